What follows belongs to an exercise in optimizing a design on an open flow for small area and a short achievable clock period; a production flow would make more cautious choices. Where RTL was checked, it was by simulation tests only, not by an equivalence proof against the original. Order is by start time. A run may have started before the one above it ended, and the first run may already hold edits. Not every run is shown, and edits may drop behaviour that the tests do not exercise. For run 15, only the layout was checked, not whether the RTL still works.

==> config.mk <==
export PLATFORM = sky130hd
export DESIGN_NAME = cordicsqrt
export DESIGN_NICKNAME = cordicsqrt
export VERILOG_FILES = /design/flow/design.v
export SDC_FILE = /design/flow/constraint.sdc
export NUM_CORES = 4
export LEC_CHECK = 0
export CAP_MARGIN = 20
export CORE_MARGIN = 2
export CORE_UTILIZATION = 40
export SLEW_MARGIN = 20
==> constraint.sdc <==
create_clock -name core_clock -period 10.0 [get_ports {clk}]
set_input_delay 2.0000 -clock core_clock [delete_from_list [all_inputs] [get_ports {clk}]]
set_output_delay 2.0000 -clock core_clock [all_outputs]
set_load 0.01 [all_outputs]
==> design.v <==
module Vectoring_Single
  					 #(parameter i = 0,
    		  					 width = 16)
  					  (input clk,
                       input signed [width-1:0] xin,
                       input signed [width-1:0] yin,
                       input dir_in,
                       output dir_out,
                       input signed [width-1:0] x_ref,
                       output reg signed [width-1:0] x_out,y_out
                      );
  reg signed [width-1:0] x;
  reg signed [width-1:0] y;
  reg signed [width-1:0] x_add_out;
  reg signed [width-1:0] y_add_out;
  wire [width-1:0] x_shift;
  wire [width-1:0] y_shift;
  assign x_shift = xin >>> i;
  assign y_shift = yin >>> i;
  assign dir_out = (x_out < x_ref) & (y_out[width-1] == 0);
  always@(*)
    begin
      if(dir_in == 1)
        begin
          x_add_out = xin + y_shift;
          y_add_out = yin - x_shift;
        end
      else
        begin
          x_add_out = xin - y_shift;
          y_add_out = yin + x_shift;
        end
    end
  always@(posedge clk) begin
    x_out <= x_add_out;
  	y_out <= y_add_out;
  end
endmodule
module Rotation_Single
  					#(parameter i = 0,
    		  					 width = 16,
                      			 f_width = 14)
  					  (input clk,
                       input signed [width-1:0] xin,
                       input signed [width-1:0] yin,
                       input [1:0] dir_in,
                       input [width-1:0] sec,
                       output reg signed [width-1:0] x_out,y_out
                      );
  reg signed [width-1:0] x;
  reg signed [width-1:0] y;
  reg signed [width-1:0] x_add_out;
  reg signed [width-1:0] y_add_out;
  wire [width-1:0] x_shift;
  wire [width-1:0] y_shift;
  wire [2*width-1:0] x_mult;
  wire [2*width-1:0] y_mult;
  assign x_mult = sec*xin;
  assign y_mult = sec*yin;
  assign x_shift = xin >>> i;
  assign y_shift = yin >>> i;
  always@(*)
    begin
      if(dir_in[0] == 1)
        begin
          x_add_out = xin + y_shift;
          y_add_out = yin - x_shift;
        end
      else
        begin
          x_add_out = xin - y_shift;
          y_add_out = yin + x_shift;
        end
    end
  always@(posedge clk) begin
    if (dir_in[1]^dir_in[0] == 0) begin
    	x_out <= x_add_out;
  		y_out <= y_add_out;
    end  
    else begin
      x_out <= x_mult[width+f_width-1:f_width];
      y_out <= y_mult[width+f_width-1:f_width];
    end
  end
endmodule
module index16_module(input [15:0] num , output reg [3:0] out);
  always@(*)
    begin
      casez(num)
        16'b1zzzzzzzzzzzzzzz : out = 'd0;
        16'b01zzzzzzzzzzzzzz : out = 'd1;
        16'b001zzzzzzzzzzzzz : out = 'd2;
        16'b0001zzzzzzzzzzzz : out = 'd3;
        16'b00001zzzzzzzzzzz : out = 'd4;
        16'b000001zzzzzzzzzz : out = 'd5;
        16'b0000001zzzzzzzzz : out = 'd6;
        16'b00000001zzzzzzzz : out = 'd7;
        16'b000000001zzzzzzz : out = 'd8;
        16'b0000000001zzzzzz : out = 'd9;
        16'b00000000001zzzzz : out = 'd10;
        16'b000000000001zzzz : out = 'd11;
        16'b0000000000001zzz : out = 'd12;
        16'b00000000000001zz : out = 'd13;
        16'b000000000000001z : out = 'd14;
        16'b0000000000000001 : out = 'd15;
        default : out = 'd0;
      endcase
    end  
endmodule
module barrel_shift_left_16 (input [15:0] in, output [15:0] out, input [3:0] ctrl);
  wire [15:0] shift_0, shift_1, shift_2, shift_3;
  assign shift_0 = ctrl[0] ? in << 1 : in;
  assign shift_1 = ctrl[1] ? shift_0 << 2 : shift_0;
  assign shift_2 = ctrl[2] ? shift_1 << 4 : shift_1;
  assign shift_3 = ctrl[3] ? shift_2 << 8 : shift_2;
  assign out = shift_3;
endmodule
module barrel_shift_right_16 (input [15:0] in, output [15:0] out, input [3:0] ctrl);
  wire [15:0] shift_0, shift_1, shift_2, shift_3;
  assign shift_0 = ctrl[0] ? in >> 1 : in;
  assign shift_1 = ctrl[1] ? shift_0 >> 2 : shift_0;
  assign shift_2 = ctrl[2] ? shift_1 >> 4 : shift_1;
  assign shift_3 = ctrl[3] ? shift_2 >> 8 : shift_2;
  assign out = shift_3;
endmodule
module cordicsqrt 
  #( parameter width = 16,
    f_width = 14,
    out_f_width = 6
  )
  (
    input [width-1:0] N,
    input clk, in_valid,
    output reg [width-1:0] sqrt,
    output out_valid
  );
  localparam [0:15] zero_rot = 16'b0111010011110011;
  localparam [15:0] sf = 16'b0010011011011101,
  					sf_root_2 = 16'b0011011011110110;
  localparam latency = 17;
  wire [$clog2(width)-1:0] index;
  wire [$clog2(width):0] init_sf;
  assign init_sf = width - index;
  reg [$clog2(width):0] init_sf_delay [15:0];
  wire [width-1:0] left_barrel_out, scaled_N;
  assign scaled_N = left_barrel_out >> (width - f_width);
  reg valid_delay [latency-1:0];
  assign out_valid = valid_delay[latency-1];
  reg [width-1:0] sec [15:0];
  initial begin
    $readmemb("sec.mem",sec);
  end
  wire [width-1:0] vector_x_out [14:0];
  wire [width-1:0] vector_y_out [14:0];
  wire [width-1:0] rotate_x_out [15:0];
  wire [width-1:0] rotate_y_out [15:0];
  wire vector_dir_out [14:0];
  wire [2*width-1:0] N2;
  wire [width-1:0] x_init;
  assign N2 = (16'b10 << f_width)*scaled_N;
  assign x_init = N2[width+f_width-1:f_width] - (16'b1 << f_width);
  reg [width-1:0] x_ref [14:0];
  reg [2*width-1:0] x_ref_in [14:0];
  wire [2*width-1:0] scaled_out;
  assign scaled_out = init_sf_delay[15][0] ? rotate_x_out[15]*sf_root_2 : rotate_x_out[15]*sf;
  wire [width-1:0] right_barrel_out;
  always @ (posedge clk) begin
    sqrt <= right_barrel_out;
  end
  genvar i;
  integer j;
  for (i=1;i<15;i=i+1) begin
  Vectoring_Single
   #(.i(i),
     .width(width))
    Vectoring
    (.clk(clk),
     .xin(vector_x_out[i-1]),
     .yin(vector_y_out[i-1]),
     .dir_in(vector_dir_out[i-1]),
     .dir_out(vector_dir_out[i]),
     .x_ref(x_ref[i]),
     .x_out(vector_x_out[i]),
     .y_out(vector_y_out[i])
    );
  end
  for (i=1;i<16;i=i+1) begin   
     Rotation_Single
       #(.i(i),
         .width(width))
        Rotation
        (.clk(clk),
         .xin(rotate_x_out[i-1]),
         .yin(rotate_y_out[i-1]),
         .dir_in({vector_dir_out[i-1], zero_rot[i]}),
         .sec(sec[i]),
         .x_out(rotate_x_out[i]),
         .y_out(rotate_y_out[i])
        );
  end
    Vectoring_Single
  #(.i(0),
     .width(width))
    Vectoring_first
    (.clk(clk),
     .xin({{width-f_width-1{1'b0}},1'b1,{f_width{1'b0}}}),
     .yin('b0),
     .dir_in('b0),
     .dir_out(vector_dir_out[0]),
     .x_ref(x_ref[0]),
     .x_out(vector_x_out[0]),
     .y_out(vector_y_out[0])
    );
    Rotation_Single
  #(.i(0),
     .width(width))
    Rotation_first
    (.clk(clk),
     .xin(N == 0 ? 0 : {{width-f_width-1{1'b0}},1'b1,{f_width{1'b0}}}),
     .yin('b0),
     .dir_in('b00),
     .sec(sec[0]),
     .x_out(rotate_x_out[0]),
     .y_out(rotate_y_out[0])
    );
  always @ (*) begin
    x_ref_in[0] <= x_init*sec[0];
    for(j=1;j<15;j=j+1) begin
      x_ref_in[j] = x_ref[j-1]*sec[j];
    end
  end
  always @ (posedge clk) begin
    for(j=0;j<15;j=j+1) begin
      x_ref[j] <= x_ref_in[j][width+f_width-1:f_width];
    end
  end
  always @ (posedge clk) begin
    init_sf_delay[0] <= init_sf;
    for(j=1;j<16;j=j+1) begin
      init_sf_delay[j] <= init_sf_delay[j-1];
    end
  end
  always @ (posedge clk) begin
    valid_delay[0] <= in_valid;
    for(j=1;j<latency;j=j+1) begin
      valid_delay[j] <= valid_delay[j-1];
    end
  end
  index16_module index_module(.num(N) , 
                       .out(index)
                      ); 
  barrel_shift_left_16 brl_shft_in(.in(N), 
                                   .out(left_barrel_out),
                                .ctrl(index));
  barrel_shift_right_16 brl_shft_out(.in(scaled_out[width+f_width-1:f_width]), 
                                     .out(right_barrel_out),
                                     .ctrl(f_width - out_f_width - (init_sf_delay[15] >> 1)));
endmodule
==> sec.mem <==
0101101010000010
0100011110001101
0100000111111000
0100000001111111
0100000000011111
0100000000000111
0100000000000001
0100000000000000
0100000000000000
0100000000000000
0100000000000000
0100000000000000
0100000000000000
0100000000000000
0100000000000000
0100000000000000
==> run.sh <==
#!/bin/bash
# synth_recipe.tcl (not shown) runs the flow's synth.tcl, then flattens the netlist and writes it again
# the make line also repeats each setting of config.mk as NAME=value (left out here)
make -C /OpenROAD-flow-scripts/flow DESIGN_CONFIG=/design/flow/config.mk WORK_HOME=/design/flow/orfs CLKGATE_MAP_FILE= SYNTH_SCRIPT=/design/flow/synth_recipe.tcl finish
==> results of run 1 <==
sequential cells by signal, indices dropped and copies added (netlist names):
| name | flops |
|---|---|
| Rotation_first.y_out | 1 |
| genblk1.Vectoring.x_out | 183 |
| genblk1.Vectoring.y_out | 168 |
| genblk2.Rotation.x_out | 222 |
| genblk2.Rotation.y_out | 193 |
| init_sf_delay | 80 |
| sqrt | 16 |
| valid_delay | 17 |
| x_ref | 240 |
cell families after synthesis:
group / after synthesis
multiplexers: 124
AND/OR/NAND/NOR: 1995
flip-flops: 1120
adder cells (fa/ha/maj): 3073
AO/OA/AOI/OAI: 2182
other: 2
XOR/XNOR: 840
buffers and inverters: 2244
cell usage after synthesis (43+ instances only):
cell type and n:
fa_1 758, o31ai_1 103, mux2_2 51, xnor2_1 580
nand2_1 612, nor3_1 177, nand2b_1 99, o21ai_0 564
nor2_1 530, nand3_1 112, dfxtp_1 1120, a21oi_1 630
a21o_1 261, inv_1 2104, o21a_1 79, clkbuf_1 107
o21bai_1 128, nor2b_1 120, a21boi_0 88, nand4_1 43
ha_1 2315, and3_1 61, or3_1 54, or2_2 47
xor2_1 257, mux2i_1 70, a31oi_1 68
layer usage:
metal | GRT usage | share of wire
met4 | 0.0413 | 0.026
met3 | 0.0165 | 0.024
met5 | 0 | 0
met2 | 0.285 | 0.48
met1 | 0.206 | 0.47
stage by stage:
step / utilization / worst slack (ns) / instances / hold slack [ns] / instance area (µm²)
after floorplan: - / 1.27 / 11600 / 0.310 / 107000
after global placement: 0.421 / 0.387 / 15100 / 0.310 / 112000
after detailed placement: 0.421 / 0.370 / 15100 / 0.312 / 112000
after CTS: 0.438 / 1.22 / 15300 / 0.307 / 116000
after global routing: 0.438 / 0.612 / 15300 / 0.314 / 116000
final: 0.438 / 1.16 / 15300 / 0.304 / 116000
layout make-up:
cell class / count / area (µm²) / area share
clock buffer: 196 / 4080 / 0.0351
multi-input combinational: 8220 / 76100 / 0.655
timing repair buffer: 100 / 836 / 0.00720
sequential: 1120 / 22400 / 0.193
clock inverter: 41 / 434 / 0.00374
inverter: 2108 / 7910 / 0.0681
tap: 3533 / 4420 / 0.0381
how the worst max path moves through the flow:
| stage | slack (ns) | endpoint | start |
|---|---|---|---|
| 4_1_cts | 1.22 | x_ref[0][15] | N[4] |
| 3_3_place_gp | 0.39 | x_ref[0][14] | N[4] |
| 5_1_grt | 0.61 | x_ref[0][15] | N[4] |
| 3_5_place_dp | 0.37 | x_ref[0][14] | N[4] |
| 6_report | 1.16 | x_ref[0][15] | N[4] |
| 2_1_floorplan | 1.27 | x_ref[0][14] | N[12] |
==> flow_metrics.env, run 1 <==
export IMPL_status="complete, no violations"
export IMPL_grt_max_degree=88
export IMPL_syn_avg_cell_area_um2=9.22
export IMPL_hold_class="reg -> reg"
export IMPL_root_buffer="clkbuf_16"
export IMPL_cp_start_kind="primary input"
export IMPL_path_buf_inv=7
export IMPL_ys_seq_elements=1120
export IMPL_cts_tree="done"
export IMPL_viasPerCell=4.83
export IMPL_synth_distinct_cells=95
export IMPL_rrSetupSlack_ns=2.74
export IMPL_worst_path_max_fanout=5
export IMPL_cts_made_buffers=140
export IMPL_cts_hold_buf=0
export IMPL_worstPathRequired_ns=10.69
export IMPL_hold_depth=0
export IMPL_tightest_slew_ns=0.963
export IMPL_r2r_end="sqrt[0]"
export IMPL_synthCells=11600
export IMPL_post_route_min_period_ns=8.84
export IMPL_hpwl_um=177000
export IMPL_post_route_cells_drive_above_1_share=0.0373
export IMPL_cts_clk_slew_worst_paths_ns=0.06
export IMPL_drt_iter0_drc=2635
export IMPL_crit_path_end_kind="flop"
export IMPL_yosysTopAreaCell="ha_1"
export IMPL_yosysTopAreaCellShare=0.271
export IMPL_ys_flop_type="dfxtp_1"
export IMPL_drtPass1Iterations=5
export IMPL_vias=73900
export IMPL_layout_commonest_cell="ha_1"
export IMPL_clockBufferDepth=4
export IMPL_r2r_start="genblk2[15].Rotation.x_out[10]"
export IMPL_rsz0062_at_grt="no"
export IMPL_path_class="in -> reg"
export IMPL_synth_xor_area_frac=0.0693
export IMPL_cpPeakStageDelay_ns=0.52
export IMPL_die_h_um=521
export IMPL_yosysWarnings=42
export IMPL_slew_headroom=0.358
export IMPL_cts_repair_resized=0
export IMPL_ys_seq_area_frac=0.210
export IMPL_fmax_mhz=113
export IMPL_synth_adder_area_share=0.413
export IMPL_syn_to_final_growth_pct=8.77
export IMPL_nFillCells=26200
export IMPL_setup_violations_final=0
export IMPL_post_cts_buffers=0
export IMPL_io_pins=35
export IMPL_synth_top_family_by_area="adder cells"
export IMPL_die_area_um2=271000
export IMPL_drv_slew=0
export IMPL_hold_viol_final=0
export IMPL_rows=189
export IMPL_synth_area_um2=107000
export IMPL_grt_total_usage=0.160
export IMPL_mostFrequentLayoutCells="ha_1, inv_1, dfxtp_1"
export IMPL_finalSetupTns_ns=0
export IMPL_htree_levels=4
export IMPL_port_buffers=34
export IMPL_fin_nets=14800
export IMPL_ant_nets=0
export IMPL_min_from="init_sf_delay[14][2]"
export IMPL_slowest_stage="nor4_1"
export IMPL_cts_sinks=1120
export IMPL_grt_pass1_vias=74500
export IMPL_holdPathEnd="init_sf_delay[15][2]"
export IMPL_synth_area_top_cells="ha_1, dfxtp_1, fa_1"
export IMPL_min_period_over_period=0.884
export IMPL_start_util=0.403
export IMPL_gp_congestion=0.838
export IMPL_cpLargestDelayFamily="adder cells"
export IMPL_r2r_cells=21
export IMPL_synth_compound_area_frac=0.127
export IMPL_grt_pass1_wl_um=365000
export IMPL_synthArstFlopShare=0
export IMPL_antenna_found_initial=0
export IMPL_route_detailed_drc=0
export IMPL_n_antenna_cell=0
export IMPL_synth_edf_count=0
export IMPL_cp_data_arrival_time_ns=9.54
export IMPL_skew_ns=0.0606
export IMPL_worstSetupPathDepth=32
export IMPL_clk_latency_ns=0.82
export IMPL_die_w_um=521
export IMPL_maxCapViolCount=0
export IMPL_grt_overflow=0
export IMPL_drt_total_wl_um=213000
export IMPL_synth_mux_area_frac=0.0126
export IMPL_synthSimpleGateAreaFrac=0.0885
export IMPL_coreArea_um2=265000
export IMPL_wl_per_cell_um=13.9
Power of run 1 is not shown: default switching activity piles up to over one toggle a cycle in this logic, so the estimate is an artifact.
==> run 2: too many edits to list; what changed since run 1 <==
design.v: 258 -> 1158 lines; modules unchanged: 0
  cordicsqrt: edited, 133 -> 1158 lines, shown in part
  removed: Vectoring_Single, Rotation_Single, index16_module, barrel_shift_left_16, barrel_shift_right_16
==> module cordicsqrt as of run 2, first 29 of 1158 lines <==
module cordicsqrt (
    input [15:0] N,
    input clk, in_valid,
    output [15:0] sqrt,
    output out_valid
  );
  wire [0:0] v = in_valid;
  wire [3:0] idx = N_q1[15] ? 4'd0 : N_q1[14] ? 4'd1 : N_q1[13] ? 4'd2 : N_q1[12] ? 4'd3 : N_q1[11] ? 4'd4 : N_q1[10] ? 4'd5 : N_q1[9] ? 4'd6 : N_q1[8] ? 4'd7 : N_q1[7] ? 4'd8 : N_q1[6] ? 4'd9 : N_q1[5] ? 4'd10 : N_q1[4] ? 4'd11 : N_q1[3] ? 4'd12 : N_q1[2] ? 4'd13 : N_q1[1] ? 4'd14 : N_q1[0] ? 4'd15 : 4'd0;
  wire [0:0] z = ~|N_q1;
  wire [15:0] nsh = N_q1 << idx;
  wire [12:0] m = nsh[14:2];
  wire [12:0] xr0_op_1 = m_q2;
  wire [12:0] xr0_op_2 = m_q2;
  wire [12:0] xr0_op_3 = m_q2;
  wire [12:0] xr0_op_4 = m_q2;
  wire [12:0] xr0_op_5 = m_q2;
  wire [12:0] xr0_op_6 = m_q2;
  wire xr0_fa_7_s = xr0_op_1[8] ^ xr0_op_2[2] ^ xr0_op_3[0];
  wire xr0_fa_7_c = (xr0_op_1[8] & xr0_op_2[2]) | (xr0_op_1[8] & xr0_op_3[0]) | (xr0_op_2[2] & xr0_op_3[0]);
  wire xr0_fa_8_s = xr0_op_1[9] ^ xr0_op_2[3] ^ xr0_op_3[1];
  wire xr0_fa_8_c = (xr0_op_1[9] & xr0_op_2[3]) | (xr0_op_1[9] & xr0_op_3[1]) | (xr0_op_2[3] & xr0_op_3[1]);
  wire xr0_fa_9_s = xr0_op_1[10] ^ xr0_op_2[4] ^ xr0_op_3[2];
  wire xr0_fa_9_c = (xr0_op_1[10] & xr0_op_2[4]) | (xr0_op_1[10] & xr0_op_3[2]) | (xr0_op_2[4] & xr0_op_3[2]);
  wire xr0_fa_10_s = xr0_op_1[11] ^ xr0_op_2[5] ^ xr0_op_3[3];
  wire xr0_fa_10_c = (xr0_op_1[11] & xr0_op_2[5]) | (xr0_op_1[11] & xr0_op_3[3]) | (xr0_op_2[5] & xr0_op_3[3]);
  wire xr0_fa_11_s = xr0_op_1[12] ^ xr0_op_2[6] ^ xr0_op_3[4];
  wire xr0_fa_11_c = (xr0_op_1[12] & xr0_op_2[6]) | (xr0_op_1[12] & xr0_op_3[4]) | (xr0_op_2[6] & xr0_op_3[4]);
  wire xr0_fa_12_s = ~xr0_op_4[2] ^ ~xr0_op_5[0] ^ 1'b1;
  wire xr0_fa_12_c = (~xr0_op_4[2] & ~xr0_op_5[0]) | (~xr0_op_4[2] & 1'b1) | (~xr0_op_5[0] & 1'b1);
removed: sec.mem
==> flow_metrics.env, run 2 <==
export IMPL_status="complete, no violations"
export IMPL_slowest_stage="fa_1"
export IMPL_synth_area_um2=49600
export IMPL_post_route_cells_drive_above_1_share=0.0489
export IMPL_synth_edf_count=0
export IMPL_met3_length_um=3300
export IMPL_grt_pass1_vias=34700
export IMPL_final_cells=6951
export IMPL_cp_data_arrival_time_ns=6.48
export IMPL_yosysWarnings=1
export IMPL_yosysTopAreaCellShare=0.344
export IMPL_cpMostUsedCell="fa_1"
export IMPL_post_cts_buffers=0
export IMPL_slew_headroom=0.337
export IMPL_tightest_slew_ns=0.990
export IMPL_met2_length_um=48100
export IMPL_grt_pass1_wl_um=171000
export IMPL_cpLargestDelayFamily="adder cells"
export IMPL_cts_hold_buf=0
export IMPL_regArea_um2=17100
export IMPL_placed_cell_area_um2=51800
export IMPL_n_antenna_cell=0
export IMPL_htree_levels=3
export IMPL_grt_total_usage=0.163
export IMPL_setup_violations_final=0
export IMPL_hold_viol_final=0
export IMPL_fin_nets=6080
export IMPL_path_class="reg -> reg"
export IMPL_synth_distinct_cells=88
export IMPL_die_area_um2=127000
export IMPL_io_pins=35
export IMPL_min_period_over_period=0.587
export IMPL_cpPeakStageDelay_ns=0.53
export IMPL_skew_ns=0.0310
export IMPL_drv_slew=0
export IMPL_crit_path_end_kind="flop"
export IMPL_ys_seq_elements=852
export IMPL_ys_flop_type="dfxtp_1"
export IMPL_yosysMostFrequentCell="dfxtp_1"
export IMPL_dpl_cell_count=6783
export IMPL_worst_path_max_fanout=4
export IMPL_drt_met1_wl_um=47300
export IMPL_worstPathRequired_ns=10.61
export IMPL_yosysTopAreaCell="dfxtp_1"
export IMPL_syn_to_final_growth_pct=11.2
export IMPL_post_route_min_period_ns=5.87
export IMPL_viasPerCell=4.91
export IMPL_die_h_um=356
export IMPL_port_buffers=34
export IMPL_final_area_um2=55100
export IMPL_drt_iter0_drc=1804
export IMPL_nFillCells=11800
export IMPL_cts_repair_resized=0
export IMPL_rsz0062_at_grt="no"
export IMPL_synthArstFlopShare=0
export IMPL_cts_sinks=852
export IMPL_clockBufferDepth=3
export IMPL_ant_nets=0
export IMPL_path_buf_inv=5
export IMPL_cts_tree="done"
export IMPL_synthCells=5167
export IMPL_mostFrequentLayoutCells="dfxtp_1, inv_1, ha_1"
export IMPL_cts_made_buffers=91
export IMPL_synth_area_top_cells="dfxtp_1, ha_1, fa_1"
export IMPL_ys_seq_area_frac=0.344
export IMPL_coreArea_um2=123000
export IMPL_drtPass1Iterations=5
export IMPL_maxCapViolCount=0
export IMPL_route_detailed_drc=0
export IMPL_fmax_mhz=170
export IMPL_die_w_um=356
export IMPL_cp_cell_sequence="inv_1 > fa_1 > fa_1 > inv_1 > fa_1 > inv_1 > fa_1 > inv_1 > fa_1 > inv_1 > fa_1 > fa_1 > fa_1 > nor4_1 > nand2_1 > a211oi_1 > a21oi_1 > nand2b_1 > or2_2 > nor4_1 > xnor2_1"
export IMPL_hold_class="reg -> reg"
export IMPL_vias=34200
export IMPL_syn_avg_cell_area_um2=9.59
export IMPL_clk_latency_ns=0.68
export IMPL_grt_max_degree=67
export IMPL_hpwl_um=80800
export IMPL_finalSetupTns_ns=0
export IMPL_start_util=0.402
export IMPL_cts_clk_slew_worst_paths_ns=0.06
export IMPL_cp_start_kind="flop"
export IMPL_multi_input_area_um2=29800
export IMPL_gp_congestion=0.877
export IMPL_rows=129
export IMPL_drt_total_wl_um=102000
export IMPL_grt_overflow=0
export IMPL_synthTopCellsByCount="dfxtp_1, inv_1, ha_1"
export IMPL_root_buffer="clkbuf_16"
export IMPL_top_layer="met4"
export IMPL_layout_commonest_cell="dfxtp_1"
export IMPL_antenna_found_initial=2
export IMPL_wl_per_cell_um=14.6
## run 2: cell count changes in the layout (fill, tap and decap cells not counted), moves of 71 or more
| cell | change |
|---|---|
| a21boi_0 | -72 |
| dfxtp_1 | -270 |
| ha_1 | -1734 |
| nand2_1 | -356 |
| o31ai_1 | -71 |
| xnor2_1 | -201 |
| a21o_1 | -190 |
| fa_1 | -516 |
| inv_1 | -1474 |
| nor2_1 | -211 |
| o21bai_1 | -76 |
| a21oi_1 | -325 |
| o21ai_0 | -387 |
## run 2: worst paths after layout
path                    from          to  slack [ns]  cells after the start
hold / removal    code_q3[2]  code_q4[2]        0.32                      0
setup reg to reg   xr0_q3[7]  xr1_q4[11]        4.13                     21
hold reg to reg   code_q3[2]  code_q4[2]        0.32                      0
setup / recovery   xr0_q3[7]  xr1_q4[11]        4.13                     21
## run 2: cell type report
type / count / area share
Sequential cell: 852 / 0.310
Multi-Input combinational cell: 3605 / 0.541
Timing Repair Buffer: 54 / 0.00890
Tap cell: 1637 / 0.0372
Clock buffer: 133 / 0.0493
Clock inverter: 35 / 0.0103
Inverter: 635 / 0.0433
## run 2: stage by stage
step                hold slack [ns]  setup slack (ns)   util
floorplan                     0.310              4.56      -
global placement              0.310              4.21  0.420
detailed placement            0.312              4.12  0.420
CTS                           0.322              4.09  0.447
global route                  0.328              3.70  0.447
finish                        0.321              4.13  0.447
## run 2: metal layers
layer / up-vias / global-route usage
met5: - / 0
met4: 0 / 0.0497
met3: 180 / 0.0259
met2: 463 / 0.279
met1: 15800 / 0.211
li1: 17700 / -
## run 2: cell families (layout without fill, tap and decap cells)
group / after synthesis / count (layout) / synth area share
flops: 852 / 852 / 0.344
mux: 64 / 64 / 0.0144
simple gates: 1176 / 1176 / 0.115
buf+inv: 710 / 857 / 0.0540
xor+xnor: 577 / 577 / 0.102
fa+ha+maj: 823 / 823 / 0.244
compound gates: 965 / 965 / 0.126
## run 2: worst register-to-register path, delay by kind of cell (launching register included)
family / cells / cell delay, ns
AOI/OAI and AO/OA: 2 / 0.51
and+or+nand+nor: 5 / 1.12
DFF: 1 / 0.40
buffers and inverters: 5 / 0.46
adders and majority gates: 8 / 3.16
xor gates and xnor gates: 1 / 0.16
Power of run 2 is left out for the same reason.
==> run 3: too many edits to list; what changed since run 2 <==
design.v: 1158 -> 1174 lines; modules unchanged: 0
  cordicsqrt: edited, 1158 -> 1174 lines, shown in part
==> module cordicsqrt as of run 3, first 32 of 1174 lines <==
module cordicsqrt (
    input [15:0] N,
    input clk, in_valid,
    output [15:0] sqrt,
    output out_valid
  );
  wire [0:0] v = in_valid;
  wire [3:0] idx = N_q1[15] ? 4'd0 : N_q1[14] ? 4'd1 : N_q1[13] ? 4'd2 : N_q1[12] ? 4'd3 : N_q1[11] ? 4'd4 : N_q1[10] ? 4'd5 : N_q1[9] ? 4'd6 : N_q1[8] ? 4'd7 : N_q1[7] ? 4'd8 : N_q1[6] ? 4'd9 : N_q1[5] ? 4'd10 : N_q1[4] ? 4'd11 : N_q1[3] ? 4'd12 : N_q1[2] ? 4'd13 : N_q1[1] ? 4'd14 : N_q1[0] ? 4'd15 : 4'd0;
  wire [0:0] z = ~|N_q1;
  wire [15:0] nsh = N_q1 << idx;
  wire [12:0] m = nsh[14:2];
  wire [12:0] xr0_op_1 = m_q2;
  wire [12:0] xr0_op_2 = m_q2;
  wire [12:0] xr0_op_3 = m_q2;
  wire [12:0] xr0_op_4 = m_q2;
  wire [12:0] xr0_op_5 = m_q2;
  wire [12:0] xr0_op_6 = m_q2;
  wire xr0_ha_7_s = xr0_op_1[10] ^ xr0_op_2[4];
  wire xr0_ha_7_c = xr0_op_1[10] & xr0_op_2[4];
  wire xr0_ha_8_s = xr0_op_1[11] ^ xr0_op_2[5];
  wire xr0_ha_8_c = xr0_op_1[11] & xr0_op_2[5];
  wire xr0_fa_9_s = xr0_op_1[12] ^ xr0_op_2[6] ^ xr0_op_3[4];
  wire xr0_fa_9_c = (xr0_op_1[12] & xr0_op_2[6]) | (xr0_op_1[12] & xr0_op_3[4]) | (xr0_op_2[6] & xr0_op_3[4]);
  wire xr0_ha_10_s = ~xr0_op_4[2] ^ ~xr0_op_5[0];
  wire xr0_ha_10_c = ~xr0_op_4[2] & ~xr0_op_5[0];
  wire xr0_fa_11_s = xr0_op_2[7] ^ xr0_op_3[5] ^ ~xr0_op_4[3];
  wire xr0_fa_11_c = (xr0_op_2[7] & xr0_op_3[5]) | (xr0_op_2[7] & ~xr0_op_4[3]) | (xr0_op_3[5] & ~xr0_op_4[3]);
  wire xr0_fa_12_s = xr0_op_2[8] ^ xr0_op_3[6] ^ ~xr0_op_4[4];
  wire xr0_fa_12_c = (xr0_op_2[8] & xr0_op_3[6]) | (xr0_op_2[8] & ~xr0_op_4[4]) | (xr0_op_3[6] & ~xr0_op_4[4]);
  wire xr0_fa_13_s = xr0_op_2[9] ^ xr0_op_3[7] ^ ~xr0_op_4[5];
  wire xr0_fa_13_c = (xr0_op_2[9] & xr0_op_3[7]) | (xr0_op_2[9] & ~xr0_op_4[5]) | (xr0_op_3[7] & ~xr0_op_4[5]);
  wire xr0_fa_14_s = xr0_op_2[10] ^ xr0_op_3[8] ^ ~xr0_op_4[6];
==> flow_metrics.env, run 3 <==
export IMPL_status="complete, no violations"
export IMPL_crit_path_end_kind="flop"
export IMPL_drv_slew=0
export IMPL_fmax_mhz=232
export IMPL_io_pins=35
export IMPL_fin_ws_ns=5.69
export IMPL_synth_area_top_cells="dfxtp_1, ha_1, fa_1"
export IMPL_dpl_cell_count=7257
export IMPL_rows=133
export IMPL_final_area_um2=58700
export IMPL_yosysMostFrequentCell="dfxtp_1"
export IMPL_coreArea_um2=131000
export IMPL_die_h_um=367
export IMPL_r2r_start="idx_q19[0]"
export IMPL_htree_levels=3
export IMPL_cts_made_buffers=102
export IMPL_start_util=0.402
export IMPL_grt_max_degree=93
export IMPL_cts_sinks=937
export IMPL_die_w_um=367
export IMPL_antenna_found_initial=0
export IMPL_synthArstFlopShare=0
export IMPL_route_detailed_drc=0
export IMPL_ys_seq_area_frac=0.356
export IMPL_tightest_slew_ns=1.03
export IMPL_cts_tree="done"
export IMPL_r2r_cells=13
export IMPL_ys_flop_type="dfxtp_1"
export IMPL_post_route_cells_drive_above_1_share=0.0502
export IMPL_synth_distinct_cells=93
export IMPL_cts_clk_slew_worst_paths_ns=0.06
export IMPL_die_area_um2=135000
export IMPL_rrSetupSlack_ns=5.69
export IMPL_drtPass1Iterations=5
export IMPL_layout_commonest_cell="dfxtp_1"
export IMPL_skew_ns=0.0261
export IMPL_multi_input_area_um2=31100
export IMPL_syn_to_final_growth_pct=11.3
export IMPL_root_buffer="clkbuf_16"
export IMPL_yosysTopAreaCellShare=0.356
export IMPL_synthTopCellsByCount="dfxtp_1, ha_1, inv_1"
export IMPL_rsz0062_at_grt="no"
export IMPL_cts_hold_buf=0
export IMPL_synth_area_um2=52700
export IMPL_min_from="d4_q5"
export IMPL_cp_data_arrival_time_ns=4.89
export IMPL_finalSetupTns_ns=0
export IMPL_vias=36400
export IMPL_gp_congestion=0.870
export IMPL_grt_total_usage=0.152
export IMPL_hold_depth=0
export IMPL_min_period_over_period=0.431
export IMPL_place_ws_ns=5.70
export IMPL_cts_repair_resized=0
export IMPL_ys_seq_elements=937
export IMPL_synthCells=5540
export IMPL_cp_start_kind="flop"
export IMPL_hold_viol_final=0
export IMPL_fin_nets=6509
export IMPL_post_route_min_period_ns=4.31
export IMPL_syn_avg_cell_area_um2=9.51
export IMPL_setup_violations_final=0
export IMPL_clk_latency_ns=0.70
export IMPL_hpwl_um=81000
export IMPL_synth_edf_count=0
export IMPL_port_buffers=34
export IMPL_ant_nets=0
export IMPL_regArea_um2=18800
export IMPL_wl_per_cell_um=13.8
export IMPL_path_class="reg -> reg"
export IMPL_crit_start="idx_q19[0]"
export IMPL_yosysWarnings=1
export IMPL_viasPerCell=4.89
export IMPL_grt_pass1_wl_um=174000
export IMPL_maxCapViolCount=0
export IMPL_grt_pass1_vias=36400
export IMPL_placed_cell_area_um2=55000
export IMPL_clockBufferDepth=3
export IMPL_n_antenna_cell=0
export IMPL_grt_overflow=0
export IMPL_final_cells=7449
export IMPL_drt_total_wl_um=103000
export IMPL_slew_headroom=0.310
export IMPL_mostFrequentLayoutCells="dfxtp_1, ha_1, inv_1"
export IMPL_nFillCells=12700
export IMPL_post_cts_buffers=0
export IMPL_worstPathRequired_ns=10.58
export IMPL_drt_iter0_drc=1643
export IMPL_yosysTopAreaCell="dfxtp_1"
export IMPL_hold_class="reg -> reg"
export IMPL_worst_path_max_fanout=44
## run 3: cell types whose count changed after synthesis, moves of 28 or more
cell,before,now
nor2_1,318,389
inv_1,630,672
or3_1,45,15
o21ai_1,0,46
o21bai_1,52,80
fa_1,242,176
ha_1,581,709
xor2_1,198,163
a31oi_1,67,38
a21oi_1,301,356
dfxtp_1,852,937
nand3_1,130,82
## run 3: cells by family after synthesis
| logic type | count (synthesis) | synth area share |
|---|---|---|
| DFF | 937 | 0.356 |
| other | 1 | 0.0000711 |
| muxes | 56 | 0.0132 |
| buffers and inverters | 766 | 0.0547 |
| adders and majority gates | 886 | 0.235 |
| AOI/OAI and AO/OA | 1148 | 0.142 |
| and+or+nand+nor | 1189 | 0.107 |
| xor gates and xnor gates | 557 | 0.0926 |
## run 3: worst paths after layout
| kind | to |
|---|---|
| worst max-delay path | ps_lc_q20 |
| worst min-delay path | d4_q6 |
| worst max register to register | ps_lc_q20 |
| worst min register to register | d4_q6 |
## run 3: layout make-up
type	instances	area share
multi-input cells	3837	0.529
flip-flops and latches	937	0.320
clock buffers	146	0.0508
inverters	677	0.0433
well taps	1755	0.0374
clock inverters	46	0.0112
repair buffers	51	0.00798
## run 3: metrics by stage
stage	utilization	hold WS (ns)
after floorplan	-	0.310
after global placement	0.420	0.310
after detailed placement	0.420	0.312
after CTS	0.447	0.298
after global routing	0.447	0.309
final	0.447	0.300
## run 3: metal layers
layer,up-vias,global-route usage,share of wire
li1,19000,-,-
met1,16700,0.193,0.46
met2,563,0.266,0.48
met3,174,0.0241,0.036
met4,0,0.0422,0.025
met5,-,0,0
## run 3: worst max-delay path, cell delays in order, from the launching register on
cell	delay, ns
dfxtp_1	0.31
buf_4	0.38
inv_1	0.25
buf_4	0.33
ha_1	0.35
fa_1	0.49
fa_1	0.49
inv_1	0.05
fa_1	0.47
inv_1	0.04
ha_1	0.19
a2111oi_0	0.36
o21ai_0	0.17
a221o_1	0.31
Power of run 3 is left out for the same reason.
==> run 4, diff against run 3 <==
--- a/design.v
+++ b/design.v
@@ -9,6 +9,8 @@
   wire [0:0] z = ~|N_q1;
   wire [15:0] nsh = N_q1 << idx;
   wire [12:0] m = nsh[14:2];
+  wire [0:0] par = idx[0];
+  wire [3:0] sh = z ? 4'd15 : (({1'b0,idx} + 5'd1) >> 1);
   wire [12:0] xr0_op_1 = m_q2;
   wire [12:0] xr0_op_2 = m_q2;
   wire [12:0] xr0_op_3 = m_q2;
@@ -109,39 +111,15 @@
   wire xr0_ha_52_c = xr0_op_6[12] & 1'b1;
   wire [27:0] xr0_ra_53 = {xr0_ha_51_c, xr0_fa_50_c, xr0_fa_49_c, xr0_fa_48_c, xr0_fa_47_c, xr0_fa_46_c, xr0_fa_45_c, xr0_fa_44_c, xr0_fa_43_c, xr0_fa_42_c, xr0_fa_41_c, xr0_fa_40_c, xr0_fa_39_c, xr0_fa_38_c, xr0_fa_37_c, xr0_fa_36_c, xr0_fa_35_c, xr0_ha_34_c, xr0_op_3[0], xr0_op_1[7], xr0_op_1[6], xr0_op_1[5], xr0_op_1[4], xr0_op_1[3], xr0_op_1[2], xr0_op_1[1], xr0_op_1[0], 1'b0};
   wire [27:0] xr0_rb_54 = {xr0_ha_52_s, xr0_ha_51_s, xr0_fa_50_s, xr0_fa_49_s, xr0_fa_48_s, xr0_fa_47_s, xr0_fa_46_s, xr0_fa_45_s, xr0_fa_44_s, xr0_fa_43_s, xr0_fa_42_s, xr0_fa_41_s, xr0_fa_40_s, xr0_fa_39_s, xr0_fa_38_s, xr0_fa_37_s, xr0_fa_36_s, xr0_fa_35_s, xr0_ha_34_s, xr0_op_2[1], xr0_op_2[0], 1'b0, 1'b0, 1'b0, 1'b0, 1'b0, 1'b0, 1'b0};
-  wire [14:0] xr0_ha = xr0_ra_53[27:13];
-  wire [14:0] xr0_hb = xr0_rb_54[27:13];
-  wire [13:0] xr0_lo = {1'b0,xr0_ra_53[12:0]} + {1'b0,xr0_rb_54[12:0]};
-  wire [0:0] xr0_lc = xr0_lo[13];
-  wire [3:0] code = (m_q2 >= 13'd8170) ? 4'd14 : (m_q2 >= 13'd8029) ? 4'd13 : (m_q2 >= 13'd7773) ? 4'd12 : (m_q2 >= 13'd7405) ? 4'd11 : (m_q2 >= 13'd6913) ? 4'd10 : (m_q2 >= 13'd6314) ? 4'd9 : (m_q2 >= 13'd5794) ? 4'd8 : (m_q2 >= 13'd5224) ? 4'd7 : (m_q2 >= 13'd4400) ? 4'd6 : (m_q2 >= 13'd3509) ? 4'd5 : (m_q2 >= 13'd2592) ? 4'd4 : (m_q2 >= 13'd1638) ? 4'd3 : (m_q2 >= 13'd629) ? 4'd2 : 4'd1;
-  wire [14:0] xr0 = xr0_ha_q3 + xr0_hb_q3 + {14'd0,xr0_lc_q3};
-  reg [13:0] t4;
-  always @(*) case (code_q3)
-      4'd0: t4 = 14'd123;
-      4'd1: t4 = 14'd123;
-      4'd2: t4 = 14'd1134;
-      4'd3: t4 = 14'd2136;
-      4'd4: t4 = 14'd3040;
-      4'd5: t4 = 14'd3964;
-      4'd6: t4 = 14'd4820;
-      4'd7: t4 = 14'd5608;
-      4'd8: t4 = 14'd5977;
-      4'd9: t4 = 14'd6628;
-      4'd10: t4 = 14'd7173;
-      4'd11: t4 = 14'd7610;
-      4'd12: t4 = 14'd7912;
-      4'd13: t4 = 14'd8116;
-      4'd14: t4 = 14'd8192;
-      4'd15: t4 = 14'd123;
-      default: t4 = 14'd0;
-    endcase
-  wire [0:0] d4 = {1'b0,m_q3} >= t4;
-  wire [14:0] xr1_op_1 = xr0_q4;
-  wire [14:0] xr1_op_2 = xr0_q4;
-  wire [14:0] xr1_op_3 = xr0_q4;
-  wire [14:0] xr1_op_4 = xr0_q4;
-  wire [14:0] xr1_op_5 = xr0_q4;
-  wire [14:0] xr1_op_6 = xr0_q4;
+  wire [27:0] xr0_full = xr0_ra_53 + xr0_rb_54;
+  wire [14:0] xr0 = xr0_full[27:13];
+  wire [4:0] c5 = (m_q2 >= 13'd8170) ? 5'd28 : (m_q2 >= 13'd8116) ? 5'd27 : (m_q2 >= 13'd8029) ? 5'd26 : (m_q2 >= 13'd7912) ? 5'd25 : (m_q2 >= 13'd7773) ? 5'd24 : (m_q2 >= 13'd7610) ? 5'd23 : (m_q2 >= 13'd7405) ? 5'd22 : (m_q2 >= 13'd7173) ? 5'd21 : (m_q2 >= 13'd6913) ? 5'd20 : (m_q2 >= 13'd6628) ? 5'd19 : (m_q2 >= 13'd6314) ? 5'd18 : (m_q2 >= 13'd5977) ? 5'd17 : (m_q2 >= 13'd5794) ? 5'd16 : (m_q2 >= 13'd5608) ? 5'd15 : (m_q2 >= 13'd5224) ? 5'd14 : (m_q2 >= 13'd4820) ? 5'd13 : (m_q2 >= 13'd4400) ? 5'd12 : (m_q2 >= 13'd3964) ? 5'd11 : (m_q2 >= 13'd3509) ? 5'd10 : (m_q2 >= 13'd3040) ? 5'd9 : (m_q2 >= 13'd2592) ? 5'd8 : (m_q2 >= 13'd2136) ? 5'd7 : (m_q2 >= 13'd1638) ? 5'd6 : (m_q2 >= 13'd1134) ? 5'd5 : (m_q2 >= 13'd629) ? 5'd4 : (m_q2 >= 13'd123) ? 5'd3 : 5'd2;
+  wire [14:0] xr1_op_1 = xr0_q3;
+  wire [14:0] xr1_op_2 = xr0_q3;
+  wire [14:0] xr1_op_3 = xr0_q3;
+  wire [14:0] xr1_op_4 = xr0_q3;
+  wire [14:0] xr1_op_5 = xr0_q3;
+  wire [14:0] xr1_op_6 = xr0_q3;
   wire xr1_ha_7_s = xr1_op_1[7] ^ ~xr1_op_2[5];
   wire xr1_ha_7_c = xr1_op_1[7] & ~xr1_op_2[5];
   wire xr1_ha_8_s = xr1_op_1[8] ^ ~xr1_op_2[6];
@@ -276,14 +254,11 @@
   wire xr1_ha_72_c = xr1_op_6[14] & 1'b1;
   wire [28:0] xr1_ra_73 = {xr1_ha_71_c, xr1_fa_70_c, xr1_fa_69_c, xr1_fa_68_c, xr1_fa_67_c, xr1_fa_66_c, xr1_fa_65_c, xr1_fa_64_c, xr1_fa_63_c, xr1_fa_62_c, xr1_fa_61_c, xr1_fa_60_c, xr1_fa_59_c, xr1_fa_58_c, xr1_fa_57_c, xr1_fa_56_c, xr1_fa_55_c, xr1_fa_54_c, xr1_fa_53_c, xr1_fa_52_c, xr1_fa_51_c, xr1_fa_50_c, xr1_fa_49_c, xr1_fa_48_c, xr1_ha_47_c, xr1_ha_46_c, 1'b1, xr1_op_1[1], xr1_op_1[0]};
   wire [28:0] xr1_rb_74 = {xr1_ha_72_s, xr1_ha_71_s, xr1_fa_70_s, xr1_fa_69_s, xr1_fa_68_s, xr1_fa_67_s, xr1_fa_66_s, xr1_fa_65_s, xr1_fa_64_s, xr1_fa_63_s, xr1_fa_62_s, xr1_fa_61_s, xr1_fa_60_s, xr1_fa_59_s, xr1_fa_58_s, xr1_fa_57_s, xr1_fa_56_s, xr1_fa_55_s, xr1_fa_54_s, xr1_fa_53_s, xr1_fa_52_s, xr1_fa_51_s, xr1_fa_50_s, xr1_fa_49_s, xr1_fa_48_s, xr1_ha_47_s, xr1_ha_46_s, 1'b0, 1'b0};
-  wire [14:0] xr1_ha = xr1_ra_73[28:14];
-  wire [14:0] xr1_hb = xr1_rb_74[28:14];
-  wire [14:0] xr1_lo = {1'b0,xr1_ra_73[13:0]} + {1'b0,xr1_rb_74[13:0]};
-  wire [0:0] xr1_lc = xr1_lo[14];
-  wire [14:0] xr1 = xr1_ha_q5 + xr1_hb_q5 + {14'd0,xr1_lc_q5};
-  wire [14:0] xr2_op_1 = xr1_q6;
-  wire [14:0] xr2_op_2 = xr1_q6;
-  wire [14:0] xr2_op_3 = xr1_q6;
+  wire [28:0] xr1_full = xr1_ra_73 + xr1_rb_74;
+  wire [14:0] xr1 = xr1_full[28:14];
+  wire [14:0] xr2_op_1 = xr1_q4;
+  wire [14:0] xr2_op_2 = xr1_q4;
+  wire [14:0] xr2_op_3 = xr1_q4;
   wire xr2_ha_4_s = ~xr2_op_1[11] ^ xr2_op_2[5];
   wire xr2_ha_4_c = ~xr2_op_1[11] & xr2_op_2[5];
   wire xr2_fa_5_s = ~xr2_op_1[12] ^ xr2_op_2[6] ^ xr2_op_3[1];
@@ -318,9 +293,9 @@
   wire [28:0] xr2_rb_20 = {xr2_ha_18_s, xr2_ha_17_s, xr2_ha_16_s, xr2_ha_15_s, xr2_ha_14_s, xr2_fa_13_s, xr2_fa_12_s, xr2_fa_11_s, xr2_fa_10_s, xr2_fa_9_s, xr2_fa_8_s, xr2_fa_7_s, xr2_fa_6_s, xr2_fa_5_s, xr2_ha_4_s, xr2_op_2[4], xr2_op_2[3], xr2_op_2[2], xr2_op_2[1], xr2_op_2[0], 1'b0, 1'b0, 1'b0, 1'b0, 1'b0, 1'b1, 1'b0, 1'b0, 1'b0};
   wire [28:0] xr2_full = xr2_ra_19 + xr2_rb_20;
   wire [14:0] xr2 = xr2_full[28:14];
-  wire [14:0] xr3_op_1 = xr2_q7;
-  wire [14:0] xr3_op_2 = xr2_q7;
-  wire [14:0] xr3_op_3 = xr2_q7;
+  wire [14:0] xr3_op_1 = xr2_q5;
+  wire [14:0] xr3_op_2 = xr2_q5;
+  wire [14:0] xr3_op_3 = xr2_q5;
   wire xr3_ha_4_s = ~xr3_op_1[14] ^ xr3_op_2[7];
   wire xr3_ha_4_c = ~xr3_op_1[14] & xr3_op_2[7];
   wire xr3_fa_5_s = xr3_op_2[8] ^ xr3_op_3[1] ^ 1'b1;
@@ -355,9 +330,9 @@
   wire [28:0] xr3_rb_20 = {xr3_ha_18_s, xr3_ha_17_s, xr3_ha_16_s, xr3_ha_15_s, xr3_ha_14_s, xr3_ha_13_s, xr3_ha_12_s, xr3_fa_11_s, xr3_fa_10_s, xr3_fa_9_s, xr3_fa_8_s, xr3_fa_7_s, xr3_fa_6_s, xr3_fa_5_s, xr3_ha_4_s, xr3_op_2[6], xr3_op_2[5], xr3_op_2[4], xr3_op_2[3], xr3_op_2[2], xr3_op_2[1], xr3_op_2[0], 1'b0, 1'b0, 1'b0, 1'b0, 1'b0, 1'b0, 1'b1};
   wire [28:0] xr3_full = xr3_ra_19 + xr3_rb_20;
   wire [14:0] xr3 = xr3_full[28:14];
-  wire [14:0] xr4_op_1 = xr3_q8;
-  wire [14:0] xr4_op_2 = xr3_q8;
-  wire [14:0] xr4_op_3 = xr3_q8;
+  wire [14:0] xr4_op_1 = xr3_q6;
+  wire [14:0] xr4_op_2 = xr3_q6;
+  wire [14:0] xr4_op_3 = xr3_q6;
   wire xr4_ha_4_s = ~xr4_op_1[14] ^ xr4_op_2[9];
   wire xr4_ha_4_c = ~xr4_op_1[14] & xr4_op_2[9];
   wire xr4_fa_5_s = xr4_op_2[10] ^ xr4_op_3[1] ^ 1'b1;
@@ -392,9 +367,9 @@
   wire [28:0] xr4_rb_20 = {xr4_ha_18_s, xr4_ha_17_s, xr4_ha_16_s, xr4_ha_15_s, xr4_ha_14_s, xr4_ha_13_s, xr4_ha_12_s, xr4_ha_11_s, xr4_ha_10_s, xr4_fa_9_s, xr4_fa_8_s, xr4_fa_7_s, xr4_fa_6_s, xr4_fa_5_s, xr4_ha_4_s, xr4_op_2[8], xr4_op_2[7], xr4_op_2[6], xr4_op_2[5], xr4_op_2[4], xr4_op_2[3], xr4_op_2[2], xr4_op_2[1], xr4_op_2[0], 1'b0, 1'b0, 1'b0, 1'b0, 1'b1};
   wire [28:0] xr4_full = xr4_ra_19 + xr4_rb_20;
   wire [14:0] xr4 = xr4_full[28:14];
-  wire [14:0] xr5_op_1 = xr4_q9;
-  wire [14:0] xr5_op_2 = xr4_q9;
-  wire [14:0] xr5_op_3 = xr4_q9;
+  wire [14:0] xr5_op_1 = xr4_q7;
+  wire [14:0] xr5_op_2 = xr4_q7;
+  wire [14:0] xr5_op_3 = xr4_q7;
   wire xr5_ha_4_s = ~xr5_op_1[14] ^ xr5_op_2[11];
   wire xr5_ha_4_c = ~xr5_op_1[14] & xr5_op_2[11];
   wire xr5_fa_5_s = xr5_op_2[12] ^ xr5_op_3[1] ^ 1'b1;
@@ -429,9 +404,8 @@
   wire [28:0] xr5_rb_20 = {xr5_ha_18_s, xr5_ha_17_s, xr5_ha_16_s, xr5_ha_15_s, xr5_ha_14_s, xr5_ha_13_s, xr5_ha_12_s, xr5_ha_11_s, xr5_ha_10_s, xr5_ha_9_s, xr5_ha_8_s, xr5_fa_7_s, xr5_fa_6_s, xr5_fa_5_s, xr5_ha_4_s, xr5_op_2[10], xr5_op_2[9], xr5_op_2[8], xr5_op_2[7], xr5_op_2[6], xr5_op_2[5], xr5_op_2[4], xr5_op_2[3], xr5_op_2[2], xr5_op_2[1], xr5_op_2[0], 1'b0, 1'b0, 1'b1};
   wire [28:0] xr5_full = xr5_ra_19 + xr5_rb_20;
   wire [14:0] xr5 = xr5_full[28:14];
-  wire [4:0] c5 = {code_q10,d4_q10};
   reg [15:0] vx5;
-  always @(*) case (c5)
+  always @(*) case (c5_q8)
       5'd0: vx5 = 16'd65094;
       5'd1: vx5 = 16'd1242;
       5'd2: vx5 = 16'd65094;
@@ -467,7 +441,7 @@
       default: vx5 = 16'd0;
     endcase
   reg [14:0] vy5;
-  always @(*) case (c5)
+  always @(*) case (c5_q8)
       5'd0: vy5 = 15'd26972;
       5'd1: vy5 = 15'd26948;
       5'd2: vy5 = 15'd26972;
@@ -502,44 +476,44 @@
       5'd31: vy5 = 15'd26948;
       default: vy5 = 15'd0;
     endcase
-  reg [14:0] rx5;
-  always @(*) case (c5)
-      5'd0: rx5 = 15'd19069;
-      5'd1: rx5 = 15'd19656;
-      5'd2: rx5 = 15'd19069;
-      5'd3: rx5 = 15'd19656;
-      5'd4: rx5 = 15'd20216;
-      5'd5: rx5 = 15'd20765;
-      5'd6: rx5 = 15'd21289;
-      5'd7: rx5 = 15'd21797;
-      5'd8: rx5 = 15'd22217;
-      5'd9: rx5 = 15'd22685;
-      5'd10: rx5 = 15'd23125;
-      5'd11: rx5 = 15'd23549;
-      5'd12: rx5 = 15'd23944;
-      5'd13: rx5 = 15'd24321;
-      5'd14: rx5 = 15'd24669;
-      5'd15: rx5 = 15'd24999;
-      5'd16: rx5 = 15'd25007;
-      5'd17: rx5 = 15'd25312;
-      5'd18: rx5 = 15'd25586;
-      5'd19: rx5 = 15'd25842;
-      5'd20: rx5 = 15'd26069;
-      5'd21: rx5 = 15'd26274;
-      5'd22: rx5 = 15'd26447;
-      5'd23: rx5 = 15'd26601;
-      5'd24: rx5 = 15'd26713;
-      5'd25: rx5 = 15'd26818;
-      5'd26: rx5 = 15'd26891;
-      5'd27: rx5 = 15'd26944;
-      5'd28: rx5 = 15'd26971;
-      5'd29: rx5 = 15'd26972;
-      5'd30: rx5 = 15'd19069;
-      5'd31: rx5 = 15'd19656;
-      default: rx5 = 15'd0;
+  reg [13:0] rx5;
+  always @(*) case (c5_q8)
+      5'd0: rx5 = 14'd2685;
+      5'd1: rx5 = 14'd3272;
+      5'd2: rx5 = 14'd2685;
+      5'd3: rx5 = 14'd3272;
+      5'd4: rx5 = 14'd3832;
+      5'd5: rx5 = 14'd4381;
+      5'd6: rx5 = 14'd4905;
+      5'd7: rx5 = 14'd5413;
+      5'd8: rx5 = 14'd5833;
+      5'd9: rx5 = 14'd6301;
+      5'd10: rx5 = 14'd6741;
+      5'd11: rx5 = 14'd7165;
+      5'd12: rx5 = 14'd7560;
+      5'd13: rx5 = 14'd7937;
+      5'd14: rx5 = 14'd8285;
+      5'd15: rx5 = 14'd8615;
+      5'd16: rx5 = 14'd8623;
+      5'd17: rx5 = 14'd8928;
+      5'd18: rx5 = 14'd9202;
+      5'd19: rx5 = 14'd9458;
+      5'd20: rx5 = 14'd9685;
+      5'd21: rx5 = 14'd9890;
+      5'd22: rx5 = 14'd10063;
+      5'd23: rx5 = 14'd10217;
+      5'd24: rx5 = 14'd10329;
+      5'd25: rx5 = 14'd10434;
+      5'd26: rx5 = 14'd10507;
+      5'd27: rx5 = 14'd10560;
+      5'd28: rx5 = 14'd10587;
+      5'd29: rx5 = 14'd10588;
+      5'd30: rx5 = 14'd2685;
+      5'd31: rx5 = 14'd3272;
+      default: rx5 = 14'd0;
     endcase
   reg [14:0] ry5;
-  always @(*) case (c5)
+  always @(*) case (c5_q8)
       5'd0: ry5 = 15'd19069;
       5'd1: ry5 = 15'd18466;
       5'd2: ry5 = 15'd19069;
@@ -574,106 +548,116 @@
       5'd31: ry5 = 15'd18466;
       default: ry5 = 15'd0;
     endcase
-  wire [10:0] e5 = xr5_q10[10:0] - vx5[10:0];
+  wire [10:0] e5 = xr5_q8[10:0] - vx5[10:0];
   wire [0:0] d5 = ~e5[10] & (|e5);
-  wire [10:0] ep5 = e5 + {10'd0,xr5_q10[14]};
-  wire [9:0] ys6 = vy5_q11 >> 6;
-  wire [9:0] e6 = ep5_q11[9:0] + (ys6 ^ {10{d5_q11}}) + {9'd0,d5_q11};
+  wire [0:0] dn5 = e5[10] | ~(|e5);
+  wire [10:0] ep5 = e5 + {10'd0,xr5_q8[14]};
+  wire [9:0] ys6 = vy5_q9 >> 6;
+  wire [9:0] e6 = ep5_q9[9:0] + (ys6 ^ {10{d5_q9}}) + {9'd0,d5_q9};
   wire [0:0] d6 = ~e6[9] & (|e6);
-  wire [15:0] xs6 = {{6{vx5_q11[15]}},vx5_q11[15:6]};
-  wire [15:0] vx6 = vx5_q11 + ({1'b0,vy5_q11} >> 6 ^ {16{~d5_q11}}) + {15'd0,~d5_q11};
-  wire [14:0] vy6 = vy5_q11 + (xs6[14:0] ^ {15{d5_q11}}) + {14'd0,d5_q11};
-  wire [0:0] rot6 = ~d5_q11;
-  wire [14:0] rys6 = ry5_q11 >> 6;
-  wire [14:0] rxs6 = rx5_q11 >> 6;
-  wire [14:0] rx6 = rx5_q11 + (~rys6 & {15{rot6}}) + 15'd1;
-  wire [14:0] ry6 = ry5_q11 + (rot6 ? rxs6 : {14'd0,ry5_q11[14]});
-  wire [8:0] ys7 = vy6_q12 >> 7;
-  wire [8:0] e7 = e6_q12[8:0] + (ys7 ^ {9{d6_q12}}) + {8'd0,d6_q12};
+  wire [0:0] dn6 = e6[9] | ~(|e6);
+  wire [15:0] xs6 = {{6{vx5_q9[15]}},vx5_q9[15:6]};
+  wire [15:0] vx6 = vx5_q9 + ({1'b0,vy5_q9} >> 6 ^ {16{dn5_q9}}) + {15'd0,dn5_q9};
+  wire [14:0] vy6 = vy5_q9 + (xs6[14:0] ^ {15{d5_q9}}) + {14'd0,d5_q9};
+  wire [14:0] rys6 = ry5_q9 >> 6;
+  wire [14:0] rxs6 = {1'b1,rx5_q9} >> 6;
+  wire [14:0] rxf6 = {1'b1,rx5_q9} + (~rys6 & {15{dn5_q9}}) + 15'd1;
+  wire [14:0] ry6 = ry5_q9 + (dn5_q9 ? rxs6 : {14'd0,ry5_q9[14]});
+  wire [13:0] rx6 = rxf6[13:0];
+  wire [8:0] ys7 = vy6_q10 >> 7;
+  wire [8:0] e7 = e6_q10[8:0] + (ys7 ^ {9{d6_q10}}) + {8'd0,d6_q10};
   wire [0:0] d7 = ~e7[8] & (|e7);
-  wire [15:0] xs7 = {{7{vx6_q12[15]}},vx6_q12[15:7]};
-  wire [15:0] vx7 = vx6_q12 + ({1'b0,vy6_q12} >> 7 ^ {16{~d6_q12}}) + {15'd0,~d6_q12};
-  wire [14:0] vy7 = vy6_q12 + (xs7[14:0] ^ {15{d6_q12}}) + {14'd0,d6_q12};
-  wire [0:0] rot7 = ~d6_q12;
-  wire [14:0] rys7 = ry6_q12 >> 7;
-  wire [14:0] rxs7 = rx6_q12 >> 7;
-  wire [14:0] rx7 = rx6_q12 + (~rys7 & {15{rot7}}) + {14'd0,rot7};
-  wire [14:0] ry7 = ry6_q12 + (rxs7 & {15{rot7}});
-  wire [7:0] ys8 = vy7_q13 >> 8;
-  wire [7:0] e8 = e7_q13[7:0] + (ys8 ^ {8{d7_q13}}) + {7'd0,d7_q13};
+  wire [0:0] dn7 = e7[8] | ~(|e7);
+  wire [15:0] xs7 = {{7{vx6_q10[15]}},vx6_q10[15:7]};
+  wire [15:0] vx7 = vx6_q10 + ({1'b0,vy6_q10} >> 7 ^ {16{dn6_q10}}) + {15'd0,dn6_q10};
+  wire [14:0] vy7 = vy6_q10 + (xs7[14:0] ^ {15{d6_q10}}) + {14'd0,d6_q10};
+  wire [14:0] rys7 = ry6_q10 >> 7;
+  wire [14:0] rxs7 = {1'b1,rx6_q10} >> 7;
+  wire [14:0] rxf7 = {1'b1,rx6_q10} + (~rys7 & {15{dn6_q10}}) + {14'd0,dn6_q10};
+  wire [14:0] ry7 = ry6_q10 + (rxs7 & {15{dn6_q10}});
+  wire [13:0] rx7 = rxf7[13:0];
+  wire [7:0] ys8 = vy7_q11 >> 8;
+  wire [7:0] e8 = e7_q11[7:0] + (ys8 ^ {8{d7_q11}}) + {7'd0,d7_q11};
   wire [0:0] d8 = ~e8[7] & (|e8);
-  wire [15:0] xs8 = {{8{vx7_q13[15]}},vx7_q13[15:8]};
-  wire [15:0] vx8 = vx7_q13 + ({1'b0,vy7_q13} >> 8 ^ {16{~d7_q13}}) + {15'd0,~d7_q13};
-  wire [14:0] vy8 = vy7_q13 + (xs8[14:0] ^ {15{d7_q13}}) + {14'd0,d7_q13};
-  wire [0:0] rot8 = d7_q13;
-  wire [14:0] rys8 = ry7_q13 >> 8;
-  wire [14:0] rxs8 = rx7_q13 >> 8;
-  wire [14:0] rx8 = rx7_q13 + (rys8 & {15{rot8}});
-  wire [14:0] ry8 = ry7_q13 + (~rxs8 & {15{rot8}}) + {14'd0,rot8};
-  wire [6:0] ys9 = vy8_q14 >> 9;
-  wire [6:0] e9 = e8_q14[6:0] + (ys9 ^ {7{d8_q14}}) + {6'd0,d8_q14};
+  wire [0:0] dn8 = e8[7] | ~(|e8);
+  wire [15:0] xs8 = {{8{vx7_q11[15]}},vx7_q11[15:8]};
+  wire [15:0] vx8 = vx7_q11 + ({1'b0,vy7_q11} >> 8 ^ {16{dn7_q11}}) + {15'd0,dn7_q11};
+  wire [14:0] vy8 = vy7_q11 + (xs8[14:0] ^ {15{d7_q11}}) + {14'd0,d7_q11};
+  wire [14:0] rys8 = ry7_q11 >> 8;
+  wire [14:0] rxs8 = {1'b1,rx7_q11} >> 8;
+  wire [14:0] rxf8 = {1'b1,rx7_q11} + (rys8 & {15{d7_q11}});
+  wire [14:0] ry8 = ry7_q11 + (~rxs8 & {15{d7_q11}}) + {14'd0,d7_q11};
+  wire [13:0] rx8 = rxf8[13:0];
+  wire [6:0] ys9 = vy8_q12 >> 9;
+  wire [6:0] e9 = e8_q12[6:0] + (ys9 ^ {7{d8_q12}}) + {6'd0,d8_q12};
   wire [0:0] d9 = ~e9[6] & (|e9);
-  wire [15:0] xs9 = {{9{vx8_q14[15]}},vx8_q14[15:9]};
-  wire [15:0] vx9 = vx8_q14 + ({1'b0,vy8_q14} >> 9 ^ {16{~d8_q14}}) + {15'd0,~d8_q14};
-  wire [14:0] vy9 = vy8_q14 + (xs9[14:0] ^ {15{d8_q14}}) + {14'd0,d8_q14};
-  wire [0:0] rot9 = d8_q14;
-  wire [14:0] rys9 = ry8_q14 >> 9;
-  wire [14:0] rxs9 = rx8_q14 >> 9;
-  wire [14:0] rx9 = rx8_q14 + (rys9 & {15{rot9}});
-  wire [14:0] ry9 = ry8_q14 + (~rxs9 & {15{rot9}}) + {14'd0,rot9};
-  wire [5:0] ys10 = vy9_q15 >> 10;
-  wire [5:0] e10 = e9_q15[5:0] + (ys10 ^ {6{d9_q15}}) + {5'd0,d9_q15};
+  wire [0:0] dn9 = e9[6] | ~(|e9);
+  wire [15:0] xs9 = {{9{vx8_q12[15]}},vx8_q12[15:9]};
+  wire [15:0] vx9 = vx8_q12 + ({1'b0,vy8_q12} >> 9 ^ {16{dn8_q12}}) + {15'd0,dn8_q12};
+  wire [14:0] vy9 = vy8_q12 + (xs9[14:0] ^ {15{d8_q12}}) + {14'd0,d8_q12};
+  wire [14:0] rys9 = ry8_q12 >> 9;
+  wire [14:0] rxs9 = {1'b1,rx8_q12} >> 9;
+  wire [14:0] rxf9 = {1'b1,rx8_q12} + (rys9 & {15{d8_q12}});
+  wire [14:0] ry9 = ry8_q12 + (~rxs9 & {15{d8_q12}}) + {14'd0,d8_q12};
+  wire [13:0] rx9 = rxf9[13:0];
+  wire [5:0] ys10 = vy9_q13 >> 10;
+  wire [5:0] e10 = e9_q13[5:0] + (ys10 ^ {6{d9_q13}}) + {5'd0,d9_q13};
   wire [0:0] d10 = ~e10[5] & (|e10);
-  wire [15:0] xs10 = {{10{vx9_q15[15]}},vx9_q15[15:10]};
-  wire [15:0] vx10 = vx9_q15 + ({1'b0,vy9_q15} >> 10 ^ {16{~d9_q15}}) + {15'd0,~d9_q15};
-  wire [14:0] vy10 = vy9_q15 + (xs10[14:0] ^ {15{d9_q15}}) + {14'd0,d9_q15};
-  wire [0:0] rot10 = d9_q15;
-  wire [14:0] rys10 = ry9_q15 >> 10;
-  wire [14:0] rxs10 = rx9_q15 >> 10;
-  wire [14:0] rx10 = rx9_q15 + (rys10 & {15{rot10}});
-  wire [14:0] ry10 = ry9_q15 + (~rxs10 & {15{rot10}}) + {14'd0,rot10};
-  wire [4:0] ys11 = vy10_q16 >> 11;
-  wire [4:0] e11 = e10_q16[4:0] + (ys11 ^ {5{d10_q16}}) + {4'd0,d10_q16};
+  wire [0:0] dn10 = e10[5] | ~(|e10);
+  wire [15:0] xs10 = {{10{vx9_q13[15]}},vx9_q13[15:10]};
+  wire [15:0] vx10 = vx9_q13 + ({1'b0,vy9_q13} >> 10 ^ {16{dn9_q13}}) + {15'd0,dn9_q13};
+  wire [14:0] vy10 = vy9_q13 + (xs10[14:0] ^ {15{d9_q13}}) + {14'd0,d9_q13};
+  wire [14:0] rys10 = ry9_q13 >> 10;
+  wire [14:0] rxs10 = {1'b1,rx9_q13} >> 10;
+  wire [14:0] rxf10 = {1'b1,rx9_q13} + (rys10 & {15{d9_q13}});
+  wire [14:0] ry10 = ry9_q13 + (~rxs10 & {15{d9_q13}}) + {14'd0,d9_q13};
+  wire [13:0] rx10 = rxf10[13:0];
+  wire [4:0] ys11 = vy10_q14 >> 11;
+  wire [4:0] e11 = e10_q14[4:0] + (ys11 ^ {5{d10_q14}}) + {4'd0,d10_q14};
   wire [0:0] d11 = ~e11[4] & (|e11);
-  wire [15:0] xs11 = {{11{vx10_q16[15]}},vx10_q16[15:11]};
-  wire [15:0] vx11 = vx10_q16 + ({1'b0,vy10_q16} >> 11 ^ {16{~d10_q16}}) + {15'd0,~d10_q16};
-  wire [14:0] vy11 = vy10_q16 + (xs11[14:0] ^ {15{d10_q16}}) + {14'd0,d10_q16};
-  wire [0:0] rot11 = d10_q16;
-  wire [14:0] rys11 = ry10_q16 >> 11;
-  wire [14:0] rxs11 = rx10_q16 >> 11;
-  wire [14:0] rx11 = rx10_q16 + (rys11 & {15{rot11}});
-  wire [14:0] ry11 = ry10_q16 + (~rxs11 & {15{rot11}}) + {14'd0,rot11};
-  wire [4:0] ys12 = vy11_q17 >> 12;
-  wire [4:0] e12 = e11_q17[4:0] + (ys12 ^ {5{d11_q17}}) + {4'd0,d11_q17};
+  wire [0:0] dn11 = e11[4] | ~(|e11);
+  wire [15:0] xs11 = {{11{vx10_q14[15]}},vx10_q14[15:11]};
+  wire [15:0] vx11 = vx10_q14 + ({1'b0,vy10_q14} >> 11 ^ {16{dn10_q14}}) + {15'd0,dn10_q14};
+  wire [14:0] vy11 = vy10_q14 + (xs11[14:0] ^ {15{d10_q14}}) + {14'd0,d10_q14};
+  wire [14:0] rys11 = ry10_q14 >> 11;
+  wire [14:0] rxs11 = {1'b1,rx10_q14} >> 11;
+  wire [14:0] rxf11 = {1'b1,rx10_q14} + (rys11 & {15{d10_q14}});
+  wire [14:0] ry11 = ry10_q14 + (~rxs11 & {15{d10_q14}}) + {14'd0,d10_q14};
+  wire [13:0] rx11 = rxf11[13:0];
+  wire [4:0] ys12 = vy11_q15 >> 12;
+  wire [4:0] e12 = e11_q15[4:0] + (ys12 ^ {5{d11_q15}}) + {4'd0,d11_q15};
   wire [0:0] d12 = ~e12[4] & (|e12);
-  wire [15:0] xs12 = {{12{vx11_q17[15]}},vx11_q17[15:12]};
-  wire [15:0] vx12 = vx11_q17 + ({1'b0,vy11_q17} >> 12 ^ {16{~d11_q17}}) + {15'd0,~d11_q17};
-  wire [14:0] vy12 = vy11_q17 + (xs12[14:0] ^ {15{d11_q17}}) + {14'd0,d11_q17};
-  wire [0:0] rot12 = ~d11_q17;
-  wire [14:0] rys12 = ry11_q17 >> 12;
-  wire [14:0] rxs12 = rx11_q17 >> 12;
-  wire [14:0] rx12 = rx11_q17 + (~rys12 & {15{rot12}}) + {14'd0,rot12};
-  wire [14:0] ry12 = ry11_q17 + (rxs12 & {15{rot12}});
-  wire [4:0] ys13 = vy12_q18 >> 13;
-  wire [4:0] e13 = e12_q18[4:0] + (ys13 ^ {5{d12_q18}}) + {4'd0,d12_q18};
+  wire [0:0] dn12 = e12[4] | ~(|e12);
+  wire [15:0] xs12 = {{12{vx11_q15[15]}},vx11_q15[15:12]};
+  wire [15:0] vx12 = vx11_q15 + ({1'b0,vy11_q15} >> 12 ^ {16{dn11_q15}}) + {15'd0,dn11_q15};
+  wire [14:0] vy12 = vy11_q15 + (xs12[14:0] ^ {15{d11_q15}}) + {14'd0,d11_q15};
+  wire [14:0] rys12 = ry11_q15 >> 12;
+  wire [14:0] rxs12 = {1'b1,rx11_q15} >> 12;
+  wire [14:0] rxf12 = {1'b1,rx11_q15} + (~rys12 & {15{dn11_q15}}) + {14'd0,dn11_q15};
+  wire [14:0] ry12 = ry11_q15 + (rxs12 & {15{dn11_q15}});
+  wire [13:0] rx12 = rxf12[13:0];
+  wire [4:0] ys13 = vy12_q16 >> 13;
+  wire [4:0] e13 = e12_q16[4:0] + (ys13 ^ {5{d12_q16}}) + {4'd0,d12_q16};
   wire [0:0] d13 = ~e13[4] & (|e13);
-  wire [0:0] rot13 = ~d12_q18;
-  wire [14:0] rys13 = ry12_q18 >> 13;
-  wire [14:0] rxs13 = rx12_q18 >> 13;
-  wire [14:0] rx13 = rx12_q18 + (~rys13 & {15{rot13}}) + {14'd0,rot13};
-  wire [14:0] ry13 = ry12_q18 + (rxs13 & {15{rot13}});
-  wire [0:0] b14 = d13_q19 & ry13_q19[14];
-  wire [14:0] ps_op_1 = rx13_q19;
-  wire [14:0] ps_mx_2 = rx13_q19;
-  wire ps_p_3 = idx_q19[0];
-  wire [14:0] ps_mx_4 = rx13_q19;
-  wire ps_p_5 = idx_q19[0];
-  wire [14:0] ps_mx_6 = rx13_q19;
-  wire ps_p_7 = idx_q19[0];
-  wire [14:0] ps_mx_8 = rx13_q19;
-  wire ps_p_9 = idx_q19[0];
-  wire [14:0] ps_mx_10 = rx13_q19;
-  wire ps_p_11 = idx_q19[0];
+  wire [0:0] dn13 = e13[4] | ~(|e13);
+  wire [14:0] rys13 = ry12_q16 >> 13;
+  wire [14:0] rxs13 = {1'b1,rx12_q16} >> 13;
+  wire [14:0] rxf13 = {1'b1,rx12_q16} + (~rys13 & {15{dn12_q16}}) + {14'd0,dn12_q16};
+  wire [14:0] ry13 = ry12_q16 + (rxs13 & {15{dn12_q16}});
+  wire [13:0] rx13 = rxf13[13:0];
+  wire [0:0] b14 = d13_q17 & ry13_q17[14];
+  wire [14:0] X13 = {1'b1,rx13_q17};
+  wire [14:0] ps_op_1 = X13;
+  wire [14:0] ps_mx_2 = X13;
+  wire ps_p_3 = par_q17;
+  wire [14:0] ps_mx_4 = X13;
+  wire ps_p_5 = par_q17;
+  wire [14:0] ps_mx_6 = X13;
+  wire ps_p_7 = par_q17;
+  wire [14:0] ps_mx_8 = X13;
+  wire ps_p_9 = par_q17;
+  wire [14:0] ps_mx_10 = X13;
+  wire ps_p_11 = par_q17;
   wire ps_ha_12_s = ~ps_op_1[5] ^ (~ps_p_3 & ps_mx_2[0]);
   wire ps_ha_12_c = ~ps_op_1[5] & (~ps_p_3 & ps_mx_2[0]);
   wire ps_ha_13_s = ~ps_op_1[6] ^ (ps_p_3 ? ps_mx_2[0] : ps_mx_2[1]);
@@ -684,16 +668,16 @@
   wire ps_ha_15_c = ps_p_5 & (ps_p_9 ? ~ps_mx_8[1] : ~ps_mx_8[0]);
   wire ps_fa_16_s = ps_p_5 ^ (~ps_p_7 | ~ps_mx_6[0]) ^ (ps_p_9 ? ~ps_mx_8[2] : ~ps_mx_8[1]);
   wire ps_fa_16_c = (ps_p_5 & (~ps_p_7 | ~ps_mx_6[0])) | (ps_p_5 & (ps_p_9 ? ~ps_mx_8[2] : ~ps_mx_8[1])) | ((~ps_p_7 | ~ps_mx_6[0]) & (ps_p_9 ? ~ps_mx_8[2] : ~ps_mx_8[1]));
-  wire ps_ha_17_s = (~ps_p_11 & ps_mx_10[3]) ^ (b14 & ~idx_q19[0]);
-  wire ps_ha_17_c = (~ps_p_11 & ps_mx_10[3]) & (b14 & ~idx_q19[0]);
+  wire ps_ha_17_s = (~ps_p_11 & ps_mx_10[3]) ^ (b14 & ~par_q17);
+  wire ps_ha_17_c = (~ps_p_11 & ps_mx_10[3]) & (b14 & ~par_q17);
   wire ps_fa_18_s = ps_p_5 ^ (~ps_p_7 | ~ps_mx_6[1]) ^ (ps_p_9 ? ~ps_mx_8[3] : ~ps_mx_8[2]);
   wire ps_fa_18_c = (ps_p_5 & (~ps_p_7 | ~ps_mx_6[1])) | (ps_p_5 & (ps_p_9 ? ~ps_mx_8[3] : ~ps_mx_8[2])) | ((~ps_p_7 | ~ps_mx_6[1]) & (ps_p_9 ? ~ps_mx_8[3] : ~ps_mx_8[2]));
   wire ps_ha_19_s = (~ps_p_11 & ps_mx_10[4]) ^ b14;
   wire ps_ha_19_c = (~ps_p_11 & ps_mx_10[4]) & b14;
   wire ps_fa_20_s = ps_p_5 ^ (ps_p_7 ? ~ps_mx_6[2] : ~ps_mx_6[0]) ^ (ps_p_9 ? ~ps_mx_8[4] : ~ps_mx_8[3]);
   wire ps_fa_20_c = (ps_p_5 & (ps_p_7 ? ~ps_mx_6[2] : ~ps_mx_6[0])) | (ps_p_5 & (ps_p_9 ? ~ps_mx_8[4] : ~ps_mx_8[3])) | ((ps_p_7 ? ~ps_mx_6[2] : ~ps_mx_6[0]) & (ps_p_9 ? ~ps_mx_8[4] : ~ps_mx_8[3]));
-  wire ps_ha_21_s = (~ps_p_11 & ps_mx_10[5]) ^ (b14 & idx_q19[0]);
-  wire ps_ha_21_c = (~ps_p_11 & ps_mx_10[5]) & (b14 & idx_q19[0]);
+  wire ps_ha_21_s = (~ps_p_11 & ps_mx_10[5]) ^ (b14 & par_q17);
+  wire ps_ha_21_c = (~ps_p_11 & ps_mx_10[5]) & (b14 & par_q17);
   wire ps_fa_22_s = ps_p_5 ^ (ps_p_7 ? ~ps_mx_6[3] : ~ps_mx_6[1]) ^ (ps_p_9 ? ~ps_mx_8[5] : ~ps_mx_8[4]);
   wire ps_fa_22_c = (ps_p_5 & (ps_p_7 ? ~ps_mx_6[3] : ~ps_mx_6[1])) | (ps_p_5 & (ps_p_9 ? ~ps_mx_8[5] : ~ps_mx_8[4])) | ((ps_p_7 ? ~ps_mx_6[3] : ~ps_mx_6[1]) & (ps_p_9 ? ~ps_mx_8[5] : ~ps_mx_8[4]));
   wire ps_ha_23_s = (~ps_p_11 & ps_mx_10[6]) ^ b14;
@@ -720,8 +704,8 @@
   wire ps_ha_33_c = (ps_p_9 ? ~ps_mx_8[10] : ~ps_mx_8[9]) & (~ps_p_11 & ps_mx_10[11]);
   wire ps_fa_34_s = ~ps_op_1[4] ^ (ps_p_5 ? ~ps_mx_4[1] : ps_mx_4[1]) ^ (ps_p_7 ? ~ps_mx_6[9] : ~ps_mx_6[7]);
   wire ps_fa_34_c = (~ps_op_1[4] & (ps_p_5 ? ~ps_mx_4[1] : ps_mx_4[1])) | (~ps_op_1[4] & (ps_p_7 ? ~ps_mx_6[9] : ~ps_mx_6[7])) | ((ps_p_5 ? ~ps_mx_4[1] : ps_mx_4[1]) & (ps_p_7 ? ~ps_mx_6[9] : ~ps_mx_6[7]));
-  wire ps_fa_35_s = (ps_p_9 ? ~ps_mx_8[11] : ~ps_mx_8[10]) ^ (~ps_p_11 & ps_mx_10[12]) ^ (b14 & idx_q19[0]);
-  wire ps_fa_35_c = ((ps_p_9 ? ~ps_mx_8[11] : ~ps_mx_8[10]) & (~ps_p_11 & ps_mx_10[12])) | ((ps_p_9 ? ~ps_mx_8[11] : ~ps_mx_8[10]) & (b14 & idx_q19[0])) | ((~ps_p_11 & ps_mx_10[12]) & (b14 & idx_q19[0]));
+  wire ps_fa_35_s = (ps_p_9 ? ~ps_mx_8[11] : ~ps_mx_8[10]) ^ (~ps_p_11 & ps_mx_10[12]) ^ (b14 & par_q17);
+  wire ps_fa_35_c = ((ps_p_9 ? ~ps_mx_8[11] : ~ps_mx_8[10]) & (~ps_p_11 & ps_mx_10[12])) | ((ps_p_9 ? ~ps_mx_8[11] : ~ps_mx_8[10]) & (b14 & par_q17)) | ((~ps_p_11 & ps_mx_10[12]) & (b14 & par_q17));
   wire ps_fa_36_s = (ps_p_5 ? ~ps_mx_4[2] : ps_mx_4[2]) ^ (ps_p_7 ? ~ps_mx_6[10] : ~ps_mx_6[8]) ^ (ps_p_9 ? ~ps_mx_8[12] : ~ps_mx_8[11]);
   wire ps_fa_36_c = ((ps_p_5 ? ~ps_mx_4[2] : ps_mx_4[2]) & (ps_p_7 ? ~ps_mx_6[10] : ~ps_mx_6[8])) | ((ps_p_5 ? ~ps_mx_4[2] : ps_mx_4[2]) & (ps_p_9 ? ~ps_mx_8[12] : ~ps_mx_8[11])) | ((ps_p_7 ? ~ps_mx_6[10] : ~ps_mx_6[8]) & (ps_p_9 ? ~ps_mx_8[12] : ~ps_mx_8[11]));
   wire ps_fa_37_s = (~ps_p_11 & ps_mx_10[13]) ^ b14 ^ ps_ha_12_s;
@@ -758,8 +742,8 @@
   wire ps_ha_52_c = ~ps_op_1[14] & (ps_p_3 ? ps_mx_2[8] : ps_mx_2[9]);
   wire ps_ha_53_s = ps_p_5 ^ (~ps_p_11 & ps_mx_10[0]);
   wire ps_ha_53_c = ps_p_5 & (~ps_p_11 & ps_mx_10[0]);
-  wire ps_fa_54_s = (~ps_p_11 & ps_mx_10[1]) ^ (b14 & idx_q19[0]) ^ 1'b1;
-  wire ps_fa_54_c = ((~ps_p_11 & ps_mx_10[1]) & (b14 & idx_q19[0])) | ((~ps_p_11 & ps_mx_10[1]) & 1'b1) | ((b14 & idx_q19[0]) & 1'b1);
+  wire ps_fa_54_s = (~ps_p_11 & ps_mx_10[1]) ^ (b14 & par_q17) ^ 1'b1;
+  wire ps_fa_54_c = ((~ps_p_11 & ps_mx_10[1]) & (b14 & par_q17)) | ((~ps_p_11 & ps_mx_10[1]) & 1'b1) | ((b14 & par_q17) & 1'b1);
   wire ps_fa_55_s = (~ps_p_11 & ps_mx_10[2]) ^ b14 ^ ps_ha_14_c;
   wire ps_fa_55_c = ((~ps_p_11 & ps_mx_10[2]) & b14) | ((~ps_p_11 & ps_mx_10[2]) & ps_ha_14_c) | (b14 & ps_ha_14_c);
   wire ps_fa_56_s = 1'b1 ^ ps_ha_15_c ^ ps_fa_16_s;
@@ -814,8 +798,8 @@
   wire ps_ha_80_c = (ps_p_3 ? ps_mx_2[13] : ps_mx_2[14]) & ps_p_5;
   wire ps_ha_81_s = (ps_p_3 & ps_mx_2[14]) ^ ps_p_5;
   wire ps_ha_81_c = (ps_p_3 & ps_mx_2[14]) & ps_p_5;
-  wire ps_ha_82_s = ps_p_11 ^ (b14 & ~idx_q19[0]);
-  wire ps_ha_82_c = ps_p_11 & (b14 & ~idx_q19[0]);
+  wire ps_ha_82_s = ps_p_11 ^ (b14 & ~par_q17);
+  wire ps_ha_82_c = ps_p_11 & (b14 & ~par_q17);
   wire ps_fa_83_s = ps_ha_14_s ^ ps_ha_53_c ^ ps_fa_54_s;
   wire ps_fa_83_c = (ps_ha_14_s & ps_ha_53_c) | (ps_ha_14_s & ps_fa_54_s) | (ps_ha_53_c & ps_fa_54_s);
   wire ps_fa_84_s = ps_ha_15_s ^ ps_fa_54_c ^ ps_fa_55_s;
@@ -880,9 +864,8 @@
   wire [15:0] ps_hb = ps_rb_113[29:14];
   wire [14:0] ps_lo = {1'b0,ps_ra_112[13:0]} + {1'b0,ps_rb_113[13:0]};
   wire [0:0] ps_lc = ps_lo[14];
-  wire [15:0] ps = ps_ha_q20 + ps_hb_q20 + {15'd0,ps_lc_q20};
-  wire [3:0] shamt = ({1'b0,idx_q20} + 5'd1) >> 1;
-  wire [15:0] res = z_q20 ? 16'd0 : (ps >> shamt);
+  wire [15:0] ps = ps_ha_q18 + ps_hb_q18 + {15'd0,ps_lc_q18};
+  wire [15:0] res = ps >> sh_q18;
   reg [15:0] N_q1;
   always @(posedge clk) N_q1 <= N;
   reg [0:0] v_q1;
@@ -923,252 +906,222 @@
   always @(posedge clk) v_q18 <= v_q17;
   reg [0:0] v_q19;
   always @(posedge clk) v_q19 <= v_q18;
-  reg [0:0] v_q20;
-  always @(posedge clk) v_q20 <= v_q19;
-  reg [0:0] v_q21;
-  always @(posedge clk) v_q21 <= v_q20;
-  reg [3:0] idx_q2;
-  always @(posedge clk) idx_q2 <= idx;
-  reg [3:0] idx_q3;
-  always @(posedge clk) idx_q3 <= idx_q2;
-  reg [3:0] idx_q4;
-  always @(posedge clk) idx_q4 <= idx_q3;
-  reg [3:0] idx_q5;
-  always @(posedge clk) idx_q5 <= idx_q4;
-  reg [3:0] idx_q6;
-  always @(posedge clk) idx_q6 <= idx_q5;
-  reg [3:0] idx_q7;
-  always @(posedge clk) idx_q7 <= idx_q6;
-  reg [3:0] idx_q8;
-  always @(posedge clk) idx_q8 <= idx_q7;
-  reg [3:0] idx_q9;
-  always @(posedge clk) idx_q9 <= idx_q8;
-  reg [3:0] idx_q10;
-  always @(posedge clk) idx_q10 <= idx_q9;
-  reg [3:0] idx_q11;
-  always @(posedge clk) idx_q11 <= idx_q10;
-  reg [3:0] idx_q12;
-  always @(posedge clk) idx_q12 <= idx_q11;
-  reg [3:0] idx_q13;
-  always @(posedge clk) idx_q13 <= idx_q12;
-  reg [3:0] idx_q14;
-  always @(posedge clk) idx_q14 <= idx_q13;
-  reg [3:0] idx_q15;
-  always @(posedge clk) idx_q15 <= idx_q14;
-  reg [3:0] idx_q16;
-  always @(posedge clk) idx_q16 <= idx_q15;
-  reg [3:0] idx_q17;
-  always @(posedge clk) idx_q17 <= idx_q16;
-  reg [3:0] idx_q18;
-  always @(posedge clk) idx_q18 <= idx_q17;
-  reg [3:0] idx_q19;
-  always @(posedge clk) idx_q19 <= idx_q18;
-  reg [3:0] idx_q20;
-  always @(posedge clk) idx_q20 <= idx_q19;
-  reg [0:0] z_q2;
-  always @(posedge clk) z_q2 <= z;
-  reg [0:0] z_q3;
-  always @(posedge clk) z_q3 <= z_q2;
-  reg [0:0] z_q4;
-  always @(posedge clk) z_q4 <= z_q3;
-  reg [0:0] z_q5;
-  always @(posedge clk) z_q5 <= z_q4;
-  reg [0:0] z_q6;
-  always @(posedge clk) z_q6 <= z_q5;
-  reg [0:0] z_q7;
-  always @(posedge clk) z_q7 <= z_q6;
-  reg [0:0] z_q8;
-  always @(posedge clk) z_q8 <= z_q7;
-  reg [0:0] z_q9;
-  always @(posedge clk) z_q9 <= z_q8;
-  reg [0:0] z_q10;
-  always @(posedge clk) z_q10 <= z_q9;
-  reg [0:0] z_q11;
-  always @(posedge clk) z_q11 <= z_q10;
-  reg [0:0] z_q12;
-  always @(posedge clk) z_q12 <= z_q11;
-  reg [0:0] z_q13;
-  always @(posedge clk) z_q13 <= z_q12;
-  reg [0:0] z_q14;
-  always @(posedge clk) z_q14 <= z_q13;
-  reg [0:0] z_q15;
-  always @(posedge clk) z_q15 <= z_q14;
-  reg [0:0] z_q16;
-  always @(posedge clk) z_q16 <= z_q15;
-  reg [0:0] z_q17;
-  always @(posedge clk) z_q17 <= z_q16;
-  reg [0:0] z_q18;
-  always @(posedge clk) z_q18 <= z_q17;
-  reg [0:0] z_q19;
-  always @(posedge clk) z_q19 <= z_q18;
-  reg [0:0] z_q20;
-  always @(posedge clk) z_q20 <= z_q19;
   reg [12:0] m_q2;
   always @(posedge clk) m_q2 <= m;
-  reg [12:0] m_q3;
-  always @(posedge clk) m_q3 <= m_q2;
-  reg [14:0] xr0_ha_q3;
-  always @(posedge clk) xr0_ha_q3 <= xr0_ha;
-  reg [14:0] xr0_hb_q3;
-  always @(posedge clk) xr0_hb_q3 <= xr0_hb;
-  reg [0:0] xr0_lc_q3;
-  always @(posedge clk) xr0_lc_q3 <= xr0_lc;
-  reg [14:0] xr0_q4;
-  always @(posedge clk) xr0_q4 <= xr0;
-  reg [14:0] xr1_ha_q5;
-  always @(posedge clk) xr1_ha_q5 <= xr1_ha;
-  reg [14:0] xr1_hb_q5;
-  always @(posedge clk) xr1_hb_q5 <= xr1_hb;
-  reg [0:0] xr1_lc_q5;
-  always @(posedge clk) xr1_lc_q5 <= xr1_lc;
-  reg [14:0] xr1_q6;
-  always @(posedge clk) xr1_q6 <= xr1;
-  reg [14:0] xr2_q7;
-  always @(posedge clk) xr2_q7 <= xr2;
-  reg [14:0] xr3_q8;
-  always @(posedge clk) xr3_q8 <= xr3;
-  reg [14:0] xr4_q9;
-  always @(posedge clk) xr4_q9 <= xr4;
-  reg [14:0] xr5_q10;
-  always @(posedge clk) xr5_q10 <= xr5;
-  reg [3:0] code_q3;
-  always @(posedge clk) code_q3 <= code;
-  reg [3:0] code_q4;
-  always @(posedge clk) code_q4 <= code_q3;
-  reg [3:0] code_q5;
-  always @(posedge clk) code_q5 <= code_q4;
-  reg [3:0] code_q6;
-  always @(posedge clk) code_q6 <= code_q5;
-  reg [3:0] code_q7;
-  always @(posedge clk) code_q7 <= code_q6;
-  reg [3:0] code_q8;
-  always @(posedge clk) code_q8 <= code_q7;
-  reg [3:0] code_q9;
-  always @(posedge clk) code_q9 <= code_q8;
-  reg [3:0] code_q10;
-  always @(posedge clk) code_q10 <= code_q9;
-  reg [0:0] d4_q4;
-  always @(posedge clk) d4_q4 <= d4;
-  reg [0:0] d4_q5;
-  always @(posedge clk) d4_q5 <= d4_q4;
-  reg [0:0] d4_q6;
-  always @(posedge clk) d4_q6 <= d4_q5;
-  reg [0:0] d4_q7;
-  always @(posedge clk) d4_q7 <= d4_q6;
-  reg [0:0] d4_q8;
-  always @(posedge clk) d4_q8 <= d4_q7;
-  reg [0:0] d4_q9;
-  always @(posedge clk) d4_q9 <= d4_q8;
-  reg [0:0] d4_q10;
-  always @(posedge clk) d4_q10 <= d4_q9;
-  reg [15:0] vx5_q11;
-  always @(posedge clk) vx5_q11 <= vx5;
-  reg [14:0] vy5_q11;
-  always @(posedge clk) vy5_q11 <= vy5;
-  reg [14:0] rx5_q11;
-  always @(posedge clk) rx5_q11 <= rx5;
-  reg [14:0] ry5_q11;
-  always @(posedge clk) ry5_q11 <= ry5;
-  reg [0:0] d5_q11;
-  always @(posedge clk) d5_q11 <= d5;
-  reg [10:0] ep5_q11;
-  always @(posedge clk) ep5_q11 <= ep5;
-  reg [9:0] e6_q12;
-  always @(posedge clk) e6_q12 <= e6;
-  reg [0:0] d6_q12;
-  always @(posedge clk) d6_q12 <= d6;
-  reg [15:0] vx6_q12;
-  always @(posedge clk) vx6_q12 <= vx6;
-  reg [14:0] vy6_q12;
-  always @(posedge clk) vy6_q12 <= vy6;
-  reg [8:0] e7_q13;
-  always @(posedge clk) e7_q13 <= e7;
-  reg [0:0] d7_q13;
-  always @(posedge clk) d7_q13 <= d7;
-  reg [15:0] vx7_q13;
-  always @(posedge clk) vx7_q13 <= vx7;
-  reg [14:0] vy7_q13;
-  always @(posedge clk) vy7_q13 <= vy7;
-  reg [7:0] e8_q14;
-  always @(posedge clk) e8_q14 <= e8;
-  reg [0:0] d8_q14;
-  always @(posedge clk) d8_q14 <= d8;
-  reg [15:0] vx8_q14;
-  always @(posedge clk) vx8_q14 <= vx8;
-  reg [14:0] vy8_q14;
-  always @(posedge clk) vy8_q14 <= vy8;
-  reg [6:0] e9_q15;
-  always @(posedge clk) e9_q15 <= e9;
-  reg [0:0] d9_q15;
-  always @(posedge clk) d9_q15 <= d9;
-  reg [15:0] vx9_q15;
-  always @(posedge clk) vx9_q15 <= vx9;
-  reg [14:0] vy9_q15;
-  always @(posedge clk) vy9_q15 <= vy9;
-  reg [5:0] e10_q16;
-  always @(posedge clk) e10_q16 <= e10;
-  reg [0:0] d10_q16;
-  always @(posedge clk) d10_q16 <= d10;
-  reg [15:0] vx10_q16;
-  always @(posedge clk) vx10_q16 <= vx10;
-  reg [14:0] vy10_q16;
-  always @(posedge clk) vy10_q16 <= vy10;
-  reg [4:0] e11_q17;
-  always @(posedge clk) e11_q17 <= e11;
-  reg [0:0] d11_q17;
-  always @(posedge clk) d11_q17 <= d11;
-  reg [15:0] vx11_q17;
-  always @(posedge clk) vx11_q17 <= vx11;
-  reg [14:0] vy11_q17;
-  always @(posedge clk) vy11_q17 <= vy11;
-  reg [4:0] e12_q18;
-  always @(posedge clk) e12_q18 <= e12;
-  reg [0:0] d12_q18;
-  always @(posedge clk) d12_q18 <= d12;
-  reg [14:0] vy12_q18;
-  always @(posedge clk) vy12_q18 <= vy12;
-  reg [0:0] d13_q19;
-  always @(posedge clk) d13_q19 <= d13;
-  reg [14:0] rx6_q12;
-  always @(posedge clk) rx6_q12 <= rx6;
-  reg [14:0] ry6_q12;
-  always @(posedge clk) ry6_q12 <= ry6;
-  reg [14:0] rx7_q13;
-  always @(posedge clk) rx7_q13 <= rx7;
-  reg [14:0] ry7_q13;
-  always @(posedge clk) ry7_q13 <= ry7;
-  reg [14:0] rx8_q14;
-  always @(posedge clk) rx8_q14 <= rx8;
-  reg [14:0] ry8_q14;
-  always @(posedge clk) ry8_q14 <= ry8;
-  reg [14:0] rx9_q15;
-  always @(posedge clk) rx9_q15 <= rx9;
-  reg [14:0] ry9_q15;
-  always @(posedge clk) ry9_q15 <= ry9;
-  reg [14:0] rx10_q16;
-  always @(posedge clk) rx10_q16 <= rx10;
-  reg [14:0] ry10_q16;
-  always @(posedge clk) ry10_q16 <= ry10;
-  reg [14:0] rx11_q17;
-  always @(posedge clk) rx11_q17 <= rx11;
-  reg [14:0] ry11_q17;
-  always @(posedge clk) ry11_q17 <= ry11;
-  reg [14:0] rx12_q18;
-  always @(posedge clk) rx12_q18 <= rx12;
-  reg [14:0] ry12_q18;
-  always @(posedge clk) ry12_q18 <= ry12;
-  reg [14:0] rx13_q19;
-  always @(posedge clk) rx13_q19 <= rx13;
-  reg [14:0] ry13_q19;
-  always @(posedge clk) ry13_q19 <= ry13;
-  reg [15:0] ps_ha_q20;
-  always @(posedge clk) ps_ha_q20 <= ps_ha;
-  reg [15:0] ps_hb_q20;
-  always @(posedge clk) ps_hb_q20 <= ps_hb;
-  reg [0:0] ps_lc_q20;
-  always @(posedge clk) ps_lc_q20 <= ps_lc;
-  reg [15:0] res_q21;
-  always @(posedge clk) res_q21 <= res;
-  assign sqrt = res_q21;
-  assign out_valid = v_q21;
+  reg [0:0] par_q2;
+  always @(posedge clk) par_q2 <= par;
+  reg [0:0] par_q3;
+  always @(posedge clk) par_q3 <= par_q2;
+  reg [0:0] par_q4;
+  always @(posedge clk) par_q4 <= par_q3;
+  reg [0:0] par_q5;
+  always @(posedge clk) par_q5 <= par_q4;
+  reg [0:0] par_q6;
+  always @(posedge clk) par_q6 <= par_q5;
+  reg [0:0] par_q7;
+  always @(posedge clk) par_q7 <= par_q6;
+  reg [0:0] par_q8;
+  always @(posedge clk) par_q8 <= par_q7;
+  reg [0:0] par_q9;
+  always @(posedge clk) par_q9 <= par_q8;
+  reg [0:0] par_q10;
+  always @(posedge clk) par_q10 <= par_q9;
+  reg [0:0] par_q11;
+  always @(posedge clk) par_q11 <= par_q10;
+  reg [0:0] par_q12;
+  always @(posedge clk) par_q12 <= par_q11;
+  reg [0:0] par_q13;
+  always @(posedge clk) par_q13 <= par_q12;
+  reg [0:0] par_q14;
+  always @(posedge clk) par_q14 <= par_q13;
+  reg [0:0] par_q15;
+  always @(posedge clk) par_q15 <= par_q14;
+  reg [0:0] par_q16;
+  always @(posedge clk) par_q16 <= par_q15;
+  reg [0:0] par_q17;
+  always @(posedge clk) par_q17 <= par_q16;
+  reg [3:0] sh_q2;
+  always @(posedge clk) sh_q2 <= sh;
+  reg [3:0] sh_q3;
+  always @(posedge clk) sh_q3 <= sh_q2;
+  reg [3:0] sh_q4;
+  always @(posedge clk) sh_q4 <= sh_q3;
+  reg [3:0] sh_q5;
+  always @(posedge clk) sh_q5 <= sh_q4;
+  reg [3:0] sh_q6;
+  always @(posedge clk) sh_q6 <= sh_q5;
+  reg [3:0] sh_q7;
+  always @(posedge clk) sh_q7 <= sh_q6;
+  reg [3:0] sh_q8;
+  always @(posedge clk) sh_q8 <= sh_q7;
+  reg [3:0] sh_q9;
+  always @(posedge clk) sh_q9 <= sh_q8;
+  reg [3:0] sh_q10;
+  always @(posedge clk) sh_q10 <= sh_q9;
+  reg [3:0] sh_q11;
+  always @(posedge clk) sh_q11 <= sh_q10;
+  reg [3:0] sh_q12;
+  always @(posedge clk) sh_q12 <= sh_q11;
+  reg [3:0] sh_q13;
+  always @(posedge clk) sh_q13 <= sh_q12;
+  reg [3:0] sh_q14;
+  always @(posedge clk) sh_q14 <= sh_q13;
+  reg [3:0] sh_q15;
+  always @(posedge clk) sh_q15 <= sh_q14;
+  reg [3:0] sh_q16;
+  always @(posedge clk) sh_q16 <= sh_q15;
+  reg [3:0] sh_q17;
+  always @(posedge clk) sh_q17 <= sh_q16;
+  reg [3:0] sh_q18;
+  always @(posedge clk) sh_q18 <= sh_q17;
+  reg [14:0] xr0_q3;
+  always @(posedge clk) xr0_q3 <= xr0;
+  reg [14:0] xr1_q4;
+  always @(posedge clk) xr1_q4 <= xr1;
+  reg [14:0] xr2_q5;
+  always @(posedge clk) xr2_q5 <= xr2;
+  reg [14:0] xr3_q6;
+  always @(posedge clk) xr3_q6 <= xr3;
+  reg [14:0] xr4_q7;
+  always @(posedge clk) xr4_q7 <= xr4;
+  reg [14:0] xr5_q8;
+  always @(posedge clk) xr5_q8 <= xr5;
+  reg [4:0] c5_q3;
+  always @(posedge clk) c5_q3 <= c5;
+  reg [4:0] c5_q4;
+  always @(posedge clk) c5_q4 <= c5_q3;
+  reg [4:0] c5_q5;
+  always @(posedge clk) c5_q5 <= c5_q4;
+  reg [4:0] c5_q6;
+  always @(posedge clk) c5_q6 <= c5_q5;
+  reg [4:0] c5_q7;
+  always @(posedge clk) c5_q7 <= c5_q6;
+  reg [4:0] c5_q8;
+  always @(posedge clk) c5_q8 <= c5_q7;
+  reg [15:0] vx5_q9;
+  always @(posedge clk) vx5_q9 <= vx5;
+  reg [14:0] vy5_q9;
+  always @(posedge clk) vy5_q9 <= vy5;
+  reg [13:0] rx5_q9;
+  always @(posedge clk) rx5_q9 <= rx5;
+  reg [14:0] ry5_q9;
+  always @(posedge clk) ry5_q9 <= ry5;
+  reg [0:0] d5_q9;
+  always @(posedge clk) d5_q9 <= d5;
+  reg [0:0] dn5_q9;
+  always @(posedge clk) dn5_q9 <= dn5;
+  reg [10:0] ep5_q9;
+  always @(posedge clk) ep5_q9 <= ep5;
+  reg [9:0] e6_q10;
+  always @(posedge clk) e6_q10 <= e6;
+  reg [0:0] d6_q10;
+  always @(posedge clk) d6_q10 <= d6;
+  reg [0:0] dn6_q10;
+  always @(posedge clk) dn6_q10 <= dn6;
+  reg [15:0] vx6_q10;
+  always @(posedge clk) vx6_q10 <= vx6;
+  reg [14:0] vy6_q10;
+  always @(posedge clk) vy6_q10 <= vy6;
+  reg [8:0] e7_q11;
+  always @(posedge clk) e7_q11 <= e7;
+  reg [0:0] d7_q11;
+  always @(posedge clk) d7_q11 <= d7;
+  reg [0:0] dn7_q11;
+  always @(posedge clk) dn7_q11 <= dn7;
+  reg [15:0] vx7_q11;
+  always @(posedge clk) vx7_q11 <= vx7;
+  reg [14:0] vy7_q11;
+  always @(posedge clk) vy7_q11 <= vy7;
+  reg [7:0] e8_q12;
+  always @(posedge clk) e8_q12 <= e8;
+  reg [0:0] d8_q12;
+  always @(posedge clk) d8_q12 <= d8;
+  reg [0:0] dn8_q12;
+  always @(posedge clk) dn8_q12 <= dn8;
+  reg [15:0] vx8_q12;
+  always @(posedge clk) vx8_q12 <= vx8;
+  reg [14:0] vy8_q12;
+  always @(posedge clk) vy8_q12 <= vy8;
+  reg [6:0] e9_q13;
+  always @(posedge clk) e9_q13 <= e9;
+  reg [0:0] d9_q13;
+  always @(posedge clk) d9_q13 <= d9;
+  reg [0:0] dn9_q13;
+  always @(posedge clk) dn9_q13 <= dn9;
+  reg [15:0] vx9_q13;
+  always @(posedge clk) vx9_q13 <= vx9;
+  reg [14:0] vy9_q13;
+  always @(posedge clk) vy9_q13 <= vy9;
+  reg [5:0] e10_q14;
+  always @(posedge clk) e10_q14 <= e10;
+  reg [0:0] d10_q14;
+  always @(posedge clk) d10_q14 <= d10;
+  reg [0:0] dn10_q14;
+  always @(posedge clk) dn10_q14 <= dn10;
+  reg [15:0] vx10_q14;
+  always @(posedge clk) vx10_q14 <= vx10;
+  reg [14:0] vy10_q14;
+  always @(posedge clk) vy10_q14 <= vy10;
+  reg [4:0] e11_q15;
+  always @(posedge clk) e11_q15 <= e11;
+  reg [0:0] d11_q15;
+  always @(posedge clk) d11_q15 <= d11;
+  reg [0:0] dn11_q15;
+  always @(posedge clk) dn11_q15 <= dn11;
+  reg [15:0] vx11_q15;
+  always @(posedge clk) vx11_q15 <= vx11;
+  reg [14:0] vy11_q15;
+  always @(posedge clk) vy11_q15 <= vy11;
+  reg [4:0] e12_q16;
+  always @(posedge clk) e12_q16 <= e12;
+  reg [0:0] d12_q16;
+  always @(posedge clk) d12_q16 <= d12;
+  reg [0:0] dn12_q16;
+  always @(posedge clk) dn12_q16 <= dn12;
+  reg [14:0] vy12_q16;
+  always @(posedge clk) vy12_q16 <= vy12;
+  reg [0:0] d13_q17;
+  always @(posedge clk) d13_q17 <= d13;
+  reg [14:0] ry6_q10;
+  always @(posedge clk) ry6_q10 <= ry6;
+  reg [13:0] rx6_q10;
+  always @(posedge clk) rx6_q10 <= rx6;
+  reg [14:0] ry7_q11;
+  always @(posedge clk) ry7_q11 <= ry7;
+  reg [13:0] rx7_q11;
+  always @(posedge clk) rx7_q11 <= rx7;
+  reg [14:0] ry8_q12;
+  always @(posedge clk) ry8_q12 <= ry8;
+  reg [13:0] rx8_q12;
+  always @(posedge clk) rx8_q12 <= rx8;
+  reg [14:0] ry9_q13;
+  always @(posedge clk) ry9_q13 <= ry9;
+  reg [13:0] rx9_q13;
+  always @(posedge clk) rx9_q13 <= rx9;
+  reg [14:0] ry10_q14;
+  always @(posedge clk) ry10_q14 <= ry10;
+  reg [13:0] rx10_q14;
+  always @(posedge clk) rx10_q14 <= rx10;
+  reg [14:0] ry11_q15;
+  always @(posedge clk) ry11_q15 <= ry11;
+  reg [13:0] rx11_q15;
+  always @(posedge clk) rx11_q15 <= rx11;
+  reg [14:0] ry12_q16;
+  always @(posedge clk) ry12_q16 <= ry12;
+  reg [13:0] rx12_q16;
+  always @(posedge clk) rx12_q16 <= rx12;
+  reg [14:0] ry13_q17;
+  always @(posedge clk) ry13_q17 <= ry13;
+  reg [13:0] rx13_q17;
+  always @(posedge clk) rx13_q17 <= rx13;
+  reg [15:0] ps_ha_q18;
+  always @(posedge clk) ps_ha_q18 <= ps_ha;
+  reg [15:0] ps_hb_q18;
+  always @(posedge clk) ps_hb_q18 <= ps_hb;
+  reg [0:0] ps_lc_q18;
+  always @(posedge clk) ps_lc_q18 <= ps_lc;
+  reg [15:0] res_q19;
+  always @(posedge clk) res_q19 <= res;
+  assign sqrt = res_q19;
+  assign out_valid = v_q19;
 endmodule
==> flow_metrics.env, run 4 <==
export IMPL_worst_path_max_fanout=6
export IMPL_htree_levels=3
export IMPL_hpwl_um=79200
export IMPL_placed_cell_area_um2=52800
export IMPL_synth_edf_count=0
export IMPL_ys_seq_area_frac=0.331
export IMPL_ys_seq_elements=839
export IMPL_ant_nets=0
export IMPL_viasPerCell=5.04
export IMPL_dpl_cell_count=7002
export IMPL_path_buf_inv=4
export IMPL_hold_slack_ns=0.320
export IMPL_synthTopCellsByCount="dfxtp_1, ha_1, inv_1"
export IMPL_yosysTopAreaCell="dfxtp_1"
export IMPL_die_h_um=360
export IMPL_finalSetupTns_ns=0
export IMPL_r2r_start="xr0_q3[10]"
export IMPL_cts_repair_resized=0
export IMPL_drt_total_wl_um=101000
export IMPL_coreArea_um2=126000
export IMPL_grt_pass1_vias=36400
export IMPL_cts_made_buffers=95
export IMPL_rows=130
export IMPL_final_cells=7178
export IMPL_wl_per_cell_um=14.1
export IMPL_cts_tree="done"
export IMPL_mostFrequentLayoutCells="dfxtp_1, ha_1, inv_1"
export IMPL_status="complete, no violations"
export IMPL_synth_area_top_cells="dfxtp_1, ha_1, fa_1"
export IMPL_cpPeakStageDelay_ns=0.52
export IMPL_drt_iter0_drc=1985
export IMPL_cpMostUsedCell="inv_1"
export IMPL_synthCells=5402
export IMPL_post_cts_buffers=0
export IMPL_crit_path_end_kind="flop"
export IMPL_fin_nets=6321
export IMPL_yosysWarnings=1
export IMPL_fmax_mhz=211
export IMPL_crit_start="xr0_q3[10]"
export IMPL_hold_class="reg -> reg"
export IMPL_nFillCells=12100
export IMPL_n_antenna_cell=0
export IMPL_ys_flop_type="dfxtp_1"
export IMPL_port_buffers=34
export IMPL_drtPass1Iterations=8
export IMPL_worstPathRequired_ns=10.55
export IMPL_grt_total_usage=0.157
export IMPL_cp_start_kind="flop"
export IMPL_cts_hold_buf=0
export IMPL_drv_slew=0
export IMPL_tightest_slew_ns=0.974
export IMPL_cp_cell_sequence="inv_1 > fa_1 > inv_1 > fa_1 > inv_1 > fa_1 > inv_1 > ha_1 > and3_1 > and3_1 > a32oi_1 > a21o_1 > o211ai_1 > o41ai_4 > o21ai_2 > o41ai_2 > o21bai_1 > xnor2_1"
export IMPL_post_route_cells_drive_above_1_share=0.0550
export IMPL_post_route_min_period_ns=4.73
export IMPL_start_util=0.403
export IMPL_grt_max_degree=75
export IMPL_synthArstFlopShare=0
export IMPL_die_area_um2=130000
export IMPL_gp_congestion=0.857
export IMPL_grt_pass1_wl_um=173000
export IMPL_min_period_over_period=0.473
export IMPL_root_buffer="clkbuf_16"
export IMPL_route_detailed_drc=0
export IMPL_final_area_um2=56300
export IMPL_cts_sinks=839
export IMPL_antenna_found_initial=0
export IMPL_grt_overflow=0
export IMPL_maxCapViolCount=0
export IMPL_cpLargestDelayFamily="adder cells"
export IMPL_yosysMostFrequentCell="dfxtp_1"
export IMPL_syn_avg_cell_area_um2=9.38
export IMPL_clk_latency_ns=0.68
export IMPL_io_pins=35
export IMPL_min_from="c5_q3[0]"
export IMPL_synth_distinct_cells=107
export IMPL_hold_viol_final=0
export IMPL_die_w_um=360
export IMPL_path_class="reg -> reg"
export IMPL_clockBufferDepth=3
export IMPL_slew_headroom=0.348
export IMPL_yosysTopAreaCellShare=0.331
export IMPL_rsz0062_at_grt="no"
export IMPL_cp_data_arrival_time_ns=5.28
export IMPL_cts_clk_slew_worst_paths_ns=0.06
export IMPL_synth_area_um2=50700
export IMPL_layout_commonest_cell="dfxtp_1"
export IMPL_setup_violations_final=0
export IMPL_syn_to_final_growth_pct=11.2
export IMPL_slowest_stage="dfxtp_1"
export IMPL_vias=36200
export IMPL_skew_ns=0.0307
[run 4: routing by layer]
layer  vias to the layer above  GRT usage  wire, µm
met2                       511      0.285     50400
met4                         0     0.0454      2510
met1                     16800      0.190     44900
met3                       178     0.0226      3240
li1                      18700          -         -
met5                         -          0         0
[run 4: logic make-up after synthesis]
kind of cell    synth area share
simple gates               0.113
compound gates             0.155
fa+ha+maj                  0.236
flops                      0.331
buf+inv                   0.0522
xor+xnor                   0.101
mux                       0.0125
other cells            0.0000740
[run 4: cell type report]
type                       count  area (µm²)  share of cell area
sequential                   839       16800               0.298
inverter                     591        2220              0.0394
clock inverter                57         938              0.0167
timing repair buffer          54         498             0.00884
clock buffer                 118        2580              0.0459
tap                         1650        2060              0.0366
multi-input combinational   3869       31200               0.554
[run 4: stage by stage]
| stage | setup WS, ns | utilization |
|---|---|---|
| floorplan | 5.73 | - |
| global placement | 5.30 | 0.420 |
| detailed placement | 5.30 | 0.420 |
| CTS | 5.27 | 0.448 |
| global route | 4.94 | 0.448 |
| finish | 5.27 | 0.448 |
[run 4: path summary, 6_finish.rpt]
kind / slack (ns) / endpoint / cells past startpoint
setup / recovery: 5.27 / xr1_q4[14] / 18
hold / removal: 0.32 / c5_q4[0] / 0
setup reg to reg: 5.27 / xr1_q4[14] / 18
hold reg to reg: 0.32 / c5_q4[0] / 0
Power of run 4 is left out for the same reason.
==> run 5, diff against run 4 <==
==> flow/run.sh (new file) <==
#!/bin/bash
set -o pipefail
export SETUP_SLACK_MARGIN=${MARGIN:-6.5}
bash standard.sh > standard.log 2>&1
==> standard.sh (new file) <==
#!/bin/bash
# synth_recipe.tcl (not shown) runs the flow's synth.tcl, then flattens the netlist and writes it again
# the make line also repeats each setting of config.mk as NAME=value (left out here)
make -C /OpenROAD-flow-scripts/flow DESIGN_CONFIG=/design/flow/config.mk WORK_HOME=/design/flow/orfs CLKGATE_MAP_FILE= SYNTH_SCRIPT=/design/flow/synth_recipe.tcl "${@:-finish}"
removed: run.sh
==> flow_metrics.env, run 5 <==
export IMPL_status="complete, no violations"
export IMPL_n_antenna_cell=0
export IMPL_grt_overflow=0
export IMPL_clk_latency_ns=0.70
export IMPL_dpl_cell_count=7000
export IMPL_synthTopCellsByCount="dfxtp_1, ha_1, inv_1"
export IMPL_grt_max_degree=75
export IMPL_crit_path_end_kind="flop"
export IMPL_slew_headroom=0.272
export IMPL_setup_violations_final=0
export IMPL_clockBufferDepth=3
export IMPL_synth_area_um2=50700
export IMPL_hold_class="reg -> reg"
export IMPL_skew_ns=0.0272
export IMPL_cts_clk_slew_worst_paths_ns=0.07
export IMPL_ys_seq_elements=839
export IMPL_start_util=0.403
export IMPL_vias=36500
export IMPL_post_route_cells_drive_above_1_share=0.0878
export IMPL_grt_total_usage=0.159
export IMPL_grt_pass1_vias=36500
export IMPL_hold_depth=0
export IMPL_cpMostUsedCell="fa_1"
export IMPL_min_period_over_period=0.425
export IMPL_route_detailed_drc=0
export IMPL_yosysTopAreaCellShare=0.331
export IMPL_antenna_found_initial=0
export IMPL_cts_sinks=839
export IMPL_worstPathRequired_ns=10.58
export IMPL_maxCapViolCount=0
export IMPL_coreArea_um2=126000
export IMPL_yosysWarnings=1
export IMPL_rrSetupSlack_ns=5.75
export IMPL_r2r_start="xr0_q3[14]"
export IMPL_cts_made_buffers=95
export IMPL_synth_distinct_cells=107
export IMPL_r2r_end="xr1_q4[14]"
export IMPL_htree_levels=3
export IMPL_final_cells=7233
export IMPL_finalSetupTns_ns=0
export IMPL_yosysTopAreaCell="dfxtp_1"
export IMPL_syn_avg_cell_area_um2=9.38
export IMPL_fin_nets=6373
export IMPL_drt_iter0_drc=1850
export IMPL_wl_per_cell_um=14.3
export IMPL_yosysMostFrequentCell="dfxtp_1"
export IMPL_drt_total_wl_um=103000
export IMPL_synthCells=5402
export IMPL_synth_area_top_cells="dfxtp_1, ha_1, fa_1"
export IMPL_min_from="sh_q10[3]"
export IMPL_cpPeakStageDelay_ns=0.52
export IMPL_ys_flop_type="dfxtp_1"
export IMPL_r2r_cells=18
export IMPL_post_route_min_period_ns=4.25
export IMPL_cp_cell_sequence="inv_6 > fa_1 > inv_1 > fa_1 > inv_1 > fa_1 > inv_2 > ha_4 > and3_4 > and3_4 > a32oi_2 > a21o_1 > o211ai_1 > o41ai_4 > o21ai_2 > o41ai_2 > o21bai_1 > xnor2_1"
export IMPL_die_h_um=360
export IMPL_port_buffers=34
export IMPL_rsz0062_at_grt="yes"
export IMPL_die_area_um2=130000
export IMPL_syn_to_final_growth_pct=13.3
export IMPL_hold_viol_final=0
export IMPL_io_pins=35
export IMPL_drv_slew=0
export IMPL_grt_pass1_wl_um=175000
export IMPL_rows=130
export IMPL_drtPass1Iterations=6
export IMPL_hpwl_um=79400
export IMPL_cp_start_kind="flop"
export IMPL_worst_path_max_fanout=3
export IMPL_ys_seq_area_frac=0.331
export IMPL_root_buffer="clkbuf_16"
export IMPL_gp_congestion=0.868
export IMPL_ant_nets=0
export IMPL_layout_commonest_cell="dfxtp_1"
export IMPL_viasPerCell=5.05
export IMPL_synthArstFlopShare=0
export IMPL_path_class="reg -> reg"
export IMPL_cp_data_arrival_time_ns=4.82
export IMPL_mostFrequentLayoutCells="dfxtp_1, ha_1, inv_1"
export IMPL_cts_hold_buf=0
export IMPL_tightest_slew_ns=1.09
export IMPL_die_w_um=360
export IMPL_cts_tree="done"
export IMPL_holdPathEnd="sh_q11[3]"
export IMPL_synth_edf_count=0
export IMPL_fmax_mhz=236
export IMPL_slowest_stage="fa_1"
run 5: per-stage QoR:
step	hold slack (ns)	setup WS, ns	instance area (µm²)	utilization
after floorplan	0.310	5.80	50900	-
after global placement	0.310	5.43	52900	0.421
after detailed placement	0.312	5.39	52900	0.421
after CTS	0.317	5.75	57000	0.453
after global routing	0.320	5.57	57400	0.457
final	0.309	5.75	57400	0.457
run 5: how the worst max path moves through the flow:
stage	start	to	slack, ns	cells past startpoint
floorplan	xr0_q3[14]	xr1_q4[14]	5.80	18
detailed placement	xr0_q3[9]	xr1_q4[14]	5.39	18
finish	xr0_q3[14]	xr1_q4[14]	5.75	18
global route	xr0_q3[14]	xr1_q4[14]	5.57	18
CTS	xr0_q3[14]	xr1_q4[14]	5.75	18
global placement	xr0_q3[11]	xr1_q4[14]	5.43	16
run 5: what timing repair did:
item	in CTS	in global routing
gates cloned	3	0
setup buffers	39	13
gates resized for setup	86	93
pin swaps	40	23
hold endpoints to repair	0	0
setup endpoints to repair	56	59
run 5: cell type report:
cell class	count	area, µm²
timing repair buffer	106	1020
clock buffer	116	2610
tap	1650	2060
clock inverter	62	896
multi-input combinational	3869	31700
inverter	591	2260
sequential	839	16900
fill	11900	68300
run 5: cell families after synthesis:
kind of cell,after synthesis,share of synthesized area
AND/OR/NAND/NOR,1205,0.113
other,1,0.0000740
buffers and inverters,694,0.0522
AO/OA/AOI/OAI,1173,0.155
XOR/XNOR,582,0.101
adder cells (fa/ha/maj),853,0.236
multiplexers,55,0.0125
flip-flops,839,0.331
run 5: worst max-delay path: cells and delay by family, from the launching register on:
kind	cells	cell delay (ns)
AND/OR/NAND/NOR	2	0.32
buffers and inverters	4	0.17
adder cells (fa/ha/maj)	4	1.72
AO/OA/AOI/OAI	7	1.39
XOR/XNOR	1	0.14
flip-flops	1	0.37
run 5: routing by layer:
layer  track usage  vias up  share of wire
li1              -    18800              -
met1         0.193    16900           0.44
met2         0.288      564           0.50
met3        0.0250      204          0.037
met4        0.0484        0          0.026
met5             0        -              0
Power of run 5 is left out for the same reason.
==> run 6, diff against run 5 <==
--- a/design.v
+++ b/design.v
@@ -111,15 +111,18 @@
   wire xr0_ha_52_c = xr0_op_6[12] & 1'b1;
   wire [27:0] xr0_ra_53 = {xr0_ha_51_c, xr0_fa_50_c, xr0_fa_49_c, xr0_fa_48_c, xr0_fa_47_c, xr0_fa_46_c, xr0_fa_45_c, xr0_fa_44_c, xr0_fa_43_c, xr0_fa_42_c, xr0_fa_41_c, xr0_fa_40_c, xr0_fa_39_c, xr0_fa_38_c, xr0_fa_37_c, xr0_fa_36_c, xr0_fa_35_c, xr0_ha_34_c, xr0_op_3[0], xr0_op_1[7], xr0_op_1[6], xr0_op_1[5], xr0_op_1[4], xr0_op_1[3], xr0_op_1[2], xr0_op_1[1], xr0_op_1[0], 1'b0};
   wire [27:0] xr0_rb_54 = {xr0_ha_52_s, xr0_ha_51_s, xr0_fa_50_s, xr0_fa_49_s, xr0_fa_48_s, xr0_fa_47_s, xr0_fa_46_s, xr0_fa_45_s, xr0_fa_44_s, xr0_fa_43_s, xr0_fa_42_s, xr0_fa_41_s, xr0_fa_40_s, xr0_fa_39_s, xr0_fa_38_s, xr0_fa_37_s, xr0_fa_36_s, xr0_fa_35_s, xr0_ha_34_s, xr0_op_2[1], xr0_op_2[0], 1'b0, 1'b0, 1'b0, 1'b0, 1'b0, 1'b0, 1'b0};
-  wire [27:0] xr0_full = xr0_ra_53 + xr0_rb_54;
-  wire [14:0] xr0 = xr0_full[27:13];
+  wire [14:0] xr0_ha = xr0_ra_53[27:13];
+  wire [14:0] xr0_hb = xr0_rb_54[27:13];
+  wire [13:0] xr0_lo = {1'b0,xr0_ra_53[12:0]} + {1'b0,xr0_rb_54[12:0]};
+  wire [0:0] xr0_lc = xr0_lo[13];
   wire [4:0] c5 = (m_q2 >= 13'd8170) ? 5'd28 : (m_q2 >= 13'd8116) ? 5'd27 : (m_q2 >= 13'd8029) ? 5'd26 : (m_q2 >= 13'd7912) ? 5'd25 : (m_q2 >= 13'd7773) ? 5'd24 : (m_q2 >= 13'd7610) ? 5'd23 : (m_q2 >= 13'd7405) ? 5'd22 : (m_q2 >= 13'd7173) ? 5'd21 : (m_q2 >= 13'd6913) ? 5'd20 : (m_q2 >= 13'd6628) ? 5'd19 : (m_q2 >= 13'd6314) ? 5'd18 : (m_q2 >= 13'd5977) ? 5'd17 : (m_q2 >= 13'd5794) ? 5'd16 : (m_q2 >= 13'd5608) ? 5'd15 : (m_q2 >= 13'd5224) ? 5'd14 : (m_q2 >= 13'd4820) ? 5'd13 : (m_q2 >= 13'd4400) ? 5'd12 : (m_q2 >= 13'd3964) ? 5'd11 : (m_q2 >= 13'd3509) ? 5'd10 : (m_q2 >= 13'd3040) ? 5'd9 : (m_q2 >= 13'd2592) ? 5'd8 : (m_q2 >= 13'd2136) ? 5'd7 : (m_q2 >= 13'd1638) ? 5'd6 : (m_q2 >= 13'd1134) ? 5'd5 : (m_q2 >= 13'd629) ? 5'd4 : (m_q2 >= 13'd123) ? 5'd3 : 5'd2;
-  wire [14:0] xr1_op_1 = xr0_q3;
-  wire [14:0] xr1_op_2 = xr0_q3;
-  wire [14:0] xr1_op_3 = xr0_q3;
-  wire [14:0] xr1_op_4 = xr0_q3;
-  wire [14:0] xr1_op_5 = xr0_q3;
-  wire [14:0] xr1_op_6 = xr0_q3;
+  wire [14:0] xr0 = xr0_ha_q3 + xr0_hb_q3 + {14'd0,xr0_lc_q3};
+  wire [14:0] xr1_op_1 = xr0_q4;
+  wire [14:0] xr1_op_2 = xr0_q4;
+  wire [14:0] xr1_op_3 = xr0_q4;
+  wire [14:0] xr1_op_4 = xr0_q4;
+  wire [14:0] xr1_op_5 = xr0_q4;
+  wire [14:0] xr1_op_6 = xr0_q4;
   wire xr1_ha_7_s = xr1_op_1[7] ^ ~xr1_op_2[5];
   wire xr1_ha_7_c = xr1_op_1[7] & ~xr1_op_2[5];
   wire xr1_ha_8_s = xr1_op_1[8] ^ ~xr1_op_2[6];
@@ -254,11 +257,14 @@
   wire xr1_ha_72_c = xr1_op_6[14] & 1'b1;
   wire [28:0] xr1_ra_73 = {xr1_ha_71_c, xr1_fa_70_c, xr1_fa_69_c, xr1_fa_68_c, xr1_fa_67_c, xr1_fa_66_c, xr1_fa_65_c, xr1_fa_64_c, xr1_fa_63_c, xr1_fa_62_c, xr1_fa_61_c, xr1_fa_60_c, xr1_fa_59_c, xr1_fa_58_c, xr1_fa_57_c, xr1_fa_56_c, xr1_fa_55_c, xr1_fa_54_c, xr1_fa_53_c, xr1_fa_52_c, xr1_fa_51_c, xr1_fa_50_c, xr1_fa_49_c, xr1_fa_48_c, xr1_ha_47_c, xr1_ha_46_c, 1'b1, xr1_op_1[1], xr1_op_1[0]};
   wire [28:0] xr1_rb_74 = {xr1_ha_72_s, xr1_ha_71_s, xr1_fa_70_s, xr1_fa_69_s, xr1_fa_68_s, xr1_fa_67_s, xr1_fa_66_s, xr1_fa_65_s, xr1_fa_64_s, xr1_fa_63_s, xr1_fa_62_s, xr1_fa_61_s, xr1_fa_60_s, xr1_fa_59_s, xr1_fa_58_s, xr1_fa_57_s, xr1_fa_56_s, xr1_fa_55_s, xr1_fa_54_s, xr1_fa_53_s, xr1_fa_52_s, xr1_fa_51_s, xr1_fa_50_s, xr1_fa_49_s, xr1_fa_48_s, xr1_ha_47_s, xr1_ha_46_s, 1'b0, 1'b0};
-  wire [28:0] xr1_full = xr1_ra_73 + xr1_rb_74;
-  wire [14:0] xr1 = xr1_full[28:14];
-  wire [14:0] xr2_op_1 = xr1_q4;
-  wire [14:0] xr2_op_2 = xr1_q4;
-  wire [14:0] xr2_op_3 = xr1_q4;
+  wire [14:0] xr1_ha = xr1_ra_73[28:14];
+  wire [14:0] xr1_hb = xr1_rb_74[28:14];
+  wire [14:0] xr1_lo = {1'b0,xr1_ra_73[13:0]} + {1'b0,xr1_rb_74[13:0]};
+  wire [0:0] xr1_lc = xr1_lo[14];
+  wire [14:0] xr1 = xr1_ha_q5 + xr1_hb_q5 + {14'd0,xr1_lc_q5};
+  wire [14:0] xr2_op_1 = xr1_q6;
+  wire [14:0] xr2_op_2 = xr1_q6;
+  wire [14:0] xr2_op_3 = xr1_q6;
   wire xr2_ha_4_s = ~xr2_op_1[11] ^ xr2_op_2[5];
   wire xr2_ha_4_c = ~xr2_op_1[11] & xr2_op_2[5];
   wire xr2_fa_5_s = ~xr2_op_1[12] ^ xr2_op_2[6] ^ xr2_op_3[1];
@@ -293,9 +299,9 @@
   wire [28:0] xr2_rb_20 = {xr2_ha_18_s, xr2_ha_17_s, xr2_ha_16_s, xr2_ha_15_s, xr2_ha_14_s, xr2_fa_13_s, xr2_fa_12_s, xr2_fa_11_s, xr2_fa_10_s, xr2_fa_9_s, xr2_fa_8_s, xr2_fa_7_s, xr2_fa_6_s, xr2_fa_5_s, xr2_ha_4_s, xr2_op_2[4], xr2_op_2[3], xr2_op_2[2], xr2_op_2[1], xr2_op_2[0], 1'b0, 1'b0, 1'b0, 1'b0, 1'b0, 1'b1, 1'b0, 1'b0, 1'b0};
   wire [28:0] xr2_full = xr2_ra_19 + xr2_rb_20;
   wire [14:0] xr2 = xr2_full[28:14];
-  wire [14:0] xr3_op_1 = xr2_q5;
-  wire [14:0] xr3_op_2 = xr2_q5;
-  wire [14:0] xr3_op_3 = xr2_q5;
+  wire [14:0] xr3_op_1 = xr2_q7;
+  wire [14:0] xr3_op_2 = xr2_q7;
+  wire [14:0] xr3_op_3 = xr2_q7;
   wire xr3_ha_4_s = ~xr3_op_1[14] ^ xr3_op_2[7];
   wire xr3_ha_4_c = ~xr3_op_1[14] & xr3_op_2[7];
   wire xr3_fa_5_s = xr3_op_2[8] ^ xr3_op_3[1] ^ 1'b1;
@@ -330,9 +336,9 @@
   wire [28:0] xr3_rb_20 = {xr3_ha_18_s, xr3_ha_17_s, xr3_ha_16_s, xr3_ha_15_s, xr3_ha_14_s, xr3_ha_13_s, xr3_ha_12_s, xr3_fa_11_s, xr3_fa_10_s, xr3_fa_9_s, xr3_fa_8_s, xr3_fa_7_s, xr3_fa_6_s, xr3_fa_5_s, xr3_ha_4_s, xr3_op_2[6], xr3_op_2[5], xr3_op_2[4], xr3_op_2[3], xr3_op_2[2], xr3_op_2[1], xr3_op_2[0], 1'b0, 1'b0, 1'b0, 1'b0, 1'b0, 1'b0, 1'b1};
   wire [28:0] xr3_full = xr3_ra_19 + xr3_rb_20;
   wire [14:0] xr3 = xr3_full[28:14];
-  wire [14:0] xr4_op_1 = xr3_q6;
-  wire [14:0] xr4_op_2 = xr3_q6;
-  wire [14:0] xr4_op_3 = xr3_q6;
+  wire [14:0] xr4_op_1 = xr3_q8;
+  wire [14:0] xr4_op_2 = xr3_q8;
+  wire [14:0] xr4_op_3 = xr3_q8;
   wire xr4_ha_4_s = ~xr4_op_1[14] ^ xr4_op_2[9];
   wire xr4_ha_4_c = ~xr4_op_1[14] & xr4_op_2[9];
   wire xr4_fa_5_s = xr4_op_2[10] ^ xr4_op_3[1] ^ 1'b1;
@@ -367,9 +373,9 @@
   wire [28:0] xr4_rb_20 = {xr4_ha_18_s, xr4_ha_17_s, xr4_ha_16_s, xr4_ha_15_s, xr4_ha_14_s, xr4_ha_13_s, xr4_ha_12_s, xr4_ha_11_s, xr4_ha_10_s, xr4_fa_9_s, xr4_fa_8_s, xr4_fa_7_s, xr4_fa_6_s, xr4_fa_5_s, xr4_ha_4_s, xr4_op_2[8], xr4_op_2[7], xr4_op_2[6], xr4_op_2[5], xr4_op_2[4], xr4_op_2[3], xr4_op_2[2], xr4_op_2[1], xr4_op_2[0], 1'b0, 1'b0, 1'b0, 1'b0, 1'b1};
   wire [28:0] xr4_full = xr4_ra_19 + xr4_rb_20;
   wire [14:0] xr4 = xr4_full[28:14];
-  wire [14:0] xr5_op_1 = xr4_q7;
-  wire [14:0] xr5_op_2 = xr4_q7;
-  wire [14:0] xr5_op_3 = xr4_q7;
+  wire [14:0] xr5_op_1 = xr4_q9;
+  wire [14:0] xr5_op_2 = xr4_q9;
+  wire [14:0] xr5_op_3 = xr4_q9;
   wire xr5_ha_4_s = ~xr5_op_1[14] ^ xr5_op_2[11];
   wire xr5_ha_4_c = ~xr5_op_1[14] & xr5_op_2[11];
   wire xr5_fa_5_s = xr5_op_2[12] ^ xr5_op_3[1] ^ 1'b1;
@@ -405,7 +411,7 @@
   wire [28:0] xr5_full = xr5_ra_19 + xr5_rb_20;
   wire [14:0] xr5 = xr5_full[28:14];
   reg [15:0] vx5;
-  always @(*) case (c5_q8)
+  always @(*) case (c5_q10)
       5'd0: vx5 = 16'd65094;
       5'd1: vx5 = 16'd1242;
       5'd2: vx5 = 16'd65094;
@@ -441,7 +447,7 @@
       default: vx5 = 16'd0;
     endcase
   reg [14:0] vy5;
-  always @(*) case (c5_q8)
+  always @(*) case (c5_q10)
       5'd0: vy5 = 15'd26972;
       5'd1: vy5 = 15'd26948;
       5'd2: vy5 = 15'd26972;
@@ -477,7 +483,7 @@
       default: vy5 = 15'd0;
     endcase
   reg [13:0] rx5;
-  always @(*) case (c5_q8)
+  always @(*) case (c5_q10)
       5'd0: rx5 = 14'd2685;
       5'd1: rx5 = 14'd3272;
       5'd2: rx5 = 14'd2685;
@@ -513,7 +519,7 @@
       default: rx5 = 14'd0;
     endcase
   reg [14:0] ry5;
-  always @(*) case (c5_q8)
+  always @(*) case (c5_q10)
       5'd0: ry5 = 15'd19069;
       5'd1: ry5 = 15'd18466;
       5'd2: ry5 = 15'd19069;
@@ -548,116 +554,116 @@
       5'd31: ry5 = 15'd18466;
       default: ry5 = 15'd0;
     endcase
-  wire [10:0] e5 = xr5_q8[10:0] - vx5[10:0];
+  wire [10:0] e5 = xr5_q10[10:0] - vx5[10:0];
   wire [0:0] d5 = ~e5[10] & (|e5);
   wire [0:0] dn5 = e5[10] | ~(|e5);
-  wire [10:0] ep5 = e5 + {10'd0,xr5_q8[14]};
-  wire [9:0] ys6 = vy5_q9 >> 6;
-  wire [9:0] e6 = ep5_q9[9:0] + (ys6 ^ {10{d5_q9}}) + {9'd0,d5_q9};
+  wire [10:0] ep5 = e5 + {10'd0,xr5_q10[14]};
+  wire [9:0] ys6 = vy5_q11 >> 6;
+  wire [9:0] e6 = ep5_q11[9:0] + (ys6 ^ {10{d5_q11}}) + {9'd0,d5_q11};
   wire [0:0] d6 = ~e6[9] & (|e6);
   wire [0:0] dn6 = e6[9] | ~(|e6);
-  wire [15:0] xs6 = {{6{vx5_q9[15]}},vx5_q9[15:6]};
-  wire [15:0] vx6 = vx5_q9 + ({1'b0,vy5_q9} >> 6 ^ {16{dn5_q9}}) + {15'd0,dn5_q9};
-  wire [14:0] vy6 = vy5_q9 + (xs6[14:0] ^ {15{d5_q9}}) + {14'd0,d5_q9};
-  wire [14:0] rys6 = ry5_q9 >> 6;
-  wire [14:0] rxs6 = {1'b1,rx5_q9} >> 6;
-  wire [14:0] rxf6 = {1'b1,rx5_q9} + (~rys6 & {15{dn5_q9}}) + 15'd1;
-  wire [14:0] ry6 = ry5_q9 + (dn5_q9 ? rxs6 : {14'd0,ry5_q9[14]});
+  wire [15:0] xs6 = {{6{vx5_q11[15]}},vx5_q11[15:6]};
+  wire [15:0] vx6 = vx5_q11 + ({1'b0,vy5_q11} >> 6 ^ {16{dn5_q11}}) + {15'd0,dn5_q11};
+  wire [14:0] vy6 = vy5_q11 + (xs6[14:0] ^ {15{d5_q11}}) + {14'd0,d5_q11};
+  wire [14:0] rys6 = ry5_q11 >> 6;
+  wire [14:0] rxs6 = {1'b1,rx5_q11} >> 6;
+  wire [14:0] rxf6 = {1'b1,rx5_q11} + (~rys6 & {15{dn5_q11}}) + 15'd1;
+  wire [14:0] ry6 = ry5_q11 + (dn5_q11 ? rxs6 : {14'd0,ry5_q11[14]});
   wire [13:0] rx6 = rxf6[13:0];
-  wire [8:0] ys7 = vy6_q10 >> 7;
-  wire [8:0] e7 = e6_q10[8:0] + (ys7 ^ {9{d6_q10}}) + {8'd0,d6_q10};
+  wire [8:0] ys7 = vy6_q12 >> 7;
+  wire [8:0] e7 = e6_q12[8:0] + (ys7 ^ {9{d6_q12}}) + {8'd0,d6_q12};
   wire [0:0] d7 = ~e7[8] & (|e7);
   wire [0:0] dn7 = e7[8] | ~(|e7);
-  wire [15:0] xs7 = {{7{vx6_q10[15]}},vx6_q10[15:7]};
-  wire [15:0] vx7 = vx6_q10 + ({1'b0,vy6_q10} >> 7 ^ {16{dn6_q10}}) + {15'd0,dn6_q10};
-  wire [14:0] vy7 = vy6_q10 + (xs7[14:0] ^ {15{d6_q10}}) + {14'd0,d6_q10};
-  wire [14:0] rys7 = ry6_q10 >> 7;
-  wire [14:0] rxs7 = {1'b1,rx6_q10} >> 7;
-  wire [14:0] rxf7 = {1'b1,rx6_q10} + (~rys7 & {15{dn6_q10}}) + {14'd0,dn6_q10};
-  wire [14:0] ry7 = ry6_q10 + (rxs7 & {15{dn6_q10}});
+  wire [15:0] xs7 = {{7{vx6_q12[15]}},vx6_q12[15:7]};
+  wire [15:0] vx7 = vx6_q12 + ({1'b0,vy6_q12} >> 7 ^ {16{dn6_q12}}) + {15'd0,dn6_q12};
+  wire [14:0] vy7 = vy6_q12 + (xs7[14:0] ^ {15{d6_q12}}) + {14'd0,d6_q12};
+  wire [14:0] rys7 = ry6_q12 >> 7;
+  wire [14:0] rxs7 = {1'b1,rx6_q12} >> 7;
+  wire [14:0] rxf7 = {1'b1,rx6_q12} + (~rys7 & {15{dn6_q12}}) + {14'd0,dn6_q12};
+  wire [14:0] ry7 = ry6_q12 + (rxs7 & {15{dn6_q12}});
   wire [13:0] rx7 = rxf7[13:0];
-  wire [7:0] ys8 = vy7_q11 >> 8;
-  wire [7:0] e8 = e7_q11[7:0] + (ys8 ^ {8{d7_q11}}) + {7'd0,d7_q11};
+  wire [7:0] ys8 = vy7_q13 >> 8;
+  wire [7:0] e8 = e7_q13[7:0] + (ys8 ^ {8{d7_q13}}) + {7'd0,d7_q13};
   wire [0:0] d8 = ~e8[7] & (|e8);
   wire [0:0] dn8 = e8[7] | ~(|e8);
-  wire [15:0] xs8 = {{8{vx7_q11[15]}},vx7_q11[15:8]};
-  wire [15:0] vx8 = vx7_q11 + ({1'b0,vy7_q11} >> 8 ^ {16{dn7_q11}}) + {15'd0,dn7_q11};
-  wire [14:0] vy8 = vy7_q11 + (xs8[14:0] ^ {15{d7_q11}}) + {14'd0,d7_q11};
-  wire [14:0] rys8 = ry7_q11 >> 8;
-  wire [14:0] rxs8 = {1'b1,rx7_q11} >> 8;
-  wire [14:0] rxf8 = {1'b1,rx7_q11} + (rys8 & {15{d7_q11}});
-  wire [14:0] ry8 = ry7_q11 + (~rxs8 & {15{d7_q11}}) + {14'd0,d7_q11};
+  wire [15:0] xs8 = {{8{vx7_q13[15]}},vx7_q13[15:8]};
+  wire [15:0] vx8 = vx7_q13 + ({1'b0,vy7_q13} >> 8 ^ {16{dn7_q13}}) + {15'd0,dn7_q13};
+  wire [14:0] vy8 = vy7_q13 + (xs8[14:0] ^ {15{d7_q13}}) + {14'd0,d7_q13};
+  wire [14:0] rys8 = ry7_q13 >> 8;
+  wire [14:0] rxs8 = {1'b1,rx7_q13} >> 8;
+  wire [14:0] rxf8 = {1'b1,rx7_q13} + (rys8 & {15{d7_q13}});
+  wire [14:0] ry8 = ry7_q13 + (~rxs8 & {15{d7_q13}}) + {14'd0,d7_q13};
   wire [13:0] rx8 = rxf8[13:0];
-  wire [6:0] ys9 = vy8_q12 >> 9;
-  wire [6:0] e9 = e8_q12[6:0] + (ys9 ^ {7{d8_q12}}) + {6'd0,d8_q12};
+  wire [6:0] ys9 = vy8_q14 >> 9;
+  wire [6:0] e9 = e8_q14[6:0] + (ys9 ^ {7{d8_q14}}) + {6'd0,d8_q14};
   wire [0:0] d9 = ~e9[6] & (|e9);
   wire [0:0] dn9 = e9[6] | ~(|e9);
-  wire [15:0] xs9 = {{9{vx8_q12[15]}},vx8_q12[15:9]};
-  wire [15:0] vx9 = vx8_q12 + ({1'b0,vy8_q12} >> 9 ^ {16{dn8_q12}}) + {15'd0,dn8_q12};
-  wire [14:0] vy9 = vy8_q12 + (xs9[14:0] ^ {15{d8_q12}}) + {14'd0,d8_q12};
-  wire [14:0] rys9 = ry8_q12 >> 9;
-  wire [14:0] rxs9 = {1'b1,rx8_q12} >> 9;
-  wire [14:0] rxf9 = {1'b1,rx8_q12} + (rys9 & {15{d8_q12}});
-  wire [14:0] ry9 = ry8_q12 + (~rxs9 & {15{d8_q12}}) + {14'd0,d8_q12};
+  wire [15:0] xs9 = {{9{vx8_q14[15]}},vx8_q14[15:9]};
+  wire [15:0] vx9 = vx8_q14 + ({1'b0,vy8_q14} >> 9 ^ {16{dn8_q14}}) + {15'd0,dn8_q14};
+  wire [14:0] vy9 = vy8_q14 + (xs9[14:0] ^ {15{d8_q14}}) + {14'd0,d8_q14};
+  wire [14:0] rys9 = ry8_q14 >> 9;
+  wire [14:0] rxs9 = {1'b1,rx8_q14} >> 9;
+  wire [14:0] rxf9 = {1'b1,rx8_q14} + (rys9 & {15{d8_q14}});
+  wire [14:0] ry9 = ry8_q14 + (~rxs9 & {15{d8_q14}}) + {14'd0,d8_q14};
   wire [13:0] rx9 = rxf9[13:0];
-  wire [5:0] ys10 = vy9_q13 >> 10;
-  wire [5:0] e10 = e9_q13[5:0] + (ys10 ^ {6{d9_q13}}) + {5'd0,d9_q13};
+  wire [5:0] ys10 = vy9_q15 >> 10;
+  wire [5:0] e10 = e9_q15[5:0] + (ys10 ^ {6{d9_q15}}) + {5'd0,d9_q15};
   wire [0:0] d10 = ~e10[5] & (|e10);
   wire [0:0] dn10 = e10[5] | ~(|e10);
-  wire [15:0] xs10 = {{10{vx9_q13[15]}},vx9_q13[15:10]};
-  wire [15:0] vx10 = vx9_q13 + ({1'b0,vy9_q13} >> 10 ^ {16{dn9_q13}}) + {15'd0,dn9_q13};
-  wire [14:0] vy10 = vy9_q13 + (xs10[14:0] ^ {15{d9_q13}}) + {14'd0,d9_q13};
-  wire [14:0] rys10 = ry9_q13 >> 10;
-  wire [14:0] rxs10 = {1'b1,rx9_q13} >> 10;
-  wire [14:0] rxf10 = {1'b1,rx9_q13} + (rys10 & {15{d9_q13}});
-  wire [14:0] ry10 = ry9_q13 + (~rxs10 & {15{d9_q13}}) + {14'd0,d9_q13};
+  wire [15:0] xs10 = {{10{vx9_q15[15]}},vx9_q15[15:10]};
+  wire [15:0] vx10 = vx9_q15 + ({1'b0,vy9_q15} >> 10 ^ {16{dn9_q15}}) + {15'd0,dn9_q15};
+  wire [14:0] vy10 = vy9_q15 + (xs10[14:0] ^ {15{d9_q15}}) + {14'd0,d9_q15};
+  wire [14:0] rys10 = ry9_q15 >> 10;
+  wire [14:0] rxs10 = {1'b1,rx9_q15} >> 10;
+  wire [14:0] rxf10 = {1'b1,rx9_q15} + (rys10 & {15{d9_q15}});
+  wire [14:0] ry10 = ry9_q15 + (~rxs10 & {15{d9_q15}}) + {14'd0,d9_q15};
   wire [13:0] rx10 = rxf10[13:0];
-  wire [4:0] ys11 = vy10_q14 >> 11;
-  wire [4:0] e11 = e10_q14[4:0] + (ys11 ^ {5{d10_q14}}) + {4'd0,d10_q14};
+  wire [4:0] ys11 = vy10_q16 >> 11;
+  wire [4:0] e11 = e10_q16[4:0] + (ys11 ^ {5{d10_q16}}) + {4'd0,d10_q16};
   wire [0:0] d11 = ~e11[4] & (|e11);
   wire [0:0] dn11 = e11[4] | ~(|e11);
-  wire [15:0] xs11 = {{11{vx10_q14[15]}},vx10_q14[15:11]};
-  wire [15:0] vx11 = vx10_q14 + ({1'b0,vy10_q14} >> 11 ^ {16{dn10_q14}}) + {15'd0,dn10_q14};
-  wire [14:0] vy11 = vy10_q14 + (xs11[14:0] ^ {15{d10_q14}}) + {14'd0,d10_q14};
-  wire [14:0] rys11 = ry10_q14 >> 11;
-  wire [14:0] rxs11 = {1'b1,rx10_q14} >> 11;
-  wire [14:0] rxf11 = {1'b1,rx10_q14} + (rys11 & {15{d10_q14}});
-  wire [14:0] ry11 = ry10_q14 + (~rxs11 & {15{d10_q14}}) + {14'd0,d10_q14};
+  wire [15:0] xs11 = {{11{vx10_q16[15]}},vx10_q16[15:11]};
+  wire [15:0] vx11 = vx10_q16 + ({1'b0,vy10_q16} >> 11 ^ {16{dn10_q16}}) + {15'd0,dn10_q16};
+  wire [14:0] vy11 = vy10_q16 + (xs11[14:0] ^ {15{d10_q16}}) + {14'd0,d10_q16};
+  wire [14:0] rys11 = ry10_q16 >> 11;
+  wire [14:0] rxs11 = {1'b1,rx10_q16} >> 11;
+  wire [14:0] rxf11 = {1'b1,rx10_q16} + (rys11 & {15{d10_q16}});
+  wire [14:0] ry11 = ry10_q16 + (~rxs11 & {15{d10_q16}}) + {14'd0,d10_q16};
   wire [13:0] rx11 = rxf11[13:0];
-  wire [4:0] ys12 = vy11_q15 >> 12;
-  wire [4:0] e12 = e11_q15[4:0] + (ys12 ^ {5{d11_q15}}) + {4'd0,d11_q15};
+  wire [4:0] ys12 = vy11_q17 >> 12;
+  wire [4:0] e12 = e11_q17[4:0] + (ys12 ^ {5{d11_q17}}) + {4'd0,d11_q17};
   wire [0:0] d12 = ~e12[4] & (|e12);
   wire [0:0] dn12 = e12[4] | ~(|e12);
-  wire [15:0] xs12 = {{12{vx11_q15[15]}},vx11_q15[15:12]};
-  wire [15:0] vx12 = vx11_q15 + ({1'b0,vy11_q15} >> 12 ^ {16{dn11_q15}}) + {15'd0,dn11_q15};
-  wire [14:0] vy12 = vy11_q15 + (xs12[14:0] ^ {15{d11_q15}}) + {14'd0,d11_q15};
-  wire [14:0] rys12 = ry11_q15 >> 12;
-  wire [14:0] rxs12 = {1'b1,rx11_q15} >> 12;
-  wire [14:0] rxf12 = {1'b1,rx11_q15} + (~rys12 & {15{dn11_q15}}) + {14'd0,dn11_q15};
-  wire [14:0] ry12 = ry11_q15 + (rxs12 & {15{dn11_q15}});
+  wire [15:0] xs12 = {{12{vx11_q17[15]}},vx11_q17[15:12]};
+  wire [15:0] vx12 = vx11_q17 + ({1'b0,vy11_q17} >> 12 ^ {16{dn11_q17}}) + {15'd0,dn11_q17};
+  wire [14:0] vy12 = vy11_q17 + (xs12[14:0] ^ {15{d11_q17}}) + {14'd0,d11_q17};
+  wire [14:0] rys12 = ry11_q17 >> 12;
+  wire [14:0] rxs12 = {1'b1,rx11_q17} >> 12;
+  wire [14:0] rxf12 = {1'b1,rx11_q17} + (~rys12 & {15{dn11_q17}}) + {14'd0,dn11_q17};
+  wire [14:0] ry12 = ry11_q17 + (rxs12 & {15{dn11_q17}});
   wire [13:0] rx12 = rxf12[13:0];
-  wire [4:0] ys13 = vy12_q16 >> 13;
-  wire [4:0] e13 = e12_q16[4:0] + (ys13 ^ {5{d12_q16}}) + {4'd0,d12_q16};
+  wire [4:0] ys13 = vy12_q18 >> 13;
+  wire [4:0] e13 = e12_q18[4:0] + (ys13 ^ {5{d12_q18}}) + {4'd0,d12_q18};
   wire [0:0] d13 = ~e13[4] & (|e13);
   wire [0:0] dn13 = e13[4] | ~(|e13);
-  wire [14:0] rys13 = ry12_q16 >> 13;
-  wire [14:0] rxs13 = {1'b1,rx12_q16} >> 13;
-  wire [14:0] rxf13 = {1'b1,rx12_q16} + (~rys13 & {15{dn12_q16}}) + {14'd0,dn12_q16};
-  wire [14:0] ry13 = ry12_q16 + (rxs13 & {15{dn12_q16}});
+  wire [14:0] rys13 = ry12_q18 >> 13;
+  wire [14:0] rxs13 = {1'b1,rx12_q18} >> 13;
+  wire [14:0] rxf13 = {1'b1,rx12_q18} + (~rys13 & {15{dn12_q18}}) + {14'd0,dn12_q18};
+  wire [14:0] ry13 = ry12_q18 + (rxs13 & {15{dn12_q18}});
   wire [13:0] rx13 = rxf13[13:0];
-  wire [0:0] b14 = d13_q17 & ry13_q17[14];
-  wire [14:0] X13 = {1'b1,rx13_q17};
+  wire [0:0] b14 = d13_q19 & ry13_q19[14];
+  wire [14:0] X13 = {1'b1,rx13_q19};
   wire [14:0] ps_op_1 = X13;
   wire [14:0] ps_mx_2 = X13;
-  wire ps_p_3 = par_q17;
+  wire ps_p_3 = par_q19;
   wire [14:0] ps_mx_4 = X13;
-  wire ps_p_5 = par_q17;
+  wire ps_p_5 = par_q19;
   wire [14:0] ps_mx_6 = X13;
-  wire ps_p_7 = par_q17;
+  wire ps_p_7 = par_q19;
   wire [14:0] ps_mx_8 = X13;
-  wire ps_p_9 = par_q17;
+  wire ps_p_9 = par_q19;
   wire [14:0] ps_mx_10 = X13;
-  wire ps_p_11 = par_q17;
+  wire ps_p_11 = par_q19;
   wire ps_ha_12_s = ~ps_op_1[5] ^ (~ps_p_3 & ps_mx_2[0]);
   wire ps_ha_12_c = ~ps_op_1[5] & (~ps_p_3 & ps_mx_2[0]);
   wire ps_ha_13_s = ~ps_op_1[6] ^ (ps_p_3 ? ps_mx_2[0] : ps_mx_2[1]);
@@ -668,16 +674,16 @@
   wire ps_ha_15_c = ps_p_5 & (ps_p_9 ? ~ps_mx_8[1] : ~ps_mx_8[0]);
   wire ps_fa_16_s = ps_p_5 ^ (~ps_p_7 | ~ps_mx_6[0]) ^ (ps_p_9 ? ~ps_mx_8[2] : ~ps_mx_8[1]);
   wire ps_fa_16_c = (ps_p_5 & (~ps_p_7 | ~ps_mx_6[0])) | (ps_p_5 & (ps_p_9 ? ~ps_mx_8[2] : ~ps_mx_8[1])) | ((~ps_p_7 | ~ps_mx_6[0]) & (ps_p_9 ? ~ps_mx_8[2] : ~ps_mx_8[1]));
-  wire ps_ha_17_s = (~ps_p_11 & ps_mx_10[3]) ^ (b14 & ~par_q17);
-  wire ps_ha_17_c = (~ps_p_11 & ps_mx_10[3]) & (b14 & ~par_q17);
+  wire ps_ha_17_s = (~ps_p_11 & ps_mx_10[3]) ^ (b14 & ~par_q19);
+  wire ps_ha_17_c = (~ps_p_11 & ps_mx_10[3]) & (b14 & ~par_q19);
   wire ps_fa_18_s = ps_p_5 ^ (~ps_p_7 | ~ps_mx_6[1]) ^ (ps_p_9 ? ~ps_mx_8[3] : ~ps_mx_8[2]);
   wire ps_fa_18_c = (ps_p_5 & (~ps_p_7 | ~ps_mx_6[1])) | (ps_p_5 & (ps_p_9 ? ~ps_mx_8[3] : ~ps_mx_8[2])) | ((~ps_p_7 | ~ps_mx_6[1]) & (ps_p_9 ? ~ps_mx_8[3] : ~ps_mx_8[2]));
   wire ps_ha_19_s = (~ps_p_11 & ps_mx_10[4]) ^ b14;
   wire ps_ha_19_c = (~ps_p_11 & ps_mx_10[4]) & b14;
   wire ps_fa_20_s = ps_p_5 ^ (ps_p_7 ? ~ps_mx_6[2] : ~ps_mx_6[0]) ^ (ps_p_9 ? ~ps_mx_8[4] : ~ps_mx_8[3]);
   wire ps_fa_20_c = (ps_p_5 & (ps_p_7 ? ~ps_mx_6[2] : ~ps_mx_6[0])) | (ps_p_5 & (ps_p_9 ? ~ps_mx_8[4] : ~ps_mx_8[3])) | ((ps_p_7 ? ~ps_mx_6[2] : ~ps_mx_6[0]) & (ps_p_9 ? ~ps_mx_8[4] : ~ps_mx_8[3]));
-  wire ps_ha_21_s = (~ps_p_11 & ps_mx_10[5]) ^ (b14 & par_q17);
-  wire ps_ha_21_c = (~ps_p_11 & ps_mx_10[5]) & (b14 & par_q17);
+  wire ps_ha_21_s = (~ps_p_11 & ps_mx_10[5]) ^ (b14 & par_q19);
+  wire ps_ha_21_c = (~ps_p_11 & ps_mx_10[5]) & (b14 & par_q19);
   wire ps_fa_22_s = ps_p_5 ^ (ps_p_7 ? ~ps_mx_6[3] : ~ps_mx_6[1]) ^ (ps_p_9 ? ~ps_mx_8[5] : ~ps_mx_8[4]);
   wire ps_fa_22_c = (ps_p_5 & (ps_p_7 ? ~ps_mx_6[3] : ~ps_mx_6[1])) | (ps_p_5 & (ps_p_9 ? ~ps_mx_8[5] : ~ps_mx_8[4])) | ((ps_p_7 ? ~ps_mx_6[3] : ~ps_mx_6[1]) & (ps_p_9 ? ~ps_mx_8[5] : ~ps_mx_8[4]));
   wire ps_ha_23_s = (~ps_p_11 & ps_mx_10[6]) ^ b14;
@@ -704,8 +710,8 @@
   wire ps_ha_33_c = (ps_p_9 ? ~ps_mx_8[10] : ~ps_mx_8[9]) & (~ps_p_11 & ps_mx_10[11]);
   wire ps_fa_34_s = ~ps_op_1[4] ^ (ps_p_5 ? ~ps_mx_4[1] : ps_mx_4[1]) ^ (ps_p_7 ? ~ps_mx_6[9] : ~ps_mx_6[7]);
   wire ps_fa_34_c = (~ps_op_1[4] & (ps_p_5 ? ~ps_mx_4[1] : ps_mx_4[1])) | (~ps_op_1[4] & (ps_p_7 ? ~ps_mx_6[9] : ~ps_mx_6[7])) | ((ps_p_5 ? ~ps_mx_4[1] : ps_mx_4[1]) & (ps_p_7 ? ~ps_mx_6[9] : ~ps_mx_6[7]));
-  wire ps_fa_35_s = (ps_p_9 ? ~ps_mx_8[11] : ~ps_mx_8[10]) ^ (~ps_p_11 & ps_mx_10[12]) ^ (b14 & par_q17);
-  wire ps_fa_35_c = ((ps_p_9 ? ~ps_mx_8[11] : ~ps_mx_8[10]) & (~ps_p_11 & ps_mx_10[12])) | ((ps_p_9 ? ~ps_mx_8[11] : ~ps_mx_8[10]) & (b14 & par_q17)) | ((~ps_p_11 & ps_mx_10[12]) & (b14 & par_q17));
+  wire ps_fa_35_s = (ps_p_9 ? ~ps_mx_8[11] : ~ps_mx_8[10]) ^ (~ps_p_11 & ps_mx_10[12]) ^ (b14 & par_q19);
+  wire ps_fa_35_c = ((ps_p_9 ? ~ps_mx_8[11] : ~ps_mx_8[10]) & (~ps_p_11 & ps_mx_10[12])) | ((ps_p_9 ? ~ps_mx_8[11] : ~ps_mx_8[10]) & (b14 & par_q19)) | ((~ps_p_11 & ps_mx_10[12]) & (b14 & par_q19));
   wire ps_fa_36_s = (ps_p_5 ? ~ps_mx_4[2] : ps_mx_4[2]) ^ (ps_p_7 ? ~ps_mx_6[10] : ~ps_mx_6[8]) ^ (ps_p_9 ? ~ps_mx_8[12] : ~ps_mx_8[11]);
   wire ps_fa_36_c = ((ps_p_5 ? ~ps_mx_4[2] : ps_mx_4[2]) & (ps_p_7 ? ~ps_mx_6[10] : ~ps_mx_6[8])) | ((ps_p_5 ? ~ps_mx_4[2] : ps_mx_4[2]) & (ps_p_9 ? ~ps_mx_8[12] : ~ps_mx_8[11])) | ((ps_p_7 ? ~ps_mx_6[10] : ~ps_mx_6[8]) & (ps_p_9 ? ~ps_mx_8[12] : ~ps_mx_8[11]));
   wire ps_fa_37_s = (~ps_p_11 & ps_mx_10[13]) ^ b14 ^ ps_ha_12_s;
@@ -742,8 +748,8 @@
   wire ps_ha_52_c = ~ps_op_1[14] & (ps_p_3 ? ps_mx_2[8] : ps_mx_2[9]);
   wire ps_ha_53_s = ps_p_5 ^ (~ps_p_11 & ps_mx_10[0]);
   wire ps_ha_53_c = ps_p_5 & (~ps_p_11 & ps_mx_10[0]);
-  wire ps_fa_54_s = (~ps_p_11 & ps_mx_10[1]) ^ (b14 & par_q17) ^ 1'b1;
-  wire ps_fa_54_c = ((~ps_p_11 & ps_mx_10[1]) & (b14 & par_q17)) | ((~ps_p_11 & ps_mx_10[1]) & 1'b1) | ((b14 & par_q17) & 1'b1);
+  wire ps_fa_54_s = (~ps_p_11 & ps_mx_10[1]) ^ (b14 & par_q19) ^ 1'b1;
+  wire ps_fa_54_c = ((~ps_p_11 & ps_mx_10[1]) & (b14 & par_q19)) | ((~ps_p_11 & ps_mx_10[1]) & 1'b1) | ((b14 & par_q19) & 1'b1);
   wire ps_fa_55_s = (~ps_p_11 & ps_mx_10[2]) ^ b14 ^ ps_ha_14_c;
   wire ps_fa_55_c = ((~ps_p_11 & ps_mx_10[2]) & b14) | ((~ps_p_11 & ps_mx_10[2]) & ps_ha_14_c) | (b14 & ps_ha_14_c);
   wire ps_fa_56_s = 1'b1 ^ ps_ha_15_c ^ ps_fa_16_s;
@@ -798,8 +804,8 @@
   wire ps_ha_80_c = (ps_p_3 ? ps_mx_2[13] : ps_mx_2[14]) & ps_p_5;
   wire ps_ha_81_s = (ps_p_3 & ps_mx_2[14]) ^ ps_p_5;
   wire ps_ha_81_c = (ps_p_3 & ps_mx_2[14]) & ps_p_5;
-  wire ps_ha_82_s = ps_p_11 ^ (b14 & ~par_q17);
-  wire ps_ha_82_c = ps_p_11 & (b14 & ~par_q17);
+  wire ps_ha_82_s = ps_p_11 ^ (b14 & ~par_q19);
+  wire ps_ha_82_c = ps_p_11 & (b14 & ~par_q19);
   wire ps_fa_83_s = ps_ha_14_s ^ ps_ha_53_c ^ ps_fa_54_s;
   wire ps_fa_83_c = (ps_ha_14_s & ps_ha_53_c) | (ps_ha_14_s & ps_fa_54_s) | (ps_ha_53_c & ps_fa_54_s);
   wire ps_fa_84_s = ps_ha_15_s ^ ps_fa_54_c ^ ps_fa_55_s;
@@ -860,12 +866,11 @@
   wire ps_fa_111_c = (ps_p_5 & 1'b1) | (ps_p_5 & ps_ha_81_c) | (1'b1 & ps_ha_81_c);
   wire [29:0] ps_ra_112 = {ps_fa_110_c, ps_fa_109_c, ps_fa_108_c, ps_fa_107_c, ps_fa_106_c, ps_fa_105_c, ps_fa_104_c, ps_fa_103_c, ps_fa_102_c, ps_fa_101_c, ps_fa_100_c, ps_fa_99_c, ps_fa_98_c, ps_fa_97_c, ps_fa_96_c, ps_fa_95_c, ps_fa_94_c, ps_fa_93_c, ps_fa_92_c, ps_fa_91_c, ps_fa_90_c, ps_fa_89_c, ps_fa_88_c, ps_fa_87_c, ps_fa_86_c, ps_fa_85_c, ps_fa_84_c, ps_fa_83_c, ps_ha_82_c, ps_ha_53_s};
   wire [29:0] ps_rb_113 = {ps_fa_111_s, ps_fa_110_s, ps_fa_109_s, ps_fa_108_s, ps_fa_107_s, ps_fa_106_s, ps_fa_105_s, ps_fa_104_s, ps_fa_103_s, ps_fa_102_s, ps_fa_101_s, ps_fa_100_s, ps_fa_99_s, ps_fa_98_s, ps_fa_97_s, ps_fa_96_s, ps_fa_95_s, ps_fa_94_s, ps_fa_93_s, ps_fa_92_s, ps_fa_91_s, ps_fa_90_s, ps_fa_89_s, ps_fa_88_s, ps_fa_87_s, ps_fa_86_s, ps_fa_85_s, ps_fa_84_s, ps_fa_83_s, ps_ha_82_s};
-  wire [15:0] ps_ha = ps_ra_112[29:14];
-  wire [15:0] ps_hb = ps_rb_113[29:14];
-  wire [14:0] ps_lo = {1'b0,ps_ra_112[13:0]} + {1'b0,ps_rb_113[13:0]};
-  wire [0:0] ps_lc = ps_lo[14];
-  wire [15:0] ps = ps_ha_q18 + ps_hb_q18 + {15'd0,ps_lc_q18};
-  wire [15:0] res = ps >> sh_q18;
+  wire [29:0] ps_fa = ps_ra_112;
+  wire [29:0] ps_fb = ps_rb_113;
+  wire [29:0] ps_sum = ps_fa_q20 + ps_fb_q20;
+  wire [15:0] ps = ps_sum[29:14];
+  wire [15:0] res = ps >> sh_q20;
   reg [15:0] N_q1;
   always @(posedge clk) N_q1 <= N;
   reg [0:0] v_q1;
@@ -906,6 +911,10 @@
   always @(posedge clk) v_q18 <= v_q17;
   reg [0:0] v_q19;
   always @(posedge clk) v_q19 <= v_q18;
+  reg [0:0] v_q20;
+  always @(posedge clk) v_q20 <= v_q19;
+  reg [0:0] v_q21;
+  always @(posedge clk) v_q21 <= v_q20;
   reg [12:0] m_q2;
   always @(posedge clk) m_q2 <= m;
   reg [0:0] par_q2;
@@ -940,6 +949,10 @@
   always @(posedge clk) par_q16 <= par_q15;
   reg [0:0] par_q17;
   always @(posedge clk) par_q17 <= par_q16;
+  reg [0:0] par_q18;
+  always @(posedge clk) par_q18 <= par_q17;
+  reg [0:0] par_q19;
+  always @(posedge clk) par_q19 <= par_q18;
   reg [3:0] sh_q2;
   always @(posedge clk) sh_q2 <= sh;
   reg [3:0] sh_q3;
@@ -974,18 +987,34 @@
   always @(posedge clk) sh_q17 <= sh_q16;
   reg [3:0] sh_q18;
   always @(posedge clk) sh_q18 <= sh_q17;
-  reg [14:0] xr0_q3;
-  always @(posedge clk) xr0_q3 <= xr0;
-  reg [14:0] xr1_q4;
-  always @(posedge clk) xr1_q4 <= xr1;
-  reg [14:0] xr2_q5;
-  always @(posedge clk) xr2_q5 <= xr2;
-  reg [14:0] xr3_q6;
-  always @(posedge clk) xr3_q6 <= xr3;
-  reg [14:0] xr4_q7;
-  always @(posedge clk) xr4_q7 <= xr4;
-  reg [14:0] xr5_q8;
-  always @(posedge clk) xr5_q8 <= xr5;
+  reg [3:0] sh_q19;
+  always @(posedge clk) sh_q19 <= sh_q18;
+  reg [3:0] sh_q20;
+  always @(posedge clk) sh_q20 <= sh_q19;
+  reg [14:0] xr0_ha_q3;
+  always @(posedge clk) xr0_ha_q3 <= xr0_ha;
+  reg [14:0] xr0_hb_q3;
+  always @(posedge clk) xr0_hb_q3 <= xr0_hb;
+  reg [0:0] xr0_lc_q3;
+  always @(posedge clk) xr0_lc_q3 <= xr0_lc;
+  reg [14:0] xr0_q4;
+  always @(posedge clk) xr0_q4 <= xr0;
+  reg [14:0] xr1_ha_q5;
+  always @(posedge clk) xr1_ha_q5 <= xr1_ha;
+  reg [14:0] xr1_hb_q5;
+  always @(posedge clk) xr1_hb_q5 <= xr1_hb;
+  reg [0:0] xr1_lc_q5;
+  always @(posedge clk) xr1_lc_q5 <= xr1_lc;
+  reg [14:0] xr1_q6;
+  always @(posedge clk) xr1_q6 <= xr1;
+  reg [14:0] xr2_q7;
+  always @(posedge clk) xr2_q7 <= xr2;
+  reg [14:0] xr3_q8;
+  always @(posedge clk) xr3_q8 <= xr3;
+  reg [14:0] xr4_q9;
+  always @(posedge clk) xr4_q9 <= xr4;
+  reg [14:0] xr5_q10;
+  always @(posedge clk) xr5_q10 <= xr5;
   reg [4:0] c5_q3;
   always @(posedge clk) c5_q3 <= c5;
   reg [4:0] c5_q4;
@@ -998,130 +1027,132 @@
   always @(posedge clk) c5_q7 <= c5_q6;
   reg [4:0] c5_q8;
   always @(posedge clk) c5_q8 <= c5_q7;
-  reg [15:0] vx5_q9;
-  always @(posedge clk) vx5_q9 <= vx5;
-  reg [14:0] vy5_q9;
-  always @(posedge clk) vy5_q9 <= vy5;
-  reg [13:0] rx5_q9;
-  always @(posedge clk) rx5_q9 <= rx5;
-  reg [14:0] ry5_q9;
-  always @(posedge clk) ry5_q9 <= ry5;
-  reg [0:0] d5_q9;
-  always @(posedge clk) d5_q9 <= d5;
-  reg [0:0] dn5_q9;
-  always @(posedge clk) dn5_q9 <= dn5;
-  reg [10:0] ep5_q9;
-  always @(posedge clk) ep5_q9 <= ep5;
-  reg [9:0] e6_q10;
-  always @(posedge clk) e6_q10 <= e6;
-  reg [0:0] d6_q10;
-  always @(posedge clk) d6_q10 <= d6;
-  reg [0:0] dn6_q10;
-  always @(posedge clk) dn6_q10 <= dn6;
-  reg [15:0] vx6_q10;
-  always @(posedge clk) vx6_q10 <= vx6;
-  reg [14:0] vy6_q10;
-  always @(posedge clk) vy6_q10 <= vy6;
-  reg [8:0] e7_q11;
-  always @(posedge clk) e7_q11 <= e7;
-  reg [0:0] d7_q11;
-  always @(posedge clk) d7_q11 <= d7;
-  reg [0:0] dn7_q11;
-  always @(posedge clk) dn7_q11 <= dn7;
-  reg [15:0] vx7_q11;
-  always @(posedge clk) vx7_q11 <= vx7;
-  reg [14:0] vy7_q11;
-  always @(posedge clk) vy7_q11 <= vy7;
-  reg [7:0] e8_q12;
-  always @(posedge clk) e8_q12 <= e8;
-  reg [0:0] d8_q12;
-  always @(posedge clk) d8_q12 <= d8;
-  reg [0:0] dn8_q12;
-  always @(posedge clk) dn8_q12 <= dn8;
-  reg [15:0] vx8_q12;
-  always @(posedge clk) vx8_q12 <= vx8;
-  reg [14:0] vy8_q12;
-  always @(posedge clk) vy8_q12 <= vy8;
-  reg [6:0] e9_q13;
-  always @(posedge clk) e9_q13 <= e9;
-  reg [0:0] d9_q13;
-  always @(posedge clk) d9_q13 <= d9;
-  reg [0:0] dn9_q13;
-  always @(posedge clk) dn9_q13 <= dn9;
-  reg [15:0] vx9_q13;
-  always @(posedge clk) vx9_q13 <= vx9;
-  reg [14:0] vy9_q13;
-  always @(posedge clk) vy9_q13 <= vy9;
-  reg [5:0] e10_q14;
-  always @(posedge clk) e10_q14 <= e10;
-  reg [0:0] d10_q14;
-  always @(posedge clk) d10_q14 <= d10;
-  reg [0:0] dn10_q14;
-  always @(posedge clk) dn10_q14 <= dn10;
-  reg [15:0] vx10_q14;
-  always @(posedge clk) vx10_q14 <= vx10;
-  reg [14:0] vy10_q14;
-  always @(posedge clk) vy10_q14 <= vy10;
-  reg [4:0] e11_q15;
-  always @(posedge clk) e11_q15 <= e11;
-  reg [0:0] d11_q15;
-  always @(posedge clk) d11_q15 <= d11;
-  reg [0:0] dn11_q15;
-  always @(posedge clk) dn11_q15 <= dn11;
-  reg [15:0] vx11_q15;
-  always @(posedge clk) vx11_q15 <= vx11;
-  reg [14:0] vy11_q15;
-  always @(posedge clk) vy11_q15 <= vy11;
-  reg [4:0] e12_q16;
-  always @(posedge clk) e12_q16 <= e12;
-  reg [0:0] d12_q16;
-  always @(posedge clk) d12_q16 <= d12;
-  reg [0:0] dn12_q16;
-  always @(posedge clk) dn12_q16 <= dn12;
-  reg [14:0] vy12_q16;
-  always @(posedge clk) vy12_q16 <= vy12;
-  reg [0:0] d13_q17;
-  always @(posedge clk) d13_q17 <= d13;
-  reg [14:0] ry6_q10;
-  always @(posedge clk) ry6_q10 <= ry6;
-  reg [13:0] rx6_q10;
-  always @(posedge clk) rx6_q10 <= rx6;
-  reg [14:0] ry7_q11;
-  always @(posedge clk) ry7_q11 <= ry7;
-  reg [13:0] rx7_q11;
-  always @(posedge clk) rx7_q11 <= rx7;
-  reg [14:0] ry8_q12;
-  always @(posedge clk) ry8_q12 <= ry8;
-  reg [13:0] rx8_q12;
-  always @(posedge clk) rx8_q12 <= rx8;
-  reg [14:0] ry9_q13;
-  always @(posedge clk) ry9_q13 <= ry9;
-  reg [13:0] rx9_q13;
-  always @(posedge clk) rx9_q13 <= rx9;
-  reg [14:0] ry10_q14;
-  always @(posedge clk) ry10_q14 <= ry10;
-  reg [13:0] rx10_q14;
-  always @(posedge clk) rx10_q14 <= rx10;
-  reg [14:0] ry11_q15;
-  always @(posedge clk) ry11_q15 <= ry11;
-  reg [13:0] rx11_q15;
-  always @(posedge clk) rx11_q15 <= rx11;
-  reg [14:0] ry12_q16;
-  always @(posedge clk) ry12_q16 <= ry12;
-  reg [13:0] rx12_q16;
-  always @(posedge clk) rx12_q16 <= rx12;
-  reg [14:0] ry13_q17;
-  always @(posedge clk) ry13_q17 <= ry13;
-  reg [13:0] rx13_q17;
-  always @(posedge clk) rx13_q17 <= rx13;
-  reg [15:0] ps_ha_q18;
-  always @(posedge clk) ps_ha_q18 <= ps_ha;
-  reg [15:0] ps_hb_q18;
-  always @(posedge clk) ps_hb_q18 <= ps_hb;
-  reg [0:0] ps_lc_q18;
-  always @(posedge clk) ps_lc_q18 <= ps_lc;
-  reg [15:0] res_q19;
-  always @(posedge clk) res_q19 <= res;
-  assign sqrt = res_q19;
-  assign out_valid = v_q19;
+  reg [4:0] c5_q9;
+  always @(posedge clk) c5_q9 <= c5_q8;
+  reg [4:0] c5_q10;
+  always @(posedge clk) c5_q10 <= c5_q9;
+  reg [15:0] vx5_q11;
+  always @(posedge clk) vx5_q11 <= vx5;
+  reg [14:0] vy5_q11;
+  always @(posedge clk) vy5_q11 <= vy5;
+  reg [13:0] rx5_q11;
+  always @(posedge clk) rx5_q11 <= rx5;
+  reg [14:0] ry5_q11;
+  always @(posedge clk) ry5_q11 <= ry5;
+  reg [0:0] d5_q11;
+  always @(posedge clk) d5_q11 <= d5;
+  reg [0:0] dn5_q11;
+  always @(posedge clk) dn5_q11 <= dn5;
+  reg [10:0] ep5_q11;
+  always @(posedge clk) ep5_q11 <= ep5;
+  reg [9:0] e6_q12;
+  always @(posedge clk) e6_q12 <= e6;
+  reg [0:0] d6_q12;
+  always @(posedge clk) d6_q12 <= d6;
+  reg [0:0] dn6_q12;
+  always @(posedge clk) dn6_q12 <= dn6;
+  reg [15:0] vx6_q12;
+  always @(posedge clk) vx6_q12 <= vx6;
+  reg [14:0] vy6_q12;
+  always @(posedge clk) vy6_q12 <= vy6;
+  reg [8:0] e7_q13;
+  always @(posedge clk) e7_q13 <= e7;
+  reg [0:0] d7_q13;
+  always @(posedge clk) d7_q13 <= d7;
+  reg [0:0] dn7_q13;
+  always @(posedge clk) dn7_q13 <= dn7;
+  reg [15:0] vx7_q13;
+  always @(posedge clk) vx7_q13 <= vx7;
+  reg [14:0] vy7_q13;
+  always @(posedge clk) vy7_q13 <= vy7;
+  reg [7:0] e8_q14;
+  always @(posedge clk) e8_q14 <= e8;
+  reg [0:0] d8_q14;
+  always @(posedge clk) d8_q14 <= d8;
+  reg [0:0] dn8_q14;
+  always @(posedge clk) dn8_q14 <= dn8;
+  reg [15:0] vx8_q14;
+  always @(posedge clk) vx8_q14 <= vx8;
+  reg [14:0] vy8_q14;
+  always @(posedge clk) vy8_q14 <= vy8;
+  reg [6:0] e9_q15;
+  always @(posedge clk) e9_q15 <= e9;
+  reg [0:0] d9_q15;
+  always @(posedge clk) d9_q15 <= d9;
+  reg [0:0] dn9_q15;
+  always @(posedge clk) dn9_q15 <= dn9;
+  reg [15:0] vx9_q15;
+  always @(posedge clk) vx9_q15 <= vx9;
+  reg [14:0] vy9_q15;
+  always @(posedge clk) vy9_q15 <= vy9;
+  reg [5:0] e10_q16;
+  always @(posedge clk) e10_q16 <= e10;
+  reg [0:0] d10_q16;
+  always @(posedge clk) d10_q16 <= d10;
+  reg [0:0] dn10_q16;
+  always @(posedge clk) dn10_q16 <= dn10;
+  reg [15:0] vx10_q16;
+  always @(posedge clk) vx10_q16 <= vx10;
+  reg [14:0] vy10_q16;
+  always @(posedge clk) vy10_q16 <= vy10;
+  reg [4:0] e11_q17;
+  always @(posedge clk) e11_q17 <= e11;
+  reg [0:0] d11_q17;
+  always @(posedge clk) d11_q17 <= d11;
+  reg [0:0] dn11_q17;
+  always @(posedge clk) dn11_q17 <= dn11;
+  reg [15:0] vx11_q17;
+  always @(posedge clk) vx11_q17 <= vx11;
+  reg [14:0] vy11_q17;
+  always @(posedge clk) vy11_q17 <= vy11;
+  reg [4:0] e12_q18;
+  always @(posedge clk) e12_q18 <= e12;
+  reg [0:0] d12_q18;
+  always @(posedge clk) d12_q18 <= d12;
+  reg [0:0] dn12_q18;
+  always @(posedge clk) dn12_q18 <= dn12;
+  reg [14:0] vy12_q18;
+  always @(posedge clk) vy12_q18 <= vy12;
+  reg [0:0] d13_q19;
+  always @(posedge clk) d13_q19 <= d13;
+  reg [14:0] ry6_q12;
+  always @(posedge clk) ry6_q12 <= ry6;
+  reg [13:0] rx6_q12;
+  always @(posedge clk) rx6_q12 <= rx6;
+  reg [14:0] ry7_q13;
+  always @(posedge clk) ry7_q13 <= ry7;
+  reg [13:0] rx7_q13;
+  always @(posedge clk) rx7_q13 <= rx7;
+  reg [14:0] ry8_q14;
+  always @(posedge clk) ry8_q14 <= ry8;
+  reg [13:0] rx8_q14;
+  always @(posedge clk) rx8_q14 <= rx8;
+  reg [14:0] ry9_q15;
+  always @(posedge clk) ry9_q15 <= ry9;
+  reg [13:0] rx9_q15;
+  always @(posedge clk) rx9_q15 <= rx9;
+  reg [14:0] ry10_q16;
+  always @(posedge clk) ry10_q16 <= ry10;
+  reg [13:0] rx10_q16;
+  always @(posedge clk) rx10_q16 <= rx10;
+  reg [14:0] ry11_q17;
+  always @(posedge clk) ry11_q17 <= ry11;
+  reg [13:0] rx11_q17;
+  always @(posedge clk) rx11_q17 <= rx11;
+  reg [14:0] ry12_q18;
+  always @(posedge clk) ry12_q18 <= ry12;
+  reg [13:0] rx12_q18;
+  always @(posedge clk) rx12_q18 <= rx12;
+  reg [14:0] ry13_q19;
+  always @(posedge clk) ry13_q19 <= ry13;
+  reg [13:0] rx13_q19;
+  always @(posedge clk) rx13_q19 <= rx13;
+  reg [29:0] ps_fa_q20;
+  always @(posedge clk) ps_fa_q20 <= ps_fa;
+  reg [29:0] ps_fb_q20;
+  always @(posedge clk) ps_fb_q20 <= ps_fb;
+  reg [15:0] res_q21;
+  always @(posedge clk) res_q21 <= res;
+  assign sqrt = res_q21;
+  assign out_valid = v_q21;
 endmodule
==> flow/run.sh (replaced) <==
#!/bin/bash
set -o pipefail
export SETUP_SLACK_MARGIN=${MARGIN:-6.6}
bash standard.sh > standard.log 2>&1
==> flow_metrics.env, run 6 <==
export IMPL_status="complete, no violations"
export IMPL_worstSetupPathDepth=1
export IMPL_synth_xor_area_frac=0.0973
export IMPL_worstPathRequired_ns=8.00
export IMPL_post_route_cells_drive_above_1_share=0.0568
export IMPL_cpLargestDelayFamily="flip-flops"
export IMPL_syn_to_final_growth_pct=11.4
export IMPL_crit_path_end_kind="output pin"
export IMPL_antenna_found_initial=0
export IMPL_post_route_min_period_ns=3.33
export IMPL_r2r_end="rx7_q13[13]"
export IMPL_hold_class="reg -> reg"
export IMPL_io_pins=35
export IMPL_synth_adder_area_share=0.227
export IMPL_vias=36400
export IMPL_rows=133
export IMPL_crit_path_end="sqrt[9]"
export IMPL_fmax_mhz=300
export IMPL_gp_congestion=0.883
export IMPL_synth_area_top_cells="dfxtp_1, ha_1, fa_1"
export IMPL_grt_overflow=0
export IMPL_hold_viol_final=0
export IMPL_yosysTopAreaCell="dfxtp_1"
export IMPL_largest_register="ps_fa_q20"
export IMPL_layout_commonest_cell="dfxtp_1"
export IMPL_path_class="reg -> out"
export IMPL_yosysMostFrequentCell="dfxtp_1"
export IMPL_yosysTopAreaCellShare=0.360
export IMPL_hpwl_um=81900
export IMPL_cpPeakStageDelay_ns=0.36
export IMPL_clockBufferDepth=3
export IMPL_reg_largest_list="ps_fa_q20: 30 flops, ps_fb_q20: 29 flops"
export IMPL_cts_clk_slew_worst_paths_ns=0.06
export IMPL_cts_sinks=950
export IMPL_synth_mux_area_frac=0.0149
export IMPL_r2r_cells=13
export IMPL_grt_pass1_vias=36400
export IMPL_synthTopCellsByCount="dfxtp_1, ha_1, inv_1"
export IMPL_drt_iter0_drc=2288
export IMPL_cp_data_arrival_time_ns=1.33
export IMPL_synth_area_um2=52800
export IMPL_route_detailed_drc=0
export IMPL_cp_start_kind="flop"
export IMPL_grt_pass1_wl_um=178000
export IMPL_n_antenna_cell=0
export IMPL_ys_seq_elements=950
export IMPL_drt_total_wl_um=106000
export IMPL_tightest_slew_ns=0.923
export IMPL_coreArea_um2=131000
export IMPL_die_w_um=367
export IMPL_cp_cell_sequence="clkdlybuf4s15_1"
export IMPL_r2r_start="dn6_q12"
export IMPL_fin_nets=6456
export IMPL_ant_nets=0
export IMPL_rrSetupSlack_ns=6.73
export IMPL_crit_start="res_q21[9]"
export IMPL_finalSetupTns_ns=0
export IMPL_synth_edf_count=0
export IMPL_ys_seq_area_frac=0.360
export IMPL_path_buf_inv=1
export IMPL_cts_tree="done"
export IMPL_grt_total_usage=0.156
export IMPL_slowest_stage="dfxtp_1"
export IMPL_die_h_um=367
export IMPL_rsz0062_at_grt="yes"
export IMPL_synthCells=5543
export IMPL_yosysWarnings=1
export IMPL_worst_path_max_fanout=1
export IMPL_min_period_over_period=0.333
export IMPL_cts_made_buffers=103
export IMPL_root_buffer="clkbuf_16"
export IMPL_synth_compound_area_frac=0.147
export IMPL_synth_top_family_by_area="adder cells"
export IMPL_wl_per_cell_um=14.3
export IMPL_largest_reg_flops=30
export IMPL_clk_latency_ns=0.70
export IMPL_port_buffers=34
export IMPL_syn_avg_cell_area_um2=9.53
export IMPL_htree_levels=3
export IMPL_maxCapViolCount=0
export IMPL_ys_flop_type="dfxtp_1"
export IMPL_die_area_um2=135000
export IMPL_slew_headroom=0.384
export IMPL_synth_distinct_cells=87
export IMPL_grt_max_degree=78
export IMPL_drv_slew=0
export IMPL_setup_violations_final=0
export IMPL_synthSimpleGateAreaFrac=0.103
export IMPL_skew_ns=0.0306
export IMPL_synthArstFlopShare=0
export IMPL_mostFrequentLayoutCells="dfxtp_1, ha_1, inv_1"
export IMPL_drtPass1Iterations=6
export IMPL_viasPerCell=4.90
export IMPL_start_util=0.402
-- run 6: layout make-up --
| type | count | area [µm²] |
|---|---|---|
| multi-input combinational | 3873 | 31200 |
| inverter | 607 | 2280 |
| clock inverter | 46 | 682 |
| tap | 1755 | 2200 |
| fill | 12500 | 72500 |
| timing repair buffer | 48 | 455 |
| clock buffer | 143 | 2950 |
| sequential | 950 | 19100 |
-- run 6: repair_timing --
item | in CTS | in global routing
setup endpoints to repair | 33 | 52
setup buffers | 0 | 2
hold endpoints to repair | 0 | 0
gates resized for setup | 27 | 58
hold buffers | 0 | 0
pin swaps | 0 | 3
-- run 6: cell families (layout without fill, tap and decap cells) --
| group | count (synthesis) | count (layout) |
|---|---|---|
| other | 1 | 1 |
| AND/OR/NAND/NOR | 1161 | 1161 |
| adder cells (fa/ha/maj) | 855 | 855 |
| flip-flops | 950 | 950 |
| multiplexers | 67 | 67 |
| XOR/XNOR | 587 | 587 |
| AO/OA/AOI/OAI | 1202 | 1202 |
| buffers and inverters | 720 | 844 |
-- run 6: worst min-delay path by stage --
stage               cells past startpoint        end  startpoint
floorplan                               0    par_q19     par_q18
CTS                                     0  sh_q11[2]   sh_q10[2]
global placement                        0       v_q7        v_q6
detailed placement                      0   c5_q8[0]    c5_q7[0]
global route                            0   c5_q8[0]    c5_q7[0]
finish                                  0       v_q5        v_q4
-- run 6: stage by stage --
| step | hold WS, ns | instance area, µm² | worst slack [ns] | util | std cells |
|---|---|---|---|---|---|
| 6_report | 0.321 | 58800 | 6.67 | 0.448 | 7422 |
| 4_1_cts | 0.321 | 58600 | 6.53 | 0.447 | 7420 |
| 2_1_floorplan | 0.310 | 52800 | 6.63 | - | 5543 |
| 3_5_place_dp | 0.312 | 55000 | 6.13 | 0.419 | 7231 |
| 5_1_grt | 0.324 | 58800 | 6.43 | 0.448 | 7422 |
| 3_3_place_gp | 0.311 | 55000 | 6.18 | 0.419 | 7231 |
-- run 6: per-layer routing --
layer / vias up / track usage / part of all wire
li1: 19000 / - / -
met1: 16600 / 0.204 / 0.48
met2: 555 / 0.264 / 0.46
met3: 188 / 0.0213 / 0.034
met4: 0 / 0.0541 / 0.028
met5: - / 0 / 0
Power of run 6 is left out for the same reason.
## Run 7: large edit since run 6, in outline
design.v: 1158 -> 1253 lines; modules unchanged: 0
  cordicsqrt: edited, 1158 -> 1253 lines, shown in part
==> module cordicsqrt, changes in run 7, first 15 of 1198 lines <==
@@ -9,8 +9,7 @@
   wire [0:0] z = ~|N_q1;
   wire [15:0] nsh = N_q1 << idx;
   wire [12:0] m = nsh[14:2];
-  wire [0:0] par = idx[0];
-  wire [3:0] sh = z ? 4'd15 : (({1'b0,idx} + 5'd1) >> 1);
+  wire [4:0] tag = ~v_q1 ? 5'd17 : z ? 5'd16 : {1'b0,idx};
   wire [12:0] xr0_op_1 = m_q2;
   wire [12:0] xr0_op_2 = m_q2;
   wire [12:0] xr0_op_3 = m_q2;
@@ -115,7 +114,7 @@
   wire [14:0] xr0_hb = xr0_rb_54[27:13];
   wire [13:0] xr0_lo = {1'b0,xr0_ra_53[12:0]} + {1'b0,xr0_rb_54[12:0]};
   wire [0:0] xr0_lc = xr0_lo[13];
-  wire [4:0] c5 = (m_q2 >= 13'd8170) ? 5'd28 : (m_q2 >= 13'd8116) ? 5'd27 : (m_q2 >= 13'd8029) ? 5'd26 : (m_q2 >= 13'd7912) ? 5'd25 : (m_q2 >= 13'd7773) ? 5'd24 : (m_q2 >= 13'd7610) ? 5'd23 : (m_q2 >= 13'd7405) ? 5'd22 : (m_q2 >= 13'd7173) ? 5'd21 : (m_q2 >= 13'd6913) ? 5'd20 : (m_q2 >= 13'd6628) ? 5'd19 : (m_q2 >= 13'd6314) ? 5'd18 : (m_q2 >= 13'd5977) ? 5'd17 : (m_q2 >= 13'd5794) ? 5'd16 : (m_q2 >= 13'd5608) ? 5'd15 : (m_q2 >= 13'd5224) ? 5'd14 : (m_q2 >= 13'd4820) ? 5'd13 : (m_q2 >= 13'd4400) ? 5'd12 : (m_q2 >= 13'd3964) ? 5'd11 : (m_q2 >= 13'd3509) ? 5'd10 : (m_q2 >= 13'd3040) ? 5'd9 : (m_q2 >= 13'd2592) ? 5'd8 : (m_q2 >= 13'd2136) ? 5'd7 : (m_q2 >= 13'd1638) ? 5'd6 : (m_q2 >= 13'd1134) ? 5'd5 : (m_q2 >= 13'd629) ? 5'd4 : (m_q2 >= 13'd123) ? 5'd3 : 5'd2;
==> flow_metrics.env, run 7 <==
export IMPL_die_h_um=360
export IMPL_grt_max_degree=92
export IMPL_start_util=0.403
export IMPL_r2r_cells=14
export IMPL_layout_commonest_cell="dfxtp_1"
export IMPL_route_detailed_drc=0
export IMPL_fmax_mhz=303
export IMPL_status="complete, no violations"
export IMPL_met3_length_um=6500
export IMPL_cts_clk_slew_worst_paths_ns=0.06
export IMPL_mostFrequentLayoutCells="dfxtp_1, ha_1, inv_1"
export IMPL_post_route_cells_drive_above_1_share=0.0601
export IMPL_yosysMostFrequentCell="dfxtp_1"
export IMPL_min_period_over_period=0.330
export IMPL_vias=38600
export IMPL_grt_pass1_vias=38200
export IMPL_grt_pass1_wl_um=200000
export IMPL_worstPathRequired_ns=10.63
export IMPL_die_area_um2=129000
export IMPL_crit_path_end_kind="flop"
export IMPL_clk_latency_ns=0.71
export IMPL_ys_seq_elements=855
export IMPL_post_route_min_period_ns=3.30
export IMPL_hold_depth=0
export IMPL_cp_data_arrival_time_ns=3.94
export IMPL_skew_ns=0.0281
export IMPL_drv_slew=0
export IMPL_gp_congestion=0.952
export IMPL_yosysTopAreaCell="dfxtp_1"
export IMPL_met2_length_um=59100
export IMPL_synth_distinct_cells=87
export IMPL_synth_area_top_cells="dfxtp_1, ha_1, fa_1"
export IMPL_reg_largest_list="ps_fa_q19: 30 flops, ps_fb_q19: 29 flops"
export IMPL_grt_total_usage=0.189
export IMPL_fin_nets=6377
export IMPL_coreArea_um2=126000
export IMPL_path_class="reg -> reg"
export IMPL_n_antenna_cell=0
export IMPL_place_ws_ns=6.32
export IMPL_clockBufferDepth=3
export IMPL_drt_iter0_drc=2642
export IMPL_largest_register="ps_fa_q19"
export IMPL_largest_reg_flops=30
export IMPL_worst_path_max_fanout=24
export IMPL_yosysWarnings=1
export IMPL_root_buffer="clkbuf_16"
export IMPL_syn_avg_cell_area_um2=9.09
export IMPL_top_layer="met5"
export IMPL_drt_met1_wl_um=53100
export IMPL_synthArstFlopShare=0
export IMPL_io_pins=35
export IMPL_antenna_found_initial=4
export IMPL_synthTopCellsByCount="dfxtp_1, ha_1, inv_1"
export IMPL_wl_per_cell_um=17.0
export IMPL_cts_made_buffers=95
export IMPL_hpwl_um=94000
export IMPL_grt_overflow=0
export IMPL_slew_headroom=0.300
export IMPL_setup_violations_final=0
export IMPL_cp_start_kind="flop"
export IMPL_synthCells=5564
export IMPL_viasPerCell=5.28
export IMPL_cts_tree="done"
export IMPL_port_buffers=34
export IMPL_tightest_slew_ns=1.05
export IMPL_ys_flop_type="dfxtp_1"
export IMPL_drt_total_wl_um=124000
export IMPL_ant_nets=0
export IMPL_syn_to_final_growth_pct=11.5
export IMPL_finalSetupTns_ns=0
export IMPL_drtPass1Iterations=6
export IMPL_maxCapViolCount=0
export IMPL_cts_sinks=855
export IMPL_cts_hold_buf=0
export IMPL_ys_seq_area_frac=0.338
export IMPL_rows=130
export IMPL_htree_levels=3
export IMPL_yosysTopAreaCellShare=0.338
export IMPL_synth_edf_count=0
export IMPL_die_w_um=360
export IMPL_synth_area_um2=50600
export IMPL_fin_ws_ns=6.70
export IMPL_hold_viol_final=0
export IMPL_hold_class="reg -> reg"
export IMPL_rsz0062_at_grt="yes"
## run 7: cell types whose count changed in the layout (fill, tap and decap cells not counted), moves of 51 or more
cell,before,now
ha_1,683,616
xor2_1,294,242
nand2_1,305,356
nor2_1,340,399
inv_1,596,541
dfxtp_1,932,840
## run 7: final cells by class
cell class / count / area (µm²)
clock buffers: 125 / 2680
clock inverters: 52 / 727
fillers: 12200 / 69200
inverters: 554 / 2100
multi-input cells: 3980 / 30900
flip-flops and latches: 855 / 17200
well taps: 1650 / 2060
repair buffers: 87 / 798
repair inverters: 2 / 15.0
## run 7: per-stage QoR
step	hold WS [ns]	cells	utilization	cell area [µm²]
4_1_cts	0.305	7296	0.447	56100
6_report	0.308	7305	0.449	56400
3_5_place_dp	0.312	7115	0.419	52600
5_1_grt	0.313	7305	0.449	56400
3_3_place_gp	0.310	7115	0.419	52600
2_1_floorplan	0.310	5564	-	50600
## run 7: routing by layer
layer / GRT usage / up-vias
met5: 0 / -
met4: 0.0815 / 2
met3: 0.0309 / 333
met2: 0.325 / 1097
met1: 0.233 / 17800
li1: - / 19300
## run 7: cells by family after synthesis
kind of cell | share of synthesized area
AOI/OAI and AO/OA | 0.171
and+or+nand+nor | 0.121
DFF | 0.338
adders and majority gates | 0.219
buffers and inverters | 0.0546
xor gates and xnor gates | 0.0862
muxes | 0.00945
other | 0.0000741
## run 7: worst paths after layout
kind / from / endpoint / slack, ns
worst max-delay path: d8_q13 / ry9_q14[13] / 6.70
worst min-delay path: tag_q13[3] / tag_q14[3] / 0.31
worst max register to register: d8_q13 / ry9_q14[13] / 6.70
worst min register to register: tag_q13[3] / tag_q14[3] / 0.31
## run 7: worst max-delay path, cell delays in order (launching register included)
cell	delay, ns
dfxtp_1	0.35
buf_12	0.21
clkinvlp_4	0.21
nor2_4	0.17
ha_1	0.23
nor2b_1	0.12
o21ai_0	0.18
a21boi_0	0.14
o21ai_1	0.18
a21oi_1	0.12
o21a_1	0.20
o31a_1	0.27
o31a_1	0.27
or4b_1	0.48
nand3_1	0.09
## run 7: repair_timing
item / in CTS / in global routing
pin swaps: 0 / 10
gates resized for setup: 34 / 58
gates cloned: 2 / 0
setup buffers: 2 / 9
endpoints found under the setup margin: 54 / 54
Power of run 7 is left out for the same reason.
==> run 8, diff against run 7 <==
--- a/config.mk
+++ b/config.mk
@@ -7,5 +7,6 @@
 export LEC_CHECK = 0
 export CAP_MARGIN = 20
 export CORE_MARGIN = 2
-export CORE_UTILIZATION = 40
+export CORE_UTILIZATION = 60
+export CTS_BUF_LIST = sky130_fd_sc_hd__clkbuf_8
 export SLEW_MARGIN = 20
==> flow_metrics.env, run 8 <==
export IMPL_status="complete, no violations"
export IMPL_largest_reg_flops=30
export IMPL_root_buffer="clkbuf_8"
export IMPL_cp_start_kind="flop"
export IMPL_min_period_over_period=0.332
export IMPL_ys_seq_area_frac=0.338
export IMPL_hold_viol_final=0
export IMPL_post_route_min_period_ns=3.32
export IMPL_synthCells=5564
export IMPL_fmax_mhz=301
export IMPL_clockBufferDepth=3
export IMPL_synthArstFlopShare=0
export IMPL_cpPeakStageDelay_ns=0.30
export IMPL_die_area_um2=86600
export IMPL_slowest_stage="dfxtp_1"
export IMPL_layout_commonest_cell="dfxtp_1"
export IMPL_drtPass1Iterations=6
export IMPL_port_buffers=34
export IMPL_drv_slew=0
export IMPL_ys_seq_elements=855
export IMPL_slew_headroom=0.295
export IMPL_synth_edf_count=0
export IMPL_viasPerCell=5.77
export IMPL_synth_area_top_cells="dfxtp_1, ha_1, fa_1"
export IMPL_synth_top_family_by_area="adder cells"
export IMPL_cts_made_buffers=147
export IMPL_synthSimpleGateAreaFrac=0.121
export IMPL_synth_compound_area_frac=0.171
export IMPL_grt_total_usage=0.281
export IMPL_cts_hold_buf=0
export IMPL_post_route_cells_drive_above_1_share=0.0714
export IMPL_synth_area_um2=50600
export IMPL_clk_latency_ns=0.84
export IMPL_finalSetupTns_ns=0
export IMPL_cp_data_arrival_time_ns=1.32
export IMPL_tightest_slew_ns=1.06
export IMPL_yosysTopAreaCellShare=0.338
export IMPL_route_detailed_drc=0
export IMPL_syn_to_final_growth_pct=9.14
export IMPL_drt_iter0_drc=3002
export IMPL_cts_tree="done"
export IMPL_rsz0062_at_grt="yes"
export IMPL_drt_total_wl_um=122000
export IMPL_synth_distinct_cells=87
export IMPL_htree_levels=4
export IMPL_worstPathRequired_ns=8.00
export IMPL_syn_avg_cell_area_um2=9.09
export IMPL_cts_sinks=855
export IMPL_yosysWarnings=1
export IMPL_ant_nets=0
export IMPL_synth_xor_area_frac=0.0862
export IMPL_reg_largest_list="ps_fa_q19: 30 flops, ps_fb_q19: 29 flops"
export IMPL_final_core_util=0.661
export IMPL_skew_ns=0.0543
export IMPL_yosysMostFrequentCell="dfxtp_1"
export IMPL_setup_violations_final=0
export IMPL_coreArea_um2=83600
export IMPL_grt_pass1_vias=38500
export IMPL_yosysTopAreaCell="dfxtp_1"
export IMPL_path_buf_inv=1
export IMPL_path_class="reg -> out"
export IMPL_wl_per_cell_um=17.9
export IMPL_antenna_found_initial=2
export IMPL_cp_cell_sequence="clkdlybuf4s15_1"
export IMPL_grt_max_degree=81
export IMPL_io_pins=35
export IMPL_worst_path_max_fanout=1
export IMPL_vias=39300
export IMPL_cts_clk_slew_worst_paths_ns=0.06
export IMPL_fin_nets=6420
export IMPL_mostFrequentLayoutCells="dfxtp_1, ha_1, inv_1"
export IMPL_synth_adder_area_share=0.219
export IMPL_grt_overflow=0
export IMPL_hpwl_um=91200
export IMPL_rows=106
export IMPL_hold_class="reg -> reg"
export IMPL_start_util=0.605
export IMPL_grt_pass1_wl_um=196000
export IMPL_maxCapViolCount=0
export IMPL_crit_path_end_kind="output pin"
export IMPL_die_h_um=294
export IMPL_synth_mux_area_frac=0.00945
export IMPL_gp_congestion=1.00
export IMPL_largest_register="ps_fa_q19"
export IMPL_cpLargestDelayFamily="flip-flops"
export IMPL_synthTopCellsByCount="dfxtp_1, ha_1, inv_1"
export IMPL_ys_flop_type="dfxtp_1"
export IMPL_die_w_um=294
-- run 8: cell counts after synthesis --
Identical to the previous run, type by type.
-- run 8: per-stage QoR --
stage / cell area [µm²] / setup WS [ns] / hold slack [ns] / std cells
floorplan: 50600 / 6.47 / 0.310 / 5564
global placement: 51900 / 6.36 / 0.310 / 6544
detailed placement: 51900 / 6.32 / 0.312 / 6544
CTS: 55000 / 6.54 / 0.306 / 6806
global route: 55200 / 6.38 / 0.319 / 6808
finish: 55200 / 6.68 / 0.300 / 6808
-- run 8: layout make-up --
type,count,area (µm²)
clock inverters,69,502
flip-flops and latches,855,17200
fillers,6973,28400
diodes,2,5.00
repair inverters,2,15.0
well taps,1080,1350
repair buffers,78,653
multi-input cells,3980,30800
clock buffers,188,2590
inverters,554,2090
-- run 8: kinds of logic after synthesis --
| logic type | Yosys count |
|---|---|
| mux | 42 |
| xor+xnor | 498 |
| fa+ha+maj | 786 |
| compound gates | 1337 |
| other cells | 1 |
| simple gates | 1316 |
| flops | 855 |
| buf+inv | 729 |
-- run 8: worst paths after layout --
| check | from | to | slack, ns | cells after the start |
|---|---|---|---|---|
| max | res_q20[3] | sqrt[3] | 6.68 | 1 |
| max reg2reg | dn11_q16 | rx12_q17[12] | 6.69 | 14 |
| min reg2reg | tag_q11[4] | tag_q12[4] | 0.30 | 0 |
| min | tag_q11[4] | tag_q12[4] | 0.30 | 0 |
-- run 8: timing repair --
action,4_1_cts,5_1_grt
buffers inserted,3,0
pin swaps,0,4
endpoints found under the hold margin,0,0
setup endpoints to repair,47,64
gates resized for setup,70,64
cloned,2,0
-- run 8: per-layer routing --
layer  track usage  vias up  share of wire
met5             0        -              0
met4         0.125        0          0.044
met3        0.0535      377          0.061
met2         0.486     1292           0.48
met1         0.339    18200           0.42
li1              -    19400              -
Power of run 8 is left out for the same reason.
==> run 9, diff against run 8 <==
==> flow/run.sh (replaced) <==
#!/bin/bash
set -o pipefail
export SETUP_SLACK_MARGIN=${MARGIN:-6.9}
bash standard.sh > standard.log 2>&1
--- a/config.mk
+++ b/config.mk
@@ -7,6 +7,5 @@
 export LEC_CHECK = 0
 export CAP_MARGIN = 20
 export CORE_MARGIN = 2
-export CORE_UTILIZATION = 60
-export CTS_BUF_LIST = sky130_fd_sc_hd__clkbuf_8
+export CORE_UTILIZATION = 40
 export SLEW_MARGIN = 20
==> flow_metrics.env, run 9 <==
export IMPL_status="complete, no violations"
export IMPL_clk_latency_ns=0.71
export IMPL_grt_total_usage=0.183
export IMPL_r2r_cells=11
export IMPL_grt_busiest_layer="met2"
export IMPL_fin_ws_ns=6.82
export IMPL_cts_made_buffers=94
export IMPL_drt_iter0_drc=2750
export IMPL_yosysTopAreaCellShare=0.338
export IMPL_ant_nets=0
export IMPL_rsz0062_at_grt="yes"
export IMPL_hold_slack_ns=0.302
export IMPL_ys_flop_type="dfxtp_1"
export IMPL_htree_levels=3
export IMPL_grt_pass1_wl_um=196000
export IMPL_largest_register="ps_fa_q19"
export IMPL_ys_seq_elements=855
export IMPL_r2r_start="ps_fb_q19[5]"
export IMPL_cts_clk_slew_worst_paths_ns=0.07
export IMPL_place_ws_ns=6.29
export IMPL_die_area_um2=129000
export IMPL_crit_path_end_kind="flop"
export IMPL_clockBufferDepth=3
export IMPL_post_route_min_period_ns=3.18
export IMPL_die_w_um=360
export IMPL_cp_cell_sequence="ha_4 > a21o_1 > a2111oi_4 > a21o_4 > a311o_1 > a31oi_4 > or4_4 > a21oi_4 > a31oi_4 > o21ai_2 > o22ai_2"
export IMPL_start_util=0.403
export IMPL_hold_class="reg -> reg"
export IMPL_slowest_stage="or4_4"
export IMPL_min_from="tag_q6[0]"
export IMPL_use_met3=0.0330
export IMPL_fin_nets=6432
export IMPL_largest_reg_flops=30
export IMPL_die_h_um=360
export IMPL_wl_per_cell_um=16.6
export IMPL_layout_commonest_cell="dfxtp_1"
export IMPL_final_cells=7358
export IMPL_antenna_found_initial=0
export IMPL_tightest_slew_ns=1.23
export IMPL_ys_seq_area_frac=0.338
export IMPL_cts_sinks=855
export IMPL_min_period_over_period=0.318
export IMPL_synth_area_um2=50600
export IMPL_cpMostUsedCell="a31oi_4"
export IMPL_route_detailed_drc=0
export IMPL_cts_hold_buf=0
export IMPL_root_buffer="clkbuf_16"
export IMPL_vias=38500
export IMPL_hpwl_um=90700
export IMPL_cp_data_arrival_time_ns=3.74
export IMPL_yosysMostFrequentCell="dfxtp_1"
export IMPL_holdPathEnd="tag_q7[0]"
export IMPL_r2r_end="res_q20[5]"
export IMPL_drtPass1Iterations=8
export IMPL_grt_max_degree=84
export IMPL_viasPerCell=5.24
export IMPL_port_buffers=34
export IMPL_skew_ns=0.0421
export IMPL_synth_area_top_cells="dfxtp_1, ha_1, fa_1"
export IMPL_coreArea_um2=126000
export IMPL_cts_tree="done"
export IMPL_grt_overflow=0
export IMPL_gp_congestion=0.983
export IMPL_drv_slew=0
export IMPL_cpPeakStageDelay_ns=0.47
export IMPL_finalSetupTns_ns=0
export IMPL_synth_distinct_cells=87
export IMPL_post_route_cells_drive_above_1_share=0.0920
export IMPL_grt_util_met1=0.239
export IMPL_reg_largest_list="ps_fa_q19: 30 flops, ps_fb_q19: 29 flops"
export IMPL_hold_depth=0
export IMPL_use_met2=0.300
export IMPL_worstPathRequired_ns=10.56
export IMPL_slew_headroom=0.183
export IMPL_syn_avg_cell_area_um2=9.09
export IMPL_io_pins=35
export IMPL_path_class="reg -> reg"
export IMPL_grt_pass1_vias=37100
export IMPL_yosysWarnings=1
export IMPL_hold_viol_final=0
export IMPL_synthTopCellsByCount="dfxtp_1, ha_1, inv_1"
export IMPL_rows=130
export IMPL_mostFrequentLayoutCells="dfxtp_1, ha_1, inv_1"
export IMPL_n_antenna_cell=0
export IMPL_synth_edf_count=0
export IMPL_syn_to_final_growth_pct=13.1
export IMPL_dpl_cell_count=7109
export IMPL_drt_total_wl_um=122000
export IMPL_setup_violations_final=0
export IMPL_rrSetupSlack_ns=6.82
export IMPL_worst_path_max_fanout=4
export IMPL_yosysTopAreaCell="dfxtp_1"
export IMPL_cp_start_kind="flop"
export IMPL_synthCells=5564
export IMPL_fmax_mhz=314
export IMPL_maxCapViolCount=0
export IMPL_synthArstFlopShare=0
==> run 9: stage by stage <==
stage           util  instance area, µm²
2_1_floorplan      -               50600
3_3_place_gp   0.419               52600
3_5_place_dp   0.419               52600
4_1_cts        0.448               56300
5_1_grt        0.456               57200
6_report       0.456               57200
==> run 9: worst max-delay path, delay by kind of cell, from the launching register on <==
kind / cells / cell delay [ns]
adder cells (fa/ha/maj): 1 / 0.24
AND/OR/NAND/NOR: 1 / 0.47
AO/OA/AOI/OAI: 9 / 1.99
flip-flops: 1 / 0.33
==> run 9: cell type report <==
type / instances / area, µm²
fillers: 12000 / 68400
clock inverters: 42 / 512
flip-flops and latches: 855 / 17200
well taps: 1650 / 2060
multi-input cells: 3980 / 31400
repair buffers: 145 / 1230
clock buffers: 132 / 2700
inverters: 554 / 2100
==> run 9: logic make-up (layout without fill, tap and decap cells) <==
group | Yosys count | in the layout | share of synthesized area
multiplexers | 42 | 42 | 0.00945
XOR/XNOR | 498 | 498 | 0.0862
AO/OA/AOI/OAI | 1337 | 1337 | 0.171
flip-flops | 855 | 855 | 0.338
buffers and inverters | 729 | 873 | 0.0546
other | 1 | 1 | 0.0000741
adder cells (fa/ha/maj) | 786 | 786 | 0.219
AND/OR/NAND/NOR | 1316 | 1316 | 0.121
==> run 9: metal layers <==
| layer | wire [µm] | vias up | share of wire |
|---|---|---|---|
| li1 | - | 19400 | - |
| met1 | 54800 | 17700 | 0.45 |
| met2 | 55700 | 1090 | 0.46 |
| met3 | 6770 | 326 | 0.055 |
| met4 | 4790 | 0 | 0.039 |
| met5 | 0 | - | 0 |
==> run 9: repair_timing <==
action,in CTS,in global routing
buffers inserted,36,39
pin swaps,18,85
endpoints found under the setup margin,103,110
gates resized for setup,146,163
==> run 9: how the worst max path moves through the flow <==
stage | startpoint | to | cells after the start
after floorplan | d8_q13 | vy9_q14[14] | 14
after global placement | d7_q12 | ry8_q13[13] | 13
after detailed placement | d7_q12 | ry8_q13[13] | 13
after CTS | res_q20[1] | sqrt[1] | 1
after global routing | d8_q13 | vy9_q14[14] | 13
final | ps_fb_q19[5] | res_q20[5] | 11
Power of run 9 is left out for the same reason.
==> run 10, diff against run 9 <==
==> flow/run.sh (replaced) <==
#!/bin/bash
set -o pipefail
export SETUP_SLACK_MARGIN=${MARGIN:-6.6}
export CTS_ARGS="-sink_clustering_enable -repair_clock_nets -sink_clustering_size ${CSIZE:-20} -sink_clustering_max_diameter ${CDIAM:-80} -dont_use_dummy_load -buf_list {sky130_fd_sc_hd__clkbuf_16}"
bash standard.sh > standard.log 2>&1
--- a/config.mk
+++ b/config.mk
@@ -7,5 +7,5 @@
 export LEC_CHECK = 0
 export CAP_MARGIN = 20
 export CORE_MARGIN = 2
-export CORE_UTILIZATION = 40
+export CORE_UTILIZATION = 60
 export SLEW_MARGIN = 20
==> flow_metrics.env, run 10 <==
export IMPL_layout_commonest_cell="dfxtp_1"
export IMPL_die_area_um2=86600
export IMPL_ys_seq_elements=855
export IMPL_cp_data_arrival_time_ns=3.85
export IMPL_n_antenna_cell=0
export IMPL_slowest_stage="dfxtp_1"
export IMPL_synthCells=5564
export IMPL_io_pins=35
export IMPL_largest_register="ps_fa_q19"
export IMPL_worst_path_max_fanout=25
export IMPL_finalSetupTns_ns=0
export IMPL_drtPass1Iterations=6
export IMPL_cp_start_kind="flop"
export IMPL_place_ws_ns=6.32
export IMPL_fmax_mhz=301
export IMPL_yosysWarnings=1
export IMPL_skew_ns=0.0309
export IMPL_die_h_um=294
export IMPL_yosysTopAreaCellShare=0.338
export IMPL_post_route_cells_drive_above_1_share=0.0414
export IMPL_cts_sinks=855
export IMPL_tightest_slew_ns=1.05
export IMPL_clockBufferDepth=3
export IMPL_grt_pass1_wl_um=193000
export IMPL_port_buffers=34
export IMPL_final_cells=6606
export IMPL_cp_cell_sequence="buf_12 > clkinvlp_4 > nor2_2 > ha_1 > nor2b_1 > o21ai_0 > a21boi_0 > o21ai_0 > a21boi_0 > o21ai_1 > o21ai_0 > and2_1 > o31a_1 > o311ai_0"
export IMPL_syn_to_final_growth_pct=5.90
export IMPL_cpMostUsedCell="o21ai_0"
export IMPL_synthArstFlopShare=0
export IMPL_route_detailed_drc=0
export IMPL_synthTopCellsByCount="dfxtp_1, ha_1, inv_1"
export IMPL_slew_headroom=0.297
export IMPL_status="complete, no violations"
export IMPL_hold_class="reg -> reg"
export IMPL_maxCapViolCount=0
export IMPL_hold_viol_final=0
export IMPL_grt_total_usage=0.273
export IMPL_rsz0062_at_grt="yes"
export IMPL_worstPathRequired_ns=10.52
export IMPL_coreArea_um2=83600
export IMPL_yosysMostFrequentCell="dfxtp_1"
export IMPL_die_w_um=294
export IMPL_reg_largest_list="ps_fa_q19: 30 flops, ps_fb_q19: 29 flops"
export IMPL_drt_iter0_drc=2781
export IMPL_grt_overflow=0
export IMPL_post_route_min_period_ns=3.32
export IMPL_largest_reg_flops=30
export IMPL_fin_nets=6330
export IMPL_cpPeakStageDelay_ns=0.38
export IMPL_final_area_um2=53600
export IMPL_cts_tree="done"
export IMPL_drt_total_wl_um=120000
export IMPL_setup_violations_final=0
export IMPL_ys_seq_area_frac=0.338
export IMPL_min_period_over_period=0.332
export IMPL_yosysTopAreaCell="dfxtp_1"
export IMPL_hpwl_um=91200
export IMPL_viasPerCell=5.82
export IMPL_ant_nets=0
export IMPL_fin_ws_ns=6.68
export IMPL_synth_distinct_cells=87
export IMPL_htree_levels=2
export IMPL_drv_slew=0
export IMPL_rows=106
export IMPL_crit_path_end_kind="flop"
export IMPL_cts_made_buffers=54
export IMPL_mostFrequentLayoutCells="dfxtp_1, ha_1, inv_1"
export IMPL_wl_per_cell_um=18.2
export IMPL_vias=38500
export IMPL_dpl_cell_count=6544
export IMPL_root_buffer="clkbuf_16"
export IMPL_syn_avg_cell_area_um2=9.09
export IMPL_cts_hold_buf=0
export IMPL_clk_latency_ns=0.63
export IMPL_placed_cell_area_um2=51900
export IMPL_grt_max_degree=81
export IMPL_synth_area_top_cells="dfxtp_1, ha_1, fa_1"
export IMPL_gp_congestion=1.00
export IMPL_synth_area_um2=50600
export IMPL_antenna_found_initial=0
export IMPL_grt_pass1_vias=37400
export IMPL_synth_edf_count=0
export IMPL_cts_clk_slew_worst_paths_ns=0.08
export IMPL_start_util=0.605
export IMPL_path_class="reg -> reg"
export IMPL_ys_flop_type="dfxtp_1"
==> run 10: cell counts after synthesis <==
Identical to the previous run, type by type.
==> run 10: layout make-up <==
type	instances	area (µm²)
Fill cell	7115	30000
Inverter	554	2090
Timing Repair Buffer	81	733
Tap cell	1080	1350
Clock buffer	54	1350
Sequential cell	855	17200
Multi-Input combinational cell	3980	30900
Timing Repair inverter	2	15.0
==> run 10: worst max-delay path: cells and delay by family (launching register included) <==
family / cells / cell delay, ns
compound gates: 8 / 1.64
fa+ha+maj: 1 / 0.25
buf+inv: 2 / 0.43
flops: 1 / 0.38
simple gates: 3 / 0.52
==> run 10: layer usage <==
| metal | track usage | up-vias | part of all wire |
|---|---|---|---|
| met5 | 0 | - | 0 |
| met4 | 0.0999 | 0 | 0.038 |
| met3 | 0.0369 | 298 | 0.057 |
| met2 | 0.483 | 1167 | 0.48 |
| met1 | 0.339 | 17900 | 0.42 |
| li1 | - | 19100 | - |
==> run 10: kinds of logic (layout without fill, tap and decap cells) <==
logic type,Yosys count,in the layout,share of synthesized area
AOI/OAI and AO/OA,1337,1337,0.171
xor gates and xnor gates,498,498,0.0862
adders and majority gates,786,786,0.219
buffers and inverters,729,691,0.0546
DFF,855,855,0.338
muxes,42,42,0.00945
other,1,1,0.0000741
and+or+nand+nor,1316,1316,0.121
==> run 10: timing repair <==
action	4_1_cts	5_1_grt
gates cloned	2	1
setup endpoints to repair	49	59
buffers inserted	1	4
pin swaps	0	5
resized for setup	30	62
==> run 10: worst paths after layout <==
path	from	end	slack [ns]	cells after the start
max	d7_q12	ry8_q13[13]	6.68	14
max reg2reg	d7_q12	ry8_q13[13]	6.68	14
min	ck_q3[0]	ck_q4[0]	0.30	0
min reg2reg	ck_q3[0]	ck_q4[0]	0.30	0
==> run 10: metrics by stage <==
stage / hold WS (ns) / utilization
finish: 0.300 / 0.641
global route: 0.302 / 0.641
CTS: 0.303 / 0.638
detailed placement: 0.312 / 0.621
global placement: 0.310 / 0.621
floorplan: 0.310 / -
Power of run 10 is left out for the same reason.
==> run 11, diff against run 10 <==
==> flow/run.sh (replaced) <==
#!/bin/bash
set -o pipefail
export SETUP_SLACK_MARGIN=${MARGIN:-6.9}
export CTS_ARGS="-sink_clustering_enable -repair_clock_nets -sink_clustering_size ${CSIZE:-30} -sink_clustering_max_diameter ${CDIAM:-120} -dont_use_dummy_load -buf_list {sky130_fd_sc_hd__clkbuf_16}"
bash standard.sh > standard.log 2>&1
--- a/config.mk
+++ b/config.mk
@@ -5,6 +5,7 @@
 export SDC_FILE = /design/flow/constraint.sdc
 export NUM_CORES = 4
 export LEC_CHECK = 0
+export ABC_AREA = 1
 export CAP_MARGIN = 20
 export CORE_MARGIN = 2
 export CORE_UTILIZATION = 60
==> flow_metrics.env, run 11 <==
export IMPL_worst_path_max_fanout=3
export IMPL_syn_avg_cell_area_um2=8.72
export IMPL_met3_length_um=6440
export IMPL_worstPathRequired_ns=10.48
export IMPL_yosysTopAreaCellShare=0.354
export IMPL_maxCapViolCount=0
export IMPL_min_period_over_period=0.380
export IMPL_largest_reg_flops=30
export IMPL_drt_iter0_drc=2554
export IMPL_synthArstFlopShare=0
export IMPL_hold_class="reg -> reg"
export IMPL_cts_sinks=855
export IMPL_synth_edf_count=0
export IMPL_drv_slew=0
export IMPL_finalSetupTns_ns=0
export IMPL_grt_total_usage=0.280
export IMPL_rsz0062_at_grt="yes"
export IMPL_rows=104
export IMPL_fin_nets=6644
export IMPL_hold_viol_final=0
export IMPL_skew_ns=0.0823
export IMPL_yosysMostFrequentCell="inv_1"
export IMPL_die_h_um=288
export IMPL_setup_violations_final=0
export IMPL_crit_path_end_kind="flop"
export IMPL_yosysTopAreaCell="dfxtp_1"
export IMPL_top_layer="met5"
export IMPL_syn_to_final_growth_pct=13.7
export IMPL_slowest_stage="dfxtp_2"
export IMPL_n_antenna_cell=0
export IMPL_post_route_min_period_ns=3.80
export IMPL_synthTopCellsByCount="inv_1, dfxtp_1, ha_1"
export IMPL_port_buffers=34
export IMPL_hpwl_um=87500
export IMPL_cts_tree="done"
export IMPL_gp_congestion=1.01
export IMPL_root_buffer="clkbuf_16"
export IMPL_met2_length_um=56100
export IMPL_cp_start_kind="flop"
export IMPL_htree_levels=2
export IMPL_coreArea_um2=80200
export IMPL_largest_register="ps_fa_q19"
export IMPL_post_route_cells_drive_above_1_share=0.146
export IMPL_clockBufferDepth=3
export IMPL_mostFrequentLayoutCells="inv_1, dfxtp_1, ha_1"
export IMPL_synth_area_top_cells="dfxtp_1, ha_1, xor2_1"
export IMPL_start_util=0.603
export IMPL_fmax_mhz=263
export IMPL_yosysWarnings=1
export IMPL_die_w_um=288
export IMPL_route_detailed_drc=0
export IMPL_status="complete, no violations"
export IMPL_cpMostUsedCell="nand2_2"
export IMPL_clk_latency_ns=0.60
export IMPL_viasPerCell=5.41
export IMPL_ant_nets=0
export IMPL_tightest_slew_ns=0.839
export IMPL_grt_pass1_vias=36400
export IMPL_cts_made_buffers=36
export IMPL_ys_seq_area_frac=0.354
export IMPL_drtPass1Iterations=6
export IMPL_synth_area_um2=48300
export IMPL_ys_seq_elements=855
export IMPL_wl_per_cell_um=17.4
export IMPL_nFillCells=6411
export IMPL_io_pins=35
export IMPL_drt_total_wl_um=120000
export IMPL_grt_pass1_wl_um=187000
export IMPL_path_class="reg -> reg"
export IMPL_synthCells=5538
export IMPL_reg_largest_list="ps_fa_q19: 30 flops, ps_fb_q19: 29 flops"
export IMPL_cpPeakStageDelay_ns=0.34
export IMPL_die_area_um2=82800
export IMPL_rrSetupSlack_ns=6.20
export IMPL_grt_max_degree=58
export IMPL_ys_flop_type="dfxtp_1"
export IMPL_cp_data_arrival_time_ns=4.28
export IMPL_grt_overflow=0
export IMPL_antenna_found_initial=2
export IMPL_slew_headroom=0.440
export IMPL_drt_met1_wl_um=52800
export IMPL_synth_distinct_cells=67
export IMPL_layout_commonest_cell="inv_1"
export IMPL_vias=37300
export IMPL_cts_clk_slew_worst_paths_ns=0.10
## run 11: critical path: cells and delay by family, from the launching register on
kind                       cells  cell delay, ns
and+or+nand+nor               19            1.73
adders and majority gates      1            0.25
buffers and inverters          1            0.04
DFF                            1            0.34
AOI/OAI and AO/OA             10            1.33
## run 11: repair_timing
item	CTS	global route
buffers inserted	152	142
hold buffers	0	0
endpoints found under the setup margin	128	114
gates cloned	2	0
pin swaps	98	239
gates resized for setup	249	381
## run 11: path summary, 6_finish.rpt
check	depth (start not counted)	to	from
min reg2reg	0	tag_q14[0]	tag_q13[0]
max	31	res_q20[0]	ps_fb_q19[1]
min	0	tag_q14[0]	tag_q13[0]
max reg2reg	31	res_q20[0]	ps_fb_q19[1]
## run 11: cell families (layout without fill, tap and decap cells)
logic type / Yosys count / in the layout / synth area share
xor+xnor: 537 / 537 / 0.0974
flops: 855 / 855 / 0.354
simple gates: 1318 / 1318 / 0.113
other cells: 1 / 1 / 0.0000776
fa+ha+maj: 784 / 784 / 0.229
compound gates: 1069 / 1069 / 0.128
buf+inv: 963 / 1265 / 0.0751
mux: 11 / 11 / 0.00238
## run 11: routing by layer
metal / GRT usage / vias to the layer above
li1: - / 18600
met1: 0.368 / 17300
met2: 0.468 / 1076
met3: 0.0384 / 327
met4: 0.103 / 2
met5: 0 / -
## run 11: area by class of cell
class                   count  area [µm²]  share of cell area
repair inverters            1        7.51            0.000137
inverters                 878        3350              0.0611
clock buffers              36         901              0.0164
flip-flops and latches    855       17300               0.314
multi-input cells        3720       29200               0.531
repair buffers            350        2900              0.0528
well taps                1060        1330              0.0242
## run 11: stage by stage
| stage | cell area (µm²) | std cells | utilization | worst slack, ns | hold WS (ns) |
|---|---|---|---|---|---|
| floorplan | 48500 | 5538 | - | 6.71 | 0.310 |
| global placement | 50000 | 6568 | 0.623 | 5.98 | 0.310 |
| detailed placement | 50000 | 6568 | 0.623 | 6.08 | 0.312 |
| CTS | 52500 | 6758 | 0.655 | 6.33 | 0.299 |
| global route | 54900 | 6900 | 0.685 | 5.88 | 0.293 |
| finish | 54900 | 6900 | 0.685 | 6.20 | 0.297 |
Power of run 11 is left out for the same reason.
==> run 12, diff against run 11 <==
==> flow/run.sh (replaced) <==
#!/bin/bash
set -o pipefail
export SETUP_SLACK_MARGIN=${MARGIN:-7.1}
export CTS_ARGS="-sink_clustering_enable -repair_clock_nets -sink_clustering_size ${CSIZE:-30} -sink_clustering_max_diameter ${CDIAM:-120} -dont_use_dummy_load -buf_list {sky130_fd_sc_hd__clkbuf_16}"
bash standard.sh > standard.log 2>&1
==> flow_metrics.env, run 12 <==
export IMPL_fmax_mhz=275
export IMPL_cts_clk_slew_worst_paths_ns=0.11
export IMPL_drt_total_wl_um=137000
export IMPL_drtPass1Iterations=6
export IMPL_worstPathRequired_ns=10.48
export IMPL_rsz0062_at_grt="yes"
export IMPL_grt_total_usage=0.294
export IMPL_yosysTopAreaCellShare=0.354
export IMPL_synth_area_um2=48300
export IMPL_slew_headroom=0.393
export IMPL_ys_seq_area_frac=0.354
export IMPL_hold_slack_ns=0.301
export IMPL_yosysTopAreaCell="dfxtp_1"
export IMPL_die_h_um=288
export IMPL_min_from="ck_q4[3]"
export IMPL_vias=39400
export IMPL_yosysMostFrequentCell="inv_1"
export IMPL_post_route_cells_drive_above_1_share=0.204
export IMPL_synth_area_top_cells="dfxtp_1, ha_1, xor2_1"
export IMPL_hpwl_um=89600
export IMPL_slowest_stage="dfxtp_2"
export IMPL_viasPerCell=5.56
export IMPL_yosysWarnings=1
export IMPL_setup_violations_final=0
export IMPL_skew_ns=0.0940
export IMPL_r2r_end="res_q20[0]"
export IMPL_syn_to_final_growth_pct=19.0
export IMPL_grt_pass1_vias=37600
export IMPL_hold_class="reg -> reg"
export IMPL_mostFrequentLayoutCells="inv_1, dfxtp_1, ha_1"
export IMPL_grt_overflow=0
export IMPL_synthArstFlopShare=0
export IMPL_synthCells=5538
export IMPL_fin_ws_ns=6.36
export IMPL_path_buf_inv=8
export IMPL_start_util=0.603
export IMPL_cp_start_kind="flop"
export IMPL_crit_path_end_kind="flop"
export IMPL_synth_edf_count=0
export IMPL_hold_viol_final=0
export IMPL_cpPeakStageDelay_ns=0.35
export IMPL_synth_distinct_cells=67
export IMPL_die_area_um2=82800
export IMPL_grt_max_degree=53
export IMPL_gp_congestion=1.02
export IMPL_io_pins=35
export IMPL_place_ws_ns=6.23
export IMPL_port_buffers=34
export IMPL_largest_reg_flops=30
export IMPL_cpMostUsedCell="buf_4"
export IMPL_wl_per_cell_um=19.3
export IMPL_hold_depth=0
export IMPL_die_w_um=288
export IMPL_htree_levels=2
export IMPL_reg_largest_list="ps_fa_q19: 30 flops, ps_fb_q19: 29 flops"
export IMPL_dpl_cell_count=6567
export IMPL_clockBufferDepth=3
export IMPL_ant_nets=0
export IMPL_grt_pass1_wl_um=195000
export IMPL_antenna_found_initial=1
export IMPL_syn_avg_cell_area_um2=8.72
export IMPL_drv_slew=0
export IMPL_r2r_start="ps_fb_q19[1]"
export IMPL_route_detailed_drc=0
export IMPL_cts_tree="done"
export IMPL_layout_commonest_cell="inv_1"
export IMPL_cts_sinks=855
export IMPL_min_period_over_period=0.364
export IMPL_cts_hold_buf=0
export IMPL_cpLargestDelayFamily="compound AO/OA/AOI/OAI gates"
export IMPL_ys_seq_elements=855
export IMPL_cp_data_arrival_time_ns=4.12
export IMPL_path_class="reg -> reg"
export IMPL_ys_flop_type="dfxtp_1"
export IMPL_holdPathEnd="ck_q5[3]"
export IMPL_fin_nets=6819
export IMPL_post_route_min_period_ns=3.64
export IMPL_r2r_cells=29
export IMPL_coreArea_um2=80200
export IMPL_clk_latency_ns=0.62
export IMPL_worst_path_max_fanout=2
export IMPL_tightest_slew_ns=0.900
export IMPL_synthTopCellsByCount="inv_1, dfxtp_1, ha_1"
export IMPL_root_buffer="clkbuf_16"
export IMPL_drt_iter0_drc=2880
export IMPL_rrSetupSlack_ns=6.36
export IMPL_status="complete, no violations"
export IMPL_finalSetupTns_ns=0
export IMPL_rows=104
export IMPL_final_cells=7076
export IMPL_maxCapViolCount=0
export IMPL_largest_register="ps_fa_q19"
export IMPL_cts_made_buffers=36
==> run 12: cell counts after synthesis <==
Identical to the previous run, type by type.
==> run 12: what timing repair did <==
action                     CTS  global route
gates cloned                 1             0
resized for setup          357           505
setup endpoints to repair  194           172
pin swaps                  204           382
setup buffers              316           155
==> run 12: routing by layer <==
| layer | share of wire | vias to the layer above | wire [µm] | global-route usage |
|---|---|---|---|---|
| met2 | 0.48 | 1408 | 65400 | 0.495 |
| met5 | 0.000095 | - | 13 | 0 |
| met4 | 0.052 | 2 | 7160 | 0.121 |
| met1 | 0.42 | 18600 | 57100 | 0.383 |
| met3 | 0.052 | 456 | 7140 | 0.0349 |
| li1 | - | 18900 | - | - |
==> run 12: worst max path at each step <==
stage	depth (start not counted)	endpoint	start
global placement	34	ck_q3[0]	m_q2[12]
finish	29	res_q20[0]	ps_fb_q19[1]
CTS	28	res_q20[3]	ps_fa_q19[1]
floorplan	25	xr3_q8[14]	xr2_q7[9]
global route	31	res_q20[1]	ps_fa_q19[1]
detailed placement	31	res_q20[0]	ps_fa_q19[1]
==> run 12: kinds of logic after synthesis <==
| kind of cell | Yosys count | synth area share |
|---|---|---|
| fa+ha+maj | 784 | 0.229 |
| other cells | 1 | 0.0000776 |
| compound gates | 1069 | 0.128 |
| xor+xnor | 537 | 0.0974 |
| simple gates | 1318 | 0.113 |
| mux | 11 | 0.00238 |
| buf+inv | 963 | 0.0751 |
| flops | 855 | 0.354 |
==> run 12: worst reg2reg max path: cells and delay by family, from the launching register on <==
family | cells | cell delay (ns)
AO/OA/AOI/OAI | 10 | 1.09
adder cells (fa/ha/maj) | 1 | 0.26
buffers and inverters | 8 | 1.00
flip-flops | 1 | 0.35
AND/OR/NAND/NOR | 10 | 0.82
==> run 12: area by class of cell <==
cell class                 instances  area [µm²]
multi-input combinational       3720       30100
fill                            5656       22700
sequential                       855       17300
timing repair buffer             525        4470
inverter                         878        3360
tap                             1060        1330
clock buffer                      36         901
timing repair inverter             1        7.51
antenna                            1        2.50
==> run 12: metrics by stage <==
stage | utilization | instance area, µm²
2_1_floorplan | - | 48800
3_3_place_gp | 0.626 | 50100
3_5_place_dp | 0.626 | 50100
4_1_cts | 0.677 | 54300
5_1_grt | 0.717 | 57500
6_report | 0.717 | 57500
Power of run 12 is left out for the same reason.
==> run 13, diff against run 12 <==
==> flow/run.sh (replaced) <==
#!/bin/bash
set -o pipefail
export SETUP_SLACK_MARGIN=${MARGIN:-6.9}
export CTS_ARGS="-sink_clustering_enable -repair_clock_nets -sink_clustering_size ${CSIZE:-20} -sink_clustering_max_diameter ${CDIAM:-80} -dont_use_dummy_load -buf_list {sky130_fd_sc_hd__clkbuf_16}"
bash standard.sh > standard.log 2>&1
==> flow_metrics.env, run 13 <==
export IMPL_die_w_um=288
export IMPL_cts_tree="done"
export IMPL_yosysTopAreaCellShare=0.354
export IMPL_cts_made_buffers=52
export IMPL_use_met3=0.0372
export IMPL_hold_viol_final=0
export IMPL_synth_area_top_cells="dfxtp_1, ha_1, xor2_1"
export IMPL_min_period_over_period=0.379
export IMPL_port_buffers=34
export IMPL_post_route_min_period_ns=3.79
export IMPL_route_detailed_drc=0
export IMPL_rows=104
export IMPL_worst_path_max_fanout=3
export IMPL_reg_largest_list="ps_fa_q19: 30 flops, ps_fb_q19: 29 flops"
export IMPL_grt_busiest_layer="met2"
export IMPL_crit_path_end_kind="flop"
export IMPL_grt_util_met1=0.369
export IMPL_gp_congestion=1.01
export IMPL_r2r_start="ps_fb_q19[1]"
export IMPL_cpMostUsedCell="nand2_2"
export IMPL_drt_total_wl_um=121000
export IMPL_synth_distinct_cells=67
export IMPL_coreArea_um2=80200
export IMPL_clockBufferDepth=3
export IMPL_maxCapViolCount=0
export IMPL_yosysMostFrequentCell="inv_1"
export IMPL_antenna_found_initial=1
export IMPL_hold_class="reg -> reg"
export IMPL_cpPeakStageDelay_ns=0.33
export IMPL_syn_avg_cell_area_um2=8.72
export IMPL_path_class="reg -> reg"
export IMPL_cts_clk_slew_worst_paths_ns=0.08
export IMPL_hpwl_um=87500
export IMPL_viasPerCell=5.41
export IMPL_syn_to_final_growth_pct=14.7
export IMPL_ys_seq_area_frac=0.354
export IMPL_wl_per_cell_um=17.5
export IMPL_setup_violations_final=0
export IMPL_cp_start_kind="flop"
export IMPL_synthArstFlopShare=0
export IMPL_drtPass1Iterations=6
export IMPL_tightest_slew_ns=0.870
export IMPL_slowest_stage="dfxtp_2"
export IMPL_cts_hold_buf=0
export IMPL_vias=37400
export IMPL_start_util=0.603
export IMPL_grt_pass1_wl_um=187000
export IMPL_largest_register="ps_fa_q19"
export IMPL_worstPathRequired_ns=10.47
export IMPL_ant_nets=0
export IMPL_die_h_um=288
export IMPL_layout_commonest_cell="inv_1"
export IMPL_yosysTopAreaCell="dfxtp_1"
export IMPL_die_area_um2=82800
export IMPL_largest_reg_flops=30
export IMPL_htree_levels=2
export IMPL_fin_nets=6658
export IMPL_synthTopCellsByCount="inv_1, dfxtp_1, ha_1"
export IMPL_grt_pass1_vias=36400
export IMPL_grt_overflow=0
export IMPL_drv_slew=0
export IMPL_ys_flop_type="dfxtp_1"
export IMPL_rsz0062_at_grt="yes"
export IMPL_synth_area_um2=48300
export IMPL_clk_latency_ns=0.63
export IMPL_mostFrequentLayoutCells="inv_1, dfxtp_1, ha_1"
export IMPL_n_antenna_cell=0
export IMPL_drt_iter0_drc=2564
export IMPL_io_pins=35
export IMPL_use_met2=0.469
export IMPL_skew_ns=0.0710
export IMPL_yosysWarnings=1
export IMPL_fmax_mhz=264
export IMPL_ys_seq_elements=855
export IMPL_post_route_cells_drive_above_1_share=0.153
export IMPL_slew_headroom=0.419
export IMPL_nFillCells=6369
export IMPL_cp_data_arrival_time_ns=4.26
export IMPL_status="complete, no violations"
export IMPL_grt_total_usage=0.280
export IMPL_synthCells=5538
export IMPL_finalSetupTns_ns=0
export IMPL_synth_edf_count=0
export IMPL_cts_sinks=855
export IMPL_min_from="ck_q5[5]"
export IMPL_grt_max_degree=58
export IMPL_crit_start="ps_fb_q19[1]"
export IMPL_root_buffer="clkbuf_16"
[run 13: cell types whose count changed in the layout (fill, tap and decap cells not counted), moves of 13 or more]
cell and delta:
clkbuf_16 +16, nor2_1 +13, xor2_1 +14, o21ai_2 -14, ha_1 +15, a21oi_1 +55, ha_4 -18, buf_6 -41
inv_2 -16, buf_4 -141, inv_1 +18, a21oi_2 -50
[run 13: worst paths after layout]
check                    end  slack [ns]  cells past startpoint
setup / recovery  res_q20[0]        6.21                     31
hold / removal      ck_q6[5]        0.29                      0
setup reg to reg  res_q20[0]        6.21                     31
hold reg to reg     ck_q6[5]        0.29                      0
[run 13: cell families (layout without fill, tap and decap cells)]
kind of cell / count (synthesis) / after routing / share of synthesized area
buffers and inverters: 963 / 1279 / 0.0751
xor gates and xnor gates: 537 / 537 / 0.0974
DFF: 855 / 855 / 0.354
and+or+nand+nor: 1318 / 1318 / 0.113
muxes: 11 / 11 / 0.00238
other: 1 / 1 / 0.0000776
adders and majority gates: 784 / 784 / 0.229
AOI/OAI and AO/OA: 1069 / 1069 / 0.128
[run 13: routing by layer]
| metal | share of wire | routed length, µm |
|---|---|---|
| met1 | 0.44 | 53000 |
| met2 | 0.47 | 56500 |
| met3 | 0.053 | 6390 |
| met4 | 0.041 | 4940 |
| met5 | 0.00011 | 13 |
[run 13: through the flow]
stage | setup WS (ns) | utilization | hold WS [ns] | instances | area [µm²]
after floorplan | 6.71 | - | 0.310 | 5538 | 48500
after global placement | 5.98 | 0.623 | 0.310 | 6568 | 50000
after detailed placement | 6.08 | 0.623 | 0.312 | 6568 | 50000
after CTS | 6.30 | 0.659 | 0.295 | 6765 | 52800
after global routing | 5.90 | 0.691 | 0.302 | 6914 | 55400
final | 6.21 | 0.691 | 0.291 | 6914 | 55400
[run 13: final cells by class]
class / instances / area [µm²] / area share
clock buffer: 52 / 1300 / 0.0235
inverter: 878 / 3350 / 0.0605
multi-input combinational: 3720 / 29200 / 0.527
sequential: 855 / 17300 / 0.312
tap: 1060 / 1330 / 0.0239
timing repair buffer: 348 / 2930 / 0.0529
timing repair inverter: 1 / 7.51 / 0.000136
[run 13: what timing repair did]
item | in CTS | in global routing
setup endpoints to repair | 131 | 121
gates cloned | 2 | 0
setup buffers | 143 | 149
gates resized for setup | 241 | 427
pin swaps | 96 | 264
[run 13: worst max-delay path, delay by kind of cell, from the launching register on]
kind            cells  cell delay (ns)
buf+inv             1             0.04
fa+ha+maj           1             0.25
simple gates       19             1.72
flops               1             0.33
compound gates     10             1.26
Power of run 13 is left out for the same reason.
==> run 14, diff against run 13 <==
--- a/config.mk
+++ b/config.mk
@@ -5,7 +5,6 @@
 export SDC_FILE = /design/flow/constraint.sdc
 export NUM_CORES = 4
 export LEC_CHECK = 0
-export ABC_AREA = 1
 export CAP_MARGIN = 20
 export CORE_MARGIN = 2
 export CORE_UTILIZATION = 60
==> flow_metrics.env, run 14 <==
export IMPL_drt_iter0_drc=2637
export IMPL_grt_pass1_vias=37400
export IMPL_cp_data_arrival_time_ns=3.67
export IMPL_synthCells=5564
export IMPL_synth_compound_area_frac=0.171
export IMPL_drv_slew=0
export IMPL_status="complete, no violations"
export IMPL_cts_sinks=855
export IMPL_worst_path_max_fanout=24
export IMPL_synthSimpleGateAreaFrac=0.121
export IMPL_grt_total_usage=0.272
export IMPL_wl_per_cell_um=18.1
export IMPL_worstPathRequired_ns=10.56
export IMPL_n_antenna_cell=0
export IMPL_min_period_over_period=0.312
export IMPL_finalSetupTns_ns=0
export IMPL_yosysTopAreaCellShare=0.338
export IMPL_ys_seq_elements=855
export IMPL_maxCapViolCount=0
export IMPL_mostFrequentLayoutCells="dfxtp_1, ha_1, inv_1"
export IMPL_rsz0062_at_grt="yes"
export IMPL_largest_reg_flops=30
export IMPL_viasPerCell=5.84
export IMPL_hpwl_um=90300
export IMPL_root_buffer="clkbuf_16"
export IMPL_cts_clk_slew_worst_paths_ns=0.07
export IMPL_rrSetupSlack_ns=6.88
export IMPL_port_buffers=34
export IMPL_synth_mux_area_frac=0.00945
export IMPL_crit_path_end_kind="flop"
export IMPL_cts_tree="done"
export IMPL_synth_distinct_cells=87
export IMPL_die_area_um2=86600
export IMPL_start_util=0.605
export IMPL_synthTopCellsByCount="dfxtp_1, ha_1, inv_1"
export IMPL_ant_nets=0
export IMPL_grt_overflow=0
export IMPL_skew_ns=0.0470
export IMPL_synth_xor_area_frac=0.0862
export IMPL_layout_commonest_cell="dfxtp_1"
export IMPL_clockBufferDepth=3
export IMPL_synth_area_top_cells="dfxtp_1, ha_1, fa_1"
export IMPL_drtPass1Iterations=6
export IMPL_setup_violations_final=0
export IMPL_die_h_um=294
export IMPL_fmax_mhz=321
export IMPL_route_detailed_drc=0
export IMPL_rows=106
export IMPL_vias=38900
export IMPL_slew_headroom=0.342
export IMPL_synth_edf_count=0
export IMPL_ys_flop_type="dfxtp_1"
export IMPL_synth_adder_area_share=0.219
export IMPL_grt_max_degree=91
export IMPL_hold_slack_ns=0.290
export IMPL_fin_nets=6381
export IMPL_tightest_slew_ns=0.983
export IMPL_hold_viol_final=0
export IMPL_syn_avg_cell_area_um2=9.09
export IMPL_synthArstFlopShare=0
export IMPL_post_route_cells_drive_above_1_share=0.0742
export IMPL_io_pins=35
export IMPL_coreArea_um2=83600
export IMPL_die_w_um=294
export IMPL_yosysTopAreaCell="dfxtp_1"
export IMPL_ys_seq_area_frac=0.338
export IMPL_post_route_min_period_ns=3.12
export IMPL_grt_pass1_wl_um=192000
export IMPL_largest_register="ps_fa_q19"
export IMPL_hold_class="reg -> reg"
export IMPL_synth_area_um2=50600
export IMPL_gp_congestion=0.991
export IMPL_drt_total_wl_um=120000
export IMPL_cts_made_buffers=53
export IMPL_syn_to_final_growth_pct=7.73
export IMPL_path_class="reg -> reg"
export IMPL_clk_latency_ns=0.63
export IMPL_synth_top_family_by_area="adder cells"
export IMPL_antenna_found_initial=1
export IMPL_reg_largest_list="ps_fa_q19: 30 flops, ps_fb_q19: 29 flops"
export IMPL_yosysMostFrequentCell="dfxtp_1"
export IMPL_htree_levels=2
export IMPL_cp_start_kind="flop"
export IMPL_yosysWarnings=1
==> run 14: cells by family after synthesis <==
logic type               Yosys count
AO/OA/AOI/OAI                   1337
XOR/XNOR                         498
adder cells (fa/ha/maj)          786
buffers and inverters            729
flip-flops                       855
multiplexers                      42
other                              1
AND/OR/NAND/NOR                 1316
==> run 14: path summary, 6_finish.rpt <==
check	depth (start not counted)	end	start
setup / recovery	8	vx6_q11[10]	ck_q10[1]
hold / removal	0	ck_q5[1]	ck_q4[1]
setup reg to reg	8	vx6_q11[10]	ck_q10[1]
hold reg to reg	0	ck_q5[1]	ck_q4[1]
==> run 14: final cells by class <==
| class | instances | area (µm²) |
|---|---|---|
| repair buffers | 133 | 1090 |
| inverters | 554 | 2110 |
| flip-flops and latches | 855 | 17200 |
| clock buffers | 53 | 1330 |
| multi-input cells | 3980 | 31400 |
| fillers | 6929 | 29100 |
| repair inverters | 2 | 15.0 |
| well taps | 1080 | 1350 |
==> run 14: repair_timing <==
item,CTS,global route
setup buffers,26,36
cloned,2,0
pin swaps,17,73
hold buffers,0,0
resized for setup,133,168
setup endpoints to repair,102,88
==> run 14: per-layer routing <==
layer	routed length, µm	GRT usage	vias up
met5	0	0	-
met4	5130	0.110	0
met3	7070	0.0359	323
met2	58000	0.472	1268
met1	50200	0.341	18100
li1	-	-	19200
==> run 14: worst max-delay path: stages (launching register included) <==
cell and delay [ns]:
dfxtp_1 0.30, buf_4 0.23, inv_1 0.42, ha_1 0.73
nor2_2 0.23, nor2_1 0.23, a21oi_1 0.09, a221oi_1 0.62
a21o_1 0.18
==> run 14: metrics by stage <==
step           worst slack [ns]  utilization  instances  instance area (µm²)
2_1_floorplan              6.72            -       5564                50600
3_3_place_gp               6.44        0.621       6540                51900
3_5_place_dp               6.36        0.621       6540                51900
4_1_cts                    6.85        0.641       6621                53600
5_1_grt                    6.75        0.652       6657                54500
6_report                   6.88        0.652       6657                54500
Power of run 14 is left out for the same reason.
==> run 15, diff against run 14 <==
--- a/design.v
+++ b/design.v
@@ -110,18 +110,15 @@
   wire xr0_ha_52_c = xr0_op_6[12] & 1'b1;
   wire [27:0] xr0_ra_53 = {xr0_ha_51_c, xr0_fa_50_c, xr0_fa_49_c, xr0_fa_48_c, xr0_fa_47_c, xr0_fa_46_c, xr0_fa_45_c, xr0_fa_44_c, xr0_fa_43_c, xr0_fa_42_c, xr0_fa_41_c, xr0_fa_40_c, xr0_fa_39_c, xr0_fa_38_c, xr0_fa_37_c, xr0_fa_36_c, xr0_fa_35_c, xr0_ha_34_c, xr0_op_3[0], xr0_op_1[7], xr0_op_1[6], xr0_op_1[5], xr0_op_1[4], xr0_op_1[3], xr0_op_1[2], xr0_op_1[1], xr0_op_1[0], 1'b0};
   wire [27:0] xr0_rb_54 = {xr0_ha_52_s, xr0_ha_51_s, xr0_fa_50_s, xr0_fa_49_s, xr0_fa_48_s, xr0_fa_47_s, xr0_fa_46_s, xr0_fa_45_s, xr0_fa_44_s, xr0_fa_43_s, xr0_fa_42_s, xr0_fa_41_s, xr0_fa_40_s, xr0_fa_39_s, xr0_fa_38_s, xr0_fa_37_s, xr0_fa_36_s, xr0_fa_35_s, xr0_ha_34_s, xr0_op_2[1], xr0_op_2[0], 1'b0, 1'b0, 1'b0, 1'b0, 1'b0, 1'b0, 1'b0};
-  wire [14:0] xr0_ha = xr0_ra_53[27:13];
-  wire [14:0] xr0_hb = xr0_rb_54[27:13];
-  wire [13:0] xr0_lo = {1'b0,xr0_ra_53[12:0]} + {1'b0,xr0_rb_54[12:0]};
-  wire [0:0] xr0_lc = xr0_lo[13];
+  wire [27:0] xr0_full = xr0_ra_53 + xr0_rb_54;
+  wire [14:0] xr0 = xr0_full[27:13];
   wire [5:0] ck = (m_q2 >= 13'd8187) ? 6'd57 : (m_q2 >= 13'd8170) ? 6'd56 : (m_q2 >= 13'd8148) ? 6'd55 : (m_q2 >= 13'd8116) ? 6'd54 : (m_q2 >= 13'd8077) ? 6'd53 : (m_q2 >= 13'd8029) ? 6'd52 : (m_q2 >= 13'd7975) ? 6'd51 : (m_q2 >= 13'd7912) ? 6'd50 : (m_q2 >= 13'd7842) ? 6'd49 : (m_q2 >= 13'd7773) ? 6'd48 : (m_q2 >= 13'd7702) ? 6'd47 : (m_q2 >= 13'd7610) ? 6'd46 : (m_q2 >= 13'd7513) ? 6'd45 : (m_q2 >= 13'd7405) ? 6'd44 : (m_q2 >= 13'd7293) ? 6'd43 : (m_q2 >= 13'd7173) ? 6'd42 : (m_q2 >= 13'd7046) ? 6'd41 : (m_q2 >= 13'd6913) ? 6'd40 : (m_q2 >= 13'd6776) ? 6'd39 : (m_q2 >= 13'd6628) ? 6'd38 : (m_q2 >= 13'd6475) ? 6'd37 : (m_q2 >= 13'd6314) ? 6'd36 : (m_q2 >= 13'd6149) ? 6'd35 : (m_q2 >= 13'd5977) ? 6'd34 : (m_q2 >= 13'd5799) ? 6'd33 : (m_q2 >= 13'd5794) ? 6'd32 : (m_q2 >= 13'd5791) ? 6'd31 : (m_q2 >= 13'd5608) ? 6'd30 : (m_q2 >= 13'd5419) ? 6'd29 : (m_q2 >= 13'd5224) ? 6'd28 : (m_q2 >= 13'd5025) ? 6'd27 : (m_q2 >= 13'd4820) ? 6'd26 : (m_q2 >= 13'd4611) ? 6'd25 : (m_q2 >= 13'd4400) ? 6'd24 : (m_q2 >= 13'd4186) ? 6'd23 : (m_q2 >= 13'd3964) ? 6'd22 : (m_q2 >= 13'd3738) ? 6'd21 : (m_q2 >= 13'd3509) ? 6'd20 : (m_q2 >= 13'd3277) ? 6'd19 : (m_q2 >= 13'd3040) ? 6'd18 : (m_q2 >= 13'd2802) ? 6'd17 : (m_q2 >= 13'd2592) ? 6'd16 : (m_q2 >= 13'd2382) ? 6'd15 : (m_q2 >= 13'd2136) ? 6'd14 : (m_q2 >= 13'd1889) ? 6'd13 : (m_q2 >= 13'd1638) ? 6'd12 : (m_q2 >= 13'd1388) ? 6'd11 : (m_q2 >= 13'd1134) ? 6'd10 : (m_q2 >= 13'd881) ? 6'd9 : (m_q2 >= 13'd629) ? 6'd8 : (m_q2 >= 13'd379) ? 6'd7 : (m_q2 >= 13'd123) ? 6'd6 : 6'd5;
-  wire [14:0] xr0 = xr0_ha_q3 + xr0_hb_q3 + {14'd0,xr0_lc_q3};
-  wire [14:0] xr1_op_1 = xr0_q4;
-  wire [14:0] xr1_op_2 = xr0_q4;
-  wire [14:0] xr1_op_3 = xr0_q4;
-  wire [14:0] xr1_op_4 = xr0_q4;
-  wire [14:0] xr1_op_5 = xr0_q4;
-  wire [14:0] xr1_op_6 = xr0_q4;
+  wire [14:0] xr1_op_1 = xr0_q3;
+  wire [14:0] xr1_op_2 = xr0_q3;
+  wire [14:0] xr1_op_3 = xr0_q3;
+  wire [14:0] xr1_op_4 = xr0_q3;
+  wire [14:0] xr1_op_5 = xr0_q3;
+  wire [14:0] xr1_op_6 = xr0_q3;
   wire xr1_ha_7_s = xr1_op_1[7] ^ ~xr1_op_2[5];
   wire xr1_ha_7_c = xr1_op_1[7] & ~xr1_op_2[5];
   wire xr1_ha_8_s = xr1_op_1[8] ^ ~xr1_op_2[6];
@@ -256,14 +253,11 @@
   wire xr1_ha_72_c = xr1_op_6[14] & 1'b1;
   wire [28:0] xr1_ra_73 = {xr1_ha_71_c, xr1_fa_70_c, xr1_fa_69_c, xr1_fa_68_c, xr1_fa_67_c, xr1_fa_66_c, xr1_fa_65_c, xr1_fa_64_c, xr1_fa_63_c, xr1_fa_62_c, xr1_fa_61_c, xr1_fa_60_c, xr1_fa_59_c, xr1_fa_58_c, xr1_fa_57_c, xr1_fa_56_c, xr1_fa_55_c, xr1_fa_54_c, xr1_fa_53_c, xr1_fa_52_c, xr1_fa_51_c, xr1_fa_50_c, xr1_fa_49_c, xr1_fa_48_c, xr1_ha_47_c, xr1_ha_46_c, 1'b1, xr1_op_1[1], xr1_op_1[0]};
   wire [28:0] xr1_rb_74 = {xr1_ha_72_s, xr1_ha_71_s, xr1_fa_70_s, xr1_fa_69_s, xr1_fa_68_s, xr1_fa_67_s, xr1_fa_66_s, xr1_fa_65_s, xr1_fa_64_s, xr1_fa_63_s, xr1_fa_62_s, xr1_fa_61_s, xr1_fa_60_s, xr1_fa_59_s, xr1_fa_58_s, xr1_fa_57_s, xr1_fa_56_s, xr1_fa_55_s, xr1_fa_54_s, xr1_fa_53_s, xr1_fa_52_s, xr1_fa_51_s, xr1_fa_50_s, xr1_fa_49_s, xr1_fa_48_s, xr1_ha_47_s, xr1_ha_46_s, 1'b0, 1'b0};
-  wire [14:0] xr1_ha = xr1_ra_73[28:14];
-  wire [14:0] xr1_hb = xr1_rb_74[28:14];
-  wire [14:0] xr1_lo = {1'b0,xr1_ra_73[13:0]} + {1'b0,xr1_rb_74[13:0]};
-  wire [0:0] xr1_lc = xr1_lo[14];
-  wire [14:0] xr1 = xr1_ha_q5 + xr1_hb_q5 + {14'd0,xr1_lc_q5};
-  wire [14:0] xr2_op_1 = xr1_q6;
-  wire [14:0] xr2_op_2 = xr1_q6;
-  wire [14:0] xr2_op_3 = xr1_q6;
+  wire [28:0] xr1_full = xr1_ra_73 + xr1_rb_74;
+  wire [14:0] xr1 = xr1_full[28:14];
+  wire [14:0] xr2_op_1 = xr1_q4;
+  wire [14:0] xr2_op_2 = xr1_q4;
+  wire [14:0] xr2_op_3 = xr1_q4;
   wire xr2_ha_4_s = ~xr2_op_1[11] ^ xr2_op_2[5];
   wire xr2_ha_4_c = ~xr2_op_1[11] & xr2_op_2[5];
   wire xr2_fa_5_s = ~xr2_op_1[12] ^ xr2_op_2[6] ^ xr2_op_3[1];
@@ -298,9 +292,9 @@
   wire [28:0] xr2_rb_20 = {xr2_ha_18_s, xr2_ha_17_s, xr2_ha_16_s, xr2_ha_15_s, xr2_ha_14_s, xr2_fa_13_s, xr2_fa_12_s, xr2_fa_11_s, xr2_fa_10_s, xr2_fa_9_s, xr2_fa_8_s, xr2_fa_7_s, xr2_fa_6_s, xr2_fa_5_s, xr2_ha_4_s, xr2_op_2[4], xr2_op_2[3], xr2_op_2[2], xr2_op_2[1], xr2_op_2[0], 1'b0, 1'b0, 1'b0, 1'b0, 1'b0, 1'b1, 1'b0, 1'b0, 1'b0};
   wire [28:0] xr2_full = xr2_ra_19 + xr2_rb_20;
   wire [14:0] xr2 = xr2_full[28:14];
-  wire [14:0] xr3_op_1 = xr2_q7;
-  wire [14:0] xr3_op_2 = xr2_q7;
-  wire [14:0] xr3_op_3 = xr2_q7;
+  wire [14:0] xr3_op_1 = xr2_q5;
+  wire [14:0] xr3_op_2 = xr2_q5;
+  wire [14:0] xr3_op_3 = xr2_q5;
   wire xr3_ha_4_s = ~xr3_op_1[14] ^ xr3_op_2[7];
   wire xr3_ha_4_c = ~xr3_op_1[14] & xr3_op_2[7];
   wire xr3_fa_5_s = xr3_op_2[8] ^ xr3_op_3[1] ^ 1'b1;
@@ -335,9 +329,9 @@
   wire [28:0] xr3_rb_20 = {xr3_ha_18_s, xr3_ha_17_s, xr3_ha_16_s, xr3_ha_15_s, xr3_ha_14_s, xr3_ha_13_s, xr3_ha_12_s, xr3_fa_11_s, xr3_fa_10_s, xr3_fa_9_s, xr3_fa_8_s, xr3_fa_7_s, xr3_fa_6_s, xr3_fa_5_s, xr3_ha_4_s, xr3_op_2[6], xr3_op_2[5], xr3_op_2[4], xr3_op_2[3], xr3_op_2[2], xr3_op_2[1], xr3_op_2[0], 1'b0, 1'b0, 1'b0, 1'b0, 1'b0, 1'b0, 1'b1};
   wire [28:0] xr3_full = xr3_ra_19 + xr3_rb_20;
   wire [14:0] xr3 = xr3_full[28:14];
-  wire [14:0] xr4_op_1 = xr3_q8;
-  wire [14:0] xr4_op_2 = xr3_q8;
-  wire [14:0] xr4_op_3 = xr3_q8;
+  wire [14:0] xr4_op_1 = xr3_q6;
+  wire [14:0] xr4_op_2 = xr3_q6;
+  wire [14:0] xr4_op_3 = xr3_q6;
   wire xr4_ha_4_s = ~xr4_op_1[14] ^ xr4_op_2[9];
   wire xr4_ha_4_c = ~xr4_op_1[14] & xr4_op_2[9];
   wire xr4_fa_5_s = xr4_op_2[10] ^ xr4_op_3[1] ^ 1'b1;
@@ -372,9 +366,9 @@
   wire [28:0] xr4_rb_20 = {xr4_ha_18_s, xr4_ha_17_s, xr4_ha_16_s, xr4_ha_15_s, xr4_ha_14_s, xr4_ha_13_s, xr4_ha_12_s, xr4_ha_11_s, xr4_ha_10_s, xr4_fa_9_s, xr4_fa_8_s, xr4_fa_7_s, xr4_fa_6_s, xr4_fa_5_s, xr4_ha_4_s, xr4_op_2[8], xr4_op_2[7], xr4_op_2[6], xr4_op_2[5], xr4_op_2[4], xr4_op_2[3], xr4_op_2[2], xr4_op_2[1], xr4_op_2[0], 1'b0, 1'b0, 1'b0, 1'b0, 1'b1};
   wire [28:0] xr4_full = xr4_ra_19 + xr4_rb_20;
   wire [14:0] xr4 = xr4_full[28:14];
-  wire [14:0] xr5_op_1 = xr4_q9;
-  wire [14:0] xr5_op_2 = xr4_q9;
-  wire [14:0] xr5_op_3 = xr4_q9;
+  wire [14:0] xr5_op_1 = xr4_q7;
+  wire [14:0] xr5_op_2 = xr4_q7;
+  wire [14:0] xr5_op_3 = xr4_q7;
   wire xr5_ha_4_s = ~xr5_op_1[14] ^ xr5_op_2[11];
   wire xr5_ha_4_c = ~xr5_op_1[14] & xr5_op_2[11];
   wire xr5_fa_5_s = xr5_op_2[12] ^ xr5_op_3[1] ^ 1'b1;
@@ -410,7 +404,7 @@
   wire [28:0] xr5_full = xr5_ra_19 + xr5_rb_20;
   wire [14:0] xr5 = xr5_full[28:14];
   reg [15:0] vx6;
-  always @(*) case (ck_q10)
+  always @(*) case (ck_q8)
       6'd0: vx6 = 16'd65515;
       6'd1: vx6 = 16'd65515;
       6'd2: vx6 = 16'd65515;
@@ -478,7 +472,7 @@
       default: vx6 = 16'd0;
     endcase
   reg [14:0] vy6;
-  always @(*) case (ck_q10)
+  always @(*) case (ck_q8)
       6'd0: vy6 = 15'd26979;
       6'd1: vy6 = 15'd26979;
       6'd2: vy6 = 15'd26979;
@@ -546,7 +540,7 @@
       default: vy6 = 15'd0;
     endcase
   reg [13:0] rx6;
-  always @(*) case (ck_q10)
+  always @(*) case (ck_q8)
       6'd0: rx6 = 14'd2686;
       6'd1: rx6 = 14'd2686;
       6'd2: rx6 = 14'd2686;
@@ -614,7 +608,7 @@
       default: rx6 = 14'd0;
     endcase
   reg [14:0] ry6;
-  always @(*) case (ck_q10)
+  always @(*) case (ck_q8)
       6'd0: ry6 = 15'd19070;
       6'd1: ry6 = 15'd19070;
       6'd2: ry6 = 15'd19070;
@@ -682,7 +676,7 @@
       default: ry6 = 15'd0;
     endcase
   reg [9:0] nvx6;
-  always @(*) case (ck_q10)
+  always @(*) case (ck_q8)
       6'd0: nvx6 = 10'd20;
       6'd1: nvx6 = 10'd20;
       6'd2: nvx6 = 10'd20;
@@ -749,93 +743,93 @@
       6'd63: nvx6 = 10'd20;
       default: nvx6 = 10'd0;
     endcase
-  wire [9:0] e6 = xr5_q10[9:0] + nvx6 + {9'd0,xr5_q10[14]};
+  wire [9:0] e6 = xr5_q8[9:0] + nvx6 + {9'd0,xr5_q8[14]};
   wire [0:0] d6 = ~e6[9];
   wire [0:0] dn6 = e6[9];
-  wire [8:0] ys7 = vy6_q11 >> 7;
-  wire [8:0] e7 = e6_q11[8:0] + (ys7 ^ {9{d6_q11}}) + {8'd0,d6_q11};
+  wire [8:0] ys7 = vy6_q9 >> 7;
+  wire [8:0] e7 = e6_q9[8:0] + (ys7 ^ {9{d6_q9}}) + {8'd0,d6_q9};
   wire [0:0] d7 = ~e7[8];
   wire [0:0] dn7 = e7[8];
-  wire [15:0] xs7 = {{7{vx6_q11[15]}},vx6_q11[15:7]};
-  wire [15:0] vx7 = vx6_q11 + ({1'b0,vy6_q11} >> 7 ^ {16{dn6_q11}}) + {15'd0,dn6_q11};
-  wire [14:0] vy7 = vy6_q11 + (xs7[14:0] ^ {15{d6_q11}}) + {14'd0,d6_q11};
-  wire [14:0] rys7 = ry6_q11 >> 7;
-  wire [14:0] rxs7 = {1'b1,rx6_q11} >> 7;
-  wire [14:0] rxf7 = {1'b1,rx6_q11} + (~rys7 & {15{dn6_q11}}) + {14'd0,dn6_q11};
-  wire [14:0] ry7 = ry6_q11 + (rxs7 & {15{dn6_q11}});
+  wire [15:0] xs7 = {{7{vx6_q9[15]}},vx6_q9[15:7]};
+  wire [15:0] vx7 = vx6_q9 + ({1'b0,vy6_q9} >> 7 ^ {16{dn6_q9}}) + {15'd0,dn6_q9};
+  wire [14:0] vy7 = vy6_q9 + (xs7[14:0] ^ {15{d6_q9}}) + {14'd0,d6_q9};
+  wire [14:0] rys7 = ry6_q9 >> 7;
+  wire [14:0] rxs7 = {1'b1,rx6_q9} >> 7;
+  wire [14:0] rxf7 = {1'b1,rx6_q9} + (~rys7 & {15{dn6_q9}}) + {14'd0,dn6_q9};
+  wire [14:0] ry7 = ry6_q9 + (rxs7 & {15{dn6_q9}});
   wire [13:0] rx7 = rxf7[13:0];
-  wire [7:0] ys8 = vy7_q12 >> 8;
-  wire [7:0] e8 = e7_q12[7:0] + (ys8 ^ {8{d7_q12}}) + {7'd0,d7_q12};
+  wire [7:0] ys8 = vy7_q10 >> 8;
+  wire [7:0] e8 = e7_q10[7:0] + (ys8 ^ {8{d7_q10}}) + {7'd0,d7_q10};
   wire [0:0] d8 = ~e8[7];
   wire [0:0] dn8 = e8[7];
-  wire [15:0] xs8 = {{8{vx7_q12[15]}},vx7_q12[15:8]};
-  wire [15:0] vx8 = vx7_q12 + ({1'b0,vy7_q12} >> 8 ^ {16{dn7_q12}}) + {15'd0,dn7_q12};
-  wire [14:0] vy8 = vy7_q12 + (xs8[14:0] ^ {15{d7_q12}}) + {14'd0,d7_q12};
-  wire [14:0] rys8 = ry7_q12 >> 8;
-  wire [14:0] rxs8 = {1'b1,rx7_q12} >> 8;
-  wire [14:0] rxf8 = {1'b1,rx7_q12} + (rys8 & {15{d7_q12}});
-  wire [14:0] ry8 = ry7_q12 + (~rxs8 & {15{d7_q12}}) + {14'd0,d7_q12};
+  wire [15:0] xs8 = {{8{vx7_q10[15]}},vx7_q10[15:8]};
+  wire [15:0] vx8 = vx7_q10 + ({1'b0,vy7_q10} >> 8 ^ {16{dn7_q10}}) + {15'd0,dn7_q10};
+  wire [14:0] vy8 = vy7_q10 + (xs8[14:0] ^ {15{d7_q10}}) + {14'd0,d7_q10};
+  wire [14:0] rys8 = ry7_q10 >> 8;
+  wire [14:0] rxs8 = {1'b1,rx7_q10} >> 8;
+  wire [14:0] rxf8 = {1'b1,rx7_q10} + (rys8 & {15{d7_q10}});
+  wire [14:0] ry8 = ry7_q10 + (~rxs8 & {15{d7_q10}}) + {14'd0,d7_q10};
   wire [13:0] rx8 = rxf8[13:0];
-  wire [6:0] ys9 = vy8_q13 >> 9;
-  wire [6:0] e9 = e8_q13[6:0] + (ys9 ^ {7{d8_q13}}) + {6'd0,d8_q13};
+  wire [6:0] ys9 = vy8_q11 >> 9;
+  wire [6:0] e9 = e8_q11[6:0] + (ys9 ^ {7{d8_q11}}) + {6'd0,d8_q11};
   wire [0:0] d9 = ~e9[6];
   wire [0:0] dn9 = e9[6];
-  wire [15:0] xs9 = {{9{vx8_q13[15]}},vx8_q13[15:9]};
-  wire [15:0] vx9 = vx8_q13 + ({1'b0,vy8_q13} >> 9 ^ {16{dn8_q13}}) + {15'd0,dn8_q13};
-  wire [14:0] vy9 = vy8_q13 + (xs9[14:0] ^ {15{d8_q13}}) + {14'd0,d8_q13};
-  wire [14:0] rys9 = ry8_q13 >> 9;
-  wire [14:0] rxs9 = {1'b1,rx8_q13} >> 9;
-  wire [14:0] rxf9 = {1'b1,rx8_q13} + (rys9 & {15{d8_q13}});
-  wire [14:0] ry9 = ry8_q13 + (~rxs9 & {15{d8_q13}}) + {14'd0,d8_q13};
+  wire [15:0] xs9 = {{9{vx8_q11[15]}},vx8_q11[15:9]};
+  wire [15:0] vx9 = vx8_q11 + ({1'b0,vy8_q11} >> 9 ^ {16{dn8_q11}}) + {15'd0,dn8_q11};
+  wire [14:0] vy9 = vy8_q11 + (xs9[14:0] ^ {15{d8_q11}}) + {14'd0,d8_q11};
+  wire [14:0] rys9 = ry8_q11 >> 9;
+  wire [14:0] rxs9 = {1'b1,rx8_q11} >> 9;
+  wire [14:0] rxf9 = {1'b1,rx8_q11} + (rys9 & {15{d8_q11}});
+  wire [14:0] ry9 = ry8_q11 + (~rxs9 & {15{d8_q11}}) + {14'd0,d8_q11};
   wire [13:0] rx9 = rxf9[13:0];
-  wire [5:0] ys10 = vy9_q14 >> 10;
-  wire [5:0] e10 = e9_q14[5:0] + (ys10 ^ {6{d9_q14}}) + {5'd0,d9_q14};
+  wire [5:0] ys10 = vy9_q12 >> 10;
+  wire [5:0] e10 = e9_q12[5:0] + (ys10 ^ {6{d9_q12}}) + {5'd0,d9_q12};
   wire [0:0] d10 = ~e10[5];
   wire [0:0] dn10 = e10[5];
-  wire [15:0] xs10 = {{10{vx9_q14[15]}},vx9_q14[15:10]};
-  wire [15:0] vx10 = vx9_q14 + ({1'b0,vy9_q14} >> 10 ^ {16{dn9_q14}}) + {15'd0,dn9_q14};
-  wire [14:0] vy10 = vy9_q14 + (xs10[14:0] ^ {15{d9_q14}}) + {14'd0,d9_q14};
-  wire [14:0] rys10 = ry9_q14 >> 10;
-  wire [14:0] rxs10 = {1'b1,rx9_q14} >> 10;
-  wire [14:0] rxf10 = {1'b1,rx9_q14} + (rys10 & {15{d9_q14}});
-  wire [14:0] ry10 = ry9_q14 + (~rxs10 & {15{d9_q14}}) + {14'd0,d9_q14};
+  wire [15:0] xs10 = {{10{vx9_q12[15]}},vx9_q12[15:10]};
+  wire [15:0] vx10 = vx9_q12 + ({1'b0,vy9_q12} >> 10 ^ {16{dn9_q12}}) + {15'd0,dn9_q12};
+  wire [14:0] vy10 = vy9_q12 + (xs10[14:0] ^ {15{d9_q12}}) + {14'd0,d9_q12};
+  wire [14:0] rys10 = ry9_q12 >> 10;
+  wire [14:0] rxs10 = {1'b1,rx9_q12} >> 10;
+  wire [14:0] rxf10 = {1'b1,rx9_q12} + (rys10 & {15{d9_q12}});
+  wire [14:0] ry10 = ry9_q12 + (~rxs10 & {15{d9_q12}}) + {14'd0,d9_q12};
   wire [13:0] rx10 = rxf10[13:0];
-  wire [5:0] ys11 = vy10_q15 >> 11;
-  wire [5:0] e11 = e10_q15[5:0] + (ys11 ^ {6{d10_q15}}) + {5'd0,d10_q15};
+  wire [5:0] ys11 = vy10_q13 >> 11;
+  wire [5:0] e11 = e10_q13[5:0] + (ys11 ^ {6{d10_q13}}) + {5'd0,d10_q13};
   wire [0:0] d11 = ~e11[5];
   wire [0:0] dn11 = e11[5];
-  wire [15:0] xs11 = {{11{vx10_q15[15]}},vx10_q15[15:11]};
-  wire [15:0] vx11 = vx10_q15 + ({1'b0,vy10_q15} >> 11 ^ {16{dn10_q15}}) + {15'd0,dn10_q15};
-  wire [14:0] vy11 = vy10_q15 + (xs11[14:0] ^ {15{d10_q15}}) + {14'd0,d10_q15};
-  wire [14:0] rys11 = ry10_q15 >> 11;
-  wire [14:0] rxs11 = {1'b1,rx10_q15} >> 11;
-  wire [14:0] rxf11 = {1'b1,rx10_q15} + (rys11 & {15{d10_q15}});
-  wire [14:0] ry11 = ry10_q15 + (~rxs11 & {15{d10_q15}}) + {14'd0,d10_q15};
+  wire [15:0] xs11 = {{11{vx10_q13[15]}},vx10_q13[15:11]};
+  wire [15:0] vx11 = vx10_q13 + ({1'b0,vy10_q13} >> 11 ^ {16{dn10_q13}}) + {15'd0,dn10_q13};
+  wire [14:0] vy11 = vy10_q13 + (xs11[14:0] ^ {15{d10_q13}}) + {14'd0,d10_q13};
+  wire [14:0] rys11 = ry10_q13 >> 11;
+  wire [14:0] rxs11 = {1'b1,rx10_q13} >> 11;
+  wire [14:0] rxf11 = {1'b1,rx10_q13} + (rys11 & {15{d10_q13}});
+  wire [14:0] ry11 = ry10_q13 + (~rxs11 & {15{d10_q13}}) + {14'd0,d10_q13};
   wire [13:0] rx11 = rxf11[13:0];
-  wire [4:0] ys12 = vy11_q16 >> 12;
-  wire [4:0] e12 = e11_q16[4:0] + (ys12 ^ {5{d11_q16}}) + {4'd0,d11_q16};
+  wire [4:0] ys12 = vy11_q14 >> 12;
+  wire [4:0] e12 = e11_q14[4:0] + (ys12 ^ {5{d11_q14}}) + {4'd0,d11_q14};
   wire [0:0] d12 = ~e12[4];
   wire [0:0] dn12 = e12[4];
-  wire [15:0] xs12 = {{12{vx11_q16[15]}},vx11_q16[15:12]};
-  wire [15:0] vx12 = vx11_q16 + ({1'b0,vy11_q16} >> 12 ^ {16{dn11_q16}}) + {15'd0,dn11_q16};
-  wire [14:0] vy12 = vy11_q16 + (xs12[14:0] ^ {15{d11_q16}}) + {14'd0,d11_q16};
-  wire [14:0] rys12 = ry11_q16 >> 12;
-  wire [14:0] rxs12 = {1'b1,rx11_q16} >> 12;
-  wire [14:0] rxf12 = {1'b1,rx11_q16} + (~rys12 & {15{dn11_q16}}) + {14'd0,dn11_q16};
-  wire [14:0] ry12 = ry11_q16 + (rxs12 & {15{dn11_q16}});
+  wire [15:0] xs12 = {{12{vx11_q14[15]}},vx11_q14[15:12]};
+  wire [15:0] vx12 = vx11_q14 + ({1'b0,vy11_q14} >> 12 ^ {16{dn11_q14}}) + {15'd0,dn11_q14};
+  wire [14:0] vy12 = vy11_q14 + (xs12[14:0] ^ {15{d11_q14}}) + {14'd0,d11_q14};
+  wire [14:0] rys12 = ry11_q14 >> 12;
+  wire [14:0] rxs12 = {1'b1,rx11_q14} >> 12;
+  wire [14:0] rxf12 = {1'b1,rx11_q14} + (~rys12 & {15{dn11_q14}}) + {14'd0,dn11_q14};
+  wire [14:0] ry12 = ry11_q14 + (rxs12 & {15{dn11_q14}});
   wire [13:0] rx12 = rxf12[13:0];
-  wire [4:0] ys13 = vy12_q17 >> 13;
-  wire [4:0] e13 = e12_q17[4:0] + (ys13 ^ {5{d12_q17}}) + {4'd0,d12_q17};
+  wire [4:0] ys13 = vy12_q15 >> 13;
+  wire [4:0] e13 = e12_q15[4:0] + (ys13 ^ {5{d12_q15}}) + {4'd0,d12_q15};
   wire [0:0] d13 = ~e13[4];
   wire [0:0] dn13 = e13[4];
-  wire [14:0] rys13 = ry12_q17 >> 13;
-  wire [14:0] rxs13 = {1'b1,rx12_q17} >> 13;
-  wire [14:0] rxf13 = {1'b1,rx12_q17} + (~rys13 & {15{dn12_q17}}) + {14'd0,dn12_q17};
-  wire [14:0] ry13 = ry12_q17 + (rxs13 & {15{dn12_q17}});
+  wire [14:0] rys13 = ry12_q15 >> 13;
+  wire [14:0] rxs13 = {1'b1,rx12_q15} >> 13;
+  wire [14:0] rxf13 = {1'b1,rx12_q15} + (~rys13 & {15{dn12_q15}}) + {14'd0,dn12_q15};
+  wire [14:0] ry13 = ry12_q15 + (rxs13 & {15{dn12_q15}});
   wire [13:0] rx13 = rxf13[13:0];
-  wire [0:0] b14 = d13_q18 & ry13_q18[14];
-  wire [14:0] X13 = {1'b1,rx13_q18};
-  wire [0:0] par = tag_q18[0];
+  wire [0:0] b14 = d13_q16 & ry13_q16[14];
+  wire [14:0] X13 = {1'b1,rx13_q16};
+  wire [0:0] par = tag_q16[0];
   wire [14:0] ps_op_1 = X13;
   wire [14:0] ps_mx_2 = X13;
   wire ps_p_3 = par;
@@ -1051,10 +1045,10 @@
   wire [29:0] ps_rb_113 = {ps_fa_111_s, ps_fa_110_s, ps_fa_109_s, ps_fa_108_s, ps_fa_107_s, ps_fa_106_s, ps_fa_105_s, ps_fa_104_s, ps_fa_103_s, ps_fa_102_s, ps_fa_101_s, ps_fa_100_s, ps_fa_99_s, ps_fa_98_s, ps_fa_97_s, ps_fa_96_s, ps_fa_95_s, ps_fa_94_s, ps_fa_93_s, ps_fa_92_s, ps_fa_91_s, ps_fa_90_s, ps_fa_89_s, ps_fa_88_s, ps_fa_87_s, ps_fa_86_s, ps_fa_85_s, ps_fa_84_s, ps_fa_83_s, ps_ha_82_s};
   wire [29:0] ps_fa = ps_ra_112;
   wire [29:0] ps_fb = ps_rb_113;
-  wire [29:0] ps_sum = ps_fa_q19 + ps_fb_q19;
+  wire [29:0] ps_sum = ps_fa_q17 + ps_fb_q17;
   wire [15:0] ps = ps_sum[29:14];
-  wire [3:0] sh = tag_q19[4] ? 4'd15 : (({1'b0,tag_q19[3:0]} + 5'd1) >> 1);
-  wire [0:0] ov = tag_q19 != 5'd17;
+  wire [3:0] sh = tag_q17[4] ? 4'd15 : (({1'b0,tag_q17[3:0]} + 5'd1) >> 1);
+  wire [0:0] ov = tag_q17 != 5'd17;
   wire [15:0] res = ps >> sh;
   reg [15:0] N_q1;
   always @(posedge clk) N_q1 <= N;
@@ -1094,34 +1088,18 @@
   always @(posedge clk) tag_q16 <= tag_q15;
   reg [4:0] tag_q17;
   always @(posedge clk) tag_q17 <= tag_q16;
-  reg [4:0] tag_q18;
-  always @(posedge clk) tag_q18 <= tag_q17;
-  reg [4:0] tag_q19;
-  always @(posedge clk) tag_q19 <= tag_q18;
-  reg [14:0] xr0_ha_q3;
-  always @(posedge clk) xr0_ha_q3 <= xr0_ha;
-  reg [14:0] xr0_hb_q3;
-  always @(posedge clk) xr0_hb_q3 <= xr0_hb;
-  reg [0:0] xr0_lc_q3;
-  always @(posedge clk) xr0_lc_q3 <= xr0_lc;
-  reg [14:0] xr0_q4;
-  always @(posedge clk) xr0_q4 <= xr0;
-  reg [14:0] xr1_ha_q5;
-  always @(posedge clk) xr1_ha_q5 <= xr1_ha;
-  reg [14:0] xr1_hb_q5;
-  always @(posedge clk) xr1_hb_q5 <= xr1_hb;
-  reg [0:0] xr1_lc_q5;
-  always @(posedge clk) xr1_lc_q5 <= xr1_lc;
-  reg [14:0] xr1_q6;
-  always @(posedge clk) xr1_q6 <= xr1;
-  reg [14:0] xr2_q7;
-  always @(posedge clk) xr2_q7 <= xr2;
-  reg [14:0] xr3_q8;
-  always @(posedge clk) xr3_q8 <= xr3;
-  reg [14:0] xr4_q9;
-  always @(posedge clk) xr4_q9 <= xr4;
-  reg [14:0] xr5_q10;
-  always @(posedge clk) xr5_q10 <= xr5;
+  reg [14:0] xr0_q3;
+  always @(posedge clk) xr0_q3 <= xr0;
+  reg [14:0] xr1_q4;
+  always @(posedge clk) xr1_q4 <= xr1;
+  reg [14:0] xr2_q5;
+  always @(posedge clk) xr2_q5 <= xr2;
+  reg [14:0] xr3_q6;
+  always @(posedge clk) xr3_q6 <= xr3;
+  reg [14:0] xr4_q7;
+  always @(posedge clk) xr4_q7 <= xr4;
+  reg [14:0] xr5_q8;
+  always @(posedge clk) xr5_q8 <= xr5;
   reg [5:0] ck_q3;
   always @(posedge clk) ck_q3 <= ck;
   reg [5:0] ck_q4;
@@ -1134,120 +1112,116 @@
   always @(posedge clk) ck_q7 <= ck_q6;
   reg [5:0] ck_q8;
   always @(posedge clk) ck_q8 <= ck_q7;
-  reg [5:0] ck_q9;
-  always @(posedge clk) ck_q9 <= ck_q8;
-  reg [5:0] ck_q10;
-  always @(posedge clk) ck_q10 <= ck_q9;
-  reg [15:0] vx6_q11;
-  always @(posedge clk) vx6_q11 <= vx6;
-  reg [14:0] vy6_q11;
-  always @(posedge clk) vy6_q11 <= vy6;
-  reg [13:0] rx6_q11;
-  always @(posedge clk) rx6_q11 <= rx6;
-  reg [14:0] ry6_q11;
-  always @(posedge clk) ry6_q11 <= ry6;
-  reg [9:0] e6_q11;
-  always @(posedge clk) e6_q11 <= e6;
-  reg [0:0] d6_q11;
-  always @(posedge clk) d6_q11 <= d6;
-  reg [0:0] dn6_q11;
-  always @(posedge clk) dn6_q11 <= dn6;
-  reg [8:0] e7_q12;
-  always @(posedge clk) e7_q12 <= e7;
-  reg [0:0] d7_q12;
-  always @(posedge clk) d7_q12 <= d7;
-  reg [0:0] dn7_q12;
-  always @(posedge clk) dn7_q12 <= dn7;
-  reg [15:0] vx7_q12;
-  always @(posedge clk) vx7_q12 <= vx7;
-  reg [14:0] vy7_q12;
-  always @(posedge clk) vy7_q12 <= vy7;
-  reg [7:0] e8_q13;
-  always @(posedge clk) e8_q13 <= e8;
-  reg [0:0] d8_q13;
-  always @(posedge clk) d8_q13 <= d8;
-  reg [0:0] dn8_q13;
-  always @(posedge clk) dn8_q13 <= dn8;
-  reg [15:0] vx8_q13;
-  always @(posedge clk) vx8_q13 <= vx8;
-  reg [14:0] vy8_q13;
-  always @(posedge clk) vy8_q13 <= vy8;
-  reg [6:0] e9_q14;
-  always @(posedge clk) e9_q14 <= e9;
-  reg [0:0] d9_q14;
-  always @(posedge clk) d9_q14 <= d9;
-  reg [0:0] dn9_q14;
-  always @(posedge clk) dn9_q14 <= dn9;
-  reg [15:0] vx9_q14;
-  always @(posedge clk) vx9_q14 <= vx9;
-  reg [14:0] vy9_q14;
-  always @(posedge clk) vy9_q14 <= vy9;
-  reg [5:0] e10_q15;
-  always @(posedge clk) e10_q15 <= e10;
-  reg [0:0] d10_q15;
-  always @(posedge clk) d10_q15 <= d10;
-  reg [0:0] dn10_q15;
-  always @(posedge clk) dn10_q15 <= dn10;
-  reg [15:0] vx10_q15;
-  always @(posedge clk) vx10_q15 <= vx10;
-  reg [14:0] vy10_q15;
-  always @(posedge clk) vy10_q15 <= vy10;
-  reg [5:0] e11_q16;
-  always @(posedge clk) e11_q16 <= e11;
-  reg [0:0] d11_q16;
-  always @(posedge clk) d11_q16 <= d11;
-  reg [0:0] dn11_q16;
-  always @(posedge clk) dn11_q16 <= dn11;
-  reg [15:0] vx11_q16;
-  always @(posedge clk) vx11_q16 <= vx11;
-  reg [14:0] vy11_q16;
-  always @(posedge clk) vy11_q16 <= vy11;
-  reg [4:0] e12_q17;
-  always @(posedge clk) e12_q17 <= e12;
-  reg [0:0] d12_q17;
-  always @(posedge clk) d12_q17 <= d12;
-  reg [0:0] dn12_q17;
-  always @(posedge clk) dn12_q17 <= dn12;
-  reg [14:0] vy12_q17;
-  always @(posedge clk) vy12_q17 <= vy12;
-  reg [0:0] d13_q18;
-  always @(posedge clk) d13_q18 <= d13;
-  reg [14:0] ry7_q12;
-  always @(posedge clk) ry7_q12 <= ry7;
-  reg [13:0] rx7_q12;
-  always @(posedge clk) rx7_q12 <= rx7;
-  reg [14:0] ry8_q13;
-  always @(posedge clk) ry8_q13 <= ry8;
-  reg [13:0] rx8_q13;
-  always @(posedge clk) rx8_q13 <= rx8;
-  reg [14:0] ry9_q14;
-  always @(posedge clk) ry9_q14 <= ry9;
-  reg [13:0] rx9_q14;
-  always @(posedge clk) rx9_q14 <= rx9;
-  reg [14:0] ry10_q15;
-  always @(posedge clk) ry10_q15 <= ry10;
-  reg [13:0] rx10_q15;
-  always @(posedge clk) rx10_q15 <= rx10;
-  reg [14:0] ry11_q16;
-  always @(posedge clk) ry11_q16 <= ry11;
-  reg [13:0] rx11_q16;
-  always @(posedge clk) rx11_q16 <= rx11;
-  reg [14:0] ry12_q17;
-  always @(posedge clk) ry12_q17 <= ry12;
-  reg [13:0] rx12_q17;
-  always @(posedge clk) rx12_q17 <= rx12;
-  reg [14:0] ry13_q18;
-  always @(posedge clk) ry13_q18 <= ry13;
-  reg [13:0] rx13_q18;
-  always @(posedge clk) rx13_q18 <= rx13;
-  reg [29:0] ps_fa_q19;
-  always @(posedge clk) ps_fa_q19 <= ps_fa;
-  reg [29:0] ps_fb_q19;
-  always @(posedge clk) ps_fb_q19 <= ps_fb;
-  reg [0:0] ov_q20;
-  always @(posedge clk) ov_q20 <= ov;
-  reg [15:0] res_q20;
-  always @(posedge clk) res_q20 <= res;
-  assign sqrt = res_q20;
-  assign out_valid = ov_q20;
+  reg [15:0] vx6_q9;
+  always @(posedge clk) vx6_q9 <= vx6;
+  reg [14:0] vy6_q9;
+  always @(posedge clk) vy6_q9 <= vy6;
+  reg [13:0] rx6_q9;
+  always @(posedge clk) rx6_q9 <= rx6;
+  reg [14:0] ry6_q9;
+  always @(posedge clk) ry6_q9 <= ry6;
+  reg [9:0] e6_q9;
+  always @(posedge clk) e6_q9 <= e6;
+  reg [0:0] d6_q9;
+  always @(posedge clk) d6_q9 <= d6;
+  reg [0:0] dn6_q9;
+  always @(posedge clk) dn6_q9 <= dn6;
+  reg [8:0] e7_q10;
+  always @(posedge clk) e7_q10 <= e7;
+  reg [0:0] d7_q10;
+  always @(posedge clk) d7_q10 <= d7;
+  reg [0:0] dn7_q10;
+  always @(posedge clk) dn7_q10 <= dn7;
+  reg [15:0] vx7_q10;
+  always @(posedge clk) vx7_q10 <= vx7;
+  reg [14:0] vy7_q10;
+  always @(posedge clk) vy7_q10 <= vy7;
+  reg [7:0] e8_q11;
+  always @(posedge clk) e8_q11 <= e8;
+  reg [0:0] d8_q11;
+  always @(posedge clk) d8_q11 <= d8;
+  reg [0:0] dn8_q11;
+  always @(posedge clk) dn8_q11 <= dn8;
+  reg [15:0] vx8_q11;
+  always @(posedge clk) vx8_q11 <= vx8;
+  reg [14:0] vy8_q11;
+  always @(posedge clk) vy8_q11 <= vy8;
+  reg [6:0] e9_q12;
+  always @(posedge clk) e9_q12 <= e9;
+  reg [0:0] d9_q12;
+  always @(posedge clk) d9_q12 <= d9;
+  reg [0:0] dn9_q12;
+  always @(posedge clk) dn9_q12 <= dn9;
+  reg [15:0] vx9_q12;
+  always @(posedge clk) vx9_q12 <= vx9;
+  reg [14:0] vy9_q12;
+  always @(posedge clk) vy9_q12 <= vy9;
+  reg [5:0] e10_q13;
+  always @(posedge clk) e10_q13 <= e10;
+  reg [0:0] d10_q13;
+  always @(posedge clk) d10_q13 <= d10;
+  reg [0:0] dn10_q13;
+  always @(posedge clk) dn10_q13 <= dn10;
+  reg [15:0] vx10_q13;
+  always @(posedge clk) vx10_q13 <= vx10;
+  reg [14:0] vy10_q13;
+  always @(posedge clk) vy10_q13 <= vy10;
+  reg [5:0] e11_q14;
+  always @(posedge clk) e11_q14 <= e11;
+  reg [0:0] d11_q14;
+  always @(posedge clk) d11_q14 <= d11;
+  reg [0:0] dn11_q14;
+  always @(posedge clk) dn11_q14 <= dn11;
+  reg [15:0] vx11_q14;
+  always @(posedge clk) vx11_q14 <= vx11;
+  reg [14:0] vy11_q14;
+  always @(posedge clk) vy11_q14 <= vy11;
+  reg [4:0] e12_q15;
+  always @(posedge clk) e12_q15 <= e12;
+  reg [0:0] d12_q15;
+  always @(posedge clk) d12_q15 <= d12;
+  reg [0:0] dn12_q15;
+  always @(posedge clk) dn12_q15 <= dn12;
+  reg [14:0] vy12_q15;
+  always @(posedge clk) vy12_q15 <= vy12;
+  reg [0:0] d13_q16;
+  always @(posedge clk) d13_q16 <= d13;
+  reg [14:0] ry7_q10;
+  always @(posedge clk) ry7_q10 <= ry7;
+  reg [13:0] rx7_q10;
+  always @(posedge clk) rx7_q10 <= rx7;
+  reg [14:0] ry8_q11;
+  always @(posedge clk) ry8_q11 <= ry8;
+  reg [13:0] rx8_q11;
+  always @(posedge clk) rx8_q11 <= rx8;
+  reg [14:0] ry9_q12;
+  always @(posedge clk) ry9_q12 <= ry9;
+  reg [13:0] rx9_q12;
+  always @(posedge clk) rx9_q12 <= rx9;
+  reg [14:0] ry10_q13;
+  always @(posedge clk) ry10_q13 <= ry10;
+  reg [13:0] rx10_q13;
+  always @(posedge clk) rx10_q13 <= rx10;
+  reg [14:0] ry11_q14;
+  always @(posedge clk) ry11_q14 <= ry11;
+  reg [13:0] rx11_q14;
+  always @(posedge clk) rx11_q14 <= rx11;
+  reg [14:0] ry12_q15;
+  always @(posedge clk) ry12_q15 <= ry12;
+  reg [13:0] rx12_q15;
+  always @(posedge clk) rx12_q15 <= rx12;
+  reg [14:0] ry13_q16;
+  always @(posedge clk) ry13_q16 <= ry13;
+  reg [13:0] rx13_q16;
+  always @(posedge clk) rx13_q16 <= rx13;
+  reg [29:0] ps_fa_q17;
+  always @(posedge clk) ps_fa_q17 <= ps_fa;
+  reg [29:0] ps_fb_q17;
+  always @(posedge clk) ps_fb_q17 <= ps_fb;
+  reg [0:0] ov_q18;
+  always @(posedge clk) ov_q18 <= ov;
+  reg [15:0] res_q18;
+  always @(posedge clk) res_q18 <= res;
+  assign sqrt = res_q18;
+  assign out_valid = ov_q18;
 endmodule
==> flow_metrics.env, run 15 <==
export IMPL_grt_max_degree=76
export IMPL_die_w_um=288
export IMPL_root_buffer="clkbuf_16"
export IMPL_io_pins=35
export IMPL_worst_path_max_fanout=2
export IMPL_synth_area_top_cells="dfxtp_1, ha_1, fa_1"
export IMPL_layout_commonest_cell="dfxtp_1"
export IMPL_largest_register="ps_fa_q17"
export IMPL_cp_start_kind="flop"
export IMPL_multi_input_area_um2=31800
export IMPL_yosysTopAreaCell="dfxtp_1"
export IMPL_drv_slew=0
export IMPL_min_period_over_period=0.398
export IMPL_grt_pass1_vias=36800
export IMPL_largest_reg_flops=30
export IMPL_skew_ns=0.0713
export IMPL_synth_edf_count=0
export IMPL_cp_data_arrival_time_ns=4.54
export IMPL_port_buffers=34
export IMPL_clockBufferDepth=3
export IMPL_status="complete, no violations"
export IMPL_finalSetupTns_ns=0
export IMPL_crit_path_end_kind="flop"
export IMPL_gp_congestion=1.01
export IMPL_clk_latency_ns=0.63
export IMPL_cts_sinks=771
export IMPL_synth_area_um2=48500
export IMPL_die_h_um=288
export IMPL_worstPathRequired_ns=10.56
export IMPL_setup_violations_final=0
export IMPL_rows=104
export IMPL_start_util=0.604
export IMPL_path_class="reg -> reg"
export IMPL_yosysWarnings=1
export IMPL_ant_nets=0
export IMPL_rsz0062_at_grt="yes"
export IMPL_mostFrequentLayoutCells="dfxtp_1, ha_1, inv_1"
export IMPL_grt_overflow=0
export IMPL_wl_per_cell_um=18.0
export IMPL_cts_made_buffers=49
export IMPL_reg_largest_list="ps_fa_q17: 30 flops, ps_fb_q17: 29 flops"
export IMPL_nFillCells=6567
export IMPL_grt_pass1_wl_um=189000
export IMPL_antenna_found_initial=0
export IMPL_synth_distinct_cells=82
export IMPL_post_route_min_period_ns=3.98
export IMPL_post_route_cells_drive_above_1_share=0.132
export IMPL_syn_to_final_growth_pct=12.6
export IMPL_drt_iter0_drc=3477
export IMPL_final_core_util=0.680
export IMPL_cts_hold_buf=0
export IMPL_hold_class="reg -> reg"
export IMPL_viasPerCell=5.76
export IMPL_coreArea_um2=80300
export IMPL_synthCells=5415
export IMPL_hpwl_um=86300
export IMPL_hold_slack_ns=0.320
export IMPL_n_antenna_cell=0
export IMPL_ys_flop_type="dfxtp_1"
export IMPL_regArea_um2=15600
export IMPL_syn_avg_cell_area_um2=8.95
export IMPL_ys_seq_area_frac=0.319
export IMPL_slew_headroom=0.283
export IMPL_grt_total_usage=0.280
export IMPL_fin_ws_ns=6.02
export IMPL_route_detailed_drc=0
export IMPL_yosysTopAreaCellShare=0.319
export IMPL_synthTopCellsByCount="dfxtp_1, ha_1, inv_1"
export IMPL_yosysMostFrequentCell="dfxtp_1"
export IMPL_vias=38100
export IMPL_drt_total_wl_um=119000
export IMPL_fmax_mhz=251
export IMPL_synthArstFlopShare=0
export IMPL_fin_nets=6356
export IMPL_place_ws_ns=5.38
export IMPL_ys_seq_elements=771
export IMPL_hold_viol_final=0
export IMPL_drtPass1Iterations=8
export IMPL_tightest_slew_ns=1.08
export IMPL_maxCapViolCount=0
export IMPL_cts_tree="done"
export IMPL_cts_clk_slew_worst_paths_ns=0.08
export IMPL_die_area_um2=83000
export IMPL_htree_levels=2
run 15: final cells by class:
class | count | share of cell area
repair buffers | 266 | 0.0430
inverters | 583 | 0.0415
flip-flops and latches | 771 | 0.286
clock buffers | 49 | 0.0225
repair inverters | 1 | 0.000138
well taps | 1060 | 0.0243
multi-input cells | 3883 | 0.582
run 15: critical path, cell delays in order, from the launching register on:
cell,delay (ns)
dfxtp_4,0.37
inv_6,0.04
fa_1,0.52
inv_1,0.05
fa_1,0.47
inv_1,0.05
fa_1,0.49
inv_2,0.05
ha_4,0.21
a21o_1,0.18
a21o_1,0.18
a21o_1,0.18
a21oi_2,0.16
o21ai_2,0.10
nand4_1,0.14
a31oi_4,0.12
buf_6,0.15
a21o_1,0.18
a21oi_2,0.15
xnor2_1,0.12
run 15: logic make-up (layout without fill, tap and decap cells):
family,count (synthesis),in the layout,share of synthesized area
AO/OA/AOI/OAI,1318,1318,0.174
XOR/XNOR,515,515,0.0931
adder cells (fa/ha/maj),784,784,0.228
buffers and inverters,761,899,0.0590
flip-flops,771,771,0.319
multiplexers,55,55,0.0128
other,1,1,0.0000774
AND/OR/NAND/NOR,1210,1210,0.115
run 15: what timing repair did:
item / CTS / global route
setup endpoints to repair: 200 / 154
cloned: 4 / 2
pin swaps: 118 / 161
setup buffers: 123 / 79
gates resized for setup: 325 / 203
run 15: path summary, 6_finish.rpt:
| check | start | end | slack, ns | cells after the start |
|---|---|---|---|---|
| worst min-delay path | tag_q4[4] | tag_q5[4] | 0.32 | 0 |
| worst min register to register | tag_q4[4] | tag_q5[4] | 0.32 | 0 |
| worst max register to register | xr0_q3[14] | xr1_q4[11] | 6.02 | 19 |
| worst max-delay path | xr0_q3[14] | xr1_q4[11] | 6.02 | 19 |
run 15: per-stage QoR:
stage,cells,cell area (µm²)
after CTS,6532,53100
after global routing,6613,54600
after floorplan,5415,48900
final,6613,54600
after detailed placement,6356,50000
after global placement,6356,50000
run 15: layer usage:
metal / vias to the layer above / part of all wire / GRT usage
met2: 1210 / 0.47 / 0.476
met4: 0 / 0.036 / 0.0997
met1: 17800 / 0.43 / 0.370
met3: 280 / 0.057 / 0.0317
met5: - / 0 / 0
li1: 18800 / - / -
Power of run 15 is left out for the same reason.
==> run 16, diff against run 15 <==
==> design.v: back to that of run 7 <==
==> flow/run.sh (replaced) <==
#!/bin/bash
set -o pipefail
export SETUP_SLACK_MARGIN=${MARGIN:-7.1}
export CTS_ARGS="-sink_clustering_enable -repair_clock_nets -sink_clustering_size ${CSIZE:-20} -sink_clustering_max_diameter ${CDIAM:-80} -dont_use_dummy_load -buf_list {sky130_fd_sc_hd__clkbuf_16}"
bash standard.sh > standard.log 2>&1
==> flow_metrics.env, run 16 <==
export IMPL_min_from="tag_q5[3]"
export IMPL_r2r_start="d10_q15"
export IMPL_slowest_stage="dfxtp_1"
export IMPL_largest_register="ps_fa_q19"
export IMPL_grt_total_usage=0.281
export IMPL_r2r_end="ry11_q16[14]"
export IMPL_grt_max_degree=90
export IMPL_ant_nets=0
export IMPL_slew_headroom=0.405
export IMPL_post_route_min_period_ns=3.08
export IMPL_io_pins=35
export IMPL_hold_depth=0
export IMPL_yosysMostFrequentCell="dfxtp_1"
export IMPL_route_detailed_drc=0
export IMPL_worst_path_max_fanout=1
export IMPL_rrSetupSlack_ns=6.94
export IMPL_layout_commonest_cell="dfxtp_1"
export IMPL_cp_start_kind="flop"
export IMPL_hold_class="reg -> reg"
export IMPL_finalSetupTns_ns=0
export IMPL_setup_violations_final=0
export IMPL_die_area_um2=86600
export IMPL_vias=39600
export IMPL_synth_area_um2=50600
export IMPL_drtPass1Iterations=6
export IMPL_htree_levels=2
export IMPL_syn_to_final_growth_pct=11.4
export IMPL_min_period_over_period=0.308
export IMPL_cpLargestDelayFamily="flip-flops"
export IMPL_worstPathRequired_ns=8.00
export IMPL_syn_avg_cell_area_um2=9.09
export IMPL_antenna_found_initial=1
export IMPL_grt_pass1_wl_um=198000
export IMPL_cts_hold_buf=0
export IMPL_cts_made_buffers=51
export IMPL_port_buffers=34
export IMPL_tightest_slew_ns=0.883
export IMPL_reg_largest_list="ps_fa_q19: 30 flops, ps_fb_q19: 29 flops"
export IMPL_fin_nets=6506
export IMPL_die_w_um=294
export IMPL_ys_flop_type="dfxtp_1"
export IMPL_synthArstFlopShare=0
export IMPL_gp_congestion=0.993
export IMPL_holdPathEnd="tag_q6[3]"
export IMPL_rows=106
export IMPL_cp_data_arrival_time_ns=1.08
export IMPL_yosysTopAreaCellShare=0.338
export IMPL_viasPerCell=5.84
export IMPL_hold_viol_final=0
export IMPL_cts_tree="done"
export IMPL_synthTopCellsByCount="dfxtp_1, ha_1, inv_1"
export IMPL_yosysTopAreaCell="dfxtp_1"
export IMPL_synth_distinct_cells=87
export IMPL_crit_path_end_kind="output pin"
export IMPL_path_class="reg -> out"
export IMPL_start_util=0.605
export IMPL_ys_seq_elements=855
export IMPL_cp_cell_sequence="buf_2"
export IMPL_clockBufferDepth=3
export IMPL_post_route_cells_drive_above_1_share=0.122
export IMPL_nFillCells=6785
export IMPL_largest_reg_flops=30
export IMPL_ys_seq_area_frac=0.338
export IMPL_synth_edf_count=0
export IMPL_die_h_um=294
export IMPL_n_antenna_cell=0
export IMPL_drv_slew=0
export IMPL_root_buffer="clkbuf_16"
export IMPL_coreArea_um2=83600
export IMPL_grt_overflow=0
export IMPL_dpl_cell_count=6537
export IMPL_status="complete, no violations"
export IMPL_yosysWarnings=1
export IMPL_cts_sinks=855
export IMPL_grt_pass1_vias=38400
export IMPL_synth_area_top_cells="dfxtp_1, ha_1, fa_1"
export IMPL_skew_ns=0.0450
export IMPL_cts_clk_slew_worst_paths_ns=0.08
export IMPL_fmax_mhz=325
export IMPL_final_cells=6782
export IMPL_mostFrequentLayoutCells="dfxtp_1, ha_1, inv_1"
export IMPL_hpwl_um=90700
export IMPL_clk_latency_ns=0.64
export IMPL_drt_iter0_drc=3150
export IMPL_wl_per_cell_um=18.3
export IMPL_drt_total_wl_um=124000
export IMPL_final_core_util=0.674
export IMPL_cpPeakStageDelay_ns=0.32
export IMPL_r2r_cells=14
export IMPL_synthCells=5564
export IMPL_maxCapViolCount=0
export IMPL_rsz0062_at_grt="yes"
export IMPL_path_buf_inv=1
run 16: per-stage QoR:
stage	area [µm²]	hold WS (ns)	setup slack, ns
after floorplan	50800	0.309	6.93
after global placement	52000	0.310	6.41
after detailed placement	52000	0.312	6.37
after CTS	54700	0.318	6.84
after global routing	56300	0.324	6.81
final	56300	0.317	6.92
run 16: cells by family (layout without fill, tap and decap cells):
family / after synthesis / count (layout) / synth area share
AOI/OAI and AO/OA: 1337 / 1337 / 0.171
xor gates and xnor gates: 498 / 498 / 0.0862
adders and majority gates: 786 / 786 / 0.219
buffers and inverters: 729 / 867 / 0.0546
DFF: 855 / 855 / 0.338
muxes: 42 / 42 / 0.00945
other: 1 / 1 / 0.0000741
and+or+nand+nor: 1316 / 1316 / 0.121
run 16: layout make-up:
type,count,area (µm²),share of cell area
multi-input cells,3980,32100,0.570
well taps,1080,1350,0.0240
repair buffers,260,2220,0.0394
repair inverters,2,15.0,0.000266
flip-flops and latches,855,17300,0.306
clock buffers,51,1280,0.0227
inverters,554,2130,0.0378
run 16: how the worst max path moves through the flow:
stage / start / end / slack (ns) / cells after the start
after floorplan: d10_q15 / ry11_q16[14] / 6.93 / 15
after global placement: tag_q18[0] / ps_fb_q19[15] / 6.41 / 9
after detailed placement: tag_q18[0] / ps_fb_q19[15] / 6.37 / 9
after CTS: rx10_q15[11] / ry11_q16[14] / 6.84 / 14
after global routing: d10_q15 / ry11_q16[14] / 6.81 / 14
final: res_q20[3] / sqrt[3] / 6.92 / 1
run 16: per-layer routing:
metal	up-vias	wire (µm)	GRT usage
met5	-	0	0
met4	0	5360	0.115
met3	351	6650	0.0403
met2	1220	60800	0.498
met1	18600	51600	0.341
li1	19500	-	-
run 16: timing repair:
action                                  4_1_cts  5_1_grt
buffers inserted                            107       85
cloned                                        2        0
pin swaps                                    87      159
resized for setup                           235      261
endpoints found under the setup margin      207      177
Power of run 16 is left out for the same reason.
==> run 17, diff against run 16 <==
==> flow/run.sh (replaced) <==
#!/bin/bash
set -o pipefail
export SETUP_SLACK_MARGIN=${MARGIN:-6.9}
export CTS_ARGS="-sink_clustering_enable -repair_clock_nets -sink_clustering_size ${CSIZE:-20} -sink_clustering_max_diameter ${CDIAM:-80} -dont_use_dummy_load -buf_list {sky130_fd_sc_hd__clkbuf_16}"
bash standard.sh > standard.log 2>&1
--- a/config.mk
+++ b/config.mk
@@ -7,5 +7,6 @@
 export LEC_CHECK = 0
 export CAP_MARGIN = 20
 export CORE_MARGIN = 2
-export CORE_UTILIZATION = 60
+export CORE_UTILIZATION = 70
+export PLACE_DENSITY = 0.75
 export SLEW_MARGIN = 20
==> flow_metrics.env, run 17 <==
export IMPL_synth_distinct_cells=87
export IMPL_fmax_mhz=315
export IMPL_tightest_slew_ns=0.899
export IMPL_route_detailed_drc=0
export IMPL_drt_total_wl_um=125000
export IMPL_yosysTopAreaCellShare=0.338
export IMPL_port_buffers=34
export IMPL_antenna_found_initial=0
export IMPL_synth_edf_count=0
export IMPL_synthCells=5564
export IMPL_ys_seq_elements=855
export IMPL_status="complete, no violations"
export IMPL_min_period_over_period=0.317
export IMPL_cp_start_kind="flop"
export IMPL_synthTopCellsByCount="dfxtp_1, ha_1, inv_1"
export IMPL_slew_headroom=0.385
export IMPL_clk_latency_ns=0.62
export IMPL_layout_commonest_cell="dfxtp_1"
export IMPL_viasPerCell=6.10
export IMPL_io_pins=35
export IMPL_die_area_um2=74400
export IMPL_holdPathEnd="tag_q12[3]"
export IMPL_drv_slew=0
export IMPL_grt_pass1_wl_um=197000
export IMPL_n_antenna_cell=0
export IMPL_cts_clk_slew_worst_paths_ns=0.08
export IMPL_final_cells=6530
export IMPL_gp_congestion=1.03
export IMPL_rsz0062_at_grt="yes"
export IMPL_worstPathRequired_ns=10.43
export IMPL_cts_tree="done"
export IMPL_die_w_um=273
export IMPL_drtPass1Iterations=10
export IMPL_yosysTopAreaCell="dfxtp_1"
export IMPL_min_from="tag_q11[3]"
export IMPL_crit_path_end_kind="flop"
export IMPL_ant_nets=0
export IMPL_yosysWarnings=1
export IMPL_largest_reg_flops=30
export IMPL_hold_class="reg -> reg"
export IMPL_dpl_cell_count=6406
export IMPL_coreArea_um2=71500
export IMPL_setup_violations_final=0
export IMPL_cp_data_arrival_time_ns=3.60
export IMPL_wl_per_cell_um=19.1
export IMPL_path_class="reg -> reg"
export IMPL_cts_hold_buf=0
export IMPL_post_route_min_period_ns=3.17
export IMPL_root_buffer="clkbuf_16"
export IMPL_cts_made_buffers=50
export IMPL_clockBufferDepth=3
export IMPL_vias=39800
export IMPL_drt_iter0_drc=3458
export IMPL_r2r_cells=11
export IMPL_htree_levels=2
export IMPL_ys_seq_area_frac=0.338
export IMPL_grt_max_degree=86
export IMPL_start_util=0.708
export IMPL_hold_depth=0
export IMPL_synth_area_top_cells="dfxtp_1, ha_1, fa_1"
export IMPL_r2r_end="res_q20[1]"
export IMPL_hold_slack_ns=0.317
export IMPL_rrSetupSlack_ns=6.83
export IMPL_syn_to_final_growth_pct=7.35
export IMPL_die_h_um=273
export IMPL_synthArstFlopShare=0
export IMPL_hpwl_um=92100
export IMPL_grt_overflow=0
export IMPL_worst_path_max_fanout=4
export IMPL_maxCapViolCount=0
export IMPL_grt_pass1_vias=38900
export IMPL_hold_viol_final=0
export IMPL_post_route_cells_drive_above_1_share=0.0746
export IMPL_finalSetupTns_ns=0
export IMPL_synth_area_um2=50600
export IMPL_skew_ns=0.0252
export IMPL_fin_nets=6384
export IMPL_rows=98
export IMPL_reg_largest_list="ps_fa_q19: 30 flops, ps_fb_q19: 29 flops"
export IMPL_grt_total_usage=0.324
export IMPL_mostFrequentLayoutCells="dfxtp_1, ha_1, inv_1"
export IMPL_cts_sinks=855
export IMPL_syn_avg_cell_area_um2=9.09
export IMPL_ys_flop_type="dfxtp_1"
export IMPL_largest_register="ps_fa_q19"
export IMPL_yosysMostFrequentCell="dfxtp_1"
export IMPL_nFillCells=4970
export IMPL_r2r_start="ps_fb_q19[10]"
[run 17: cell types whose count changed in the layout (fill, tap and decap cells not counted), sizes merged]
cell	delta
buf	-123
inv	+2
clkinvlp	-1
[run 17: kinds of logic after synthesis]
| family | share of synthesized area |
|---|---|
| AOI/OAI and AO/OA | 0.171 |
| xor gates and xnor gates | 0.0862 |
| adders and majority gates | 0.219 |
| buffers and inverters | 0.0546 |
| DFF | 0.338 |
| muxes | 0.00945 |
| other | 0.0000741 |
| and+or+nand+nor | 0.121 |
[run 17: final cells by class]
cell class                      count  area [µm²]  share of cell area
Clock buffer                       50        1250              0.0230
Inverter                          554        2100              0.0387
Multi-Input combinational cell   3980       31400               0.578
Sequential cell                   855       17200               0.317
Tap cell                          950        1190              0.0219
Timing Repair Buffer              138        1140              0.0209
Timing Repair inverter              3        20.0            0.000369
[run 17: per-stage QoR]
| step | instance area (µm²) | utilization | setup slack (ns) |
|---|---|---|---|
| floorplan | 50600 | - | 6.72 |
| global placement | 51700 | 0.723 | 6.45 |
| detailed placement | 51700 | 0.723 | 6.31 |
| CTS | 53400 | 0.746 | 6.88 |
| global route | 54300 | 0.760 | 6.72 |
| finish | 54300 | 0.760 | 6.83 |
[run 17: worst max-delay path, stage by stage (launching register included)]
cell and delay [ns]:
dfxtp_2 0.34, ha_4 0.23, a21o_1 0.20, a211oi_2 0.32, o211a_1 0.29, a311o_1 0.32
a31oi_4 0.13, or4_4 0.52, a21oi_4 0.19, a31oi_2 0.10, o211ai_1 0.23, a31oi_1 0.13
[run 17: timing repair]
action / CTS / global route
gates cloned: 3 / 0
buffers inserted: 28 / 43
resized for setup: 137 / 161
pin swaps: 17 / 69
endpoints found under the hold margin: 0 / 0
endpoints found under the setup margin: 116 / 114
[run 17: layer usage]
layer | routed length (µm) | global-route usage | vias up
li1 | - | - | 19200
met1 | 49700 | 0.387 | 18700
met2 | 60800 | 0.571 | 1476
met3 | 8120 | 0.0537 | 391
met4 | 6140 | 0.146 | 0
met5 | 0 | 0 | -
[run 17: worst max path at each step]
| stage | start | end | slack, ns | depth (start not counted) |
|---|---|---|---|---|
| global placement | tag_q18[0] | ps_fb_q19[14] | 6.45 | 8 |
| detailed placement | d7_q12 | ry8_q13[13] | 6.31 | 13 |
| global route | d7_q12 | ry8_q13[13] | 6.72 | 13 |
| floorplan | d8_q13 | vy9_q14[14] | 6.72 | 14 |
| CTS | d7_q12 | ry8_q13[13] | 6.88 | 13 |
| finish | ps_fb_q19[10] | res_q20[1] | 6.83 | 11 |
Power of run 17 is left out for the same reason.
==> run 18, diff against run 17 <==
--- a/design.v
+++ b/design.v
@@ -409,141 +409,141 @@
   wire [28:0] xr5_rb_20 = {xr5_ha_18_s, xr5_ha_17_s, xr5_ha_16_s, xr5_ha_15_s, xr5_ha_14_s, xr5_ha_13_s, xr5_ha_12_s, xr5_ha_11_s, xr5_ha_10_s, xr5_ha_9_s, xr5_ha_8_s, xr5_fa_7_s, xr5_fa_6_s, xr5_fa_5_s, xr5_ha_4_s, xr5_op_2[10], xr5_op_2[9], xr5_op_2[8], xr5_op_2[7], xr5_op_2[6], xr5_op_2[5], xr5_op_2[4], xr5_op_2[3], xr5_op_2[2], xr5_op_2[1], xr5_op_2[0], 1'b0, 1'b0, 1'b1};
   wire [28:0] xr5_full = xr5_ra_19 + xr5_rb_20;
   wire [14:0] xr5 = xr5_full[28:14];
-  reg [15:0] vx6;
+  reg [8:0] vx6;
   always @(*) case (ck_q10)
-      6'd0: vx6 = 16'd65515;
-      6'd1: vx6 = 16'd65515;
-      6'd2: vx6 = 16'd65515;
-      6'd3: vx6 = 16'd65515;
-      6'd4: vx6 = 16'd65515;
-      6'd5: vx6 = 16'd65515;
-      6'd6: vx6 = 16'd821;
-      6'd7: vx6 = 16'd1663;
-      6'd8: vx6 = 16'd2475;
-      6'd9: vx6 = 16'd3313;
-      6'd10: vx6 = 16'd4147;
-      6'd11: vx6 = 16'd4977;
-      6'd12: vx6 = 16'd5801;
-      6'd13: vx6 = 16'd6621;
-      6'd14: vx6 = 16'd7434;
-      6'd15: vx6 = 16'd8240;
-      6'd16: vx6 = 16'd8822;
-      6'd17: vx6 = 16'd9614;
-      6'd18: vx6 = 16'd10396;
-      6'd19: vx6 = 16'd11168;
-      6'd20: vx6 = 16'd11928;
-      6'd21: vx6 = 16'd12678;
-      6'd22: vx6 = 16'd13415;
-      6'd23: vx6 = 16'd14139;
-      6'd24: vx6 = 16'd14827;
-      6'd25: vx6 = 16'd15523;
-      6'd26: vx6 = 16'd16204;
-      6'd27: vx6 = 16'd16870;
-      6'd28: vx6 = 16'd17518;
-      6'd29: vx6 = 16'd18150;
-      6'd30: vx6 = 16'd18764;
-      6'd31: vx6 = 16'd19360;
-      6'd32: vx6 = 16'd18791;
-      6'd33: vx6 = 16'd19385;
-      6'd34: vx6 = 16'd19962;
-      6'd35: vx6 = 16'd20518;
-      6'd36: vx6 = 16'd21055;
-      6'd37: vx6 = 16'd21571;
-      6'd38: vx6 = 16'd22066;
-      6'd39: vx6 = 16'd22540;
-      6'd40: vx6 = 16'd22978;
-      6'd41: vx6 = 16'd23408;
-      6'd42: vx6 = 16'd23815;
-      6'd43: vx6 = 16'd24199;
-      6'd44: vx6 = 16'd24560;
-      6'd45: vx6 = 16'd24896;
-      6'd46: vx6 = 16'd25208;
-      6'd47: vx6 = 16'd25496;
-      6'd48: vx6 = 16'd25691;
-      6'd49: vx6 = 16'd25935;
-      6'd50: vx6 = 16'd26154;
-      6'd51: vx6 = 16'd26348;
-      6'd52: vx6 = 16'd26517;
-      6'd53: vx6 = 16'd26659;
-      6'd54: vx6 = 16'd26775;
-      6'd55: vx6 = 16'd26865;
-      6'd56: vx6 = 16'd26929;
-      6'd57: vx6 = 16'd26967;
-      6'd58: vx6 = 16'd65515;
-      6'd59: vx6 = 16'd65515;
-      6'd60: vx6 = 16'd65515;
-      6'd61: vx6 = 16'd65515;
-      6'd62: vx6 = 16'd65515;
-      6'd63: vx6 = 16'd65515;
-      default: vx6 = 16'd0;
+      6'd0: vx6 = 9'd511;
+      6'd1: vx6 = 9'd511;
+      6'd2: vx6 = 9'd511;
+      6'd3: vx6 = 9'd511;
+      6'd4: vx6 = 9'd511;
+      6'd5: vx6 = 9'd511;
+      6'd6: vx6 = 9'd6;
+      6'd7: vx6 = 9'd12;
+      6'd8: vx6 = 9'd19;
+      6'd9: vx6 = 9'd25;
+      6'd10: vx6 = 9'd32;
+      6'd11: vx6 = 9'd38;
+      6'd12: vx6 = 9'd45;
+      6'd13: vx6 = 9'd51;
+      6'd14: vx6 = 9'd58;
+      6'd15: vx6 = 9'd64;
+      6'd16: vx6 = 9'd68;
+      6'd17: vx6 = 9'd75;
+      6'd18: vx6 = 9'd81;
+      6'd19: vx6 = 9'd87;
+      6'd20: vx6 = 9'd93;
+      6'd21: vx6 = 9'd99;
+      6'd22: vx6 = 9'd104;
+      6'd23: vx6 = 9'd110;
+      6'd24: vx6 = 9'd115;
+      6'd25: vx6 = 9'd121;
+      6'd26: vx6 = 9'd126;
+      6'd27: vx6 = 9'd131;
+      6'd28: vx6 = 9'd136;
+      6'd29: vx6 = 9'd141;
+      6'd30: vx6 = 9'd146;
+      6'd31: vx6 = 9'd151;
+      6'd32: vx6 = 9'd146;
+      6'd33: vx6 = 9'd151;
+      6'd34: vx6 = 9'd155;
+      6'd35: vx6 = 9'd160;
+      6'd36: vx6 = 9'd164;
+      6'd37: vx6 = 9'd168;
+      6'd38: vx6 = 9'd172;
+      6'd39: vx6 = 9'd176;
+      6'd40: vx6 = 9'd179;
+      6'd41: vx6 = 9'd182;
+      6'd42: vx6 = 9'd186;
+      6'd43: vx6 = 9'd189;
+      6'd44: vx6 = 9'd191;
+      6'd45: vx6 = 9'd194;
+      6'd46: vx6 = 9'd196;
+      6'd47: vx6 = 9'd199;
+      6'd48: vx6 = 9'd200;
+      6'd49: vx6 = 9'd202;
+      6'd50: vx6 = 9'd204;
+      6'd51: vx6 = 9'd205;
+      6'd52: vx6 = 9'd207;
+      6'd53: vx6 = 9'd208;
+      6'd54: vx6 = 9'd209;
+      6'd55: vx6 = 9'd209;
+      6'd56: vx6 = 9'd210;
+      6'd57: vx6 = 9'd210;
+      6'd58: vx6 = 9'd511;
+      6'd59: vx6 = 9'd511;
+      6'd60: vx6 = 9'd511;
+      6'd61: vx6 = 9'd511;
+      6'd62: vx6 = 9'd511;
+      6'd63: vx6 = 9'd511;
+      default: vx6 = 9'd0;
     endcase
-  reg [14:0] vy6;
+  reg [13:0] vy6;
   always @(*) case (ck_q10)
-      6'd0: vy6 = 15'd26979;
-      6'd1: vy6 = 15'd26979;
-      6'd2: vy6 = 15'd26979;
-      6'd3: vy6 = 15'd26979;
-      6'd4: vy6 = 15'd26979;
-      6'd5: vy6 = 15'd26979;
-      6'd6: vy6 = 15'd26967;
-      6'd7: vy6 = 15'd26929;
-      6'd8: vy6 = 15'd26865;
-      6'd9: vy6 = 15'd26775;
-      6'd10: vy6 = 15'd26659;
-      6'd11: vy6 = 15'd26517;
-      6'd12: vy6 = 15'd26348;
-      6'd13: vy6 = 15'd26154;
-      6'd14: vy6 = 15'd25935;
-      6'd15: vy6 = 15'd25691;
-      6'd16: vy6 = 15'd25496;
-      6'd17: vy6 = 15'd25208;
-      6'd18: vy6 = 15'd24896;
-      6'd19: vy6 = 15'd24560;
-      6'd20: vy6 = 15'd24199;
-      6'd21: vy6 = 15'd23815;
-      6'd22: vy6 = 15'd23408;
-      6'd23: vy6 = 15'd22978;
-      6'd24: vy6 = 15'd22540;
-      6'd25: vy6 = 15'd22066;
-      6'd26: vy6 = 15'd21571;
-      6'd27: vy6 = 15'd21055;
-      6'd28: vy6 = 15'd20518;
-      6'd29: vy6 = 15'd19962;
-      6'd30: vy6 = 15'd19385;
-      6'd31: vy6 = 15'd18791;
-      6'd32: vy6 = 15'd19360;
-      6'd33: vy6 = 15'd18764;
-      6'd34: vy6 = 15'd18150;
-      6'd35: vy6 = 15'd17518;
-      6'd36: vy6 = 15'd16870;
-      6'd37: vy6 = 15'd16204;
-      6'd38: vy6 = 15'd15523;
-      6'd39: vy6 = 15'd14827;
-      6'd40: vy6 = 15'd14139;
-      6'd41: vy6 = 15'd13415;
-      6'd42: vy6 = 15'd12678;
-      6'd43: vy6 = 15'd11928;
-      6'd44: vy6 = 15'd11168;
-      6'd45: vy6 = 15'd10396;
-      6'd46: vy6 = 15'd9614;
-      6'd47: vy6 = 15'd8822;
-      6'd48: vy6 = 15'd8240;
-      6'd49: vy6 = 15'd7434;
-      6'd50: vy6 = 15'd6621;
-      6'd51: vy6 = 15'd5801;
-      6'd52: vy6 = 15'd4977;
-      6'd53: vy6 = 15'd4147;
-      6'd54: vy6 = 15'd3313;
-      6'd55: vy6 = 15'd2475;
-      6'd56: vy6 = 15'd1663;
-      6'd57: vy6 = 15'd821;
-      6'd58: vy6 = 15'd26979;
-      6'd59: vy6 = 15'd26979;
-      6'd60: vy6 = 15'd26979;
-      6'd61: vy6 = 15'd26979;
-      6'd62: vy6 = 15'd26979;
-      6'd63: vy6 = 15'd26979;
-      default: vy6 = 15'd0;
+      6'd0: vy6 = 14'd13489;
+      6'd1: vy6 = 14'd13489;
+      6'd2: vy6 = 14'd13489;
+      6'd3: vy6 = 14'd13489;
+      6'd4: vy6 = 14'd13489;
+      6'd5: vy6 = 14'd13489;
+      6'd6: vy6 = 14'd13483;
+      6'd7: vy6 = 14'd13464;
+      6'd8: vy6 = 14'd13432;
+      6'd9: vy6 = 14'd13387;
+      6'd10: vy6 = 14'd13329;
+      6'd11: vy6 = 14'd13258;
+      6'd12: vy6 = 14'd13174;
+      6'd13: vy6 = 14'd13077;
+      6'd14: vy6 = 14'd12967;
+      6'd15: vy6 = 14'd12845;
+      6'd16: vy6 = 14'd12748;
+      6'd17: vy6 = 14'd12604;
+      6'd18: vy6 = 14'd12448;
+      6'd19: vy6 = 14'd12280;
+      6'd20: vy6 = 14'd12099;
+      6'd21: vy6 = 14'd11907;
+      6'd22: vy6 = 14'd11704;
+      6'd23: vy6 = 14'd11489;
+      6'd24: vy6 = 14'd11270;
+      6'd25: vy6 = 14'd11033;
+      6'd26: vy6 = 14'd10785;
+      6'd27: vy6 = 14'd10527;
+      6'd28: vy6 = 14'd10259;
+      6'd29: vy6 = 14'd9981;
+      6'd30: vy6 = 14'd9692;
+      6'd31: vy6 = 14'd9395;
+      6'd32: vy6 = 14'd9680;
+      6'd33: vy6 = 14'd9382;
+      6'd34: vy6 = 14'd9075;
+      6'd35: vy6 = 14'd8759;
+      6'd36: vy6 = 14'd8435;
+      6'd37: vy6 = 14'd8102;
+      6'd38: vy6 = 14'd7761;
+      6'd39: vy6 = 14'd7413;
+      6'd40: vy6 = 14'd7069;
+      6'd41: vy6 = 14'd6707;
+      6'd42: vy6 = 14'd6339;
+      6'd43: vy6 = 14'd5964;
+      6'd44: vy6 = 14'd5584;
+      6'd45: vy6 = 14'd5198;
+      6'd46: vy6 = 14'd4807;
+      6'd47: vy6 = 14'd4411;
+      6'd48: vy6 = 14'd4120;
+      6'd49: vy6 = 14'd3717;
+      6'd50: vy6 = 14'd3310;
+      6'd51: vy6 = 14'd2900;
+      6'd52: vy6 = 14'd2488;
+      6'd53: vy6 = 14'd2073;
+      6'd54: vy6 = 14'd1656;
+      6'd55: vy6 = 14'd1237;
+      6'd56: vy6 = 14'd831;
+      6'd57: vy6 = 14'd410;
+      6'd58: vy6 = 14'd13489;
+      6'd59: vy6 = 14'd13489;
+      6'd60: vy6 = 14'd13489;
+      6'd61: vy6 = 14'd13489;
+      6'd62: vy6 = 14'd13489;
+      6'd63: vy6 = 14'd13489;
+      default: vy6 = 14'd0;
     endcase
   reg [13:0] rx6;
   always @(*) case (ck_q10)
@@ -752,88 +752,125 @@
   wire [9:0] e6 = xr5_q10[9:0] + nvx6 + {9'd0,xr5_q10[14]};
   wire [0:0] d6 = ~e6[9];
   wire [0:0] dn6 = e6[9];
-  wire [8:0] ys7 = vy6_q11 >> 7;
+  wire [14:0] vyp6 = {vy6_q11,1'd0};
+  wire [8:0] ys7 = vyp6 >> 7;
   wire [8:0] e7 = e6_q11[8:0] + (ys7 ^ {9{d6_q11}}) + {8'd0,d6_q11};
   wire [0:0] d7 = ~e7[8];
   wire [0:0] dn7 = e7[8];
-  wire [15:0] xs7 = {{7{vx6_q11[15]}},vx6_q11[15:7]};
-  wire [15:0] vx7 = vx6_q11 + ({1'b0,vy6_q11} >> 7 ^ {16{dn6_q11}}) + {15'd0,dn6_q11};
-  wire [14:0] vy7 = vy6_q11 + (xs7[14:0] ^ {15{d6_q11}}) + {14'd0,d6_q11};
-  wire [14:0] rys7 = ry6_q11 >> 7;
+  wire [15:0] vxp6 = {vx6_q11,7'd0};
+  wire [15:0] xs7 = {{7{vxp6[15]}},vxp6[15:7]};
+  wire [15:0] vxf7 = vxp6 + ({1'b0,vyp6} >> 7 ^ {16{dn6_q11}}) + {15'd0,dn6_q11};
+  wire [6:0] vx7 = vxf7[15:9];
+  wire [14:0] vyf7 = vyp6 + (xs7[14:0] ^ {15{d6_q11}}) + {14'd0,d6_q11};
+  wire [13:0] vy7 = vyf7[14:1];
+  wire [14:0] ryp6 = ry6_q11;
+  wire [14:0] rys7 = ryp6 >> 7;
   wire [14:0] rxs7 = {1'b1,rx6_q11} >> 7;
   wire [14:0] rxf7 = {1'b1,rx6_q11} + (~rys7 & {15{dn6_q11}}) + {14'd0,dn6_q11};
-  wire [14:0] ry7 = ry6_q11 + (rxs7 & {15{dn6_q11}});
+  wire [14:0] ryf7 = ryp6 + (rxs7 & {15{dn6_q11}});
+  wire [14:0] ry7 = ryf7[14:0];
   wire [13:0] rx7 = rxf7[13:0];
-  wire [7:0] ys8 = vy7_q12 >> 8;
+  wire [14:0] vyp7 = {vy7_q12,1'd0};
+  wire [7:0] ys8 = vyp7 >> 8;
   wire [7:0] e8 = e7_q12[7:0] + (ys8 ^ {8{d7_q12}}) + {7'd0,d7_q12};
   wire [0:0] d8 = ~e8[7];
   wire [0:0] dn8 = e8[7];
-  wire [15:0] xs8 = {{8{vx7_q12[15]}},vx7_q12[15:8]};
-  wire [15:0] vx8 = vx7_q12 + ({1'b0,vy7_q12} >> 8 ^ {16{dn7_q12}}) + {15'd0,dn7_q12};
-  wire [14:0] vy8 = vy7_q12 + (xs8[14:0] ^ {15{d7_q12}}) + {14'd0,d7_q12};
-  wire [14:0] rys8 = ry7_q12 >> 8;
+  wire [15:0] vxp7 = {vx7_q12,9'd0};
+  wire [15:0] xs8 = {{8{vxp7[15]}},vxp7[15:8]};
+  wire [15:0] vxf8 = vxp7 + ({1'b0,vyp7} >> 8 ^ {16{dn7_q12}}) + {15'd0,dn7_q12};
+  wire [5:0] vx8 = vxf8[15:10];
+  wire [14:0] vyf8 = vyp7 + (xs8[14:0] ^ {15{d7_q12}}) + {14'd0,d7_q12};
+  wire [13:0] vy8 = vyf8[14:1];
+  wire [14:0] ryp7 = ry7_q12;
+  wire [14:0] rys8 = ryp7 >> 8;
   wire [14:0] rxs8 = {1'b1,rx7_q12} >> 8;
   wire [14:0] rxf8 = {1'b1,rx7_q12} + (rys8 & {15{d7_q12}});
-  wire [14:0] ry8 = ry7_q12 + (~rxs8 & {15{d7_q12}}) + {14'd0,d7_q12};
+  wire [14:0] ryf8 = ryp7 + (~rxs8 & {15{d7_q12}}) + {14'd0,d7_q12};
+  wire [14:0] ry8 = ryf8[14:0];
   wire [13:0] rx8 = rxf8[13:0];
-  wire [6:0] ys9 = vy8_q13 >> 9;
+  wire [14:0] vyp8 = {vy8_q13,1'd0};
+  wire [6:0] ys9 = vyp8 >> 9;
   wire [6:0] e9 = e8_q13[6:0] + (ys9 ^ {7{d8_q13}}) + {6'd0,d8_q13};
   wire [0:0] d9 = ~e9[6];
   wire [0:0] dn9 = e9[6];
-  wire [15:0] xs9 = {{9{vx8_q13[15]}},vx8_q13[15:9]};
-  wire [15:0] vx9 = vx8_q13 + ({1'b0,vy8_q13} >> 9 ^ {16{dn8_q13}}) + {15'd0,dn8_q13};
-  wire [14:0] vy9 = vy8_q13 + (xs9[14:0] ^ {15{d8_q13}}) + {14'd0,d8_q13};
-  wire [14:0] rys9 = ry8_q13 >> 9;
+  wire [15:0] vxp8 = {vx8_q13,10'd0};
+  wire [15:0] xs9 = {{9{vxp8[15]}},vxp8[15:9]};
+  wire [15:0] vxf9 = vxp8 + ({1'b0,vyp8} >> 9 ^ {16{dn8_q13}}) + {15'd0,dn8_q13};
+  wire [4:0] vx9 = vxf9[15:11];
+  wire [14:0] vyf9 = vyp8 + (xs9[14:0] ^ {15{d8_q13}}) + {14'd0,d8_q13};
+  wire [13:0] vy9 = vyf9[14:1];
+  wire [14:0] ryp8 = ry8_q13;
+  wire [14:0] rys9 = ryp8 >> 9;
   wire [14:0] rxs9 = {1'b1,rx8_q13} >> 9;
   wire [14:0] rxf9 = {1'b1,rx8_q13} + (rys9 & {15{d8_q13}});
-  wire [14:0] ry9 = ry8_q13 + (~rxs9 & {15{d8_q13}}) + {14'd0,d8_q13};
+  wire [14:0] ryf9 = ryp8 + (~rxs9 & {15{d8_q13}}) + {14'd0,d8_q13};
+  wire [14:0] ry9 = ryf9[14:0];
   wire [13:0] rx9 = rxf9[13:0];
-  wire [5:0] ys10 = vy9_q14 >> 10;
+  wire [14:0] vyp9 = {vy9_q14,1'd0};
+  wire [5:0] ys10 = vyp9 >> 10;
   wire [5:0] e10 = e9_q14[5:0] + (ys10 ^ {6{d9_q14}}) + {5'd0,d9_q14};
   wire [0:0] d10 = ~e10[5];
   wire [0:0] dn10 = e10[5];
-  wire [15:0] xs10 = {{10{vx9_q14[15]}},vx9_q14[15:10]};
-  wire [15:0] vx10 = vx9_q14 + ({1'b0,vy9_q14} >> 10 ^ {16{dn9_q14}}) + {15'd0,dn9_q14};
-  wire [14:0] vy10 = vy9_q14 + (xs10[14:0] ^ {15{d9_q14}}) + {14'd0,d9_q14};
-  wire [14:0] rys10 = ry9_q14 >> 10;
+  wire [15:0] vxp9 = {vx9_q14,11'd0};
+  wire [15:0] xs10 = {{10{vxp9[15]}},vxp9[15:10]};
+  wire [15:0] vxf10 = vxp9 + ({1'b0,vyp9} >> 10 ^ {16{dn9_q14}}) + {15'd0,dn9_q14};
+  wire [3:0] vx10 = vxf10[15:12];
+  wire [14:0] vyf10 = vyp9 + (xs10[14:0] ^ {15{d9_q14}}) + {14'd0,d9_q14};
+  wire [13:0] vy10 = vyf10[14:1];
+  wire [14:0] ryp9 = ry9_q14;
+  wire [14:0] rys10 = ryp9 >> 10;
   wire [14:0] rxs10 = {1'b1,rx9_q14} >> 10;
   wire [14:0] rxf10 = {1'b1,rx9_q14} + (rys10 & {15{d9_q14}});
-  wire [14:0] ry10 = ry9_q14 + (~rxs10 & {15{d9_q14}}) + {14'd0,d9_q14};
+  wire [14:0] ryf10 = ryp9 + (~rxs10 & {15{d9_q14}}) + {14'd0,d9_q14};
+  wire [13:0] ry10 = ryf10[14:1];
   wire [13:0] rx10 = rxf10[13:0];
-  wire [5:0] ys11 = vy10_q15 >> 11;
+  wire [14:0] vyp10 = {vy10_q15,1'd0};
+  wire [5:0] ys11 = vyp10 >> 11;
   wire [5:0] e11 = e10_q15[5:0] + (ys11 ^ {6{d10_q15}}) + {5'd0,d10_q15};
   wire [0:0] d11 = ~e11[5];
   wire [0:0] dn11 = e11[5];
-  wire [15:0] xs11 = {{11{vx10_q15[15]}},vx10_q15[15:11]};
-  wire [15:0] vx11 = vx10_q15 + ({1'b0,vy10_q15} >> 11 ^ {16{dn10_q15}}) + {15'd0,dn10_q15};
-  wire [14:0] vy11 = vy10_q15 + (xs11[14:0] ^ {15{d10_q15}}) + {14'd0,d10_q15};
-  wire [14:0] rys11 = ry10_q15 >> 11;
+  wire [15:0] vxp10 = {vx10_q15,12'd0};
+  wire [15:0] xs11 = {{11{vxp10[15]}},vxp10[15:11]};
+  wire [15:0] vxf11 = vxp10 + ({1'b0,vyp10} >> 11 ^ {16{dn10_q15}}) + {15'd0,dn10_q15};
+  wire [1:0] vx11 = vxf11[15:14];
+  wire [14:0] vyf11 = vyp10 + (xs11[14:0] ^ {15{d10_q15}}) + {14'd0,d10_q15};
+  wire [10:0] vy11 = vyf11[14:4];
+  wire [14:0] ryp10 = {ry10_q15,1'd0};
+  wire [14:0] rys11 = ryp10 >> 11;
   wire [14:0] rxs11 = {1'b1,rx10_q15} >> 11;
   wire [14:0] rxf11 = {1'b1,rx10_q15} + (rys11 & {15{d10_q15}});
-  wire [14:0] ry11 = ry10_q15 + (~rxs11 & {15{d10_q15}}) + {14'd0,d10_q15};
+  wire [14:0] ryf11 = ryp10 + (~rxs11 & {15{d10_q15}}) + {14'd0,d10_q15};
+  wire [5:0] ry11 = ryf11[14:9];
   wire [13:0] rx11 = rxf11[13:0];
-  wire [4:0] ys12 = vy11_q16 >> 12;
+  wire [14:0] vyp11 = {vy11_q16,4'd0};
+  wire [4:0] ys12 = vyp11 >> 12;
   wire [4:0] e12 = e11_q16[4:0] + (ys12 ^ {5{d11_q16}}) + {4'd0,d11_q16};
   wire [0:0] d12 = ~e12[4];
   wire [0:0] dn12 = e12[4];
-  wire [15:0] xs12 = {{12{vx11_q16[15]}},vx11_q16[15:12]};
-  wire [15:0] vx12 = vx11_q16 + ({1'b0,vy11_q16} >> 12 ^ {16{dn11_q16}}) + {15'd0,dn11_q16};
-  wire [14:0] vy12 = vy11_q16 + (xs12[14:0] ^ {15{d11_q16}}) + {14'd0,d11_q16};
-  wire [14:0] rys12 = ry11_q16 >> 12;
+  wire [15:0] vxp11 = {vx11_q16,14'd0};
+  wire [15:0] xs12 = {{12{vxp11[15]}},vxp11[15:12]};
+  wire [14:0] vyf12 = vyp11 + (xs12[14:0] ^ {15{d11_q16}}) + {14'd0,d11_q16};
+  wire [1:0] vy12 = vyf12[14:13];
+  wire [14:0] ryp11 = {ry11_q16,9'd0};
+  wire [14:0] rys12 = ryp11 >> 12;
   wire [14:0] rxs12 = {1'b1,rx11_q16} >> 12;
   wire [14:0] rxf12 = {1'b1,rx11_q16} + (~rys12 & {15{dn11_q16}}) + {14'd0,dn11_q16};
-  wire [14:0] ry12 = ry11_q16 + (rxs12 & {15{dn11_q16}});
+  wire [14:0] ryf12 = ryp11 + (rxs12 & {15{dn11_q16}});
+  wire [5:0] ry12 = ryf12[14:9];
   wire [13:0] rx12 = rxf12[13:0];
-  wire [4:0] ys13 = vy12_q17 >> 13;
+  wire [14:0] vyp12 = {vy12_q17,13'd0};
+  wire [4:0] ys13 = vyp12 >> 13;
   wire [4:0] e13 = e12_q17[4:0] + (ys13 ^ {5{d12_q17}}) + {4'd0,d12_q17};
   wire [0:0] d13 = ~e13[4];
   wire [0:0] dn13 = e13[4];
-  wire [14:0] rys13 = ry12_q17 >> 13;
+  wire [14:0] ryp12 = {ry12_q17,9'd0};
+  wire [14:0] rys13 = ryp12 >> 13;
   wire [14:0] rxs13 = {1'b1,rx12_q17} >> 13;
   wire [14:0] rxf13 = {1'b1,rx12_q17} + (~rys13 & {15{dn12_q17}}) + {14'd0,dn12_q17};
-  wire [14:0] ry13 = ry12_q17 + (rxs13 & {15{dn12_q17}});
+  wire [14:0] ryf13 = ryp12 + (rxs13 & {15{dn12_q17}});
+  wire [5:0] ry13 = ryf13[14:9];
   wire [13:0] rx13 = rxf13[13:0];
-  wire [0:0] b14 = d13_q18 & ry13_q18[14];
+  wire [0:0] b14 = d13_q18 & ry13_q18[5];
   wire [14:0] X13 = {1'b1,rx13_q18};
   wire [0:0] par = tag_q18[0];
   wire [14:0] ps_op_1 = X13;
@@ -1138,9 +1175,9 @@
   always @(posedge clk) ck_q9 <= ck_q8;
   reg [5:0] ck_q10;
   always @(posedge clk) ck_q10 <= ck_q9;
-  reg [15:0] vx6_q11;
+  reg [8:0] vx6_q11;
   always @(posedge clk) vx6_q11 <= vx6;
-  reg [14:0] vy6_q11;
+  reg [13:0] vy6_q11;
   always @(posedge clk) vy6_q11 <= vy6;
   reg [13:0] rx6_q11;
   always @(posedge clk) rx6_q11 <= rx6;
@@ -1158,9 +1195,9 @@
   always @(posedge clk) d7_q12 <= d7;
   reg [0:0] dn7_q12;
   always @(posedge clk) dn7_q12 <= dn7;
-  reg [15:0] vx7_q12;
+  reg [6:0] vx7_q12;
   always @(posedge clk) vx7_q12 <= vx7;
-  reg [14:0] vy7_q12;
+  reg [13:0] vy7_q12;
   always @(posedge clk) vy7_q12 <= vy7;
   reg [7:0] e8_q13;
   always @(posedge clk) e8_q13 <= e8;
@@ -1168,9 +1205,9 @@
   always @(posedge clk) d8_q13 <= d8;
   reg [0:0] dn8_q13;
   always @(posedge clk) dn8_q13 <= dn8;
-  reg [15:0] vx8_q13;
+  reg [5:0] vx8_q13;
   always @(posedge clk) vx8_q13 <= vx8;
-  reg [14:0] vy8_q13;
+  reg [13:0] vy8_q13;
   always @(posedge clk) vy8_q13 <= vy8;
   reg [6:0] e9_q14;
   always @(posedge clk) e9_q14 <= e9;
@@ -1178,9 +1215,9 @@
   always @(posedge clk) d9_q14 <= d9;
   reg [0:0] dn9_q14;
   always @(posedge clk) dn9_q14 <= dn9;
-  reg [15:0] vx9_q14;
+  reg [4:0] vx9_q14;
   always @(posedge clk) vx9_q14 <= vx9;
-  reg [14:0] vy9_q14;
+  reg [13:0] vy9_q14;
   always @(posedge clk) vy9_q14 <= vy9;
   reg [5:0] e10_q15;
   always @(posedge clk) e10_q15 <= e10;
@@ -1188,9 +1225,9 @@
   always @(posedge clk) d10_q15 <= d10;
   reg [0:0] dn10_q15;
   always @(posedge clk) dn10_q15 <= dn10;
-  reg [15:0] vx10_q15;
+  reg [3:0] vx10_q15;
   always @(posedge clk) vx10_q15 <= vx10;
-  reg [14:0] vy10_q15;
+  reg [13:0] vy10_q15;
   always @(posedge clk) vy10_q15 <= vy10;
   reg [5:0] e11_q16;
   always @(posedge clk) e11_q16 <= e11;
@@ -1198,9 +1235,9 @@
   always @(posedge clk) d11_q16 <= d11;
   reg [0:0] dn11_q16;
   always @(posedge clk) dn11_q16 <= dn11;
-  reg [15:0] vx11_q16;
+  reg [1:0] vx11_q16;
   always @(posedge clk) vx11_q16 <= vx11;
-  reg [14:0] vy11_q16;
+  reg [10:0] vy11_q16;
   always @(posedge clk) vy11_q16 <= vy11;
   reg [4:0] e12_q17;
   always @(posedge clk) e12_q17 <= e12;
@@ -1208,7 +1245,7 @@
   always @(posedge clk) d12_q17 <= d12;
   reg [0:0] dn12_q17;
   always @(posedge clk) dn12_q17 <= dn12;
-  reg [14:0] vy12_q17;
+  reg [1:0] vy12_q17;
   always @(posedge clk) vy12_q17 <= vy12;
   reg [0:0] d13_q18;
   always @(posedge clk) d13_q18 <= d13;
@@ -1224,19 +1261,19 @@
   always @(posedge clk) ry9_q14 <= ry9;
   reg [13:0] rx9_q14;
   always @(posedge clk) rx9_q14 <= rx9;
-  reg [14:0] ry10_q15;
+  reg [13:0] ry10_q15;
   always @(posedge clk) ry10_q15 <= ry10;
   reg [13:0] rx10_q15;
   always @(posedge clk) rx10_q15 <= rx10;
-  reg [14:0] ry11_q16;
+  reg [5:0] ry11_q16;
   always @(posedge clk) ry11_q16 <= ry11;
   reg [13:0] rx11_q16;
   always @(posedge clk) rx11_q16 <= rx11;
-  reg [14:0] ry12_q17;
+  reg [5:0] ry12_q17;
   always @(posedge clk) ry12_q17 <= ry12;
   reg [13:0] rx12_q17;
   always @(posedge clk) rx12_q17 <= rx12;
-  reg [14:0] ry13_q18;
+  reg [5:0] ry13_q18;
   always @(posedge clk) ry13_q18 <= ry13;
   reg [13:0] rx13_q18;
   always @(posedge clk) rx13_q18 <= rx13;
--- a/config.mk
+++ b/config.mk
@@ -7,6 +7,5 @@
 export LEC_CHECK = 0
 export CAP_MARGIN = 20
 export CORE_MARGIN = 2
-export CORE_UTILIZATION = 70
-export PLACE_DENSITY = 0.75
+export CORE_UTILIZATION = 60
 export SLEW_MARGIN = 20
==> flow_metrics.env, run 18 <==
export IMPL_cpLargestDelayFamily="compound AO/OA/AOI/OAI gates"
export IMPL_clk_latency_ns=0.63
export IMPL_port_buffers=34
export IMPL_synthCells=5057
export IMPL_worst_path_max_fanout=4
export IMPL_drtPass1Iterations=7
export IMPL_hold_slack_ns=0.287
export IMPL_grt_total_usage=0.265
export IMPL_cp_cell_sequence="nor2b_4 > ha_4 > a21o_1 > fa_2 > a21o_1 > a21oi_2 > nor2_1 > o21a_1 > o21a_1 > o21a_1 > o21a_1 > o31a_1 > o31ai_2 > xnor2_1"
export IMPL_tightest_slew_ns=0.914
export IMPL_grt_pass1_vias=33500
export IMPL_synthTopCellsByCount="dfxtp_1, ha_1, inv_1"
export IMPL_yosysWarnings=1
export IMPL_finalSetupTns_ns=0
export IMPL_die_h_um=280
export IMPL_cpMostUsedCell="o21a_1"
export IMPL_layout_commonest_cell="dfxtp_1"
export IMPL_synth_area_um2=45900
export IMPL_cts_sinks=769
export IMPL_maxCapViolCount=0
export IMPL_synthArstFlopShare=0
export IMPL_wl_per_cell_um=17.3
export IMPL_setup_violations_final=0
export IMPL_ys_seq_elements=769
export IMPL_viasPerCell=5.72
export IMPL_grt_busiest_layer="met2"
export IMPL_grt_pass1_wl_um=171000
export IMPL_synth_distinct_cells=87
export IMPL_path_buf_inv=0
export IMPL_cts_clk_slew_worst_paths_ns=0.08
export IMPL_syn_to_final_growth_pct=7.55
export IMPL_r2r_start="d9_q14"
export IMPL_yosysTopAreaCellShare=0.336
export IMPL_grt_max_degree=89
export IMPL_skew_ns=0.0636
export IMPL_drt_total_wl_um=104000
export IMPL_hpwl_um=77800
export IMPL_post_route_min_period_ns=3.09
export IMPL_fin_nets=5806
export IMPL_die_area_um2=78700
export IMPL_io_pins=35
export IMPL_syn_avg_cell_area_um2=9.07
export IMPL_grt_overflow=0
export IMPL_cts_tree="done"
export IMPL_crit_start="d9_q14"
export IMPL_final_core_util=0.650
export IMPL_root_buffer="clkbuf_16"
export IMPL_yosysTopAreaCell="dfxtp_1"
export IMPL_hold_class="reg -> reg"
export IMPL_post_route_cells_drive_above_1_share=0.0702
export IMPL_min_period_over_period=0.309
export IMPL_path_class="reg -> reg"
export IMPL_htree_levels=2
export IMPL_die_w_um=280
export IMPL_crit_path_end_kind="flop"
export IMPL_cts_made_buffers=48
export IMPL_route_detailed_drc=0
export IMPL_yosysMostFrequentCell="dfxtp_1"
export IMPL_grt_util_met1=0.358
export IMPL_min_from="tag_q2[1]"
export IMPL_largest_register="ps_fa_q19"
export IMPL_n_antenna_cell=0
export IMPL_ant_nets=0
export IMPL_worstPathRequired_ns=10.51
export IMPL_drt_iter0_drc=2627
export IMPL_largest_reg_flops=30
export IMPL_cp_start_kind="flop"
export IMPL_start_util=0.605
export IMPL_coreArea_um2=75800
export IMPL_clockBufferDepth=3
export IMPL_rsz0062_at_grt="yes"
export IMPL_reg_largest_list="ps_fa_q19: 30 flops, ps_fb_q19: 29 flops"
export IMPL_synth_edf_count=0
export IMPL_cts_hold_buf=0
export IMPL_hold_viol_final=0
export IMPL_slowest_stage="dfxtp_4"
export IMPL_antenna_found_initial=4
export IMPL_rows=101
export IMPL_synth_area_top_cells="dfxtp_1, ha_1, fa_1"
export IMPL_mostFrequentLayoutCells="dfxtp_1, ha_1, inv_1"
export IMPL_fmax_mhz=324
export IMPL_cp_data_arrival_time_ns=3.60
export IMPL_status="complete, no violations"
export IMPL_final_area_um2=49300
export IMPL_use_met2=0.433
export IMPL_ys_seq_area_frac=0.336
export IMPL_cpPeakStageDelay_ns=0.38
export IMPL_use_met3=0.0404
export IMPL_gp_congestion=0.965
export IMPL_ys_flop_type="dfxtp_1"
export IMPL_slew_headroom=0.387
export IMPL_vias=34500
export IMPL_drv_slew=0
export IMPL_placed_cell_area_um2=47100
## run 18: timing repair
| action | CTS | global route |
|---|---|---|
| pin swaps | 16 | 57 |
| setup endpoints to repair | 117 | 77 |
| cloned | 0 | 1 |
| setup buffers | 24 | 27 |
| gates resized for setup | 117 | 134 |
| endpoints found under the hold margin | 0 | 0 |
## run 18: kinds of logic (layout without fill, tap and decap cells)
group | after synthesis | in the layout | share of synthesized area
AOI/OAI and AO/OA | 1224 | 1225 | 0.173
xor gates and xnor gates | 399 | 399 | 0.0762
adders and majority gates | 731 | 731 | 0.225
buffers and inverters | 699 | 697 | 0.0574
DFF | 769 | 769 | 0.336
muxes | 43 | 43 | 0.0107
other | 1 | 1 | 0.0000818
and+or+nand+nor | 1191 | 1191 | 0.122
## run 18: path summary, 6_finish.rpt
kind	slack (ns)	to	cells after the start
min	0.29	tag_q3[1]	0
max	6.91	ry10_q15[13]	14
max reg2reg	6.91	ry10_q15[13]	14
min reg2reg	0.29	tag_q3[1]	0
## run 18: cell type report
type	count	area (µm²)
well taps	978	1220
fillers	6407	26500
repair buffers	113	937
inverters	536	2030
flip-flops and latches	769	15500
clock buffers	48	1200
multi-input cells	3590	28500
## run 18: routing by layer
metal | vias to the layer above | part of all wire
met5 | - | 0.00020
met4 | 4 | 0.031
met2 | 1014 | 0.46
met1 | 15900 | 0.45
met3 | 252 | 0.062
li1 | 17400 | -
## run 18: stage by stage
stage          std cells  worst slack (ns)
5_1_grt             6034              6.76
4_1_cts             6006              6.83
2_1_floorplan       5057              6.72
6_report            6034              6.91
3_5_place_dp        5934              6.36
3_3_place_gp        5934              6.46
Power of run 18 is left out for the same reason.
==> run 19, diff against run 18 <==
==> flow/run.sh (replaced) <==
#!/bin/bash
set -o pipefail
export SETUP_SLACK_MARGIN=${MARGIN:-7.1}
export CTS_ARGS="-sink_clustering_enable -repair_clock_nets -sink_clustering_size ${CSIZE:-20} -sink_clustering_max_diameter ${CDIAM:-80} -dont_use_dummy_load -buf_list {sky130_fd_sc_hd__clkbuf_16}"
bash standard.sh > standard.log 2>&1
==> flow_metrics.env, run 19 <==
export IMPL_coreArea_um2=75800
export IMPL_maxCapViolCount=0
export IMPL_clk_latency_ns=0.62
export IMPL_gp_congestion=0.999
export IMPL_cts_tree="done"
export IMPL_drt_met1_wl_um=47700
export IMPL_rsz0062_at_grt="yes"
export IMPL_hold_viol_final=0
export IMPL_port_buffers=34
export IMPL_met2_length_um=50300
export IMPL_root_buffer="clkbuf_16"
export IMPL_yosysWarnings=1
export IMPL_die_h_um=280
export IMPL_hold_class="reg -> reg"
export IMPL_grt_overflow=0
export IMPL_hpwl_um=78000
export IMPL_finalSetupTns_ns=0
export IMPL_nFillCells=6285
export IMPL_start_util=0.605
export IMPL_drv_slew=0
export IMPL_synth_area_top_cells="dfxtp_1, ha_1, fa_1"
export IMPL_grt_total_usage=0.270
export IMPL_synth_top_family_by_area="adder cells"
export IMPL_synthCells=5057
export IMPL_largest_reg_flops=30
export IMPL_yosysTopAreaCell="dfxtp_1"
export IMPL_die_w_um=280
export IMPL_largest_register="ps_fa_q19"
export IMPL_final_cells=6147
export IMPL_multi_input_area_um2=29100
export IMPL_die_area_um2=78700
export IMPL_skew_ns=0.0450
export IMPL_vias=35500
export IMPL_synth_adder_area_share=0.225
export IMPL_drt_total_wl_um=108000
export IMPL_grt_pass1_vias=34400
export IMPL_syn_to_final_growth_pct=11.1
export IMPL_yosysTopAreaCellShare=0.336
export IMPL_cp_start_kind="flop"
export IMPL_worstPathRequired_ns=10.48
export IMPL_slew_headroom=0.278
export IMPL_placed_cell_area_um2=47100
export IMPL_cts_made_buffers=49
export IMPL_ys_seq_elements=769
export IMPL_htree_levels=2
export IMPL_synth_compound_area_frac=0.173
export IMPL_cp_data_arrival_time_ns=3.62
export IMPL_setup_violations_final=0
export IMPL_synth_xor_area_frac=0.0762
export IMPL_synthTopCellsByCount="dfxtp_1, ha_1, inv_1"
export IMPL_reg_largest_list="ps_fa_q19: 30 flops, ps_fb_q19: 29 flops"
export IMPL_post_route_min_period_ns=3.14
export IMPL_dpl_cell_count=5932
export IMPL_post_route_cells_drive_above_1_share=0.116
export IMPL_top_layer="met4"
export IMPL_cts_clk_slew_worst_paths_ns=0.08
export IMPL_cts_sinks=769
export IMPL_rows=101
export IMPL_antenna_found_initial=3
export IMPL_synthSimpleGateAreaFrac=0.122
export IMPL_synth_area_um2=45900
export IMPL_clockBufferDepth=3
export IMPL_syn_avg_cell_area_um2=9.07
export IMPL_drt_iter0_drc=2906
export IMPL_synth_distinct_cells=87
export IMPL_hold_slack_ns=0.311
export IMPL_regArea_um2=15500
export IMPL_status="complete, no violations"
export IMPL_fmax_mhz=319
export IMPL_io_pins=35
export IMPL_ys_seq_area_frac=0.336
export IMPL_worst_path_max_fanout=4
export IMPL_mostFrequentLayoutCells="dfxtp_1, ha_1, inv_1"
export IMPL_ant_nets=0
export IMPL_grt_max_degree=89
export IMPL_yosysMostFrequentCell="dfxtp_1"
export IMPL_path_class="reg -> reg"
export IMPL_met3_length_um=6170
export IMPL_layout_commonest_cell="dfxtp_1"
export IMPL_final_area_um2=51000
export IMPL_viasPerCell=5.77
export IMPL_crit_path_end_kind="flop"
export IMPL_wl_per_cell_um=17.5
export IMPL_drtPass1Iterations=6
export IMPL_route_detailed_drc=0
export IMPL_min_period_over_period=0.314
export IMPL_fin_nets=5917
export IMPL_grt_pass1_wl_um=175000
export IMPL_ys_flop_type="dfxtp_1"
export IMPL_tightest_slew_ns=1.08
export IMPL_synth_mux_area_frac=0.0107
export IMPL_synthArstFlopShare=0
export IMPL_synth_edf_count=0
run 19: cell counts after synthesis:
Identical to the previous run, type by type.
run 19: metrics by stage:
step / utilization / setup WS (ns)
after floorplan: - / 6.72
after global placement: 0.622 / 6.47
after detailed placement: 0.622 / 6.42
after CTS: 0.654 / 6.90
after global routing: 0.672 / 6.79
final: 0.672 / 6.86
run 19: routing by layer:
layer	vias to the layer above	track usage
li1	17600	-
met1	16600	0.360
met2	1051	0.452
met3	233	0.0348
met4	0	0.0887
met5	-	0
run 19: cell type report:
class,count,area share
Tap cell,978,0.0240
Inverter,536,0.0407
Multi-Input combinational cell,3590,0.570
Clock buffer,49,0.0241
Sequential cell,769,0.304
Timing Repair Buffer,223,0.0366
Antenna cell,2,0.0000982
run 19: cell families (layout without fill, tap and decap cells):
logic type / count (synthesis) / count (layout)
AND/OR/NAND/NOR: 1191 / 1191
other: 1 / 3
flip-flops: 769 / 769
multiplexers: 43 / 43
adder cells (fa/ha/maj): 731 / 731
AO/OA/AOI/OAI: 1224 / 1225
XOR/XNOR: 399 / 399
buffers and inverters: 699 / 808
run 19: worst paths after layout:
check	startpoint	end	slack, ns	cells after the start
setup reg to reg	ps_fa_q19[10]	res_q20[3]	6.86	12
hold / removal	ck_q6[3]	ck_q7[3]	0.31	0
setup / recovery	ps_fa_q19[10]	res_q20[3]	6.86	12
hold reg to reg	ck_q6[3]	ck_q7[3]	0.31	0
run 19: critical path: stages (launching register included):
cell and delay (ns):
dfxtp_2 0.34, ha_4 0.24, a21o_1 0.20, a211oi_4 0.30
a2bb2oi_4 0.24, a311oi_4 0.14, buf_4 0.17, o211a_4 0.24
nor3_4 0.19, xnor2_2 0.10, a211o_1 0.40, o211ai_1 0.29
a31oi_1 0.14
run 19: what timing repair did:
action	in CTS	in global routing
hold buffers	0	0
buffers inserted	99	64
setup endpoints to repair	138	146
cloned	0	1
gates resized for setup	208	240
pin swaps	92	122
Power of run 19 is left out for the same reason.
==> run 20, diff against run 19 <==
==> flow/run.sh (replaced) <==
#!/bin/bash
set -o pipefail
export SETUP_SLACK_MARGIN=${MARGIN:-7.1}
export CTS_ARGS="-sink_clustering_enable -repair_clock_nets -sink_clustering_size ${CSIZE:-30} -sink_clustering_max_diameter ${CDIAM:-100} -dont_use_dummy_load -buf_list {sky130_fd_sc_hd__clkbuf_16}"
bash standard.sh > standard.log 2>&1
==> flow_metrics.env, run 20 <==
export IMPL_status="complete, no violations"
export IMPL_coreArea_um2=75800
export IMPL_mostFrequentLayoutCells="dfxtp_1, ha_1, inv_1"
export IMPL_cpLargestDelayFamily="compound AO/OA/AOI/OAI gates"
export IMPL_synth_area_um2=45900
export IMPL_ys_seq_area_frac=0.336
export IMPL_root_buffer="clkbuf_16"
export IMPL_crit_path_end_kind="flop"
export IMPL_synth_xor_area_frac=0.0762
export IMPL_worst_path_max_fanout=3
export IMPL_worstPathRequired_ns=10.53
export IMPL_crit_start="d9_q14"
export IMPL_route_detailed_drc=0
export IMPL_slew_headroom=0.328
export IMPL_hold_depth=0
export IMPL_synth_adder_area_share=0.225
export IMPL_grt_max_degree=89
export IMPL_largest_reg_flops=30
export IMPL_reg_largest_list="ps_fa_q19: 30 flops, ps_fb_q19: 29 flops"
export IMPL_viasPerCell=5.76
export IMPL_grt_total_usage=0.268
export IMPL_clk_latency_ns=0.61
export IMPL_wl_per_cell_um=17.4
export IMPL_setup_violations_final=0
export IMPL_fmax_mhz=325
export IMPL_post_route_cells_drive_above_1_share=0.120
export IMPL_vias=35500
export IMPL_r2r_start="d9_q14"
export IMPL_skew_ns=0.0543
export IMPL_synthTopCellsByCount="dfxtp_1, ha_1, inv_1"
export IMPL_synthCells=5057
export IMPL_syn_avg_cell_area_um2=9.07
export IMPL_cpMostUsedCell="o21a_1"
export IMPL_yosysWarnings=1
export IMPL_ys_flop_type="dfxtp_1"
export IMPL_r2r_end="ry10_q15[13]"
export IMPL_yosysMostFrequentCell="dfxtp_1"
export IMPL_drt_iter0_drc=2658
export IMPL_cpPeakStageDelay_ns=0.38
export IMPL_grt_overflow=0
export IMPL_finalSetupTns_ns=0
export IMPL_synth_top_family_by_area="adder cells"
export IMPL_path_buf_inv=0
export IMPL_layout_commonest_cell="dfxtp_1"
export IMPL_die_w_um=280
export IMPL_synthArstFlopShare=0
export IMPL_cp_cell_sequence="nor2b_4 > ha_4 > a21o_1 > fa_2 > a21o_1 > a21oi_2 > nor2_1 > o21a_1 > o21a_1 > o21a_1 > o21a_1 > o31a_1 > o31ai_2 > xnor2_1"
export IMPL_worstSetupPathDepth=14
export IMPL_die_h_um=280
export IMPL_yosysTopAreaCell="dfxtp_1"
export IMPL_r2r_cells=14
export IMPL_ant_nets=0
export IMPL_yosysTopAreaCellShare=0.336
export IMPL_largest_register="ps_fa_q19"
export IMPL_die_area_um2=78700
export IMPL_gp_congestion=0.999
export IMPL_hold_viol_final=0
export IMPL_hold_class="reg -> reg"
export IMPL_grt_pass1_wl_um=174000
export IMPL_min_period_over_period=0.308
export IMPL_cts_made_buffers=36
export IMPL_grt_pass1_vias=34200
export IMPL_fin_nets=5923
export IMPL_syn_to_final_growth_pct=10.9
export IMPL_antenna_found_initial=4
export IMPL_maxCapViolCount=0
export IMPL_rows=101
export IMPL_rrSetupSlack_ns=6.92
export IMPL_drv_slew=0
export IMPL_path_class="reg -> reg"
export IMPL_cp_start_kind="flop"
export IMPL_start_util=0.605
export IMPL_post_route_min_period_ns=3.08
export IMPL_cts_tree="done"
export IMPL_cp_data_arrival_time_ns=3.61
export IMPL_htree_levels=2
export IMPL_crit_path_end="ry10_q15[13]"
export IMPL_clockBufferDepth=3
export IMPL_synth_compound_area_frac=0.173
export IMPL_drt_total_wl_um=107000
export IMPL_io_pins=35
export IMPL_drtPass1Iterations=6
export IMPL_synthSimpleGateAreaFrac=0.122
export IMPL_hpwl_um=78000
export IMPL_slowest_stage="dfxtp_4"
export IMPL_tightest_slew_ns=1.01
export IMPL_synth_edf_count=0
export IMPL_cts_sinks=769
export IMPL_port_buffers=34
export IMPL_synth_distinct_cells=87
export IMPL_ys_seq_elements=769
export IMPL_synth_mux_area_frac=0.0107
export IMPL_synth_area_top_cells="dfxtp_1, ha_1, fa_1"
export IMPL_rsz0062_at_grt="yes"
export IMPL_cts_clk_slew_worst_paths_ns=0.11
export IMPL_cts_hold_buf=0
==> run 20: area by class of cell <==
cell class	instances	area (µm²)
Fill cell	6299	25000
Tap cell	978	1220
Timing Repair Buffer	242	2030
Multi-Input combinational cell	3590	29100
Sequential cell	769	15500
Antenna cell	1	2.50
Clock buffer	36	901
Inverter	536	2070
==> run 20: worst min-delay path by stage <==
stage | startpoint | endpoint
finish | tag_q5[0] | tag_q6[0]
global route | tag_q5[0] | tag_q6[0]
CTS | tag_q5[0] | tag_q6[0]
detailed placement | tag_q9[3] | tag_q10[3]
global placement | tag_q9[2] | tag_q10[2]
floorplan | tag_q17[0] | tag_q18[0]
==> run 20: per-stage QoR <==
step | std cells | utilization | hold WS, ns | setup WS (ns) | area (µm²)
after floorplan | 5057 | - | 0.309 | 6.72 | 46000
after global placement | 5932 | 0.622 | 0.310 | 6.47 | 47100
after detailed placement | 5932 | 0.622 | 0.312 | 6.42 | 47100
after CTS | 6069 | 0.651 | 0.295 | 6.94 | 49400
after global routing | 6151 | 0.671 | 0.294 | 6.77 | 50800
final | 6152 | 0.671 | 0.294 | 6.92 | 50800
==> run 20: worst register-to-register path, delay by kind of cell (launching register included) <==
family                     cells  cell delay [ns]
AOI/OAI and AO/OA              9             1.72
xor gates and xnor gates       1             0.14
adders and majority gates      2             0.54
DFF                            1             0.38
and+or+nand+nor                2             0.22
==> run 20: cells by family after synthesis <==
family | after synthesis
AO/OA/AOI/OAI | 1224
XOR/XNOR | 399
adder cells (fa/ha/maj) | 731
buffers and inverters | 699
flip-flops | 769
multiplexers | 43
other | 1
AND/OR/NAND/NOR | 1191
==> run 20: per-layer routing <==
| metal | vias up | global-route usage | share of wire | wire (µm) |
|---|---|---|---|---|
| met1 | 16600 | 0.361 | 0.45 | 47800 |
| met2 | 1030 | 0.450 | 0.47 | 50100 |
| met3 | 221 | 0.0321 | 0.056 | 5960 |
| li1 | 17600 | - | - | - |
| met4 | 0 | 0.0832 | 0.031 | 3320 |
| met5 | - | 0 | 0 | 0 |
==> run 20: what timing repair did <==
item / 4_1_cts / 5_1_grt
resized for setup: 226 / 235
gates cloned: 0 / 1
endpoints found under the setup margin: 141 / 150
setup buffers: 101 / 81
pin swaps: 99 / 131
Power of run 20 is left out for the same reason.
==> run 21, diff against run 20 <==
==> flow/run.sh (replaced) <==
#!/bin/bash
set -o pipefail
export SETUP_SLACK_MARGIN=${MARGIN:-6.7}
export CTS_ARGS="-sink_clustering_enable -repair_clock_nets -sink_clustering_size ${CSIZE:-20} -sink_clustering_max_diameter ${CDIAM:-80} -dont_use_dummy_load -buf_list {sky130_fd_sc_hd__clkbuf_16}"
bash standard.sh > standard.log 2>&1
==> flow_metrics.env, run 21 <==
export IMPL_ys_flop_type="dfxtp_1"
export IMPL_cp_data_arrival_time_ns=3.61
export IMPL_min_period_over_period=0.322
export IMPL_r2r_end="vx6_q11[3]"
export IMPL_grt_total_usage=0.263
export IMPL_cts_tree="done"
export IMPL_synthTopCellsByCount="dfxtp_1, ha_1, inv_1"
export IMPL_crit_start="ck_q10[0]"
export IMPL_ys_seq_area_frac=0.336
export IMPL_synth_area_top_cells="dfxtp_1, ha_1, fa_1"
export IMPL_syn_to_final_growth_pct=6.41
export IMPL_io_pins=35
export IMPL_worstPathRequired_ns=10.39
export IMPL_status="complete, no violations"
export IMPL_grt_pass1_wl_um=169000
export IMPL_grt_overflow=0
export IMPL_slowest_stage="nor2_1"
export IMPL_maxCapViolCount=0
export IMPL_antenna_found_initial=0
export IMPL_path_class="reg -> reg"
export IMPL_final_area_um2=48800
export IMPL_skew_ns=0.0647
export IMPL_syn_avg_cell_area_um2=9.07
export IMPL_layout_commonest_cell="dfxtp_1"
export IMPL_tightest_slew_ns=1.13
export IMPL_grt_pass1_vias=33100
export IMPL_die_h_um=280
export IMPL_hpwl_um=78300
export IMPL_placed_cell_area_um2=47100
export IMPL_reg_largest_list="ps_fa_q19: 30 flops, ps_fb_q19: 29 flops"
export IMPL_htree_levels=2
export IMPL_drt_iter0_drc=2665
export IMPL_vias=34500
export IMPL_yosysTopAreaCell="dfxtp_1"
export IMPL_fmax_mhz=310
export IMPL_cpPeakStageDelay_ns=0.67
export IMPL_root_buffer="clkbuf_16"
export IMPL_cp_start_kind="flop"
export IMPL_clk_latency_ns=0.61
export IMPL_cts_clk_slew_worst_paths_ns=0.08
export IMPL_crit_path_end_kind="flop"
export IMPL_worst_path_max_fanout=22
export IMPL_wl_per_cell_um=17.4
export IMPL_die_w_um=280
export IMPL_yosysTopAreaCellShare=0.336
export IMPL_r2r_cells=9
export IMPL_setup_violations_final=0
export IMPL_synthArstFlopShare=0
export IMPL_route_detailed_drc=0
export IMPL_die_area_um2=78700
export IMPL_port_buffers=34
export IMPL_gp_congestion=0.956
export IMPL_post_route_cells_drive_above_1_share=0.0465
export IMPL_drt_total_wl_um=104000
export IMPL_ys_seq_elements=769
export IMPL_r2r_start="ck_q10[0]"
export IMPL_slew_headroom=0.244
export IMPL_coreArea_um2=75800
export IMPL_hold_class="reg -> reg"
export IMPL_cts_sinks=769
export IMPL_hold_slack_ns=0.295
export IMPL_yosysWarnings=1
export IMPL_post_route_min_period_ns=3.22
export IMPL_fin_nets=5778
export IMPL_synthCells=5057
export IMPL_crit_path_end="vx6_q11[3]"
export IMPL_min_from="tag_q8[1]"
export IMPL_hold_viol_final=0
export IMPL_clockBufferDepth=3
export IMPL_synth_area_um2=45900
export IMPL_rows=101
export IMPL_yosysMostFrequentCell="dfxtp_1"
export IMPL_viasPerCell=5.75
export IMPL_cp_cell_sequence="buf_4 > inv_1 > ha_2 > nor2_1 > nor3_1 > a31oi_1 > nor2_1 > a31oi_1 > a21oi_1"
export IMPL_drv_slew=0
export IMPL_largest_register="ps_fa_q19"
export IMPL_mostFrequentLayoutCells="dfxtp_1, ha_1, inv_1"
export IMPL_synth_edf_count=0
export IMPL_grt_max_degree=90
export IMPL_rsz0062_at_grt="yes"
export IMPL_cts_made_buffers=49
export IMPL_synth_distinct_cells=87
export IMPL_largest_reg_flops=30
export IMPL_rrSetupSlack_ns=6.78
export IMPL_drtPass1Iterations=7
export IMPL_start_util=0.605
export IMPL_n_antenna_cell=0
export IMPL_ant_nets=0
export IMPL_finalSetupTns_ns=0
## run 21: changes by cell type in the layout (fill, tap and decap cells not counted), sizes merged, moves of 2 or more
cell | before | now
buf | 225 | 48
clkinv | 4 | 2
clkinvlp | 6 | 2
clkbuf | 36 | 52
inv | 526 | 532
dlygate4sd2 | 0 | 17
## run 21: logic make-up (layout without fill, tap and decap cells)
kind of cell	after synthesis	in the layout	share of synthesized area
simple gates	1191	1191	0.122
xor+xnor	399	399	0.0762
flops	769	769	0.336
compound gates	1224	1224	0.173
fa+ha+maj	731	731	0.225
mux	43	43	0.0107
other cells	1	1	0.0000818
buf+inv	699	670	0.0574
## run 21: worst min path at each step
stage | endpoint | slack (ns) | cells past startpoint
finish | tag_q9[1] | 0.30 | 0
global placement | tag_q17[4] | 0.31 | 0
floorplan | tag_q18[0] | 0.31 | 0
detailed placement | tag_q11[0] | 0.31 | 0
global route | tag_q9[1] | 0.31 | 0
CTS | tag_q9[1] | 0.29 | 0
## run 21: metrics by stage
stage | worst slack [ns] | cells | utilization
detailed placement | 6.32 | 5936 | 0.621
global placement | 6.45 | 5936 | 0.621
CTS | 6.67 | 5989 | 0.638
finish | 6.78 | 6006 | 0.644
global route | 6.60 | 6006 | 0.644
floorplan | 6.63 | 5057 | -
## run 21: metal layers
| layer | wire length (µm) | vias to the layer above | global-route usage |
|---|---|---|---|
| met5 | 0 | - | 0 |
| met4 | 2830 | 0 | 0.0775 |
| met3 | 5970 | 206 | 0.0328 |
| met2 | 48100 | 1058 | 0.435 |
| met1 | 47400 | 15900 | 0.359 |
| li1 | - | 17300 | - |
## run 21: worst max-delay path, delay by kind of cell (launching register included)
kind                       cells  cell delay (ns)
and+or+nand+nor                3             0.86
adders and majority gates      1             0.56
buffers and inverters          2             0.78
DFF                            1             0.30
AOI/OAI and AO/OA              3             0.49
## run 21: final cells by class
type / instances / area (µm²)
flip-flops and latches: 769 / 15400
inverters: 536 / 2020
repair buffers: 85 / 779
clock buffers: 49 / 1230
multi-input cells: 3589 / 28100
fillers: 6500 / 27000
well taps: 978 / 1220
## run 21: timing repair
item                                    in CTS  in global routing
setup buffers                                4                 15
hold buffers                                 0                  0
resized for setup                           34                 74
endpoints found under the setup margin      55                 70
pin swaps                                    2                 25
cloned                                       0                  2
Power of run 21 is left out for the same reason.
==> run 22, diff against run 21 <==
==> flow/run.sh (replaced) <==
#!/bin/bash
set -o pipefail
export SETUP_SLACK_MARGIN=${MARGIN:-6.9}
export CTS_ARGS="-sink_clustering_enable -repair_clock_nets -sink_clustering_size ${CSIZE:-20} -sink_clustering_max_diameter ${CDIAM:-80} -dont_use_dummy_load -buf_list {sky130_fd_sc_hd__clkbuf_8}"
bash standard.sh > standard.log 2>&1
==> flow_metrics.env, run 22 <==
export IMPL_cpPeakStageDelay_ns=0.34
export IMPL_die_area_um2=78700
export IMPL_status="complete, no violations"
export IMPL_ys_seq_elements=769
export IMPL_synthCells=5057
export IMPL_viasPerCell=5.70
export IMPL_cts_sinks=769
export IMPL_post_route_cells_drive_above_1_share=0.0711
export IMPL_cp_data_arrival_time_ns=1.15
export IMPL_skew_ns=0.0901
export IMPL_die_w_um=280
export IMPL_path_class="reg -> out"
export IMPL_cts_clk_slew_worst_paths_ns=0.11
export IMPL_hold_class="reg -> reg"
export IMPL_grt_max_degree=89
export IMPL_synth_distinct_cells=87
export IMPL_gp_congestion=0.965
export IMPL_root_buffer="clkbuf_8"
export IMPL_post_route_min_period_ns=3.15
export IMPL_fin_nets=5810
export IMPL_largest_register="ps_fa_q19"
export IMPL_ys_flop_type="dfxtp_1"
export IMPL_fmax_mhz=317
export IMPL_vias=34400
export IMPL_r2r_start="d9_q14"
export IMPL_cp_start_kind="flop"
export IMPL_clk_latency_ns=0.71
export IMPL_slowest_stage="dfxtp_2"
export IMPL_grt_overflow=0
export IMPL_min_from="tag_q2[1]"
export IMPL_hold_viol_final=0
export IMPL_cts_hold_buf=0
export IMPL_mostFrequentLayoutCells="dfxtp_1, ha_1, inv_1"
export IMPL_start_util=0.605
export IMPL_syn_to_final_growth_pct=6.44
export IMPL_slew_headroom=0.304
export IMPL_crit_start="res_q20[6]"
export IMPL_synthArstFlopShare=0
export IMPL_hpwl_um=77800
export IMPL_cp_cell_sequence="buf_6"
export IMPL_rsz0062_at_grt="yes"
export IMPL_io_pins=35
export IMPL_tightest_slew_ns=1.04
export IMPL_antenna_found_initial=5
export IMPL_route_detailed_drc=0
export IMPL_grt_pass1_vias=33400
export IMPL_yosysWarnings=1
export IMPL_grt_total_usage=0.263
export IMPL_maxCapViolCount=0
export IMPL_yosysMostFrequentCell="dfxtp_1"
export IMPL_worst_path_max_fanout=1
export IMPL_yosysTopAreaCellShare=0.336
export IMPL_drt_total_wl_um=104000
export IMPL_final_cells=6039
export IMPL_drt_iter0_drc=2501
export IMPL_min_period_over_period=0.315
export IMPL_dpl_cell_count=5934
export IMPL_coreArea_um2=75800
export IMPL_layout_commonest_cell="dfxtp_1"
export IMPL_setup_violations_final=0
export IMPL_grt_pass1_wl_um=170000
export IMPL_crit_path_end_kind="output pin"
export IMPL_worstPathRequired_ns=8.00
export IMPL_clockBufferDepth=3
export IMPL_drv_slew=0
export IMPL_port_buffers=34
export IMPL_ant_nets=0
export IMPL_ys_seq_area_frac=0.336
export IMPL_rows=101
export IMPL_synth_edf_count=0
export IMPL_die_h_um=280
export IMPL_largest_reg_flops=30
export IMPL_cts_made_buffers=48
export IMPL_wl_per_cell_um=17.2
export IMPL_syn_avg_cell_area_um2=9.07
export IMPL_cpLargestDelayFamily="flip-flops"
export IMPL_reg_largest_list="ps_fa_q19: 30 flops, ps_fb_q19: 29 flops"
export IMPL_yosysTopAreaCell="dfxtp_1"
export IMPL_path_buf_inv=1
export IMPL_synthTopCellsByCount="dfxtp_1, ha_1, inv_1"
export IMPL_synth_area_top_cells="dfxtp_1, ha_1, fa_1"
export IMPL_htree_levels=2
export IMPL_finalSetupTns_ns=0
export IMPL_cts_tree="done"
export IMPL_drtPass1Iterations=6
export IMPL_synth_area_um2=45900
[run 22: timing repair]
action	CTS	global route
hold endpoints to repair	0	0
pin swaps	16	51
buffers inserted	26	30
endpoints found under the setup margin	118	86
gates resized for setup	119	135
gates cloned	0	0
[run 22: cell families after synthesis]
family                   after synthesis  synth area share
AO/OA/AOI/OAI                       1224             0.173
AND/OR/NAND/NOR                     1191             0.122
flip-flops                           769             0.336
adder cells (fa/ha/maj)              731             0.225
buffers and inverters                699            0.0574
XOR/XNOR                             399            0.0762
multiplexers                          43            0.0107
other                                  1         0.0000818
[run 22: cell type report]
type / count / area [µm²]
Inverter: 536 / 2030
Antenna cell: 1 / 2.50
Fill cell: 6442 / 27000
Tap cell: 978 / 1220
Multi-Input combinational cell: 3589 / 28500
Clock buffer: 48 / 661
Sequential cell: 769 / 15500
Timing Repair Buffer: 118 / 975
[run 22: routing by layer]
layer / global-route usage / share of wire / up-vias
met3: 0.0386 / 0.058 / 256
met2: 0.428 / 0.45 / 1014
met5: 0 / 0.00020 / -
li1: - / - / 17300
met1: 0.358 / 0.45 / 15800
met4: 0.0890 / 0.034 / 4
[run 22: path summary, 6_finish.rpt]
check | end | slack (ns) | cells after the start
max | sqrt[6] | 6.85 | 1
max reg2reg | ry10_q15[13] | 6.91 | 14
min | tag_q3[1] | 0.27 | 0
min reg2reg | tag_q3[1] | 0.27 | 0
[run 22: stage by stage]
step | utilization | hold WS, ns | cell area [µm²] | setup WS [ns]
floorplan | - | 0.309 | 45900 | 6.72
global placement | 0.621 | 0.310 | 47100 | 6.46
detailed placement | 0.621 | 0.312 | 47100 | 6.36
CTS | 0.634 | 0.269 | 48100 | 6.79
global route | 0.644 | 0.263 | 48800 | 6.76
finish | 0.644 | 0.267 | 48800 | 6.85
Power of run 22 is left out for the same reason.
==> run 23, diff against run 22 <==
==> flow/run.sh (replaced) <==
#!/bin/bash
set -o pipefail
export SETUP_SLACK_MARGIN=${MARGIN:-6.9}
export CTS_ARGS="-sink_clustering_enable -repair_clock_nets -sink_clustering_size ${CSIZE:-20} -sink_clustering_max_diameter ${CDIAM:-80} -dont_use_dummy_load -buf_list {sky130_fd_sc_hd__clkbuf_16}"
bash standard.sh > standard.log 2>&1
--- a/config.mk
+++ b/config.mk
@@ -5,7 +5,7 @@
 export SDC_FILE = /design/flow/constraint.sdc
 export NUM_CORES = 4
 export LEC_CHECK = 0
-export CAP_MARGIN = 20
+export CAP_MARGIN = 10
 export CORE_MARGIN = 2
 export CORE_UTILIZATION = 60
-export SLEW_MARGIN = 20
+export SLEW_MARGIN = 10
==> flow_metrics.env, run 23 <==
export IMPL_synthTopCellsByCount="dfxtp_1, ha_1, inv_1"
export IMPL_yosysTopAreaCellShare=0.336
export IMPL_coreArea_um2=75800
export IMPL_hold_viol_final=0
export IMPL_syn_avg_cell_area_um2=9.07
export IMPL_maxCapViolCount=0
export IMPL_drtPass1Iterations=7
export IMPL_cp_data_arrival_time_ns=3.60
export IMPL_synth_distinct_cells=87
export IMPL_n_antenna_cell=0
export IMPL_viasPerCell=5.72
export IMPL_fin_nets=5806
export IMPL_grt_total_usage=0.265
export IMPL_gp_congestion=0.965
export IMPL_cpMostUsedCell="o21a_1"
export IMPL_clockBufferDepth=3
export IMPL_cpPeakStageDelay_ns=0.38
export IMPL_cp_cell_sequence="nor2b_4 > ha_4 > a21o_1 > fa_2 > a21o_1 > a21oi_2 > nor2_1 > o21a_1 > o21a_1 > o21a_1 > o21a_1 > o31a_1 > o31ai_2 > xnor2_1"
export IMPL_ys_seq_area_frac=0.336
export IMPL_path_class="reg -> reg"
export IMPL_synth_area_um2=45900
export IMPL_grt_overflow=0
export IMPL_holdPathEnd="tag_q3[1]"
export IMPL_antenna_found_initial=4
export IMPL_ys_flop_type="dfxtp_1"
export IMPL_synth_area_top_cells="dfxtp_1, ha_1, fa_1"
export IMPL_start_util=0.605
export IMPL_status="complete, no violations"
export IMPL_largest_reg_flops=30
export IMPL_worstPathRequired_ns=10.51
export IMPL_synthArstFlopShare=0
export IMPL_rrSetupSlack_ns=6.91
export IMPL_htree_levels=2
export IMPL_min_from="tag_q2[1]"
export IMPL_synthCells=5057
export IMPL_post_route_min_period_ns=3.09
export IMPL_yosysMostFrequentCell="dfxtp_1"
export IMPL_cts_clk_slew_worst_paths_ns=0.08
export IMPL_drt_total_wl_um=104000
export IMPL_slowest_stage="dfxtp_4"
export IMPL_min_period_over_period=0.309
export IMPL_mostFrequentLayoutCells="dfxtp_1, ha_1, inv_1"
export IMPL_syn_to_final_growth_pct=7.55
export IMPL_cts_hold_buf=0
export IMPL_rows=101
export IMPL_tightest_slew_ns=0.914
export IMPL_rsz0062_at_grt="yes"
export IMPL_ant_nets=0
export IMPL_vias=34500
export IMPL_drv_slew=0
export IMPL_cts_tree="done"
export IMPL_synth_edf_count=0
export IMPL_grt_max_degree=89
export IMPL_hold_depth=0
export IMPL_wl_per_cell_um=17.3
export IMPL_layout_commonest_cell="dfxtp_1"
export IMPL_yosysTopAreaCell="dfxtp_1"
export IMPL_hold_class="reg -> reg"
export IMPL_die_area_um2=78700
export IMPL_fmax_mhz=324
export IMPL_crit_path_end_kind="flop"
export IMPL_cts_made_buffers=48
export IMPL_port_buffers=34
export IMPL_r2r_start="d9_q14"
export IMPL_grt_pass1_vias=33500
export IMPL_root_buffer="clkbuf_16"
export IMPL_largest_register="ps_fa_q19"
export IMPL_yosysWarnings=1
export IMPL_crit_start="d9_q14"
export IMPL_ys_seq_elements=769
export IMPL_skew_ns=0.0636
export IMPL_clk_latency_ns=0.63
export IMPL_r2r_end="ry10_q15[13]"
export IMPL_route_detailed_drc=0
export IMPL_post_route_cells_drive_above_1_share=0.0702
export IMPL_r2r_cells=14
export IMPL_hpwl_um=77800
export IMPL_cts_sinks=769
export IMPL_setup_violations_final=0
export IMPL_cp_start_kind="flop"
export IMPL_finalSetupTns_ns=0
export IMPL_die_h_um=280
export IMPL_io_pins=35
export IMPL_reg_largest_list="ps_fa_q19: 30 flops, ps_fb_q19: 29 flops"
export IMPL_worst_path_max_fanout=4
export IMPL_die_w_um=280
export IMPL_slew_headroom=0.387
export IMPL_drt_iter0_drc=2627
export IMPL_grt_pass1_wl_um=171000
-- run 23: final cells by class --
class,instances,area (µm²)
Clock buffer,48,1200
Tap cell,978,1220
Fill cell,6407,26500
Multi-Input combinational cell,3590,28500
Inverter,536,2030
Timing Repair Buffer,113,937
Sequential cell,769,15500
-- run 23: metrics by stage --
step           cell area [µm²]  utilization  instances  setup WS, ns  hold WS [ns]
2_1_floorplan            45900            -       5057          6.72         0.309
4_1_cts                  48600        0.641       6006          6.83         0.286
6_report                 49300        0.650       6034          6.91         0.287
5_1_grt                  49300        0.650       6034          6.76         0.288
3_3_place_gp             47100        0.621       5934          6.46         0.310
3_5_place_dp             47100        0.621       5934          6.36         0.312
-- run 23: critical path: cells and delay by family (launching register included) --
kind            cells  cell delay, ns
fa+ha+maj           2            0.55
simple gates        2            0.23
xor+xnor            1            0.11
flops               1            0.38
compound gates      9            1.72
-- run 23: repair_timing --
item                                    CTS  global route
buffers inserted                         24            27
pin swaps                                16            57
endpoints found under the setup margin  117            77
resized for setup                       117           134
cloned                                    0             1
-- run 23: logic make-up (layout without fill, tap and decap cells) --
family / Yosys count / count (layout) / share of synthesized area
compound gates: 1224 / 1225 / 0.173
xor+xnor: 399 / 399 / 0.0762
fa+ha+maj: 731 / 731 / 0.225
buf+inv: 699 / 697 / 0.0574
flops: 769 / 769 / 0.336
mux: 43 / 43 / 0.0107
other cells: 1 / 1 / 0.0000818
simple gates: 1191 / 1191 / 0.122
-- run 23: worst max-delay path by stage --
stage / to / slack [ns]
floorplan: ry10_q15[13] / 6.72
global placement: ps_fb_q19[15] / 6.46
detailed placement: ps_fb_q19[15] / 6.36
CTS: ry10_q15[13] / 6.83
global route: ry10_q15[13] / 6.76
finish: ry10_q15[13] / 6.91
-- run 23: routing by layer --
metal,wire length [µm],global-route usage,share of wire
met2,47700,0.433,0.46
met3,6470,0.0404,0.062
met5,21,0,0.00020
met1,46900,0.358,0.45
met4,3250,0.0887,0.031
Power of run 23 is left out for the same reason.
==> run 24, diff against run 23 <==
--- a/config.mk
+++ b/config.mk
@@ -5,7 +5,8 @@
 export SDC_FILE = /design/flow/constraint.sdc
 export NUM_CORES = 4
 export LEC_CHECK = 0
-export CAP_MARGIN = 10
+export ABC_AREA = 1
+export CAP_MARGIN = 20
 export CORE_MARGIN = 2
 export CORE_UTILIZATION = 60
-export SLEW_MARGIN = 10
+export SLEW_MARGIN = 20
==> flow_metrics.env, run 24 <==
export IMPL_nFillCells=5840
export IMPL_yosysWarnings=1
export IMPL_synth_area_top_cells="dfxtp_1, ha_1, xor2_1"
export IMPL_slowest_stage="dfxtp_2"
export IMPL_largest_register="ps_fa_q19"
export IMPL_ys_seq_elements=769
export IMPL_ys_seq_area_frac=0.351
export IMPL_port_buffers=34
export IMPL_drt_total_wl_um=111000
export IMPL_die_w_um=274
export IMPL_hold_class="reg -> reg"
export IMPL_cp_start_kind="flop"
export IMPL_synthArstFlopShare=0
export IMPL_viasPerCell=5.42
export IMPL_syn_to_final_growth_pct=13.5
export IMPL_grt_pass1_vias=32800
export IMPL_htree_levels=2
export IMPL_synth_edf_count=0
export IMPL_hpwl_um=82700
export IMPL_skew_ns=0.0762
export IMPL_cpPeakStageDelay_ns=0.34
export IMPL_synthCells=5078
export IMPL_post_route_min_period_ns=3.47
export IMPL_rows=99
export IMPL_cts_sinks=769
export IMPL_layout_commonest_cell="inv_1"
export IMPL_drt_iter0_drc=2250
export IMPL_io_pins=35
export IMPL_grt_total_usage=0.285
export IMPL_reg_largest_list="ps_fa_q19: 30 flops, ps_fb_q19: 29 flops"
export IMPL_hold_viol_final=0
export IMPL_syn_avg_cell_area_um2=8.63
export IMPL_wl_per_cell_um=17.6
export IMPL_worstSetupPathDepth=26
export IMPL_cts_clk_slew_worst_paths_ns=0.08
export IMPL_vias=34100
export IMPL_cts_made_buffers=47
export IMPL_die_area_um2=75200
export IMPL_drv_slew=0
export IMPL_clk_latency_ns=0.60
export IMPL_fin_nets=6078
export IMPL_largest_reg_flops=30
export IMPL_grt_pass1_wl_um=171000
export IMPL_path_buf_inv=3
export IMPL_antenna_found_initial=0
export IMPL_yosysTopAreaCellShare=0.351
export IMPL_setup_violations_final=0
export IMPL_mostFrequentLayoutCells="inv_1, dfxtp_1, ha_1"
export IMPL_hold_depth=0
export IMPL_maxCapViolCount=0
export IMPL_cpLargestDelayFamily="compound AO/OA/AOI/OAI gates"
export IMPL_status="complete, no violations"
export IMPL_r2r_cells=26
export IMPL_n_antenna_cell=0
export IMPL_ys_flop_type="dfxtp_1"
export IMPL_slew_headroom=0.200
export IMPL_gp_congestion=1.03
export IMPL_drtPass1Iterations=6
export IMPL_yosysTopAreaCell="dfxtp_1"
export IMPL_fmax_mhz=288
export IMPL_worstPathRequired_ns=10.44
export IMPL_grt_overflow=0
export IMPL_crit_path_end_kind="flop"
export IMPL_rsz0062_at_grt="yes"
export IMPL_synthTopCellsByCount="inv_1, dfxtp_1, ha_1"
export IMPL_start_util=0.604
export IMPL_path_class="reg -> reg"
export IMPL_ant_nets=0
export IMPL_route_detailed_drc=0
export IMPL_cp_data_arrival_time_ns=3.91
export IMPL_root_buffer="clkbuf_16"
export IMPL_die_h_um=274
export IMPL_yosysMostFrequentCell="inv_1"
export IMPL_worst_path_max_fanout=3
export IMPL_grt_max_degree=52
export IMPL_tightest_slew_ns=1.19
export IMPL_finalSetupTns_ns=0
export IMPL_final_core_util=0.685
export IMPL_clockBufferDepth=3
export IMPL_synth_distinct_cells=62
export IMPL_post_route_cells_drive_above_1_share=0.131
export IMPL_synth_area_um2=43800
export IMPL_cts_tree="done"
export IMPL_min_period_over_period=0.347
export IMPL_coreArea_um2=72600
-- run 24: layer usage --
layer	vias up	wire, µm	GRT usage
met5	-	0	0
met4	0	4910	0.115
met3	320	5770	0.0330
met2	1084	53600	0.496
met1	15700	46500	0.361
li1	17000	-	-
-- run 24: path summary, 6_finish.rpt --
kind	slack, ns	to	startpoint
worst max-delay path	6.53	res_q20[10]	ps_fb_q19[4]
worst min-delay path	0.33	tag_q5[1]	tag_q4[1]
worst max register to register	6.53	res_q20[10]	ps_fb_q19[4]
worst min register to register	0.33	tag_q5[1]	tag_q4[1]
-- run 24: cells by family (layout without fill, tap and decap cells) --
kind of cell               Yosys count  after routing  share of synthesized area
DFF                                769            769                      0.351
and+or+nand+nor                   1233           1233                      0.115
xor gates and xnor gates           448            448                     0.0896
AOI/OAI and AO/OA                  979            979                      0.129
adders and majority gates          730            730                      0.235
other                                1              1                  0.0000856
buffers and inverters              915           1165                     0.0786
muxes                                3              3                   0.000685
-- run 24: area by class of cell --
cell class              count  area (µm²)  share of cell area
clock buffers              47        1180              0.0236
inverters                 841        3220              0.0648
multi-input cells        3394       26400               0.531
flip-flops and latches    769       15500               0.312
well taps                 959        1200              0.0241
repair buffers            276        2210              0.0444
repair inverters            1        7.51            0.000151
-- run 24: worst register-to-register path: stages (launching register included) --
cell and delay, ns:
dfxtp_2 0.34, ha_4 0.27, nand4_1 0.11, o221ai_2 0.22, a31oi_1 0.11, nor2_1 0.15
a211oi_2 0.05, o21ai_1 0.17, a21oi_1 0.10, o21bai_1 0.17, nand2_1 0.09, nand2_2 0.08
inv_2 0.04, nor2_2 0.11, nor2_1 0.06, inv_1 0.08, nand2_2 0.06, nand2_2 0.09
a21o_1 0.17, nand2_1 0.08, nand3_1 0.12, nand3_2 0.11, nand3_2 0.11, a21oi_2 0.06
a31oi_1 0.20, buf_4 0.14, nor2_1 0.03
-- run 24: through the flow --
stage	hold WS, ns	cell area, µm²	std cells	setup WS [ns]
after floorplan	0.309	43900	5078	6.76
after global placement	0.310	45300	6015	6.19
after detailed placement	0.312	45300	6015	6.13
after CTS	0.327	48100	6192	6.57
after global routing	0.333	49700	6287	6.20
final	0.326	49700	6287	6.53
-- run 24: timing repair --
action | CTS | global route
buffers inserted | 129 | 95
pin swaps | 83 | 202
hold buffers | 0 | 0
gates cloned | 1 | 0
resized for setup | 275 | 255
setup endpoints to repair | 128 | 82
Power of run 24 is left out for the same reason.

## port drivers added, routing unchanged
In the flow no input, the clock included, has a driving cell. The finished layouts below were timed again as built, in two steps. Step 1 sets driving cells, clkbuf_16 on the clock port and buf_2 on the other inputs (assumed; they add their load-dependent delay and slew). Step 2, shift: input delay + t, output delay - t, t = (earliest + latest rising clock arrival at the registers) / 2. This alone moves slack from input paths to output paths. Slacks: no drivers / after step 1 / after step 2; pairs: no drivers / after step 1.
run	shift t [ns]	setup slack, ns	worst slew at a driven data input, ns
run 1	0.871	1.158 / 1.227 / 0.356	0.04
run 2	0.742	4.132 / 4.132 / 4.132	0.04
run 3	0.751	5.695 / 5.695 / 5.695	0.04
run 4	0.733	5.271 / 5.271 / 5.271	0.03
run 5	0.758	5.754 / 5.754 / 5.754	0.03
run 6	0.769	6.666 / 6.592 / 6.731	0.04
run 7	0.758	6.699 / 6.636 / 6.699	0.04
run 8	0.873	6.675 / 6.613 / 6.685	0.05
run 9	0.774	6.820 / 6.744 / 6.820	0.05
run 10	0.686	6.676 / 6.671 / 6.676	0.06
run 11	0.631	6.195 / 6.195 / 6.195	0.03
run 12	0.639	6.361 / 6.361 / 6.361	0.03
run 13	0.662	6.207 / 6.208 / 6.208	0.03
run 14	0.677	6.883 / 6.876 / 6.883	0.06
run 15	0.668	6.021 / 6.021 / 6.021	0.03
run 16	0.691	6.924 / 6.855 / 6.937	0.07
run 17	0.678	6.830 / 6.830 / 6.830	0.07
run 18	0.669	6.909 / 6.861 / 6.909	0.05
run 19	0.669	6.862 / 6.862 / 6.862	0.04
run 20	0.653	6.923 / 6.903 / 6.923	0.04
run 21	0.649	6.779 / 6.755 / 6.779	0.03
run 22	0.728	6.846 / 6.783 / 6.905	0.05
run 23	0.669	6.909 / 6.861 / 6.909	0.05
run 24	0.637	6.530 / 6.530 / 6.530	0.05
After both steps every run listed still meets setup and hold. For run 1, which loses most, drivers alone change the setup slack by +0.069 ns; drivers and shift together by -0.802 ns.
